This design comes from an exercise in tuning for small area on the open sky130 flow, not from production work.
Where RTL was checked, it was by simulation tests only, not by an equivalence proof against the original.
Order is by start time. A run may have started before the one above it ended, and the first run may already hold edits.
Some runs may be left out. An edit can pass the tests and still lose a function that they never use.
Function not checked in runs 3 to 6, 9 to 12, 14 and 15: the RTL went through the layout flow alone.
Power is estimated from default activity; no workload was simulated.

`config.mk`:
```
export PLATFORM = sky130hd
export DESIGN_NAME = fpga_top
export DESIGN_NICKNAME = fpga_top
export VERILOG_FILES = /design/flow/design.v
export SDC_FILE = /design/flow/constraint.sdc
export NUM_CORES = 4
export LEC_CHECK = 0
export CAP_MARGIN = 20
export CORE_MARGIN = 2
export CORE_UTILIZATION = 40
export SLEW_MARGIN = 20
```
`design.v`:
```
`timescale 1ns/1ps
module edge_det #( 
    parameter   FF_NUM = 2 
) ( 
    input clk,
    input rst_n,
    input din,
    output din_pos_edge,
    output din_neg_edge
    ); 
generate
if (FF_NUM == 1) begin
    reg               din_ff;
    always@(posedge clk or negedge rst_n) begin
        if(~rst_n) 
            din_ff <= 1'b1;
        else 
            din_ff <= din  ;
    end
    assign  din_pos_edge = din & ~din_ff; 
    reg  [FF_NUM-1:0] din_fall_ff;
    always@(posedge clk or negedge rst_n) begin
        if(~rst_n) 
            din_fall_ff <= 1'b0;
        else 
            din_fall_ff <= din  ;
    end
    assign  din_neg_edge = ~din & din_fall_ff; 
end
else begin
    reg  [FF_NUM-1:0] din_ff;
    always@(posedge clk or negedge rst_n) begin
        if(~rst_n) 
            din_ff <= {FF_NUM{1'b1}};
        else 
            din_ff <= { din_ff[FF_NUM-2:0],din } ;
    end
    assign  din_pos_edge = din_ff[FF_NUM-2] & ~din_ff[FF_NUM-1]; 
    reg  [FF_NUM-1:0] din_fall_ff;
    always@(posedge clk or negedge rst_n) begin
        if(~rst_n) 
            din_fall_ff <= {FF_NUM{1'b0}};
        else 
            din_fall_ff <= { din_fall_ff[FF_NUM-2:0],din } ;
    end
    assign  din_neg_edge = ~din_fall_ff[FF_NUM-2] & din_fall_ff[FF_NUM-1]; 
end
endgenerate 
endmodule 
module uart_tx 
#(
    parameter  CLK        =   26'd50000000    ,     
    parameter  BAUD        =   17'd115200            
)
(
    input   wire            clk         ,
    input   wire            rstn        ,   
    input   wire    [7 : 0] data_in     ,    
    input   wire            flag_in     ,    
    output  wire            tx_done     ,    
    output  reg             UART_tx          
);
    localparam Baud_Clk     =   CLK/BAUD       ;     
    reg             tx_en       ;    
    reg             flag_bit    ;    
    reg [8 : 0]     cnt_baud    ;    
    reg [3 : 0]     cnt_bit     ;    
    always @(posedge clk or negedge rstn) begin
        if(!rstn) begin
            tx_en <= 1'b0;
        end
        else if(cnt_bit == 4'd9 && flag_bit == 1'b1) begin
            tx_en <= 1'b0;
        end
        else if(flag_in == 1'b1) begin
            tx_en <= 1'b1;
        end
    end
    always @(posedge clk or negedge rstn) begin
        if(!rstn) begin
            cnt_baud <= 9'd0;
        end
        else if(cnt_baud == Baud_Clk - 1'b1 || tx_en == 1'b0) begin
            cnt_baud <= 9'd0;
        end
        else begin
            cnt_baud <= cnt_baud + 9'd1;
        end
    end
    always @(posedge clk or negedge rstn) begin
        if(!rstn) begin
            flag_bit <= 1'b0;
        end
        else if(cnt_baud == 9'd1) begin
            flag_bit <= 1'b1;
        end
        else begin
            flag_bit <= 1'b0;
        end
    end
    always @(posedge clk or negedge rstn) begin
        if(!rstn) begin
            cnt_bit <= 4'd0;
        end
        else if(cnt_bit == 4'd9 && flag_bit == 1'b1) begin
            cnt_bit <= 4'd0;
        end
        else if(flag_bit == 1'b1 && tx_en == 1'b1) begin
            cnt_bit <= cnt_bit + 4'd1;
        end
        else begin
            cnt_bit <= cnt_bit;
        end
    end
    always @(posedge clk or negedge rstn) begin
        if(!rstn) begin
            UART_tx <= 1'd1;
        end
        else if(flag_bit == 1'b1) begin
            case (cnt_bit)
                0:       UART_tx <= 1'd0        ;
                1:       UART_tx <= data_in[0]  ;
                2:       UART_tx <= data_in[1]  ;
                3:       UART_tx <= data_in[2]  ;
                4:       UART_tx <= data_in[3]  ;
                5:       UART_tx <= data_in[4]  ;
                6:       UART_tx <= data_in[5]  ;
                7:       UART_tx <= data_in[6]  ;
                8:       UART_tx <= data_in[7]  ;
                9:       UART_tx <= 1'd1        ;
                default: UART_tx <= 1'd1        ;
            endcase
        end
    end
edge_det #(.FF_NUM (2) ) U_TX_DONE (.clk (clk) , .rst_n (rstn),  .din (tx_en),  .din_pos_edge ( ) ,  .din_neg_edge( tx_done ) ); 
endmodule  
module tx8 #(
    parameter  CLKFREQ     =   26'd50000000 ,     
    parameter  BAUD        =   17'd115200   ,      
    parameter  INIT_PAHSE  =   8'd50
) (
    input   clk, rst_n,
    input      [7 : 0] d0,    
    input      [7 : 0] d1,    
    input      [7 : 0] d2,    
    input      [7 : 0] d3,    
    input      [7 : 0] d4,    
    input      [7 : 0] d5,    
    input      [7 : 0] d6,    
    input      [7 : 0] d7,    
    output     UART_tx
);
reg [7:0] tx_data;
wire tx_done ;
reg [2:0]  cnt_byte_index;
reg   pi_flag;
reg  [26:0]  cnt_wait ;
wire [25:0]  clk_freq = CLKFREQ;
always @(posedge clk or negedge rst_n) 
    if(!rst_n) 
        cnt_wait <= CLKFREQ;
    else if(cnt_wait == CLKFREQ + clk_freq[25:8] * INIT_PAHSE )
        cnt_wait <= clk_freq[25:8] * INIT_PAHSE; 
    else 
        cnt_wait <= cnt_wait + 1; 
reg tx_en;
always @(posedge clk or negedge rst_n) begin
    if(!rst_n) 
        tx_en  <= 1'b0; 
    else if(cnt_wait == CLKFREQ + clk_freq[25:8] * INIT_PAHSE )
        tx_en  <= 1'b1; 
    else if(tx_done && cnt_byte_index == 3'h7) 
        tx_en  <= 1'b0; 
    else;
end
localparam Baud_Clk     =   CLKFREQ/BAUD       ;     
reg [3:0]  cnt_flag;
reg [8:0]  cnt_baud;
always @(posedge clk or negedge rst_n) begin
    if(!rst_n) begin
        cnt_baud <= 9'd0;
    end
    else begin
        cnt_baud <= cnt_baud + 9'd1;
    end
end
wire baud_en = cnt_baud == 9'h00f;
always @(posedge clk or negedge rst_n) begin
    if(!rst_n) begin
        cnt_flag <= 4'd0;
    end
    else if(baud_en == 1'b1)
        cnt_flag <= cnt_flag + 4'd1;
end
always @(posedge clk or negedge rst_n) begin
    if(!rst_n) begin
        pi_flag  <= 1'b0;
    end
    else if(cnt_flag == 4'h1 && baud_en)
        pi_flag  <= 1'b1;
    else 
        pi_flag  <= 1'b0;
end
always @(posedge clk or negedge rst_n) 
    if(!rst_n) 
        cnt_byte_index <= 3'h0;
    else if (tx_done) 
            cnt_byte_index <= cnt_byte_index + 1;
    else if( tx_en == 1'b0) 
        cnt_byte_index <= 3'h0;
always@(*)
    case(cnt_byte_index)
    3'h0: tx_data = d0;
    3'h1: tx_data = d1;
    3'h2: tx_data = d2;
    3'h3: tx_data = d3;
    3'h4: tx_data = d4;
    3'h5: tx_data = d5;
    3'h6: tx_data = d6;
    3'h7: tx_data = d7;
    endcase;
uart_tx
#(
    .BAUD(BAUD     ) ,
    .CLK (CLKFREQ  )
)uart_tx_inst
(
    .clk     (clk  ),
    .rstn    (rst_n),
    .data_in     (tx_data ),
    .tx_done     (tx_done ),
    .flag_in     (pi_flag & tx_en  ),
    .UART_tx    (UART_tx)
);
endmodule
module fpga_top (
output tx_R19,
output tx_T11,
output tx_T10,
output tx_T12,
output tx_U12,
output tx_U13,
output tx_V13,
output tx_V12,
output tx_W13,
output tx_T14,
output tx_T15,
output tx_P14,
output tx_R14,
output tx_Y16,
output tx_Y17,
output tx_W14,
output tx_Y14,
output tx_T16,
output tx_U17,
output tx_V15,
output tx_W15,
output tx_U14,
output tx_U15,
output tx_U18,
output tx_U19,
output tx_P19,
output tx_N20,
output tx_P20,
output tx_T20,
output tx_U20,
output tx_V20,
output tx_W20,
output tx_Y18,
output tx_Y19,
output tx_V16,
output tx_W16,
output tx_R16,
output tx_R17,
output tx_T17,
output tx_R18,
output tx_V17,
output tx_V18,
output tx_W18,
output tx_W19,
output tx_N17,
output tx_P18,
output tx_P15,
output tx_P16,
output tx_T19,
output tx_G14,
output tx_C20,
output tx_B20,
output tx_B19,
output tx_A20,
output tx_E17,
output tx_D18,
output tx_D19,
output tx_D20,
output tx_E18,
output tx_E19,
output tx_F16,
output tx_F17,
output tx_M19,
output tx_M20,
output tx_M17,
output tx_M18,
output tx_L19,
output tx_L20,
output tx_K19,
output tx_J19,
output tx_L16,
output tx_L17,
output tx_K17,
output tx_K18,
output tx_H16,
output tx_H17,
output tx_J18,
output tx_H18,
output tx_F19,
output tx_F20,
output tx_G17,
output tx_G18,
output tx_J20,
output tx_H20,
output tx_G19,
output tx_G20,
output tx_H15,
output tx_G15,
output tx_K14,
output tx_J14,
output tx_N15,
output tx_N16,
output tx_L14,
output tx_L15,
output tx_M14,
output tx_M15,
output tx_K16,
output tx_J16,
output tx_J15,
input clk,
input rst_n );
tx8 #(.BAUD('d230 ), .INIT_PAHSE (8'd1), .CLKFREQ ('d100_000 )) U_R19(
    .clk     (clk), .rst_n   (rst_n),
    .d0(8'd82), 
    .d1(8'd49), 
    .d2(8'd57), 
    .d3(8'd32), 
    .d4(8'd32), 
    .d5(8'd32), 
    .d6(8'd32), 
    .d7(8'd32), 
    .UART_tx (tx_R19));
tx8 #(.BAUD('d230 ), .INIT_PAHSE (8'd2), .CLKFREQ ('d100_000 )) U_T11(
    .clk     (clk), .rst_n   (rst_n),
    .d0(8'd84), 
    .d1(8'd49), 
    .d2(8'd49), 
    .d3(8'd32), 
    .d4(8'd32), 
    .d5(8'd32), 
    .d6(8'd32), 
    .d7(8'd32), 
    .UART_tx (tx_T11));
tx8 #(.BAUD('d230 ), .INIT_PAHSE (8'd3), .CLKFREQ ('d100_000 )) U_T10(
    .clk     (clk), .rst_n   (rst_n),
    .d0(8'd84), 
    .d1(8'd49), 
    .d2(8'd48), 
    .d3(8'd32), 
    .d4(8'd32), 
    .d5(8'd32), 
    .d6(8'd32), 
    .d7(8'd32), 
    .UART_tx (tx_T10));
tx8 #(.BAUD('d230 ), .INIT_PAHSE (8'd4), .CLKFREQ ('d100_000 )) U_T12(
    .clk     (clk), .rst_n   (rst_n),
    .d0(8'd84), 
    .d1(8'd49), 
    .d2(8'd50), 
    .d3(8'd32), 
    .d4(8'd32), 
    .d5(8'd32), 
    .d6(8'd32), 
    .d7(8'd32), 
    .UART_tx (tx_T12));
tx8 #(.BAUD('d230 ), .INIT_PAHSE (8'd5), .CLKFREQ ('d100_000 )) U_U12(
    .clk     (clk), .rst_n   (rst_n),
    .d0(8'd85), 
    .d1(8'd49), 
    .d2(8'd50), 
    .d3(8'd32), 
    .d4(8'd32), 
    .d5(8'd32), 
    .d6(8'd32), 
    .d7(8'd32), 
    .UART_tx (tx_U12));
tx8 #(.BAUD('d230 ), .INIT_PAHSE (8'd6), .CLKFREQ ('d100_000 )) U_U13(
    .clk     (clk), .rst_n   (rst_n),
    .d0(8'd85), 
    .d1(8'd49), 
    .d2(8'd51), 
    .d3(8'd32), 
    .d4(8'd32), 
    .d5(8'd32), 
    .d6(8'd32), 
    .d7(8'd32), 
    .UART_tx (tx_U13));
tx8 #(.BAUD('d230 ), .INIT_PAHSE (8'd7), .CLKFREQ ('d100_000 )) U_V13(
    .clk     (clk), .rst_n   (rst_n),
    .d0(8'd86), 
    .d1(8'd49), 
    .d2(8'd51), 
    .d3(8'd32), 
    .d4(8'd32), 
    .d5(8'd32), 
    .d6(8'd32), 
    .d7(8'd32), 
    .UART_tx (tx_V13));
tx8 #(.BAUD('d230 ), .INIT_PAHSE (8'd8), .CLKFREQ ('d100_000 )) U_V12(
    .clk     (clk), .rst_n   (rst_n),
    .d0(8'd86), 
    .d1(8'd49), 
    .d2(8'd50), 
    .d3(8'd32), 
    .d4(8'd32), 
    .d5(8'd32), 
    .d6(8'd32), 
    .d7(8'd32), 
    .UART_tx (tx_V12));
tx8 #(.BAUD('d230 ), .INIT_PAHSE (8'd9), .CLKFREQ ('d100_000 )) U_W13(
    .clk     (clk), .rst_n   (rst_n),
    .d0(8'd87), 
    .d1(8'd49), 
    .d2(8'd51), 
    .d3(8'd32), 
    .d4(8'd32), 
    .d5(8'd32), 
    .d6(8'd32), 
    .d7(8'd32), 
    .UART_tx (tx_W13));
tx8 #(.BAUD('d230 ), .INIT_PAHSE (8'd10), .CLKFREQ ('d100_000 )) U_T14(
    .clk     (clk), .rst_n   (rst_n),
    .d0(8'd84), 
    .d1(8'd49), 
    .d2(8'd52), 
    .d3(8'd32), 
    .d4(8'd32), 
    .d5(8'd32), 
    .d6(8'd32), 
    .d7(8'd32), 
    .UART_tx (tx_T14));
tx8 #(.BAUD('d230 ), .INIT_PAHSE (8'd11), .CLKFREQ ('d100_000 )) U_T15(
    .clk     (clk), .rst_n   (rst_n),
    .d0(8'd84), 
    .d1(8'd49), 
    .d2(8'd53), 
    .d3(8'd32), 
    .d4(8'd32), 
    .d5(8'd32), 
    .d6(8'd32), 
    .d7(8'd32), 
    .UART_tx (tx_T15));
tx8 #(.BAUD('d230 ), .INIT_PAHSE (8'd12), .CLKFREQ ('d100_000 )) U_P14(
    .clk     (clk), .rst_n   (rst_n),
    .d0(8'd80), 
    .d1(8'd49), 
    .d2(8'd52), 
    .d3(8'd32), 
    .d4(8'd32), 
    .d5(8'd32), 
    .d6(8'd32), 
    .d7(8'd32), 
    .UART_tx (tx_P14));
tx8 #(.BAUD('d230 ), .INIT_PAHSE (8'd13), .CLKFREQ ('d100_000 )) U_R14(
    .clk     (clk), .rst_n   (rst_n),
    .d0(8'd82), 
    .d1(8'd49), 
    .d2(8'd52), 
    .d3(8'd32), 
    .d4(8'd32), 
    .d5(8'd32), 
    .d6(8'd32), 
    .d7(8'd32), 
    .UART_tx (tx_R14));
tx8 #(.BAUD('d230 ), .INIT_PAHSE (8'd14), .CLKFREQ ('d100_000 )) U_Y16(
    .clk     (clk), .rst_n   (rst_n),
    .d0(8'd89), 
    .d1(8'd49), 
    .d2(8'd54), 
    .d3(8'd32), 
    .d4(8'd32), 
    .d5(8'd32), 
    .d6(8'd32), 
    .d7(8'd32), 
    .UART_tx (tx_Y16));
tx8 #(.BAUD('d230 ), .INIT_PAHSE (8'd15), .CLKFREQ ('d100_000 )) U_Y17(
    .clk     (clk), .rst_n   (rst_n),
    .d0(8'd89), 
    .d1(8'd49), 
    .d2(8'd55), 
    .d3(8'd32), 
    .d4(8'd32), 
    .d5(8'd32), 
    .d6(8'd32), 
    .d7(8'd32), 
    .UART_tx (tx_Y17));
tx8 #(.BAUD('d230 ), .INIT_PAHSE (8'd16), .CLKFREQ ('d100_000 )) U_W14(
    .clk     (clk), .rst_n   (rst_n),
    .d0(8'd87), 
    .d1(8'd49), 
    .d2(8'd52), 
    .d3(8'd32), 
    .d4(8'd32), 
    .d5(8'd32), 
    .d6(8'd32), 
    .d7(8'd32), 
    .UART_tx (tx_W14));
tx8 #(.BAUD('d230 ), .INIT_PAHSE (8'd17), .CLKFREQ ('d100_000 )) U_Y14(
    .clk     (clk), .rst_n   (rst_n),
    .d0(8'd89), 
    .d1(8'd49), 
    .d2(8'd52), 
    .d3(8'd32), 
    .d4(8'd32), 
    .d5(8'd32), 
    .d6(8'd32), 
    .d7(8'd32), 
    .UART_tx (tx_Y14));
tx8 #(.BAUD('d230 ), .INIT_PAHSE (8'd18), .CLKFREQ ('d100_000 )) U_T16(
    .clk     (clk), .rst_n   (rst_n),
    .d0(8'd84), 
    .d1(8'd49), 
    .d2(8'd54), 
    .d3(8'd32), 
    .d4(8'd32), 
    .d5(8'd32), 
    .d6(8'd32), 
    .d7(8'd32), 
    .UART_tx (tx_T16));
tx8 #(.BAUD('d230 ), .INIT_PAHSE (8'd19), .CLKFREQ ('d100_000 )) U_U17(
    .clk     (clk), .rst_n   (rst_n),
    .d0(8'd85), 
    .d1(8'd49), 
    .d2(8'd55), 
    .d3(8'd32), 
    .d4(8'd32), 
    .d5(8'd32), 
    .d6(8'd32), 
    .d7(8'd32), 
    .UART_tx (tx_U17));
tx8 #(.BAUD('d230 ), .INIT_PAHSE (8'd20), .CLKFREQ ('d100_000 )) U_V15(
    .clk     (clk), .rst_n   (rst_n),
    .d0(8'd86), 
    .d1(8'd49), 
    .d2(8'd53), 
    .d3(8'd32), 
    .d4(8'd32), 
    .d5(8'd32), 
    .d6(8'd32), 
    .d7(8'd32), 
    .UART_tx (tx_V15));
tx8 #(.BAUD('d230 ), .INIT_PAHSE (8'd21), .CLKFREQ ('d100_000 )) U_W15(
    .clk     (clk), .rst_n   (rst_n),
    .d0(8'd87), 
    .d1(8'd49), 
    .d2(8'd53), 
    .d3(8'd32), 
    .d4(8'd32), 
    .d5(8'd32), 
    .d6(8'd32), 
    .d7(8'd32), 
    .UART_tx (tx_W15));
tx8 #(.BAUD('d230 ), .INIT_PAHSE (8'd22), .CLKFREQ ('d100_000 )) U_U14(
    .clk     (clk), .rst_n   (rst_n),
    .d0(8'd85), 
    .d1(8'd49), 
    .d2(8'd52), 
    .d3(8'd32), 
    .d4(8'd32), 
    .d5(8'd32), 
    .d6(8'd32), 
    .d7(8'd32), 
    .UART_tx (tx_U14));
tx8 #(.BAUD('d230 ), .INIT_PAHSE (8'd23), .CLKFREQ ('d100_000 )) U_U15(
    .clk     (clk), .rst_n   (rst_n),
    .d0(8'd85), 
    .d1(8'd49), 
    .d2(8'd53), 
    .d3(8'd32), 
    .d4(8'd32), 
    .d5(8'd32), 
    .d6(8'd32), 
    .d7(8'd32), 
    .UART_tx (tx_U15));
tx8 #(.BAUD('d230 ), .INIT_PAHSE (8'd24), .CLKFREQ ('d100_000 )) U_U18(
    .clk     (clk), .rst_n   (rst_n),
    .d0(8'd85), 
    .d1(8'd49), 
    .d2(8'd56), 
    .d3(8'd32), 
    .d4(8'd32), 
    .d5(8'd32), 
    .d6(8'd32), 
    .d7(8'd32), 
    .UART_tx (tx_U18));
tx8 #(.BAUD('d230 ), .INIT_PAHSE (8'd25), .CLKFREQ ('d100_000 )) U_U19(
    .clk     (clk), .rst_n   (rst_n),
    .d0(8'd85), 
    .d1(8'd49), 
    .d2(8'd57), 
    .d3(8'd32), 
    .d4(8'd32), 
    .d5(8'd32), 
    .d6(8'd32), 
    .d7(8'd32), 
    .UART_tx (tx_U19));
tx8 #(.BAUD('d230 ), .INIT_PAHSE (8'd26), .CLKFREQ ('d100_000 )) U_P19(
    .clk     (clk), .rst_n   (rst_n),
    .d0(8'd80), 
    .d1(8'd49), 
    .d2(8'd57), 
    .d3(8'd32), 
    .d4(8'd32), 
    .d5(8'd32), 
    .d6(8'd32), 
    .d7(8'd32), 
    .UART_tx (tx_P19));
tx8 #(.BAUD('d230 ), .INIT_PAHSE (8'd27), .CLKFREQ ('d100_000 )) U_N20(
    .clk     (clk), .rst_n   (rst_n),
    .d0(8'd78), 
    .d1(8'd50), 
    .d2(8'd48), 
    .d3(8'd32), 
    .d4(8'd32), 
    .d5(8'd32), 
    .d6(8'd32), 
    .d7(8'd32), 
    .UART_tx (tx_N20));
tx8 #(.BAUD('d230 ), .INIT_PAHSE (8'd28), .CLKFREQ ('d100_000 )) U_P20(
    .clk     (clk), .rst_n   (rst_n),
    .d0(8'd80), 
    .d1(8'd50), 
    .d2(8'd48), 
    .d3(8'd32), 
    .d4(8'd32), 
    .d5(8'd32), 
    .d6(8'd32), 
    .d7(8'd32), 
    .UART_tx (tx_P20));
tx8 #(.BAUD('d230 ), .INIT_PAHSE (8'd29), .CLKFREQ ('d100_000 )) U_T20(
    .clk     (clk), .rst_n   (rst_n),
    .d0(8'd84), 
    .d1(8'd50), 
    .d2(8'd48), 
    .d3(8'd32), 
    .d4(8'd32), 
    .d5(8'd32), 
    .d6(8'd32), 
    .d7(8'd32), 
    .UART_tx (tx_T20));
tx8 #(.BAUD('d230 ), .INIT_PAHSE (8'd30), .CLKFREQ ('d100_000 )) U_U20(
    .clk     (clk), .rst_n   (rst_n),
    .d0(8'd85), 
    .d1(8'd50), 
    .d2(8'd48), 
    .d3(8'd32), 
    .d4(8'd32), 
    .d5(8'd32), 
    .d6(8'd32), 
    .d7(8'd32), 
    .UART_tx (tx_U20));
tx8 #(.BAUD('d230 ), .INIT_PAHSE (8'd31), .CLKFREQ ('d100_000 )) U_V20(
    .clk     (clk), .rst_n   (rst_n),
    .d0(8'd86), 
    .d1(8'd50), 
    .d2(8'd48), 
    .d3(8'd32), 
    .d4(8'd32), 
    .d5(8'd32), 
    .d6(8'd32), 
    .d7(8'd32), 
    .UART_tx (tx_V20));
tx8 #(.BAUD('d230 ), .INIT_PAHSE (8'd32), .CLKFREQ ('d100_000 )) U_W20(
    .clk     (clk), .rst_n   (rst_n),
    .d0(8'd87), 
    .d1(8'd50), 
    .d2(8'd48), 
    .d3(8'd32), 
    .d4(8'd32), 
    .d5(8'd32), 
    .d6(8'd32), 
    .d7(8'd32), 
    .UART_tx (tx_W20));
tx8 #(.BAUD('d230 ), .INIT_PAHSE (8'd33), .CLKFREQ ('d100_000 )) U_Y18(
    .clk     (clk), .rst_n   (rst_n),
    .d0(8'd89), 
    .d1(8'd49), 
    .d2(8'd56), 
    .d3(8'd32), 
    .d4(8'd32), 
    .d5(8'd32), 
    .d6(8'd32), 
    .d7(8'd32), 
    .UART_tx (tx_Y18));
tx8 #(.BAUD('d230 ), .INIT_PAHSE (8'd34), .CLKFREQ ('d100_000 )) U_Y19(
    .clk     (clk), .rst_n   (rst_n),
    .d0(8'd89), 
    .d1(8'd49), 
    .d2(8'd57), 
    .d3(8'd32), 
    .d4(8'd32), 
    .d5(8'd32), 
    .d6(8'd32), 
    .d7(8'd32), 
    .UART_tx (tx_Y19));
tx8 #(.BAUD('d230 ), .INIT_PAHSE (8'd35), .CLKFREQ ('d100_000 )) U_V16(
    .clk     (clk), .rst_n   (rst_n),
    .d0(8'd86), 
    .d1(8'd49), 
    .d2(8'd54), 
    .d3(8'd32), 
    .d4(8'd32), 
    .d5(8'd32), 
    .d6(8'd32), 
    .d7(8'd32), 
    .UART_tx (tx_V16));
tx8 #(.BAUD('d230 ), .INIT_PAHSE (8'd36), .CLKFREQ ('d100_000 )) U_W16(
    .clk     (clk), .rst_n   (rst_n),
    .d0(8'd87), 
    .d1(8'd49), 
    .d2(8'd54), 
    .d3(8'd32), 
    .d4(8'd32), 
    .d5(8'd32), 
    .d6(8'd32), 
    .d7(8'd32), 
    .UART_tx (tx_W16));
tx8 #(.BAUD('d230 ), .INIT_PAHSE (8'd37), .CLKFREQ ('d100_000 )) U_R16(
    .clk     (clk), .rst_n   (rst_n),
    .d0(8'd82), 
    .d1(8'd49), 
    .d2(8'd54), 
    .d3(8'd32), 
    .d4(8'd32), 
    .d5(8'd32), 
    .d6(8'd32), 
    .d7(8'd32), 
    .UART_tx (tx_R16));
tx8 #(.BAUD('d230 ), .INIT_PAHSE (8'd38), .CLKFREQ ('d100_000 )) U_R17(
    .clk     (clk), .rst_n   (rst_n),
    .d0(8'd82), 
    .d1(8'd49), 
    .d2(8'd55), 
    .d3(8'd32), 
    .d4(8'd32), 
    .d5(8'd32), 
    .d6(8'd32), 
    .d7(8'd32), 
    .UART_tx (tx_R17));
tx8 #(.BAUD('d230 ), .INIT_PAHSE (8'd39), .CLKFREQ ('d100_000 )) U_T17(
    .clk     (clk), .rst_n   (rst_n),
    .d0(8'd84), 
    .d1(8'd49), 
    .d2(8'd55), 
    .d3(8'd32), 
    .d4(8'd32), 
    .d5(8'd32), 
    .d6(8'd32), 
    .d7(8'd32), 
    .UART_tx (tx_T17));
tx8 #(.BAUD('d230 ), .INIT_PAHSE (8'd40), .CLKFREQ ('d100_000 )) U_R18(
    .clk     (clk), .rst_n   (rst_n),
    .d0(8'd82), 
    .d1(8'd49), 
    .d2(8'd56), 
    .d3(8'd32), 
    .d4(8'd32), 
    .d5(8'd32), 
    .d6(8'd32), 
    .d7(8'd32), 
    .UART_tx (tx_R18));
tx8 #(.BAUD('d230 ), .INIT_PAHSE (8'd41), .CLKFREQ ('d100_000 )) U_V17(
    .clk     (clk), .rst_n   (rst_n),
    .d0(8'd86), 
    .d1(8'd49), 
    .d2(8'd55), 
    .d3(8'd32), 
    .d4(8'd32), 
    .d5(8'd32), 
    .d6(8'd32), 
    .d7(8'd32), 
    .UART_tx (tx_V17));
tx8 #(.BAUD('d230 ), .INIT_PAHSE (8'd42), .CLKFREQ ('d100_000 )) U_V18(
    .clk     (clk), .rst_n   (rst_n),
    .d0(8'd86), 
    .d1(8'd49), 
    .d2(8'd56), 
    .d3(8'd32), 
    .d4(8'd32), 
    .d5(8'd32), 
    .d6(8'd32), 
    .d7(8'd32), 
    .UART_tx (tx_V18));
tx8 #(.BAUD('d230 ), .INIT_PAHSE (8'd43), .CLKFREQ ('d100_000 )) U_W18(
    .clk     (clk), .rst_n   (rst_n),
    .d0(8'd87), 
    .d1(8'd49), 
    .d2(8'd56), 
    .d3(8'd32), 
    .d4(8'd32), 
    .d5(8'd32), 
    .d6(8'd32), 
    .d7(8'd32), 
    .UART_tx (tx_W18));
tx8 #(.BAUD('d230 ), .INIT_PAHSE (8'd44), .CLKFREQ ('d100_000 )) U_W19(
    .clk     (clk), .rst_n   (rst_n),
    .d0(8'd87), 
    .d1(8'd49), 
    .d2(8'd57), 
    .d3(8'd32), 
    .d4(8'd32), 
    .d5(8'd32), 
    .d6(8'd32), 
    .d7(8'd32), 
    .UART_tx (tx_W19));
tx8 #(.BAUD('d230 ), .INIT_PAHSE (8'd45), .CLKFREQ ('d100_000 )) U_N17(
    .clk     (clk), .rst_n   (rst_n),
    .d0(8'd78), 
    .d1(8'd49), 
    .d2(8'd55), 
    .d3(8'd32), 
    .d4(8'd32), 
    .d5(8'd32), 
    .d6(8'd32), 
    .d7(8'd32), 
    .UART_tx (tx_N17));
tx8 #(.BAUD('d230 ), .INIT_PAHSE (8'd46), .CLKFREQ ('d100_000 )) U_P18(
    .clk     (clk), .rst_n   (rst_n),
    .d0(8'd80), 
    .d1(8'd49), 
    .d2(8'd56), 
    .d3(8'd32), 
    .d4(8'd32), 
    .d5(8'd32), 
    .d6(8'd32), 
    .d7(8'd32), 
    .UART_tx (tx_P18));
tx8 #(.BAUD('d230 ), .INIT_PAHSE (8'd47), .CLKFREQ ('d100_000 )) U_P15(
    .clk     (clk), .rst_n   (rst_n),
    .d0(8'd80), 
    .d1(8'd49), 
    .d2(8'd53), 
    .d3(8'd32), 
    .d4(8'd32), 
    .d5(8'd32), 
    .d6(8'd32), 
    .d7(8'd32), 
    .UART_tx (tx_P15));
tx8 #(.BAUD('d230 ), .INIT_PAHSE (8'd48), .CLKFREQ ('d100_000 )) U_P16(
    .clk     (clk), .rst_n   (rst_n),
    .d0(8'd80), 
    .d1(8'd49), 
    .d2(8'd54), 
    .d3(8'd32), 
    .d4(8'd32), 
    .d5(8'd32), 
    .d6(8'd32), 
    .d7(8'd32), 
    .UART_tx (tx_P16));
tx8 #(.BAUD('d230 ), .INIT_PAHSE (8'd49), .CLKFREQ ('d100_000 )) U_T19(
    .clk     (clk), .rst_n   (rst_n),
    .d0(8'd84), 
    .d1(8'd49), 
    .d2(8'd57), 
    .d3(8'd32), 
    .d4(8'd32), 
    .d5(8'd32), 
    .d6(8'd32), 
    .d7(8'd32), 
    .UART_tx (tx_T19));
tx8 #(.BAUD('d230 ), .INIT_PAHSE (8'd50), .CLKFREQ ('d100_000 )) U_G14(
    .clk     (clk), .rst_n   (rst_n),
    .d0(8'd71), 
    .d1(8'd49), 
    .d2(8'd52), 
    .d3(8'd32), 
    .d4(8'd32), 
    .d5(8'd32), 
    .d6(8'd32), 
    .d7(8'd32), 
    .UART_tx (tx_G14));
tx8 #(.BAUD('d230 ), .INIT_PAHSE (8'd51), .CLKFREQ ('d100_000 )) U_C20(
    .clk     (clk), .rst_n   (rst_n),
    .d0(8'd67), 
    .d1(8'd50), 
    .d2(8'd48), 
    .d3(8'd32), 
    .d4(8'd32), 
    .d5(8'd32), 
    .d6(8'd32), 
    .d7(8'd32), 
    .UART_tx (tx_C20));
tx8 #(.BAUD('d230 ), .INIT_PAHSE (8'd52), .CLKFREQ ('d100_000 )) U_B20(
    .clk     (clk), .rst_n   (rst_n),
    .d0(8'd66), 
    .d1(8'd50), 
    .d2(8'd48), 
    .d3(8'd32), 
    .d4(8'd32), 
    .d5(8'd32), 
    .d6(8'd32), 
    .d7(8'd32), 
    .UART_tx (tx_B20));
tx8 #(.BAUD('d230 ), .INIT_PAHSE (8'd53), .CLKFREQ ('d100_000 )) U_B19(
    .clk     (clk), .rst_n   (rst_n),
    .d0(8'd66), 
    .d1(8'd49), 
    .d2(8'd57), 
    .d3(8'd32), 
    .d4(8'd32), 
    .d5(8'd32), 
    .d6(8'd32), 
    .d7(8'd32), 
    .UART_tx (tx_B19));
tx8 #(.BAUD('d230 ), .INIT_PAHSE (8'd54), .CLKFREQ ('d100_000 )) U_A20(
    .clk     (clk), .rst_n   (rst_n),
    .d0(8'd65), 
    .d1(8'd50), 
    .d2(8'd48), 
    .d3(8'd32), 
    .d4(8'd32), 
    .d5(8'd32), 
    .d6(8'd32), 
    .d7(8'd32), 
    .UART_tx (tx_A20));
tx8 #(.BAUD('d230 ), .INIT_PAHSE (8'd55), .CLKFREQ ('d100_000 )) U_E17(
    .clk     (clk), .rst_n   (rst_n),
    .d0(8'd69), 
    .d1(8'd49), 
    .d2(8'd55), 
    .d3(8'd32), 
    .d4(8'd32), 
    .d5(8'd32), 
    .d6(8'd32), 
    .d7(8'd32), 
    .UART_tx (tx_E17));
tx8 #(.BAUD('d230 ), .INIT_PAHSE (8'd56), .CLKFREQ ('d100_000 )) U_D18(
    .clk     (clk), .rst_n   (rst_n),
    .d0(8'd68), 
    .d1(8'd49), 
    .d2(8'd56), 
    .d3(8'd32), 
    .d4(8'd32), 
    .d5(8'd32), 
    .d6(8'd32), 
    .d7(8'd32), 
    .UART_tx (tx_D18));
tx8 #(.BAUD('d230 ), .INIT_PAHSE (8'd57), .CLKFREQ ('d100_000 )) U_D19(
    .clk     (clk), .rst_n   (rst_n),
    .d0(8'd68), 
    .d1(8'd49), 
    .d2(8'd57), 
    .d3(8'd32), 
    .d4(8'd32), 
    .d5(8'd32), 
    .d6(8'd32), 
    .d7(8'd32), 
    .UART_tx (tx_D19));
tx8 #(.BAUD('d230 ), .INIT_PAHSE (8'd58), .CLKFREQ ('d100_000 )) U_D20(
    .clk     (clk), .rst_n   (rst_n),
    .d0(8'd68), 
    .d1(8'd50), 
    .d2(8'd48), 
    .d3(8'd32), 
    .d4(8'd32), 
    .d5(8'd32), 
    .d6(8'd32), 
    .d7(8'd32), 
    .UART_tx (tx_D20));
tx8 #(.BAUD('d230 ), .INIT_PAHSE (8'd59), .CLKFREQ ('d100_000 )) U_E18(
    .clk     (clk), .rst_n   (rst_n),
    .d0(8'd69), 
    .d1(8'd49), 
    .d2(8'd56), 
    .d3(8'd32), 
    .d4(8'd32), 
    .d5(8'd32), 
    .d6(8'd32), 
    .d7(8'd32), 
    .UART_tx (tx_E18));
tx8 #(.BAUD('d230 ), .INIT_PAHSE (8'd60), .CLKFREQ ('d100_000 )) U_E19(
    .clk     (clk), .rst_n   (rst_n),
    .d0(8'd69), 
    .d1(8'd49), 
    .d2(8'd57), 
    .d3(8'd32), 
    .d4(8'd32), 
    .d5(8'd32), 
    .d6(8'd32), 
    .d7(8'd32), 
    .UART_tx (tx_E19));
tx8 #(.BAUD('d230 ), .INIT_PAHSE (8'd61), .CLKFREQ ('d100_000 )) U_F16(
    .clk     (clk), .rst_n   (rst_n),
    .d0(8'd70), 
    .d1(8'd49), 
    .d2(8'd54), 
    .d3(8'd32), 
    .d4(8'd32), 
    .d5(8'd32), 
    .d6(8'd32), 
    .d7(8'd32), 
    .UART_tx (tx_F16));
tx8 #(.BAUD('d230 ), .INIT_PAHSE (8'd62), .CLKFREQ ('d100_000 )) U_F17(
    .clk     (clk), .rst_n   (rst_n),
    .d0(8'd70), 
    .d1(8'd49), 
    .d2(8'd55), 
    .d3(8'd32), 
    .d4(8'd32), 
    .d5(8'd32), 
    .d6(8'd32), 
    .d7(8'd32), 
    .UART_tx (tx_F17));
tx8 #(.BAUD('d230 ), .INIT_PAHSE (8'd63), .CLKFREQ ('d100_000 )) U_M19(
    .clk     (clk), .rst_n   (rst_n),
    .d0(8'd77), 
    .d1(8'd49), 
    .d2(8'd57), 
    .d3(8'd32), 
    .d4(8'd32), 
    .d5(8'd32), 
    .d6(8'd32), 
    .d7(8'd32), 
    .UART_tx (tx_M19));
tx8 #(.BAUD('d230 ), .INIT_PAHSE (8'd64), .CLKFREQ ('d100_000 )) U_M20(
    .clk     (clk), .rst_n   (rst_n),
    .d0(8'd77), 
    .d1(8'd50), 
    .d2(8'd48), 
    .d3(8'd32), 
    .d4(8'd32), 
    .d5(8'd32), 
    .d6(8'd32), 
    .d7(8'd32), 
    .UART_tx (tx_M20));
tx8 #(.BAUD('d230 ), .INIT_PAHSE (8'd65), .CLKFREQ ('d100_000 )) U_M17(
    .clk     (clk), .rst_n   (rst_n),
    .d0(8'd77), 
    .d1(8'd49), 
    .d2(8'd55), 
    .d3(8'd32), 
    .d4(8'd32), 
    .d5(8'd32), 
    .d6(8'd32), 
    .d7(8'd32), 
    .UART_tx (tx_M17));
tx8 #(.BAUD('d230 ), .INIT_PAHSE (8'd66), .CLKFREQ ('d100_000 )) U_M18(
    .clk     (clk), .rst_n   (rst_n),
    .d0(8'd77), 
    .d1(8'd49), 
    .d2(8'd56), 
    .d3(8'd32), 
    .d4(8'd32), 
    .d5(8'd32), 
    .d6(8'd32), 
    .d7(8'd32), 
    .UART_tx (tx_M18));
tx8 #(.BAUD('d230 ), .INIT_PAHSE (8'd67), .CLKFREQ ('d100_000 )) U_L19(
    .clk     (clk), .rst_n   (rst_n),
    .d0(8'd76), 
    .d1(8'd49), 
    .d2(8'd57), 
    .d3(8'd32), 
    .d4(8'd32), 
    .d5(8'd32), 
    .d6(8'd32), 
    .d7(8'd32), 
    .UART_tx (tx_L19));
tx8 #(.BAUD('d230 ), .INIT_PAHSE (8'd68), .CLKFREQ ('d100_000 )) U_L20(
    .clk     (clk), .rst_n   (rst_n),
    .d0(8'd76), 
    .d1(8'd50), 
    .d2(8'd48), 
    .d3(8'd32), 
    .d4(8'd32), 
    .d5(8'd32), 
    .d6(8'd32), 
    .d7(8'd32), 
    .UART_tx (tx_L20));
tx8 #(.BAUD('d230 ), .INIT_PAHSE (8'd69), .CLKFREQ ('d100_000 )) U_K19(
    .clk     (clk), .rst_n   (rst_n),
    .d0(8'd75), 
    .d1(8'd49), 
    .d2(8'd57), 
    .d3(8'd32), 
    .d4(8'd32), 
    .d5(8'd32), 
    .d6(8'd32), 
    .d7(8'd32), 
    .UART_tx (tx_K19));
tx8 #(.BAUD('d230 ), .INIT_PAHSE (8'd70), .CLKFREQ ('d100_000 )) U_J19(
    .clk     (clk), .rst_n   (rst_n),
    .d0(8'd74), 
    .d1(8'd49), 
    .d2(8'd57), 
    .d3(8'd32), 
    .d4(8'd32), 
    .d5(8'd32), 
    .d6(8'd32), 
    .d7(8'd32), 
    .UART_tx (tx_J19));
tx8 #(.BAUD('d230 ), .INIT_PAHSE (8'd71), .CLKFREQ ('d100_000 )) U_L16(
    .clk     (clk), .rst_n   (rst_n),
    .d0(8'd76), 
    .d1(8'd49), 
    .d2(8'd54), 
    .d3(8'd32), 
    .d4(8'd32), 
    .d5(8'd32), 
    .d6(8'd32), 
    .d7(8'd32), 
    .UART_tx (tx_L16));
tx8 #(.BAUD('d230 ), .INIT_PAHSE (8'd72), .CLKFREQ ('d100_000 )) U_L17(
    .clk     (clk), .rst_n   (rst_n),
    .d0(8'd76), 
    .d1(8'd49), 
    .d2(8'd55), 
    .d3(8'd32), 
    .d4(8'd32), 
    .d5(8'd32), 
    .d6(8'd32), 
    .d7(8'd32), 
    .UART_tx (tx_L17));
tx8 #(.BAUD('d230 ), .INIT_PAHSE (8'd73), .CLKFREQ ('d100_000 )) U_K17(
    .clk     (clk), .rst_n   (rst_n),
    .d0(8'd75), 
    .d1(8'd49), 
    .d2(8'd55), 
    .d3(8'd32), 
    .d4(8'd32), 
    .d5(8'd32), 
    .d6(8'd32), 
    .d7(8'd32), 
    .UART_tx (tx_K17));
tx8 #(.BAUD('d230 ), .INIT_PAHSE (8'd74), .CLKFREQ ('d100_000 )) U_K18(
    .clk     (clk), .rst_n   (rst_n),
    .d0(8'd75), 
    .d1(8'd49), 
    .d2(8'd56), 
    .d3(8'd32), 
    .d4(8'd32), 
    .d5(8'd32), 
    .d6(8'd32), 
    .d7(8'd32), 
    .UART_tx (tx_K18));
tx8 #(.BAUD('d230 ), .INIT_PAHSE (8'd75), .CLKFREQ ('d100_000 )) U_H16(
    .clk     (clk), .rst_n   (rst_n),
    .d0(8'd72), 
    .d1(8'd49), 
    .d2(8'd54), 
    .d3(8'd32), 
    .d4(8'd32), 
    .d5(8'd32), 
    .d6(8'd32), 
    .d7(8'd32), 
    .UART_tx (tx_H16));
tx8 #(.BAUD('d230 ), .INIT_PAHSE (8'd76), .CLKFREQ ('d100_000 )) U_H17(
    .clk     (clk), .rst_n   (rst_n),
    .d0(8'd72), 
    .d1(8'd49), 
    .d2(8'd55), 
    .d3(8'd32), 
    .d4(8'd32), 
    .d5(8'd32), 
    .d6(8'd32), 
    .d7(8'd32), 
    .UART_tx (tx_H17));
tx8 #(.BAUD('d230 ), .INIT_PAHSE (8'd77), .CLKFREQ ('d100_000 )) U_J18(
    .clk     (clk), .rst_n   (rst_n),
    .d0(8'd74), 
    .d1(8'd49), 
    .d2(8'd56), 
    .d3(8'd32), 
    .d4(8'd32), 
    .d5(8'd32), 
    .d6(8'd32), 
    .d7(8'd32), 
    .UART_tx (tx_J18));
tx8 #(.BAUD('d230 ), .INIT_PAHSE (8'd78), .CLKFREQ ('d100_000 )) U_H18(
    .clk     (clk), .rst_n   (rst_n),
    .d0(8'd72), 
    .d1(8'd49), 
    .d2(8'd56), 
    .d3(8'd32), 
    .d4(8'd32), 
    .d5(8'd32), 
    .d6(8'd32), 
    .d7(8'd32), 
    .UART_tx (tx_H18));
tx8 #(.BAUD('d230 ), .INIT_PAHSE (8'd79), .CLKFREQ ('d100_000 )) U_F19(
    .clk     (clk), .rst_n   (rst_n),
    .d0(8'd70), 
    .d1(8'd49), 
    .d2(8'd57), 
    .d3(8'd32), 
    .d4(8'd32), 
    .d5(8'd32), 
    .d6(8'd32), 
    .d7(8'd32), 
    .UART_tx (tx_F19));
tx8 #(.BAUD('d230 ), .INIT_PAHSE (8'd80), .CLKFREQ ('d100_000 )) U_F20(
    .clk     (clk), .rst_n   (rst_n),
    .d0(8'd70), 
    .d1(8'd50), 
    .d2(8'd48), 
    .d3(8'd32), 
    .d4(8'd32), 
    .d5(8'd32), 
    .d6(8'd32), 
    .d7(8'd32), 
    .UART_tx (tx_F20));
tx8 #(.BAUD('d230 ), .INIT_PAHSE (8'd81), .CLKFREQ ('d100_000 )) U_G17(
    .clk     (clk), .rst_n   (rst_n),
    .d0(8'd71), 
    .d1(8'd49), 
    .d2(8'd55), 
    .d3(8'd32), 
    .d4(8'd32), 
    .d5(8'd32), 
    .d6(8'd32), 
    .d7(8'd32), 
    .UART_tx (tx_G17));
tx8 #(.BAUD('d230 ), .INIT_PAHSE (8'd82), .CLKFREQ ('d100_000 )) U_G18(
    .clk     (clk), .rst_n   (rst_n),
    .d0(8'd71), 
    .d1(8'd49), 
    .d2(8'd56), 
    .d3(8'd32), 
    .d4(8'd32), 
    .d5(8'd32), 
    .d6(8'd32), 
    .d7(8'd32), 
    .UART_tx (tx_G18));
tx8 #(.BAUD('d230 ), .INIT_PAHSE (8'd83), .CLKFREQ ('d100_000 )) U_J20(
    .clk     (clk), .rst_n   (rst_n),
    .d0(8'd74), 
    .d1(8'd50), 
    .d2(8'd48), 
    .d3(8'd32), 
    .d4(8'd32), 
    .d5(8'd32), 
    .d6(8'd32), 
    .d7(8'd32), 
    .UART_tx (tx_J20));
tx8 #(.BAUD('d230 ), .INIT_PAHSE (8'd84), .CLKFREQ ('d100_000 )) U_H20(
    .clk     (clk), .rst_n   (rst_n),
    .d0(8'd72), 
    .d1(8'd50), 
    .d2(8'd48), 
    .d3(8'd32), 
    .d4(8'd32), 
    .d5(8'd32), 
    .d6(8'd32), 
    .d7(8'd32), 
    .UART_tx (tx_H20));
tx8 #(.BAUD('d230 ), .INIT_PAHSE (8'd85), .CLKFREQ ('d100_000 )) U_G19(
    .clk     (clk), .rst_n   (rst_n),
    .d0(8'd71), 
    .d1(8'd49), 
    .d2(8'd57), 
    .d3(8'd32), 
    .d4(8'd32), 
    .d5(8'd32), 
    .d6(8'd32), 
    .d7(8'd32), 
    .UART_tx (tx_G19));
tx8 #(.BAUD('d230 ), .INIT_PAHSE (8'd86), .CLKFREQ ('d100_000 )) U_G20(
    .clk     (clk), .rst_n   (rst_n),
    .d0(8'd71), 
    .d1(8'd50), 
    .d2(8'd48), 
    .d3(8'd32), 
    .d4(8'd32), 
    .d5(8'd32), 
    .d6(8'd32), 
    .d7(8'd32), 
    .UART_tx (tx_G20));
tx8 #(.BAUD('d230 ), .INIT_PAHSE (8'd87), .CLKFREQ ('d100_000 )) U_H15(
    .clk     (clk), .rst_n   (rst_n),
    .d0(8'd72), 
    .d1(8'd49), 
    .d2(8'd53), 
    .d3(8'd32), 
    .d4(8'd32), 
    .d5(8'd32), 
    .d6(8'd32), 
    .d7(8'd32), 
    .UART_tx (tx_H15));
tx8 #(.BAUD('d230 ), .INIT_PAHSE (8'd88), .CLKFREQ ('d100_000 )) U_G15(
    .clk     (clk), .rst_n   (rst_n),
    .d0(8'd71), 
    .d1(8'd49), 
    .d2(8'd53), 
    .d3(8'd32), 
    .d4(8'd32), 
    .d5(8'd32), 
    .d6(8'd32), 
    .d7(8'd32), 
    .UART_tx (tx_G15));
tx8 #(.BAUD('d230 ), .INIT_PAHSE (8'd89), .CLKFREQ ('d100_000 )) U_K14(
    .clk     (clk), .rst_n   (rst_n),
    .d0(8'd75), 
    .d1(8'd49), 
    .d2(8'd52), 
    .d3(8'd32), 
    .d4(8'd32), 
    .d5(8'd32), 
    .d6(8'd32), 
    .d7(8'd32), 
    .UART_tx (tx_K14));
tx8 #(.BAUD('d230 ), .INIT_PAHSE (8'd90), .CLKFREQ ('d100_000 )) U_J14(
    .clk     (clk), .rst_n   (rst_n),
    .d0(8'd74), 
    .d1(8'd49), 
    .d2(8'd52), 
    .d3(8'd32), 
    .d4(8'd32), 
    .d5(8'd32), 
    .d6(8'd32), 
    .d7(8'd32), 
    .UART_tx (tx_J14));
tx8 #(.BAUD('d230 ), .INIT_PAHSE (8'd91), .CLKFREQ ('d100_000 )) U_N15(
    .clk     (clk), .rst_n   (rst_n),
    .d0(8'd78), 
    .d1(8'd49), 
    .d2(8'd53), 
    .d3(8'd32), 
    .d4(8'd32), 
    .d5(8'd32), 
    .d6(8'd32), 
    .d7(8'd32), 
    .UART_tx (tx_N15));
tx8 #(.BAUD('d230 ), .INIT_PAHSE (8'd92), .CLKFREQ ('d100_000 )) U_N16(
    .clk     (clk), .rst_n   (rst_n),
    .d0(8'd78), 
    .d1(8'd49), 
    .d2(8'd54), 
    .d3(8'd32), 
    .d4(8'd32), 
    .d5(8'd32), 
    .d6(8'd32), 
    .d7(8'd32), 
    .UART_tx (tx_N16));
tx8 #(.BAUD('d230 ), .INIT_PAHSE (8'd93), .CLKFREQ ('d100_000 )) U_L14(
    .clk     (clk), .rst_n   (rst_n),
    .d0(8'd76), 
    .d1(8'd49), 
    .d2(8'd52), 
    .d3(8'd32), 
    .d4(8'd32), 
    .d5(8'd32), 
    .d6(8'd32), 
    .d7(8'd32), 
    .UART_tx (tx_L14));
tx8 #(.BAUD('d230 ), .INIT_PAHSE (8'd94), .CLKFREQ ('d100_000 )) U_L15(
    .clk     (clk), .rst_n   (rst_n),
    .d0(8'd76), 
    .d1(8'd49), 
    .d2(8'd53), 
    .d3(8'd32), 
    .d4(8'd32), 
    .d5(8'd32), 
    .d6(8'd32), 
    .d7(8'd32), 
    .UART_tx (tx_L15));
tx8 #(.BAUD('d230 ), .INIT_PAHSE (8'd95), .CLKFREQ ('d100_000 )) U_M14(
    .clk     (clk), .rst_n   (rst_n),
    .d0(8'd77), 
    .d1(8'd49), 
    .d2(8'd52), 
    .d3(8'd32), 
    .d4(8'd32), 
    .d5(8'd32), 
    .d6(8'd32), 
    .d7(8'd32), 
    .UART_tx (tx_M14));
tx8 #(.BAUD('d230 ), .INIT_PAHSE (8'd96), .CLKFREQ ('d100_000 )) U_M15(
    .clk     (clk), .rst_n   (rst_n),
    .d0(8'd77), 
    .d1(8'd49), 
    .d2(8'd53), 
    .d3(8'd32), 
    .d4(8'd32), 
    .d5(8'd32), 
    .d6(8'd32), 
    .d7(8'd32), 
    .UART_tx (tx_M15));
tx8 #(.BAUD('d230 ), .INIT_PAHSE (8'd97), .CLKFREQ ('d100_000 )) U_K16(
    .clk     (clk), .rst_n   (rst_n),
    .d0(8'd75), 
    .d1(8'd49), 
    .d2(8'd54), 
    .d3(8'd32), 
    .d4(8'd32), 
    .d5(8'd32), 
    .d6(8'd32), 
    .d7(8'd32), 
    .UART_tx (tx_K16));
tx8 #(.BAUD('d230 ), .INIT_PAHSE (8'd98), .CLKFREQ ('d100_000 )) U_J16(
    .clk     (clk), .rst_n   (rst_n),
    .d0(8'd74), 
    .d1(8'd49), 
    .d2(8'd54), 
    .d3(8'd32), 
    .d4(8'd32), 
    .d5(8'd32), 
    .d6(8'd32), 
    .d7(8'd32), 
    .UART_tx (tx_J16));
tx8 #(.BAUD('d230 ), .INIT_PAHSE (8'd99), .CLKFREQ ('d100_000 )) U_J15(
    .clk     (clk), .rst_n   (rst_n),
    .d0(8'd74), 
    .d1(8'd49), 
    .d2(8'd53), 
    .d3(8'd32), 
    .d4(8'd32), 
    .d5(8'd32), 
    .d6(8'd32), 
    .d7(8'd32), 
    .UART_tx (tx_J15));
endmodule
```
`constraint.sdc`:
```
create_clock -name core_clock -period 6.0 [get_ports {clk}]
set_input_delay 1.2000 -clock core_clock [delete_from_list [all_inputs] [get_ports {clk}]]
set_output_delay 1.2000 -clock core_clock [all_outputs]
set_load 0.01 [all_outputs]
```
`run.sh`:
```
#!/bin/bash
# synth_recipe.tcl (not shown) runs the flow's synth.tcl, then flattens the netlist and writes it again
# the make line also repeats each setting of config.mk as NAME=value (left out here)
make -C /OpenROAD-flow-scripts/flow DESIGN_CONFIG=/design/flow/config.mk WORK_HOME=/design/flow/orfs CLKGATE_MAP_FILE= SYNTH_SCRIPT=/design/flow/synth_recipe.tcl finish
```
==> out/summary.txt, run 1 <==
outcome -> no timing/DRC/antenna violations
ys async rst share -> 100.0%
Post-Syn Nets -> 29320
num ports -> 101
routed len/inst -> 13.08 um
DR vias -> 193300
Detailed Route WL -> 508400 um
Post-Synth Simple-Gate Area -> 21.00%
CP required -> 4.80 ns
worst-path cell chain -> clkdlybuf4s50_1
Post-layout nets -> 30030
number of synthesized flops with an enable pin -> 0
WP buf/inv -> 1
gr usage total -> 13.61%
most frequent cells after synthesis -> 5544 x dfrtp_1, 3153 x nor2_1, 2508 x nand2_1, 2395 x xnor2_1, 2160 x nand3_1
Levels on crit path -> 1
violation count after the first detailed-route iteration -> 10190
setup tns final -> 0 ns
Slew headroom -> 23.56%
r2r endpoint -> U_T20.cnt_wait[26]
Unique masters post-synth -> 93
CTS Buffer Depth -> 4
predominant post-synthesis flop cell -> dfrtp_1
starting density of the core -> 40.16%
TritonCTS clock tree -> yes
r2r setup slk -> 3.50 ns
post-CTS setup buffers -> 0
largest family of logic cells by synthesized area -> simple AND/OR/NAND/NOR gates
Remaining Overflow, GRT -> 0
Synth Warn # -> 101
H-tree Lvls -> 6
drt drc -> 0
Synth Area in XOR/XNOR -> 12.32%
antenna violations before repair -> 2
first-pass GRT wire length -> 910100 um
largest net degree at the start of global routing -> 162
crit path DAT -> 2.26 ns
CTS clk-pin slew, worst paths -> 0.06 ns
# setup viols final -> 0
port bufs -> 100
complex-gate fraction of the synthesized area -> 3.788%
Hold WS -> 0.1732 ns
DIE WIDTH -> 860.8 um
vias in the first global route -> 195000
post-synthesis mux area share -> 0.9962%
synthesized area -> 293600 um2
Setup crit start kind -> flop
Detail Placement HPWL -> 334900 um
dominant cells by area after synthesis -> dfrtp_1 47%, xnor2_1 7.1%, ha_1 6.6%
post-synthesis sequential element count -> 6237
Cells after Synth -> 27760
Setup Crit Path Kind -> flop to primary output
share of the synthesized area in the top cell type -> 47.25%
DP Worst Slack -> 2.907 ns
CTS root buf -> clkbuf_16
cell family with most CP delay -> buffers and inverters
adder-cell share of the synthesized area -> 6.647%
fmax -> 288.8 MHz
Hold Path Class -> input port to asynchronous set/reset pin
layout cell share with drive strength beyond 1 -> 7.836%
RSZ-0062 raised after global routing -> no
Leak Pwr -> 148.8 nW
Worst IR Drop VDD -> 0.3356 mV
Layout area overhead -> 13.07%
pwr dens -> 261.9 nW/um2
Max stage delay on crit path -> 0.64 ns
period utilization -> 57.71%
Via density -> 4.974
Clock Latency Late Sink -> 1.10 ns
Final GP Congestion -> 0.7805
Final Util -> 45.41%
Hold Fails Final Rpt -> 0
CTS buffer count -> 683
syn avg cell area -> 10.58 um2
TritonCTS Sinks -> 6237
R2R Path Start -> U_T20.cnt_wait[0]
Die H -> 860.8 um
Slew Limit Fails -> 0
Max Cap Violations -> 0
most numerous cell in the Yosys netlist -> dfrtp_1
crit path max fanout -> 2
slowest CP cell -> clkdlybuf4s50_1
actual transition at the worst max-transition pin -> 1.131 ns
final worst slack -> 2.537 ns
hold_buf cts -> 0
Worst Reg-to-Reg Cells -> 8
sequential-to-total area share from yosys stat -> 53.45%
DR pass1 iterations -> 6
Die ar. -> 741000 um2
post_cts resized -> 0
Yosys top cell by area -> dfrtp_1
Worst setup EP type -> primary output
antenna-violating nets left -> 0
min Tclk post-route -> 3.463 ns
core area -> 731100 um2
skew final -> 0.04640 ns
row cnt -> 314
==> worst max path at each step <==
stage	endpoint	slack (ns)	from
final	tx_T19	2.54	U_T19.uart_tx_inst.UART_tx
after global routing	tx_T19	2.40	U_T19.uart_tx_inst.UART_tx
after CTS	tx_N16	2.35	U_N16.uart_tx_inst.UART_tx
after detailed placement	U_G14.uart_tx_inst.cnt_baud[0]	2.91	rst_n
after global placement	U_G14.uart_tx_inst.cnt_baud[0]	2.94	rst_n
after floorplan	U_P15.cnt_wait[23]	3.89	U_P15.cnt_wait[0]
==> per-layer routing <==
layer  GRT usage (%)  share of wire (%)  up-vias
met5               0                  0        -
met4           3.238                2.2        0
met3           1.821                2.8      790
li1                -                  -    96710
met2           22.65                 46     1557
met1           18.93                 49    94260
==> per-stage QoR <==
step | power (mW) | cell area [um2] | instances
after floorplan | 42.85 | 293600 | 27760
after global routing | 90.49 | 332000 | 38870
after CTS | 88.66 | 332000 | 38870
after detailed placement | 43.82 | 307900 | 37580
after global placement | 43.80 | 307900 | 37580
final | 86.95 | 332000 | 38870
==> where the power goes <==
part	internal [mW]	switching (mW)
logic	0.0887	0.801
registers	42.1	0
clock network	26.2	17.8
==> logic make-up (layout without fill, tap and decap cells) <==
family                   Yosys count  count (layout)
XOR/XNOR                        4131            4131
buffers and inverters           1411            2726
multiplexers                     282             282
adder cells (fa/ha/maj)         1560            1560
AO/OA/AOI/OAI                   1875            1875
AND/OR/NAND/NOR                12260           12260
flip-flops                      6237            6237
other                              0               1
==> cells in the final DEF, fill, tap and decap left out, types with 102 or more instances in the layout <==
cell	n
dfrtp_1	5544
nand4_1	756
and4_1	215
clkbuf_16	686
nor2b_1	193
clkbuf_8	157
nand3_1	2160
clkinv_2	136
nand2_1	2508
buf_4	102
mux2i_1	200
or3_1	153
ha_1	1560
dfstp_2	693
or4_1	285
nor4_1	462
nor4b_1	215
clkbuf_1	155
nor2_1	3153
and2_1	150
a21oi_1	526
nand2b_1	173
xor2_1	1736
inv_1	1192
o21ai_0	671
and3_1	858
xnor2_1	2395
nor3_1	554
==> layout make-up <==
class,count,area (um2)
clock inverters,289,4161
flip-flops and latches,6237,156900
multi-input cells,20110,131600
inverters,1192,4474
fillers,67460,399100
clock buffers,998,19910
repair buffers,247,2685
well taps,9796,12260
diodes,1,2.502
==> run 2, diff against run 1 <==
==> design.v (replaced) <==
module fpga_top (
output tx_R19,
output tx_T11,
output tx_T10,
output tx_T12,
output tx_U12,
output tx_U13,
output tx_V13,
output tx_V12,
output tx_W13,
output tx_T14,
output tx_T15,
output tx_P14,
output tx_R14,
output tx_Y16,
output tx_Y17,
output tx_W14,
output tx_Y14,
output tx_T16,
output tx_U17,
output tx_V15,
output tx_W15,
output tx_U14,
output tx_U15,
output tx_U18,
output tx_U19,
output tx_P19,
output tx_N20,
output tx_P20,
output tx_T20,
output tx_U20,
output tx_V20,
output tx_W20,
output tx_Y18,
output tx_Y19,
output tx_V16,
output tx_W16,
output tx_R16,
output tx_R17,
output tx_T17,
output tx_R18,
output tx_V17,
output tx_V18,
output tx_W18,
output tx_W19,
output tx_N17,
output tx_P18,
output tx_P15,
output tx_P16,
output tx_T19,
output tx_G14,
output tx_C20,
output tx_B20,
output tx_B19,
output tx_A20,
output tx_E17,
output tx_D18,
output tx_D19,
output tx_D20,
output tx_E18,
output tx_E19,
output tx_F16,
output tx_F17,
output tx_M19,
output tx_M20,
output tx_M17,
output tx_M18,
output tx_L19,
output tx_L20,
output tx_K19,
output tx_J19,
output tx_L16,
output tx_L17,
output tx_K17,
output tx_K18,
output tx_H16,
output tx_H17,
output tx_J18,
output tx_H18,
output tx_F19,
output tx_F20,
output tx_G17,
output tx_G18,
output tx_J20,
output tx_H20,
output tx_G19,
output tx_G20,
output tx_H15,
output tx_G15,
output tx_K14,
output tx_J14,
output tx_N15,
output tx_N16,
output tx_L14,
output tx_L15,
output tx_M14,
output tx_M15,
output tx_K16,
output tx_J16,
output tx_J15,
input clk,
input rst_n );
reg  [8:0] w;               
reg  [4:0] j;               
reg  signed [17:0] e;       
reg        first;           
reg  [99:1] sh;             
reg  [99:1] q;              
wire tick = (w == 9'd0);
wire sweep = (w != 9'd0) && (w <= 9'd99);
wire adv = tick && (j == 5'd9);
wire signed [17:0] e_rest = e - 18'sd38610;
wire signed [17:0] e_adv  = e_rest + 18'sd8192;
wire wrap = e_adv >= 18'sd61391;
always @(posedge clk or negedge rst_n)
  if (!rst_n) begin
    w <= 9'd151; j <= 5'd18; e <= -18'sd38083; first <= 1'b1;
  end else begin
    if (tick) begin
      w <= (j == 5'd18) ? 9'd379 : 9'd433;
      j <= (j == 5'd18) ? 5'd0 : j + 5'd1;
    end else
      w <= w - 9'd1;
    if (sweep) e <= e + 18'sd390;
    else if (adv) e <= wrap ? e_adv - 18'sd100001 : e_adv;
    else if (tick) e <= e_rest;
    if (adv && wrap) first <= 1'b0;
  end
reg [4:0] let_r; reg d1_r; reg [3:0] d2_r;
always @(*) begin
  case (w[6:0])
    7'd1: begin let_r = 5'd18; d1_r = 1'b0; d2_r = 4'd9; end
    7'd2: begin let_r = 5'd20; d1_r = 1'b0; d2_r = 4'd1; end
    7'd3: begin let_r = 5'd20; d1_r = 1'b0; d2_r = 4'd0; end
    7'd4: begin let_r = 5'd20; d1_r = 1'b0; d2_r = 4'd2; end
    7'd5: begin let_r = 5'd21; d1_r = 1'b0; d2_r = 4'd2; end
    7'd6: begin let_r = 5'd21; d1_r = 1'b0; d2_r = 4'd3; end
    7'd7: begin let_r = 5'd22; d1_r = 1'b0; d2_r = 4'd3; end
    7'd8: begin let_r = 5'd22; d1_r = 1'b0; d2_r = 4'd2; end
    7'd9: begin let_r = 5'd23; d1_r = 1'b0; d2_r = 4'd3; end
    7'd10: begin let_r = 5'd20; d1_r = 1'b0; d2_r = 4'd4; end
    7'd11: begin let_r = 5'd20; d1_r = 1'b0; d2_r = 4'd5; end
    7'd12: begin let_r = 5'd16; d1_r = 1'b0; d2_r = 4'd4; end
    7'd13: begin let_r = 5'd18; d1_r = 1'b0; d2_r = 4'd4; end
    7'd14: begin let_r = 5'd25; d1_r = 1'b0; d2_r = 4'd6; end
    7'd15: begin let_r = 5'd25; d1_r = 1'b0; d2_r = 4'd7; end
    7'd16: begin let_r = 5'd23; d1_r = 1'b0; d2_r = 4'd4; end
    7'd17: begin let_r = 5'd25; d1_r = 1'b0; d2_r = 4'd4; end
    7'd18: begin let_r = 5'd20; d1_r = 1'b0; d2_r = 4'd6; end
    7'd19: begin let_r = 5'd21; d1_r = 1'b0; d2_r = 4'd7; end
    7'd20: begin let_r = 5'd22; d1_r = 1'b0; d2_r = 4'd5; end
    7'd21: begin let_r = 5'd23; d1_r = 1'b0; d2_r = 4'd5; end
    7'd22: begin let_r = 5'd21; d1_r = 1'b0; d2_r = 4'd4; end
    7'd23: begin let_r = 5'd21; d1_r = 1'b0; d2_r = 4'd5; end
    7'd24: begin let_r = 5'd21; d1_r = 1'b0; d2_r = 4'd8; end
    7'd25: begin let_r = 5'd21; d1_r = 1'b0; d2_r = 4'd9; end
    7'd26: begin let_r = 5'd16; d1_r = 1'b0; d2_r = 4'd9; end
    7'd27: begin let_r = 5'd14; d1_r = 1'b1; d2_r = 4'd0; end
    7'd28: begin let_r = 5'd16; d1_r = 1'b1; d2_r = 4'd0; end
    7'd29: begin let_r = 5'd20; d1_r = 1'b1; d2_r = 4'd0; end
    7'd30: begin let_r = 5'd21; d1_r = 1'b1; d2_r = 4'd0; end
    7'd31: begin let_r = 5'd22; d1_r = 1'b1; d2_r = 4'd0; end
    7'd32: begin let_r = 5'd23; d1_r = 1'b1; d2_r = 4'd0; end
    7'd33: begin let_r = 5'd25; d1_r = 1'b0; d2_r = 4'd8; end
    7'd34: begin let_r = 5'd25; d1_r = 1'b0; d2_r = 4'd9; end
    7'd35: begin let_r = 5'd22; d1_r = 1'b0; d2_r = 4'd6; end
    7'd36: begin let_r = 5'd23; d1_r = 1'b0; d2_r = 4'd6; end
    7'd37: begin let_r = 5'd18; d1_r = 1'b0; d2_r = 4'd6; end
    7'd38: begin let_r = 5'd18; d1_r = 1'b0; d2_r = 4'd7; end
    7'd39: begin let_r = 5'd20; d1_r = 1'b0; d2_r = 4'd7; end
    7'd40: begin let_r = 5'd18; d1_r = 1'b0; d2_r = 4'd8; end
    7'd41: begin let_r = 5'd22; d1_r = 1'b0; d2_r = 4'd7; end
    7'd42: begin let_r = 5'd22; d1_r = 1'b0; d2_r = 4'd8; end
    7'd43: begin let_r = 5'd23; d1_r = 1'b0; d2_r = 4'd8; end
    7'd44: begin let_r = 5'd23; d1_r = 1'b0; d2_r = 4'd9; end
    7'd45: begin let_r = 5'd14; d1_r = 1'b0; d2_r = 4'd7; end
    7'd46: begin let_r = 5'd16; d1_r = 1'b0; d2_r = 4'd8; end
    7'd47: begin let_r = 5'd16; d1_r = 1'b0; d2_r = 4'd5; end
    7'd48: begin let_r = 5'd16; d1_r = 1'b0; d2_r = 4'd6; end
    7'd49: begin let_r = 5'd20; d1_r = 1'b0; d2_r = 4'd9; end
    7'd50: begin let_r = 5'd7; d1_r = 1'b0; d2_r = 4'd4; end
    7'd51: begin let_r = 5'd3; d1_r = 1'b1; d2_r = 4'd0; end
    7'd52: begin let_r = 5'd2; d1_r = 1'b1; d2_r = 4'd0; end
    7'd53: begin let_r = 5'd2; d1_r = 1'b0; d2_r = 4'd9; end
    7'd54: begin let_r = 5'd1; d1_r = 1'b1; d2_r = 4'd0; end
    7'd55: begin let_r = 5'd5; d1_r = 1'b0; d2_r = 4'd7; end
    7'd56: begin let_r = 5'd4; d1_r = 1'b0; d2_r = 4'd8; end
    7'd57: begin let_r = 5'd4; d1_r = 1'b0; d2_r = 4'd9; end
    7'd58: begin let_r = 5'd4; d1_r = 1'b1; d2_r = 4'd0; end
    7'd59: begin let_r = 5'd5; d1_r = 1'b0; d2_r = 4'd8; end
    7'd60: begin let_r = 5'd5; d1_r = 1'b0; d2_r = 4'd9; end
    7'd61: begin let_r = 5'd6; d1_r = 1'b0; d2_r = 4'd6; end
    7'd62: begin let_r = 5'd6; d1_r = 1'b0; d2_r = 4'd7; end
    7'd63: begin let_r = 5'd13; d1_r = 1'b0; d2_r = 4'd9; end
    7'd64: begin let_r = 5'd13; d1_r = 1'b1; d2_r = 4'd0; end
    7'd65: begin let_r = 5'd13; d1_r = 1'b0; d2_r = 4'd7; end
    7'd66: begin let_r = 5'd13; d1_r = 1'b0; d2_r = 4'd8; end
    7'd67: begin let_r = 5'd12; d1_r = 1'b0; d2_r = 4'd9; end
    7'd68: begin let_r = 5'd12; d1_r = 1'b1; d2_r = 4'd0; end
    7'd69: begin let_r = 5'd11; d1_r = 1'b0; d2_r = 4'd9; end
    7'd70: begin let_r = 5'd10; d1_r = 1'b0; d2_r = 4'd9; end
    7'd71: begin let_r = 5'd12; d1_r = 1'b0; d2_r = 4'd6; end
    7'd72: begin let_r = 5'd12; d1_r = 1'b0; d2_r = 4'd7; end
    7'd73: begin let_r = 5'd11; d1_r = 1'b0; d2_r = 4'd7; end
    7'd74: begin let_r = 5'd11; d1_r = 1'b0; d2_r = 4'd8; end
    7'd75: begin let_r = 5'd8; d1_r = 1'b0; d2_r = 4'd6; end
    7'd76: begin let_r = 5'd8; d1_r = 1'b0; d2_r = 4'd7; end
    7'd77: begin let_r = 5'd10; d1_r = 1'b0; d2_r = 4'd8; end
    7'd78: begin let_r = 5'd8; d1_r = 1'b0; d2_r = 4'd8; end
    7'd79: begin let_r = 5'd6; d1_r = 1'b0; d2_r = 4'd9; end
    7'd80: begin let_r = 5'd6; d1_r = 1'b1; d2_r = 4'd0; end
    7'd81: begin let_r = 5'd7; d1_r = 1'b0; d2_r = 4'd7; end
    7'd82: begin let_r = 5'd7; d1_r = 1'b0; d2_r = 4'd8; end
    7'd83: begin let_r = 5'd10; d1_r = 1'b1; d2_r = 4'd0; end
    7'd84: begin let_r = 5'd8; d1_r = 1'b1; d2_r = 4'd0; end
    7'd85: begin let_r = 5'd7; d1_r = 1'b0; d2_r = 4'd9; end
    7'd86: begin let_r = 5'd7; d1_r = 1'b1; d2_r = 4'd0; end
    7'd87: begin let_r = 5'd8; d1_r = 1'b0; d2_r = 4'd5; end
    7'd88: begin let_r = 5'd7; d1_r = 1'b0; d2_r = 4'd5; end
    7'd89: begin let_r = 5'd11; d1_r = 1'b0; d2_r = 4'd4; end
    7'd90: begin let_r = 5'd10; d1_r = 1'b0; d2_r = 4'd4; end
    7'd91: begin let_r = 5'd14; d1_r = 1'b0; d2_r = 4'd5; end
    7'd92: begin let_r = 5'd14; d1_r = 1'b0; d2_r = 4'd6; end
    7'd93: begin let_r = 5'd12; d1_r = 1'b0; d2_r = 4'd4; end
    7'd94: begin let_r = 5'd12; d1_r = 1'b0; d2_r = 4'd5; end
    7'd95: begin let_r = 5'd13; d1_r = 1'b0; d2_r = 4'd4; end
    7'd96: begin let_r = 5'd13; d1_r = 1'b0; d2_r = 4'd5; end
    7'd97: begin let_r = 5'd11; d1_r = 1'b0; d2_r = 4'd6; end
    7'd98: begin let_r = 5'd10; d1_r = 1'b0; d2_r = 4'd6; end
    7'd99: begin let_r = 5'd10; d1_r = 1'b0; d2_r = 4'd5; end
    default: begin let_r = 5'bx; d1_r = 1'bx; d2_r = 4'bx; end
  endcase
end
wire lt64k = ~e[17] & ~e[16];
wire wrapact = ~first & e[17] & (e < -18'sd34465);
wire act = lt64k | wrapact;
wire [2:0] b = e[15:13];
reg [7:0] ch;
always @(*) begin
  if (wrapact || b >= 3'd3) ch = 8'h20;
  else if (b == 3'd0) ch = {3'b010, let_r};
  else if (b == 3'd1) ch = {6'b001100, d1_r, ~d1_r};
  else ch = {4'b0011, d2_r};
end
reg feed;
always @(*) begin
  if (!act) feed = 1'b1;
  else if (j == 5'd0) feed = 1'b0;
  else if (j <= 5'd8) feed = ch[j[2:0]-3'd1];
  else feed = 1'b1;
end
always @(posedge clk) sh <= {sh[98:1], feed};
always @(posedge clk or negedge rst_n)
  if (!rst_n) q <= {99{1'b1}};
  else if (tick) q <= sh;
assign tx_R19 = q[1];
assign tx_T11 = q[2];
assign tx_T10 = q[3];
assign tx_T12 = q[4];
assign tx_U12 = q[5];
assign tx_U13 = q[6];
assign tx_V13 = q[7];
assign tx_V12 = q[8];
assign tx_W13 = q[9];
assign tx_T14 = q[10];
assign tx_T15 = q[11];
assign tx_P14 = q[12];
assign tx_R14 = q[13];
assign tx_Y16 = q[14];
assign tx_Y17 = q[15];
assign tx_W14 = q[16];
assign tx_Y14 = q[17];
assign tx_T16 = q[18];
assign tx_U17 = q[19];
assign tx_V15 = q[20];
assign tx_W15 = q[21];
assign tx_U14 = q[22];
assign tx_U15 = q[23];
assign tx_U18 = q[24];
assign tx_U19 = q[25];
assign tx_P19 = q[26];
assign tx_N20 = q[27];
assign tx_P20 = q[28];
assign tx_T20 = q[29];
assign tx_U20 = q[30];
assign tx_V20 = q[31];
assign tx_W20 = q[32];
assign tx_Y18 = q[33];
assign tx_Y19 = q[34];
assign tx_V16 = q[35];
assign tx_W16 = q[36];
assign tx_R16 = q[37];
assign tx_R17 = q[38];
assign tx_T17 = q[39];
assign tx_R18 = q[40];
assign tx_V17 = q[41];
assign tx_V18 = q[42];
assign tx_W18 = q[43];
assign tx_W19 = q[44];
assign tx_N17 = q[45];
assign tx_P18 = q[46];
assign tx_P15 = q[47];
assign tx_P16 = q[48];
assign tx_T19 = q[49];
assign tx_G14 = q[50];
assign tx_C20 = q[51];
assign tx_B20 = q[52];
assign tx_B19 = q[53];
assign tx_A20 = q[54];
assign tx_E17 = q[55];
assign tx_D18 = q[56];
assign tx_D19 = q[57];
assign tx_D20 = q[58];
assign tx_E18 = q[59];
assign tx_E19 = q[60];
assign tx_F16 = q[61];
assign tx_F17 = q[62];
assign tx_M19 = q[63];
assign tx_M20 = q[64];
assign tx_M17 = q[65];
assign tx_M18 = q[66];
assign tx_L19 = q[67];
assign tx_L20 = q[68];
assign tx_K19 = q[69];
assign tx_J19 = q[70];
assign tx_L16 = q[71];
assign tx_L17 = q[72];
assign tx_K17 = q[73];
assign tx_K18 = q[74];
assign tx_H16 = q[75];
assign tx_H17 = q[76];
assign tx_J18 = q[77];
assign tx_H18 = q[78];
assign tx_F19 = q[79];
assign tx_F20 = q[80];
assign tx_G17 = q[81];
assign tx_G18 = q[82];
assign tx_J20 = q[83];
assign tx_H20 = q[84];
assign tx_G19 = q[85];
assign tx_G20 = q[86];
assign tx_H15 = q[87];
assign tx_G15 = q[88];
assign tx_K14 = q[89];
assign tx_J14 = q[90];
assign tx_N15 = q[91];
assign tx_N16 = q[92];
assign tx_L14 = q[93];
assign tx_L15 = q[94];
assign tx_M14 = q[95];
assign tx_M15 = q[96];
assign tx_K16 = q[97];
assign tx_J16 = q[98];
assign tx_J15 = q[99];
endmodule
==> run 2 against run 1 <==
Synthesized cell count fell by 96%. Largest cell class unchanged. Flip-flop and latch count fell by 6006. Critical path type is now flop to flop. Highest routed layer unchanged. Utilization rose by 2.8 points. Final cell count fell by 96%. Routed wire length fell by 95%. Clock skew fell by 0.036 ns.
==> out/summary.txt, run 2 <==
TritonCTS clock tree -> yes
Clock Latency Late Sink -> 0.51 ns
Die ar. -> 27440 um2
routed len/inst -> 16.56 um
actual transition at the worst max-transition pin -> 1.060 ns
antenna-violating nets left -> 0
TritonCTS Sinks -> 231
ys async rst share -> 57.14%
Layout area overhead -> 19.20%
core area -> 25840 um2
hold depth -> 0
outcome -> no timing/DRC/antenna violations
antenna violations before repair -> 0
Post-Syn Nets -> 1186
post_cts resized -> 0
Detailed Route WL -> 25960 um
DR vias -> 8377
cell seen most often among critical-path stages -> buf_4
HP Start -> sh[7]
Sequential Area -> 5434 um2
layout cell share with drive strength beyond 1 -> 16.30%
Max stage delay on crit path -> 0.76 ns
Die H -> 165.7 um
Cells after Synth -> 1162
Remaining Overflow, GRT -> 0
crit path DAT -> 4.33 ns
Max Cap Violations -> 0
CP required -> 6.42 ns
post-CTS setup buffers -> 0
Hold Fails Final Rpt -> 0
dominant cells by area after synthesis -> dfstp_2 30%, dfxtp_1 19%, nand2_1 13%
CTS buffer count -> 24
Hold Path Class -> flop to flop
first-pass GRT wire length -> 43640 um
met3 Use GR -> 5.639%
Final GP Congestion -> 0.8913
Via density -> 5.342
gr usage total -> 18.79%
violation count after the first detailed-route iteration -> 832
fillers -> 2450
CTS root buf -> clkbuf_16
commonest non-fill, non-tap cells in the layout -> 375 x nand2_1, 119 x dfstp_2, 99 x clkdlybuf4s50_1, 99 x dfxtp_1, 59 x o21ai_0
share of the synthesized area in the top cell type -> 29.91%
r2r endpoint -> j[4]
met2 usage -> 28.79%
predominant post-synthesis flop cell -> dfstp_2
most common cell after layout, fill and taps aside -> nand2_1
DIE WIDTH -> 165.7 um
met1 GRT Util -> 26.19%
fmax -> 255.5 MHz
# setup viols final -> 0
DR pass1 iterations -> 5
largest net degree at the start of global routing -> 90
number of synthesized flops with an enable pin -> 0
Multi-input gate area -> 4604 um2
Unique masters post-synth -> 88
Yosys top cell by area -> dfstp_2
Antenna Cells -> 0
H-tree Lvls -> 1
Slew Limit Fails -> 0
Largest regs -> q (99), sh (99), e (18)
row cnt -> 59
Post-layout nets -> 1239
crit path max fanout -> 86
slowest CP cell -> buf_4
worst-path cell chain -> buf_4 -> nor2_1 -> nand4_1 -> nor3_2 -> buf_4 -> buf_4 -> and3_1 -> nor2_1 -> a311oi_1
Synth Warn # -> 1
RSZ-0062 raised after global routing -> no
Worst Hold End -> sh[8]
hold_buf cts -> 0
starting density of the core -> 40.46%
R2R Path Start -> w[3]
setup tns final -> 0 ns
most frequent cells after synthesis -> 375 x nand2_1, 119 x dfstp_2, 99 x dfxtp_1, 59 x clkbuf_1, 59 x o21ai_0
layer with the highest usage -> met2
CTS Buffer Depth -> 3
sequential-to-total area share from yosys stat -> 51.98%
period utilization -> 65.24%
Slew headroom -> 29.31%
Setup crit start kind -> flop
synthesized area -> 10450 um2
Worst setup EP type -> flop
syn avg cell area -> 8.996 um2
vias in the first global route -> 8266
most numerous cell in the Yosys netlist -> nand2_1
drt drc -> 0
Detail Placement HPWL -> 16620 um
CTS clk-pin slew, worst paths -> 0.06 ns
Setup Crit Path Kind -> flop to flop
num ports -> 101
port bufs -> 100
min Tclk post-route -> 3.914 ns
r2r setup slk -> 2.09 ns
skew final -> 0.009910 ns
post-synthesis sequential element count -> 231
Worst Reg-to-Reg Cells -> 9
## run 2: layout make-up
type,instances,share of cell area [%]
inverter,25,0.7531
timing repair buffer,107,8.465
tap,335,3.364
multi-input combinational,826,36.95
clock buffer,33,5.824
sequential,231,43.61
clock inverter,11,1.034
## run 2: logic make-up (layout without fill, tap and decap cells)
group	Yosys count	in the layout	synth area share, %
xor+xnor	28	28	2.418
flops	231	231	51.98
mux	13	13	1.628
fa+ha+maj	22	22	2.633
simple gates	534	534	21.98
buf+inv	105	176	4.117
compound gates	229	229	15.25
## run 2: per-stage QoR
| step | hold WS [ns] | utilization (%) | cell area [um2] | std cells | setup WS, ns |
|---|---|---|---|---|---|
| floorplan | 0.3306 | - | 10450 | 1162 | 2.758 |
| global placement | 0.3321 | 44.92 | 11610 | 1524 | 2.162 |
| detailed placement | 0.3353 | 44.92 | 11610 | 1524 | 2.105 |
| CTS | 0.3499 | 48.23 | 12460 | 1568 | 2.100 |
| global route | 0.3558 | 48.23 | 12460 | 1568 | 1.709 |
| finish | 0.3468 | 48.23 | 12460 | 1568 | 2.086 |
## run 2: worst max-delay path: cells and delay by family (launching register included)
kind,cells,cell delay (ns)
flip-flops,1,0.36
AND/OR/NAND/NOR,5,1.80
AO/OA/AOI/OAI,1,0.23
buffers and inverters,3,1.38
## run 2: worst max path at each step
stage               cells past startpoint  slack (ns)  from   end
CTS                                     9        2.10  w[3]  j[4]
global placement                        9        2.16  w[3]  j[4]
floorplan                              12        2.76  e[2]  e[3]
detailed placement                      9        2.11  w[3]  j[4]
global route                            9        1.71  w[3]  j[4]
finish                                  9        2.09  w[3]  j[4]
## run 2: routing by layer
layer | share of wire, % | up-vias
li1 | - | 4075
met1 | 46 | 3999
met2 | 44 | 263
met3 | 8.6 | 40
met4 | 1.9 | 0
met5 | 0 | -
Power of run 2 is not shown: the default activity estimate is doubtful for this run.
==> run 3, diff against run 2 <==
--- a/design.v
+++ b/design.v
@@ -105,15 +105,21 @@
 reg  signed [17:0] e;       
 reg        first;           
-reg  [99:1] sh;             
-reg  [99:1] q;              
+reg        en;              
+reg  [99:1] sh;
+reg  [99:1] p;
 wire tick = (w == 9'd0);
-wire sweep = (w != 9'd0) && (w <= 9'd99);
-wire adv = tick && (j == 5'd9);
-wire signed [17:0] e_rest = e - 18'sd38610;
-wire signed [17:0] e_adv  = e_rest + 18'sd8192;
-wire wrap = e_adv >= 18'sd61391;
+wire sweep = ~w[8] & ~w[7] & (w[6:0] != 7'd0) & (w[6:0] <= 7'd99);
+wire adv = tick & (j == 5'd9);
+wire wrap = e >= 18'sd91809;
+reg signed [17:0] op;
+always @(*) begin
+  if (sweep) op = 18'sd390;
+  else if (adv) op = wrap ? (18'sd8192 - 18'sd38610 - 18'sd100001) : (18'sd8192 - 18'sd38610);
+  else if (tick) op = -18'sd38610;
+  else op = 18'sd0;
+end
 always @(posedge clk or negedge rst_n)
   if (!rst_n) begin
-    w <= 9'd151; j <= 5'd18; e <= -18'sd38083; first <= 1'b1;
+    w <= 9'd151; j <= 5'd18; e <= -18'sd38083; first <= 1'b1; en <= 1'b0;
   end else begin
     if (tick) begin
@@ -122,8 +128,7 @@
     end else
       w <= w - 9'd1;
-    if (sweep) e <= e + 18'sd390;
-    else if (adv) e <= wrap ? e_adv - 18'sd100001 : e_adv;
-    else if (tick) e <= e_rest;
+    e <= e + op;
     if (adv && wrap) first <= 1'b0;
+    if (tick) en <= 1'b1;
   end
 reg [4:0] let_r; reg d1_r; reg [3:0] d2_r;
@@ -250,106 +255,108 @@
   else feed = 1'b1;
 end
-always @(posedge clk) sh <= {sh[98:1], feed};
+always @(posedge clk) sh <= {sh[98:1], ~feed};
+reg ld, hold;
 always @(posedge clk or negedge rst_n)
-  if (!rst_n) q <= {99{1'b1}};
-  else if (tick) q <= sh;
-assign tx_R19 = q[1];
-assign tx_T11 = q[2];
-assign tx_T10 = q[3];
-assign tx_T12 = q[4];
-assign tx_U12 = q[5];
-assign tx_U13 = q[6];
-assign tx_V13 = q[7];
-assign tx_V12 = q[8];
-assign tx_W13 = q[9];
-assign tx_T14 = q[10];
-assign tx_T15 = q[11];
-assign tx_P14 = q[12];
-assign tx_R14 = q[13];
-assign tx_Y16 = q[14];
-assign tx_Y17 = q[15];
-assign tx_W14 = q[16];
-assign tx_Y14 = q[17];
-assign tx_T16 = q[18];
-assign tx_U17 = q[19];
-assign tx_V15 = q[20];
-assign tx_W15 = q[21];
-assign tx_U14 = q[22];
-assign tx_U15 = q[23];
-assign tx_U18 = q[24];
-assign tx_U19 = q[25];
-assign tx_P19 = q[26];
-assign tx_N20 = q[27];
-assign tx_P20 = q[28];
-assign tx_T20 = q[29];
-assign tx_U20 = q[30];
-assign tx_V20 = q[31];
-assign tx_W20 = q[32];
-assign tx_Y18 = q[33];
-assign tx_Y19 = q[34];
-assign tx_V16 = q[35];
-assign tx_W16 = q[36];
-assign tx_R16 = q[37];
-assign tx_R17 = q[38];
-assign tx_T17 = q[39];
-assign tx_R18 = q[40];
-assign tx_V17 = q[41];
-assign tx_V18 = q[42];
-assign tx_W18 = q[43];
-assign tx_W19 = q[44];
-assign tx_N17 = q[45];
-assign tx_P18 = q[46];
-assign tx_P15 = q[47];
-assign tx_P16 = q[48];
-assign tx_T19 = q[49];
-assign tx_G14 = q[50];
-assign tx_C20 = q[51];
-assign tx_B20 = q[52];
-assign tx_B19 = q[53];
-assign tx_A20 = q[54];
-assign tx_E17 = q[55];
-assign tx_D18 = q[56];
-assign tx_D19 = q[57];
-assign tx_D20 = q[58];
-assign tx_E18 = q[59];
-assign tx_E19 = q[60];
-assign tx_F16 = q[61];
-assign tx_F17 = q[62];
-assign tx_M19 = q[63];
-assign tx_M20 = q[64];
-assign tx_M17 = q[65];
-assign tx_M18 = q[66];
-assign tx_L19 = q[67];
-assign tx_L20 = q[68];
-assign tx_K19 = q[69];
-assign tx_J19 = q[70];
-assign tx_L16 = q[71];
-assign tx_L17 = q[72];
-assign tx_K17 = q[73];
-assign tx_K18 = q[74];
-assign tx_H16 = q[75];
-assign tx_H17 = q[76];
-assign tx_J18 = q[77];
-assign tx_H18 = q[78];
-assign tx_F19 = q[79];
-assign tx_F20 = q[80];
-assign tx_G17 = q[81];
-assign tx_G18 = q[82];
-assign tx_J20 = q[83];
-assign tx_H20 = q[84];
-assign tx_G19 = q[85];
-assign tx_G20 = q[86];
-assign tx_H15 = q[87];
-assign tx_G15 = q[88];
-assign tx_K14 = q[89];
-assign tx_J14 = q[90];
-assign tx_N15 = q[91];
-assign tx_N16 = q[92];
-assign tx_L14 = q[93];
-assign tx_L15 = q[94];
-assign tx_M14 = q[95];
-assign tx_M15 = q[96];
-assign tx_K16 = q[97];
-assign tx_J16 = q[98];
-assign tx_J15 = q[99];
+  if (!rst_n) begin ld <= 1'b0; hold <= 1'b1; end
+  else begin ld <= (w == 9'd1); hold <= (w != 9'd1); end
+always @(posedge clk) p <= (sh & {99{ld}}) | (p & {99{hold}});
+assign tx_R19 = ~(p[1] & en);
+assign tx_T11 = ~(p[2] & en);
+assign tx_T10 = ~(p[3] & en);
+assign tx_T12 = ~(p[4] & en);
+assign tx_U12 = ~(p[5] & en);
+assign tx_U13 = ~(p[6] & en);
+assign tx_V13 = ~(p[7] & en);
+assign tx_V12 = ~(p[8] & en);
+assign tx_W13 = ~(p[9] & en);
+assign tx_T14 = ~(p[10] & en);
+assign tx_T15 = ~(p[11] & en);
+assign tx_P14 = ~(p[12] & en);
+assign tx_R14 = ~(p[13] & en);
+assign tx_Y16 = ~(p[14] & en);
+assign tx_Y17 = ~(p[15] & en);
+assign tx_W14 = ~(p[16] & en);
+assign tx_Y14 = ~(p[17] & en);
+assign tx_T16 = ~(p[18] & en);
+assign tx_U17 = ~(p[19] & en);
+assign tx_V15 = ~(p[20] & en);
+assign tx_W15 = ~(p[21] & en);
+assign tx_U14 = ~(p[22] & en);
+assign tx_U15 = ~(p[23] & en);
+assign tx_U18 = ~(p[24] & en);
+assign tx_U19 = ~(p[25] & en);
+assign tx_P19 = ~(p[26] & en);
+assign tx_N20 = ~(p[27] & en);
+assign tx_P20 = ~(p[28] & en);
+assign tx_T20 = ~(p[29] & en);
+assign tx_U20 = ~(p[30] & en);
+assign tx_V20 = ~(p[31] & en);
+assign tx_W20 = ~(p[32] & en);
+assign tx_Y18 = ~(p[33] & en);
+assign tx_Y19 = ~(p[34] & en);
+assign tx_V16 = ~(p[35] & en);
+assign tx_W16 = ~(p[36] & en);
+assign tx_R16 = ~(p[37] & en);
+assign tx_R17 = ~(p[38] & en);
+assign tx_T17 = ~(p[39] & en);
+assign tx_R18 = ~(p[40] & en);
+assign tx_V17 = ~(p[41] & en);
+assign tx_V18 = ~(p[42] & en);
+assign tx_W18 = ~(p[43] & en);
+assign tx_W19 = ~(p[44] & en);
+assign tx_N17 = ~(p[45] & en);
+assign tx_P18 = ~(p[46] & en);
+assign tx_P15 = ~(p[47] & en);
+assign tx_P16 = ~(p[48] & en);
+assign tx_T19 = ~(p[49] & en);
+assign tx_G14 = ~(p[50] & en);
+assign tx_C20 = ~(p[51] & en);
+assign tx_B20 = ~(p[52] & en);
+assign tx_B19 = ~(p[53] & en);
+assign tx_A20 = ~(p[54] & en);
+assign tx_E17 = ~(p[55] & en);
+assign tx_D18 = ~(p[56] & en);
+assign tx_D19 = ~(p[57] & en);
+assign tx_D20 = ~(p[58] & en);
+assign tx_E18 = ~(p[59] & en);
+assign tx_E19 = ~(p[60] & en);
+assign tx_F16 = ~(p[61] & en);
+assign tx_F17 = ~(p[62] & en);
+assign tx_M19 = ~(p[63] & en);
+assign tx_M20 = ~(p[64] & en);
+assign tx_M17 = ~(p[65] & en);
+assign tx_M18 = ~(p[66] & en);
+assign tx_L19 = ~(p[67] & en);
+assign tx_L20 = ~(p[68] & en);
+assign tx_K19 = ~(p[69] & en);
+assign tx_J19 = ~(p[70] & en);
+assign tx_L16 = ~(p[71] & en);
+assign tx_L17 = ~(p[72] & en);
+assign tx_K17 = ~(p[73] & en);
+assign tx_K18 = ~(p[74] & en);
+assign tx_H16 = ~(p[75] & en);
+assign tx_H17 = ~(p[76] & en);
+assign tx_J18 = ~(p[77] & en);
+assign tx_H18 = ~(p[78] & en);
+assign tx_F19 = ~(p[79] & en);
+assign tx_F20 = ~(p[80] & en);
+assign tx_G17 = ~(p[81] & en);
+assign tx_G18 = ~(p[82] & en);
+assign tx_J20 = ~(p[83] & en);
+assign tx_H20 = ~(p[84] & en);
+assign tx_G19 = ~(p[85] & en);
+assign tx_G20 = ~(p[86] & en);
+assign tx_H15 = ~(p[87] & en);
+assign tx_G15 = ~(p[88] & en);
+assign tx_K14 = ~(p[89] & en);
+assign tx_J14 = ~(p[90] & en);
+assign tx_N15 = ~(p[91] & en);
+assign tx_N16 = ~(p[92] & en);
+assign tx_L14 = ~(p[93] & en);
+assign tx_L15 = ~(p[94] & en);
+assign tx_M14 = ~(p[95] & en);
+assign tx_M15 = ~(p[96] & en);
+assign tx_K16 = ~(p[97] & en);
+assign tx_J16 = ~(p[98] & en);
+assign tx_J15 = ~(p[99] & en);
 endmodule
--- a/config.mk
+++ b/config.mk
@@ -6,4 +6,5 @@
 export NUM_CORES = 4
 export LEC_CHECK = 0
+export ABC_AREA = 1
 export CAP_MARGIN = 20
 export CORE_MARGIN = 2
==> run 3 against run 2 <==
Still clean on timing, DRC and antenna. Critical path depth up 11. Sequential share of layout area increased by 0.57 points. Register-to-register slack worse by 0.27 ns. Clock-buffer cell count increased by 2. First-iteration DRC count down 24%. Flip-flop and latch count is 3 higher. Routed wire length is 12% lower. Maximum frequency decreased by 6.5%. Global-route usage about the same. Hold slack better by 0.0038 ns. Critical endpoint is now e[14].
==> out/summary.txt, run 3 <==
crit path max fanout -> 13
Die H -> 154.8 um
vias in the first global route -> 6721
TritonCTS clock tree -> yes
post_cts resized -> 0
share of the synthesized area in the top cell type -> 43.58%
commonest non-fill, non-tap cells in the layout -> 298 x nand2_1, 198 x dfxtp_1, 100 x clkdlybuf4s50_1
Post-Place Cell Area -> 10240 um2
routed wl met3 -> 1261 um
number of synthesized flops with an enable pin -> 0
worst-path cell chain -> inv_1 -> ha_1 -> nand2_1 -> nor2_1 -> inv_1 -> nor2_4 -> inv_2 -> nor2_2 -> inv_1 -> nor2_2 -> ha_1 -> fa_1 -> nand3_1 -> nand3_1 -> a21oi_1 -> o21bai_1 -> a21boi_1 -> o21ai_0 -> a31oi_1 -> xnor2_1
hold_buf cts -> 0
Levels on crit path -> 20
slowest CP cell -> dfstp_2
Die ar. -> 23960 um2
min Tclk post-route -> 4.186 ns
Unique masters post-synth -> 40
gr usage total -> 18.83%
Hold Fails Final Rpt -> 0
skew final -> 0.008299 ns
Setup crit start kind -> flop
actual transition at the worst max-transition pin -> 1.080 ns
routed len/inst -> 16.27 um
outcome -> no timing/DRC/antenna violations
first-pass GRT wire length -> 36710 um
dominant cells by area after synthesis -> dfxtp_1 44%, nand2_1 12%, a22o_1 9.5%
starting density of the core -> 40.42%
most numerous cell in the Yosys netlist -> nand2_1
row cnt -> 55
Max stage delay on crit path -> 0.43 ns
H-tree Lvls -> 1
most common cell after layout, fill and taps aside -> nand2_1
violation count after the first detailed-route iteration -> 634
HP Start -> sh[7]
Detail Placement HPWL -> 15240 um
RSZ-0062 raised after global routing -> no
Remaining Overflow, GRT -> 0
Slew headroom -> 27.99%
Slew Limit Fails -> 0
r2r setup slk -> 1.81 ns
crit path capture -> e[14]
DR pass1 iterations -> 7
Via density -> 5.131
CTS root buf -> clkbuf_16
antenna-violating nets left -> 0
Worst Reg-to-Reg Cells -> 20
Clock Latency Late Sink -> 0.50 ns
highest routed layer -> met4
Max Cap Violations -> 0
setup tns final -> 0 ns
Largest regs -> p (99), sh (99), e (18)
Worst Setup SP -> w[1]
CTS clk-pin slew, worst paths -> 0.07 ns
num ports -> 101
drt drc -> 0
fmax -> 238.9 MHz
met2 wire len -> 9497 um
Worst setup EP type -> flop
DR vias -> 7199
post-synthesis sequential element count -> 234
cell seen most often among critical-path stages -> inv_1
r2r endpoint -> e[14]
synthesized area -> 9096 um2
largest net degree at the start of global routing -> 101
CP required -> 6.43 ns
crit path DAT -> 4.61 ns
most frequent cells after synthesis -> 298 x nand2_1, 198 x dfxtp_1, 99 x a22o_1, 60 x nand3_1, 53 x nor2_1
Post-layout nets -> 1131
layout cell share with drive strength beyond 1 -> 8.318%
Layout area overhead -> 21.98%
core area -> 22500 um2
CTS buffer count -> 24
WP buf/inv -> 4
Post-Syn Nets -> 1053
Hold Path Class -> flop to flop
Synth Warn # -> 1
port bufs -> 100
CTS Buffer Depth -> 3
Detailed Route WL -> 22830 um
TritonCTS Sinks -> 234
Antenna Cells -> 0
post-route cell area -> 11100 um2
ys async rst share -> 15.38%
Setup Crit Path Kind -> flop to flop
period utilization -> 69.77%
sequential-to-total area share from yosys stat -> 53.77%
antenna violations before repair -> 0
Cells after Synth -> 1022
cell family with most CP delay -> simple AND/OR/NAND/NOR gates
R2R Path Start -> w[1]
predominant post-synthesis flop cell -> dfxtp_1
# setup viols final -> 0
DIE WIDTH -> 154.8 um
Yosys top cell by area -> dfxtp_1
M1 WL -> 11680 um
syn avg cell area -> 8.900 um2
Final GP Congestion -> 0.9389
post-CTS setup buffers -> 0
## run 3: changes by cell type in the layout (fill, tap and decap cells not counted), sizes merged, moves of 9 or more
cell    before  now
a211oi      16    0
a22o         0   99
dfstp      119   21
dfxtp       99  198
inv         28   65
nand2      376  298
nand3       14   60
nor2        47   65
nor2b        9    0
nor3        30    5
o21ai       65   30
xnor2       21    4
xor2         7   16
## run 3: worst min path at each step
stage | to | slack (ns) | cells after the start
floorplan | sh[10] | 0.33 | 0
global placement | sh[96] | 0.34 | 0
detailed placement | sh[42] | 0.34 | 0
CTS | sh[8] | 0.35 | 0
global route | sh[54] | 0.35 | 0
finish | sh[8] | 0.35 | 0
## run 3: final cells by class
class,instances,area [um2]
Fill cell,2115,11410
Sequential cell,234,4902
Multi-Input combinational cell,675,3735
Timing Repair Buffer,103,1044
Clock buffer,35,744.5
Tap cell,285,356.6
Inverter,62,232.7
Clock inverter,9,81.33
## run 3: cell families after synthesis
kind of cell / share of synthesized area (%)
AOI/OAI and AO/OA: 14.39
xor gates and xnor gates: 2.008
adders and majority gates: 4.072
buffers and inverters: 5.172
DFF: 53.77
and+or+nand+nor: 20.59
## run 3: per-layer routing
metal,global-route usage (%),up-vias
met3,3.250,26
li1,-,3583
met1,29.06,3370
met5,0,-
met4,4.982,0
met2,27.00,220
## run 3: through the flow
stage | setup slack (ns) | cells | util, % | hold slack, ns
floorplan | 2.577 | 1022 | - | 0.3319
global placement | 2.064 | 1358 | 45.52 | 0.3369
detailed placement | 1.841 | 1358 | 45.52 | 0.3375
CTS | 1.809 | 1402 | 49.19 | 0.3458
global route | 1.344 | 1403 | 49.31 | 0.3530
finish | 1.814 | 1403 | 49.31 | 0.3507
Power of run 3 is not shown: the default activity estimate is doubtful for this run.
==> run 4, diff against run 3 <==
==> flow/run.sh (new file) <==
#!/bin/bash
# Standard ORFS layout with smaller port buffers and a clock tree of small
# buffers without dummy loads. All tool output goes to flow.log (and ORFS's
# own per-step logs under orfs/logs).
set -o pipefail
bash standard.sh \
  ABC_AREA=1 \
  BUFFER_PORTS_ARGS="-buffer_cell sky130_fd_sc_hd__buf_1" \
  CTS_ARGS="-sink_clustering_enable -repair_clock_nets -dont_use_dummy_load -buf_list {sky130_fd_sc_hd__clkbuf_2 sky130_fd_sc_hd__clkbuf_4 sky130_fd_sc_hd__clkbuf_8}" \
  finish > flow.log 2>&1
==> standard.sh (new file) <==
#!/bin/bash
# synth_recipe.tcl (not shown) runs the flow's synth.tcl, then flattens the netlist and writes it again
# the make line also repeats each setting of config.mk as NAME=value (left out here)
make -C /OpenROAD-flow-scripts/flow DESIGN_CONFIG=/design/flow/config.mk WORK_HOME=/design/flow/orfs CLKGATE_MAP_FILE= SYNTH_SCRIPT=/design/flow/synth_recipe.tcl "${@:-finish}"
--- a/config.mk
+++ b/config.mk
@@ -6,5 +6,4 @@
 export NUM_CORES = 4
 export LEC_CHECK = 0
-export ABC_AREA = 1
 export CAP_MARGIN = 20
 export CORE_MARGIN = 2
removed: run.sh
==> run 4 against run 3 <==
Utilization down 4.1 points. Setup slack gained 0.031 ns. Routed wire length fell by 1.1%. Die area did not move. Hold slack got worse by 0.043 ns. Final cell count decreased by 0.43%. Register-to-register slack better by 0.03 ns. Final area shrank 8.4%.
==> out/summary.txt, run 4 <==
dominant cells by area after synthesis -> dfxtp_1 44%, nand2_1 12%, a22o_1 9.5%
TritonCTS Sinks -> 234
most numerous cell in the Yosys netlist -> nand2_1
share of the synthesized area in the top cell type -> 43.58%
gr usage total -> 18.81%
Slew headroom -> 32.14%
Slew Limit Fails -> 0
vias in the first global route -> 6838
synthesized area -> 9096 um2
DR pass1 iterations -> 5
Via density -> 5.168
ys async rst share -> 15.38%
Die ar. -> 23960 um2
met2 usage -> 28.00%
hold_buf cts -> 0
RSZ-0062 raised after global routing -> no
syn avg cell area -> 8.900 um2
outcome -> no timing/DRC/antenna violations
Post-Syn Nets -> 1053
Layout area overhead -> 11.79%
largest net degree at the start of global routing -> 101
Post-layout nets -> 1145
sequential-to-total area share from yosys stat -> 53.77%
Hold WS -> 0.3080 ns
DIE WIDTH -> 154.8 um
fin cells -> 1397
Hold Path Class -> flop to flop
most common cell after layout, fill and taps aside -> nand2_1
post-synthesis sequential element count -> 234
violation count after the first detailed-route iteration -> 602
Placed Instances -> 1358
drt drc -> 0
Hold Fails Final Rpt -> 0
skew final -> 0.04692 ns
post_cts resized -> 0
Detail Placement HPWL -> 15100 um
num ports -> 101
row cnt -> 55
Unique masters post-synth -> 40
Cells after Synth -> 1022
# setup viols final -> 0
r2r endpoint -> e[14]
Synth Warn # -> 1
predominant post-synthesis flop cell -> dfxtp_1
actual transition at the worst max-transition pin -> 1.018 ns
Clock Latency Late Sink -> 0.52 ns
Worst Hold End -> sh[84]
antenna-violating nets left -> 0
post-CTS setup buffers -> 0
Setup Crit Path Kind -> flop to flop
HP Start -> sh[83]
met1 GRT Util -> 27.43%
Antenna Cells -> 0
DR vias -> 7219
layer with the highest usage -> met2
Detailed Route WL -> 22580 um
port bufs -> 100
Worst Reg-to-Reg Cells -> 20
commonest non-fill, non-tap cells in the layout -> 298 x nand2_1, 198 x dfxtp_1, 99 x a22o_1, 99 x buf_1, 60 x nand3_1
final worst slack -> 1.845 ns
fmax -> 240.7 MHz
Die H -> 154.8 um
crit path max fanout -> 13
Setup crit start kind -> flop
CTS buffer count -> 38
antenna violations before repair -> 0
first-pass GRT wire length -> 36570 um
hold depth -> 0
min Tclk post-route -> 4.155 ns
setup tns final -> 0 ns
layout cell share with drive strength beyond 1 -> 8.183%
Remaining Overflow, GRT -> 0
TritonCTS clock tree -> yes
Worst setup EP type -> flop
CTS clk-pin slew, worst paths -> 0.06 ns
routed len/inst -> 16.16 um
Yosys top cell by area -> dfxtp_1
R2R Path Start -> w[1]
Largest regs -> p (99), sh (99), e (18)
number of synthesized flops with an enable pin -> 0
period utilization -> 69.25%
fillers -> 2191
Final GP Congestion -> 0.9886
CP required -> 6.42 ns
DP Worst Slack -> 1.939 ns
met3 Use GR -> 3.923%
r2r setup slk -> 1.85 ns
CTS Buffer Depth -> 3
starting density of the core -> 40.42%
most frequent cells after synthesis -> 298 x nand2_1, 198 x dfxtp_1, 99 x a22o_1, 60 x nand3_1, 53 x nor2_1
crit path DAT -> 4.57 ns
Max Cap Violations -> 0
core area -> 22500 um2
CTS root buf -> clkbuf_8
H-tree Lvls -> 2
run 4: area by class of cell:
class | count | area (um2) | area share, %
sequential | 234 | 4902 | 48.21
inverter | 62 | 232.7 | 2.289
clock buffer | 38 | 523.0 | 5.143
multi-input combinational | 675 | 3735 | 36.73
timing repair buffer | 103 | 419.2 | 4.122
tap | 285 | 356.6 | 3.507
run 4: worst max-delay path, stage by stage (launching register included):
cell      delay [ns]
dfstp_2         0.42
inv_1           0.23
ha_1            0.34
nand2_1         0.17
nor2_1          0.13
inv_1           0.09
nor2_4          0.31
inv_2           0.20
nor2_2          0.11
inv_1           0.06
nor2_2          0.20
ha_1            0.26
fa_1            0.23
nand3_1         0.08
nand3_1         0.11
a21oi_1         0.11
o21bai_1        0.29
a21boi_1        0.14
o21ai_0         0.29
a31oi_1         0.15
xnor2_1         0.15
run 4: how the worst max path moves through the flow:
stage          cells past startpoint     to  from  slack (ns)
4_1_cts                           20  e[14]  w[1]        1.90
3_3_place_gp                      20  e[14]  w[1]        2.09
6_report                          20  e[14]  w[1]        1.85
2_1_floorplan                     21  e[14]  w[0]        2.58
3_5_place_dp                      20  e[14]  w[1]        1.94
5_1_grt                           20  e[14]  w[1]        1.52
run 4: cells by family (layout without fill, tap and decap cells):
family                     Yosys count  count (layout)  synth area share [%]
and+or+nand+nor                    447             447                 20.59
adders and majority gates           29              29                 4.072
buffers and inverters              113             203                 5.172
xor gates and xnor gates            20              20                 2.008
AOI/OAI and AO/OA                  179             179                 14.39
DFF                                234             234                 53.77
run 4: per-layer routing:
metal	up-vias	wire (um)
met1	3378	11310
met4	0	404
met2	215	9607
met5	-	0
met3	42	1258
li1	3584	-
run 4: metrics by stage:
| step | cell area (um2) | utilization, % |
|---|---|---|
| after global routing | 10170 | 45.19 |
| after detailed placement | 9618 | 42.74 |
| after floorplan | 9096 | - |
| final | 10170 | 45.19 |
| after global placement | 9618 | 42.74 |
| after CTS | 10140 | 45.07 |
Power of run 4 is not shown: the default activity estimate is doubtful for this run.
==> run 5, diff against run 4 <==
==> design.v (replaced) <==
module beacon_chars(k, j, e, first, nfeed);
  input [6:0] k;
  wire [6:0] k;
  input [4:0] j;
  wire [4:0] j;
  input [17:0] e;
  wire [17:0] e;
  input first;
  wire first;
  output nfeed;
  wire nfeed;
  wire _000_;
  wire _001_;
  wire _002_;
  wire _003_;
  wire _004_;
  wire _005_;
  wire _006_;
  wire _007_;
  wire _008_;
  wire _009_;
  wire _010_;
  wire _011_;
  wire _012_;
  wire _013_;
  wire _014_;
  wire _015_;
  wire _016_;
  wire _017_;
  wire _018_;
  wire _019_;
  wire _020_;
  wire _021_;
  wire _022_;
  wire _023_;
  wire _024_;
  wire _025_;
  wire _026_;
  wire _027_;
  wire _028_;
  wire _029_;
  wire _030_;
  wire _031_;
  wire _032_;
  wire _033_;
  wire _034_;
  wire _035_;
  wire _036_;
  wire _037_;
  wire _038_;
  wire _039_;
  wire _040_;
  wire _041_;
  wire _042_;
  wire _043_;
  wire _044_;
  wire _045_;
  wire _046_;
  wire _047_;
  wire _048_;
  wire _049_;
  wire _050_;
  wire _051_;
  wire _052_;
  wire _053_;
  wire _054_;
  wire _055_;
  wire _056_;
  wire _057_;
  wire _058_;
  wire _059_;
  wire _060_;
  wire _061_;
  wire _062_;
  wire _063_;
  wire _064_;
  wire _065_;
  wire _066_;
  wire _067_;
  wire _068_;
  wire _069_;
  wire _070_;
  wire _071_;
  wire _072_;
  wire _073_;
  wire _074_;
  wire _075_;
  wire _076_;
  wire _077_;
  wire _078_;
  wire _079_;
  wire _080_;
  wire _081_;
  wire _082_;
  wire _083_;
  wire _084_;
  wire _085_;
  wire _086_;
  wire _087_;
  wire _088_;
  wire _089_;
  wire _090_;
  wire _091_;
  wire _092_;
  wire _093_;
  wire _094_;
  wire _095_;
  wire _096_;
  wire _097_;
  wire _098_;
  wire _099_;
  wire _100_;
  wire _101_;
  wire _102_;
  wire _103_;
  wire _104_;
  wire _105_;
  wire _106_;
  wire _107_;
  wire _108_;
  wire _109_;
  wire _110_;
  wire _111_;
  wire _112_;
  wire _113_;
  wire _114_;
  wire _115_;
  wire _116_;
  wire _117_;
  wire _118_;
  wire _119_;
  wire _120_;
  wire _121_;
  wire _122_;
  wire _123_;
  wire _124_;
  wire _125_;
  wire _126_;
  wire _127_;
  wire _128_;
  wire _129_;
  wire _130_;
  wire _131_;
  wire _132_;
  wire _133_;
  wire _134_;
  wire _135_;
  wire _136_;
  wire _137_;
  wire _138_;
  wire _139_;
  wire _140_;
  wire _141_;
  wire _142_;
  wire _143_;
  wire _144_;
  wire _145_;
  wire _146_;
  wire _147_;
  wire _148_;
  wire _149_;
  wire _150_;
  wire _151_;
  wire _152_;
  wire _153_;
  wire _154_;
  wire _155_;
  wire _156_;
  wire _157_;
  wire _158_;
  wire _159_;
  wire _160_;
  wire _161_;
  wire _162_;
  wire _163_;
  wire _164_;
  wire _165_;
  wire _166_;
  wire _167_;
  wire _168_;
  wire _169_;
  wire _170_;
  wire _171_;
  wire _172_;
  wire _173_;
  wire _174_;
  wire _175_;
  wire _176_;
  wire _177_;
  wire _178_;
  wire _179_;
  wire _180_;
  wire _181_;
  wire _182_;
  wire _183_;
  wire _184_;
  wire _185_;
  wire _186_;
  wire _187_;
  wire _188_;
  wire _189_;
  wire _190_;
  wire _191_;
  wire _192_;
  wire _193_;
  wire _194_;
  wire _195_;
  wire _196_;
  wire _197_;
  wire _198_;
  wire _199_;
  wire _200_;
  wire _201_;
  wire _202_;
  wire _203_;
  wire _204_;
  wire _205_;
  wire _206_;
  wire _207_;
  wire _208_;
  wire _209_;
  wire _210_;
  wire _211_;
  wire _212_;
  wire _213_;
  wire _214_;
  wire _215_;
  wire _216_;
  wire _217_;
  wire _218_;
  wire _219_;
  wire _220_;
  wire _221_;
  wire _222_;
  wire _223_;
  wire _224_;
  wire _225_;
  wire _226_;
  wire _227_;
  wire _228_;
  wire _229_;
  wire _230_;
  wire _231_;
  wire _232_;
  wire _233_;
  wire _234_;
  wire _235_;
  wire _236_;
  wire _237_;
  wire _238_;
  wire _239_;
  wire _240_;
  wire _241_;
  wire _242_;
  wire _243_;
  wire _244_;
  wire _245_;
  wire _246_;
  wire _247_;
  wire _248_;
  wire _249_;
  wire _250_;
  wire _251_;
  wire _252_;
  wire _253_;
  wire _254_;
  wire _255_;
  wire _256_;
  wire _257_;
  wire _258_;
  wire _259_;
  wire _260_;
  wire _261_;
  wire _262_;
  wire _263_;
  wire _264_;
  wire _265_;
  wire _266_;
  wire _267_;
  wire _268_;
  wire _269_;
  wire _270_;
  wire _271_;
  wire _272_;
  wire _273_;
  wire _274_;
  wire _275_;
  wire _276_;
  wire _277_;
  wire _278_;
  wire _279_;
  wire _280_;
  wire _281_;
  wire _282_;
  wire _283_;
  wire _284_;
  wire _285_;
  wire _286_;
  wire _287_;
  wire _288_;
  wire _289_;
  wire _290_;
  wire _291_;
  wire _292_;
  wire _293_;
  wire _294_;
  wire _295_;
  wire _296_;
  wire _297_;
  wire _298_;
  wire _299_;
  wire _300_;
  wire _301_;
  wire _302_;
  wire _303_;
  wire _304_;
  wire _305_;
  wire _306_;
  wire _307_;
  wire _308_;
  wire _309_;
  wire _310_;
  wire _311_;
  wire _312_;
  wire _313_;
  wire _314_;
  assign _230_ = 4'h2 >> { k[0], k[1] };
  assign _241_ = 4'h8 >> { _230_, k[3] };
  assign _250_ = 4'h2 >> { k[2], k[4] };
  assign _251_ = 4'h8 >> { _250_, _241_ };
  assign _252_ = 4'h8 >> { k[0], k[1] };
  assign _253_ = 4'h4 >> { _252_, k[3] };
  assign _254_ = 4'h1 >> { k[2], k[4] };
  assign _255_ = 4'h2 >> { _254_, _253_ };
  assign _256_ = 4'h1 >> { _255_, _251_ };
  assign _257_ = 4'h2 >> { k[3], k[4] };
  assign _258_ = 4'h8 >> { _257_, k[2] };
  assign _259_ = 4'h2 >> { _258_, _256_ };
  assign _260_ = 4'h4 >> { _252_, k[2] };
  assign _261_ = 4'h2 >> { _260_, k[0] };
  assign _262_ = 4'h2 >> { _261_, k[5] };
  assign _263_ = 4'h4 >> { _262_, _259_ };
  assign _264_ = 4'h1 >> { k[0], k[1] };
  assign _265_ = 4'h1 >> { k[3], k[4] };
  assign _266_ = 4'h4 >> { _265_, k[2] };
  assign _267_ = 4'h8 >> { _266_, _264_ };
  assign _268_ = 4'h8 >> { _267_, k[5] };
  assign _269_ = 4'h2 >> { k[5], k[0] };
  assign _270_ = 4'h8 >> { k[3], k[4] };
  assign _271_ = 4'h8 >> { _270_, k[1] };
  assign _272_ = 4'h8 >> { _271_, _269_ };
  assign _273_ = 4'h8 >> { _270_, k[2] };
  assign _274_ = 4'h4 >> { _273_, k[5] };
  assign _275_ = 4'h1 >> { _274_, _272_ };
  assign _276_ = 4'h4 >> { _275_, _268_ };
  assign _277_ = 4'h4 >> { _276_, _263_ };
  assign _278_ = 4'h1 >> { _277_, k[6] };
  assign _279_ = 4'h1 >> { k[5], k[3] };
  assign _280_ = 4'h8 >> { k[2], k[4] };
  assign _281_ = 4'h4 >> { _280_, k[0] };
  assign _282_ = 4'h8 >> { _260_, k[4] };
  assign _283_ = 4'h1 >> { _282_, _264_ };
  assign _284_ = 4'h4 >> { _283_, _281_ };
  assign _285_ = 4'h2 >> { _284_, k[6] };
  assign _286_ = 4'h8 >> { _285_, _279_ };
  assign _287_ = 4'h2 >> { _286_, e[13] };
  assign _288_ = 4'h4 >> { _287_, _278_ };
  assign _289_ = 4'h2 >> { k[5], k[6] };
  assign _290_ = 4'h8 >> { _266_, k[6] };
  assign _291_ = 4'h1 >> { _290_, _289_ };
  assign _292_ = 4'h8 >> { k[0], k[3] };
  assign _293_ = 4'h8 >> { _292_, k[2] };
  assign _294_ = 4'h1 >> { _293_, _241_ };
  assign _295_ = 4'h4 >> { _294_, _291_ };
  assign _296_ = 4'h4 >> { _292_, k[1] };
  assign _297_ = 4'h1 >> { _296_, _253_ };
  assign _298_ = 4'h1 >> { _297_, _250_ };
  assign _299_ = 4'h8 >> { _280_, _241_ };
  assign _300_ = 4'h1 >> { _299_, _298_ };
  assign _301_ = 4'h4 >> { k[2], k[4] };
  assign _302_ = 4'h4 >> { _250_, k[0] };
  assign _303_ = 4'h1 >> { _302_, _301_ };
  assign _304_ = 4'h2 >> { k[0], k[3] };
  assign _305_ = 4'h1 >> { _304_, _303_ };
  assign _306_ = 4'h2 >> { _305_, _300_ };
  assign _307_ = 4'h4 >> { _266_, _264_ };
  assign _308_ = 4'h1 >> { _307_, _293_ };
  assign _309_ = 4'h2 >> { _308_, k[5] };
  assign _310_ = 4'h8 >> { _309_, _306_ };
  assign _311_ = 4'h1 >> { _310_, k[3] };
  assign _312_ = 4'h1 >> { _311_, _250_ };
  assign _313_ = 4'h4 >> { k[0], k[1] };
  assign _314_ = 4'h4 >> { _313_, k[3] };
  assign _000_ = 4'h4 >> { _314_, k[2] };
  assign _001_ = 4'h8 >> { _301_, k[1] };
  assign _002_ = 4'h8 >> { _001_, k[0] };
  assign _003_ = 4'h1 >> { _002_, _000_ };
  assign _004_ = 4'h4 >> { _003_, _312_ };
  assign _005_ = 4'h2 >> { _004_, _295_ };
  assign _006_ = 4'h4 >> { _302_, k[1] };
  assign _007_ = 4'h8 >> { _006_, k[5] };
  assign _008_ = 4'h1 >> { _007_, _301_ };
  assign _009_ = 4'h1 >> { _008_, k[3] };
  assign _010_ = 4'h8 >> { _300_, k[5] };
  assign _011_ = 4'h2 >> { k[2], k[3] };
  assign _012_ = 4'h1 >> { _011_, _257_ };
  assign _013_ = 4'h1 >> { _012_, k[1] };
  assign _014_ = 4'h4 >> { _013_, _250_ };
  assign _015_ = 4'h8 >> { _014_, k[3] };
  assign _016_ = 4'h4 >> { k[2], k[3] };
  assign _017_ = 4'h1 >> { _016_, _011_ };
  assign _018_ = 4'h8 >> { _017_, k[1] };
  assign _019_ = 4'h8 >> { _018_, _250_ };
  assign _020_ = 4'h1 >> { _001_, k[5] };
  assign _021_ = 4'h4 >> { _020_, _019_ };
  assign _022_ = 4'h4 >> { _021_, _015_ };
  assign _023_ = 4'h1 >> { _022_, _010_ };
  assign _024_ = 4'h1 >> { _023_, _009_ };
  assign _025_ = 4'h1 >> { _024_, k[6] };
  assign _026_ = 4'h1 >> { _025_, e[13] };
  assign _027_ = 4'h4 >> { _026_, _005_ };
  assign _028_ = 4'h1 >> { _027_, _288_ };
  assign _029_ = 4'h2 >> { _028_, j[0] };
  assign _030_ = 4'h8 >> { _265_, _230_ };
  assign _031_ = 4'h8 >> { _292_, _254_ };
  assign _032_ = 4'h1 >> { _031_, k[6] };
  assign _033_ = 4'h4 >> { _032_, _030_ };
  assign _034_ = 4'h8 >> { _033_, _256_ };
  assign _035_ = 4'h2 >> { _280_, k[3] };
  assign _036_ = 4'h4 >> { _035_, _283_ };
  assign _037_ = 4'h2 >> { _314_, k[6] };
  assign _038_ = 4'h4 >> { _037_, _299_ };
  assign _039_ = 4'h4 >> { _038_, _036_ };
  assign _040_ = 4'h1 >> { _039_, _034_ };
  assign _041_ = 4'h4 >> { _258_, _230_ };
  assign _042_ = 4'h4 >> { _041_, _285_ };
  assign _043_ = 4'h1 >> { _264_, _252_ };
  assign _044_ = 4'h4 >> { _043_, _017_ };
  assign _045_ = 4'h8 >> { _270_, _264_ };
  assign _046_ = 4'h8 >> { _301_, _292_ };
  assign _047_ = 4'h1 >> { _046_, _250_ };
  assign _048_ = 4'h4 >> { _047_, _045_ };
  assign _049_ = 4'h4 >> { _048_, _044_ };
  assign _050_ = 4'h2 >> { _049_, _001_ };
  assign _051_ = 4'h4 >> { _011_, k[6] };
  assign _052_ = 4'h1 >> { _051_, _254_ };
  assign _053_ = 4'h2 >> { _052_, _313_ };
  assign _054_ = 4'h1 >> { _053_, _050_ };
  assign _055_ = 4'h4 >> { _054_, _042_ };
  assign _056_ = 4'h4 >> { _055_, _040_ };
  assign _057_ = 4'h1 >> { _056_, k[5] };
  assign _058_ = 4'h2 >> { _273_, k[0] };
  assign _059_ = 4'h4 >> { _012_, _313_ };
  assign _060_ = 4'h1 >> { _059_, _058_ };
  assign _061_ = 4'h1 >> { k[1], k[3] };
  assign _062_ = 4'h1 >> { _061_, _241_ };
  assign _063_ = 4'h1 >> { _062_, k[4] };
  assign _064_ = 4'h4 >> { k[5], k[6] };
  assign _065_ = 4'h4 >> { _064_, _260_ };
  assign _066_ = 4'h4 >> { _065_, _063_ };
  assign _067_ = 4'h4 >> { _066_, _060_ };
  assign _068_ = 4'h4 >> { _264_, k[5] };
  assign _069_ = 4'h1 >> { _068_, _043_ };
  assign _070_ = 4'h8 >> { _069_, _290_ };
  assign _071_ = 4'h1 >> { _070_, j[0] };
  assign _072_ = 4'h4 >> { _071_, _067_ };
  assign _073_ = 4'h4 >> { _072_, _288_ };
  assign _074_ = 4'h4 >> { _073_, _057_ };
  assign _075_ = 4'h1 >> { _074_, _029_ };
  assign _076_ = 4'h1 >> { _075_, j[2] };
  assign _077_ = 4'h1 >> { _076_, j[1] };
  assign _078_ = 4'h1 >> { _270_, _265_ };
  assign _079_ = 4'h1 >> { k[0], k[4] };
  assign _080_ = 4'h1 >> { _079_, _078_ };
  assign _081_ = 4'h1 >> { _080_, k[5] };
  assign _082_ = 4'h1 >> { _081_, k[6] };
  assign _083_ = 4'h8 >> { _082_, _306_ };
  assign _084_ = 4'h8 >> { _083_, _277_ };
  assign _085_ = 4'h8 >> { _289_, k[4] };
  assign _086_ = 4'h1 >> { _085_, _295_ };
  assign _087_ = 4'h2 >> { _044_, _261_ };
  assign _088_ = 4'h2 >> { _087_, _279_ };
  assign _089_ = 4'h1 >> { _088_, _086_ };
  assign _090_ = 4'h4 >> { _289_, _286_ };
  assign _091_ = 4'h4 >> { _090_, _089_ };
  assign _092_ = 4'h1 >> { _091_, _084_ };
  assign _093_ = 4'h2 >> { _092_, j[0] };
  assign _094_ = 4'h4 >> { _064_, _306_ };
  assign _095_ = 4'h1 >> { k[5], k[6] };
  assign _096_ = 4'h8 >> { _095_, _078_ };
  assign _097_ = 4'h4 >> { _096_, _015_ };
  assign _098_ = 4'h1 >> { _097_, _089_ };
  assign _099_ = 4'h4 >> { _098_, _094_ };
  assign _100_ = 4'h1 >> { _099_, j[0] };
  assign _101_ = 4'h1 >> { _100_, _093_ };
  assign _102_ = 4'h2 >> j[2:1];
  assign _103_ = 4'h4 >> { _102_, _101_ };
  assign _104_ = 4'h2 >> { _103_, e[14] };
  assign _105_ = 4'h1 >> { _104_, e[13] };
  assign _106_ = 4'h1 >> { _105_, _077_ };
  assign _107_ = 4'h1 >> { e[15], e[17] };
  assign _108_ = 4'h8 >> { e[13], e[14] };
  assign _109_ = 4'h2 >> { _108_, _107_ };
  assign _110_ = 4'h8 >> { j[2], j[0] };
  assign _111_ = 4'h4 >> { _110_, j[1] };
  assign _112_ = 4'h1 >> { _111_, _109_ };
  assign _113_ = 4'h8 >> { _301_, k[3] };
  assign _114_ = 4'h8 >> { _113_, _023_ };
  assign _115_ = 4'h8 >> { _269_, _250_ };
  assign _116_ = 4'h8 >> { _115_, _297_ };
  assign _117_ = 4'h1 >> { _116_, _310_ };
  assign _118_ = 4'h4 >> { _117_, _114_ };
  assign _119_ = 4'h1 >> { _118_, k[6] };
  assign _120_ = 4'h8 >> { _043_, _257_ };
  assign _121_ = 4'h8 >> { _001_, _292_ };
  assign _122_ = 4'h1 >> { _121_, _006_ };
  assign _123_ = 4'h4 >> { _122_, _120_ };
  assign _124_ = 4'h4 >> { _123_, _291_ };
  assign _125_ = 4'h2 >> { _124_, j[1] };
  assign _126_ = 4'h4 >> { _125_, _119_ };
  assign _127_ = 4'h1 >> { _019_, _299_ };
  assign _128_ = 4'h2 >> { _127_, k[5] };
  assign _129_ = 4'h8 >> { _068_, _257_ };
  assign _130_ = 4'h1 >> { _016_, k[5] };
  assign _131_ = 4'h4 >> { _313_, k[4] };
  assign _132_ = 4'h8 >> { _131_, _130_ };
  assign _133_ = 4'h1 >> { _132_, _129_ };
  assign _134_ = 4'h4 >> { _133_, _014_ };
  assign _135_ = 4'h8 >> { k[5], k[2] };
  assign _136_ = 4'h4 >> { _252_, k[4] };
  assign _137_ = 4'h4 >> { _136_, _135_ };
  assign _138_ = 4'h4 >> { _137_, _130_ };
  assign _139_ = 4'h8 >> { _135_, _313_ };
  assign _140_ = 4'h1 >> { _139_, k[6] };
  assign _141_ = 4'h4 >> { _140_, _272_ };
  assign _142_ = 4'h8 >> { _079_, k[5] };
  assign _143_ = 4'h4 >> { _142_, _018_ };
  assign _144_ = 4'h2 >> { _143_, _141_ };
  assign _145_ = 4'h4 >> { _144_, _138_ };
  assign _146_ = 4'h8 >> { _145_, _134_ };
  assign _147_ = 4'h4 >> { _146_, _128_ };
  assign _148_ = 4'h1 >> { _049_, k[5] };
  assign _149_ = 4'h8 >> { _307_, k[5] };
  assign _150_ = 4'h2 >> { _149_, k[6] };
  assign _151_ = 4'h4 >> { _150_, _148_ };
  assign _152_ = 4'h1 >> { _151_, _147_ };
  assign _153_ = 4'h1 >> { _152_, j[1] };
  assign _154_ = 4'h2 >> { _153_, j[0] };
  assign _155_ = 4'h4 >> { _154_, _126_ };
  assign _156_ = 4'h4 >> { _012_, k[1] };
  assign _157_ = 4'h8 >> { _156_, _306_ };
  assign _158_ = 4'h2 >> { _113_, _095_ };
  assign _159_ = 4'h4 >> { _158_, _251_ };
  assign _160_ = 4'h4 >> { _159_, _000_ };
  assign _161_ = 4'h4 >> { _160_, _157_ };
  assign _162_ = 4'h1 >> { _264_, k[2] };
  assign _163_ = 4'h4 >> { _162_, _265_ };
  assign _164_ = 4'h4 >> { _163_, _253_ };
  assign _165_ = 4'h4 >> { _156_, _314_ };
  assign _166_ = 4'h1 >> { _270_, _253_ };
  assign _167_ = 4'h1 >> { _166_, _163_ };
  assign _168_ = 4'h1 >> { _167_, _165_ };
  assign _169_ = 4'h4 >> { _168_, _164_ };
  assign _170_ = 4'h2 >> { _169_, _064_ };
  assign _171_ = 4'h1 >> { _113_, _257_ };
  assign _172_ = 4'h4 >> { _171_, _044_ };
  assign _173_ = 4'h2 >> { _172_, _123_ };
  assign _174_ = 4'h2 >> { _031_, _289_ };
  assign _175_ = 4'h4 >> { _174_, _173_ };
  assign _176_ = 4'h2 >> { _268_, j[1] };
  assign _177_ = 4'h4 >> { _176_, _175_ };
  assign _178_ = 4'h4 >> { _177_, _170_ };
  assign _179_ = 4'h4 >> { _178_, _161_ };
  assign _180_ = 4'h1 >> { _254_, k[0] };
  assign _181_ = 4'h4 >> { _180_, _257_ };
  assign _182_ = 4'h2 >> { _058_, _289_ };
  assign _183_ = 4'h4 >> { _182_, _181_ };
  assign _184_ = 4'h2 >> { _017_, k[0] };
  assign _185_ = 4'h1 >> { _184_, _250_ };
  assign _186_ = 4'h1 >> { _185_, k[5] };
  assign _187_ = 4'h4 >> { _186_, _183_ };
  assign _188_ = 4'h1 >> { _187_, _290_ };
  assign _189_ = 4'h1 >> { _188_, k[1] };
  assign _190_ = 4'h2 >> { _013_, k[5] };
  assign _191_ = 4'h2 >> { _254_, k[1] };
  assign _192_ = 4'h4 >> { _191_, _302_ };
  assign _193_ = 4'h1 >> { _192_, _190_ };
  assign _194_ = 4'h4 >> { _253_, k[4] };
  assign _195_ = 4'h1 >> { _001_, _241_ };
  assign _196_ = 4'h2 >> { _195_, k[5] };
  assign _197_ = 4'h1 >> { _196_, _194_ };
  assign _198_ = 4'h8 >> { _197_, _141_ };
  assign _199_ = 4'h4 >> { _198_, _193_ };
  assign _200_ = 4'h8 >> { _183_, k[1] };
  assign _201_ = 4'h1 >> { _200_, j[1] };
  assign _202_ = 4'h4 >> { _201_, _199_ };
  assign _203_ = 4'h4 >> { _202_, _189_ };
  assign _204_ = 4'h1 >> { _203_, j[0] };
  assign _205_ = 4'h4 >> { _204_, _179_ };
  assign _206_ = 4'h1 >> { _205_, j[2] };
  assign _207_ = 4'h4 >> { _206_, _155_ };
  assign _208_ = 4'h4 >> { _095_, _267_ };
  assign _209_ = 4'h1 >> { _296_, k[4] };
  assign _210_ = 4'h2 >> { _209_, k[2] };
  assign _211_ = 4'h4 >> { _064_, _270_ };
  assign _212_ = 4'h4 >> { _211_, _019_ };
  assign _213_ = 4'h4 >> { _212_, _210_ };
  assign _214_ = 4'h1 >> { _213_, _208_ };
  assign _215_ = 4'h8 >> { _282_, k[3] };
  assign _216_ = 4'h1 >> { _215_, _214_ };
  assign _217_ = 4'h1 >> { _216_, j[1] };
  assign _218_ = 4'h1 >> { _217_, j[0] };
  assign _219_ = 4'h8 >> { _107_, j[2] };
  assign _220_ = 4'h4 >> { _219_, _218_ };
  assign _221_ = 4'h1 >> { _220_, _207_ };
  assign _222_ = 4'h1 >> { e[13], e[14] };
  assign _223_ = 4'h4 >> { _222_, _221_ };
  assign _224_ = 4'h1 >> { _223_, _112_ };
  assign _225_ = 4'h4 >> { _224_, _106_ };
  assign _226_ = 4'h8 >> { e[2], e[4] };
  assign _227_ = 4'h8 >> { e[0], e[3] };
  assign _228_ = 4'h8 >> { _227_, e[1] };
  assign _229_ = 4'h8 >> { _228_, _226_ };
  assign _231_ = 4'h1 >> { _229_, e[5] };
  assign _232_ = 4'h2 >> { _231_, e[6] };
  assign _233_ = 4'h1 >> { _232_, e[7] };
  assign _234_ = 4'h2 >> { _233_, e[8] };
  assign _235_ = 4'h1 >> e[10:9];
  assign _236_ = 4'h4 >> { _235_, _234_ };
  assign _237_ = 4'h8 >> e[12:11];
  assign _238_ = 4'h8 >> { _237_, _108_ };
  assign _239_ = 4'h4 >> { _238_, _236_ };
  assign _240_ = 4'h2 >> { e[15], e[17] };
  assign _242_ = 4'h4 >> { _240_, _239_ };
  assign _243_ = 4'h2 >> { _242_, e[16] };
  assign _244_ = 4'h8 >> { _110_, j[1] };
  assign _245_ = 4'h1 >> { _244_, j[3] };
  assign _246_ = 4'h8 >> { first, e[17] };
  assign _247_ = 4'h1 >> { _246_, j[4] };
  assign _248_ = 4'h4 >> { _247_, _245_ };
  assign _249_ = 4'h4 >> { _248_, _243_ };
  assign nfeed = 4'h4 >> { _249_, _225_ };
endmodule
module beacon_engine (
    input  clk,
    input  rst_n,
    output nfeed,      
    output reg ld,     
    output reg hold,   
    output reg en      
);
reg  [8:0] w;               
reg  [4:0] j;               
reg  [17:0] e;              
reg        first;           
wire tick = (w == 9'd0);
wire sweep = ~w[8] & ~w[7] & (w[6:0] != 7'd0) & (w[6:0] <= 7'd99);
wire adv = tick & (j == 5'd16);
wire wrap = ~e[17] & (e[16:0] >= 17'd91809);
reg  [17:0] op;
always @(*) begin
  if (sweep) op = 18'd390;
  else if (adv) op = wrap ? 18'h2_028D : 18'h3_892E;
  else if (tick) op = 18'h3_692E;
  else op = 18'd0;
end
wire [18:0] c;
wire [17:0] e_n;
assign c[0] = 1'b0;
genvar i;
generate for (i = 0; i < 18; i = i + 1) begin : g_add
  assign e_n[i] = e[i] ^ op[i] ^ c[i];
  assign c[i+1] = (e[i] & op[i]) | (c[i] & (e[i] ^ op[i]));
end endgenerate
always @(posedge clk or negedge rst_n)
  if (!rst_n) begin
    w <= 9'd151; j <= 5'd25; e <= 18'h3_6B3D; first <= 1'b1; en <= 1'b0;
    ld <= 1'b0; hold <= 1'b1;
  end else begin
    if (tick) begin
      w <= (j == 5'd25) ? 9'd379 : 9'd433;
      j <= (j == 5'd25) ? 5'd7 : j + 5'd1;
    end else
      w <= w - 9'd1;
    e <= e_n;
    if (adv && wrap) first <= 1'b0;
    if (tick) en <= 1'b1;
    ld <= (w == 9'd1);
    hold <= (w != 9'd1);
  end
beacon_chars u_chars (.k(w[6:0]), .j(j), .e(e), .first(first), .nfeed(nfeed));
endmodule
module fpga_top (
output tx_R19,
output tx_T11,
output tx_T10,
output tx_T12,
output tx_U12,
output tx_U13,
output tx_V13,
output tx_V12,
output tx_W13,
output tx_T14,
output tx_T15,
output tx_P14,
output tx_R14,
output tx_Y16,
output tx_Y17,
output tx_W14,
output tx_Y14,
output tx_T16,
output tx_U17,
output tx_V15,
output tx_W15,
output tx_U14,
output tx_U15,
output tx_U18,
output tx_U19,
output tx_P19,
output tx_N20,
output tx_P20,
output tx_T20,
output tx_U20,
output tx_V20,
output tx_W20,
output tx_Y18,
output tx_Y19,
output tx_V16,
output tx_W16,
output tx_R16,
output tx_R17,
output tx_T17,
output tx_R18,
output tx_V17,
output tx_V18,
output tx_W18,
output tx_W19,
output tx_N17,
output tx_P18,
output tx_P15,
output tx_P16,
output tx_T19,
output tx_G14,
output tx_C20,
output tx_B20,
output tx_B19,
output tx_A20,
output tx_E17,
output tx_D18,
output tx_D19,
output tx_D20,
output tx_E18,
output tx_E19,
output tx_F16,
output tx_F17,
output tx_M19,
output tx_M20,
output tx_M17,
output tx_M18,
output tx_L19,
output tx_L20,
output tx_K19,
output tx_J19,
output tx_L16,
output tx_L17,
output tx_K17,
output tx_K18,
output tx_H16,
output tx_H17,
output tx_J18,
output tx_H18,
output tx_F19,
output tx_F20,
output tx_G17,
output tx_G18,
output tx_J20,
output tx_H20,
output tx_G19,
output tx_G20,
output tx_H15,
output tx_G15,
output tx_K14,
output tx_J14,
output tx_N15,
output tx_N16,
output tx_L14,
output tx_L15,
output tx_M14,
output tx_M15,
output tx_K16,
output tx_J16,
output tx_J15,
input clk,
input rst_n );
wire nfeed, ld, hold, en;
beacon_engine u_eng (.clk(clk), .rst_n(rst_n), .nfeed(nfeed), .ld(ld), .hold(hold), .en(en));
reg [99:1] sh;
reg [99:1] p;
always @(posedge clk) sh <= {sh[98:1], nfeed};
always @(posedge clk) p <= (sh & {99{ld}}) | (p & {99{hold}});
assign tx_R19 = ~(p[1] & en);
assign tx_T11 = ~(p[2] & en);
assign tx_T10 = ~(p[3] & en);
assign tx_T12 = ~(p[4] & en);
assign tx_U12 = ~(p[5] & en);
assign tx_U13 = ~(p[6] & en);
assign tx_V13 = ~(p[7] & en);
assign tx_V12 = ~(p[8] & en);
assign tx_W13 = ~(p[9] & en);
assign tx_T14 = ~(p[10] & en);
assign tx_T15 = ~(p[11] & en);
assign tx_P14 = ~(p[12] & en);
assign tx_R14 = ~(p[13] & en);
assign tx_Y16 = ~(p[14] & en);
assign tx_Y17 = ~(p[15] & en);
assign tx_W14 = ~(p[16] & en);
assign tx_Y14 = ~(p[17] & en);
assign tx_T16 = ~(p[18] & en);
assign tx_U17 = ~(p[19] & en);
assign tx_V15 = ~(p[20] & en);
assign tx_W15 = ~(p[21] & en);
assign tx_U14 = ~(p[22] & en);
assign tx_U15 = ~(p[23] & en);
assign tx_U18 = ~(p[24] & en);
assign tx_U19 = ~(p[25] & en);
assign tx_P19 = ~(p[26] & en);
assign tx_N20 = ~(p[27] & en);
assign tx_P20 = ~(p[28] & en);
assign tx_T20 = ~(p[29] & en);
assign tx_U20 = ~(p[30] & en);
assign tx_V20 = ~(p[31] & en);
assign tx_W20 = ~(p[32] & en);
assign tx_Y18 = ~(p[33] & en);
assign tx_Y19 = ~(p[34] & en);
assign tx_V16 = ~(p[35] & en);
assign tx_W16 = ~(p[36] & en);
assign tx_R16 = ~(p[37] & en);
assign tx_R17 = ~(p[38] & en);
assign tx_T17 = ~(p[39] & en);
assign tx_R18 = ~(p[40] & en);
assign tx_V17 = ~(p[41] & en);
assign tx_V18 = ~(p[42] & en);
assign tx_W18 = ~(p[43] & en);
assign tx_W19 = ~(p[44] & en);
assign tx_N17 = ~(p[45] & en);
assign tx_P18 = ~(p[46] & en);
assign tx_P15 = ~(p[47] & en);
assign tx_P16 = ~(p[48] & en);
assign tx_T19 = ~(p[49] & en);
assign tx_G14 = ~(p[50] & en);
assign tx_C20 = ~(p[51] & en);
assign tx_B20 = ~(p[52] & en);
assign tx_B19 = ~(p[53] & en);
assign tx_A20 = ~(p[54] & en);
assign tx_E17 = ~(p[55] & en);
assign tx_D18 = ~(p[56] & en);
assign tx_D19 = ~(p[57] & en);
assign tx_D20 = ~(p[58] & en);
assign tx_E18 = ~(p[59] & en);
assign tx_E19 = ~(p[60] & en);
assign tx_F16 = ~(p[61] & en);
assign tx_F17 = ~(p[62] & en);
assign tx_M19 = ~(p[63] & en);
assign tx_M20 = ~(p[64] & en);
assign tx_M17 = ~(p[65] & en);
assign tx_M18 = ~(p[66] & en);
assign tx_L19 = ~(p[67] & en);
assign tx_L20 = ~(p[68] & en);
assign tx_K19 = ~(p[69] & en);
assign tx_J19 = ~(p[70] & en);
assign tx_L16 = ~(p[71] & en);
assign tx_L17 = ~(p[72] & en);
assign tx_K17 = ~(p[73] & en);
assign tx_K18 = ~(p[74] & en);
assign tx_H16 = ~(p[75] & en);
assign tx_H17 = ~(p[76] & en);
assign tx_J18 = ~(p[77] & en);
assign tx_H18 = ~(p[78] & en);
assign tx_F19 = ~(p[79] & en);
assign tx_F20 = ~(p[80] & en);
assign tx_G17 = ~(p[81] & en);
assign tx_G18 = ~(p[82] & en);
assign tx_J20 = ~(p[83] & en);
assign tx_H20 = ~(p[84] & en);
assign tx_G19 = ~(p[85] & en);
assign tx_G20 = ~(p[86] & en);
assign tx_H15 = ~(p[87] & en);
assign tx_G15 = ~(p[88] & en);
assign tx_K14 = ~(p[89] & en);
assign tx_J14 = ~(p[90] & en);
assign tx_N15 = ~(p[91] & en);
assign tx_N16 = ~(p[92] & en);
assign tx_L14 = ~(p[93] & en);
assign tx_L15 = ~(p[94] & en);
assign tx_M14 = ~(p[95] & en);
assign tx_M15 = ~(p[96] & en);
assign tx_K16 = ~(p[97] & en);
assign tx_J16 = ~(p[98] & en);
assign tx_J15 = ~(p[99] & en);
endmodule
==> flow/run.sh (replaced) <==
#!/bin/bash
# Standard ORFS layout with small port buffers and a small clock tree.
set -o pipefail
bash standard.sh \
  ABC_AREA=1 \
  BUFFER_PORTS_ARGS="-buffer_cell sky130_fd_sc_hd__buf_1" \
  CTS_ARGS="-sink_clustering_enable -repair_clock_nets -dont_use_dummy_load -sink_clustering_size 16 -sink_clustering_max_diameter 60 -buf_list {sky130_fd_sc_hd__clkbuf_8}" \
  finish > flow.log 2>&1
==> run 5 against run 4 <==
Non-clock buffer count grew 42. Clock-buffer cell count shrank 18. Routed wire length shrank 10%. Now fails the layout checks on setup timing. Final area shrank 3.8%. Maximum frequency shrank 33%. Critical endpoint is now u_eng.e[17].
==> out/summary.txt, run 5 <==
outcome -> complete, but fails checks
SO Viols -> setup timing
Slew headroom -> 30.13%
RSZ-0062 raised after global routing -> yes
fillers -> 2088
CTS clk-pin slew, worst paths -> 0.09 ns
hold_buf cts -> 0
Layout area overhead -> 15.94%
Post-Synth Simple-Gate Area -> 17.09%
crit path DAT -> 6.61 ns
complex-gate fraction of the synthesized area -> 13.74%
Via density -> 5.000
Yosys top cell by area -> dfxtp_1
most frequent cells after synthesis -> 233 x nand2_1, 198 x dfxtp_1, 99 x a22o_1, 60 x inv_1, 53 x nand3_1
Setup Crit Path Kind -> flop to flop
port bufs -> 100
Remaining Overflow, GRT -> 0
post-synthesis sequential element count -> 234
vias in the first global route -> 6138
post-synthesis mux area share -> 0%
Hold Fails Final Rpt -> 0
CP required -> 6.44 ns
antenna-violating nets left -> 0
final worst slack -> -0.1728 ns
cell seen most often among critical-path stages -> fa_2
Synth Area in XOR/XNOR -> 0.4151%
CTS root buf -> clkbuf_8
CTS buffer count -> 20
Final GP Congestion -> 0.9764
Synth Warn # -> 2
share of the synthesized area in the top cell type -> 46.97%
Hold WS -> 0.3112 ns
H-tree Lvls -> 1
number of synthesized flops with an enable pin -> 0
adder-cell share of the synthesized area -> 5.663%
antenna violations before repair -> 0
commonest non-fill, non-tap cells in the layout -> 231 x nand2_1, 198 x dfxtp_1, 99 x a22o_1, 99 x buf_1, 53 x nand3_1
row cnt -> 53
violation count after the first detailed-route iteration -> 335
DIE WIDTH -> 149.3 um
Hold Path Class -> flop to flop
most common cell after layout, fill and taps aside -> nand2_1
actual transition at the worst max-transition pin -> 1.048 ns
slowest CP cell -> dfrtp_1
Detail Placement HPWL -> 13490 um
Worst setup EP type -> flop
Detailed Route WL -> 20300 um
synthesized area -> 8439 um2
layout cell share with drive strength beyond 1 -> 13.89%
syn avg cell area -> 9.601 um2
first-pass GRT wire length -> 32610 um
fmax -> 162.0 MHz
Die H -> 149.3 um
min Tclk post-route -> 6.173 ns
sequential-to-total area share from yosys stat -> 57.97%
most numerous cell in the Yosys netlist -> nand2_1
largest net degree at the start of global routing -> 101
drt drc -> 0
Slew Limit Fails -> 0
DR pass1 iterations -> 4
fin cells -> 1276
Post-Syn Nets -> 912
Antenna Cells -> 0
Max Cap Violations -> 0
predominant post-synthesis flop cell -> dfxtp_1
Largest regs -> p (99), sh (99), u_eng.e (18)
skew final -> 0.06777 ns
dominant cells by area after synthesis -> dfxtp_1 47%, nand2_1 10%, a22o_1 10%
Setup crit start kind -> flop
hold depth -> 0
# setup viols final -> 1
Cells after Synth -> 879
Die ar. -> 22280 um2
largest family of logic cells by synthesized area -> simple AND/OR/NAND/NOR gates
Max stage delay on crit path -> 0.40 ns
num ports -> 101
Post-layout nets -> 1036
CTS Buffer Depth -> 3
Clock Latency Late Sink -> 0.54 ns
crit path max fanout -> 3
gr usage total -> 18.19%
ys async rst share -> 15.38%
Placed Instances -> 1248
DR vias -> 6380
routed len/inst -> 15.91 um
Worst Reg-to-Reg Cells -> 35
TritonCTS clock tree -> yes
core area -> 20890 um2
TritonCTS Sinks -> 234
Unique masters post-synth -> 37
period utilization -> 102.9%
starting density of the core -> 40.40%
-- run 5: final cells by class --
class / instances / area (um2) / area share, %
sequential: 234 / 4903 / 50.12
multi-input combinational: 534 / 3269 / 33.41
clock buffer: 20 / 275.3 / 2.813
timing repair buffer: 145 / 726.9 / 7.430
tap: 275 / 344.1 / 3.517
inverter: 68 / 265.3 / 2.711
-- run 5: critical path, delay by kind of cell (launching register included) --
kind	cells	cell delay, ns
buffers and inverters	8	0.43
DFF	1	0.40
and+or+nand+nor	8	0.71
xor gates and xnor gates	2	0.36
adders and majority gates	17	4.18
-- run 5: per-stage QoR --
| step | TNS [ns] | instance area [um2] | util [%] | worst slack (ns) |
|---|---|---|---|---|
| after floorplan | -0.5358 | 8598 | - | -0.3522 |
| after global placement | -0.08530 | 9413 | 45.06 | -0.08530 |
| after detailed placement | -0.3259 | 9413 | 45.06 | -0.2570 |
| after CTS | -0.2258 | 9713 | 46.50 | -0.2068 |
| after global routing | -0.7459 | 9784 | 46.84 | -0.4929 |
| final | -0.1728 | 9784 | 46.84 | -0.1728 |
-- run 5: logic make-up (layout without fill, tap and decap cells) --
| group | count (synthesis) | after routing |
|---|---|---|
| AO/OA/AOI/OAI | 151 | 151 |
| buffers and inverters | 111 | 233 |
| adder cells (fa/ha/maj) | 31 | 31 |
| AND/OR/NAND/NOR | 348 | 348 |
| flip-flops | 234 | 234 |
| XOR/XNOR | 4 | 4 |
-- run 5: metal layers --
metal | routed length [um] | vias to the layer above | GRT usage [%]
met1 | 9809 | 3022 | 26.87
met5 | 0 | - | 0
li1 | - | 3151 | -
met4 | 515 | 0 | 5.667
met3 | 1180 | 43 | 2.844
met2 | 8796 | 164 | 27.33
-- run 5: final timing paths --
path                            slack, ns  startpoint           to
min in group asynchronous            0.79       rst_n  u_eng.e[10]
worst min register to register       0.31       sh[3]        sh[4]
worst max-delay path                -0.17  u_eng.w[3]  u_eng.e[17]
worst min-delay path                 0.31       sh[3]        sh[4]
max in group asynchronous            4.56       rst_n     u_eng.ld
worst max register to register      -0.17  u_eng.w[3]  u_eng.e[17]
-- run 5: timing repair --
item / 4_1_cts / 5_1_grt
setup endpoints to repair: 2 / 3
pin swaps: 2 / 0
gates resized for setup: 2 / 6
buffers inserted: 3 / 4
Power of run 5 is not shown: the default activity estimate is doubtful for this run.
==> run 6, diff against run 5 <==
==> flow/run.sh (replaced) <==
#!/bin/bash
# Standard ORFS layout with small port buffers and a small clock tree.
set -o pipefail
bash standard.sh \
  ABC_AREA=1 \
  BUFFER_PORTS_ARGS="-buffer_cell sky130_fd_sc_hd__buf_1" \
  CTS_ARGS="-sink_clustering_enable -repair_clock_nets -dont_use_dummy_load -sink_clustering_size 10 -sink_clustering_max_diameter 40 -buf_list {sky130_fd_sc_hd__clkbuf_4}" \
  finish > flow.log 2>&1
==> run 6 against run 5 <==
Still fails the layout checks on setup timing. Final area shrank 0.49%. Final cell count up 0.86%. Flip-flop and latch count did not move. Highest routed layer unchanged. Critical path depth did not move. Non-clock buffer count shrank 1. Global-route usage rose by 0.085 points. Clock skew is 0.035 ns higher. Maximum frequency grew 0.57%. Area after synthesis unchanged. Sequential share of layout area rose by 0.24 points.
==> out/summary.txt, run 6 <==
RSZ-0062 raised after global routing -> yes
post-synthesis sequential element count -> 234
Synth Area in XOR/XNOR -> 0.4151%
CP required -> 6.54 ns
crit path DAT -> 6.68 ns
met2 usage -> 27.51%
Clock Latency Late Sink -> 0.70 ns
fillers -> 2100
Worst setup EP type -> flop
cell seen most often among critical-path stages -> fa_2
Yosys top cell by area -> dfxtp_1
layout cell share with drive strength beyond 1 -> 14.74%
port bufs -> 100
Max Cap Violations -> 0
Unique masters post-synth -> 37
Die H -> 149.3 um
CTS clk-pin slew, worst paths -> 0.09 ns
Detail Placement HPWL -> 13490 um
crit path max fanout -> 3
TritonCTS Sinks -> 234
largest family of logic cells by synthesized area -> simple AND/OR/NAND/NOR gates
Worst Setup SP -> u_eng.w[3]
DR vias -> 6441
antenna violations before repair -> 1
largest net degree at the start of global routing -> 101
HP Start -> sh[4]
row cnt -> 53
first-pass GRT wire length -> 32780 um
most frequent cells after synthesis -> 233 x nand2_1, 198 x dfxtp_1, 99 x a22o_1, 60 x inv_1, 53 x nand3_1
most common cell after layout, fill and taps aside -> nand2_1
DR pass1 iterations -> 4
final worst slack -> -0.1379 ns
Synth Warn # -> 2
met3 Use GR -> 3.425%
Post-Place Cell Area -> 9413 um2
Max stage delay on crit path -> 0.40 ns
outcome -> complete, but fails checks
Slew Limit Fails -> 0
min Tclk post-route -> 6.138 ns
dominant cells by area after synthesis -> dfxtp_1 47%, nand2_1 10%, a22o_1 10%
synthesized area -> 8439 um2
met1 GRT Util -> 26.54%
predominant post-synthesis flop cell -> dfxtp_1
drt drc -> 0
post-synthesis mux area share -> 0%
Post-Syn Nets -> 912
starting density of the core -> 40.40%
Post-layout nets -> 1046
DIE WIDTH -> 149.3 um
TritonCTS clock tree -> yes
most numerous cell in the Yosys netlist -> nand2_1
Final GP Congestion -> 0.9764
# setup viols final -> 1
fmax -> 162.9 MHz
Hold Path Class -> flop to flop
Post-Synth Simple-Gate Area -> 17.09%
gr usage total -> 18.28%
Slew headroom -> 31.28%
hold_buf cts -> 0
num ports -> 101
post-route cell area -> 9737 um2
vias in the first global route -> 6229
antenna-violating nets left -> 0
syn avg cell area -> 9.601 um2
period utilization -> 102.3%
Layout area overhead -> 15.37%
Remaining Overflow, GRT -> 0
Die ar. -> 22280 um2
violation count after the first detailed-route iteration -> 397
routed len/inst -> 15.88 um
H-tree Lvls -> 1
skew final -> 0.1029 ns
Detailed Route WL -> 20440 um
share of the synthesized area in the top cell type -> 46.97%
Via density -> 5.005
layer with the highest usage -> met2
complex-gate fraction of the synthesized area -> 13.74%
SO Viols -> setup timing
Setup crit start kind -> flop
slowest CP cell -> dfrtp_1
core area -> 20890 um2
Largest regs -> p (99), sh (99), u_eng.e (18)
Setup Crit Path Kind -> flop to flop
actual transition at the worst max-transition pin -> 1.031 ns
Cells after Synth -> 879
sequential-to-total area share from yosys stat -> 57.97%
R2R Path Start -> u_eng.w[3]
Hold Fails Final Rpt -> 0
commonest non-fill, non-tap cells in the layout -> 231 x nand2_1, 198 x dfxtp_1, 99 x a22o_1, 99 x buf_1, 53 x nand3_1
ys async rst share -> 15.38%
adder-cell share of the synthesized area -> 5.663%
CTS root buf -> clkbuf_4
CTS buffer count -> 31
number of synthesized flops with an enable pin -> 0
CTS Buffer Depth -> 3
[run 6: path summary, 6_finish.rpt]
| check | end | slack [ns] | cells past startpoint |
|---|---|---|---|
| worst max-delay path | u_eng.e[17] | -0.14 | 35 |
| worst min-delay path | sh[5] | 0.24 | 0 |
| worst max register to register | u_eng.e[17] | -0.14 | 35 |
| worst min register to register | sh[5] | 0.24 | 0 |
| max in group asynchronous | u_eng.ld | 4.67 | 1 |
| min in group asynchronous | u_eng.e[1] | 0.68 | 1 |
[run 6: critical path: cells and delay by family (launching register included)]
kind	cells	cell delay [ns]
and+or+nand+nor	8	0.70
buffers and inverters	8	0.43
adders and majority gates	17	4.18
DFF	1	0.40
xor gates and xnor gates	2	0.36
[run 6: stage by stage]
stage               util, %  TNS (ns)  setup WS [ns]  cells  hold slack, ns
global route          46.61   -0.6214        -0.4308   1287          0.2837
finish                46.61   -0.1379        -0.1379   1287          0.2408
global placement      45.06  -0.08530       -0.08530   1248          0.3331
floorplan                 -   -0.5358        -0.3522    879          0.3319
CTS                   46.22   -0.1808        -0.1808   1280          0.2859
detailed placement    45.06   -0.3259        -0.2570   1248          0.3377
[run 6: logic make-up (layout without fill, tap and decap cells)]
kind of cell,count (synthesis),after routing
buffers and inverters,111,243
XOR/XNOR,4,4
flip-flops,234,234
other,0,1
AO/OA/AOI/OAI,151,151
AND/OR/NAND/NOR,348,348
adder cells (fa/ha/maj),31,31
[run 6: per-layer routing]
metal | routed length, um | vias up
li1 | - | 3184
met1 | 9739 | 3043
met2 | 8939 | 171
met3 | 1162 | 43
met4 | 595 | 0
met5 | 0 | -
[run 6: what timing repair did]
item / 4_1_cts / 5_1_grt
buffers inserted: 1 / 5
resized for setup: 2 / 6
pin swaps: 3 / 0
setup endpoints to repair: 2 / 3
[run 6: layout make-up]
class	count	area [um2]	share of cell area (%)
sequential	234	4903	50.36
multi-input combinational	534	3269	33.58
timing repair buffer	144	719.4	7.389
tap	275	344.1	3.534
inverter	68	265.3	2.724
clock buffer	31	232.7	2.390
antenna	1	2.502	0.02570
Power of run 6 is not shown: the default activity estimate is doubtful for this run.
==> run 7, diff against run 6 <==
--- a/design.v
+++ b/design.v
@@ -652,40 +652,53 @@
 reg  [8:0] w;               
 reg  [4:0] j;               
-reg  [17:0] e;              
+reg  [12:0] lo;
+reg  [4:0] hi;
+reg        cy;
 reg        first;           
-wire tick = (w == 9'd0);
-wire sweep = ~w[8] & ~w[7] & (w[6:0] != 7'd0) & (w[6:0] <= 7'd99);
-wire adv = tick & (j == 5'd16);
-wire wrap = ~e[17] & (e[16:0] >= 17'd91809);
+reg        sw;              
+reg        tk;              
+reg        adv;             
+reg        wrap;            
+wire [4:0] ht = hi + {4'd0, cy};
+wire [17:0] e = {ht, lo};
 reg  [17:0] op;
 always @(*) begin
-  if (sweep) op = 18'd390;
+  if (sw) op = 18'd390;
   else if (adv) op = wrap ? 18'h2_028D : 18'h3_892E;
-  else if (tick) op = 18'h3_692E;
+  else if (tk) op = 18'h3_692E;
   else op = 18'd0;
 end
-wire [18:0] c;
-wire [17:0] e_n;
+wire [13:0] c;
+wire [12:0] lo_n;
 assign c[0] = 1'b0;
 genvar i;
-generate for (i = 0; i < 18; i = i + 1) begin : g_add
-  assign e_n[i] = e[i] ^ op[i] ^ c[i];
-  assign c[i+1] = (e[i] & op[i]) | (c[i] & (e[i] ^ op[i]));
+generate for (i = 0; i < 13; i = i + 1) begin : g_add
+  assign lo_n[i] = lo[i] ^ op[i] ^ c[i];
+  assign c[i+1] = (lo[i] & op[i]) | (c[i] & (lo[i] ^ op[i]));
 end endgenerate
+wire last = (w == 9'd1);
 always @(posedge clk or negedge rst_n)
   if (!rst_n) begin
-    w <= 9'd151; j <= 5'd25; e <= 18'h3_6B3D; first <= 1'b1; en <= 1'b0;
+    w <= 9'd151; j <= 5'd25; lo <= 13'h0B3D; hi <= 5'h1B; cy <= 1'b0;
+    first <= 1'b1; en <= 1'b0; sw <= 1'b0; tk <= 1'b0; adv <= 1'b0; wrap <= 1'b0;
     ld <= 1'b0; hold <= 1'b1;
   end else begin
-    if (tick) begin
+    if (tk) begin
       w <= (j == 5'd25) ? 9'd379 : 9'd433;
       j <= (j == 5'd25) ? 5'd7 : j + 5'd1;
     end else
       w <= w - 9'd1;
-    e <= e_n;
+    lo <= lo_n;
+    hi <= hi + op[17:13] + {4'd0, cy};
+    cy <= c[13];
+    if (w == 9'd100) sw <= 1'b1;
+    else if (last) sw <= 1'b0;
+    tk <= last;
+    adv <= last & (j == 5'd16);
+    wrap <= ~e[17] & (e[16:0] >= 17'd91419);
     if (adv && wrap) first <= 1'b0;
-    if (tick) en <= 1'b1;
-    ld <= (w == 9'd1);
-    hold <= (w != 9'd1);
+    if (tk) en <= 1'b1;
+    ld <= last;
+    hold <= ~last;
   end
 beacon_chars u_chars (.k(w[6:0]), .j(j), .e(e), .first(first), .nfeed(nfeed));
--- a/flow/run.sh
+++ b/flow/run.sh
@@ -3,5 +3,5 @@
 set -o pipefail
 bash standard.sh \
-  ABC_AREA=1 \
+  ABC_AREA=1 RECOVER_POWER=100 \
   BUFFER_PORTS_ARGS="-buffer_cell sky130_fd_sc_hd__buf_1" \
   CTS_ARGS="-sink_clustering_enable -repair_clock_nets -dont_use_dummy_load -sink_clustering_size 10 -sink_clustering_max_diameter 40 -buf_list {sky130_fd_sc_hd__clkbuf_4}" \
==> run 7 against run 6 <==
Fails layout checks on capacitance limit, slew limit. Maximum frequency rose by 19%. Non-clock buffer count fell by 43. Sequential share of layout area rose by 2.6 points. Routed wire length fell by 6.0%. Utilization fell by 2.2 points. Critical path depth fell by 13. Setup slack improved by 0.98 ns. Hold slack improved by 0.098 ns. Register-to-register slack improved by 0.98 ns. Clock skew fell by 0.047 ns. Area after synthesis rose by 3.2%. Highest routed layer unchanged.
==> out/summary.txt, run 7 <==
R2R Path Start -> u_eng.ld
antenna violations before repair -> 0
most frequent cells after synthesis -> 203 x nand2_1, 198 x dfxtp_1, 99 x a22o_1, 60 x inv_1, 49 x nor2_1
worst-path cell chain -> nor2_1 -> inv_1 -> nor2_1 -> nor2_1 -> fa_1 -> inv_1 -> fa_1 -> fa_1 -> inv_1 -> ha_1 -> inv_1 -> fa_1 -> inv_1 -> ha_1 -> inv_1 -> fa_1 -> inv_1 -> fa_1 -> fa_1 -> ha_1 -> fa_1 -> ha_1
Detail Placement HPWL -> 12540 um
CP required -> 6.50 ns
DP Worst Slack -> 1.028 ns
Antenna Cells -> 0
sequential-to-total area share from yosys stat -> 57.34%
crit path DAT -> 5.65 ns
vias in the first global route -> 6083
Slew Limit Fails -> 323
Die ar. -> 22960 um2
Layout area overhead -> 8.321%
DIE WIDTH -> 151.5 um
period utilization -> 85.97%
syn avg cell area -> 9.804 um2
number of synthesized flops with an enable pin -> 0
most numerous cell in the Yosys netlist -> nand2_1
Largest regs -> p (99), sh (99), u_eng.lo (13)
row cnt -> 53
post_cts resized -> 0
Cells after Synth -> 888
Clock Latency Late Sink -> 0.62 ns
Final GP Congestion -> 0.9331
Placed Instances -> 1220
CTS root buf -> clkbuf_4
antenna-violating nets left -> 0
largest net degree at the start of global routing -> 101
Hold WS -> 0.3391 ns
routed len/inst -> 15.39 um
CTS Buffer Depth -> 3
CTS buffer count -> 28
Hold Path Class -> flop to flop
most common cell after layout, fill and taps aside -> nand2_1
setup tns final -> 0 ns
drt drc -> 0
Detailed Route WL -> 19210 um
commonest non-fill, non-tap cells in the layout -> 203 x nand2_1, 198 x dfxtp_1, 99 x a22o_1, 99 x buf_1, 60 x inv_1
Slew headroom -> -142.0%
min Tclk post-route -> 5.158 ns
port bufs -> 100
Via density -> 5.113
Max Cap Violations -> 4
layout cell share with drive strength beyond 1 -> 7.811%
first-pass GRT wire length -> 30940 um
dominant cells by area after synthesis -> dfxtp_1 46%, a22o_1 10%, nand2_1 8.8%
Multi-input gate area -> 3227 um2
Unique masters post-synth -> 46
slowest CP cell -> dfrtp_1
gr usage total -> 16.60%
Hold Fails Final Rpt -> 0
cell family with most CP delay -> adder cells
share of the synthesized area in the top cell type -> 45.53%
Post-layout nets -> 1011
cell seen most often among critical-path stages -> fa_1
Worst setup EP type -> flop
crit path max fanout -> 33
Sequential Area -> 4992 um2
# setup viols final -> 0
Setup Crit Path Kind -> flop to flop
ys async rst share -> 16.81%
fmax -> 193.9 MHz
fillers -> 2068
Worst Setup SP -> u_eng.ld
core area -> 21220 um2
post-synthesis sequential element count -> 238
Die H -> 151.5 um
H-tree Lvls -> 1
skew final -> 0.05600 ns
HP Start -> sh[77]
starting density of the core -> 41.03%
Synth Warn # -> 2
Remaining Overflow, GRT -> 0
SO Viols -> capacitance limit, slew limit
Max stage delay on crit path -> 0.80 ns
TritonCTS clock tree -> yes
DR vias -> 6381
Post-Syn Nets -> 924
predominant post-synthesis flop cell -> dfxtp_1
WP buf/inv -> 7
outcome -> complete, but fails checks
fin cells -> 1248
synthesized area -> 8706 um2
final worst slack -> 0.8420 ns
Setup crit start kind -> flop
actual transition at the worst max-transition pin -> 3.631 ns
Yosys top cell by area -> dfxtp_1
DR pass1 iterations -> 6
post-CTS setup buffers -> 0
hold_buf cts -> 0
num ports -> 101
TritonCTS Sinks -> 238
violation count after the first detailed-route iteration -> 419
CTS clk-pin slew, worst paths -> 0.10 ns
RSZ-0062 raised after global routing -> no
## run 7: per-layer routing
metal / wire length [um] / vias up / global-route usage, %
met5: 0 / - / 0
met4: 348 / 0 / 4.028
met3: 1175 / 35 / 2.784
met2: 8101 / 216 / 24.32
met1: 9582 / 2992 / 25.46
li1: - / 3138 / -
## run 7: layout make-up
| cell class | instances | area share [%] |
|---|---|---|
| tap | 275 | 3.649 |
| sequential | 238 | 52.94 |
| timing repair buffer | 101 | 4.020 |
| multi-input combinational | 534 | 34.22 |
| inverter | 72 | 2.945 |
| clock buffer | 28 | 2.229 |
## run 7: logic make-up (layout without fill, tap and decap cells)
family / after synthesis / in the layout / share of synthesized area (%)
xor gates and xnor gates: 7 / 7 / 0.7042
DFF: 238 / 238 / 57.34
AOI/OAI and AO/OA: 165 / 165 / 14.65
buffers and inverters: 116 / 201 / 5.548
and+or+nand+nor: 328 / 328 / 16.01
adders and majority gates: 34 / 34 / 5.749
## run 7: worst register-to-register path, cell delays in order, from the launching register on
cell,delay (ns)
dfrtp_1,0.80
nor2_1,0.24
inv_1,0.09
nor2_1,0.20
nor2_1,0.14
fa_1,0.44
inv_1,0.09
fa_1,0.20
fa_1,0.17
inv_1,0.04
ha_1,0.18
inv_1,0.08
fa_1,0.17
inv_1,0.04
ha_1,0.18
inv_1,0.07
fa_1,0.16
inv_1,0.05
fa_1,0.41
fa_1,0.40
ha_1,0.22
fa_1,0.40
ha_1,0.30
## run 7: stage by stage
stage / instance area, um2 / utilization (%)
after floorplan: 8706 / -
after global placement: 9240 / 43.54
after detailed placement: 9240 / 43.54
after CTS: 9450 / 44.53
after global routing: 9430 / 44.44
final: 9430 / 44.44
## run 7: final timing paths
kind / endpoint / slack, ns / depth (start not counted)
max in group asynchronous: u_eng.w[6] / 3.57 / 1
max reg2reg: u_eng.lo[12] / 0.84 / 22
max: u_eng.lo[12] / 0.84 / 22
min in group asynchronous: u_eng.w[5] / 1.21 / 1
min reg2reg: sh[78] / 0.34 / 0
min: sh[78] / 0.34 / 0
Power of run 7 is not shown: the default activity estimate is doubtful for this run.
==> run 8, diff against run 7 <==
--- a/flow/run.sh
+++ b/flow/run.sh
@@ -3,5 +3,5 @@
 set -o pipefail
 bash standard.sh \
-  ABC_AREA=1 RECOVER_POWER=100 \
+  ABC_AREA=1 \
   BUFFER_PORTS_ARGS="-buffer_cell sky130_fd_sc_hd__buf_1" \
   CTS_ARGS="-sink_clustering_enable -repair_clock_nets -dont_use_dummy_load -sink_clustering_size 10 -sink_clustering_max_diameter 40 -buf_list {sky130_fd_sc_hd__clkbuf_4}" \
==> run 8 against run 7 <==
The run now finishes clean. Maximum frequency rose by 5.2%. Global-route usage did not move. Synthesized cell count did not move. Routed wire length fell by 0.10%. Setup slack improved by 0.26 ns. Critical path depth did not move.
==> out/summary.txt, run 8 <==
Hold Fails Final Rpt -> 0
commonest non-fill, non-tap cells in the layout -> 203 x nand2_1, 198 x dfxtp_1, 99 x a22o_1, 99 x buf_1, 60 x inv_1
TritonCTS clock tree -> yes
Clock Latency Late Sink -> 0.62 ns
Die ar. -> 22960 um2
Post-Synth Simple-Gate Area -> 16.01%
setup tns final -> 0 ns
num ports -> 101
Via density -> 5.131
outcome -> no timing/DRC/antenna violations
Antenna Cells -> 0
port bufs -> 100
min Tclk post-route -> 4.902 ns
syn avg cell area -> 9.804 um2
layout cell share with drive strength beyond 1 -> 8.736%
Yosys top cell by area -> dfxtp_1
Sequential Area -> 5004 um2
Final GP Congestion -> 0.9331
Cells after Synth -> 888
crit path capture -> u_eng.lo[12]
crit path max fanout -> 33
Max Cap Violations -> 0
Hold Path Class -> flop to flop
RSZ-0062 raised after global routing -> no
post-synthesis mux area share -> 0%
most frequent cells after synthesis -> 203 x nand2_1, 198 x dfxtp_1, 99 x a22o_1, 60 x inv_1, 49 x nor2_1
Setup Crit Path Kind -> flop to flop
post_cts resized -> 0
period utilization -> 81.70%
Post-layout nets -> 1011
CTS Buffer Depth -> 3
gr usage total -> 16.60%
TritonCTS Sinks -> 238
ys async rst share -> 16.81%
Post-Syn Nets -> 924
complex-gate fraction of the synthesized area -> 14.65%
WP buf/inv -> 7
Worst Setup SP -> u_eng.ld
Multi-input gate area -> 3231 um2
antenna-violating nets left -> 0
sequential-to-total area share from yosys stat -> 57.34%
number of synthesized flops with an enable pin -> 0
CTS root buf -> clkbuf_4
skew final -> 0.05373 ns
synthesized area -> 8706 um2
# setup viols final -> 0
hold_buf cts -> 0
Largest regs -> p (99), sh (99), u_eng.lo (13)
post-CTS setup buffers -> 0
DIE WIDTH -> 151.5 um
share of the synthesized area in the top cell type -> 45.53%
starting density of the core -> 41.03%
CTS buffer count -> 28
dominant cells by area after synthesis -> dfxtp_1 46%, a22o_1 10%, nand2_1 8.8%
worst-path cell chain -> nor2_1 -> inv_1 -> nor2_1 -> nor2_1 -> fa_1 -> inv_1 -> fa_1 -> fa_1 -> inv_1 -> ha_1 -> inv_1 -> fa_1 -> inv_1 -> ha_1 -> inv_1 -> fa_1 -> inv_1 -> fa_1 -> fa_1 -> ha_1 -> fa_1 -> ha_1
Die H -> 151.5 um
fillers -> 2062
DR vias -> 6404
DR pass1 iterations -> 5
adder-cell share of the synthesized area -> 5.749%
largest net degree at the start of global routing -> 101
Setup crit start kind -> flop
H-tree Lvls -> 1
HP Start -> sh[77]
Remaining Overflow, GRT -> 0
r2r endpoint -> u_eng.lo[12]
most numerous cell in the Yosys netlist -> nand2_1
most common cell after layout, fill and taps aside -> nand2_1
cell family with most CP delay -> adder cells
cell seen most often among critical-path stages -> fa_1
routed len/inst -> 15.37 um
slowest CP cell -> dfrtp_4
Unique masters post-synth -> 46
Final Util -> 44.53%
Slew headroom -> 31.77%
CTS clk-pin slew, worst paths -> 0.10 ns
Worst Reg-to-Reg Cells -> 22
Detailed Route WL -> 19190 um
violation count after the first detailed-route iteration -> 452
vias in the first global route -> 6083
core area -> 21220 um2
Levels on crit path -> 22
fmax -> 204.0 MHz
CP required -> 6.50 ns
drt drc -> 0
post-synthesis sequential element count -> 238
R2R Path Start -> u_eng.ld
Layout area overhead -> 8.551%
Worst setup EP type -> flop
antenna violations before repair -> 0
Synth Warn # -> 2
Max stage delay on crit path -> 0.64 ns
r2r setup slk -> 1.10 ns
actual transition at the worst max-transition pin -> 1.023 ns
largest family of logic cells by synthesized area -> simple AND/OR/NAND/NOR gates
first-pass GRT wire length -> 30940 um
row cnt -> 53
Detail Placement HPWL -> 12540 um
Synth Area in XOR/XNOR -> 0.7042%
Slew Limit Fails -> 0
predominant post-synthesis flop cell -> dfxtp_1
crit path DAT -> 5.40 ns
run 8: cell counts after synthesis:
No cell type changed its count.
run 8: per-stage QoR:
step                      worst slack (ns)  area, um2  hold WS [ns]  instances
after floorplan                      1.625       8706        0.3319        888
after global placement               1.140       9240        0.3349       1220
after detailed placement             1.028       9240        0.3375       1220
after CTS                            1.015       9450        0.3414       1248
after global routing                0.7984       9450        0.3451       1248
final                                1.098       9450        0.3391       1248
run 8: cells by family after synthesis:
family | after synthesis
buf+inv | 116
fa+ha+maj | 34
xor+xnor | 7
compound gates | 165
simple gates | 328
flops | 238
run 8: area by class of cell:
type,instances,share of cell area [%]
inverters,72,2.939
multi-input cells,534,34.19
repair buffers,101,4.065
well taps,275,3.641
flip-flops and latches,238,52.95
clock buffers,28,2.224
run 8: worst min path at each step:
| stage | end | slack [ns] | cells past startpoint |
|---|---|---|---|
| floorplan | sh[10] | 0.33 | 0 |
| global placement | sh[31] | 0.33 | 0 |
| detailed placement | sh[7] | 0.34 | 0 |
| CTS | sh[78] | 0.34 | 0 |
| global route | sh[78] | 0.35 | 0 |
| finish | sh[78] | 0.34 | 0 |
run 8: metal layers:
metal	routed length (um)	GRT usage, %
met5	0	0
met2	8060	24.32
met3	1218	2.784
met1	9501	25.46
met4	407	4.028
Power of run 8 is not shown: the default activity estimate is doubtful for this run.
==> run 9, diff against run 8 <==
==> design.v (replaced) <==
module beacon_chars(k, j, e, first, nfeed);
  input [6:0] k;
  wire [6:0] k;
  input [4:0] j;
  wire [4:0] j;
  input [17:0] e;
  wire [17:0] e;
  input first;
  wire first;
  output nfeed;
  wire nfeed;
  wire _000_;
  wire _001_;
  wire _002_;
  wire _003_;
  wire _004_;
  wire _005_;
  wire _006_;
  wire _007_;
  wire _008_;
  wire _009_;
  wire _010_;
  wire _011_;
  wire _012_;
  wire _013_;
  wire _014_;
  wire _015_;
  wire _016_;
  wire _017_;
  wire _018_;
  wire _019_;
  wire _020_;
  wire _021_;
  wire _022_;
  wire _023_;
  wire _024_;
  wire _025_;
  wire _026_;
  wire _027_;
  wire _028_;
  wire _029_;
  wire _030_;
  wire _031_;
  wire _032_;
  wire _033_;
  wire _034_;
  wire _035_;
  wire _036_;
  wire _037_;
  wire _038_;
  wire _039_;
  wire _040_;
  wire _041_;
  wire _042_;
  wire _043_;
  wire _044_;
  wire _045_;
  wire _046_;
  wire _047_;
  wire _048_;
  wire _049_;
  wire _050_;
  wire _051_;
  wire _052_;
  wire _053_;
  wire _054_;
  wire _055_;
  wire _056_;
  wire _057_;
  wire _058_;
  wire _059_;
  wire _060_;
  wire _061_;
  wire _062_;
  wire _063_;
  wire _064_;
  wire _065_;
  wire _066_;
  wire _067_;
  wire _068_;
  wire _069_;
  wire _070_;
  wire _071_;
  wire _072_;
  wire _073_;
  wire _074_;
  wire _075_;
  wire _076_;
  wire _077_;
  wire _078_;
  wire _079_;
  wire _080_;
  wire _081_;
  wire _082_;
  wire _083_;
  wire _084_;
  wire _085_;
  wire _086_;
  wire _087_;
  wire _088_;
  wire _089_;
  wire _090_;
  wire _091_;
  wire _092_;
  wire _093_;
  wire _094_;
  wire _095_;
  wire _096_;
  wire _097_;
  wire _098_;
  wire _099_;
  wire _100_;
  wire _101_;
  wire _102_;
  wire _103_;
  wire _104_;
  wire _105_;
  wire _106_;
  wire _107_;
  wire _108_;
  wire _109_;
  wire _110_;
  wire _111_;
  wire _112_;
  wire _113_;
  wire _114_;
  wire _115_;
  wire _116_;
  wire _117_;
  wire _118_;
  wire _119_;
  wire _120_;
  wire _121_;
  wire _122_;
  wire _123_;
  wire _124_;
  wire _125_;
  wire _126_;
  wire _127_;
  wire _128_;
  wire _129_;
  wire _130_;
  wire _131_;
  wire _132_;
  wire _133_;
  wire _134_;
  wire _135_;
  wire _136_;
  wire _137_;
  wire _138_;
  wire _139_;
  wire _140_;
  wire _141_;
  wire _142_;
  wire _143_;
  wire _144_;
  wire _145_;
  wire _146_;
  wire _147_;
  wire _148_;
  wire _149_;
  wire _150_;
  wire _151_;
  wire _152_;
  wire _153_;
  wire _154_;
  wire _155_;
  wire _156_;
  wire _157_;
  wire _158_;
  wire _159_;
  wire _160_;
  wire _161_;
  wire _162_;
  wire _163_;
  wire _164_;
  wire _165_;
  wire _166_;
  wire _167_;
  wire _168_;
  wire _169_;
  wire _170_;
  wire _171_;
  wire _172_;
  wire _173_;
  wire _174_;
  wire _175_;
  wire _176_;
  wire _177_;
  wire _178_;
  wire _179_;
  wire _180_;
  wire _181_;
  wire _182_;
  wire _183_;
  wire _184_;
  wire _185_;
  wire _186_;
  wire _187_;
  wire _188_;
  wire _189_;
  wire _190_;
  wire _191_;
  wire _192_;
  wire _193_;
  wire _194_;
  wire _195_;
  wire _196_;
  wire _197_;
  wire _198_;
  wire _199_;
  wire _200_;
  wire _201_;
  wire _202_;
  wire _203_;
  wire _204_;
  wire _205_;
  wire _206_;
  wire _207_;
  wire _208_;
  wire _209_;
  wire _210_;
  wire _211_;
  wire _212_;
  wire _213_;
  wire _214_;
  wire _215_;
  wire _216_;
  wire _217_;
  wire _218_;
  wire _219_;
  wire _220_;
  wire _221_;
  wire _222_;
  wire _223_;
  wire _224_;
  wire _225_;
  wire _226_;
  wire _227_;
  wire _228_;
  wire _229_;
  wire _230_;
  wire _231_;
  wire _232_;
  wire _233_;
  wire _234_;
  wire _235_;
  wire _236_;
  wire _237_;
  wire _238_;
  wire _239_;
  wire _240_;
  wire _241_;
  wire _242_;
  wire _243_;
  wire _244_;
  wire _245_;
  wire _246_;
  wire _247_;
  wire _248_;
  wire _249_;
  wire _250_;
  wire _251_;
  wire _252_;
  wire _253_;
  wire _254_;
  wire _255_;
  wire _256_;
  wire _257_;
  wire _258_;
  wire _259_;
  wire _260_;
  wire _261_;
  wire _262_;
  wire _263_;
  wire _264_;
  wire _265_;
  wire _266_;
  wire _267_;
  wire _268_;
  wire _269_;
  wire _270_;
  wire _271_;
  wire _272_;
  wire _273_;
  wire _274_;
  wire _275_;
  wire _276_;
  wire _277_;
  wire _278_;
  wire _279_;
  wire _280_;
  wire _281_;
  wire _282_;
  wire _283_;
  wire _284_;
  wire _285_;
  wire _286_;
  wire _287_;
  wire _288_;
  wire _289_;
  wire _290_;
  wire _291_;
  wire _292_;
  wire _293_;
  wire _294_;
  wire _295_;
  wire _296_;
  wire _297_;
  wire _298_;
  wire _299_;
  wire _300_;
  wire _301_;
  wire _302_;
  wire _303_;
  wire _304_;
  wire _305_;
  assign _230_ = 4'h8 >> e[14:13];
  assign _240_ = 4'h1 >> { _230_, e[15] };
  assign _241_ = 4'h1 >> { k[0], k[1] };
  assign _242_ = 4'h8 >> { k[0], k[1] };
  assign _243_ = 4'h1 >> { _242_, _241_ };
  assign _244_ = 4'h4 >> { _243_, k[2] };
  assign _245_ = 4'h8 >> { _244_, k[3] };
  assign _246_ = 4'h2 >> { _245_, k[4] };
  assign _247_ = 4'h1 >> k[2:1];
  assign _248_ = 4'h8 >> { k[2], k[0] };
  assign _249_ = 4'h8 >> { _248_, k[1] };
  assign _250_ = 4'h1 >> { _249_, _247_ };
  assign _251_ = 4'h2 >> { _250_, k[3] };
  assign _252_ = 4'h1 >> { _242_, k[2] };
  assign _253_ = 4'h2 >> { _243_, k[3] };
  assign _254_ = 4'h4 >> { _253_, _252_ };
  assign _255_ = 4'h1 >> { _254_, _251_ };
  assign _256_ = 4'h8 >> { _255_, _246_ };
  assign _257_ = 4'h8 >> k[2:1];
  assign _258_ = 4'h1 >> { _257_, _247_ };
  assign _259_ = 4'h1 >> { _258_, k[3] };
  assign _260_ = 4'h2 >> { _259_, _256_ };
  assign _261_ = 4'h8 >> { _257_, k[3] };
  assign _262_ = 4'h1 >> { _261_, k[4] };
  assign _263_ = 4'h1 >> { _244_, k[3] };
  assign _264_ = 4'h4 >> { _263_, _249_ };
  assign _265_ = 4'h1 >> { _264_, k[3] };
  assign _266_ = 4'h2 >> { _265_, _262_ };
  assign _267_ = 4'h1 >> { _266_, _260_ };
  assign _268_ = 4'h2 >> { _267_, k[5] };
  assign _269_ = 4'h2 >> { k[2], k[0] };
  assign _270_ = 4'h4 >> { _269_, k[1] };
  assign _271_ = 4'h4 >> { k[1], k[3] };
  assign _272_ = 4'h1 >> { _271_, _270_ };
  assign _273_ = 4'h8 >> { _272_, k[4] };
  assign _274_ = 4'h2 >> { _269_, k[3] };
  assign _275_ = 4'h4 >> { _274_, _249_ };
  assign _276_ = 4'h2 >> { _275_, _273_ };
  assign _277_ = 4'h1 >> { _249_, k[3] };
  assign _278_ = 4'h4 >> { _277_, _270_ };
  assign _279_ = 4'h8 >> { _258_, k[3] };
  assign _280_ = 4'h2 >> { _279_, _262_ };
  assign _281_ = 4'h4 >> { k[0], k[1] };
  assign _282_ = 4'h2 >> { _281_, k[3] };
  assign _283_ = 4'h1 >> { _282_, k[4] };
  assign _284_ = 4'h1 >> { _283_, _280_ };
  assign _285_ = 4'h1 >> { _284_, _278_ };
  assign _286_ = 4'h1 >> { _285_, _276_ };
  assign _287_ = 4'h1 >> { _286_, k[5] };
  assign _288_ = 4'h1 >> { _287_, k[6] };
  assign _289_ = 4'h4 >> { _288_, _268_ };
  assign _290_ = 4'h1 >> e[14:13];
  assign _291_ = 4'h4 >> { _290_, e[15] };
  assign _292_ = 4'h1 >> { k[3], k[4] };
  assign _293_ = 4'h4 >> { _292_, k[2] };
  assign _294_ = 4'h8 >> { _293_, k[5] };
  assign _295_ = 4'h2 >> { _294_, k[6] };
  assign _296_ = 4'h8 >> { _293_, _241_ };
  assign _297_ = 4'h2 >> { _296_, k[5] };
  assign _298_ = 4'h2 >> { _297_, k[6] };
  assign _299_ = 4'h1 >> { _298_, _295_ };
  assign _300_ = 4'h4 >> { _243_, k[3] };
  assign _301_ = 4'h1 >> { _300_, k[4] };
  assign _302_ = 4'h1 >> { _301_, _293_ };
  assign _303_ = 4'h1 >> { _302_, _245_ };
  assign _304_ = 4'h1 >> { _281_, _248_ };
  assign _305_ = 4'h2 >> { _304_, k[3] };
  assign _000_ = 4'h2 >> { _305_, _303_ };
  assign _001_ = 4'h2 >> { _300_, k[4] };
  assign _002_ = 4'h8 >> { k[3], k[4] };
  assign _003_ = 4'h4 >> { _258_, k[0] };
  assign _004_ = 4'h8 >> { _003_, _002_ };
  assign _005_ = 4'h2 >> { _004_, k[2] };
  assign _006_ = 4'h8 >> { _005_, _001_ };
  assign _007_ = 4'h1 >> { _006_, k[5] };
  assign _008_ = 4'h4 >> { _007_, _000_ };
  assign _009_ = 4'h1 >> { _008_, _299_ };
  assign _010_ = 4'h2 >> { _009_, _291_ };
  assign _011_ = 4'h4 >> { _010_, _289_ };
  assign _012_ = 4'h1 >> { k[2], k[0] };
  assign _013_ = 4'h2 >> { _012_, _277_ };
  assign _014_ = 4'h2 >> { _013_, _256_ };
  assign _015_ = 4'h1 >> { _252_, k[3] };
  assign _016_ = 4'h1 >> { _015_, _305_ };
  assign _017_ = 4'h1 >> { _016_, k[4] };
  assign _018_ = 4'h1 >> { _017_, _014_ };
  assign _019_ = 4'h2 >> { _018_, k[5] };
  assign _020_ = 4'h2 >> { _001_, _284_ };
  assign _021_ = 4'h2 >> { _020_, _019_ };
  assign _022_ = 4'h2 >> k[2:1];
  assign _023_ = 4'h2 >> { _022_, k[4] };
  assign _024_ = 4'h1 >> { _293_, k[5] };
  assign _025_ = 4'h4 >> { _024_, _023_ };
  assign _026_ = 4'h4 >> { _025_, _279_ };
  assign _027_ = 4'h1 >> { _026_, k[6] };
  assign _028_ = 4'h4 >> { _027_, _021_ };
  assign _029_ = 4'h8 >> { k[2], k[3] };
  assign _030_ = 4'h4 >> { _247_, k[3] };
  assign _031_ = 4'h2 >> { _030_, k[4] };
  assign _032_ = 4'h1 >> { _031_, _276_ };
  assign _033_ = 4'h1 >> { _032_, _029_ };
  assign _034_ = 4'h1 >> { _278_, k[5] };
  assign _035_ = 4'h4 >> { _274_, _241_ };
  assign _036_ = 4'h2 >> { _035_, _034_ };
  assign _037_ = 4'h4 >> { _036_, _033_ };
  assign _038_ = 4'h8 >> { _294_, _243_ };
  assign _039_ = 4'h2 >> { _038_, k[6] };
  assign _040_ = 4'h4 >> { _039_, _037_ };
  assign _041_ = 4'h1 >> { _040_, _028_ };
  assign _042_ = 4'h2 >> { _041_, e[14] };
  assign _043_ = 4'h4 >> { _281_, k[3] };
  assign _044_ = 4'h2 >> { _043_, k[4] };
  assign _045_ = 4'h8 >> { _044_, _255_ };
  assign _046_ = 4'h4 >> { _045_, _014_ };
  assign _047_ = 4'h2 >> { _046_, _297_ };
  assign _048_ = 4'h1 >> { _043_, k[4] };
  assign _049_ = 4'h4 >> { _252_, k[5] };
  assign _050_ = 4'h4 >> { _049_, _048_ };
  assign _051_ = 4'h4 >> { _050_, _256_ };
  assign _052_ = 4'h1 >> { _051_, k[6] };
  assign _053_ = 4'h1 >> { _002_, k[5] };
  assign _054_ = 4'h2 >> { _053_, _052_ };
  assign _055_ = 4'h4 >> { _054_, _047_ };
  assign _056_ = 4'h4 >> { _035_, k[4] };
  assign _057_ = 4'h2 >> { _056_, _034_ };
  assign _058_ = 4'h2 >> { _057_, _295_ };
  assign _059_ = 4'h2 >> { _248_, k[4] };
  assign _060_ = 4'h4 >> { _059_, _252_ };
  assign _061_ = 4'h1 >> { _060_, _241_ };
  assign _062_ = 4'h1 >> { _061_, k[5] };
  assign _063_ = 4'h8 >> { _062_, _058_ };
  assign _064_ = 4'h1 >> { _063_, e[14] };
  assign _065_ = 4'h4 >> { _064_, _055_ };
  assign _066_ = 4'h1 >> { _065_, _291_ };
  assign _067_ = 4'h4 >> { _066_, _042_ };
  assign _068_ = 4'h1 >> { _067_, _011_ };
  assign _069_ = 4'h2 >> { _068_, j[0] };
  assign _070_ = 4'h1 >> { _258_, _242_ };
  assign _071_ = 4'h2 >> { _070_, _263_ };
  assign _072_ = 4'h2 >> { _071_, _246_ };
  assign _073_ = 4'h4 >> { _272_, _242_ };
  assign _074_ = 4'h8 >> { _271_, _269_ };
  assign _075_ = 4'h1 >> { _074_, _073_ };
  assign _076_ = 4'h1 >> { _075_, k[4] };
  assign _077_ = 4'h1 >> { _076_, k[5] };
  assign _078_ = 4'h4 >> { _077_, _072_ };
  assign _079_ = 4'h2 >> { _012_, k[3] };
  assign _080_ = 4'h8 >> { _304_, k[3] };
  assign _081_ = 4'h4 >> { _080_, _003_ };
  assign _082_ = 4'h2 >> { _081_, _079_ };
  assign _083_ = 4'h4 >> { _082_, _248_ };
  assign _084_ = 4'h4 >> { k[0], k[3] };
  assign _085_ = 4'h2 >> { _084_, k[4] };
  assign _086_ = 4'h1 >> { _085_, _060_ };
  assign _087_ = 4'h1 >> { _086_, _261_ };
  assign _088_ = 4'h4 >> { _087_, _083_ };
  assign _089_ = 4'h4 >> { _271_, _269_ };
  assign _090_ = 4'h1 >> { _089_, k[4] };
  assign _091_ = 4'h4 >> { _090_, _082_ };
  assign _092_ = 4'h2 >> { _091_, k[5] };
  assign _093_ = 4'h4 >> { _092_, _088_ };
  assign _094_ = 4'h1 >> { _093_, _078_ };
  assign _095_ = 4'h1 >> { _094_, k[6] };
  assign _096_ = 4'h4 >> { _294_, _243_ };
  assign _097_ = 4'h8 >> { _241_, k[3] };
  assign _098_ = 4'h4 >> { _084_, k[2] };
  assign _099_ = 4'h1 >> { _098_, _097_ };
  assign _100_ = 4'h4 >> { _099_, _251_ };
  assign _101_ = 4'h4 >> { _100_, _302_ };
  assign _102_ = 4'h1 >> { _086_, _081_ };
  assign _103_ = 4'h1 >> { _102_, k[5] };
  assign _104_ = 4'h4 >> { _103_, _101_ };
  assign _105_ = 4'h1 >> { _104_, _096_ };
  assign _106_ = 4'h2 >> { _105_, k[6] };
  assign _107_ = 4'h1 >> { _106_, _095_ };
  assign _108_ = 4'h8 >> { _107_, _066_ };
  assign _109_ = 4'h4 >> { _274_, _258_ };
  assign _110_ = 4'h1 >> { _074_, _248_ };
  assign _111_ = 4'h4 >> { _110_, _109_ };
  assign _112_ = 4'h8 >> { _111_, _000_ };
  assign _113_ = 4'h1 >> { _271_, _254_ };
  assign _114_ = 4'h2 >> { _113_, k[4] };
  assign _115_ = 4'h2 >> { _114_, k[5] };
  assign _116_ = 4'h4 >> { _115_, _112_ };
  assign _117_ = 4'h4 >> { _085_, _070_ };
  assign _118_ = 4'h4 >> { _079_, _258_ };
  assign _119_ = 4'h1 >> { _118_, _302_ };
  assign _120_ = 4'h1 >> { _119_, _117_ };
  assign _121_ = 4'h1 >> { _120_, k[5] };
  assign _122_ = 4'h1 >> { _121_, k[6] };
  assign _123_ = 4'h4 >> { _122_, _116_ };
  assign _124_ = 4'h4 >> { _294_, k[1] };
  assign _125_ = 4'h4 >> { _001_, _251_ };
  assign _126_ = 4'h2 >> { _097_, _252_ };
  assign _127_ = 4'h2 >> { _126_, _048_ };
  assign _128_ = 4'h1 >> { _127_, k[5] };
  assign _129_ = 4'h4 >> { _128_, _125_ };
  assign _130_ = 4'h1 >> { _129_, _124_ };
  assign _131_ = 4'h2 >> { _130_, k[6] };
  assign _132_ = 4'h2 >> { _131_, _291_ };
  assign _133_ = 4'h4 >> { _132_, _123_ };
  assign _134_ = 4'h1 >> { _133_, j[0] };
  assign _135_ = 4'h4 >> { _134_, _108_ };
  assign _136_ = 4'h1 >> { _135_, _069_ };
  assign _137_ = 4'h1 >> { _136_, j[1] };
  assign _138_ = 4'h1 >> { _030_, _029_ };
  assign _139_ = 4'h2 >> { _138_, _032_ };
  assign _140_ = 4'h1 >> { _139_, _004_ };
  assign _141_ = 4'h1 >> { _140_, k[5] };
  assign _142_ = 4'h2 >> { _264_, k[4] };
  assign _143_ = 4'h2 >> { _109_, _301_ };
  assign _144_ = 4'h2 >> { _143_, k[5] };
  assign _145_ = 4'h4 >> { _144_, _142_ };
  assign _146_ = 4'h1 >> { _145_, k[6] };
  assign _147_ = 4'h4 >> { _146_, _141_ };
  assign _148_ = 4'h8 >> { _250_, k[3] };
  assign _149_ = 4'h2 >> { _148_, _303_ };
  assign _150_ = 4'h8 >> { _273_, k[0] };
  assign _151_ = 4'h1 >> { _150_, _072_ };
  assign _152_ = 4'h4 >> { _151_, _149_ };
  assign _153_ = 4'h2 >> { _152_, _298_ };
  assign _154_ = 4'h1 >> { _153_, _147_ };
  assign _155_ = 4'h2 >> { _154_, _291_ };
  assign _156_ = 4'h4 >> { _053_, _280_ };
  assign _157_ = 4'h1 >> { _156_, k[6] };
  assign _158_ = 4'h4 >> { _157_, _019_ };
  assign _159_ = 4'h2 >> { _291_, e[14] };
  assign _160_ = 4'h4 >> { _159_, _058_ };
  assign _161_ = 4'h4 >> { _160_, _158_ };
  assign _162_ = 4'h1 >> { _161_, j[0] };
  assign _163_ = 4'h4 >> { _162_, _155_ };
  assign _164_ = 4'h8 >> { _117_, _269_ };
  assign _165_ = 4'h1 >> { _164_, k[5] };
  assign _166_ = 4'h4 >> { _032_, _262_ };
  assign _167_ = 4'h2 >> { _166_, _165_ };
  assign _168_ = 4'h2 >> { _118_, _283_ };
  assign _169_ = 4'h4 >> { _168_, _263_ };
  assign _170_ = 4'h8 >> { _002_, _249_ };
  assign _171_ = 4'h2 >> { _170_, k[5] };
  assign _172_ = 4'h4 >> { _171_, _169_ };
  assign _173_ = 4'h1 >> { _172_, _167_ };
  assign _174_ = 4'h1 >> { _173_, k[6] };
  assign _175_ = 4'h4 >> { _247_, k[0] };
  assign _176_ = 4'h2 >> { _175_, _001_ };
  assign _177_ = 4'h1 >> { _176_, _262_ };
  assign _178_ = 4'h4 >> { _177_, _091_ };
  assign _179_ = 4'h1 >> { _178_, k[5] };
  assign _180_ = 4'h2 >> { _179_, _295_ };
  assign _181_ = 4'h2 >> { _180_, _291_ };
  assign _182_ = 4'h4 >> { _181_, _174_ };
  assign _183_ = 4'h2 >> { _017_, _297_ };
  assign _184_ = 4'h4 >> { _183_, _045_ };
  assign _185_ = 4'h2 >> { _184_, _052_ };
  assign _186_ = 4'h4 >> { _061_, k[5] };
  assign _187_ = 4'h4 >> { _186_, _057_ };
  assign _188_ = 4'h2 >> { _187_, k[6] };
  assign _189_ = 4'h2 >> { _188_, e[14] };
  assign _190_ = 4'h4 >> { _189_, _185_ };
  assign _191_ = 4'h2 >> { _190_, j[0] };
  assign _192_ = 4'h4 >> { _191_, _182_ };
  assign _193_ = 4'h2 >> { _192_, j[1] };
  assign _194_ = 4'h4 >> { _193_, _163_ };
  assign _195_ = 4'h1 >> { _194_, _137_ };
  assign _196_ = 4'h2 >> { _195_, _240_ };
  assign _197_ = 4'h1 >> { _196_, j[2] };
  assign _198_ = 4'h1 >> { _240_, j[0] };
  assign _199_ = 4'h1 >> { _198_, _291_ };
  assign _200_ = 4'h4 >> { _165_, _296_ };
  assign _201_ = 4'h8 >> { _029_, _281_ };
  assign _202_ = 4'h2 >> { _201_, k[5] };
  assign _203_ = 4'h4 >> { _202_, _031_ };
  assign _204_ = 4'h1 >> { _203_, _200_ };
  assign _205_ = 4'h1 >> { k[6], j[0] };
  assign _206_ = 4'h8 >> { _205_, _240_ };
  assign _207_ = 4'h4 >> { _206_, _204_ };
  assign _208_ = 4'h1 >> { _207_, _199_ };
  assign _209_ = 4'h1 >> { _208_, j[1] };
  assign _210_ = 4'h4 >> j[1:0];
  assign _211_ = 4'h8 >> { _210_, _291_ };
  assign _212_ = 4'h2 >> { _211_, j[2] };
  assign _213_ = 4'h4 >> { _212_, _209_ };
  assign _214_ = 4'h1 >> { _213_, _197_ };
  assign _215_ = 4'h8 >> { e[2], e[4] };
  assign _216_ = 4'h8 >> { e[0], e[3] };
  assign _217_ = 4'h8 >> { _216_, e[1] };
  assign _218_ = 4'h8 >> { _217_, _215_ };
  assign _219_ = 4'h1 >> { _218_, e[5] };
  assign _220_ = 4'h2 >> { _219_, e[6] };
  assign _221_ = 4'h1 >> { _220_, e[7] };
  assign _222_ = 4'h2 >> { _221_, e[8] };
  assign _223_ = 4'h1 >> e[10:9];
  assign _224_ = 4'h4 >> { _223_, _222_ };
  assign _225_ = 4'h8 >> { e[11], e[12] };
  assign _226_ = 4'h4 >> { _225_, _224_ };
  assign _227_ = 4'h2 >> { e[15], e[17] };
  assign _228_ = 4'h4 >> { _227_, first };
  assign _229_ = 4'h8 >> { _228_, _230_ };
  assign _231_ = 4'h4 >> { _229_, _226_ };
  assign _232_ = 4'h2 >> { _231_, e[16] };
  assign _233_ = 4'h8 >> j[1:0];
  assign _234_ = 4'h8 >> { _233_, j[2] };
  assign _235_ = 4'h1 >> { _234_, j[3] };
  assign _236_ = 4'h2 >> { e[16], e[17] };
  assign _237_ = 4'h1 >> { _236_, j[4] };
  assign _238_ = 4'h4 >> { _237_, _235_ };
  assign _239_ = 4'h4 >> { _238_, _232_ };
  assign nfeed = 4'h4 >> { _239_, _214_ };
endmodule
module beacon_engine (
    input  clk,
    input  rst_n,
    output nfeed,      
    output reg ld,     
    output reg hold,   
    output reg en      
);
reg  [8:0] w;               
reg  [4:0] j;               
reg  [12:0] lo;
reg  [4:0] hi;
reg        cy;
reg        first;           
reg        wrap;            
wire tk = ld;               
wire sw = ~w[8] & ~w[7] & (w[6:0] != 7'd0) & (w[6:0] <= 7'd99);    
wire adv = tk & (j == 5'd16);    
wire [4:0] ht = hi + {4'd0, cy};
wire [17:0] e = {ht, lo};
reg  [17:0] op;
always @(*) begin
  if (sw) op = 18'd390;
  else if (adv) op = wrap ? 18'h2_028D : 18'h3_892E;
  else if (tk) op = 18'h3_692E;
  else op = 18'd0;
end
wire [13:0] c;
wire [12:0] lo_n;
assign c[0] = 1'b0;
genvar i;
generate for (i = 0; i < 13; i = i + 1) begin : g_add
  assign lo_n[i] = lo[i] ^ op[i] ^ c[i];
  assign c[i+1] = (lo[i] & op[i]) | (c[i] & (lo[i] ^ op[i]));
end endgenerate
wire last = (w == 9'd1);
always @(posedge clk or negedge rst_n)
  if (!rst_n) begin
    w <= 9'd151; j <= 5'd25; lo <= 13'h0B3D; hi <= 5'h1B; cy <= 1'b0;
    first <= 1'b1; en <= 1'b0; wrap <= 1'b0;
    ld <= 1'b0; hold <= 1'b1;
  end else begin
    if (tk) begin
      w <= (j == 5'd25) ? 9'd379 : 9'd433;
      j <= (j == 5'd25) ? 5'd7 : j + 5'd1;
    end else
      w <= w - 9'd1;
    lo <= lo_n;
    hi <= hi + op[17:13] + {4'd0, cy};
    cy <= c[13];
    wrap <= ~ht[4] & ((ht[3] & ht[2]) | ((ht[3:0] == 4'd11) & (lo >= 13'h51B)));
    if (adv && wrap) first <= 1'b0;
    if (tk) en <= 1'b1;
    ld <= last;
    hold <= ~last;
  end
beacon_chars u_chars (.k(w[6:0]), .j(j), .e(e), .first(first), .nfeed(nfeed));
endmodule
module fpga_top (
output tx_R19,
output tx_T11,
output tx_T10,
output tx_T12,
output tx_U12,
output tx_U13,
output tx_V13,
output tx_V12,
output tx_W13,
output tx_T14,
output tx_T15,
output tx_P14,
output tx_R14,
output tx_Y16,
output tx_Y17,
output tx_W14,
output tx_Y14,
output tx_T16,
output tx_U17,
output tx_V15,
output tx_W15,
output tx_U14,
output tx_U15,
output tx_U18,
output tx_U19,
output tx_P19,
output tx_N20,
output tx_P20,
output tx_T20,
output tx_U20,
output tx_V20,
output tx_W20,
output tx_Y18,
output tx_Y19,
output tx_V16,
output tx_W16,
output tx_R16,
output tx_R17,
output tx_T17,
output tx_R18,
output tx_V17,
output tx_V18,
output tx_W18,
output tx_W19,
output tx_N17,
output tx_P18,
output tx_P15,
output tx_P16,
output tx_T19,
output tx_G14,
output tx_C20,
output tx_B20,
output tx_B19,
output tx_A20,
output tx_E17,
output tx_D18,
output tx_D19,
output tx_D20,
output tx_E18,
output tx_E19,
output tx_F16,
output tx_F17,
output tx_M19,
output tx_M20,
output tx_M17,
output tx_M18,
output tx_L19,
output tx_L20,
output tx_K19,
output tx_J19,
output tx_L16,
output tx_L17,
output tx_K17,
output tx_K18,
output tx_H16,
output tx_H17,
output tx_J18,
output tx_H18,
output tx_F19,
output tx_F20,
output tx_G17,
output tx_G18,
output tx_J20,
output tx_H20,
output tx_G19,
output tx_G20,
output tx_H15,
output tx_G15,
output tx_K14,
output tx_J14,
output tx_N15,
output tx_N16,
output tx_L14,
output tx_L15,
output tx_M14,
output tx_M15,
output tx_K16,
output tx_J16,
output tx_J15,
input clk,
input rst_n );
wire nfeed, ld, hold, en;
beacon_engine u_eng (.clk(clk), .rst_n(rst_n), .nfeed(nfeed), .ld(ld), .hold(hold), .en(en));
reg [99:1] sh;
reg [99:1] p;
always @(posedge clk) sh <= {sh[98:1], nfeed};
always @(posedge clk) p <= (sh & {99{ld}}) | (p & {99{hold}});
assign tx_R19 = ~(p[1] & en);
assign tx_T11 = ~(p[2] & en);
assign tx_T10 = ~(p[3] & en);
assign tx_T12 = ~(p[4] & en);
assign tx_U12 = ~(p[5] & en);
assign tx_U13 = ~(p[6] & en);
assign tx_V13 = ~(p[7] & en);
assign tx_V12 = ~(p[8] & en);
assign tx_W13 = ~(p[9] & en);
assign tx_T14 = ~(p[10] & en);
assign tx_T15 = ~(p[11] & en);
assign tx_P14 = ~(p[12] & en);
assign tx_R14 = ~(p[13] & en);
assign tx_Y16 = ~(p[14] & en);
assign tx_Y17 = ~(p[15] & en);
assign tx_W14 = ~(p[16] & en);
assign tx_Y14 = ~(p[17] & en);
assign tx_T16 = ~(p[18] & en);
assign tx_U17 = ~(p[19] & en);
assign tx_V15 = ~(p[20] & en);
assign tx_W15 = ~(p[21] & en);
assign tx_U14 = ~(p[22] & en);
assign tx_U15 = ~(p[23] & en);
assign tx_U18 = ~(p[24] & en);
assign tx_U19 = ~(p[25] & en);
assign tx_P19 = ~(p[26] & en);
assign tx_N20 = ~(p[27] & en);
assign tx_P20 = ~(p[28] & en);
assign tx_T20 = ~(p[29] & en);
assign tx_U20 = ~(p[30] & en);
assign tx_V20 = ~(p[31] & en);
assign tx_W20 = ~(p[32] & en);
assign tx_Y18 = ~(p[33] & en);
assign tx_Y19 = ~(p[34] & en);
assign tx_V16 = ~(p[35] & en);
assign tx_W16 = ~(p[36] & en);
assign tx_R16 = ~(p[37] & en);
assign tx_R17 = ~(p[38] & en);
assign tx_T17 = ~(p[39] & en);
assign tx_R18 = ~(p[40] & en);
assign tx_V17 = ~(p[41] & en);
assign tx_V18 = ~(p[42] & en);
assign tx_W18 = ~(p[43] & en);
assign tx_W19 = ~(p[44] & en);
assign tx_N17 = ~(p[45] & en);
assign tx_P18 = ~(p[46] & en);
assign tx_P15 = ~(p[47] & en);
assign tx_P16 = ~(p[48] & en);
assign tx_T19 = ~(p[49] & en);
assign tx_G14 = ~(p[50] & en);
assign tx_C20 = ~(p[51] & en);
assign tx_B20 = ~(p[52] & en);
assign tx_B19 = ~(p[53] & en);
assign tx_A20 = ~(p[54] & en);
assign tx_E17 = ~(p[55] & en);
assign tx_D18 = ~(p[56] & en);
assign tx_D19 = ~(p[57] & en);
assign tx_D20 = ~(p[58] & en);
assign tx_E18 = ~(p[59] & en);
assign tx_E19 = ~(p[60] & en);
assign tx_F16 = ~(p[61] & en);
assign tx_F17 = ~(p[62] & en);
assign tx_M19 = ~(p[63] & en);
assign tx_M20 = ~(p[64] & en);
assign tx_M17 = ~(p[65] & en);
assign tx_M18 = ~(p[66] & en);
assign tx_L19 = ~(p[67] & en);
assign tx_L20 = ~(p[68] & en);
assign tx_K19 = ~(p[69] & en);
assign tx_J19 = ~(p[70] & en);
assign tx_L16 = ~(p[71] & en);
assign tx_L17 = ~(p[72] & en);
assign tx_K17 = ~(p[73] & en);
assign tx_K18 = ~(p[74] & en);
assign tx_H16 = ~(p[75] & en);
assign tx_H17 = ~(p[76] & en);
assign tx_J18 = ~(p[77] & en);
assign tx_H18 = ~(p[78] & en);
assign tx_F19 = ~(p[79] & en);
assign tx_F20 = ~(p[80] & en);
assign tx_G17 = ~(p[81] & en);
assign tx_G18 = ~(p[82] & en);
assign tx_J20 = ~(p[83] & en);
assign tx_H20 = ~(p[84] & en);
assign tx_G19 = ~(p[85] & en);
assign tx_G20 = ~(p[86] & en);
assign tx_H15 = ~(p[87] & en);
assign tx_G15 = ~(p[88] & en);
assign tx_K14 = ~(p[89] & en);
assign tx_J14 = ~(p[90] & en);
assign tx_N15 = ~(p[91] & en);
assign tx_N16 = ~(p[92] & en);
assign tx_L14 = ~(p[93] & en);
assign tx_L15 = ~(p[94] & en);
assign tx_M14 = ~(p[95] & en);
assign tx_M15 = ~(p[96] & en);
assign tx_K16 = ~(p[97] & en);
assign tx_J16 = ~(p[98] & en);
assign tx_J15 = ~(p[99] & en);
endmodule
==> run 9 against run 8 <==
Critical path type unchanged. Flip-flop and latch count down 2. Highest routed layer unchanged. Utilization up 0.24 points. Sequential share of layout area down 0.48 points. Clock skew up 0.027 ns.
==> out/summary.txt, run 9 <==
outcome -> no timing/DRC/antenna violations
row cnt -> 53
Layout area overhead -> 9.252%
Max Cap Violations -> 0
RSZ-0062 raised after global routing -> no
most common cell after layout, fill and taps aside -> nand2_1
Hold Path Class -> flop to flop
largest net degree at the start of global routing -> 101
CTS clk-pin slew, worst paths -> 0.10 ns
port bufs -> 100
DR vias -> 6335
Antenna Cells -> 0
hold_buf cts -> 0
min Tclk post-route -> 5.605 ns
fillers -> 2083
most numerous cell in the Yosys netlist -> nand2_1
Setup crit start kind -> flop
CP required -> 6.48 ns
gr usage total -> 16.45%
Unique masters post-synth -> 43
post-CTS setup buffers -> 0
synthesized area -> 8642 um2
dominant cells by area after synthesis -> dfxtp_1 46%, a22o_1 10%, nand2_1 8.8%
vias in the first global route -> 6098
TritonCTS Sinks -> 236
Slew headroom -> 32.08%
Detail Placement HPWL -> 12510 um
crit path DAT -> 6.08 ns
Yosys top cell by area -> dfxtp_1
CTS Buffer Depth -> 3
starting density of the core -> 40.98%
actual transition at the worst max-transition pin -> 1.019 ns
Final GP Congestion -> 0.9665
DR pass1 iterations -> 5
Clock Latency Late Sink -> 0.65 ns
crit path max fanout -> 12
number of synthesized flops with an enable pin -> 0
routed len/inst -> 15.21 um
Cells after Synth -> 885
DIE WIDTH -> 151.0 um
commonest non-fill, non-tap cells in the layout -> 203 x nand2_1, 198 x dfxtp_1, 99 x a22o_1, 99 x buf_1, 61 x inv_1
CTS buffer count -> 30
ys async rst share -> 16.10%
Die ar. -> 22800 um2
syn avg cell area -> 9.765 um2
Slew Limit Fails -> 0
Setup Crit Path Kind -> flop to flop
core area -> 21090 um2
share of the synthesized area in the top cell type -> 45.87%
drt drc -> 0
Remaining Overflow, GRT -> 0
Synth Warn # -> 2
first-pass GRT wire length -> 30470 um
violation count after the first detailed-route iteration -> 361
Largest regs -> p (99), sh (99), u_eng.lo (13)
num ports -> 101
Worst setup EP type -> flop
fmax -> 178.4 MHz
post-synthesis sequential element count -> 236
most frequent cells after synthesis -> 203 x nand2_1, 198 x dfxtp_1, 99 x a22o_1, 62 x inv_1, 41 x nand3_1
Hold Fails Final Rpt -> 0
antenna-violating nets left -> 0
antenna violations before repair -> 0
sequential-to-total area share from yosys stat -> 57.19%
# setup viols final -> 0
Detailed Route WL -> 19010 um
skew final -> 0.08106 ns
Post-Syn Nets -> 919
period utilization -> 93.41%
Post-layout nets -> 1011
predominant post-synthesis flop cell -> dfxtp_1
Die H -> 151.0 um
TritonCTS clock tree -> yes
CTS root buf -> clkbuf_4
setup tns final -> 0 ns
Via density -> 5.068
H-tree Lvls -> 1
layout cell share with drive strength beyond 1 -> 9.333%
## run 9: cell types whose count changed after synthesis, moves of 3 or more
| cell | delta |
|---|---|
| a21oi_1 | +16 |
| nor2_1 | -14 |
| o21ai_0 | +8 |
| nand2_2 | -6 |
| inv_2 | +4 |
| buf_2 | -3 |
| clkbuf_1 | +3 |
| clkinv_1 | -3 |
| inv_4 | -3 |
| nand3_2 | +3 |
| xnor2_1 | +3 |
## run 9: critical path: stages, from the launching register on
cell and delay, ns:
dfstp_2 0.69, inv_4 0.09, ha_2 0.23, nand3_4 0.12, nor2_1 0.06, nor2_1 0.08
o21ai_0 0.11, inv_2 0.15, a21oi_1 0.12, fa_1 0.47, fa_1 0.42, fa_1 0.40
inv_1 0.07, ha_1 0.13, inv_1 0.05, fa_1 0.38, inv_1 0.07, ha_1 0.14
inv_1 0.05, fa_1 0.40, fa_1 0.40, inv_1 0.08, fa_1 0.18, ha_1 0.19
fa_1 0.19, ha_1 0.22
## run 9: kinds of logic after synthesis
logic type      count (synthesis)  share of synthesized area, %
compound gates                182                         15.36
xor+xnor                       10                         1.014
fa+ha+maj                      32                         5.502
buf+inv                       119                         5.863
flops                         236                         57.19
simple gates                  306                         15.07
## run 9: final cells by class
| class | instances | area [um2] | area share (%) |
|---|---|---|---|
| clock buffer | 30 | 225.2 | 2.385 |
| timing repair buffer | 106 | 434.2 | 4.598 |
| tap | 275 | 344.1 | 3.644 |
| multi-input combinational | 530 | 3203 | 33.93 |
| sequential | 236 | 4954 | 52.46 |
| inverter | 73 | 281.5 | 2.982 |
## run 9: what timing repair did
| action | CTS | global route |
|---|---|---|
| setup endpoints to repair | 0 | 3 |
| resized for setup | 0 | 5 |
| hold endpoints to repair | 0 | 0 |
## run 9: layer usage
metal / track usage, % / vias up / part of all wire (%)
li1: - / 3156 / -
met3: 3.223 / 37 / 5.2
met1: 23.95 / 2959 / 50
met5: 0 / - / 0
met4: 4.533 / 0 / 2.2
met2: 24.93 / 183 / 43
## run 9: worst paths after layout
kind                                 start      endpoint  slack, ns  cells past startpoint
worst min register to register      sh[10]        sh[11]       0.30                      0
min in group asynchronous            rst_n      u_eng.cy       0.67                      1
worst min-delay path                sh[10]        sh[11]       0.30                      0
worst max-delay path            u_eng.w[0]  u_eng.lo[12]       0.40                     25
worst max register to register  u_eng.w[0]  u_eng.lo[12]       0.40                     25
max in group asynchronous            rst_n      u_eng.ld       4.64                      1
## run 9: through the flow
stage | util (%) | instance area (um2) | hold WS (ns) | worst slack, ns | cells
3_5_place_dp | 43.65 | 9204 | 0.3368 | 0.2267 | 1220
6_report | 44.77 | 9442 | 0.2975 | 0.3952 | 1250
4_1_cts | 44.71 | 9429 | 0.3104 | 0.1999 | 1250
3_3_place_gp | 43.55 | 9184 | 0.3362 | 0.3667 | 1219
2_1_floorplan | - | 8642 | 0.3319 | 0.6083 | 885
5_1_grt | 44.77 | 9442 | 0.3037 | 0.009789 | 1250
Power of run 9 is not shown: the default activity estimate is doubtful for this run.
==> run 10, diff against run 9 <==
==> design.v (replaced) <==
module beacon_chars(k, j, e, first, nfeed);
  input [6:0] k;
  wire [6:0] k;
  input [4:0] j;
  wire [4:0] j;
  input [17:0] e;
  wire [17:0] e;
  input first;
  wire first;
  output nfeed;
  wire nfeed;
  wire _000_;
  wire _001_;
  wire _002_;
  wire _003_;
  wire _004_;
  wire _005_;
  wire _006_;
  wire _007_;
  wire _008_;
  wire _009_;
  wire _010_;
  wire _011_;
  wire _012_;
  wire _013_;
  wire _014_;
  wire _015_;
  wire _016_;
  wire _017_;
  wire _018_;
  wire _019_;
  wire _020_;
  wire _021_;
  wire _022_;
  wire _023_;
  wire _024_;
  wire _025_;
  wire _026_;
  wire _027_;
  wire _028_;
  wire _029_;
  wire _030_;
  wire _031_;
  wire _032_;
  wire _033_;
  wire _034_;
  wire _035_;
  wire _036_;
  wire _037_;
  wire _038_;
  wire _039_;
  wire _040_;
  wire _041_;
  wire _042_;
  wire _043_;
  wire _044_;
  wire _045_;
  wire _046_;
  wire _047_;
  wire _048_;
  wire _049_;
  wire _050_;
  wire _051_;
  wire _052_;
  wire _053_;
  wire _054_;
  wire _055_;
  wire _056_;
  wire _057_;
  wire _058_;
  wire _059_;
  wire _060_;
  wire _061_;
  wire _062_;
  wire _063_;
  wire _064_;
  wire _065_;
  wire _066_;
  wire _067_;
  wire _068_;
  wire _069_;
  wire _070_;
  wire _071_;
  wire _072_;
  wire _073_;
  wire _074_;
  wire _075_;
  wire _076_;
  wire _077_;
  wire _078_;
  wire _079_;
  wire _080_;
  wire _081_;
  wire _082_;
  wire _083_;
  wire _084_;
  wire _085_;
  wire _086_;
  wire _087_;
  wire _088_;
  wire _089_;
  wire _090_;
  wire _091_;
  wire _092_;
  wire _093_;
  wire _094_;
  wire _095_;
  wire _096_;
  wire _097_;
  wire _098_;
  wire _099_;
  wire _100_;
  wire _101_;
  wire _102_;
  wire _103_;
  wire _104_;
  wire _105_;
  wire _106_;
  wire _107_;
  wire _108_;
  wire _109_;
  wire _110_;
  wire _111_;
  wire _112_;
  wire _113_;
  wire _114_;
  wire _115_;
  wire _116_;
  wire _117_;
  wire _118_;
  wire _119_;
  wire _120_;
  wire _121_;
  wire _122_;
  wire _123_;
  wire _124_;
  wire _125_;
  wire _126_;
  wire _127_;
  wire _128_;
  wire _129_;
  wire _130_;
  wire _131_;
  wire _132_;
  wire _133_;
  wire _134_;
  wire _135_;
  wire _136_;
  wire _137_;
  wire _138_;
  wire _139_;
  wire _140_;
  wire _141_;
  wire _142_;
  wire _143_;
  wire _144_;
  wire _145_;
  wire _146_;
  wire _147_;
  wire _148_;
  wire _149_;
  wire _150_;
  wire _151_;
  wire _152_;
  wire _153_;
  wire _154_;
  wire _155_;
  wire _156_;
  wire _157_;
  wire _158_;
  wire _159_;
  wire _160_;
  wire _161_;
  wire _162_;
  wire _163_;
  wire _164_;
  wire _165_;
  wire _166_;
  wire _167_;
  wire _168_;
  wire _169_;
  wire _170_;
  wire _171_;
  wire _172_;
  wire _173_;
  wire _174_;
  wire _175_;
  wire _176_;
  wire _177_;
  wire _178_;
  wire _179_;
  wire _180_;
  wire _181_;
  wire _182_;
  wire _183_;
  wire _184_;
  wire _185_;
  wire _186_;
  wire _187_;
  wire _188_;
  wire _189_;
  wire _190_;
  wire _191_;
  wire _192_;
  wire _193_;
  wire _194_;
  wire _195_;
  wire _196_;
  wire _197_;
  wire _198_;
  wire _199_;
  wire _200_;
  wire _201_;
  wire _202_;
  wire _203_;
  wire _204_;
  wire _205_;
  wire _206_;
  wire _207_;
  wire _208_;
  wire _209_;
  wire _210_;
  wire _211_;
  wire _212_;
  wire _213_;
  wire _214_;
  wire _215_;
  wire _216_;
  wire _217_;
  wire _218_;
  wire _219_;
  wire _220_;
  wire _221_;
  wire _222_;
  wire _223_;
  wire _224_;
  wire _225_;
  wire _226_;
  wire _227_;
  wire _228_;
  wire _229_;
  wire _230_;
  wire _231_;
  wire _232_;
  wire _233_;
  wire _234_;
  wire _235_;
  wire _236_;
  wire _237_;
  wire _238_;
  wire _239_;
  wire _240_;
  wire _241_;
  wire _242_;
  wire _243_;
  wire _244_;
  wire _245_;
  wire _246_;
  wire _247_;
  wire _248_;
  wire _249_;
  wire _250_;
  wire _251_;
  wire _252_;
  wire _253_;
  wire _254_;
  wire _255_;
  wire _256_;
  wire _257_;
  wire _258_;
  wire _259_;
  wire _260_;
  wire _261_;
  wire _262_;
  wire _263_;
  wire _264_;
  wire _265_;
  wire _266_;
  wire _267_;
  wire _268_;
  wire _269_;
  wire _270_;
  wire _271_;
  wire _272_;
  wire _273_;
  wire _274_;
  wire _275_;
  wire _276_;
  wire _277_;
  wire _278_;
  wire _279_;
  wire _280_;
  wire _281_;
  wire _282_;
  wire _283_;
  wire _284_;
  wire _285_;
  wire _286_;
  wire _287_;
  wire _288_;
  wire _289_;
  wire _290_;
  wire _291_;
  assign _225_ = 4'h1 >> { k[3], k[4] };
  assign _226_ = 4'h4 >> { _225_, k[2] };
  assign _227_ = 4'h8 >> { k[5], k[6] };
  assign _228_ = 4'h4 >> { _227_, _226_ };
  assign _229_ = 4'h4 >> { k[2], k[4] };
  assign _230_ = 4'h2 >> { k[5], k[1] };
  assign _231_ = 4'h2 >> { _230_, k[3] };
  assign _232_ = 4'h2 >> { _231_, _229_ };
  assign _233_ = 4'h8 >> { k[5], k[2] };
  assign _234_ = 4'h4 >> { k[5], k[2] };
  assign _235_ = 4'h4 >> { _234_, k[4] };
  assign _236_ = 4'h1 >> { _235_, _233_ };
  assign _237_ = 4'h8 >> { k[0], k[1] };
  assign _238_ = 4'h4 >> { _237_, k[3] };
  assign _239_ = 4'h8 >> { k[3], k[4] };
  assign _240_ = 4'h1 >> { _239_, _225_ };
  assign _241_ = 4'h4 >> { _240_, k[0] };
  assign _242_ = 4'h1 >> { k[0], k[1] };
  assign _243_ = 4'h1 >> { _242_, _237_ };
  assign _244_ = 4'h4 >> { _243_, _241_ };
  assign _245_ = 4'h8 >> { _244_, k[3] };
  assign _246_ = 4'h1 >> { _245_, _238_ };
  assign _247_ = 4'h1 >> { _246_, _236_ };
  assign _248_ = 4'h1 >> { _247_, _232_ };
  assign _249_ = 4'h2 >> { k[3], k[4] };
  assign _250_ = 4'h4 >> { _249_, k[2] };
  assign _251_ = 4'h1 >> k[2:1];
  assign _252_ = 4'h4 >> { _251_, k[5] };
  assign _253_ = 4'h8 >> { _252_, k[3] };
  assign _254_ = 4'h1 >> { _253_, k[6] };
  assign _255_ = 4'h8 >> { k[2], k[3] };
  assign _256_ = 4'h2 >> { _255_, k[4] };
  assign _257_ = 4'h1 >> { _256_, _254_ };
  assign _258_ = 4'h1 >> { _257_, _250_ };
  assign _259_ = 4'h8 >> k[5:4];
  assign _260_ = 4'h4 >> { _259_, _242_ };
  assign _261_ = 4'h1 >> { _260_, _258_ };
  assign _262_ = 4'h2 >> { _261_, _248_ };
  assign _263_ = 4'h8 >> k[2:1];
  assign _264_ = 4'h1 >> { _263_, _251_ };
  assign _265_ = 4'h2 >> { _255_, k[0] };
  assign _266_ = 4'h4 >> { _265_, _264_ };
  assign _267_ = 4'h2 >> { k[0], k[1] };
  assign _268_ = 4'h4 >> { _267_, k[5] };
  assign _269_ = 4'h1 >> { _267_, k[3] };
  assign _270_ = 4'h8 >> { k[2], k[0] };
  assign _271_ = 4'h1 >> { _270_, _269_ };
  assign _272_ = 4'h4 >> { _271_, _268_ };
  assign _273_ = 4'h1 >> { _272_, _266_ };
  assign _274_ = 4'h2 >> { _273_, k[6] };
  assign _275_ = 4'h8 >> { _252_, _249_ };
  assign _276_ = 4'h1 >> { _275_, k[6] };
  assign _277_ = 4'h1 >> { _276_, _274_ };
  assign _278_ = 4'h1 >> { _277_, _262_ };
  assign _279_ = 4'h8 >> { e[14], j[0] };
  assign _280_ = 4'h8 >> { _279_, _278_ };
  assign _281_ = 4'h4 >> { k[0], k[1] };
  assign _282_ = 4'h1 >> { _259_, _240_ };
  assign _283_ = 4'h8 >> { _282_, k[4] };
  assign _284_ = 4'h1 >> { _283_, _255_ };
  assign _285_ = 4'h1 >> { _284_, _281_ };
  assign _286_ = 4'h2 >> { _285_, _231_ };
  assign _287_ = 4'h2 >> { _243_, k[5] };
  assign _288_ = 4'h4 >> { _287_, _270_ };
  assign _289_ = 4'h4 >> { _266_, k[5] };
  assign _290_ = 4'h1 >> { _289_, _288_ };
  assign _291_ = 4'h4 >> { _290_, _286_ };
  assign _000_ = 4'h1 >> { _291_, k[4] };
  assign _001_ = 4'h8 >> { _283_, _237_ };
  assign _002_ = 4'h4 >> { _251_, k[3] };
  assign _003_ = 4'h2 >> { _002_, _259_ };
  assign _004_ = 4'h8 >> { _003_, _250_ };
  assign _005_ = 4'h1 >> { _004_, _001_ };
  assign _006_ = 4'h8 >> { _244_, _233_ };
  assign _007_ = 4'h4 >> { _249_, k[1] };
  assign _008_ = 4'h2 >> { k[2], k[0] };
  assign _009_ = 4'h1 >> { _008_, _234_ };
  assign _010_ = 4'h8 >> { _009_, _007_ };
  assign _011_ = 4'h1 >> { _010_, k[6] };
  assign _012_ = 4'h4 >> { _011_, _006_ };
  assign _013_ = 4'h8 >> { _012_, _005_ };
  assign _014_ = 4'h4 >> { _013_, _000_ };
  assign _015_ = 4'h1 >> e[14:13];
  assign _016_ = 4'h8 >> { _267_, k[2] };
  assign _017_ = 4'h8 >> { _008_, k[1] };
  assign _018_ = 4'h4 >> { _017_, k[4] };
  assign _019_ = 4'h1 >> { _018_, _016_ };
  assign _020_ = 4'h2 >> { _019_, k[3] };
  assign _021_ = 4'h1 >> { _242_, _239_ };
  assign _022_ = 4'h2 >> { _270_, k[4] };
  assign _023_ = 4'h1 >> { _022_, _021_ };
  assign _024_ = 4'h4 >> { _226_, k[5] };
  assign _025_ = 4'h4 >> { k[2], k[3] };
  assign _026_ = 4'h4 >> { _025_, _243_ };
  assign _027_ = 4'h1 >> { _026_, _024_ };
  assign _028_ = 4'h4 >> { _027_, _023_ };
  assign _029_ = 4'h4 >> { _028_, _020_ };
  assign _030_ = 4'h2 >> { _029_, k[6] };
  assign _031_ = 4'h2 >> { _030_, _015_ };
  assign _032_ = 4'h4 >> { _031_, _014_ };
  assign _033_ = 4'h1 >> { _032_, _280_ };
  assign _034_ = 4'h1 >> { _033_, _228_ };
  assign _035_ = 4'h2 >> { _249_, _243_ };
  assign _036_ = 4'h1 >> { _251_, _229_ };
  assign _037_ = 4'h4 >> { _036_, _243_ };
  assign _038_ = 4'h1 >> { _037_, _035_ };
  assign _039_ = 4'h8 >> { _038_, _285_ };
  assign _040_ = 4'h2 >> { _240_, k[0] };
  assign _041_ = 4'h1 >> { _249_, k[1] };
  assign _042_ = 4'h1 >> { _041_, _241_ };
  assign _043_ = 4'h4 >> { _042_, _040_ };
  assign _044_ = 4'h8 >> { _043_, k[2] };
  assign _045_ = 4'h8 >> { _284_, _281_ };
  assign _046_ = 4'h1 >> { _045_, _044_ };
  assign _047_ = 4'h4 >> { _046_, _039_ };
  assign _048_ = 4'h1 >> { _047_, k[5] };
  assign _049_ = 4'h8 >> { _017_, _282_ };
  assign _050_ = 4'h4 >> { k[5], k[1] };
  assign _051_ = 4'h8 >> { _050_, _226_ };
  assign _052_ = 4'h1 >> { _051_, _253_ };
  assign _053_ = 4'h1 >> { _052_, k[0] };
  assign _054_ = 4'h1 >> { _053_, _049_ };
  assign _055_ = 4'h4 >> { _054_, _048_ };
  assign _056_ = 4'h2 >> { _055_, k[6] };
  assign _057_ = 4'h4 >> { _267_, k[2] };
  assign _058_ = 4'h1 >> { _057_, _241_ };
  assign _059_ = 4'h2 >> { _058_, _259_ };
  assign _060_ = 4'h8 >> { _050_, _225_ };
  assign _061_ = 4'h1 >> { _237_, k[5] };
  assign _062_ = 4'h8 >> { _061_, _255_ };
  assign _063_ = 4'h1 >> { _062_, _060_ };
  assign _064_ = 4'h4 >> { _063_, _059_ };
  assign _065_ = 4'h8 >> { _064_, _005_ };
  assign _066_ = 4'h4 >> { _065_, k[6] };
  assign _067_ = 4'h4 >> k[2:1];
  assign _068_ = 4'h1 >> { _067_, k[0] };
  assign _069_ = 4'h4 >> { _068_, _043_ };
  assign _070_ = 4'h1 >> { _022_, _240_ };
  assign _071_ = 4'h1 >> { _070_, _234_ };
  assign _072_ = 4'h1 >> { k[2], k[0] };
  assign _073_ = 4'h2 >> { _072_, _264_ };
  assign _074_ = 4'h4 >> { _073_, _071_ };
  assign _075_ = 4'h1 >> { _074_, _275_ };
  assign _076_ = 4'h4 >> { _075_, _069_ };
  assign _077_ = 4'h8 >> { _076_, _066_ };
  assign _078_ = 4'h2 >> { _077_, e[14] };
  assign _079_ = 4'h4 >> { _078_, _056_ };
  assign _080_ = 4'h1 >> { _079_, j[0] };
  assign _081_ = 4'h1 >> { _080_, _034_ };
  assign _082_ = 4'h8 >> { _025_, _281_ };
  assign _083_ = 4'h4 >> { _250_, k[0] };
  assign _084_ = 4'h8 >> { _229_, k[0] };
  assign _085_ = 4'h1 >> { _239_, k[5] };
  assign _086_ = 4'h1 >> { _085_, k[6] };
  assign _087_ = 4'h4 >> { _086_, _084_ };
  assign _088_ = 4'h4 >> { _087_, _083_ };
  assign _089_ = 4'h8 >> { _088_, _248_ };
  assign _090_ = 4'h4 >> { _254_, _225_ };
  assign _091_ = 4'h2 >> { _090_, _085_ };
  assign _092_ = 4'h4 >> { _091_, _274_ };
  assign _093_ = 4'h1 >> { _092_, _089_ };
  assign _094_ = 4'h4 >> { _267_, _229_ };
  assign _095_ = 4'h4 >> { _094_, _093_ };
  assign _096_ = 4'h8 >> { _001_, k[2] };
  assign _097_ = 4'h4 >> { _251_, _241_ };
  assign _098_ = 4'h2 >> { _097_, k[6] };
  assign _099_ = 4'h4 >> { _098_, _096_ };
  assign _100_ = 4'h4 >> { _099_, _095_ };
  assign _101_ = 4'h8 >> { _266_, k[3] };
  assign _102_ = 4'h1 >> { k[5], k[6] };
  assign _103_ = 4'h1 >> { k[1], k[4] };
  assign _104_ = 4'h8 >> { k[1], k[4] };
  assign _105_ = 4'h1 >> { _104_, _103_ };
  assign _106_ = 4'h4 >> { _105_, _264_ };
  assign _107_ = 4'h2 >> { _106_, _102_ };
  assign _108_ = 4'h1 >> { _016_, _238_ };
  assign _109_ = 4'h8 >> { _108_, _107_ };
  assign _110_ = 4'h4 >> { _109_, _101_ };
  assign _111_ = 4'h1 >> { _110_, _100_ };
  assign _112_ = 4'h1 >> { _111_, _082_ };
  assign _113_ = 4'h8 >> { _237_, _225_ };
  assign _114_ = 4'h8 >> { _267_, k[3] };
  assign _115_ = 4'h1 >> { _281_, _251_ };
  assign _116_ = 4'h4 >> { _115_, _007_ };
  assign _117_ = 4'h4 >> { _116_, _114_ };
  assign _118_ = 4'h4 >> { _117_, _106_ };
  assign _119_ = 4'h2 >> { _118_, k[5] };
  assign _120_ = 4'h1 >> { _119_, _113_ };
  assign _121_ = 4'h4 >> { _120_, _112_ };
  assign _122_ = 4'h4 >> { _015_, j[0] };
  assign _123_ = 4'h4 >> { _122_, _051_ };
  assign _124_ = 4'h4 >> { _123_, _121_ };
  assign _125_ = 4'h2 >> { _072_, _022_ };
  assign _126_ = 4'h2 >> { _125_, _021_ };
  assign _127_ = 4'h1 >> { _126_, _066_ };
  assign _128_ = 4'h8 >> { _127_, e[13] };
  assign _129_ = 4'h4 >> { _128_, _093_ };
  assign _130_ = 4'h1 >> { _129_, _124_ };
  assign _131_ = 4'h2 >> { _130_, _081_ };
  assign _132_ = 4'h4 >> { _130_, _081_ };
  assign _133_ = 4'h1 >> { _132_, j[1] };
  assign _134_ = 4'h4 >> { _133_, _131_ };
  assign _135_ = 4'h4 >> { _038_, _030_ };
  assign _136_ = 4'h8 >> { _049_, k[4] };
  assign _137_ = 4'h8 >> { _233_, k[3] };
  assign _138_ = 4'h4 >> { _137_, _105_ };
  assign _139_ = 4'h8 >> { _138_, k[0] };
  assign _140_ = 4'h1 >> { _139_, k[6] };
  assign _141_ = 4'h4 >> { _140_, _136_ };
  assign _142_ = 4'h1 >> { _141_, _135_ };
  assign _143_ = 4'h8 >> { _232_, k[3] };
  assign _144_ = 4'h1 >> { _275_, _235_ };
  assign _145_ = 4'h4 >> { _144_, _143_ };
  assign _146_ = 4'h2 >> { _145_, _014_ };
  assign _147_ = 4'h1 >> { _146_, _142_ };
  assign _148_ = 4'h8 >> { _015_, j[0] };
  assign _149_ = 4'h4 >> { _148_, _147_ };
  assign _150_ = 4'h1 >> { _126_, _225_ };
  assign _151_ = 4'h8 >> { _150_, _288_ };
  assign _152_ = 4'h1 >> { _097_, k[5] };
  assign _153_ = 4'h4 >> { _234_, _225_ };
  assign _154_ = 4'h1 >> { _153_, _287_ };
  assign _155_ = 4'h4 >> { _154_, _152_ };
  assign _156_ = 4'h2 >> { _155_, _284_ };
  assign _157_ = 4'h4 >> { _156_, _151_ };
  assign _158_ = 4'h8 >> { _065_, k[6] };
  assign _159_ = 4'h1 >> { _138_, _239_ };
  assign _160_ = 4'h8 >> { _102_, _242_ };
  assign _161_ = 4'h1 >> { _160_, _057_ };
  assign _162_ = 4'h4 >> { _161_, _159_ };
  assign _163_ = 4'h1 >> { _162_, _253_ };
  assign _164_ = 4'h4 >> { _163_, _158_ };
  assign _165_ = 4'h4 >> { _164_, _157_ };
  assign _166_ = 4'h1 >> { _038_, _024_ };
  assign _167_ = 4'h8 >> { _166_, _158_ };
  assign _168_ = 4'h2 >> { _167_, _122_ };
  assign _169_ = 4'h4 >> { _168_, _165_ };
  assign _170_ = 4'h4 >> { e[14], j[0] };
  assign _171_ = 4'h8 >> { _170_, _093_ };
  assign _172_ = 4'h1 >> { _171_, _169_ };
  assign _173_ = 4'h4 >> { _172_, _149_ };
  assign _174_ = 4'h1 >> { _173_, _228_ };
  assign _175_ = 4'h1 >> { _281_, k[3] };
  assign _176_ = 4'h8 >> { _175_, _107_ };
  assign _177_ = 4'h2 >> { _176_, _279_ };
  assign _178_ = 4'h4 >> { _177_, _127_ };
  assign _179_ = 4'h4 >> { _178_, _278_ };
  assign _180_ = 4'h4 >> { _179_, _093_ };
  assign _181_ = 4'h2 >> { _180_, j[1] };
  assign _182_ = 4'h4 >> { _181_, _174_ };
  assign _183_ = 4'h8 >> e[14:13];
  assign _184_ = 4'h1 >> { _183_, e[15] };
  assign _185_ = 4'h4 >> { _184_, j[2] };
  assign _186_ = 4'h4 >> { _185_, _182_ };
  assign _187_ = 4'h4 >> { _186_, _134_ };
  assign _188_ = 4'h8 >> { e[2], e[4] };
  assign _189_ = 4'h8 >> { e[0], e[3] };
  assign _190_ = 4'h8 >> { _189_, e[1] };
  assign _191_ = 4'h8 >> { _190_, _188_ };
  assign _192_ = 4'h1 >> { _191_, e[5] };
  assign _193_ = 4'h2 >> { _192_, e[6] };
  assign _194_ = 4'h1 >> { _193_, e[7] };
  assign _195_ = 4'h2 >> { _194_, e[8] };
  assign _196_ = 4'h1 >> e[10:9];
  assign _197_ = 4'h4 >> { _196_, _195_ };
  assign _198_ = 4'h8 >> { e[11], e[12] };
  assign _199_ = 4'h4 >> { _198_, _197_ };
  assign _200_ = 4'h2 >> { e[15], e[16] };
  assign _201_ = 4'h4 >> { _200_, first };
  assign _202_ = 4'h8 >> { _201_, _183_ };
  assign _203_ = 4'h4 >> { _202_, _199_ };
  assign _204_ = 4'h2 >> { _203_, e[17] };
  assign _205_ = 4'h8 >> { _024_, _242_ };
  assign _206_ = 4'h1 >> { _003_, j[0] };
  assign _207_ = 4'h4 >> { _206_, _205_ };
  assign _208_ = 4'h8 >> { _207_, _141_ };
  assign _209_ = 4'h1 >> { j[1], e[15] };
  assign _210_ = 4'h8 >> { _209_, _015_ };
  assign _211_ = 4'h4 >> { _210_, _208_ };
  assign _212_ = 4'h1 >> { _184_, j[0] };
  assign _213_ = 4'h2 >> { _122_, j[1] };
  assign _214_ = 4'h2 >> { _213_, j[2] };
  assign _215_ = 4'h4 >> { _214_, _212_ };
  assign _216_ = 4'h4 >> { _215_, _211_ };
  assign _217_ = 4'h8 >> j[1:0];
  assign _218_ = 4'h8 >> { _217_, j[2] };
  assign _219_ = 4'h1 >> { _218_, j[3] };
  assign _220_ = 4'h4 >> { e[16], e[17] };
  assign _221_ = 4'h1 >> { _220_, j[4] };
  assign _222_ = 4'h4 >> { _221_, _219_ };
  assign _223_ = 4'h4 >> { _222_, _216_ };
  assign _224_ = 4'h4 >> { _223_, _204_ };
  assign nfeed = 4'h4 >> { _224_, _187_ };
endmodule
module beacon_engine (
    input  clk,
    input  rst_n,
    output nfeed,      
    output reg ld,     
    output reg hold,   
    output reg en      
);
reg  [8:0] w;               
reg  [4:0] j;               
reg  [12:0] lo;
reg  [4:0] hi;
reg        cy;
reg        first;           
reg        wrap;            
wire tk = ld;               
wire sw = ~w[8] & ~w[7] & (w[6:0] != 7'd0) & (w[6:0] <= 7'd99);    
wire adv = tk & (j == 5'd16);    
wire [4:0] ht = hi + {4'd0, cy};
wire [17:0] e = {ht, lo};
reg  [17:0] op;
always @(*) begin
  if (sw) op = 18'd390;
  else if (adv) op = wrap ? 18'h2_028D : 18'h3_892E;
  else if (tk) op = 18'h3_692E;
  else op = 18'd0;
end
wire [13:0] c;
wire [12:0] lo_n;
assign c[0] = 1'b0;
genvar i;
generate for (i = 0; i < 13; i = i + 1) begin : g_add
  assign lo_n[i] = lo[i] ^ op[i] ^ c[i];
  assign c[i+1] = (lo[i] & op[i]) | (c[i] & (lo[i] ^ op[i]));
end endgenerate
wire last = (w == 9'd1);
always @(posedge clk or negedge rst_n)
  if (!rst_n) begin
    w <= 9'd151; j <= 5'd25; lo <= 13'h0B3D; hi <= 5'h1B; cy <= 1'b0;
    first <= 1'b1; en <= 1'b0; wrap <= 1'b0;
    ld <= 1'b0; hold <= 1'b1;
  end else begin
    if (tk) begin
      w <= (j == 5'd25) ? 9'd379 : 9'd433;
      j <= (j == 5'd25) ? 5'd7 : j + 5'd1;
    end else
      w <= w - 9'd1;
    lo <= lo_n;
    hi <= hi + op[17:13] + {4'd0, cy};
    cy <= c[13];
    wrap <= ~ht[4] & ((ht[3] & ht[2]) | ((ht[3:0] == 4'd11) & (lo >= 13'h51B)));
    if (adv && wrap) first <= 1'b0;
    if (tk) en <= 1'b1;
    ld <= last;
    hold <= ~last;
  end
beacon_chars u_chars (.k(w[6:0]), .j(j), .e(e), .first(first), .nfeed(nfeed));
endmodule
module fpga_top (
output tx_R19,
output tx_T11,
output tx_T10,
output tx_T12,
output tx_U12,
output tx_U13,
output tx_V13,
output tx_V12,
output tx_W13,
output tx_T14,
output tx_T15,
output tx_P14,
output tx_R14,
output tx_Y16,
output tx_Y17,
output tx_W14,
output tx_Y14,
output tx_T16,
output tx_U17,
output tx_V15,
output tx_W15,
output tx_U14,
output tx_U15,
output tx_U18,
output tx_U19,
output tx_P19,
output tx_N20,
output tx_P20,
output tx_T20,
output tx_U20,
output tx_V20,
output tx_W20,
output tx_Y18,
output tx_Y19,
output tx_V16,
output tx_W16,
output tx_R16,
output tx_R17,
output tx_T17,
output tx_R18,
output tx_V17,
output tx_V18,
output tx_W18,
output tx_W19,
output tx_N17,
output tx_P18,
output tx_P15,
output tx_P16,
output tx_T19,
output tx_G14,
output tx_C20,
output tx_B20,
output tx_B19,
output tx_A20,
output tx_E17,
output tx_D18,
output tx_D19,
output tx_D20,
output tx_E18,
output tx_E19,
output tx_F16,
output tx_F17,
output tx_M19,
output tx_M20,
output tx_M17,
output tx_M18,
output tx_L19,
output tx_L20,
output tx_K19,
output tx_J19,
output tx_L16,
output tx_L17,
output tx_K17,
output tx_K18,
output tx_H16,
output tx_H17,
output tx_J18,
output tx_H18,
output tx_F19,
output tx_F20,
output tx_G17,
output tx_G18,
output tx_J20,
output tx_H20,
output tx_G19,
output tx_G20,
output tx_H15,
output tx_G15,
output tx_K14,
output tx_J14,
output tx_N15,
output tx_N16,
output tx_L14,
output tx_L15,
output tx_M14,
output tx_M15,
output tx_K16,
output tx_J16,
output tx_J15,
input clk,
input rst_n );
wire nfeed, ld, hold, en;
beacon_engine u_eng (.clk(clk), .rst_n(rst_n), .nfeed(nfeed), .ld(ld), .hold(hold), .en(en));
reg [99:1] sh;
reg [99:1] p;
always @(posedge clk) sh <= {sh[98:1], nfeed};
always @(posedge clk) p <= (sh & {99{ld}}) | (p & {99{hold}});
assign tx_R19 = ~(p[1] & en);
assign tx_T11 = ~(p[2] & en);
assign tx_T10 = ~(p[3] & en);
assign tx_T12 = ~(p[4] & en);
assign tx_U12 = ~(p[5] & en);
assign tx_U13 = ~(p[6] & en);
assign tx_V13 = ~(p[7] & en);
assign tx_V12 = ~(p[8] & en);
assign tx_W13 = ~(p[9] & en);
assign tx_T14 = ~(p[10] & en);
assign tx_T15 = ~(p[11] & en);
assign tx_P14 = ~(p[12] & en);
assign tx_R14 = ~(p[13] & en);
assign tx_Y16 = ~(p[14] & en);
assign tx_Y17 = ~(p[15] & en);
assign tx_W14 = ~(p[16] & en);
assign tx_Y14 = ~(p[17] & en);
assign tx_T16 = ~(p[18] & en);
assign tx_U17 = ~(p[19] & en);
assign tx_V15 = ~(p[20] & en);
assign tx_W15 = ~(p[21] & en);
assign tx_U14 = ~(p[22] & en);
assign tx_U15 = ~(p[23] & en);
assign tx_U18 = ~(p[24] & en);
assign tx_U19 = ~(p[25] & en);
assign tx_P19 = ~(p[26] & en);
assign tx_N20 = ~(p[27] & en);
assign tx_P20 = ~(p[28] & en);
assign tx_T20 = ~(p[29] & en);
assign tx_U20 = ~(p[30] & en);
assign tx_V20 = ~(p[31] & en);
assign tx_W20 = ~(p[32] & en);
assign tx_Y18 = ~(p[33] & en);
assign tx_Y19 = ~(p[34] & en);
assign tx_V16 = ~(p[35] & en);
assign tx_W16 = ~(p[36] & en);
assign tx_R16 = ~(p[37] & en);
assign tx_R17 = ~(p[38] & en);
assign tx_T17 = ~(p[39] & en);
assign tx_R18 = ~(p[40] & en);
assign tx_V17 = ~(p[41] & en);
assign tx_V18 = ~(p[42] & en);
assign tx_W18 = ~(p[43] & en);
assign tx_W19 = ~(p[44] & en);
assign tx_N17 = ~(p[45] & en);
assign tx_P18 = ~(p[46] & en);
assign tx_P15 = ~(p[47] & en);
assign tx_P16 = ~(p[48] & en);
assign tx_T19 = ~(p[49] & en);
assign tx_G14 = ~(p[50] & en);
assign tx_C20 = ~(p[51] & en);
assign tx_B20 = ~(p[52] & en);
assign tx_B19 = ~(p[53] & en);
assign tx_A20 = ~(p[54] & en);
assign tx_E17 = ~(p[55] & en);
assign tx_D18 = ~(p[56] & en);
assign tx_D19 = ~(p[57] & en);
assign tx_D20 = ~(p[58] & en);
assign tx_E18 = ~(p[59] & en);
assign tx_E19 = ~(p[60] & en);
assign tx_F16 = ~(p[61] & en);
assign tx_F17 = ~(p[62] & en);
assign tx_M19 = ~(p[63] & en);
assign tx_M20 = ~(p[64] & en);
assign tx_M17 = ~(p[65] & en);
assign tx_M18 = ~(p[66] & en);
assign tx_L19 = ~(p[67] & en);
assign tx_L20 = ~(p[68] & en);
assign tx_K19 = ~(p[69] & en);
assign tx_J19 = ~(p[70] & en);
assign tx_L16 = ~(p[71] & en);
assign tx_L17 = ~(p[72] & en);
assign tx_K17 = ~(p[73] & en);
assign tx_K18 = ~(p[74] & en);
assign tx_H16 = ~(p[75] & en);
assign tx_H17 = ~(p[76] & en);
assign tx_J18 = ~(p[77] & en);
assign tx_H18 = ~(p[78] & en);
assign tx_F19 = ~(p[79] & en);
assign tx_F20 = ~(p[80] & en);
assign tx_G17 = ~(p[81] & en);
assign tx_G18 = ~(p[82] & en);
assign tx_J20 = ~(p[83] & en);
assign tx_H20 = ~(p[84] & en);
assign tx_G19 = ~(p[85] & en);
assign tx_G20 = ~(p[86] & en);
assign tx_H15 = ~(p[87] & en);
assign tx_G15 = ~(p[88] & en);
assign tx_K14 = ~(p[89] & en);
assign tx_J14 = ~(p[90] & en);
assign tx_N15 = ~(p[91] & en);
assign tx_N16 = ~(p[92] & en);
assign tx_L14 = ~(p[93] & en);
assign tx_L15 = ~(p[94] & en);
assign tx_M14 = ~(p[95] & en);
assign tx_M15 = ~(p[96] & en);
assign tx_K16 = ~(p[97] & en);
assign tx_J16 = ~(p[98] & en);
assign tx_J15 = ~(p[99] & en);
endmodule
==> flow/run.sh (replaced) <==
#!/bin/bash
# Standard ORFS layout with small port buffers and a small clock tree.
set -o pipefail
bash standard.sh \
  ABC_AREA=1 \
  BUFFER_PORTS_ARGS="-buffer_cell sky130_fd_sc_hd__buf_1" \
  CTS_ARGS="-sink_clustering_enable -repair_clock_nets -dont_use_dummy_load -sink_clustering_size 12 -sink_clustering_max_diameter 40 -buf_list {sky130_fd_sc_hd__clkbuf_4}" \
  finish > flow.log 2>&1
==> run 10 against run 9 <==
Highest routed layer unchanged. Largest cell class unchanged. First-iteration DRC count grew 22%. Utilization grew 0.28 points. Final area up 0.64%. Critical path type unchanged. Setup slack gained 0.032 ns. Final cell count increased by 1.4%.
==> out/summary.txt, run 10 <==
Slew Limit Fails -> 0
most numerous cell in the Yosys netlist -> nand2_1
Synth Area in XOR/XNOR -> 0.8141%
skew final -> 0.1337 ns
routed len/inst -> 15.70 um
setup tns final -> 0 ns
TritonCTS clock tree -> yes
Die H -> 150.7 um
antenna-violating nets left -> 0
CTS root buf -> clkbuf_4
Post-Place Cell Area -> 9266 um2
DR pass1 iterations -> 5
share of the synthesized area in the top cell type -> 46.05%
Synth Warn # -> 2
crit path max fanout -> 9
DR vias -> 6368
post-synthesis mux area share -> 0%
CTS clk-pin slew, worst paths -> 0.12 ns
cell seen most often among critical-path stages -> fa_1
ys async rst share -> 16.10%
largest net degree at the start of global routing -> 101
num ports -> 101
core area -> 21090 um2
Setup Crit Path Kind -> flop to flop
Hold Fails Final Rpt -> 0
commonest non-fill, non-tap cells in the layout -> 201 x nand2_1, 198 x dfxtp_1, 99 x a22o_1, 99 x buf_1, 70 x inv_1
predominant post-synthesis flop cell -> dfxtp_1
drt drc -> 0
Detailed Route WL -> 19890 um
layout cell share with drive strength beyond 1 -> 8.880%
synthesized area -> 8607 um2
complex-gate fraction of the synthesized area -> 15.26%
Detail Placement HPWL -> 13390 um
post-CTS setup buffers -> 0
Post-Syn Nets -> 923
fmax -> 179.4 MHz
Post-Synth Simple-Gate Area -> 14.86%
period utilization -> 92.88%
Largest regs -> p (99), sh (99), u_eng.lo (13)
vias in the first global route -> 6032
Unique masters post-synth -> 38
most common cell after layout, fill and taps aside -> nand2_1
hold_buf cts -> 0
largest family of logic cells by synthesized area -> compound AO/OA/AOI/OAI gates
first-pass GRT wire length -> 31490 um
dominant cells by area after synthesis -> dfxtp_1 46%, a22o_1 10%, nand2_1 8.8%
post-synthesis sequential element count -> 236
Post-layout nets -> 1030
Cells after Synth -> 886
CTS Buffer Depth -> 3
min Tclk post-route -> 5.573 ns
slowest CP cell -> fa_1
starting density of the core -> 40.82%
Max stage delay on crit path -> 0.43 ns
number of synthesized flops with an enable pin -> 0
Final GP Congestion -> 0.9677
Die ar. -> 22710 um2
H-tree Lvls -> 1
Layout area overhead -> 10.39%
violation count after the first detailed-route iteration -> 441
Max Cap Violations -> 0
Worst setup EP type -> flop
RSZ-0062 raised after global routing -> no
adder-cell share of the synthesized area -> 5.960%
sequential-to-total area share from yosys stat -> 57.42%
syn avg cell area -> 9.714 um2
Final Util -> 45.06%
most frequent cells after synthesis -> 201 x nand2_1, 198 x dfxtp_1, 99 x a22o_1, 71 x inv_1, 46 x nor2_1
Hold Path Class -> flop to flop
Setup crit start kind -> flop
row cnt -> 53
Remaining Overflow, GRT -> 0
outcome -> no timing/DRC/antenna violations
Clock Latency Late Sink -> 0.69 ns
antenna violations before repair -> 1
actual transition at the worst max-transition pin -> 1.026 ns
# setup viols final -> 0
CP required -> 6.53 ns
DIE WIDTH -> 150.7 um
Via density -> 5.026
Yosys top cell by area -> dfxtp_1
gr usage total -> 17.23%
port bufs -> 100
post-route cell area -> 9502 um2
CTS buffer count -> 31
Slew headroom -> 31.59%
crit path DAT -> 6.10 ns
TritonCTS Sinks -> 236
[run 10: logic make-up (layout without fill, tap and decap cells)]
| kind of cell | after synthesis | after routing |
|---|---|---|
| compound gates | 178 | 178 |
| buf+inv | 118 | 223 |
| other cells | 0 | 1 |
| simple gates | 311 | 311 |
| xor+xnor | 8 | 8 |
| fa+ha+maj | 35 | 35 |
| flops | 236 | 236 |
[run 10: path summary, 6_finish.rpt]
check | from | end | slack [ns] | cells after the start
hold / removal | sh[3] | sh[4] | 0.28 | 0
max in group asynchronous | rst_n | u_eng.w[4] | 4.98 | 2
setup reg to reg | u_eng.w[0] | u_eng.lo[12] | 0.43 | 28
setup / recovery | u_eng.w[0] | u_eng.lo[12] | 0.43 | 28
min in group asynchronous | rst_n | u_eng.en | 0.55 | 2
hold reg to reg | sh[3] | sh[4] | 0.28 | 0
[run 10: area by class of cell]
class / count / area [um2]
fillers: 2115 / 11590
flip-flops and latches: 236 / 4954
multi-input cells: 532 / 3176
repair buffers: 119 / 519.2
well taps: 275 / 344.1
inverters: 73 / 274.0
clock buffers: 31 / 232.7
diodes: 1 / 2.502
[run 10: per-layer routing]
metal | wire length [um] | GRT usage (%) | part of all wire, %
met1 | 9964 | 25.58 | 50
met2 | 8395 | 25.02 | 42
met3 | 1111 | 3.455 | 5.6
met4 | 416 | 5.607 | 2.1
met5 | 0 | 0 | 0
[run 10: timing repair]
item | 4_1_cts | 5_1_grt
hold endpoints to repair | 0 | 0
endpoints found under the setup margin | 0 | 2
gates resized for setup | 0 | 2
[run 10: through the flow]
| step | hold WS (ns) | cells | setup slack (ns) |
|---|---|---|---|
| finish | 0.2797 | 1267 | 0.4274 |
| global route | 0.2766 | 1267 | 0.03269 |
| CTS | 0.2742 | 1266 | 0.3460 |
| detailed placement | 0.3368 | 1235 | 0.3152 |
| global placement | 0.3341 | 1235 | 0.3763 |
| floorplan | 0.3319 | 886 | 0.4291 |
[run 10: critical path, delay by kind of cell (launching register included)]
kind          cells  cell delay [ns]
buf+inv           9             0.64
simple gates      5             0.70
flops             1             0.42
fa+ha+maj        14             3.79
Power of run 10 is not shown: the default activity estimate is doubtful for this run.
==> run 11, diff against run 10 <==
==> flow/run.sh (replaced) <==
#!/bin/bash
# Standard ORFS layout with small port buffers and a small clock tree.
set -o pipefail
bash standard.sh \
  ABC_AREA=1 \
  BUFFER_PORTS_ARGS="-buffer_cell sky130_fd_sc_hd__buf_1" \
  CTS_ARGS="-sink_clustering_enable -repair_clock_nets -dont_use_dummy_load -sink_clustering_size 10 -sink_clustering_max_diameter 40 -buf_list {sky130_fd_sc_hd__clkbuf_4}" \
  finish > flow.log 2>&1
==> run 11 against run 10 <==
Still clean on timing, DRC and antenna. Final cell count is 0.32% higher. Hold slack better by 0.032 ns. Die area stayed put. Clock-buffer cell count is 4 higher. Critical path type unchanged. Critical endpoint unchanged. Largest cell class unchanged.
==> out/summary.txt, run 11 <==
commonest non-fill, non-tap cells in the layout -> 201 x nand2_1, 198 x dfxtp_1, 99 x a22o_1, 99 x buf_1, 70 x inv_1
core area -> 21090 um2
WP buf/inv -> 9
cell family with most CP delay -> adder cells
Clock Latency Late Sink -> 0.61 ns
most common cell after layout, fill and taps aside -> nand2_1
slowest CP cell -> fa_1
outcome -> no timing/DRC/antenna violations
Detail Placement HPWL -> 13390 um
TritonCTS Sinks -> 236
fmax -> 178.8 MHz
Die ar. -> 22710 um2
predominant post-synthesis flop cell -> dfxtp_1
Synth Warn # -> 2
min Tclk post-route -> 5.592 ns
syn avg cell area -> 9.714 um2
routed len/inst -> 15.79 um
port bufs -> 100
Post-layout nets -> 1034
Unique masters post-synth -> 38
crit path max fanout -> 9
cell seen most often among critical-path stages -> fa_1
dominant cells by area after synthesis -> dfxtp_1 46%, a22o_1 10%, nand2_1 8.8%
CP required -> 6.46 ns
gr usage total -> 17.56%
routed wl met3 -> 1125 um
Remaining Overflow, GRT -> 0
CTS buffer count -> 35
Yosys top cell by area -> dfxtp_1
largest net degree at the start of global routing -> 101
num ports -> 101
post-synthesis sequential element count -> 236
vias in the first global route -> 6060
Cells after Synth -> 886
Die H -> 150.7 um
sequential-to-total area share from yosys stat -> 57.42%
# setup viols final -> 0
DR vias -> 6368
actual transition at the worst max-transition pin -> 1.029 ns
row cnt -> 53
Setup crit start kind -> flop
drt drc -> 0
post-CTS setup buffers -> 0
Largest regs -> p (99), sh (99), u_eng.lo (13)
antenna violations before repair -> 1
highest routed layer -> met4
met2 wire len -> 8483 um
hold depth -> 0
DR pass1 iterations -> 5
RSZ-0062 raised after global routing -> no
ys async rst share -> 16.10%
Final GP Congestion -> 0.9677
synthesized area -> 8607 um2
Setup Crit Path Kind -> flop to flop
Max Cap Violations -> 0
crit path DAT -> 6.05 ns
skew final -> 0.1004 ns
Hold Fails Final Rpt -> 0
Levels on crit path -> 28
most frequent cells after synthesis -> 201 x nand2_1, 198 x dfxtp_1, 99 x a22o_1, 71 x inv_1, 46 x nor2_1
hold_buf cts -> 0
DIE WIDTH -> 150.7 um
Hold Path Class -> flop to flop
period utilization -> 93.20%
share of the synthesized area in the top cell type -> 46.05%
CTS clk-pin slew, worst paths -> 0.09 ns
antenna-violating nets left -> 0
Detailed Route WL -> 20070 um
Worst setup EP type -> flop
number of synthesized flops with an enable pin -> 0
layout cell share with drive strength beyond 1 -> 9.246%
Max stage delay on crit path -> 0.44 ns
CTS Buffer Depth -> 3
Worst Reg-to-Reg Cells -> 28
first-pass GRT wire length -> 31770 um
Slew headroom -> 31.41%
TritonCTS clock tree -> yes
post_cts resized -> 0
Via density -> 5.010
violation count after the first detailed-route iteration -> 467
setup tns final -> 0 ns
Slew Limit Fails -> 0
starting density of the core -> 40.82%
CTS root buf -> clkbuf_4
Layout area overhead -> 10.74%
H-tree Lvls -> 2
M1 WL -> 10070 um
Post-Syn Nets -> 923
most numerous cell in the Yosys netlist -> nand2_1
run 11: kinds of logic (layout without fill, tap and decap cells):
group	count (synthesis)	in the layout	synth area share (%)
other	0	1	0
buffers and inverters	118	227	5.684
DFF	236	236	57.42
adders and majority gates	35	35	5.960
and+or+nand+nor	311	311	14.86
AOI/OAI and AO/OA	178	178	15.26
xor gates and xnor gates	8	8	0.8141
run 11: worst paths after layout:
kind,start,endpoint,slack (ns)
hold / removal,sh[32],sh[33],0.31
max in group asynchronous,rst_n,u_eng.ld,4.92
setup reg to reg,u_eng.w[0],u_eng.lo[12],0.41
hold reg to reg,sh[32],sh[33],0.31
min in group asynchronous,rst_n,u_eng.en,0.63
setup / recovery,u_eng.w[0],u_eng.lo[12],0.41
run 11: layout make-up:
class | count | area (um2)
Timing Repair Buffer | 119 | 519.2
Fill cell | 2109 | 11560
Tap cell | 275 | 344.1
Multi-Input combinational cell | 532 | 3176
Inverter | 73 | 274.0
Clock buffer | 35 | 262.8
Antenna cell | 1 | 2.502
Sequential cell | 236 | 4954
run 11: worst reg2reg max path: cells and delay by family (launching register included):
kind | cells | cell delay, ns
fa+ha+maj | 14 | 3.80
simple gates | 5 | 0.70
buf+inv | 9 | 0.64
flops | 1 | 0.42
run 11: metrics by stage:
| step | setup slack [ns] | area, um2 | util, % | hold slack, ns | std cells |
|---|---|---|---|---|---|
| floorplan | 0.4291 | 8607 | - | 0.3319 | 886 |
| finish | 0.4078 | 9532 | 45.20 | 0.3120 | 1271 |
| CTS | 0.3175 | 9529 | 45.19 | 0.3045 | 1270 |
| global placement | 0.3763 | 9266 | 43.94 | 0.3341 | 1235 |
| detailed placement | 0.3152 | 9266 | 43.94 | 0.3368 | 1235 |
| global route | 0.01099 | 9532 | 45.20 | 0.3036 | 1271 |
run 11: metal layers:
layer  vias to the layer above  global-route usage (%)
met5                         -                       0
met4                         0                   6.308
met3                        35                   4.121
met2                       167                   25.09
met1                      2993                   25.80
li1                       3173                       -
Power of run 11 is not shown: the default activity estimate is doubtful for this run.
==> run 12, diff against run 11 <==
--- a/flow/run.sh
+++ b/flow/run.sh
@@ -3,5 +3,5 @@
 set -o pipefail
 bash standard.sh \
-  ABC_AREA=1 \
+  ABC_AREA=1 CORE_UTILIZATION=65 PLACE_DENSITY=0.75 \
   BUFFER_PORTS_ARGS="-buffer_cell sky130_fd_sc_hd__buf_1" \
   CTS_ARGS="-sink_clustering_enable -repair_clock_nets -dont_use_dummy_load -sink_clustering_size 10 -sink_clustering_max_diameter 40 -buf_list {sky130_fd_sc_hd__clkbuf_4}" \
==> run 12 against run 11 <==
Register-to-register slack got worse by 0.11 ns. First-iteration DRC count rose by 35%. Final cell count fell by 8.4%. Clock skew fell by 0.051 ns. Global-route usage rose by 11 points. Setup slack got worse by 0.11 ns. Area after synthesis did not move. Routed wire length rose by 1.7%. Die area fell by 38%. Utilization rose by 26 points. Critical endpoint unchanged.
==> out/summary.txt, run 12 <==
fmax -> 175.5 MHz
number of synthesized flops with an enable pin -> 0
routed len/inst -> 17.54 um
crit path DAT -> 6.22 ns
Largest regs -> p (99), sh (99), u_eng.lo (13)
RSZ-0062 raised after global routing -> no
worst-path cell chain -> buf_4 -> ha_2 -> nand2_1 -> o2111ai_1 -> nand3b_1 -> inv_2 -> a21oi_1 -> fa_1 -> fa_1 -> fa_1 -> inv_1 -> ha_1 -> inv_1 -> fa_1 -> inv_1 -> ha_1 -> inv_1 -> fa_1 -> fa_1 -> inv_1 -> fa_1 -> ha_1 -> fa_1 -> ha_1
complex-gate fraction of the synthesized area -> 15.26%
syn avg cell area -> 9.714 um2
r2r setup slk -> 0.30 ns
TritonCTS clock tree -> yes
Layout area overhead -> 8.853%
largest net degree at the start of global routing -> 112
core area -> 13090 um2
synthesized area -> 8607 um2
most common cell after layout, fill and taps aside -> nand2_1
post-synthesis mux area share -> 0%
CTS root buf -> clkbuf_4
Setup crit start kind -> flop
CTS buffer count -> 29
actual transition at the worst max-transition pin -> 1.028 ns
Max Cap Violations -> 0
Hold Fails Final Rpt -> 0
crit path max fanout -> 8
dominant cells by area after synthesis -> dfxtp_1 46%, a22o_1 10%, nand2_1 8.8%
outcome -> no timing/DRC/antenna violations
sequential-to-total area share from yosys stat -> 57.42%
row cnt -> 42
antenna violations before repair -> 1
Die H -> 119.1 um
first-pass GRT wire length -> 32710 um
Die ar. -> 14180 um2
cell family with most CP delay -> adder cells
layout cell share with drive strength beyond 1 -> 9.017%
Hold Path Class -> flop to flop
ys async rst share -> 16.10%
Clock Latency Late Sink -> 0.66 ns
CP required -> 6.52 ns
Synth Area in XOR/XNOR -> 0.8141%
H-tree Lvls -> 1
starting density of the core -> 65.78%
largest family of logic cells by synthesized area -> compound AO/OA/AOI/OAI gates
TritonCTS Sinks -> 236
cell seen most often among critical-path stages -> fa_1
Via density -> 5.735
CTS Buffer Depth -> 3
Setup Crit Path Kind -> flop to flop
vias in the first global route -> 6587
DR vias -> 6675
DIE WIDTH -> 119.1 um
Unique masters post-synth -> 38
Detail Placement HPWL -> 14170 um
most frequent cells after synthesis -> 201 x nand2_1, 198 x dfxtp_1, 99 x a22o_1, 71 x inv_1, 46 x nor2_1
adder-cell share of the synthesized area -> 5.960%
Cells after Synth -> 886
port bufs -> 100
DR pass1 iterations -> 5
share of the synthesized area in the top cell type -> 46.05%
Final GP Congestion -> 0.9664
skew final -> 0.04911 ns
Synth Warn # -> 2
Yosys top cell by area -> dfxtp_1
antenna-violating nets left -> 0
Remaining Overflow, GRT -> 0
most numerous cell in the Yosys netlist -> nand2_1
gr usage total -> 28.48%
Worst setup EP type -> flop
CTS clk-pin slew, worst paths -> 0.10 ns
predominant post-synthesis flop cell -> dfxtp_1
min Tclk post-route -> 5.699 ns
num ports -> 101
setup tns final -> 0 ns
WP buf/inv -> 7
Post-Syn Nets -> 923
Detailed Route WL -> 20420 um
post-synthesis sequential element count -> 236
period utilization -> 94.98%
Post-Synth Simple-Gate Area -> 14.86%
Max stage delay on crit path -> 0.56 ns
Slew Limit Fails -> 0
drt drc -> 0
violation count after the first detailed-route iteration -> 629
commonest non-fill, non-tap cells in the layout -> 201 x nand2_1, 198 x dfxtp_1, 99 x a22o_1, 99 x buf_1, 69 x inv_1
Post-layout nets -> 1026
Slew headroom -> 31.45%
slowest CP cell -> dfstp_2
# setup viols final -> 0
-- run 12: cell types whose count changed in the layout (fill, tap and decap cells not counted), moves of 2 or more --
cell and delta:
nor2_1 -2, buf_4 -3, clkbuf_4 -6, nor2_2 +2, ha_1 -2
-- run 12: cells by family after synthesis --
family,after synthesis
DFF,236
adders and majority gates,35
buffers and inverters,118
xor gates and xnor gates,8
AOI/OAI and AO/OA,178
and+or+nand+nor,311
-- run 12: through the flow --
stage               worst slack [ns]  std cells  instance area (um2)  hold WS [ns]  util, %
CTS                          0.07564       1158                 9301        0.2947    71.08
global placement              0.3045       1129                 9084        0.3334    69.42
global route                0.007460       1164                 9369        0.3061    71.60
detailed placement           0.09645       1129                 9084        0.3375    69.42
floorplan                     0.4291        886                 8607        0.3319        -
finish                        0.3014       1164                 9369        0.3042    71.60
-- run 12: area by class of cell --
| type | count | area [um2] |
|---|---|---|
| inverter | 73 | 277.8 |
| fill | 966 | 3716 |
| antenna | 1 | 2.502 |
| timing repair buffer | 117 | 508.0 |
| sequential | 236 | 4947 |
| multi-input combinational | 532 | 3196 |
| clock buffer | 29 | 217.7 |
| tap | 176 | 220.2 |
-- run 12: final timing paths --
| kind | cells past startpoint | start | endpoint |
|---|---|---|---|
| worst max-delay path | 24 | u_eng.w[0] | u_eng.lo[12] |
| worst min-delay path | 0 | sh[9] | sh[10] |
| worst max register to register | 24 | u_eng.w[0] | u_eng.lo[12] |
| worst min register to register | 0 | sh[9] | sh[10] |
| max in group asynchronous | 1 | rst_n | u_eng.ld |
| min in group asynchronous | 1 | rst_n | u_eng.cy |
-- run 12: what timing repair did --
action / CTS / global route
hold endpoints to repair: 0 / 0
buffers inserted: 0 / 5
hold buffers: 0 / 0
endpoints found under the setup margin: 0 / 3
resized for setup: 0 / 8
-- run 12: metal layers --
layer / GRT usage [%] / routed length (um)
met1: 39.14 / 8960
met5: 0 / 0
met2: 46.88 / 9792
met4: 8.333 / 579
met3: 4.550 / 1086
Power of run 12 is not shown: the default activity estimate is doubtful for this run.
==> run 13, diff against run 12 <==
--- a/design.v
+++ b/design.v
@@ -610,8 +610,7 @@
 reg        cy;
 reg        first;           
+reg        sw;              
+reg        adv;             
 reg        wrap;            
-wire tk = ld;               
-wire sw = ~w[8] & ~w[7] & (w[6:0] != 7'd0) & (w[6:0] <= 7'd99);    
-wire adv = tk & (j == 5'd16);    
 wire [4:0] ht = hi + {4'd0, cy};
 wire [17:0] e = {ht, lo};
@@ -632,8 +631,9 @@
 end endgenerate
 wire last = (w == 9'd1);
+wire tk = ld;               
 always @(posedge clk or negedge rst_n)
   if (!rst_n) begin
     w <= 9'd151; j <= 5'd25; lo <= 13'h0B3D; hi <= 5'h1B; cy <= 1'b0;
-    first <= 1'b1; en <= 1'b0; wrap <= 1'b0;
+    first <= 1'b1; en <= 1'b0; sw <= 1'b0; adv <= 1'b0; wrap <= 1'b0;
     ld <= 1'b0; hold <= 1'b1;
   end else begin
@@ -646,4 +646,7 @@
     hi <= hi + op[17:13] + {4'd0, cy};
     cy <= c[13];
+    if (w == 9'd100) sw <= 1'b1;
+    else if (last) sw <= 1'b0;
+    adv <= last & (j == 5'd16);
     wrap <= ~ht[4] & ((ht[3] & ht[2]) | ((ht[3:0] == 4'd11) & (lo >= 13'h51B)));
     if (adv && wrap) first <= 1'b0;
==> flow/run.sh (replaced) <==
#!/bin/bash
# Standard ORFS layout with small port buffers and a small clock tree.
set -o pipefail
bash standard.sh \
  ABC_AREA=1 \
  BUFFER_PORTS_ARGS="-buffer_cell sky130_fd_sc_hd__buf_1" \
  CTS_ARGS="-sink_clustering_enable -repair_clock_nets -dont_use_dummy_load -sink_clustering_size 10 -sink_clustering_max_diameter 40 -buf_list {sky130_fd_sc_hd__clkbuf_4}" \
  finish > flow.log 2>&1
==> run 13 against run 12 <==
Still clean. Sequential share of layout area up 0.43 points. Clock skew up 0.010 ns. Non-clock buffer count down 15. Routed wire length down 9.3%. Area after synthesis unchanged. Setup slack better by 1.0 ns. Hold slack better by 0.016 ns. Final area up 0.32%. Utilization down 27 points. Critical endpoint unchanged. Largest cell class unchanged.
==> out/summary.txt, run 13 <==
ys async rst share -> 16.81%
most numerous cell in the Yosys netlist -> nand2_1
WP buf/inv -> 6
setup tns final -> 0 ns
largest net degree at the start of global routing -> 101
CTS root buf -> clkbuf_4
CP required -> 6.51 ns
number of synthesized flops with an enable pin -> 0
RSZ-0062 raised after global routing -> no
Setup Crit Path Kind -> flop to flop
sequential-to-total area share from yosys stat -> 58.00%
antenna violations before repair -> 1
Die H -> 150.7 um
num ports -> 101
worst-path cell chain -> nor3_1 -> nor2_1 -> fa_1 -> inv_1 -> fa_1 -> fa_1 -> inv_1 -> ha_1 -> inv_1 -> fa_1 -> inv_1 -> ha_1 -> inv_1 -> fa_1 -> inv_1 -> fa_1 -> fa_1 -> ha_1 -> fa_1 -> ha_1
Multi-input gate area -> 3149 um2
Hold Path Class -> flop to flop
outcome -> no timing/DRC/antenna violations
TritonCTS Sinks -> 238
most common cell after layout, fill and taps aside -> nand2_1
CTS Buffer Depth -> 3
synthesized area -> 8607 um2
crit path DAT -> 5.20 ns
Hold Fails Final Rpt -> 0
core area -> 21090 um2
H-tree Lvls -> 1
Detail Placement HPWL -> 12050 um
Worst setup EP type -> flop
post_cts resized -> 0
vias in the first global route -> 5694
actual transition at the worst max-transition pin -> 1.021 ns
syn avg cell area -> 9.770 um2
HP Start -> sh[21]
Final GP Congestion -> 0.9581
Largest regs -> p (99), sh (99), u_eng.lo (13)
slowest CP cell -> dfrtp_4
TritonCTS clock tree -> yes
predominant post-synthesis flop cell -> dfxtp_1
skew final -> 0.05936 ns
cell family with most CP delay -> adder cells
starting density of the core -> 40.82%
gr usage total -> 15.97%
row cnt -> 53
routed len/inst -> 14.88 um
post-synthesis sequential element count -> 238
Max Cap Violations -> 0
Synth Warn # -> 2
Remaining Overflow, GRT -> 0
Detailed Route WL -> 18530 um
fmax -> 213.2 MHz
first-pass GRT wire length -> 29530 um
Worst Setup SP -> u_eng.ld
Yosys top cell by area -> dfxtp_1
cell seen most often among critical-path stages -> fa_1
DIE WIDTH -> 150.7 um
layout cell share with drive strength beyond 1 -> 7.327%
Max stage delay on crit path -> 0.49 ns
R2R Path Start -> u_eng.ld
drt drc -> 0
CTS buffer count -> 30
Layout area overhead -> 9.202%
Unique masters post-synth -> 45
Clock Latency Late Sink -> 0.61 ns
Sequential Area -> 5004 um2
Slew Limit Fails -> 0
min Tclk post-route -> 4.691 ns
Setup crit start kind -> flop
Post-Syn Nets -> 916
Cells after Synth -> 881
most frequent cells after synthesis -> 209 x nand2_1, 198 x dfxtp_1, 99 x a22o_1, 67 x inv_1, 51 x nor2_1
Die ar. -> 22710 um2
# setup viols final -> 0
hold_buf cts -> 0
CTS clk-pin slew, worst paths -> 0.10 ns
violation count after the first detailed-route iteration -> 464
antenna-violating nets left -> 0
share of the synthesized area in the top cell type -> 46.05%
fillers -> 2102
crit path max fanout -> 4
period utilization -> 78.18%
DR pass1 iterations -> 5
dominant cells by area after synthesis -> dfxtp_1 46%, a22o_1 10%, nand2_1 9.1%
DR vias -> 6221
Slew headroom -> 31.90%
Via density -> 4.997
commonest non-fill, non-tap cells in the layout -> 209 x nand2_1, 198 x dfxtp_1, 99 x a22o_1, 99 x buf_1, 67 x inv_1
Post-layout nets -> 1006
port bufs -> 100
post-CTS setup buffers -> 0
## run 13: final cells by class
class / instances / share of cell area, %
well taps: 275 / 3.661
repair buffers: 102 / 4.380
clock buffers: 30 / 2.396
multi-input cells: 529 / 33.51
diodes: 1 / 0.02662
flip-flops and latches: 238 / 53.23
inverters: 70 / 2.796
## run 13: through the flow
stage / cell area, um2 / setup WS (ns) / hold WS (ns) / cells / util [%]
final: 9399 / 1.309 / 0.3201 / 1245 / 44.57
after global routing: 9399 / 0.9580 / 0.3119 / 1245 / 44.57
after CTS: 9397 / 1.234 / 0.3248 / 1244 / 44.56
after detailed placement: 9171 / 1.196 / 0.3382 / 1214 / 43.49
after global placement: 9144 / 1.287 / 0.3343 / 1213 / 43.36
after floorplan: 8607 / 1.400 / 0.3319 / 881 / -
## run 13: final timing paths
check                               endpoint  slack (ns)  depth (start not counted)
worst max-delay path            u_eng.lo[12]        1.31                         20
worst min-delay path                  sh[22]        0.32                          0
min in group asynchronous        u_eng.lo[7]        0.70                          1
worst max register to register  u_eng.lo[12]        1.31                         20
max in group asynchronous           u_eng.ld        4.62                          1
worst min register to register        sh[22]        0.32                          0
## run 13: cell families (layout without fill, tap and decap cells)
kind of cell / count (synthesis) / in the layout / synth area share (%)
simple gates: 332 / 332 / 16.08
buf+inv: 114 / 202 / 5.408
fa+ha+maj: 33 / 33 / 5.669
other cells: 0 / 1 / 0
flops: 238 / 238 / 58.00
compound gates: 156 / 156 / 14.03
xor+xnor: 8 / 8 / 0.8141
## run 13: layer usage
layer | wire length, um | vias up | share of wire, % | global-route usage, %
met5 | 0 | - | 0 | 0
met4 | 289 | 0 | 1.6 | 4.065
met3 | 1101 | 26 | 5.9 | 3.000
met2 | 7808 | 200 | 42 | 23.11
met1 | 9330 | 2882 | 50 | 24.37
li1 | - | 3113 | - | -
## run 13: worst reg2reg max path: stages, from the launching register on
cell and delay [ns]:
dfrtp_4 0.49, nor3_1 0.38, nor2_1 0.17, fa_1 0.44
inv_1 0.08, fa_1 0.19, fa_1 0.17, inv_1 0.04
ha_1 0.18, inv_1 0.07, fa_1 0.16, inv_1 0.04
ha_1 0.18, inv_1 0.07, fa_1 0.16, inv_1 0.05
fa_1 0.41, fa_1 0.41, ha_1 0.22, fa_1 0.39
ha_1 0.29
Power of run 13 is not shown: the default activity estimate is doubtful for this run.
==> run 14, diff against run 13 <==
==> design.v (replaced) <==
module beacon_chars(k, j, e, first, nfeed);
  input [6:0] k;
  wire [6:0] k;
  input [4:0] j;
  wire [4:0] j;
  input [17:0] e;
  wire [17:0] e;
  input first;
  wire first;
  output nfeed;
  wire nfeed;
  wire _000_;
  wire _001_;
  wire _002_;
  wire _003_;
  wire _004_;
  wire _005_;
  wire _006_;
  wire _007_;
  wire _008_;
  wire _009_;
  wire _010_;
  wire _011_;
  wire _012_;
  wire _013_;
  wire _014_;
  wire _015_;
  wire _016_;
  wire _017_;
  wire _018_;
  wire _019_;
  wire _020_;
  wire _021_;
  wire _022_;
  wire _023_;
  wire _024_;
  wire _025_;
  wire _026_;
  wire _027_;
  wire _028_;
  wire _029_;
  wire _030_;
  wire _031_;
  wire _032_;
  wire _033_;
  wire _034_;
  wire _035_;
  wire _036_;
  wire _037_;
  wire _038_;
  wire _039_;
  wire _040_;
  wire _041_;
  wire _042_;
  wire _043_;
  wire _044_;
  wire _045_;
  wire _046_;
  wire _047_;
  wire _048_;
  wire _049_;
  wire _050_;
  wire _051_;
  wire _052_;
  wire _053_;
  wire _054_;
  wire _055_;
  wire _056_;
  wire _057_;
  wire _058_;
  wire _059_;
  wire _060_;
  wire _061_;
  wire _062_;
  wire _063_;
  wire _064_;
  wire _065_;
  wire _066_;
  wire _067_;
  wire _068_;
  wire _069_;
  wire _070_;
  wire _071_;
  wire _072_;
  wire _073_;
  wire _074_;
  wire _075_;
  wire _076_;
  wire _077_;
  wire _078_;
  wire _079_;
  wire _080_;
  wire _081_;
  wire _082_;
  wire _083_;
  wire _084_;
  wire _085_;
  wire _086_;
  wire _087_;
  wire _088_;
  wire _089_;
  wire _090_;
  wire _091_;
  wire _092_;
  wire _093_;
  wire _094_;
  wire _095_;
  wire _096_;
  wire _097_;
  wire _098_;
  wire _099_;
  wire _100_;
  wire _101_;
  wire _102_;
  wire _103_;
  wire _104_;
  wire _105_;
  wire _106_;
  wire _107_;
  wire _108_;
  wire _109_;
  wire _110_;
  wire _111_;
  wire _112_;
  wire _113_;
  wire _114_;
  wire _115_;
  wire _116_;
  wire _117_;
  wire _118_;
  wire _119_;
  wire _120_;
  wire _121_;
  wire _122_;
  wire _123_;
  wire _124_;
  wire _125_;
  wire _126_;
  wire _127_;
  wire _128_;
  wire _129_;
  wire _130_;
  wire _131_;
  wire _132_;
  wire _133_;
  wire _134_;
  wire _135_;
  wire _136_;
  wire _137_;
  wire _138_;
  wire _139_;
  wire _140_;
  wire _141_;
  wire _142_;
  wire _143_;
  wire _144_;
  wire _145_;
  wire _146_;
  wire _147_;
  wire _148_;
  wire _149_;
  wire _150_;
  wire _151_;
  wire _152_;
  wire _153_;
  wire _154_;
  wire _155_;
  wire _156_;
  wire _157_;
  wire _158_;
  wire _159_;
  wire _160_;
  wire _161_;
  wire _162_;
  wire _163_;
  wire _164_;
  wire _165_;
  wire _166_;
  wire _167_;
  wire _168_;
  wire _169_;
  wire _170_;
  wire _171_;
  wire _172_;
  wire _173_;
  wire _174_;
  wire _175_;
  wire _176_;
  wire _177_;
  wire _178_;
  wire _179_;
  wire _180_;
  wire _181_;
  wire _182_;
  wire _183_;
  wire _184_;
  wire _185_;
  wire _186_;
  wire _187_;
  wire _188_;
  wire _189_;
  wire _190_;
  wire _191_;
  wire _192_;
  wire _193_;
  wire _194_;
  wire _195_;
  wire _196_;
  wire _197_;
  wire _198_;
  wire _199_;
  wire _200_;
  wire _201_;
  wire _202_;
  wire _203_;
  wire _204_;
  wire _205_;
  wire _206_;
  wire _207_;
  wire _208_;
  wire _209_;
  wire _210_;
  wire _211_;
  wire _212_;
  wire _213_;
  wire _214_;
  wire _215_;
  wire _216_;
  wire _217_;
  wire _218_;
  wire _219_;
  wire _220_;
  wire _221_;
  wire _222_;
  wire _223_;
  wire _224_;
  wire _225_;
  wire _226_;
  wire _227_;
  wire _228_;
  wire _229_;
  wire _230_;
  wire _231_;
  wire _232_;
  wire _233_;
  wire _234_;
  wire _235_;
  wire _236_;
  wire _237_;
  wire _238_;
  wire _239_;
  wire _240_;
  wire _241_;
  wire _242_;
  wire _243_;
  wire _244_;
  wire _245_;
  wire _246_;
  wire _247_;
  wire _248_;
  wire _249_;
  wire _250_;
  wire _251_;
  wire _252_;
  wire _253_;
  wire _254_;
  wire _255_;
  wire _256_;
  wire _257_;
  wire _258_;
  wire _259_;
  wire _260_;
  wire _261_;
  wire _262_;
  wire _263_;
  wire _264_;
  wire _265_;
  wire _266_;
  wire _267_;
  wire _268_;
  wire _269_;
  wire _270_;
  wire _271_;
  wire _272_;
  wire _273_;
  wire _274_;
  wire _275_;
  wire _276_;
  wire _277_;
  wire _278_;
  wire _279_;
  wire _280_;
  assign _214_ = 4'h1 >> { e[15], e[13] };
  assign _215_ = 4'h4 >> { _214_, e[14] };
  assign _216_ = 4'h1 >> { k[5], k[6] };
  assign _217_ = 4'h1 >> { k[0], k[1] };
  assign _218_ = 4'h8 >> { k[2], k[4] };
  assign _219_ = 4'h1 >> { _218_, _217_ };
  assign _220_ = 4'h2 >> { k[0], k[4] };
  assign _221_ = 4'h1 >> { _220_, _219_ };
  assign _222_ = 4'h1 >> k[2:1];
  assign _223_ = 4'h8 >> k[2:1];
  assign _224_ = 4'h1 >> { _223_, _222_ };
  assign _225_ = 4'h1 >> { _224_, _221_ };
  assign _226_ = 4'h1 >> { _225_, k[0] };
  assign _227_ = 4'h1 >> { k[3], k[4] };
  assign _228_ = 4'h4 >> { _227_, k[2] };
  assign _229_ = 4'h1 >> { _228_, _226_ };
  assign _230_ = 4'h2 >> { _229_, _216_ };
  assign _231_ = 4'h4 >> { k[2], k[4] };
  assign _232_ = 4'h8 >> { _220_, k[3] };
  assign _233_ = 4'h1 >> { _232_, _231_ };
  assign _234_ = 4'h2 >> { _216_, k[1] };
  assign _235_ = 4'h4 >> { _234_, _233_ };
  assign _236_ = 4'h1 >> { _235_, _230_ };
  assign _237_ = 4'h8 >> { k[0], k[1] };
  assign _238_ = 4'h8 >> { _237_, k[4] };
  assign _239_ = 4'h1 >> { _238_, _218_ };
  assign _240_ = 4'h1 >> { _239_, _221_ };
  assign _241_ = 4'h4 >> { k[5], k[3] };
  assign _242_ = 4'h8 >> { _241_, _240_ };
  assign _243_ = 4'h8 >> { k[3], k[4] };
  assign _244_ = 4'h4 >> { _243_, k[5] };
  assign _245_ = 4'h4 >> { k[1], k[3] };
  assign _246_ = 4'h1 >> { _243_, _227_ };
  assign _247_ = 4'h1 >> { _246_, _245_ };
  assign _248_ = 4'h1 >> { k[2], k[0] };
  assign _249_ = 4'h2 >> { k[1], k[4] };
  assign _250_ = 4'h2 >> { _249_, _248_ };
  assign _251_ = 4'h8 >> { _250_, _247_ };
  assign _252_ = 4'h1 >> { _251_, _244_ };
  assign _253_ = 4'h4 >> { _252_, _242_ };
  assign _254_ = 4'h1 >> { k[5], k[2] };
  assign _255_ = 4'h4 >> { _254_, _237_ };
  assign _256_ = 4'h1 >> { _255_, _253_ };
  assign _257_ = 4'h8 >> { _256_, _236_ };
  assign _258_ = 4'h4 >> { k[5], k[0] };
  assign _259_ = 4'h1 >> { _258_, _251_ };
  assign _260_ = 4'h2 >> { _259_, _222_ };
  assign _261_ = 4'h1 >> { _260_, k[6] };
  assign _262_ = 4'h8 >> { k[2], k[3] };
  assign _263_ = 4'h1 >> { _262_, _243_ };
  assign _264_ = 4'h2 >> { _263_, k[1] };
  assign _265_ = 4'h4 >> { _222_, k[3] };
  assign _266_ = 4'h8 >> { _265_, k[0] };
  assign _267_ = 4'h1 >> { _266_, _262_ };
  assign _268_ = 4'h1 >> { _267_, k[5] };
  assign _269_ = 4'h1 >> { _268_, _264_ };
  assign _270_ = 4'h8 >> { _269_, _261_ };
  assign _271_ = 4'h1 >> { _270_, _257_ };
  assign _272_ = 4'h2 >> { _217_, k[5] };
  assign _273_ = 4'h4 >> { _272_, _237_ };
  assign _274_ = 4'h8 >> { _273_, _227_ };
  assign _275_ = 4'h1 >> { _274_, _271_ };
  assign _276_ = 4'h1 >> { _248_, _227_ };
  assign _277_ = 4'h8 >> { _276_, _226_ };
  assign _278_ = 4'h8 >> { _237_, k[2] };
  assign _279_ = 4'h2 >> { k[2], k[3] };
  assign _280_ = 4'h1 >> { _279_, _231_ };
  assign _000_ = 4'h1 >> { _280_, _217_ };
  assign _001_ = 4'h4 >> { _000_, _278_ };
  assign _002_ = 4'h2 >> { k[5], k[6] };
  assign _003_ = 4'h4 >> { _002_, _238_ };
  assign _004_ = 4'h4 >> { _003_, _001_ };
  assign _005_ = 4'h4 >> { _004_, _277_ };
  assign _006_ = 4'h4 >> { k[5], k[6] };
  assign _007_ = 4'h8 >> { _006_, k[4] };
  assign _008_ = 4'h4 >> { _007_, _265_ };
  assign _009_ = 4'h1 >> { _008_, _005_ };
  assign _010_ = 4'h4 >> { _009_, _275_ };
  assign _011_ = 4'h8 >> { _010_, _215_ };
  assign _012_ = 4'h4 >> { _241_, _222_ };
  assign _013_ = 4'h2 >> { _012_, _215_ };
  assign _014_ = 4'h2 >> { _246_, k[2] };
  assign _015_ = 4'h8 >> { k[5], k[6] };
  assign _016_ = 4'h4 >> { _015_, _228_ };
  assign _017_ = 4'h2 >> { _016_, k[6] };
  assign _018_ = 4'h8 >> { _249_, k[0] };
  assign _019_ = 4'h1 >> { _018_, k[1] };
  assign _020_ = 4'h2 >> { _019_, k[5] };
  assign _021_ = 4'h2 >> { _020_, _276_ };
  assign _022_ = 4'h4 >> { _021_, _010_ };
  assign _023_ = 4'h2 >> { k[2], k[0] };
  assign _024_ = 4'h4 >> { k[1], k[6] };
  assign _025_ = 4'h4 >> { _024_, _023_ };
  assign _026_ = 4'h2 >> { _024_, k[0] };
  assign _027_ = 4'h8 >> { _026_, _228_ };
  assign _028_ = 4'h1 >> { _027_, _025_ };
  assign _029_ = 4'h4 >> { _028_, _022_ };
  assign _030_ = 4'h1 >> { _029_, _256_ };
  assign _031_ = 4'h8 >> { _030_, _254_ };
  assign _032_ = 4'h1 >> { _030_, _254_ };
  assign _033_ = 4'h2 >> { _032_, _236_ };
  assign _034_ = 4'h4 >> { _033_, _031_ };
  assign _035_ = 4'h1 >> { _034_, _017_ };
  assign _036_ = 4'h8 >> { _035_, _014_ };
  assign _037_ = 4'h2 >> { _224_, k[0] };
  assign _038_ = 4'h1 >> { _037_, k[3] };
  assign _039_ = 4'h2 >> { k[0], k[1] };
  assign _040_ = 4'h8 >> { _039_, _246_ };
  assign _041_ = 4'h4 >> { k[0], k[4] };
  assign _042_ = 4'h8 >> { _041_, _262_ };
  assign _043_ = 4'h1 >> { _042_, _040_ };
  assign _044_ = 4'h4 >> { _043_, _038_ };
  assign _045_ = 4'h2 >> { _044_, _002_ };
  assign _046_ = 4'h4 >> { _247_, k[6] };
  assign _047_ = 4'h4 >> { _237_, _227_ };
  assign _048_ = 4'h2 >> { _047_, _041_ };
  assign _049_ = 4'h2 >> { k[2], k[4] };
  assign _050_ = 4'h4 >> { _049_, k[0] };
  assign _051_ = 4'h4 >> { _006_, _278_ };
  assign _052_ = 4'h4 >> { _051_, _050_ };
  assign _053_ = 4'h4 >> { _052_, _048_ };
  assign _054_ = 4'h1 >> { _053_, _046_ };
  assign _055_ = 4'h4 >> { _054_, _045_ };
  assign _056_ = 4'h1 >> { _055_, _036_ };
  assign _057_ = 4'h4 >> { _249_, k[3] };
  assign _058_ = 4'h2 >> { _057_, _216_ };
  assign _059_ = 4'h4 >> { _246_, _222_ };
  assign _060_ = 4'h2 >> { _059_, _058_ };
  assign _061_ = 4'h1 >> { _060_, _016_ };
  assign _062_ = 4'h4 >> { _061_, _056_ };
  assign _063_ = 4'h1 >> { _062_, _013_ };
  assign _064_ = 4'h1 >> { _063_, _011_ };
  assign _065_ = 4'h2 >> { _064_, j[1] };
  assign _066_ = 4'h8 >> { _056_, _018_ };
  assign _067_ = 4'h1 >> { _240_, _217_ };
  assign _068_ = 4'h1 >> { _067_, k[3] };
  assign _069_ = 4'h8 >> { _068_, _002_ };
  assign _070_ = 4'h1 >> { _041_, _248_ };
  assign _071_ = 4'h2 >> { _070_, k[1] };
  assign _072_ = 4'h4 >> { _249_, _248_ };
  assign _073_ = 4'h8 >> { _262_, k[0] };
  assign _074_ = 4'h1 >> { _073_, _072_ };
  assign _075_ = 4'h4 >> { _074_, _071_ };
  assign _076_ = 4'h8 >> { _075_, _017_ };
  assign _077_ = 4'h4 >> { _076_, _069_ };
  assign _078_ = 4'h1 >> { _077_, _030_ };
  assign _079_ = 4'h8 >> { _274_, k[0] };
  assign _080_ = 4'h1 >> { _079_, _040_ };
  assign _081_ = 4'h4 >> { _080_, _078_ };
  assign _082_ = 4'h1 >> { _081_, _215_ };
  assign _083_ = 4'h4 >> { _082_, _066_ };
  assign _084_ = 4'h1 >> { _279_, _245_ };
  assign _085_ = 4'h4 >> { _084_, _035_ };
  assign _086_ = 4'h1 >> { k[3], k[6] };
  assign _087_ = 4'h4 >> { _086_, _249_ };
  assign _088_ = 4'h4 >> { _087_, _041_ };
  assign _089_ = 4'h1 >> { _237_, k[5] };
  assign _090_ = 4'h8 >> { _047_, _006_ };
  assign _091_ = 4'h1 >> { _090_, _089_ };
  assign _092_ = 4'h4 >> { _091_, _088_ };
  assign _093_ = 4'h4 >> { _092_, _085_ };
  assign _094_ = 4'h1 >> { _246_, k[2] };
  assign _095_ = 4'h2 >> { k[0], k[6] };
  assign _096_ = 4'h4 >> { _095_, _094_ };
  assign _097_ = 4'h1 >> { _096_, _073_ };
  assign _098_ = 4'h1 >> { _097_, k[1] };
  assign _099_ = 4'h2 >> { _098_, _236_ };
  assign _100_ = 4'h4 >> { _099_, _093_ };
  assign _101_ = 4'h2 >> { _100_, _215_ };
  assign _102_ = 4'h1 >> { _101_, _083_ };
  assign _103_ = 4'h4 >> { _256_, k[6] };
  assign _104_ = 4'h2 >> { _069_, e[13] };
  assign _105_ = 4'h4 >> { _104_, _103_ };
  assign _106_ = 4'h1 >> { _105_, j[1] };
  assign _107_ = 4'h4 >> { _106_, _102_ };
  assign _108_ = 4'h1 >> { _107_, _065_ };
  assign _109_ = 4'h1 >> { _108_, j[0] };
  assign _110_ = 4'h4 >> { _214_, j[2] };
  assign _111_ = 4'h1 >> { _006_, _261_ };
  assign _112_ = 4'h1 >> { _008_, j[0] };
  assign _113_ = 4'h4 >> { _112_, _111_ };
  assign _114_ = 4'h2 >> { _113_, _215_ };
  assign _115_ = 4'h8 >> e[14:13];
  assign _116_ = 4'h1 >> { _115_, e[15] };
  assign _117_ = 4'h8 >> { j[2], j[0] };
  assign _118_ = 4'h1 >> { _117_, _116_ };
  assign _119_ = 4'h1 >> { _118_, j[1] };
  assign _120_ = 4'h4 >> { _119_, _114_ };
  assign _121_ = 4'h1 >> { _120_, _110_ };
  assign _122_ = 4'h2 >> { _243_, k[6] };
  assign _123_ = 4'h2 >> { _263_, k[0] };
  assign _124_ = 4'h4 >> { _123_, _122_ };
  assign _125_ = 4'h2 >> { _262_, k[4] };
  assign _126_ = 4'h2 >> { _073_, k[6] };
  assign _127_ = 4'h4 >> { _126_, _125_ };
  assign _128_ = 4'h1 >> { _127_, _124_ };
  assign _129_ = 4'h4 >> { _128_, _010_ };
  assign _130_ = 4'h2 >> { _129_, _215_ };
  assign _131_ = 4'h4 >> { _130_, _035_ };
  assign _132_ = 4'h2 >> { _068_, e[14] };
  assign _133_ = 4'h4 >> { _132_, _256_ };
  assign _134_ = 4'h8 >> { _133_, _056_ };
  assign _135_ = 4'h1 >> { _134_, _131_ };
  assign _136_ = 4'h2 >> { _038_, _223_ };
  assign _137_ = 4'h4 >> { _228_, k[5] };
  assign _138_ = 4'h4 >> { k[3], k[4] };
  assign _139_ = 4'h8 >> { _138_, _237_ };
  assign _140_ = 4'h1 >> { _139_, _057_ };
  assign _141_ = 4'h4 >> { _140_, _221_ };
  assign _142_ = 4'h4 >> { _141_, _137_ };
  assign _143_ = 4'h4 >> { _142_, _136_ };
  assign _144_ = 4'h1 >> { _143_, _135_ };
  assign _145_ = 4'h4 >> { _106_, _016_ };
  assign _146_ = 4'h1 >> { _274_, _243_ };
  assign _147_ = 4'h1 >> { _049_, k[3] };
  assign _148_ = 4'h1 >> { _227_, k[1] };
  assign _149_ = 4'h2 >> { _148_, e[14] };
  assign _150_ = 4'h4 >> { _149_, _147_ };
  assign _151_ = 4'h1 >> { _224_, e[14] };
  assign _152_ = 4'h4 >> { _151_, _228_ };
  assign _153_ = 4'h1 >> { _152_, _150_ };
  assign _154_ = 4'h8 >> { _153_, _146_ };
  assign _155_ = 4'h2 >> { _154_, _006_ };
  assign _156_ = 4'h1 >> { _049_, _231_ };
  assign _157_ = 4'h2 >> { _156_, _149_ };
  assign _158_ = 4'h2 >> { _157_, _216_ };
  assign _159_ = 4'h2 >> { _258_, k[6] };
  assign _160_ = 4'h2 >> { _159_, _253_ };
  assign _161_ = 4'h1 >> { _265_, _217_ };
  assign _162_ = 4'h1 >> { _161_, _267_ };
  assign _163_ = 4'h1 >> { _162_, _139_ };
  assign _164_ = 4'h4 >> { _163_, _160_ };
  assign _165_ = 4'h1 >> { _164_, _158_ };
  assign _166_ = 4'h4 >> { _037_, k[4] };
  assign _167_ = 4'h4 >> { _124_, _249_ };
  assign _168_ = 4'h2 >> { _167_, _058_ };
  assign _169_ = 4'h1 >> { _168_, e[14] };
  assign _170_ = 4'h1 >> { _169_, _166_ };
  assign _171_ = 4'h4 >> { _170_, _165_ };
  assign _172_ = 4'h1 >> { _171_, _155_ };
  assign _173_ = 4'h8 >> { _014_, _273_ };
  assign _174_ = 4'h8 >> { _138_, _222_ };
  assign _175_ = 4'h1 >> { _174_, e[13] };
  assign _176_ = 4'h4 >> { _175_, _173_ };
  assign _177_ = 4'h4 >> { _176_, _172_ };
  assign _178_ = 4'h2 >> { _177_, _145_ };
  assign _179_ = 4'h4 >> { _178_, _144_ };
  assign _180_ = 4'h1 >> { _145_, _135_ };
  assign _181_ = 4'h2 >> { _180_, j[0] };
  assign _182_ = 4'h4 >> { _181_, _179_ };
  assign _183_ = 4'h1 >> { _182_, _121_ };
  assign _184_ = 4'h4 >> { _183_, _109_ };
  assign _185_ = 4'h8 >> { _120_, j[2] };
  assign _186_ = 4'h4 >> { _185_, _131_ };
  assign _187_ = 4'h8 >> { e[2], e[4] };
  assign _188_ = 4'h8 >> { e[0], e[3] };
  assign _189_ = 4'h8 >> { _188_, e[1] };
  assign _190_ = 4'h8 >> { _189_, _187_ };
  assign _191_ = 4'h1 >> { _190_, e[5] };
  assign _192_ = 4'h2 >> { _191_, e[6] };
  assign _193_ = 4'h1 >> { _192_, e[7] };
  assign _194_ = 4'h2 >> { _193_, e[8] };
  assign _195_ = 4'h1 >> e[10:9];
  assign _196_ = 4'h4 >> { _195_, _194_ };
  assign _197_ = 4'h8 >> { e[11], e[12] };
  assign _198_ = 4'h4 >> { _197_, _196_ };
  assign _199_ = 4'h2 >> { e[15], e[17] };
  assign _200_ = 4'h4 >> { _199_, first };
  assign _201_ = 4'h8 >> { _200_, _115_ };
  assign _202_ = 4'h4 >> { _201_, _198_ };
  assign _203_ = 4'h2 >> { _202_, e[16] };
  assign _204_ = 4'h8 >> { _117_, j[1] };
  assign _205_ = 4'h8 >> j[2:1];
  assign _206_ = 4'h8 >> { _205_, _215_ };
  assign _207_ = 4'h2 >> { _206_, j[3] };
  assign _208_ = 4'h1 >> { _207_, _204_ };
  assign _209_ = 4'h2 >> { e[16], e[17] };
  assign _210_ = 4'h1 >> { _209_, j[4] };
  assign _211_ = 4'h4 >> { _210_, _208_ };
  assign _212_ = 4'h4 >> { _211_, _203_ };
  assign _213_ = 4'h4 >> { _212_, _186_ };
  assign nfeed = 4'h4 >> { _213_, _184_ };
endmodule
module beacon_engine (
    input  clk,
    input  rst_n,
    output nfeed,      
    output reg ld,     
    output reg hold,   
    output reg en      
);
reg  [8:0] w;               
reg  [4:0] j;               
reg  [12:0] lo;
reg  [4:0] hi;
reg        cy;
reg        first;           
reg        sw;              
reg        adv;             
reg        wrap;            
wire [4:0] ht = hi + {4'd0, cy};
wire [17:0] e = {ht, lo};
reg  [17:0] op;
always @(*) begin
  if (sw) op = 18'd390;
  else if (adv) op = wrap ? 18'h2_028D : 18'h3_892E;
  else if (tk) op = 18'h3_692E;
  else op = 18'd0;
end
wire [13:0] c;
wire [12:0] lo_n;
assign c[0] = 1'b0;
genvar i;
generate for (i = 0; i < 13; i = i + 1) begin : g_add
  assign lo_n[i] = lo[i] ^ op[i] ^ c[i];
  assign c[i+1] = (lo[i] & op[i]) | (c[i] & (lo[i] ^ op[i]));
end endgenerate
wire last = (w == 9'd1);
wire tk = ld;               
always @(posedge clk or negedge rst_n)
  if (!rst_n) begin
    w <= 9'd151; j <= 5'd25; lo <= 13'h0B3D; hi <= 5'h1B; cy <= 1'b0;
    first <= 1'b1; en <= 1'b0; sw <= 1'b0; adv <= 1'b0; wrap <= 1'b0;
    ld <= 1'b0; hold <= 1'b1;
  end else begin
    if (tk) begin
      w <= (j == 5'd25) ? 9'd379 : 9'd433;
      j <= (j == 5'd25) ? 5'd7 : j + 5'd1;
    end else
      w <= w - 9'd1;
    lo <= lo_n;
    hi <= hi + op[17:13] + {4'd0, cy};
    cy <= c[13];
    if (w == 9'd100) sw <= 1'b1;
    else if (last) sw <= 1'b0;
    adv <= last & (j == 5'd16);
    wrap <= ~ht[4] & ((ht[3] & ht[2]) | ((ht[3:0] == 4'd11) & (lo >= 13'h51B)));
    if (adv && wrap) first <= 1'b0;
    if (tk) en <= 1'b1;
    ld <= last;
    hold <= ~last;
  end
beacon_chars u_chars (.k(w[6:0]), .j(j), .e(e), .first(first), .nfeed(nfeed));
endmodule
module fpga_top (
output tx_R19,
output tx_T11,
output tx_T10,
output tx_T12,
output tx_U12,
output tx_U13,
output tx_V13,
output tx_V12,
output tx_W13,
output tx_T14,
output tx_T15,
output tx_P14,
output tx_R14,
output tx_Y16,
output tx_Y17,
output tx_W14,
output tx_Y14,
output tx_T16,
output tx_U17,
output tx_V15,
output tx_W15,
output tx_U14,
output tx_U15,
output tx_U18,
output tx_U19,
output tx_P19,
output tx_N20,
output tx_P20,
output tx_T20,
output tx_U20,
output tx_V20,
output tx_W20,
output tx_Y18,
output tx_Y19,
output tx_V16,
output tx_W16,
output tx_R16,
output tx_R17,
output tx_T17,
output tx_R18,
output tx_V17,
output tx_V18,
output tx_W18,
output tx_W19,
output tx_N17,
output tx_P18,
output tx_P15,
output tx_P16,
output tx_T19,
output tx_G14,
output tx_C20,
output tx_B20,
output tx_B19,
output tx_A20,
output tx_E17,
output tx_D18,
output tx_D19,
output tx_D20,
output tx_E18,
output tx_E19,
output tx_F16,
output tx_F17,
output tx_M19,
output tx_M20,
output tx_M17,
output tx_M18,
output tx_L19,
output tx_L20,
output tx_K19,
output tx_J19,
output tx_L16,
output tx_L17,
output tx_K17,
output tx_K18,
output tx_H16,
output tx_H17,
output tx_J18,
output tx_H18,
output tx_F19,
output tx_F20,
output tx_G17,
output tx_G18,
output tx_J20,
output tx_H20,
output tx_G19,
output tx_G20,
output tx_H15,
output tx_G15,
output tx_K14,
output tx_J14,
output tx_N15,
output tx_N16,
output tx_L14,
output tx_L15,
output tx_M14,
output tx_M15,
output tx_K16,
output tx_J16,
output tx_J15,
input clk,
input rst_n );
wire nfeed, ld, hold, en;
beacon_engine u_eng (.clk(clk), .rst_n(rst_n), .nfeed(nfeed), .ld(ld), .hold(hold), .en(en));
reg [99:1] sh;
reg [99:1] p;
always @(posedge clk) sh <= {sh[98:1], nfeed};
always @(posedge clk) p <= (sh & {99{ld}}) | (p & {99{hold}});
assign tx_R19 = ~(p[1] & en);
assign tx_T11 = ~(p[2] & en);
assign tx_T10 = ~(p[3] & en);
assign tx_T12 = ~(p[4] & en);
assign tx_U12 = ~(p[5] & en);
assign tx_U13 = ~(p[6] & en);
assign tx_V13 = ~(p[7] & en);
assign tx_V12 = ~(p[8] & en);
assign tx_W13 = ~(p[9] & en);
assign tx_T14 = ~(p[10] & en);
assign tx_T15 = ~(p[11] & en);
assign tx_P14 = ~(p[12] & en);
assign tx_R14 = ~(p[13] & en);
assign tx_Y16 = ~(p[14] & en);
assign tx_Y17 = ~(p[15] & en);
assign tx_W14 = ~(p[16] & en);
assign tx_Y14 = ~(p[17] & en);
assign tx_T16 = ~(p[18] & en);
assign tx_U17 = ~(p[19] & en);
assign tx_V15 = ~(p[20] & en);
assign tx_W15 = ~(p[21] & en);
assign tx_U14 = ~(p[22] & en);
assign tx_U15 = ~(p[23] & en);
assign tx_U18 = ~(p[24] & en);
assign tx_U19 = ~(p[25] & en);
assign tx_P19 = ~(p[26] & en);
assign tx_N20 = ~(p[27] & en);
assign tx_P20 = ~(p[28] & en);
assign tx_T20 = ~(p[29] & en);
assign tx_U20 = ~(p[30] & en);
assign tx_V20 = ~(p[31] & en);
assign tx_W20 = ~(p[32] & en);
assign tx_Y18 = ~(p[33] & en);
assign tx_Y19 = ~(p[34] & en);
assign tx_V16 = ~(p[35] & en);
assign tx_W16 = ~(p[36] & en);
assign tx_R16 = ~(p[37] & en);
assign tx_R17 = ~(p[38] & en);
assign tx_T17 = ~(p[39] & en);
assign tx_R18 = ~(p[40] & en);
assign tx_V17 = ~(p[41] & en);
assign tx_V18 = ~(p[42] & en);
assign tx_W18 = ~(p[43] & en);
assign tx_W19 = ~(p[44] & en);
assign tx_N17 = ~(p[45] & en);
assign tx_P18 = ~(p[46] & en);
assign tx_P15 = ~(p[47] & en);
assign tx_P16 = ~(p[48] & en);
assign tx_T19 = ~(p[49] & en);
assign tx_G14 = ~(p[50] & en);
assign tx_C20 = ~(p[51] & en);
assign tx_B20 = ~(p[52] & en);
assign tx_B19 = ~(p[53] & en);
assign tx_A20 = ~(p[54] & en);
assign tx_E17 = ~(p[55] & en);
assign tx_D18 = ~(p[56] & en);
assign tx_D19 = ~(p[57] & en);
assign tx_D20 = ~(p[58] & en);
assign tx_E18 = ~(p[59] & en);
assign tx_E19 = ~(p[60] & en);
assign tx_F16 = ~(p[61] & en);
assign tx_F17 = ~(p[62] & en);
assign tx_M19 = ~(p[63] & en);
assign tx_M20 = ~(p[64] & en);
assign tx_M17 = ~(p[65] & en);
assign tx_M18 = ~(p[66] & en);
assign tx_L19 = ~(p[67] & en);
assign tx_L20 = ~(p[68] & en);
assign tx_K19 = ~(p[69] & en);
assign tx_J19 = ~(p[70] & en);
assign tx_L16 = ~(p[71] & en);
assign tx_L17 = ~(p[72] & en);
assign tx_K17 = ~(p[73] & en);
assign tx_K18 = ~(p[74] & en);
assign tx_H16 = ~(p[75] & en);
assign tx_H17 = ~(p[76] & en);
assign tx_J18 = ~(p[77] & en);
assign tx_H18 = ~(p[78] & en);
assign tx_F19 = ~(p[79] & en);
assign tx_F20 = ~(p[80] & en);
assign tx_G17 = ~(p[81] & en);
assign tx_G18 = ~(p[82] & en);
assign tx_J20 = ~(p[83] & en);
assign tx_H20 = ~(p[84] & en);
assign tx_G19 = ~(p[85] & en);
assign tx_G20 = ~(p[86] & en);
assign tx_H15 = ~(p[87] & en);
assign tx_G15 = ~(p[88] & en);
assign tx_K14 = ~(p[89] & en);
assign tx_J14 = ~(p[90] & en);
assign tx_N15 = ~(p[91] & en);
assign tx_N16 = ~(p[92] & en);
assign tx_L14 = ~(p[93] & en);
assign tx_L15 = ~(p[94] & en);
assign tx_M14 = ~(p[95] & en);
assign tx_M15 = ~(p[96] & en);
assign tx_K16 = ~(p[97] & en);
assign tx_J16 = ~(p[98] & en);
assign tx_J15 = ~(p[99] & en);
endmodule
==> run 14 against run 13 <==
Maximum frequency decreased by 11%. Critical path type unchanged. Die area is essentially flat. Final area grew 0.49%. Still clean. First-iteration DRC count fell by 0.86%. Clock skew grew 0.024 ns. Register-to-register slack got worse by 0.58 ns.
==> out/summary.txt, run 14 <==
H-tree Lvls -> 2
largest net degree at the start of global routing -> 101
ys async rst share -> 16.81%
port bufs -> 100
period utilization -> 87.89%
DR vias -> 6261
post-CTS setup buffers -> 0
CTS Buffer Depth -> 3
routed wl met3 -> 1108 um
worst-path cell chain -> nand2_1 -> nor2_1 -> ha_1 -> inv_1 -> fa_1 -> fa_1 -> fa_1 -> inv_1 -> ha_1 -> inv_1 -> fa_1 -> inv_1 -> ha_1 -> inv_1 -> fa_1 -> fa_1 -> fa_1 -> inv_1 -> ha_1 -> inv_1 -> fa_1 -> inv_1 -> ha_1
Unique masters post-synth -> 40
first-pass GRT wire length -> 30170 um
Post-Syn Nets -> 911
post_cts resized -> 0
Hold Path Class -> flop to flop
min Tclk post-route -> 5.273 ns
Layout area overhead -> 9.756%
DR pass1 iterations -> 5
syn avg cell area -> 9.880 um2
number of synthesized flops with an enable pin -> 0
antenna-violating nets left -> 0
most numerous cell in the Yosys netlist -> dfxtp_1
Worst setup EP type -> flop
hold_buf cts -> 0
CTS clk-pin slew, worst paths -> 0.10 ns
Slew headroom -> 30.45%
crit path DAT -> 5.71 ns
share of the synthesized area in the top cell type -> 46.06%
actual transition at the worst max-transition pin -> 1.043 ns
# setup viols final -> 0
Synth Warn # -> 2
highest routed layer -> met4
Yosys top cell by area -> dfxtp_1
vias in the first global route -> 5943
M1 WL -> 9099 um
most common cell after layout, fill and taps aside -> dfxtp_1
dominant cells by area after synthesis -> dfxtp_1 46%, a22o_1 10%, nand2_1 8.5%
CP required -> 6.44 ns
drt drc -> 0
r2r setup slk -> 0.73 ns
TritonCTS Sinks -> 238
Remaining Overflow, GRT -> 0
gr usage total -> 16.49%
Max Cap Violations -> 0
layout cell share with drive strength beyond 1 -> 8.583%
sequential-to-total area share from yosys stat -> 58.01%
Clock Latency Late Sink -> 0.63 ns
Final GP Congestion -> 0.9459
num ports -> 101
Hold Fails Final Rpt -> 0
synthesized area -> 8606 um2
Max stage delay on crit path -> 0.43 ns
starting density of the core -> 40.81%
Die H -> 150.7 um
crit path max fanout -> 4
DIE WIDTH -> 150.7 um
fmax -> 189.6 MHz
met2 wire len -> 8127 um
CTS buffer count -> 35
antenna violations before repair -> 1
Hold WS -> 0.2970 ns
Via density -> 5.037
skew final -> 0.08296 ns
fillers -> 2063
setup tns final -> 0 ns
outcome -> no timing/DRC/antenna violations
Slew Limit Fails -> 0
post-synthesis sequential element count -> 238
row cnt -> 53
Cells after Synth -> 871
most frequent cells after synthesis -> 198 x dfxtp_1, 196 x nand2_1, 99 x a22o_1, 78 x inv_1
commonest non-fill, non-tap cells in the layout -> 198 x dfxtp_1, 196 x nand2_1, 99 x a22o_1, 99 x buf_1, 78 x inv_1
Largest regs -> p (99), sh (99), u_eng.lo (13)
slowest CP cell -> fa_1
Die ar. -> 22700 um2
Setup crit start kind -> flop
Detailed Route WL -> 18790 um
Detail Placement HPWL -> 12140 um
Post-layout nets -> 1009
Setup Crit Path Kind -> flop to flop
TritonCTS clock tree -> yes
CTS root buf -> clkbuf_4
routed len/inst -> 15.12 um
violation count after the first detailed-route iteration -> 460
core area -> 21090 um2
predominant post-synthesis flop cell -> dfxtp_1
RSZ-0062 raised after global routing -> no
[run 14: cell count changes in the layout (fill, tap and decap cells not counted), moves of 3 or more]
cell / change
nor2_1: -17
a21oi_1: +13
nand2_1: -13
inv_1: +11
nand3_1: -11
clkbuf_4: +5
ha_1: +5
nor3_1: +4
nand2_2: +3
xnor2_1: -3
[run 14: final timing paths]
check	start	end	depth (start not counted)
worst max-delay path	u_eng.adv	u_eng.lo[12]	23
worst min-delay path	sh[1]	sh[2]	0
worst max register to register	u_eng.adv	u_eng.lo[12]	23
worst min register to register	sh[1]	sh[2]	0
max in group asynchronous	rst_n	u_eng.ld	1
min in group asynchronous	rst_n	u_eng.lo[6]	1
[run 14: cell type report]
class	count	area [um2]	area share [%]
Antenna cell	1	2.502	0.02649
Clock buffer	35	262.8	2.782
Inverter	83	312.8	3.312
Multi-Input combinational cell	509	3128	33.12
Sequential cell	238	5004	52.97
Tap cell	275	344.1	3.643
Timing Repair Buffer	102	391.6	4.146
[run 14: per-layer routing]
| metal | GRT usage, % | up-vias |
|---|---|---|
| met2 | 24.86 | 194 |
| met4 | 5.561 | 0 |
| met1 | 23.44 | 2921 |
| met5 | 0 | - |
| li1 | - | 3103 |
| met3 | 3.636 | 43 |
[run 14: logic make-up after synthesis]
| family | after synthesis | synth area share, % |
|---|---|---|
| AOI/OAI and AO/OA | 171 | 15.03 |
| xor gates and xnor gates | 7 | 0.7124 |
| adders and majority gates | 38 | 6.397 |
| buffers and inverters | 124 | 5.641 |
| DFF | 238 | 58.01 |
| and+or+nand+nor | 293 | 14.20 |
[run 14: critical path: cells and delay by family (launching register included)]
kind	cells	cell delay, ns
fa+ha+maj	13	4.05
buf+inv	8	0.48
flops	1	0.38
simple gates	2	0.24
[run 14: metrics by stage]
stage	instances	util, %	worst slack, ns	area, um2
after floorplan	871	-	0.9381	8606
after global placement	1207	43.53	0.7480	9180
after detailed placement	1207	43.53	0.6936	9180
after CTS	1242	44.78	0.6714	9443
after global routing	1243	44.79	0.3286	9445
final	1243	44.79	0.7268	9445
Power of run 14 is not shown: the default activity estimate is doubtful for this run.
==> run 15, diff against run 14 <==
--- a/flow/run.sh
+++ b/flow/run.sh
@@ -3,5 +3,5 @@
 set -o pipefail
 bash standard.sh \
-  ABC_AREA=1 \
+  ABC_AREA=1 CORE_UTILIZATION=65 PLACE_DENSITY=0.75 \
   BUFFER_PORTS_ARGS="-buffer_cell sky130_fd_sc_hd__buf_1" \
   CTS_ARGS="-sink_clustering_enable -repair_clock_nets -dont_use_dummy_load -sink_clustering_size 10 -sink_clustering_max_diameter 40 -buf_list {sky130_fd_sc_hd__clkbuf_4}" \
==> run 15 against run 14 <==
Sequential share of layout area up 0.83 points. Global-route usage up 9.8 points. Utilization up 26 points. Register-to-register slack worse by 0.15 ns. Setup slack worse by 0.15 ns. Clock skew down 0.018 ns. Maximum frequency down 2.8%. Clock-buffer cell count down 4. Critical endpoint unchanged.
==> out/summary.txt, run 15 <==
row cnt -> 42
fmax -> 184.3 MHz
Post-Syn Nets -> 911
Synth Warn # -> 2
Slew headroom -> 34.95%
ys async rst share -> 16.81%
post-synthesis sequential element count -> 238
Detail Placement HPWL -> 12600 um
largest net degree at the start of global routing -> 111
drt drc -> 0
port bufs -> 100
min Tclk post-route -> 5.425 ns
CTS Buffer Depth -> 3
actual transition at the worst max-transition pin -> 0.9757 ns
Worst setup EP type -> flop
sequential-to-total area share from yosys stat -> 58.01%
CP required -> 6.52 ns
Layout area overhead -> 8.011%
skew final -> 0.06473 ns
core area -> 13090 um2
fillers -> 995
number of synthesized flops with an enable pin -> 0
TritonCTS clock tree -> yes
DR pass1 iterations -> 5
Unique masters post-synth -> 40
first-pass GRT wire length -> 30620 um
setup tns final -> 0 ns
hold_buf cts -> 0
r2r setup slk -> 0.57 ns
CTS root buf -> clkbuf_4
Hold Path Class -> flop to flop
DP Worst Slack -> 0.6212 ns
most common cell after layout, fill and taps aside -> dfxtp_1
Worst Hold End -> sh[97]
most frequent cells after synthesis -> 198 x dfxtp_1, 196 x nand2_1, 99 x a22o_1, 78 x inv_1
routed len/inst -> 16.36 um
most numerous cell in the Yosys netlist -> dfxtp_1
starting density of the core -> 65.77%
Setup Crit Path Kind -> flop to flop
Final GP Congestion -> 0.9735
Hold Fails Final Rpt -> 0
Post-layout nets -> 1005
r2r endpoint -> u_eng.lo[12]
Slew Limit Fails -> 0
predominant post-synthesis flop cell -> dfxtp_1
syn avg cell area -> 9.880 um2
Max Cap Violations -> 0
R2R Path Start -> u_eng.adv
Detailed Route WL -> 18670 um
vias in the first global route -> 6340
hold depth -> 0
Remaining Overflow, GRT -> 0
gr usage total -> 26.32%
synthesized area -> 8606 um2
Via density -> 5.608
crit path DAT -> 5.94 ns
crit path max fanout -> 4
period utilization -> 90.42%
num ports -> 101
antenna violations before repair -> 2
Die ar. -> 14180 um2
RSZ-0062 raised after global routing -> no
Yosys top cell by area -> dfxtp_1
violation count after the first detailed-route iteration -> 439
post_cts resized -> 0
# setup viols final -> 0
final worst slack -> 0.5747 ns
Largest regs -> p (99), sh (99), u_eng.lo (13)
CTS clk-pin slew, worst paths -> 0.10 ns
DIE WIDTH -> 119.1 um
H-tree Lvls -> 1
Clock Latency Late Sink -> 0.66 ns
share of the synthesized area in the top cell type -> 46.06%
TritonCTS Sinks -> 238
post-CTS setup buffers -> 0
CTS buffer count -> 31
Worst Reg-to-Reg Cells -> 23
layout cell share with drive strength beyond 1 -> 8.204%
outcome -> no timing/DRC/antenna violations
Cells after Synth -> 871
dominant cells by area after synthesis -> dfxtp_1 46%, a22o_1 10%, nand2_1 8.5%
Setup crit start kind -> flop
commonest non-fill, non-tap cells in the layout -> 198 x dfxtp_1, 196 x nand2_1, 99 x a22o_1, 99 x buf_1, 78 x inv_1
antenna-violating nets left -> 0
HP Start -> sh[96]
Die H -> 119.1 um
DR vias -> 6399
run 15: cell counts after synthesis:
No cell type changed its count.
run 15: final cells by class:
class | count | area (um2) | share of cell area [%]
sequential | 238 | 5001 | 53.80
multi-input combinational | 509 | 3128 | 33.65
clock buffer | 31 | 232.7 | 2.504
inverter | 83 | 312.8 | 3.365
timing repair buffer | 102 | 395.4 | 4.254
tap | 176 | 220.2 | 2.369
antenna | 2 | 5.005 | 0.05384
run 15: kinds of logic (layout without fill, tap and decap cells):
| logic type | after synthesis | after routing | synth area share, % |
|---|---|---|---|
| buffers and inverters | 124 | 216 | 5.641 |
| and+or+nand+nor | 293 | 293 | 14.20 |
| AOI/OAI and AO/OA | 171 | 171 | 15.03 |
| adders and majority gates | 38 | 38 | 6.397 |
| DFF | 238 | 238 | 58.01 |
| xor gates and xnor gates | 7 | 7 | 0.7124 |
| other | 0 | 2 | 0 |
run 15: how the worst max path moves through the flow:
stage	startpoint	end	slack, ns	depth (start not counted)
final	u_eng.adv	u_eng.lo[12]	0.57	23
after CTS	u_eng.adv	u_eng.lo[12]	0.55	23
after floorplan	u_eng.adv	u_eng.lo[12]	0.94	23
after detailed placement	u_eng.adv	u_eng.lo[12]	0.62	23
after global routing	u_eng.adv	u_eng.lo[12]	0.32	23
after global placement	u_eng.adv	u_eng.lo[12]	0.81	23
run 15: critical path: stages, from the launching register on:
cell and delay (ns):
dfrtp_1 0.40, nand2_1 0.11, nor2_1 0.19, ha_1 0.18, inv_1 0.05, fa_1 0.41, fa_1 0.42, fa_1 0.40
inv_1 0.07, ha_1 0.14, inv_1 0.05, fa_1 0.41, inv_1 0.08, ha_1 0.15, inv_1 0.05, fa_1 0.42
fa_1 0.42, fa_1 0.39, inv_1 0.06, ha_1 0.13, inv_1 0.05, fa_1 0.41, inv_1 0.06, ha_1 0.23
run 15: layer usage:
| metal | vias up | part of all wire, % | track usage (%) |
|---|---|---|---|
| li1 | 3075 | - | - |
| met4 | 0 | 1.5 | 7.068 |
| met2 | 194 | 47 | 42.64 |
| met3 | 27 | 6.3 | 5.603 |
| met5 | - | 0 | 0 |
| met1 | 3103 | 45 | 36.12 |
run 15: stage by stage:
stage | util [%] | hold slack, ns | cells | cell area (um2)
floorplan | - | 0.3319 | 871 | 8606
global placement | 69.19 | 0.3337 | 1108 | 9054
detailed placement | 69.19 | 0.3379 | 1108 | 9054
finish | 71.04 | 0.3132 | 1141 | 9295
CTS | 70.97 | 0.2873 | 1139 | 9286
global route | 71.02 | 0.2757 | 1140 | 9293
Power of run 15 is not shown: the default activity estimate is doubtful for this run.
==> run 16, diff against run 15 <==
==> design.v (replaced) <==
module beacon_chars(k, j, e, first, nfeed);
  input [6:0] k;
  wire [6:0] k;
  input [4:0] j;
  wire [4:0] j;
  input [17:0] e;
  wire [17:0] e;
  input first;
  wire first;
  output nfeed;
  wire nfeed;
  wire _000_;
  wire _001_;
  wire _002_;
  wire _003_;
  wire _004_;
  wire _005_;
  wire _006_;
  wire _007_;
  wire _008_;
  wire _009_;
  wire _010_;
  wire _011_;
  wire _012_;
  wire _013_;
  wire _014_;
  wire _015_;
  wire _016_;
  wire _017_;
  wire _018_;
  wire _019_;
  wire _020_;
  wire _021_;
  wire _022_;
  wire _023_;
  wire _024_;
  wire _025_;
  wire _026_;
  wire _027_;
  wire _028_;
  wire _029_;
  wire _030_;
  wire _031_;
  wire _032_;
  wire _033_;
  wire _034_;
  wire _035_;
  wire _036_;
  wire _037_;
  wire _038_;
  wire _039_;
  wire _040_;
  wire _041_;
  wire _042_;
  wire _043_;
  wire _044_;
  wire _045_;
  wire _046_;
  wire _047_;
  wire _048_;
  wire _049_;
  wire _050_;
  wire _051_;
  wire _052_;
  wire _053_;
  wire _054_;
  wire _055_;
  wire _056_;
  wire _057_;
  wire _058_;
  wire _059_;
  wire _060_;
  wire _061_;
  wire _062_;
  wire _063_;
  wire _064_;
  wire _065_;
  wire _066_;
  wire _067_;
  wire _068_;
  wire _069_;
  wire _070_;
  wire _071_;
  wire _072_;
  wire _073_;
  wire _074_;
  wire _075_;
  wire _076_;
  wire _077_;
  wire _078_;
  wire _079_;
  wire _080_;
  wire _081_;
  wire _082_;
  wire _083_;
  wire _084_;
  wire _085_;
  wire _086_;
  wire _087_;
  wire _088_;
  wire _089_;
  wire _090_;
  wire _091_;
  wire _092_;
  wire _093_;
  wire _094_;
  wire _095_;
  wire _096_;
  wire _097_;
  wire _098_;
  wire _099_;
  wire _100_;
  wire _101_;
  wire _102_;
  wire _103_;
  wire _104_;
  wire _105_;
  wire _106_;
  wire _107_;
  wire _108_;
  wire _109_;
  wire _110_;
  wire _111_;
  wire _112_;
  wire _113_;
  wire _114_;
  wire _115_;
  wire _116_;
  wire _117_;
  wire _118_;
  wire _119_;
  wire _120_;
  wire _121_;
  wire _122_;
  wire _123_;
  wire _124_;
  wire _125_;
  wire _126_;
  wire _127_;
  wire _128_;
  wire _129_;
  wire _130_;
  wire _131_;
  wire _132_;
  wire _133_;
  wire _134_;
  wire _135_;
  wire _136_;
  wire _137_;
  wire _138_;
  wire _139_;
  wire _140_;
  wire _141_;
  wire _142_;
  wire _143_;
  wire _144_;
  wire _145_;
  wire _146_;
  wire _147_;
  wire _148_;
  wire _149_;
  wire _150_;
  wire _151_;
  wire _152_;
  wire _153_;
  wire _154_;
  wire _155_;
  wire _156_;
  wire _157_;
  wire _158_;
  wire _159_;
  wire _160_;
  wire _161_;
  wire _162_;
  wire _163_;
  wire _164_;
  wire _165_;
  wire _166_;
  wire _167_;
  wire _168_;
  wire _169_;
  wire _170_;
  wire _171_;
  wire _172_;
  wire _173_;
  wire _174_;
  wire _175_;
  wire _176_;
  wire _177_;
  wire _178_;
  wire _179_;
  wire _180_;
  wire _181_;
  wire _182_;
  wire _183_;
  wire _184_;
  wire _185_;
  wire _186_;
  wire _187_;
  wire _188_;
  wire _189_;
  wire _190_;
  wire _191_;
  wire _192_;
  wire _193_;
  wire _194_;
  wire _195_;
  wire _196_;
  wire _197_;
  wire _198_;
  wire _199_;
  wire _200_;
  wire _201_;
  wire _202_;
  wire _203_;
  wire _204_;
  wire _205_;
  wire _206_;
  wire _207_;
  wire _208_;
  wire _209_;
  wire _210_;
  wire _211_;
  wire _212_;
  wire _213_;
  wire _214_;
  wire _215_;
  wire _216_;
  wire _217_;
  wire _218_;
  wire _219_;
  wire _220_;
  wire _221_;
  wire _222_;
  wire _223_;
  wire _224_;
  wire _225_;
  wire _226_;
  wire _227_;
  wire _228_;
  wire _229_;
  wire _230_;
  wire _231_;
  wire _232_;
  wire _233_;
  wire _234_;
  wire _235_;
  wire _236_;
  wire _237_;
  wire _238_;
  wire _239_;
  wire _240_;
  wire _241_;
  wire _242_;
  wire _243_;
  wire _244_;
  wire _245_;
  wire _246_;
  wire _247_;
  wire _248_;
  wire _249_;
  wire _250_;
  wire _251_;
  wire _252_;
  wire _253_;
  wire _254_;
  wire _255_;
  wire _256_;
  wire _257_;
  wire _258_;
  wire _259_;
  wire _260_;
  wire _261_;
  wire _262_;
  wire _263_;
  wire _264_;
  wire _265_;
  wire _266_;
  wire _267_;
  wire _268_;
  wire _269_;
  wire _270_;
  wire _271_;
  wire _272_;
  wire _273_;
  wire _274_;
  wire _275_;
  wire _276_;
  wire _277_;
  wire _278_;
  wire _279_;
  wire _280_;
  wire _281_;
  wire _282_;
  wire _283_;
  wire _284_;
  wire _285_;
  wire _286_;
  wire _287_;
  wire _288_;
  wire _289_;
  wire _290_;
  wire _291_;
  assign _225_ = 4'h1 >> { k[3], k[4] };
  assign _226_ = 4'h4 >> { _225_, k[2] };
  assign _227_ = 4'h8 >> { k[5], k[6] };
  assign _228_ = 4'h4 >> { _227_, _226_ };
  assign _229_ = 4'h4 >> { k[2], k[4] };
  assign _230_ = 4'h2 >> { k[5], k[1] };
  assign _231_ = 4'h2 >> { _230_, k[3] };
  assign _232_ = 4'h2 >> { _231_, _229_ };
  assign _233_ = 4'h8 >> { k[5], k[2] };
  assign _234_ = 4'h4 >> { k[5], k[2] };
  assign _235_ = 4'h4 >> { _234_, k[4] };
  assign _236_ = 4'h1 >> { _235_, _233_ };
  assign _237_ = 4'h8 >> { k[0], k[1] };
  assign _238_ = 4'h4 >> { _237_, k[3] };
  assign _239_ = 4'h8 >> { k[3], k[4] };
  assign _240_ = 4'h1 >> { _239_, _225_ };
  assign _241_ = 4'h4 >> { _240_, k[0] };
  assign _242_ = 4'h1 >> { k[0], k[1] };
  assign _243_ = 4'h1 >> { _242_, _237_ };
  assign _244_ = 4'h4 >> { _243_, _241_ };
  assign _245_ = 4'h8 >> { _244_, k[3] };
  assign _246_ = 4'h1 >> { _245_, _238_ };
  assign _247_ = 4'h1 >> { _246_, _236_ };
  assign _248_ = 4'h1 >> { _247_, _232_ };
  assign _249_ = 4'h2 >> { k[3], k[4] };
  assign _250_ = 4'h4 >> { _249_, k[2] };
  assign _251_ = 4'h1 >> k[2:1];
  assign _252_ = 4'h4 >> { _251_, k[5] };
  assign _253_ = 4'h8 >> { _252_, k[3] };
  assign _254_ = 4'h1 >> { _253_, k[6] };
  assign _255_ = 4'h8 >> { k[2], k[3] };
  assign _256_ = 4'h2 >> { _255_, k[4] };
  assign _257_ = 4'h1 >> { _256_, _254_ };
  assign _258_ = 4'h1 >> { _257_, _250_ };
  assign _259_ = 4'h8 >> k[5:4];
  assign _260_ = 4'h4 >> { _259_, _242_ };
  assign _261_ = 4'h1 >> { _260_, _258_ };
  assign _262_ = 4'h2 >> { _261_, _248_ };
  assign _263_ = 4'h8 >> k[2:1];
  assign _264_ = 4'h1 >> { _263_, _251_ };
  assign _265_ = 4'h2 >> { _255_, k[0] };
  assign _266_ = 4'h4 >> { _265_, _264_ };
  assign _267_ = 4'h2 >> { k[0], k[1] };
  assign _268_ = 4'h4 >> { _267_, k[5] };
  assign _269_ = 4'h1 >> { _267_, k[3] };
  assign _270_ = 4'h8 >> { k[2], k[0] };
  assign _271_ = 4'h1 >> { _270_, _269_ };
  assign _272_ = 4'h4 >> { _271_, _268_ };
  assign _273_ = 4'h1 >> { _272_, _266_ };
  assign _274_ = 4'h2 >> { _273_, k[6] };
  assign _275_ = 4'h8 >> { _252_, _249_ };
  assign _276_ = 4'h1 >> { _275_, k[6] };
  assign _277_ = 4'h1 >> { _276_, _274_ };
  assign _278_ = 4'h1 >> { _277_, _262_ };
  assign _279_ = 4'h8 >> { e[14], j[0] };
  assign _280_ = 4'h8 >> { _279_, _278_ };
  assign _281_ = 4'h4 >> { k[0], k[1] };
  assign _282_ = 4'h1 >> { _259_, _240_ };
  assign _283_ = 4'h8 >> { _282_, k[4] };
  assign _284_ = 4'h1 >> { _283_, _255_ };
  assign _285_ = 4'h1 >> { _284_, _281_ };
  assign _286_ = 4'h2 >> { _285_, _231_ };
  assign _287_ = 4'h2 >> { _243_, k[5] };
  assign _288_ = 4'h4 >> { _287_, _270_ };
  assign _289_ = 4'h4 >> { _266_, k[5] };
  assign _290_ = 4'h1 >> { _289_, _288_ };
  assign _291_ = 4'h4 >> { _290_, _286_ };
  assign _000_ = 4'h1 >> { _291_, k[4] };
  assign _001_ = 4'h8 >> { _283_, _237_ };
  assign _002_ = 4'h4 >> { _251_, k[3] };
  assign _003_ = 4'h2 >> { _002_, _259_ };
  assign _004_ = 4'h8 >> { _003_, _250_ };
  assign _005_ = 4'h1 >> { _004_, _001_ };
  assign _006_ = 4'h8 >> { _244_, _233_ };
  assign _007_ = 4'h4 >> { _249_, k[1] };
  assign _008_ = 4'h2 >> { k[2], k[0] };
  assign _009_ = 4'h1 >> { _008_, _234_ };
  assign _010_ = 4'h8 >> { _009_, _007_ };
  assign _011_ = 4'h1 >> { _010_, k[6] };
  assign _012_ = 4'h4 >> { _011_, _006_ };
  assign _013_ = 4'h8 >> { _012_, _005_ };
  assign _014_ = 4'h4 >> { _013_, _000_ };
  assign _015_ = 4'h1 >> e[14:13];
  assign _016_ = 4'h8 >> { _267_, k[2] };
  assign _017_ = 4'h8 >> { _008_, k[1] };
  assign _018_ = 4'h4 >> { _017_, k[4] };
  assign _019_ = 4'h1 >> { _018_, _016_ };
  assign _020_ = 4'h2 >> { _019_, k[3] };
  assign _021_ = 4'h1 >> { _242_, _239_ };
  assign _022_ = 4'h2 >> { _270_, k[4] };
  assign _023_ = 4'h1 >> { _022_, _021_ };
  assign _024_ = 4'h4 >> { _226_, k[5] };
  assign _025_ = 4'h4 >> { k[2], k[3] };
  assign _026_ = 4'h4 >> { _025_, _243_ };
  assign _027_ = 4'h1 >> { _026_, _024_ };
  assign _028_ = 4'h4 >> { _027_, _023_ };
  assign _029_ = 4'h4 >> { _028_, _020_ };
  assign _030_ = 4'h2 >> { _029_, k[6] };
  assign _031_ = 4'h2 >> { _030_, _015_ };
  assign _032_ = 4'h4 >> { _031_, _014_ };
  assign _033_ = 4'h1 >> { _032_, _280_ };
  assign _034_ = 4'h1 >> { _033_, _228_ };
  assign _035_ = 4'h2 >> { _249_, _243_ };
  assign _036_ = 4'h1 >> { _251_, _229_ };
  assign _037_ = 4'h4 >> { _036_, _243_ };
  assign _038_ = 4'h1 >> { _037_, _035_ };
  assign _039_ = 4'h8 >> { _038_, _285_ };
  assign _040_ = 4'h2 >> { _240_, k[0] };
  assign _041_ = 4'h1 >> { _249_, k[1] };
  assign _042_ = 4'h1 >> { _041_, _241_ };
  assign _043_ = 4'h4 >> { _042_, _040_ };
  assign _044_ = 4'h8 >> { _043_, k[2] };
  assign _045_ = 4'h8 >> { _284_, _281_ };
  assign _046_ = 4'h1 >> { _045_, _044_ };
  assign _047_ = 4'h4 >> { _046_, _039_ };
  assign _048_ = 4'h1 >> { _047_, k[5] };
  assign _049_ = 4'h8 >> { _017_, _282_ };
  assign _050_ = 4'h4 >> { k[5], k[1] };
  assign _051_ = 4'h8 >> { _050_, _226_ };
  assign _052_ = 4'h1 >> { _051_, _253_ };
  assign _053_ = 4'h1 >> { _052_, k[0] };
  assign _054_ = 4'h1 >> { _053_, _049_ };
  assign _055_ = 4'h4 >> { _054_, _048_ };
  assign _056_ = 4'h2 >> { _055_, k[6] };
  assign _057_ = 4'h4 >> { _267_, k[2] };
  assign _058_ = 4'h1 >> { _057_, _241_ };
  assign _059_ = 4'h2 >> { _058_, _259_ };
  assign _060_ = 4'h8 >> { _050_, _225_ };
  assign _061_ = 4'h1 >> { _237_, k[5] };
  assign _062_ = 4'h8 >> { _061_, _255_ };
  assign _063_ = 4'h1 >> { _062_, _060_ };
  assign _064_ = 4'h4 >> { _063_, _059_ };
  assign _065_ = 4'h8 >> { _064_, _005_ };
  assign _066_ = 4'h4 >> { _065_, k[6] };
  assign _067_ = 4'h4 >> k[2:1];
  assign _068_ = 4'h1 >> { _067_, k[0] };
  assign _069_ = 4'h4 >> { _068_, _043_ };
  assign _070_ = 4'h1 >> { _022_, _240_ };
  assign _071_ = 4'h1 >> { _070_, _234_ };
  assign _072_ = 4'h1 >> { k[2], k[0] };
  assign _073_ = 4'h2 >> { _072_, _264_ };
  assign _074_ = 4'h4 >> { _073_, _071_ };
  assign _075_ = 4'h1 >> { _074_, _275_ };
  assign _076_ = 4'h4 >> { _075_, _069_ };
  assign _077_ = 4'h8 >> { _076_, _066_ };
  assign _078_ = 4'h2 >> { _077_, e[14] };
  assign _079_ = 4'h4 >> { _078_, _056_ };
  assign _080_ = 4'h1 >> { _079_, j[0] };
  assign _081_ = 4'h1 >> { _080_, _034_ };
  assign _082_ = 4'h8 >> { _025_, _281_ };
  assign _083_ = 4'h4 >> { _250_, k[0] };
  assign _084_ = 4'h8 >> { _229_, k[0] };
  assign _085_ = 4'h1 >> { _239_, k[5] };
  assign _086_ = 4'h1 >> { _085_, k[6] };
  assign _087_ = 4'h4 >> { _086_, _084_ };
  assign _088_ = 4'h4 >> { _087_, _083_ };
  assign _089_ = 4'h8 >> { _088_, _248_ };
  assign _090_ = 4'h4 >> { _254_, _225_ };
  assign _091_ = 4'h2 >> { _090_, _085_ };
  assign _092_ = 4'h4 >> { _091_, _274_ };
  assign _093_ = 4'h1 >> { _092_, _089_ };
  assign _094_ = 4'h4 >> { _267_, _229_ };
  assign _095_ = 4'h4 >> { _094_, _093_ };
  assign _096_ = 4'h8 >> { _001_, k[2] };
  assign _097_ = 4'h4 >> { _251_, _241_ };
  assign _098_ = 4'h2 >> { _097_, k[6] };
  assign _099_ = 4'h4 >> { _098_, _096_ };
  assign _100_ = 4'h4 >> { _099_, _095_ };
  assign _101_ = 4'h8 >> { _266_, k[3] };
  assign _102_ = 4'h1 >> { k[5], k[6] };
  assign _103_ = 4'h1 >> { k[1], k[4] };
  assign _104_ = 4'h8 >> { k[1], k[4] };
  assign _105_ = 4'h1 >> { _104_, _103_ };
  assign _106_ = 4'h4 >> { _105_, _264_ };
  assign _107_ = 4'h2 >> { _106_, _102_ };
  assign _108_ = 4'h1 >> { _016_, _238_ };
  assign _109_ = 4'h8 >> { _108_, _107_ };
  assign _110_ = 4'h4 >> { _109_, _101_ };
  assign _111_ = 4'h1 >> { _110_, _100_ };
  assign _112_ = 4'h1 >> { _111_, _082_ };
  assign _113_ = 4'h8 >> { _237_, _225_ };
  assign _114_ = 4'h8 >> { _267_, k[3] };
  assign _115_ = 4'h1 >> { _281_, _251_ };
  assign _116_ = 4'h4 >> { _115_, _007_ };
  assign _117_ = 4'h4 >> { _116_, _114_ };
  assign _118_ = 4'h4 >> { _117_, _106_ };
  assign _119_ = 4'h2 >> { _118_, k[5] };
  assign _120_ = 4'h1 >> { _119_, _113_ };
  assign _121_ = 4'h4 >> { _120_, _112_ };
  assign _122_ = 4'h4 >> { _015_, j[0] };
  assign _123_ = 4'h4 >> { _122_, _051_ };
  assign _124_ = 4'h4 >> { _123_, _121_ };
  assign _125_ = 4'h2 >> { _072_, _022_ };
  assign _126_ = 4'h2 >> { _125_, _021_ };
  assign _127_ = 4'h1 >> { _126_, _066_ };
  assign _128_ = 4'h8 >> { _127_, e[13] };
  assign _129_ = 4'h4 >> { _128_, _093_ };
  assign _130_ = 4'h1 >> { _129_, _124_ };
  assign _131_ = 4'h2 >> { _130_, _081_ };
  assign _132_ = 4'h4 >> { _130_, _081_ };
  assign _133_ = 4'h1 >> { _132_, j[1] };
  assign _134_ = 4'h4 >> { _133_, _131_ };
  assign _135_ = 4'h4 >> { _038_, _030_ };
  assign _136_ = 4'h8 >> { _049_, k[4] };
  assign _137_ = 4'h8 >> { _233_, k[3] };
  assign _138_ = 4'h4 >> { _137_, _105_ };
  assign _139_ = 4'h8 >> { _138_, k[0] };
  assign _140_ = 4'h1 >> { _139_, k[6] };
  assign _141_ = 4'h4 >> { _140_, _136_ };
  assign _142_ = 4'h1 >> { _141_, _135_ };
  assign _143_ = 4'h8 >> { _232_, k[3] };
  assign _144_ = 4'h1 >> { _275_, _235_ };
  assign _145_ = 4'h4 >> { _144_, _143_ };
  assign _146_ = 4'h2 >> { _145_, _014_ };
  assign _147_ = 4'h1 >> { _146_, _142_ };
  assign _148_ = 4'h8 >> { _015_, j[0] };
  assign _149_ = 4'h4 >> { _148_, _147_ };
  assign _150_ = 4'h1 >> { _126_, _225_ };
  assign _151_ = 4'h8 >> { _150_, _288_ };
  assign _152_ = 4'h1 >> { _097_, k[5] };
  assign _153_ = 4'h4 >> { _234_, _225_ };
  assign _154_ = 4'h1 >> { _153_, _287_ };
  assign _155_ = 4'h4 >> { _154_, _152_ };
  assign _156_ = 4'h2 >> { _155_, _284_ };
  assign _157_ = 4'h4 >> { _156_, _151_ };
  assign _158_ = 4'h8 >> { _065_, k[6] };
  assign _159_ = 4'h1 >> { _138_, _239_ };
  assign _160_ = 4'h8 >> { _102_, _242_ };
  assign _161_ = 4'h1 >> { _160_, _057_ };
  assign _162_ = 4'h4 >> { _161_, _159_ };
  assign _163_ = 4'h1 >> { _162_, _253_ };
  assign _164_ = 4'h4 >> { _163_, _158_ };
  assign _165_ = 4'h4 >> { _164_, _157_ };
  assign _166_ = 4'h1 >> { _038_, _024_ };
  assign _167_ = 4'h8 >> { _166_, _158_ };
  assign _168_ = 4'h2 >> { _167_, _122_ };
  assign _169_ = 4'h4 >> { _168_, _165_ };
  assign _170_ = 4'h4 >> { e[14], j[0] };
  assign _171_ = 4'h8 >> { _170_, _093_ };
  assign _172_ = 4'h1 >> { _171_, _169_ };
  assign _173_ = 4'h4 >> { _172_, _149_ };
  assign _174_ = 4'h1 >> { _173_, _228_ };
  assign _175_ = 4'h1 >> { _281_, k[3] };
  assign _176_ = 4'h8 >> { _175_, _107_ };
  assign _177_ = 4'h2 >> { _176_, _279_ };
  assign _178_ = 4'h4 >> { _177_, _127_ };
  assign _179_ = 4'h4 >> { _178_, _278_ };
  assign _180_ = 4'h4 >> { _179_, _093_ };
  assign _181_ = 4'h2 >> { _180_, j[1] };
  assign _182_ = 4'h4 >> { _181_, _174_ };
  assign _183_ = 4'h8 >> e[14:13];
  assign _184_ = 4'h1 >> { _183_, e[15] };
  assign _185_ = 4'h4 >> { _184_, j[2] };
  assign _186_ = 4'h4 >> { _185_, _182_ };
  assign _187_ = 4'h4 >> { _186_, _134_ };
  assign _188_ = 4'h8 >> { e[2], e[4] };
  assign _189_ = 4'h8 >> { e[0], e[3] };
  assign _190_ = 4'h8 >> { _189_, e[1] };
  assign _191_ = 4'h8 >> { _190_, _188_ };
  assign _192_ = 4'h1 >> { _191_, e[5] };
  assign _193_ = 4'h2 >> { _192_, e[6] };
  assign _194_ = 4'h1 >> { _193_, e[7] };
  assign _195_ = 4'h2 >> { _194_, e[8] };
  assign _196_ = 4'h1 >> e[10:9];
  assign _197_ = 4'h4 >> { _196_, _195_ };
  assign _198_ = 4'h8 >> { e[11], e[12] };
  assign _199_ = 4'h4 >> { _198_, _197_ };
  assign _200_ = 4'h2 >> { e[15], e[16] };
  assign _201_ = 4'h4 >> { _200_, first };
  assign _202_ = 4'h8 >> { _201_, _183_ };
  assign _203_ = 4'h4 >> { _202_, _199_ };
  assign _204_ = 4'h2 >> { _203_, e[17] };
  assign _205_ = 4'h8 >> { _024_, _242_ };
  assign _206_ = 4'h1 >> { _003_, j[0] };
  assign _207_ = 4'h4 >> { _206_, _205_ };
  assign _208_ = 4'h8 >> { _207_, _141_ };
  assign _209_ = 4'h1 >> { j[1], e[15] };
  assign _210_ = 4'h8 >> { _209_, _015_ };
  assign _211_ = 4'h4 >> { _210_, _208_ };
  assign _212_ = 4'h1 >> { _184_, j[0] };
  assign _213_ = 4'h2 >> { _122_, j[1] };
  assign _214_ = 4'h2 >> { _213_, j[2] };
  assign _215_ = 4'h4 >> { _214_, _212_ };
  assign _216_ = 4'h4 >> { _215_, _211_ };
  assign _217_ = 4'h8 >> j[1:0];
  assign _218_ = 4'h8 >> { _217_, j[2] };
  assign _219_ = 4'h1 >> { _218_, j[3] };
  assign _220_ = 4'h4 >> { e[16], e[17] };
  assign _221_ = 4'h1 >> { _220_, j[4] };
  assign _222_ = 4'h4 >> { _221_, _219_ };
  assign _223_ = 4'h4 >> { _222_, _216_ };
  assign _224_ = 4'h4 >> { _223_, _204_ };
  assign nfeed = 4'h4 >> { _224_, _187_ };
endmodule
module beacon_engine (
    input  clk,
    input  rst_n,
    output nfeed,      
    output reg ld,     
    output reg hold,   
    output reg en      
);
reg  [8:0] w;               
reg  [4:0] j;               
reg  [12:0] lo;
reg  [4:0] hi;
reg        cy;
reg        first;           
reg        sw;              
reg        adv;             
reg        wrap;            
wire last = (w == 9'd1);
wire tk = ld;               
wire [4:0] ht = hi + {4'd0, cy};
wire [17:0] e = {ht, lo};
reg  [17:0] op;
always @(*) begin
  if (sw) op = 18'd390;
  else if (adv) op = wrap ? 18'h2_028D : 18'h3_892E;
  else if (tk) op = 18'h3_692E;
  else op = 18'd0;
end
wire [13:0] c;
wire [12:0] lo_n;
assign c[0] = 1'b0;
genvar i;
generate for (i = 0; i < 13; i = i + 1) begin : g_add
  assign lo_n[i] = lo[i] ^ op[i] ^ c[i];
  assign c[i+1] = (lo[i] & op[i]) | (c[i] & (lo[i] ^ op[i]));
end endgenerate
always @(posedge clk or negedge rst_n)
  if (!rst_n) begin
    w <= 9'd151; j <= 5'd25; lo <= 13'h0B3D; hi <= 5'h1B; cy <= 1'b0;
    first <= 1'b1; en <= 1'b0; sw <= 1'b0; adv <= 1'b0; wrap <= 1'b0;
    ld <= 1'b0; hold <= 1'b1;
  end else begin
    if (tk) begin
      w <= (j == 5'd25) ? 9'd379 : 9'd433;
      j <= (j == 5'd25) ? 5'd7 : j + 5'd1;
    end else
      w <= w - 9'd1;
    lo <= lo_n;
    hi <= hi + op[17:13] + {4'd0, cy};
    cy <= c[13];
    if (w == 9'd100) sw <= 1'b1;
    else if (last) sw <= 1'b0;
    adv <= last & (j == 5'd16);
    wrap <= ~ht[4] & ((ht[3] & ht[2]) | ((ht[3:0] == 4'd11) & (lo >= 13'h51B)));
    if (adv && wrap) first <= 1'b0;
    if (tk) en <= 1'b1;
    ld <= last;
    hold <= ~last;
  end
beacon_chars u_chars (.k(w[6:0]), .j(j), .e(e), .first(first), .nfeed(nfeed));
endmodule
module fpga_top (
output tx_R19,
output tx_T11,
output tx_T10,
output tx_T12,
output tx_U12,
output tx_U13,
output tx_V13,
output tx_V12,
output tx_W13,
output tx_T14,
output tx_T15,
output tx_P14,
output tx_R14,
output tx_Y16,
output tx_Y17,
output tx_W14,
output tx_Y14,
output tx_T16,
output tx_U17,
output tx_V15,
output tx_W15,
output tx_U14,
output tx_U15,
output tx_U18,
output tx_U19,
output tx_P19,
output tx_N20,
output tx_P20,
output tx_T20,
output tx_U20,
output tx_V20,
output tx_W20,
output tx_Y18,
output tx_Y19,
output tx_V16,
output tx_W16,
output tx_R16,
output tx_R17,
output tx_T17,
output tx_R18,
output tx_V17,
output tx_V18,
output tx_W18,
output tx_W19,
output tx_N17,
output tx_P18,
output tx_P15,
output tx_P16,
output tx_T19,
output tx_G14,
output tx_C20,
output tx_B20,
output tx_B19,
output tx_A20,
output tx_E17,
output tx_D18,
output tx_D19,
output tx_D20,
output tx_E18,
output tx_E19,
output tx_F16,
output tx_F17,
output tx_M19,
output tx_M20,
output tx_M17,
output tx_M18,
output tx_L19,
output tx_L20,
output tx_K19,
output tx_J19,
output tx_L16,
output tx_L17,
output tx_K17,
output tx_K18,
output tx_H16,
output tx_H17,
output tx_J18,
output tx_H18,
output tx_F19,
output tx_F20,
output tx_G17,
output tx_G18,
output tx_J20,
output tx_H20,
output tx_G19,
output tx_G20,
output tx_H15,
output tx_G15,
output tx_K14,
output tx_J14,
output tx_N15,
output tx_N16,
output tx_L14,
output tx_L15,
output tx_M14,
output tx_M15,
output tx_K16,
output tx_J16,
output tx_J15,
input clk,
input rst_n );
wire nfeed, ld, hold, en;
beacon_engine u_eng (.clk(clk), .rst_n(rst_n), .nfeed(nfeed), .ld(ld), .hold(hold), .en(en));
reg [99:1] sh;
reg [99:1] p;
always @(posedge clk) sh <= {sh[98:1], nfeed};
always @(posedge clk) p <= (sh & {99{ld}}) | (p & {99{hold}});
assign tx_R19 = ~(p[1] & en);
assign tx_T11 = ~(p[2] & en);
assign tx_T10 = ~(p[3] & en);
assign tx_T12 = ~(p[4] & en);
assign tx_U12 = ~(p[5] & en);
assign tx_U13 = ~(p[6] & en);
assign tx_V13 = ~(p[7] & en);
assign tx_V12 = ~(p[8] & en);
assign tx_W13 = ~(p[9] & en);
assign tx_T14 = ~(p[10] & en);
assign tx_T15 = ~(p[11] & en);
assign tx_P14 = ~(p[12] & en);
assign tx_R14 = ~(p[13] & en);
assign tx_Y16 = ~(p[14] & en);
assign tx_Y17 = ~(p[15] & en);
assign tx_W14 = ~(p[16] & en);
assign tx_Y14 = ~(p[17] & en);
assign tx_T16 = ~(p[18] & en);
assign tx_U17 = ~(p[19] & en);
assign tx_V15 = ~(p[20] & en);
assign tx_W15 = ~(p[21] & en);
assign tx_U14 = ~(p[22] & en);
assign tx_U15 = ~(p[23] & en);
assign tx_U18 = ~(p[24] & en);
assign tx_U19 = ~(p[25] & en);
assign tx_P19 = ~(p[26] & en);
assign tx_N20 = ~(p[27] & en);
assign tx_P20 = ~(p[28] & en);
assign tx_T20 = ~(p[29] & en);
assign tx_U20 = ~(p[30] & en);
assign tx_V20 = ~(p[31] & en);
assign tx_W20 = ~(p[32] & en);
assign tx_Y18 = ~(p[33] & en);
assign tx_Y19 = ~(p[34] & en);
assign tx_V16 = ~(p[35] & en);
assign tx_W16 = ~(p[36] & en);
assign tx_R16 = ~(p[37] & en);
assign tx_R17 = ~(p[38] & en);
assign tx_T17 = ~(p[39] & en);
assign tx_R18 = ~(p[40] & en);
assign tx_V17 = ~(p[41] & en);
assign tx_V18 = ~(p[42] & en);
assign tx_W18 = ~(p[43] & en);
assign tx_W19 = ~(p[44] & en);
assign tx_N17 = ~(p[45] & en);
assign tx_P18 = ~(p[46] & en);
assign tx_P15 = ~(p[47] & en);
assign tx_P16 = ~(p[48] & en);
assign tx_T19 = ~(p[49] & en);
assign tx_G14 = ~(p[50] & en);
assign tx_C20 = ~(p[51] & en);
assign tx_B20 = ~(p[52] & en);
assign tx_B19 = ~(p[53] & en);
assign tx_A20 = ~(p[54] & en);
assign tx_E17 = ~(p[55] & en);
assign tx_D18 = ~(p[56] & en);
assign tx_D19 = ~(p[57] & en);
assign tx_D20 = ~(p[58] & en);
assign tx_E18 = ~(p[59] & en);
assign tx_E19 = ~(p[60] & en);
assign tx_F16 = ~(p[61] & en);
assign tx_F17 = ~(p[62] & en);
assign tx_M19 = ~(p[63] & en);
assign tx_M20 = ~(p[64] & en);
assign tx_M17 = ~(p[65] & en);
assign tx_M18 = ~(p[66] & en);
assign tx_L19 = ~(p[67] & en);
assign tx_L20 = ~(p[68] & en);
assign tx_K19 = ~(p[69] & en);
assign tx_J19 = ~(p[70] & en);
assign tx_L16 = ~(p[71] & en);
assign tx_L17 = ~(p[72] & en);
assign tx_K17 = ~(p[73] & en);
assign tx_K18 = ~(p[74] & en);
assign tx_H16 = ~(p[75] & en);
assign tx_H17 = ~(p[76] & en);
assign tx_J18 = ~(p[77] & en);
assign tx_H18 = ~(p[78] & en);
assign tx_F19 = ~(p[79] & en);
assign tx_F20 = ~(p[80] & en);
assign tx_G17 = ~(p[81] & en);
assign tx_G18 = ~(p[82] & en);
assign tx_J20 = ~(p[83] & en);
assign tx_H20 = ~(p[84] & en);
assign tx_G19 = ~(p[85] & en);
assign tx_G20 = ~(p[86] & en);
assign tx_H15 = ~(p[87] & en);
assign tx_G15 = ~(p[88] & en);
assign tx_K14 = ~(p[89] & en);
assign tx_J14 = ~(p[90] & en);
assign tx_N15 = ~(p[91] & en);
assign tx_N16 = ~(p[92] & en);
assign tx_L14 = ~(p[93] & en);
assign tx_L15 = ~(p[94] & en);
assign tx_M14 = ~(p[95] & en);
assign tx_M15 = ~(p[96] & en);
assign tx_K16 = ~(p[97] & en);
assign tx_J16 = ~(p[98] & en);
assign tx_J15 = ~(p[99] & en);
endmodule
==> flow/run.sh (replaced) <==
#!/bin/bash
# Standard ORFS layout with small port buffers and a small clock tree.
set -o pipefail
bash standard.sh \
  ABC_AREA=1 GPL_TIMING_DRIVEN=0 \
  BUFFER_PORTS_ARGS="-buffer_cell sky130_fd_sc_hd__buf_1" \
  CTS_ARGS="-sink_clustering_enable -repair_clock_nets -dont_use_dummy_load -sink_clustering_size 10 -sink_clustering_max_diameter 40 -buf_list {sky130_fd_sc_hd__clkbuf_4}" \
  finish > flow.log 2>&1
==> run 16 against run 15 <==
Via count down 1.5%. Non-clock buffer count increased by 43. Hold slack better by 0.027 ns. Setup slack improved by 0.42 ns. Area after synthesis barely moved. Die area is 60% higher. First-iteration DRC count decreased by 8.2%. Largest cell class unchanged.
==> out/summary.txt, run 16 <==
outcome -> no timing/DRC/antenna violations
Hold WS -> 0.3403 ns
Detail Placement HPWL -> 13500 um
Via density -> 4.899
Clock Latency Late Sink -> 0.63 ns
Detailed Route WL -> 19040 um
Slew Limit Fails -> 0
predominant post-synthesis flop cell -> dfxtp_1
drt drc -> 0
RSZ-0062 raised after global routing -> no
commonest non-fill, non-tap cells in the layout -> 209 x nand2_1, 198 x dfxtp_1, 101 x buf_1
DIE WIDTH -> 150.7 um
antenna violations before repair -> 1
Largest regs -> p (99), sh (99), u_eng.lo (13)
Die ar. -> 22710 um2
Max Cap Violations -> 0
dominant cells by area after synthesis -> dfxtp_1 46%, a22o_1 10%, nand2_1 9.1%
Final Util -> 45.34%
core area -> 21090 um2
TritonCTS clock tree -> yes
sequential-to-total area share from yosys stat -> 58.00%
Final GP Congestion -> 0.9511
Post-layout nets -> 1047
Slew headroom -> 53.75%
largest net degree at the start of global routing -> 32
worst-path cell chain -> clkbuf_1 -> nor3_1 -> nor2_1 -> fa_1 -> inv_1 -> fa_1 -> fa_1 -> inv_1 -> ha_1 -> inv_1 -> fa_1 -> inv_1 -> ha_1 -> inv_1 -> fa_1 -> inv_1 -> fa_1 -> fa_1 -> ha_1 -> fa_1 -> ha_1
Max stage delay on crit path -> 0.44 ns
Layout area overhead -> 11.08%
syn avg cell area -> 9.770 um2
post-route cell area -> 9560 um2
post_cts resized -> 0
antenna-violating nets left -> 0
fmax -> 199.8 MHz
Synth Warn # -> 2
hold depth -> 0
r2r endpoint -> u_eng.lo[12]
port bufs -> 100
CTS clk-pin slew, worst paths -> 0.11 ns
met2 wire len -> 8022 um
Die H -> 150.7 um
DR vias -> 6300
CTS buffer count -> 28
CTS root buf -> clkbuf_4
number of synthesized flops with an enable pin -> 0
Hold Fails Final Rpt -> 0
CP required -> 6.49 ns
most common cell after layout, fill and taps aside -> nand2_1
num ports -> 101
Worst Hold End -> sh[15]
actual transition at the worst max-transition pin -> 0.6938 ns
most frequent cells after synthesis -> 209 x nand2_1, 198 x dfxtp_1, 99 x a22o_1, 67 x inv_1, 51 x nor2_1
layout cell share with drive strength beyond 1 -> 7.426%
period utilization -> 83.40%
highest routed layer -> met4
crit path DAT -> 5.49 ns
Yosys top cell by area -> dfxtp_1
Remaining Overflow, GRT -> 0
routed len/inst -> 14.80 um
routed wl met3 -> 976 um
# setup viols final -> 0
Unique masters post-synth -> 45
starting density of the core -> 40.82%
slowest CP cell -> fa_1
vias in the first global route -> 6086
Post-Syn Nets -> 916
Cells after Synth -> 881
setup tns final -> 0 ns
H-tree Lvls -> 1
Post-Place Cell Area -> 9348 um2
first-pass GRT wire length -> 30940 um
cell seen most often among critical-path stages -> fa_1
violation count after the first detailed-route iteration -> 403
share of the synthesized area in the top cell type -> 46.05%
post-CTS setup buffers -> 0
CTS Buffer Depth -> 3
Hold Path Class -> flop to flop
hold_buf cts -> 0
most numerous cell in the Yosys netlist -> nand2_1
synthesized area -> 8607 um2
gr usage total -> 16.79%
Worst Reg-to-Reg Cells -> 21
M1 WL -> 9634 um
R2R Path Start -> u_eng.ld
row cnt -> 53
min Tclk post-route -> 5.004 ns
skew final -> 0.04123 ns
r2r setup slk -> 1.0 ns
ys async rst share -> 16.81%
DR pass1 iterations -> 6
Setup Crit Path Kind -> flop to flop
Setup crit start kind -> flop
post-synthesis sequential element count -> 238
HP Start -> sh[14]
fillers -> 2078
TritonCTS Sinks -> 238
Worst setup EP type -> flop
crit path max fanout -> 10
-- run 16: changes by cell type after synthesis, moves of 4 or more --
cell	change
nor2_1	+17
inv_1	-11
nand2_1	+13
a21oi_1	-13
ha_1	-5
nor3_1	-4
nand3_1	+11
-- run 16: kinds of logic (layout without fill, tap and decap cells) --
family	count (synthesis)	count (layout)	synth area share, %
compound gates	156	156	14.03
xor+xnor	8	8	0.8141
simple gates	332	332	16.08
fa+ha+maj	33	33	5.669
other cells	0	1	0
buf+inv	114	243	5.408
flops	238	238	58.00
-- run 16: final cells by class --
type	instances	area [um2]	share of cell area, %
antenna	1	2.502	0.02617
buffer	44	202.7	2.120
multi-input combinational	529	3149	32.94
inverter	70	262.8	2.748
timing repair buffer	101	396.6	4.149
clock buffer	28	210.2	2.199
sequential	238	4992	52.22
tap	275	344.1	3.599
-- run 16: how the worst max path moves through the flow --
stage	start	to	slack, ns	cells past startpoint
floorplan	u_eng.ld	u_eng.lo[12]	1.40	21
global placement	u_eng.ld	u_eng.lo[12]	1.02	21
detailed placement	u_eng.ld	u_eng.lo[12]	0.96	21
CTS	u_eng.ld	u_eng.lo[12]	0.92	21
global route	u_eng.ld	u_eng.lo[12]	0.59	21
finish	u_eng.ld	u_eng.lo[12]	1.0	21
-- run 16: critical path, delay by kind of cell, from the launching register on --
family	cells	cell delay, ns
buffers and inverters	7	0.62
DFF	1	0.42
and+or+nand+nor	2	0.59
adders and majority gates	12	3.24
-- run 16: routing by layer --
layer	GRT usage (%)	vias up
met3	3.121	35
met2	24.84	164
met1	24.88	2904
met5	0	-
met4	5.047	0
li1	-	3197
-- run 16: through the flow --
| step | instances | worst slack (ns) |
|---|---|---|
| 6_report | 1286 | 0.9960 |
| 5_1_grt | 1286 | 0.5854 |
| 4_1_cts | 1285 | 0.9178 |
| 3_5_place_dp | 1257 | 0.9617 |
| 3_3_place_gp | 1256 | 1.015 |
| 2_1_floorplan | 881 | 1.400 |
Power of run 16 is not shown: the default activity estimate is doubtful for this run.
==> run 17, diff against run 16 <==
--- a/flow/run.sh
+++ b/flow/run.sh
@@ -3,5 +3,5 @@
 set -o pipefail
 bash standard.sh \
-  ABC_AREA=1 GPL_TIMING_DRIVEN=0 \
+  ABC_AREA=1 CORE_UTILIZATION=72 PLACE_DENSITY=0.82 \
   BUFFER_PORTS_ARGS="-buffer_cell sky130_fd_sc_hd__buf_1" \
   CTS_ARGS="-sink_clustering_enable -repair_clock_nets -dont_use_dummy_load -sink_clustering_size 10 -sink_clustering_max_diameter 40 -buf_list {sky130_fd_sc_hd__clkbuf_4}" \
==> run 17 against run 16 <==
Clock skew grew 0.051 ns. Final area shrank 3.6%. Synthesized cell count stayed put. Register-to-register slack better by 0.04 ns. Maximum frequency rose by 0.74%. Critical path type unchanged. Critical endpoint unchanged.
==> out/summary.txt, run 17 <==
# setup viols final -> 0
largest net degree at the start of global routing -> 112
Remaining Overflow, GRT -> 0
crit path DAT -> 5.49 ns
Post-layout nets -> 1006
Die ar. -> 12840 um2
TritonCTS clock tree -> yes
H-tree Lvls -> 1
routed len/inst -> 19.65 um
Unique masters post-synth -> 45
commonest non-fill, non-tap cells in the layout -> 209 x nand2_1, 198 x dfxtp_1, 99 x a22o_1, 99 x buf_1, 67 x inv_1
sequential-to-total area share from yosys stat -> 58.00%
post_cts resized -> 0
crit path max fanout -> 7
Setup Crit Path Kind -> flop to flop
Slew Limit Fails -> 0
Detailed Route WL -> 21890 um
vias in the first global route -> 6761
Post-Syn Nets -> 916
setup tns final -> 0 ns
most frequent cells after synthesis -> 209 x nand2_1, 198 x dfxtp_1, 99 x a22o_1, 67 x inv_1, 51 x nor2_1
period utilization -> 82.79%
antenna-violating nets left -> 0
actual transition at the worst max-transition pin -> 1.070 ns
Die H -> 113.3 um
antenna violations before repair -> 1
Largest regs -> p (99), sh (99), u_eng.lo (13)
Hold Path Class -> flop to flop
first-pass GRT wire length -> 35220 um
hold depth -> 0
num ports -> 101
post-synthesis sequential element count -> 238
M1 WL -> 8907 um
outcome -> no timing/DRC/antenna violations
predominant post-synthesis flop cell -> dfxtp_1
CTS buffer count -> 29
Yosys top cell by area -> dfxtp_1
dominant cells by area after synthesis -> dfxtp_1 46%, a22o_1 10%, nand2_1 9.1%
row cnt -> 39
synthesized area -> 8607 um2
Cells after Synth -> 881
starting density of the core -> 74.42%
Synth Warn # -> 2
Layout area overhead -> 7.050%
min Tclk post-route -> 4.967 ns
Slew headroom -> 28.67%
number of synthesized flops with an enable pin -> 0
Via density -> 6.039
CTS clk-pin slew, worst paths -> 0.11 ns
layout cell share with drive strength beyond 1 -> 7.327%
most numerous cell in the Yosys netlist -> nand2_1
DR pass1 iterations -> 5
Worst setup EP type -> flop
Clock Latency Late Sink -> 0.64 ns
DR vias -> 6728
CTS Buffer Depth -> 3
core area -> 11560 um2
TritonCTS Sinks -> 238
hold_buf cts -> 0
fmax -> 201.3 MHz
CTS root buf -> clkbuf_4
gr usage total -> 34.37%
RSZ-0062 raised after global routing -> no
highest routed layer -> met4
met2 wire len -> 10750 um
skew final -> 0.09230 ns
post-CTS setup buffers -> 0
Final GP Congestion -> 1.013
Max Cap Violations -> 0
syn avg cell area -> 9.770 um2
DIE WIDTH -> 113.3 um
CP required -> 6.52 ns
drt drc -> 0
share of the synthesized area in the top cell type -> 46.05%
Hold Fails Final Rpt -> 0
violation count after the first detailed-route iteration -> 887
routed wl met3 -> 1738 um
ys async rst share -> 16.81%
port bufs -> 100
Setup crit start kind -> flop
most common cell after layout, fill and taps aside -> nand2_1
Worst Reg-to-Reg Cells -> 20
Detail Placement HPWL -> 14130 um
run 17: cell count changes in the layout (fill, tap and decap cells not counted):
cell	change
clkbuf_1	-33
buf_2	-4
buf_1	-2
buf_6	-2
dfrtp_1	-2
buf_12	-1
buf_4	-1
clkbuf_2	+1
clkbuf_4	+1
dfrtp_2	+1
dfrtp_4	+1
diode_2	+1
run 17: kinds of logic (layout without fill, tap and decap cells):
logic type / Yosys count / in the layout / share of synthesized area (%)
DFF: 238 / 238 / 58.00
other: 0 / 2 / 0
AOI/OAI and AO/OA: 156 / 156 / 14.03
and+or+nand+nor: 332 / 332 / 16.08
adders and majority gates: 33 / 33 / 5.669
buffers and inverters: 114 / 202 / 5.408
xor gates and xnor gates: 8 / 8 / 0.8141
run 17: metal layers:
metal	vias to the layer above	track usage, %
met5	-	0
met4	0	9.919
met3	51	6.481
met2	359	59.12
met1	3209	44.72
li1	3109	-
run 17: worst paths after layout:
path	from	end	slack, ns
setup reg to reg	u_eng.sw	u_eng.lo[12]	1.03
max in group asynchronous	rst_n	u_eng.en	4.62
min in group asynchronous	rst_n	u_eng.hi[2]	0.69
setup / recovery	u_eng.sw	u_eng.lo[12]	1.03
hold / removal	sh[5]	sh[6]	0.33
hold reg to reg	sh[5]	sh[6]	0.33
run 17: final cells by class:
| class | instances | area [um2] |
|---|---|---|
| Tap cell | 143 | 178.9 |
| Fill cell | 662 | 2351 |
| Sequential cell | 238 | 4997 |
| Inverter | 70 | 262.8 |
| Antenna cell | 2 | 5.005 |
| Timing Repair Buffer | 103 | 402.9 |
| Clock buffer | 29 | 217.7 |
| Multi-Input combinational cell | 529 | 3149 |
run 17: metrics by stage:
stage               hold WS (ns)  cells  utilization, %  cell area, um2  worst slack (ns)
finish                    0.3296   1114           79.67            9214             1.033
global route              0.3472   1114           79.67            9214            0.7747
CTS                       0.3457   1112           79.60            9205             1.028
detailed placement        0.3393   1083           77.71            8987             1.093
global placement          0.3330   1083           77.71            8987             1.376
floorplan                 0.3319    881               -            8607             1.400
run 17: critical path, cell delays in order (launching register included):
cell and delay [ns]:
dfrtp_1 0.47, nor3_1 0.37, nor2_1 0.17, fa_1 0.45
inv_1 0.09, fa_1 0.20, fa_1 0.19, inv_1 0.07
ha_1 0.21, inv_1 0.10, fa_1 0.20, inv_1 0.05
ha_1 0.18, inv_1 0.08, fa_1 0.18, inv_1 0.05
fa_1 0.41, fa_1 0.40, ha_1 0.24, fa_1 0.44
ha_1 0.31
Power of run 17 is not shown: the default activity estimate is doubtful for this run.
==> run 18, diff against run 17 <==
==> flow/run.sh (replaced) <==
#!/bin/bash
# Standard ORFS layout with small port buffers and a small clock tree.
set -o pipefail
bash standard.sh \
  ABC_AREA=1 CORE_UTILIZATION=80 PLACE_DENSITY=0.88 \
  BUFFER_PORTS_ARGS="-buffer_cell sky130_fd_sc_hd__buf_1" \
  CTS_ARGS="-sink_clustering_enable -repair_clock_nets -dont_use_dummy_load -sink_clustering_size 10 -sink_clustering_max_diameter 40 -buf_list {sky130_fd_sc_hd__clkbuf_4}" \
  finish > flow.log 2>&1
==> run 18 against run 17 <==
Hold slack got worse by 0.0062 ns. Still clean. Final area decreased by 0.15%. Largest cell class unchanged. Flip-flop and latch count is the same.
==> out/summary.txt, run 18 <==
fillers -> 480
H-tree Lvls -> 1
DIE WIDTH -> 107.7 um
violation count after the first detailed-route iteration -> 737
r2r endpoint -> u_eng.lo[12]
Detailed Route WL -> 21510 um
Unique masters post-synth -> 45
routed len/inst -> 19.47 um
Clock Latency Late Sink -> 0.64 ns
setup tns final -> 0 ns
Via density -> 6.220
period utilization -> 82.76%
hold_buf cts -> 0
vias in the first global route -> 6789
Setup crit start kind -> flop
Post-layout nets -> 1006
dominant cells by area after synthesis -> dfxtp_1 46%, a22o_1 10%, nand2_1 9.1%
Layout area overhead -> 6.890%
Sequential Area -> 4997 um2
R2R Path Start -> u_eng.ld
Multi-input gate area -> 3149 um2
DR pass1 iterations -> 6
actual transition at the worst max-transition pin -> 1.075 ns
skew final -> 0.07408 ns
Worst setup EP type -> flop
Die H -> 107.7 um
Post-Syn Nets -> 916
Detail Placement HPWL -> 13880 um
Cells after Synth -> 881
CTS root buf -> clkbuf_4
share of the synthesized area in the top cell type -> 46.05%
row cnt -> 37
post_cts resized -> 0
antenna-violating nets left -> 0
antenna violations before repair -> 0
most numerous cell in the Yosys netlist -> nand2_1
predominant post-synthesis flop cell -> dfxtp_1
Max Cap Violations -> 0
Placed Instances -> 1076
crit path capture -> u_eng.lo[12]
Slew Limit Fails -> 0
most frequent cells after synthesis -> 209 x nand2_1, 198 x dfxtp_1, 99 x a22o_1, 67 x inv_1, 51 x nor2_1
sequential-to-total area share from yosys stat -> 58.00%
outcome -> no timing/DRC/antenna violations
CP required -> 6.53 ns
CTS buffer count -> 29
layout cell share with drive strength beyond 1 -> 7.327%
most common cell after layout, fill and taps aside -> nand2_1
r2r setup slk -> 1.03 ns
largest net degree at the start of global routing -> 112
crit path DAT -> 5.50 ns
synthesized area -> 8607 um2
TritonCTS Sinks -> 238
fin cells -> 1105
Synth Warn # -> 2
# setup viols final -> 0
post-CTS setup buffers -> 0
starting density of the core -> 83.00%
commonest non-fill, non-tap cells in the layout -> 209 x nand2_1, 198 x dfxtp_1, 99 x a22o_1, 99 x buf_1, 67 x inv_1
core area -> 10370 um2
Worst Reg-to-Reg Cells -> 20
Remaining Overflow, GRT -> 0
CTS clk-pin slew, worst paths -> 0.11 ns
RSZ-0062 raised after global routing -> no
drt drc -> 0
crit path max fanout -> 2
post-synthesis sequential element count -> 238
TritonCTS clock tree -> yes
Hold Fails Final Rpt -> 0
DR vias -> 6873
Die ar. -> 11600 um2
Hold Path Class -> flop to flop
fmax -> 201.4 MHz
syn avg cell area -> 9.770 um2
Slew headroom -> 28.33%
first-pass GRT wire length -> 33890 um
number of synthesized flops with an enable pin -> 0
ys async rst share -> 16.81%
Worst Setup SP -> u_eng.ld
Largest regs -> p (99), sh (99), u_eng.lo (13)
min Tclk post-route -> 4.965 ns
CTS Buffer Depth -> 3
Yosys top cell by area -> dfxtp_1
Setup Crit Path Kind -> flop to flop
Final GP Congestion -> 1.087
num ports -> 101
gr usage total -> 37.28%
Antenna Cells -> 0
port bufs -> 100
-- run 18: cell types whose count changed in the layout (fill, tap and decap cells not counted) --
cell and delta:
diode_2 -2, buf_2 +1, clkbuf_2 -1
-- run 18: logic make-up (layout without fill, tap and decap cells) --
kind of cell             Yosys count  in the layout  synth area share [%]
AND/OR/NAND/NOR                  332            332                 16.08
flip-flops                       238            238                 58.00
AO/OA/AOI/OAI                    156            156                 14.03
buffers and inverters            114            202                 5.408
adder cells (fa/ha/maj)           33             33                 5.669
XOR/XNOR                           8              8                0.8141
-- run 18: metrics by stage --
stage / area [um2] / setup slack, ns / utilization (%) / hold slack [ns]
after floorplan: 8607 / 1.400 / - / 0.3319
after global placement: 8979 / 1.367 / 86.58 / 0.3360
after detailed placement: 8979 / 1.066 / 86.58 / 0.3377
after CTS: 9196 / 1.011 / 88.68 / 0.3119
after global routing: 9200 / 0.7930 / 88.72 / 0.3177
final: 9200 / 1.035 / 88.72 / 0.3234
-- run 18: layout make-up --
class                      instances  share of cell area (%)
multi-input combinational        529                   34.23
timing repair buffer             103                   4.379
sequential                       238                   54.32
inverter                          70                   2.856
tap                              136                   1.850
clock buffer                      29                   2.366
-- run 18: worst min path at each step --
stage	start	to	slack, ns	depth (start not counted)
2_1_floorplan	sh[9]	sh[10]	0.33	0
3_3_place_gp	sh[8]	sh[9]	0.34	0
3_5_place_dp	sh[70]	sh[71]	0.34	0
4_1_cts	sh[5]	sh[6]	0.31	0
5_1_grt	sh[24]	sh[25]	0.32	0
6_report	sh[24]	sh[25]	0.32	0
-- run 18: layer usage --
layer / global-route usage, % / routed length (um) / part of all wire, %
met3: 5.932 / 1523 / 7.1
met2: 63.43 / 10650 / 50
met4: 16.39 / 914 / 4.2
met5: 0 / 0 / 0
met1: 47.16 / 8423 / 39
-- run 18: worst max-delay path: stages, from the launching register on --
cell	delay (ns)
dfrtp_4	0.50
nor3_1	0.40
nor2_1	0.19
fa_1	0.44
inv_1	0.08
fa_1	0.19
fa_1	0.17
inv_1	0.04
ha_1	0.20
inv_1	0.12
fa_1	0.22
inv_1	0.05
ha_1	0.18
inv_1	0.07
fa_1	0.17
inv_1	0.05
fa_1	0.42
fa_1	0.42
ha_1	0.25
fa_1	0.40
ha_1	0.30
Power of run 18 is not shown: the default activity estimate is doubtful for this run.
==> run 19, diff against run 18 <==
==> flow/run.sh (replaced) <==
#!/bin/bash
# Standard ORFS layout with small port buffers and a small clock tree.
set -o pipefail
bash standard.sh \
  ABC_AREA=1 CORE_UTILIZATION=65 PLACE_DENSITY=0.75 \
  BUFFER_PORTS_ARGS="-buffer_cell sky130_fd_sc_hd__buf_1" \
  CTS_ARGS="-sink_clustering_enable -repair_clock_nets -dont_use_dummy_load -sink_clustering_size 10 -sink_clustering_max_diameter 40 -buf_list {sky130_fd_sc_hd__clkbuf_4}" \
  finish > flow.log 2>&1
==> run 19 against run 18 <==
Synthesized cell count did not move. Non-clock buffer count fell by 1. Die area rose by 22%. Via count fell by 7.0%. Largest cell class unchanged. Highest routed layer unchanged.
==> out/summary.txt, run 19 <==
outcome -> no timing/DRC/antenna violations
antenna violations before repair -> 1
# setup viols final -> 0
synthesized area -> 8607 um2
Worst Hold End -> sh[98]
dominant cells by area after synthesis -> dfxtp_1 46%, a22o_1 10%, nand2_1 9.1%
actual transition at the worst max-transition pin -> 1.042 ns
CTS Buffer Depth -> 3
Placed Instances -> 1115
row cnt -> 42
Yosys top cell by area -> dfxtp_1
slowest CP cell -> dfrtp_4
R2R Path Start -> u_eng.ld
Hold Path Class -> flop to flop
TritonCTS Sinks -> 238
Clock Latency Late Sink -> 0.63 ns
r2r setup slk -> 1.17 ns
share of the synthesized area in the top cell type -> 46.05%
Slew headroom -> 30.57%
Largest regs -> p (99), sh (99), u_eng.lo (13)
Die H -> 119.1 um
Via density -> 5.587
num ports -> 101
min Tclk post-route -> 4.826 ns
DIE WIDTH -> 119.1 um
fillers -> 1017
fmax -> 207.2 MHz
Slew Limit Fails -> 0
Final GP Congestion -> 0.9031
antenna-violating nets left -> 0
first-pass GRT wire length -> 30620 um
Setup crit start kind -> flop
Die ar. -> 14180 um2
worst-path cell chain -> nor3_1 -> nor2_1 -> fa_1 -> inv_1 -> fa_1 -> fa_1 -> inv_1 -> ha_1 -> inv_1 -> fa_1 -> inv_1 -> ha_1 -> inv_1 -> fa_1 -> inv_1 -> fa_1 -> fa_1 -> ha_1 -> fa_1 -> ha_1
r2r endpoint -> u_eng.lo[12]
number of synthesized flops with an enable pin -> 0
DR pass1 iterations -> 5
Layout area overhead -> 7.327%
DR vias -> 6392
CTS root buf -> clkbuf_4
Max stage delay on crit path -> 0.55 ns
Post-Syn Nets -> 916
Synth Warn # -> 2
Worst Reg-to-Reg Cells -> 20
RSZ-0062 raised after global routing -> no
most numerous cell in the Yosys netlist -> nand2_1
violation count after the first detailed-route iteration -> 494
syn avg cell area -> 9.770 um2
crit path DAT -> 5.34 ns
Unique masters post-synth -> 45
period utilization -> 80.43%
H-tree Lvls -> 1
CP required -> 6.52 ns
ys async rst share -> 16.81%
Setup Crit Path Kind -> flop to flop
Detailed Route WL -> 18610 um
sequential-to-total area share from yosys stat -> 58.00%
routed len/inst -> 16.27 um
Detail Placement HPWL -> 12610 um
post-CTS setup buffers -> 0
Hold Fails Final Rpt -> 0
CTS clk-pin slew, worst paths -> 0.10 ns
hold depth -> 0
Max Cap Violations -> 0
Hold WS -> 0.3375 ns
gr usage total -> 26.38%
core area -> 13090 um2
Cells after Synth -> 881
most common cell after layout, fill and taps aside -> nand2_1
predominant post-synthesis flop cell -> dfxtp_1
TritonCTS clock tree -> yes
crit path max fanout -> 12
cell seen most often among critical-path stages -> fa_1
hold_buf cts -> 0
Post-layout nets -> 1004
vias in the first global route -> 6159
starting density of the core -> 65.78%
largest net degree at the start of global routing -> 102
port bufs -> 100
setup tns final -> 0 ns
most frequent cells after synthesis -> 209 x nand2_1, 198 x dfxtp_1, 99 x a22o_1, 67 x inv_1, 51 x nor2_1
CTS buffer count -> 28
post_cts resized -> 0
Remaining Overflow, GRT -> 0
commonest non-fill, non-tap cells in the layout -> 209 x nand2_1, 198 x dfxtp_1, 99 x a22o_1, 99 x buf_1, 67 x inv_1
Worst setup EP type -> flop
post-synthesis sequential element count -> 238
skew final -> 0.03825 ns
fin cells -> 1144
layout cell share with drive strength beyond 1 -> 7.135%
HP Start -> sh[97]
drt drc -> 0
-- run 19: cell counts after synthesis --
Identical to the previous run, type by type.
-- run 19: logic make-up (layout without fill, tap and decap cells) --
kind of cell	count (synthesis)	after routing	share of synthesized area, %
simple gates	332	332	16.08
xor+xnor	8	8	0.8141
flops	238	238	58.00
fa+ha+maj	33	33	5.669
buf+inv	114	200	5.408
compound gates	156	156	14.03
other cells	0	1	0
-- run 19: final cells by class --
type | instances | area (um2) | area share, %
Sequential cell | 238 | 5001 | 54.14
Inverter | 70 | 262.8 | 2.844
Antenna cell | 1 | 2.502 | 0.02709
Multi-Input combinational cell | 529 | 3149 | 34.09
Timing Repair Buffer | 102 | 391.6 | 4.239
Clock buffer | 28 | 210.2 | 2.276
Tap cell | 176 | 220.2 | 2.384
-- run 19: worst max-delay path by stage --
stage / startpoint / endpoint / slack, ns / cells after the start
final: u_eng.ld / u_eng.lo[12] / 1.17 / 20
after CTS: u_eng.ld / u_eng.lo[12] / 1.08 / 20
after global routing: u_eng.ld / u_eng.lo[12] / 0.82 / 20
after detailed placement: u_eng.ld / u_eng.lo[12] / 1.07 / 20
after floorplan: u_eng.ld / u_eng.lo[12] / 1.40 / 21
after global placement: u_eng.ld / u_eng.lo[12] / 1.23 / 20
-- run 19: layer usage --
| layer | track usage (%) | wire length, um |
|---|---|---|
| met1 | 38.34 | 8418 |
| met4 | 6.027 | 265 |
| met2 | 40.73 | 8462 |
| met5 | 0 | 0 |
| met3 | 5.843 | 1467 |
-- run 19: worst max-delay path, delay by kind of cell, from the launching register on --
kind / cells / cell delay [ns]
adder cells (fa/ha/maj): 12 / 3.24
buffers and inverters: 6 / 0.36
flip-flops: 1 / 0.55
AND/OR/NAND/NOR: 2 / 0.54
-- run 19: through the flow --
| stage | cell area (um2) | utilization (%) | setup WS [ns] |
|---|---|---|---|
| floorplan | 8607 | - | 1.400 |
| global placement | 9025 | 68.97 | 1.233 |
| detailed placement | 9025 | 68.97 | 1.066 |
| CTS | 9235 | 70.58 | 1.076 |
| global route | 9238 | 70.60 | 0.8184 |
| finish | 9238 | 70.60 | 1.174 |
Power of run 19 is not shown: the default activity estimate is doubtful for this run.
==> run 20, diff against run 19 <==
==> design.v (replaced) <==
module beacon_chars(k, j, hi, cy, lo, first, nfeed, wrap_n);
  input [6:0] k;
  wire [6:0] k;
  input [4:0] j;
  wire [4:0] j;
  input [4:0] hi;
  wire [4:0] hi;
  input cy;
  wire cy;
  input [12:0] lo;
  wire [12:0] lo;
  input first;
  wire first;
  output nfeed;
  wire nfeed;
  output wrap_n;
  wire wrap_n;
  wire _000_;
  wire _001_;
  wire _002_;
  wire _003_;
  wire _004_;
  wire _005_;
  wire _006_;
  wire _007_;
  wire _008_;
  wire _009_;
  wire _010_;
  wire _011_;
  wire _012_;
  wire _013_;
  wire _014_;
  wire _015_;
  wire _016_;
  wire _017_;
  wire _018_;
  wire _019_;
  wire _020_;
  wire _021_;
  wire _022_;
  wire _023_;
  wire _024_;
  wire _025_;
  wire _026_;
  wire _027_;
  wire _028_;
  wire _029_;
  wire _030_;
  wire _031_;
  wire _032_;
  wire _033_;
  wire _034_;
  wire _035_;
  wire _036_;
  wire _037_;
  wire _038_;
  wire _039_;
  wire _040_;
  wire _041_;
  wire _042_;
  wire _043_;
  wire _044_;
  wire _045_;
  wire _046_;
  wire _047_;
  wire _048_;
  wire _049_;
  wire _050_;
  wire _051_;
  wire _052_;
  wire _053_;
  wire _054_;
  wire _055_;
  wire _056_;
  wire _057_;
  wire _058_;
  wire _059_;
  wire _060_;
  wire _061_;
  wire _062_;
  wire _063_;
  wire _064_;
  wire _065_;
  wire _066_;
  wire _067_;
  wire _068_;
  wire _069_;
  wire _070_;
  wire _071_;
  wire _072_;
  wire _073_;
  wire _074_;
  wire _075_;
  wire _076_;
  wire _077_;
  wire _078_;
  wire _079_;
  wire _080_;
  wire _081_;
  wire _082_;
  wire _083_;
  wire _084_;
  wire _085_;
  wire _086_;
  wire _087_;
  wire _088_;
  wire _089_;
  wire _090_;
  wire _091_;
  wire _092_;
  wire _093_;
  wire _094_;
  wire _095_;
  wire _096_;
  wire _097_;
  wire _098_;
  wire _099_;
  wire _100_;
  wire _101_;
  wire _102_;
  wire _103_;
  wire _104_;
  wire _105_;
  wire _106_;
  wire _107_;
  wire _108_;
  wire _109_;
  wire _110_;
  wire _111_;
  wire _112_;
  wire _113_;
  wire _114_;
  wire _115_;
  wire _116_;
  wire _117_;
  wire _118_;
  wire _119_;
  wire _120_;
  wire _121_;
  wire _122_;
  wire _123_;
  wire _124_;
  wire _125_;
  wire _126_;
  wire _127_;
  wire _128_;
  wire _129_;
  wire _130_;
  wire _131_;
  wire _132_;
  wire _133_;
  wire _134_;
  wire _135_;
  wire _136_;
  wire _137_;
  wire _138_;
  wire _139_;
  wire _140_;
  wire _141_;
  wire _142_;
  wire _143_;
  wire _144_;
  wire _145_;
  wire _146_;
  wire _147_;
  wire _148_;
  wire _149_;
  wire _150_;
  wire _151_;
  wire _152_;
  wire _153_;
  wire _154_;
  wire _155_;
  wire _156_;
  wire _157_;
  wire _158_;
  wire _159_;
  wire _160_;
  wire _161_;
  wire _162_;
  wire _163_;
  wire _164_;
  wire _165_;
  wire _166_;
  wire _167_;
  wire _168_;
  wire _169_;
  wire _170_;
  wire _171_;
  wire _172_;
  wire _173_;
  wire _174_;
  wire _175_;
  wire _176_;
  wire _177_;
  wire _178_;
  wire _179_;
  wire _180_;
  wire _181_;
  wire _182_;
  wire _183_;
  wire _184_;
  wire _185_;
  wire _186_;
  wire _187_;
  wire _188_;
  wire _189_;
  wire _190_;
  wire _191_;
  wire _192_;
  wire _193_;
  wire _194_;
  wire _195_;
  wire _196_;
  wire _197_;
  wire _198_;
  wire _199_;
  wire _200_;
  wire _201_;
  wire _202_;
  wire _203_;
  wire _204_;
  wire _205_;
  wire _206_;
  wire _207_;
  wire _208_;
  wire _209_;
  wire _210_;
  wire _211_;
  wire _212_;
  wire _213_;
  wire _214_;
  wire _215_;
  wire _216_;
  wire _217_;
  wire _218_;
  wire _219_;
  wire _220_;
  wire _221_;
  wire _222_;
  wire _223_;
  wire _224_;
  wire _225_;
  wire _226_;
  wire _227_;
  wire _228_;
  wire _229_;
  wire _230_;
  wire _231_;
  wire _232_;
  wire _233_;
  wire _234_;
  wire _235_;
  wire _236_;
  wire _237_;
  wire _238_;
  wire _239_;
  wire _240_;
  wire _241_;
  wire _242_;
  wire _243_;
  wire _244_;
  wire _245_;
  wire _246_;
  wire _247_;
  wire _248_;
  wire _249_;
  wire _250_;
  wire _251_;
  wire _252_;
  wire _253_;
  wire _254_;
  wire _255_;
  wire _256_;
  wire _257_;
  wire _258_;
  wire _259_;
  wire _260_;
  wire _261_;
  wire _262_;
  wire _263_;
  wire _264_;
  wire _265_;
  wire _266_;
  wire _267_;
  wire _268_;
  wire _269_;
  wire _270_;
  wire _271_;
  wire _272_;
  wire _273_;
  wire _274_;
  wire _275_;
  wire _276_;
  wire _277_;
  wire _278_;
  wire _279_;
  wire _280_;
  wire _281_;
  wire _282_;
  wire _283_;
  wire _284_;
  wire _285_;
  wire _286_;
  wire _287_;
  wire _288_;
  wire _289_;
  wire _290_;
  wire _291_;
  wire _292_;
  wire _293_;
  wire _294_;
  wire _295_;
  wire _296_;
  wire _297_;
  wire _298_;
  wire _299_;
  wire _300_;
  wire _301_;
  wire _302_;
  wire _303_;
  wire _304_;
  wire _305_;
  wire _306_;
  wire _307_;
  wire _308_;
  wire _309_;
  wire _310_;
  wire _311_;
  wire _312_;
  wire _313_;
  assign _249_ = 4'h2 >> { k[0], k[1] };
  assign _250_ = 4'h4 >> { k[0], k[1] };
  assign _251_ = 4'h1 >> { _250_, _249_ };
  assign _252_ = 4'h4 >> { _251_, k[3] };
  assign _253_ = 4'h2 >> { k[5], k[2] };
  assign _254_ = 4'h8 >> k[5:4];
  assign _255_ = 4'h8 >> { _254_, _249_ };
  assign _256_ = 4'h1 >> { _255_, _253_ };
  assign _257_ = 4'h2 >> { k[5], k[1] };
  assign _258_ = 4'h8 >> { _257_, k[0] };
  assign _259_ = 4'h4 >> { k[0], k[3] };
  assign _260_ = 4'h1 >> k[5:4];
  assign _261_ = 4'h4 >> { _260_, _259_ };
  assign _262_ = 4'h1 >> { _261_, _258_ };
  assign _263_ = 4'h8 >> { _262_, _256_ };
  assign _264_ = 4'h4 >> { _263_, _252_ };
  assign _265_ = 4'h2 >> { k[3], k[4] };
  assign _266_ = 4'h8 >> { k[5], k[2] };
  assign _267_ = 4'h4 >> { _266_, _265_ };
  assign _268_ = 4'h8 >> { k[2], k[3] };
  assign _269_ = 4'h4 >> { k[0], k[4] };
  assign _270_ = 4'h2 >> { _269_, _268_ };
  assign _271_ = 4'h1 >> { k[3], k[4] };
  assign _272_ = 4'h4 >> { _271_, k[2] };
  assign _273_ = 4'h4 >> { _272_, k[5] };
  assign _274_ = 4'h1 >> { _273_, _270_ };
  assign _275_ = 4'h1 >> { _274_, _255_ };
  assign _276_ = 4'h2 >> { _275_, _267_ };
  assign _277_ = 4'h2 >> { k[2], k[4] };
  assign _278_ = 4'h8 >> { k[5], k[3] };
  assign _279_ = 4'h8 >> { _278_, _250_ };
  assign _280_ = 4'h8 >> { k[5], k[1] };
  assign _281_ = 4'h8 >> { _280_, _259_ };
  assign _282_ = 4'h1 >> { _281_, _279_ };
  assign _283_ = 4'h1 >> { _282_, _277_ };
  assign _284_ = 4'h4 >> { _265_, k[5] };
  assign _285_ = 4'h1 >> { k[0], k[3] };
  assign _286_ = 4'h8 >> { _285_, _277_ };
  assign _287_ = 4'h1 >> { _286_, k[6] };
  assign _288_ = 4'h4 >> { _287_, _284_ };
  assign _289_ = 4'h4 >> { _288_, _283_ };
  assign _290_ = 4'h4 >> { _289_, _276_ };
  assign _291_ = 4'h1 >> { k[1], k[2] };
  assign _292_ = 4'h2 >> { _291_, k[3] };
  assign _293_ = 4'h8 >> { _292_, _260_ };
  assign _294_ = 4'h2 >> { _293_, _290_ };
  assign _295_ = 4'h2 >> { k[5], k[6] };
  assign _296_ = 4'h4 >> { _295_, k[3] };
  assign _297_ = 4'h4 >> { k[1], k[2] };
  assign _298_ = 4'h4 >> { _297_, k[0] };
  assign _299_ = 4'h2 >> { _297_, k[0] };
  assign _300_ = 4'h1 >> { _299_, _298_ };
  assign _301_ = 4'h4 >> { k[1], k[4] };
  assign _302_ = 4'h2 >> { _301_, _300_ };
  assign _303_ = 4'h8 >> { _302_, _296_ };
  assign _304_ = 4'h1 >> { _303_, _294_ };
  assign _305_ = 4'h2 >> { _304_, _264_ };
  assign _306_ = 4'h8 >> { k[5], k[6] };
  assign _307_ = 4'h4 >> { _306_, _272_ };
  assign _308_ = 4'h8 >> { k[1], k[2] };
  assign _309_ = 4'h1 >> { _308_, _291_ };
  assign _310_ = 4'h4 >> { _309_, k[3] };
  assign _311_ = 4'h8 >> { k[0], k[3] };
  assign _312_ = 4'h8 >> { _311_, k[2] };
  assign _313_ = 4'h1 >> { _312_, _249_ };
  assign _000_ = 4'h1 >> { _313_, k[4] };
  assign _001_ = 4'h1 >> { _000_, _310_ };
  assign _002_ = 4'h2 >> { _001_, _295_ };
  assign _003_ = 4'h1 >> { _002_, j[0] };
  assign _004_ = 4'h8 >> { _002_, j[0] };
  assign _005_ = 4'h1 >> { _004_, _003_ };
  assign _006_ = 4'h1 >> { _005_, _307_ };
  assign _007_ = 4'h1 >> { _006_, _305_ };
  assign _008_ = 4'h8 >> { cy, hi[0] };
  assign _009_ = 4'h8 >> { _008_, hi[1] };
  assign _010_ = 4'h1 >> { cy, hi[0] };
  assign _011_ = 4'h4 >> { _010_, hi[1] };
  assign _012_ = 4'h1 >> { _011_, _009_ };
  assign _013_ = 4'h1 >> { _012_, _307_ };
  assign _014_ = 4'h4 >> { _290_, _260_ };
  assign _015_ = 4'h4 >> { _014_, _264_ };
  assign _016_ = 4'h1 >> { _010_, _008_ };
  assign _017_ = 4'h4 >> { _016_, _303_ };
  assign _018_ = 4'h4 >> { _017_, _015_ };
  assign _019_ = 4'h1 >> { _018_, _013_ };
  assign _020_ = 4'h4 >> { _006_, _304_ };
  assign _021_ = 4'h2 >> { _020_, _019_ };
  assign _022_ = 4'h4 >> { _021_, _007_ };
  assign _023_ = 4'h4 >> { k[2], k[4] };
  assign _024_ = 4'h1 >> { _023_, _277_ };
  assign _025_ = 4'h2 >> { _024_, _257_ };
  assign _026_ = 4'h2 >> { _023_, k[5] };
  assign _027_ = 4'h1 >> { _026_, _025_ };
  assign _028_ = 4'h4 >> { _291_, k[3] };
  assign _029_ = 4'h4 >> { _028_, _286_ };
  assign _030_ = 4'h8 >> { _029_, _027_ };
  assign _031_ = 4'h8 >> { _254_, _252_ };
  assign _032_ = 4'h8 >> { _031_, _300_ };
  assign _033_ = 4'h2 >> { _251_, k[5] };
  assign _034_ = 4'h1 >> { _277_, k[3] };
  assign _035_ = 4'h8 >> { _034_, _033_ };
  assign _036_ = 4'h1 >> { _035_, _032_ };
  assign _037_ = 4'h4 >> { _036_, _030_ };
  assign _038_ = 4'h8 >> { k[3], k[4] };
  assign _039_ = 4'h1 >> { _038_, _271_ };
  assign _040_ = 4'h1 >> { _277_, k[1] };
  assign _041_ = 4'h8 >> { _040_, _039_ };
  assign _042_ = 4'h1 >> { _041_, k[1] };
  assign _043_ = 4'h4 >> { _042_, _294_ };
  assign _044_ = 4'h1 >> { k[0], k[1] };
  assign _045_ = 4'h1 >> { _044_, _271_ };
  assign _046_ = 4'h4 >> { k[2], k[6] };
  assign _047_ = 4'h2 >> { _046_, _251_ };
  assign _048_ = 4'h4 >> { _047_, _045_ };
  assign _049_ = 4'h8 >> { _039_, _249_ };
  assign _050_ = 4'h2 >> { k[1], k[4] };
  assign _051_ = 4'h1 >> { _050_, _301_ };
  assign _052_ = 4'h2 >> { _265_, _253_ };
  assign _053_ = 4'h8 >> { _052_, _051_ };
  assign _054_ = 4'h1 >> { _053_, _049_ };
  assign _055_ = 4'h4 >> { _054_, _048_ };
  assign _056_ = 4'h4 >> { _055_, _043_ };
  assign _057_ = 4'h1 >> { _056_, _023_ };
  assign _058_ = 4'h2 >> { k[5], k[3] };
  assign _059_ = 4'h4 >> { _058_, _057_ };
  assign _060_ = 4'h4 >> { _278_, k[4] };
  assign _061_ = 4'h4 >> { _060_, _309_ };
  assign _062_ = 4'h4 >> { _044_, k[5] };
  assign _063_ = 4'h8 >> { _062_, _268_ };
  assign _064_ = 4'h2 >> { _063_, k[6] };
  assign _065_ = 4'h1 >> { _064_, _061_ };
  assign _066_ = 4'h4 >> { _065_, _059_ };
  assign _067_ = 4'h8 >> { _302_, _257_ };
  assign _068_ = 4'h2 >> { _291_, k[4] };
  assign _069_ = 4'h2 >> { _068_, _062_ };
  assign _070_ = 4'h8 >> { _291_, _260_ };
  assign _071_ = 4'h8 >> { _272_, _251_ };
  assign _072_ = 4'h1 >> { _071_, _070_ };
  assign _073_ = 4'h4 >> { _072_, _069_ };
  assign _074_ = 4'h4 >> { _073_, _067_ };
  assign _075_ = 4'h2 >> { _303_, k[6] };
  assign _076_ = 4'h4 >> { _075_, _074_ };
  assign _077_ = 4'h1 >> { k[5], k[6] };
  assign _078_ = 4'h1 >> { _077_, k[4] };
  assign _079_ = 4'h8 >> { _078_, _028_ };
  assign _080_ = 4'h1 >> { _278_, k[6] };
  assign _081_ = 4'h2 >> { _080_, _297_ };
  assign _082_ = 4'h1 >> { _081_, _307_ };
  assign _083_ = 4'h4 >> { _082_, _079_ };
  assign _084_ = 4'h8 >> { _083_, _056_ };
  assign _085_ = 4'h1 >> { _084_, _076_ };
  assign _086_ = 4'h2 >> { k[0], k[6] };
  assign _087_ = 4'h4 >> { k[0], k[6] };
  assign _088_ = 4'h1 >> { _087_, _086_ };
  assign _089_ = 4'h1 >> { _088_, _023_ };
  assign _090_ = 4'h4 >> { _089_, _085_ };
  assign _091_ = 4'h1 >> { _090_, _066_ };
  assign _092_ = 4'h2 >> { _091_, _037_ };
  assign _093_ = 4'h8 >> { _268_, k[1] };
  assign _094_ = 4'h2 >> { _277_, _251_ };
  assign _095_ = 4'h4 >> { _094_, _093_ };
  assign _096_ = 4'h2 >> { _095_, _274_ };
  assign _097_ = 4'h1 >> { _096_, _066_ };
  assign _098_ = 4'h1 >> { _062_, _033_ };
  assign _099_ = 4'h1 >> { _098_, _294_ };
  assign _100_ = 4'h4 >> { _269_, k[5] };
  assign _101_ = 4'h8 >> { _100_, _001_ };
  assign _102_ = 4'h1 >> { _041_, k[6] };
  assign _103_ = 4'h8 >> { _038_, _258_ };
  assign _104_ = 4'h8 >> { _078_, _044_ };
  assign _105_ = 4'h1 >> { _104_, _103_ };
  assign _106_ = 4'h8 >> { _105_, _102_ };
  assign _107_ = 4'h4 >> { _106_, _101_ };
  assign _108_ = 4'h4 >> { _107_, _099_ };
  assign _109_ = 4'h1 >> { _108_, _097_ };
  assign _110_ = 4'h8 >> { k[0], k[1] };
  assign _111_ = 4'h1 >> { _110_, _265_ };
  assign _112_ = 4'h8 >> { _110_, _265_ };
  assign _113_ = 4'h1 >> { _112_, _111_ };
  assign _114_ = 4'h2 >> { _113_, _109_ };
  assign _115_ = 4'h2 >> { _109_, _039_ };
  assign _116_ = 4'h2 >> { _115_, _295_ };
  assign _117_ = 4'h4 >> { _116_, _114_ };
  assign _118_ = 4'h1 >> { _117_, _092_ };
  assign _119_ = 4'h4 >> { _033_, k[2] };
  assign _120_ = 4'h8 >> { _058_, _301_ };
  assign _121_ = 4'h1 >> { _120_, _284_ };
  assign _122_ = 4'h4 >> { _121_, _119_ };
  assign _123_ = 4'h4 >> { _291_, k[5] };
  assign _124_ = 4'h1 >> { _038_, _311_ };
  assign _125_ = 4'h2 >> { _124_, _123_ };
  assign _126_ = 4'h1 >> { _125_, _012_ };
  assign _127_ = 4'h8 >> { _126_, _122_ };
  assign _128_ = 4'h1 >> { _127_, _118_ };
  assign _129_ = 4'h1 >> { _025_, _266_ };
  assign _130_ = 4'h8 >> { _051_, _311_ };
  assign _131_ = 4'h4 >> { _130_, _129_ };
  assign _132_ = 4'h1 >> { _131_, k[6] };
  assign _133_ = 4'h8 >> { _132_, _122_ };
  assign _134_ = 4'h8 >> { _013_, j[0] };
  assign _135_ = 4'h4 >> { _134_, _133_ };
  assign _136_ = 4'h4 >> { _135_, _128_ };
  assign _137_ = 4'h1 >> { _136_, _022_ };
  assign _138_ = 4'h1 >> { _137_, j[2] };
  assign _139_ = 4'h4 >> { _118_, j[2] };
  assign _140_ = 4'h1 >> { _012_, j[0] };
  assign _141_ = 4'h4 >> { _140_, _139_ };
  assign _142_ = 4'h2 >> { _141_, j[1] };
  assign _143_ = 4'h4 >> { _142_, _138_ };
  assign _144_ = 4'h8 >> { _109_, _049_ };
  assign _145_ = 4'h1 >> { _122_, _037_ };
  assign _146_ = 4'h2 >> { _145_, _064_ };
  assign _147_ = 4'h1 >> { _146_, _014_ };
  assign _148_ = 4'h1 >> { _147_, _101_ };
  assign _149_ = 4'h1 >> { _148_, _144_ };
  assign _150_ = 4'h1 >> { _149_, _016_ };
  assign _151_ = 4'h8 >> { _132_, _027_ };
  assign _152_ = 4'h4 >> { _151_, _148_ };
  assign _153_ = 4'h1 >> { _152_, _150_ };
  assign _154_ = 4'h8 >> { _046_, _271_ };
  assign _155_ = 4'h8 >> { _070_, k[3] };
  assign _156_ = 4'h1 >> { _155_, _154_ };
  assign _157_ = 4'h4 >> { _156_, _153_ };
  assign _158_ = 4'h8 >> { _019_, j[0] };
  assign _159_ = 4'h4 >> { _158_, _157_ };
  assign _160_ = 4'h1 >> { _311_, _285_ };
  assign _161_ = 4'h2 >> { _160_, k[1] };
  assign _162_ = 4'h8 >> { _161_, _148_ };
  assign _163_ = 4'h4 >> { _162_, _109_ };
  assign _164_ = 4'h1 >> { _123_, _110_ };
  assign _165_ = 4'h2 >> { _164_, _265_ };
  assign _166_ = 4'h2 >> { _311_, _253_ };
  assign _167_ = 4'h4 >> { _166_, _251_ };
  assign _168_ = 4'h8 >> { _044_, _267_ };
  assign _169_ = 4'h8 >> { _093_, _260_ };
  assign _170_ = 4'h1 >> { _169_, _168_ };
  assign _171_ = 4'h4 >> { _170_, _167_ };
  assign _172_ = 4'h4 >> { _171_, _165_ };
  assign _173_ = 4'h1 >> { _172_, k[6] };
  assign _174_ = 4'h4 >> { _126_, _079_ };
  assign _175_ = 4'h4 >> { _174_, _173_ };
  assign _176_ = 4'h4 >> { _175_, _144_ };
  assign _177_ = 4'h4 >> { _176_, _163_ };
  assign _178_ = 4'h1 >> { _085_, _015_ };
  assign _179_ = 4'h2 >> { _178_, _019_ };
  assign _180_ = 4'h1 >> { _179_, j[0] };
  assign _181_ = 4'h4 >> { _180_, _177_ };
  assign _182_ = 4'h1 >> { _060_, _281_ };
  assign _183_ = 4'h1 >> { _182_, k[2] };
  assign _184_ = 4'h1 >> { _183_, _109_ };
  assign _185_ = 4'h2 >> { _184_, _134_ };
  assign _186_ = 4'h4 >> { _250_, j[0] };
  assign _187_ = 4'h8 >> { _186_, _296_ };
  assign _188_ = 4'h1 >> j[2:1];
  assign _189_ = 4'h4 >> { _188_, _187_ };
  assign _190_ = 4'h4 >> { _189_, _185_ };
  assign _191_ = 4'h4 >> { _190_, _181_ };
  assign _192_ = 4'h4 >> { _191_, _159_ };
  assign _193_ = 4'h8 >> { j[2], j[0] };
  assign _194_ = 4'h8 >> { _009_, hi[2] };
  assign _195_ = 4'h2 >> { _010_, hi[1] };
  assign _196_ = 4'h1 >> { _195_, hi[2] };
  assign _197_ = 4'h1 >> { _196_, _194_ };
  assign _198_ = 4'h4 >> { _197_, _193_ };
  assign _199_ = 4'h4 >> { _030_, k[0] };
  assign _200_ = 4'h2 >> { _028_, _254_ };
  assign _201_ = 4'h2 >> { _200_, _132_ };
  assign _202_ = 4'h4 >> { _201_, _199_ };
  assign _203_ = 4'h1 >> { _202_, j[1] };
  assign _204_ = 4'h1 >> { _203_, j[0] };
  assign _205_ = 4'h2 >> { _012_, j[2] };
  assign _206_ = 4'h4 >> { _205_, _197_ };
  assign _207_ = 4'h4 >> { _206_, _204_ };
  assign _208_ = 4'h1 >> { _207_, _198_ };
  assign _209_ = 4'h4 >> { _208_, _192_ };
  assign _210_ = 4'h4 >> { _209_, _143_ };
  assign _211_ = 4'h1 >> { _194_, hi[4] };
  assign _212_ = 4'h8 >> { lo[3], lo[4] };
  assign _213_ = 4'h8 >> lo[1:0];
  assign _214_ = 4'h8 >> { _213_, lo[2] };
  assign _215_ = 4'h8 >> { _214_, _212_ };
  assign _216_ = 4'h1 >> { _215_, lo[5] };
  assign _217_ = 4'h2 >> { _216_, lo[6] };
  assign _218_ = 4'h1 >> { _217_, lo[7] };
  assign _219_ = 4'h2 >> { _218_, lo[8] };
  assign _220_ = 4'h1 >> { lo[9], lo[10] };
  assign _221_ = 4'h4 >> { _220_, _219_ };
  assign _222_ = 4'h8 >> lo[12:11];
  assign _223_ = 4'h4 >> { _222_, _221_ };
  assign _224_ = 4'h4 >> { _016_, hi[2] };
  assign _225_ = 4'h4 >> { hi[1], first };
  assign _226_ = 4'h8 >> { _225_, _224_ };
  assign _227_ = 4'h4 >> { _226_, _223_ };
  assign _228_ = 4'h1 >> { _227_, _194_ };
  assign _229_ = 4'h2 >> { _228_, hi[3] };
  assign _230_ = 4'h1 >> { _229_, _211_ };
  assign _231_ = 4'h8 >> { _193_, j[1] };
  assign _232_ = 4'h1 >> { _231_, j[3] };
  assign _233_ = 4'h2 >> hi[4:3];
  assign _234_ = 4'h1 >> { _233_, j[4] };
  assign _235_ = 4'h4 >> { _234_, _232_ };
  assign _236_ = 4'h4 >> { _235_, _230_ };
  assign nfeed = 4'h4 >> { _236_, _210_ };
  assign _237_ = 4'h1 >> { _213_, lo[2] };
  assign _238_ = 4'h2 >> { _237_, _212_ };
  assign _239_ = 4'h1 >> lo[7:6];
  assign _240_ = 4'h4 >> { _239_, lo[5] };
  assign _241_ = 4'h4 >> { _240_, _238_ };
  assign _242_ = 4'h2 >> { _241_, lo[8] };
  assign _243_ = 4'h1 >> { _242_, lo[9] };
  assign _244_ = 4'h2 >> { _243_, lo[10] };
  assign _245_ = 4'h1 >> lo[12:11];
  assign _246_ = 4'h8 >> { _245_, _224_ };
  assign _247_ = 4'h4 >> { _246_, _244_ };
  assign _248_ = 4'h8 >> { _233_, _197_ };
  assign wrap_n = 4'h4 >> { _248_, _247_ };
endmodule
module beacon_engine (
    input  clk,
    input  rst_n,
    output nfeed,      
    output reg ld,     
    output reg hold,   
    output reg en      
);
reg  [8:0] w;               
reg  [4:0] j;               
reg  [12:0] lo;
reg  [4:0] hi;
reg        cy;
reg        first;           
reg        sw;              
reg        adv;             
reg        wrap;            
wire last = (w == 9'd1);
wire tk = ld;               
wire wrap_n;
reg  [17:0] op;
always @(*) begin
  if (sw) op = 18'd390;
  else if (adv) op = wrap ? 18'h2_028D : 18'h3_892E;
  else if (tk) op = 18'h3_692E;
  else op = 18'd0;
end
wire [13:0] c;
wire [12:0] lo_n;
assign c[0] = 1'b0;
genvar i;
generate for (i = 0; i < 13; i = i + 1) begin : g_add
  assign lo_n[i] = lo[i] ^ op[i] ^ c[i];
  assign c[i+1] = (lo[i] & op[i]) | (c[i] & (lo[i] ^ op[i]));
end endgenerate
wire [5:0] ch_;
wire [4:0] hi_n;
assign ch_[0] = cy;
generate for (i = 0; i < 5; i = i + 1) begin : g_add_hi
  assign hi_n[i] = hi[i] ^ op[13+i] ^ ch_[i];
  assign ch_[i+1] = (hi[i] & op[13+i]) | (ch_[i] & (hi[i] ^ op[13+i]));
end endgenerate
always @(posedge clk or negedge rst_n)
  if (!rst_n) begin
    w <= 9'd151; j <= 5'd25; lo <= 13'h0B3D; hi <= 5'h1B; cy <= 1'b0;
    first <= 1'b1; en <= 1'b0; sw <= 1'b0; adv <= 1'b0; wrap <= 1'b0;
    ld <= 1'b0; hold <= 1'b1;
  end else begin
    if (tk) begin
      w <= (j == 5'd25) ? 9'd379 : 9'd433;
      j <= (j == 5'd25) ? 5'd7 : j + 5'd1;
    end else
      w <= w - 9'd1;
    lo <= lo_n;
    hi <= hi_n;
    cy <= c[13];
    if (w == 9'd100) sw <= 1'b1;
    else if (last) sw <= 1'b0;
    adv <= last & (j == 5'd16);
    wrap <= wrap_n;
    if (adv && wrap) first <= 1'b0;
    if (tk) en <= 1'b1;
    ld <= last;
    hold <= ~last;
  end
beacon_chars u_chars (.k(w[6:0]), .j(j), .hi(hi), .cy(cy), .lo(lo), .first(first),
    .nfeed(nfeed), .wrap_n(wrap_n));
endmodule
module fpga_top (
output tx_R19,
output tx_T11,
output tx_T10,
output tx_T12,
output tx_U12,
output tx_U13,
output tx_V13,
output tx_V12,
output tx_W13,
output tx_T14,
output tx_T15,
output tx_P14,
output tx_R14,
output tx_Y16,
output tx_Y17,
output tx_W14,
output tx_Y14,
output tx_T16,
output tx_U17,
output tx_V15,
output tx_W15,
output tx_U14,
output tx_U15,
output tx_U18,
output tx_U19,
output tx_P19,
output tx_N20,
output tx_P20,
output tx_T20,
output tx_U20,
output tx_V20,
output tx_W20,
output tx_Y18,
output tx_Y19,
output tx_V16,
output tx_W16,
output tx_R16,
output tx_R17,
output tx_T17,
output tx_R18,
output tx_V17,
output tx_V18,
output tx_W18,
output tx_W19,
output tx_N17,
output tx_P18,
output tx_P15,
output tx_P16,
output tx_T19,
output tx_G14,
output tx_C20,
output tx_B20,
output tx_B19,
output tx_A20,
output tx_E17,
output tx_D18,
output tx_D19,
output tx_D20,
output tx_E18,
output tx_E19,
output tx_F16,
output tx_F17,
output tx_M19,
output tx_M20,
output tx_M17,
output tx_M18,
output tx_L19,
output tx_L20,
output tx_K19,
output tx_J19,
output tx_L16,
output tx_L17,
output tx_K17,
output tx_K18,
output tx_H16,
output tx_H17,
output tx_J18,
output tx_H18,
output tx_F19,
output tx_F20,
output tx_G17,
output tx_G18,
output tx_J20,
output tx_H20,
output tx_G19,
output tx_G20,
output tx_H15,
output tx_G15,
output tx_K14,
output tx_J14,
output tx_N15,
output tx_N16,
output tx_L14,
output tx_L15,
output tx_M14,
output tx_M15,
output tx_K16,
output tx_J16,
output tx_J15,
input clk,
input rst_n );
wire nfeed, ld, hold, en;
beacon_engine u_eng (.clk(clk), .rst_n(rst_n), .nfeed(nfeed), .ld(ld), .hold(hold), .en(en));
reg [99:1] sh;
reg [99:1] p;
always @(posedge clk) sh <= {sh[98:1], nfeed};
always @(posedge clk) p <= (sh & {99{ld}}) | (p & {99{hold}});
assign tx_R19 = ~(p[1] & en);
assign tx_T11 = ~(p[2] & en);
assign tx_T10 = ~(p[3] & en);
assign tx_T12 = ~(p[4] & en);
assign tx_U12 = ~(p[5] & en);
assign tx_U13 = ~(p[6] & en);
assign tx_V13 = ~(p[7] & en);
assign tx_V12 = ~(p[8] & en);
assign tx_W13 = ~(p[9] & en);
assign tx_T14 = ~(p[10] & en);
assign tx_T15 = ~(p[11] & en);
assign tx_P14 = ~(p[12] & en);
assign tx_R14 = ~(p[13] & en);
assign tx_Y16 = ~(p[14] & en);
assign tx_Y17 = ~(p[15] & en);
assign tx_W14 = ~(p[16] & en);
assign tx_Y14 = ~(p[17] & en);
assign tx_T16 = ~(p[18] & en);
assign tx_U17 = ~(p[19] & en);
assign tx_V15 = ~(p[20] & en);
assign tx_W15 = ~(p[21] & en);
assign tx_U14 = ~(p[22] & en);
assign tx_U15 = ~(p[23] & en);
assign tx_U18 = ~(p[24] & en);
assign tx_U19 = ~(p[25] & en);
assign tx_P19 = ~(p[26] & en);
assign tx_N20 = ~(p[27] & en);
assign tx_P20 = ~(p[28] & en);
assign tx_T20 = ~(p[29] & en);
assign tx_U20 = ~(p[30] & en);
assign tx_V20 = ~(p[31] & en);
assign tx_W20 = ~(p[32] & en);
assign tx_Y18 = ~(p[33] & en);
assign tx_Y19 = ~(p[34] & en);
assign tx_V16 = ~(p[35] & en);
assign tx_W16 = ~(p[36] & en);
assign tx_R16 = ~(p[37] & en);
assign tx_R17 = ~(p[38] & en);
assign tx_T17 = ~(p[39] & en);
assign tx_R18 = ~(p[40] & en);
assign tx_V17 = ~(p[41] & en);
assign tx_V18 = ~(p[42] & en);
assign tx_W18 = ~(p[43] & en);
assign tx_W19 = ~(p[44] & en);
assign tx_N17 = ~(p[45] & en);
assign tx_P18 = ~(p[46] & en);
assign tx_P15 = ~(p[47] & en);
assign tx_P16 = ~(p[48] & en);
assign tx_T19 = ~(p[49] & en);
assign tx_G14 = ~(p[50] & en);
assign tx_C20 = ~(p[51] & en);
assign tx_B20 = ~(p[52] & en);
assign tx_B19 = ~(p[53] & en);
assign tx_A20 = ~(p[54] & en);
assign tx_E17 = ~(p[55] & en);
assign tx_D18 = ~(p[56] & en);
assign tx_D19 = ~(p[57] & en);
assign tx_D20 = ~(p[58] & en);
assign tx_E18 = ~(p[59] & en);
assign tx_E19 = ~(p[60] & en);
assign tx_F16 = ~(p[61] & en);
assign tx_F17 = ~(p[62] & en);
assign tx_M19 = ~(p[63] & en);
assign tx_M20 = ~(p[64] & en);
assign tx_M17 = ~(p[65] & en);
assign tx_M18 = ~(p[66] & en);
assign tx_L19 = ~(p[67] & en);
assign tx_L20 = ~(p[68] & en);
assign tx_K19 = ~(p[69] & en);
assign tx_J19 = ~(p[70] & en);
assign tx_L16 = ~(p[71] & en);
assign tx_L17 = ~(p[72] & en);
assign tx_K17 = ~(p[73] & en);
assign tx_K18 = ~(p[74] & en);
assign tx_H16 = ~(p[75] & en);
assign tx_H17 = ~(p[76] & en);
assign tx_J18 = ~(p[77] & en);
assign tx_H18 = ~(p[78] & en);
assign tx_F19 = ~(p[79] & en);
assign tx_F20 = ~(p[80] & en);
assign tx_G17 = ~(p[81] & en);
assign tx_G18 = ~(p[82] & en);
assign tx_J20 = ~(p[83] & en);
assign tx_H20 = ~(p[84] & en);
assign tx_G19 = ~(p[85] & en);
assign tx_G20 = ~(p[86] & en);
assign tx_H15 = ~(p[87] & en);
assign tx_G15 = ~(p[88] & en);
assign tx_K14 = ~(p[89] & en);
assign tx_J14 = ~(p[90] & en);
assign tx_N15 = ~(p[91] & en);
assign tx_N16 = ~(p[92] & en);
assign tx_L14 = ~(p[93] & en);
assign tx_L15 = ~(p[94] & en);
assign tx_M14 = ~(p[95] & en);
assign tx_M15 = ~(p[96] & en);
assign tx_K16 = ~(p[97] & en);
assign tx_J16 = ~(p[98] & en);
assign tx_J15 = ~(p[99] & en);
endmodule
==> run 20 against run 19 <==
Still clean on timing, DRC and antenna. Register-to-register slack got worse by 0.39 ns. Setup slack got worse by 0.39 ns. Utilization increased by 1.8 points. Die area decreased by 0.65%. First-iteration DRC count decreased by 12%. Routed wire length decreased by 0.65%. Hold slack got worse by 0.080 ns. Global-route usage increased by 0.059 points. Clock-buffer cell count increased by 2. Maximum frequency decreased by 7.5%. Final area decreased by 0.28%. Flip-flop and latch count unchanged. Highest routed layer unchanged.
==> out/summary.txt, run 20 <==
Synth Warn # -> 2
Max stage delay on crit path -> 0.59 ns
ys async rst share -> 16.81%
Detail Placement HPWL -> 12610 um
fmax -> 191.7 MHz
Largest regs -> p (99), sh (99), u_eng.lo (13)
crit path max fanout -> 22
Sequential Area -> 4997 um2
most frequent cells after synthesis -> 198 x dfxtp_1, 190 x nand2_1, 99 x a22o_1, 67 x inv_1, 44 x nor2_1
Die H -> 118.7 um
Setup crit start kind -> flop
routed len/inst -> 16.53 um
Worst setup EP type -> flop
Multi-input gate area -> 3090 um2
Via density -> 5.702
# setup viols final -> 0
period utilization -> 86.96%
Final GP Congestion -> 0.9495
CTS Buffer Depth -> 3
R2R Path Start -> u_eng.ld
skew final -> 0.1395 ns
share of the synthesized area in the top cell type -> 46.37%
sequential-to-total area share from yosys stat -> 58.40%
Cells after Synth -> 854
post-synthesis sequential element count -> 238
CTS clk-pin slew, worst paths -> 0.11 ns
DR pass1 iterations -> 5
min Tclk post-route -> 5.218 ns
syn avg cell area -> 10.01 um2
vias in the first global route -> 6301
HP Start -> sh[48]
Post-Syn Nets -> 894
hold_buf cts -> 0
crit path DAT -> 5.76 ns
number of synthesized flops with an enable pin -> 0
Max Cap Violations -> 0
Yosys top cell by area -> dfxtp_1
outcome -> no timing/DRC/antenna violations
Worst Setup SP -> u_eng.ld
violation count after the first detailed-route iteration -> 437
Slew Limit Fails -> 0
antenna violations before repair -> 0
setup tns final -> 0 ns
Post-layout nets -> 988
WP buf/inv -> 6
Layout area overhead -> 7.758%
drt drc -> 0
CP required -> 6.55 ns
core area -> 12720 um2
Unique masters post-synth -> 41
cell seen most often among critical-path stages -> fa_1
actual transition at the worst max-transition pin -> 1.056 ns
r2r setup slk -> 0.78 ns
antenna-violating nets left -> 0
starting density of the core -> 67.19%
RSZ-0062 raised after global routing -> no
Hold Fails Final Rpt -> 0
Remaining Overflow, GRT -> 0
TritonCTS clock tree -> yes
DR vias -> 6380
TritonCTS Sinks -> 238
fillers -> 952
worst-path cell chain -> clkinv_1 -> nand2_1 -> a21oi_1 -> fa_1 -> fa_1 -> fa_1 -> inv_1 -> ha_1 -> inv_1 -> fa_1 -> inv_1 -> ha_1 -> inv_1 -> fa_1 -> fa_1 -> inv_1 -> fa_1 -> ha_1 -> fa_1 -> ha_1
predominant post-synthesis flop cell -> dfxtp_1
CTS root buf -> clkbuf_4
DIE WIDTH -> 118.7 um
Detailed Route WL -> 18490 um
post-CTS setup buffers -> 0
dominant cells by area after synthesis -> dfxtp_1 46%, a22o_1 10%, nand2_1 8.3%
gr usage total -> 26.44%
port bufs -> 100
most numerous cell in the Yosys netlist -> dfxtp_1
most common cell after layout, fill and taps aside -> dfxtp_1
cell family with most CP delay -> adder cells
Hold Path Class -> flop to flop
commonest non-fill, non-tap cells in the layout -> 198 x dfxtp_1, 190 x nand2_1, 99 x a22o_1, 99 x buf_1, 67 x inv_1
Clock Latency Late Sink -> 0.66 ns
H-tree Lvls -> 1
Setup Crit Path Kind -> flop to flop
synthesized area -> 8548 um2
first-pass GRT wire length -> 30780 um
row cnt -> 41
slowest CP cell -> dfrtp_4
num ports -> 101
largest net degree at the start of global routing -> 100
CTS buffer count -> 30
layout cell share with drive strength beyond 1 -> 8.245%
Slew headroom -> 29.61%
Die ar. -> 14080 um2
post_cts resized -> 0
==> run 20: worst paths after layout <==
check                                     to  cells past startpoint
min in group asynchronous        u_eng.lo[6]                      1
max in group asynchronous           u_eng.ld                      1
worst max-delay path            u_eng.lo[12]                     20
worst min-delay path                  sh[49]                      0
worst min register to register        sh[49]                      0
worst max register to register  u_eng.lo[12]                     20
==> run 20: kinds of logic (layout without fill, tap and decap cells) <==
logic type,count (synthesis),after routing,share of synthesized area (%)
AOI/OAI and AO/OA,167,167,14.71
xor gates and xnor gates,4,4,0.4099
adders and majority gates,38,38,6.616
buffers and inverters,114,206,5.445
DFF,238,238,58.40
other,0,1,0
and+or+nand+nor,293,293,14.42
==> run 20: final cells by class <==
cell class	instances	area share, %
Sequential cell	238	54.25
Clock buffer	30	2.445
Multi-Input combinational cell	502	33.55
Tap cell	172	2.336
Timing Repair Buffer	103	4.333
Inverter	73	3.056
Antenna cell	1	0.02717
==> run 20: per-stage QoR <==
step / std cells / cell area (um2) / hold slack (ns) / worst slack [ns] / utilization, %
final: 1119 / 9211 / 0.2575 / 0.7824 / 72.40
after global routing: 1118 / 9209 / 0.2496 / 0.4392 / 72.38
after CTS: 1118 / 9209 / 0.2546 / 0.7804 / 72.38
after detailed placement: 1088 / 8984 / 0.3375 / 0.7740 / 70.61
after global placement: 1088 / 8984 / 0.3328 / 0.9207 / 70.61
after floorplan: 854 / 8548 / 0.3319 / 1.435 / -
==> run 20: per-layer routing <==
layer	GRT usage, %	routed length (um)	part of all wire, %	vias up
li1	-	-	-	3037
met1	36.10	8313	45	3116
met2	42.92	8803	48	188
met3	4.295	935	5.1	39
met4	9.226	440	2.4	0
met5	0	0	0	-
==> run 20: worst reg2reg max path, stage by stage, from the launching register on <==
cell,delay (ns)
dfrtp_4,0.59
clkinv_1,0.33
nand2_1,0.21
a21oi_1,0.16
fa_1,0.48
fa_1,0.43
fa_1,0.39
inv_1,0.06
ha_1,0.14
inv_1,0.05
fa_1,0.37
inv_1,0.07
ha_1,0.14
inv_1,0.05
fa_1,0.41
fa_1,0.39
inv_1,0.08
fa_1,0.18
ha_1,0.17
fa_1,0.18
ha_1,0.23
Power of run 20 is not shown: the default activity estimate is doubtful for this run.
==> run 21, diff against run 20 <==
==> design.v (replaced) <==
module beacon_chars(k, j, hi, cy, lo, first, nfeed, wrap_n);
  input [6:0] k;
  wire [6:0] k;
  input [4:0] j;
  wire [4:0] j;
  input [4:0] hi;
  wire [4:0] hi;
  input cy;
  wire cy;
  input [12:0] lo;
  wire [12:0] lo;
  input first;
  wire first;
  output nfeed;
  wire nfeed;
  output wrap_n;
  wire wrap_n;
  wire _000_;
  wire _001_;
  wire _002_;
  wire _003_;
  wire _004_;
  wire _005_;
  wire _006_;
  wire _007_;
  wire _008_;
  wire _009_;
  wire _010_;
  wire _011_;
  wire _012_;
  wire _013_;
  wire _014_;
  wire _015_;
  wire _016_;
  wire _017_;
  wire _018_;
  wire _019_;
  wire _020_;
  wire _021_;
  wire _022_;
  wire _023_;
  wire _024_;
  wire _025_;
  wire _026_;
  wire _027_;
  wire _028_;
  wire _029_;
  wire _030_;
  wire _031_;
  wire _032_;
  wire _033_;
  wire _034_;
  wire _035_;
  wire _036_;
  wire _037_;
  wire _038_;
  wire _039_;
  wire _040_;
  wire _041_;
  wire _042_;
  wire _043_;
  wire _044_;
  wire _045_;
  wire _046_;
  wire _047_;
  wire _048_;
  wire _049_;
  wire _050_;
  wire _051_;
  wire _052_;
  wire _053_;
  wire _054_;
  wire _055_;
  wire _056_;
  wire _057_;
  wire _058_;
  wire _059_;
  wire _060_;
  wire _061_;
  wire _062_;
  wire _063_;
  wire _064_;
  wire _065_;
  wire _066_;
  wire _067_;
  wire _068_;
  wire _069_;
  wire _070_;
  wire _071_;
  wire _072_;
  wire _073_;
  wire _074_;
  wire _075_;
  wire _076_;
  wire _077_;
  wire _078_;
  wire _079_;
  wire _080_;
  wire _081_;
  wire _082_;
  wire _083_;
  wire _084_;
  wire _085_;
  wire _086_;
  wire _087_;
  wire _088_;
  wire _089_;
  wire _090_;
  wire _091_;
  wire _092_;
  wire _093_;
  wire _094_;
  wire _095_;
  wire _096_;
  wire _097_;
  wire _098_;
  wire _099_;
  wire _100_;
  wire _101_;
  wire _102_;
  wire _103_;
  wire _104_;
  wire _105_;
  wire _106_;
  wire _107_;
  wire _108_;
  wire _109_;
  wire _110_;
  wire _111_;
  wire _112_;
  wire _113_;
  wire _114_;
  wire _115_;
  wire _116_;
  wire _117_;
  wire _118_;
  wire _119_;
  wire _120_;
  wire _121_;
  wire _122_;
  wire _123_;
  wire _124_;
  wire _125_;
  wire _126_;
  wire _127_;
  wire _128_;
  wire _129_;
  wire _130_;
  wire _131_;
  wire _132_;
  wire _133_;
  wire _134_;
  wire _135_;
  wire _136_;
  wire _137_;
  wire _138_;
  wire _139_;
  wire _140_;
  wire _141_;
  wire _142_;
  wire _143_;
  wire _144_;
  wire _145_;
  wire _146_;
  wire _147_;
  wire _148_;
  wire _149_;
  wire _150_;
  wire _151_;
  wire _152_;
  wire _153_;
  wire _154_;
  wire _155_;
  wire _156_;
  wire _157_;
  wire _158_;
  wire _159_;
  wire _160_;
  wire _161_;
  wire _162_;
  wire _163_;
  wire _164_;
  wire _165_;
  wire _166_;
  wire _167_;
  wire _168_;
  wire _169_;
  wire _170_;
  wire _171_;
  wire _172_;
  wire _173_;
  wire _174_;
  wire _175_;
  wire _176_;
  wire _177_;
  wire _178_;
  wire _179_;
  wire _180_;
  wire _181_;
  wire _182_;
  wire _183_;
  wire _184_;
  wire _185_;
  wire _186_;
  wire _187_;
  wire _188_;
  wire _189_;
  wire _190_;
  wire _191_;
  wire _192_;
  wire _193_;
  wire _194_;
  wire _195_;
  wire _196_;
  wire _197_;
  wire _198_;
  wire _199_;
  wire _200_;
  wire _201_;
  wire _202_;
  wire _203_;
  wire _204_;
  wire _205_;
  wire _206_;
  wire _207_;
  wire _208_;
  wire _209_;
  wire _210_;
  wire _211_;
  wire _212_;
  wire _213_;
  wire _214_;
  wire _215_;
  wire _216_;
  wire _217_;
  wire _218_;
  wire _219_;
  wire _220_;
  wire _221_;
  wire _222_;
  wire _223_;
  wire _224_;
  wire _225_;
  wire _226_;
  wire _227_;
  wire _228_;
  wire _229_;
  wire _230_;
  wire _231_;
  wire _232_;
  wire _233_;
  wire _234_;
  wire _235_;
  wire _236_;
  wire _237_;
  wire _238_;
  wire _239_;
  wire _240_;
  wire _241_;
  wire _242_;
  wire _243_;
  wire _244_;
  wire _245_;
  wire _246_;
  wire _247_;
  wire _248_;
  wire _249_;
  wire _250_;
  wire _251_;
  wire _252_;
  wire _253_;
  wire _254_;
  wire _255_;
  wire _256_;
  wire _257_;
  wire _258_;
  wire _259_;
  wire _260_;
  wire _261_;
  wire _262_;
  wire _263_;
  wire _264_;
  wire _265_;
  wire _266_;
  wire _267_;
  wire _268_;
  wire _269_;
  wire _270_;
  wire _271_;
  wire _272_;
  wire _273_;
  wire _274_;
  wire _275_;
  wire _276_;
  wire _277_;
  wire _278_;
  wire _279_;
  wire _280_;
  wire _281_;
  wire _282_;
  wire _283_;
  wire _284_;
  wire _285_;
  wire _286_;
  wire _287_;
  wire _288_;
  wire _289_;
  wire _290_;
  wire _291_;
  wire _292_;
  wire _293_;
  wire _294_;
  wire _295_;
  wire _296_;
  wire _297_;
  wire _298_;
  wire _299_;
  wire _300_;
  wire _301_;
  wire _302_;
  wire _303_;
  wire _304_;
  wire _305_;
  wire _306_;
  wire _307_;
  wire _308_;
  wire _309_;
  assign _245_ = 4'h8 >> { cy, hi[0] };
  assign _246_ = 4'h1 >> { cy, hi[0] };
  assign _247_ = 4'h1 >> { _246_, _245_ };
  assign _248_ = 4'h1 >> { k[3], k[4] };
  assign _249_ = 4'h4 >> { k[5], k[1] };
  assign _250_ = 4'h1 >> { k[0], k[2] };
  assign _251_ = 4'h8 >> { _250_, _249_ };
  assign _252_ = 4'h8 >> { _251_, _248_ };
  assign _253_ = 4'h4 >> { k[5], k[0] };
  assign _254_ = 4'h2 >> { k[5], k[1] };
  assign _255_ = 4'h1 >> { _254_, k[2] };
  assign _256_ = 4'h1 >> { _255_, _253_ };
  assign _257_ = 4'h2 >> { k[3], k[4] };
  assign _258_ = 4'h8 >> { _257_, k[2] };
  assign _259_ = 4'h2 >> { k[5], k[2] };
  assign _260_ = 4'h4 >> { _259_, k[0] };
  assign _261_ = 4'h1 >> { k[0], k[1] };
  assign _262_ = 4'h8 >> { k[0], k[1] };
  assign _263_ = 4'h1 >> { _262_, _261_ };
  assign _264_ = 4'h1 >> { k[1], k[2] };
  assign _265_ = 4'h2 >> { _264_, _257_ };
  assign _266_ = 4'h4 >> { _265_, _263_ };
  assign _267_ = 4'h1 >> { _266_, _260_ };
  assign _268_ = 4'h2 >> { _267_, k[1] };
  assign _269_ = 4'h1 >> { _268_, _258_ };
  assign _270_ = 4'h1 >> { _269_, _256_ };
  assign _271_ = 4'h1 >> { _270_, k[6] };
  assign _272_ = 4'h2 >> { _250_, k[5] };
  assign _273_ = 4'h2 >> { _272_, k[4] };
  assign _274_ = 4'h1 >> { k[5], k[2] };
  assign _275_ = 4'h4 >> { _274_, k[0] };
  assign _276_ = 4'h2 >> { _264_, k[3] };
  assign _277_ = 4'h4 >> { _276_, _275_ };
  assign _278_ = 4'h8 >> { _277_, _273_ };
  assign _279_ = 4'h2 >> { _278_, _271_ };
  assign _280_ = 4'h4 >> { _279_, _252_ };
  assign _281_ = 4'h1 >> { k[5], k[3] };
  assign _282_ = 4'h8 >> { k[1], k[2] };
  assign _283_ = 4'h1 >> { _282_, _264_ };
  assign _284_ = 4'h2 >> { _283_, k[0] };
  assign _285_ = 4'h2 >> { _284_, _281_ };
  assign _286_ = 4'h1 >> { k[5], k[1] };
  assign _287_ = 4'h4 >> { _248_, k[2] };
  assign _288_ = 4'h4 >> { _287_, _286_ };
  assign _289_ = 4'h1 >> { _288_, _263_ };
  assign _290_ = 4'h8 >> { _289_, _285_ };
  assign _291_ = 4'h1 >> { k[5], k[0] };
  assign _292_ = 4'h8 >> { _291_, _258_ };
  assign _293_ = 4'h2 >> { _292_, k[6] };
  assign _294_ = 4'h4 >> { _293_, _290_ };
  assign _295_ = 4'h1 >> { _294_, _280_ };
  assign _296_ = 4'h8 >> { _295_, _247_ };
  assign _297_ = 4'h1 >> { _296_, j[1] };
  assign _298_ = 4'h2 >> { k[0], k[1] };
  assign _299_ = 4'h8 >> { k[0], k[3] };
  assign _300_ = 4'h8 >> { _299_, k[2] };
  assign _301_ = 4'h1 >> { _300_, _298_ };
  assign _302_ = 4'h1 >> k[5:4];
  assign _303_ = 4'h4 >> { _302_, _301_ };
  assign _304_ = 4'h1 >> { _303_, _285_ };
  assign _305_ = 4'h2 >> { _304_, k[6] };
  assign _306_ = 4'h2 >> { k[2], k[4] };
  assign _307_ = 4'h2 >> { _306_, k[5] };
  assign _308_ = 4'h8 >> { _307_, _263_ };
  assign _309_ = 4'h4 >> { k[2], k[4] };
  assign _000_ = 4'h4 >> { _309_, k[3] };
  assign _001_ = 4'h8 >> { k[3], k[4] };
  assign _002_ = 4'h1 >> { _001_, _000_ };
  assign _003_ = 4'h2 >> { _002_, _308_ };
  assign _004_ = 4'h1 >> { _003_, k[6] };
  assign _005_ = 4'h2 >> { k[1], k[3] };
  assign _006_ = 4'h4 >> { k[1], k[3] };
  assign _007_ = 4'h1 >> { _006_, _005_ };
  assign _008_ = 4'h2 >> { _007_, k[0] };
  assign _009_ = 4'h8 >> { _008_, _307_ };
  assign _010_ = 4'h2 >> { _009_, _004_ };
  assign _011_ = 4'h4 >> { k[3], k[4] };
  assign _012_ = 4'h8 >> { _011_, _256_ };
  assign _013_ = 4'h8 >> { _309_, k[5] };
  assign _014_ = 4'h1 >> { _013_, _273_ };
  assign _015_ = 4'h1 >> { _014_, k[3] };
  assign _016_ = 4'h1 >> { _015_, _012_ };
  assign _017_ = 4'h8 >> { _016_, _010_ };
  assign _018_ = 4'h8 >> { _011_, _283_ };
  assign _019_ = 4'h1 >> { _018_, k[5] };
  assign _020_ = 4'h8 >> { _019_, _011_ };
  assign _021_ = 4'h2 >> { _262_, k[3] };
  assign _022_ = 4'h2 >> { _021_, _274_ };
  assign _023_ = 4'h1 >> { _022_, _261_ };
  assign _024_ = 4'h4 >> { _257_, k[2] };
  assign _025_ = 4'h4 >> { _024_, _286_ };
  assign _026_ = 4'h4 >> { _025_, _023_ };
  assign _027_ = 4'h1 >> { _026_, _000_ };
  assign _028_ = 4'h4 >> { _027_, _020_ };
  assign _029_ = 4'h8 >> { _028_, _304_ };
  assign _030_ = 4'h8 >> { _029_, _017_ };
  assign _031_ = 4'h1 >> { _030_, _305_ };
  assign _032_ = 4'h8 >> { _031_, k[4] };
  assign _033_ = 4'h1 >> { _032_, _281_ };
  assign _034_ = 4'h2 >> { _033_, _264_ };
  assign _035_ = 4'h4 >> { _308_, k[3] };
  assign _036_ = 4'h2 >> { _249_, k[2] };
  assign _037_ = 4'h1 >> { _036_, _251_ };
  assign _038_ = 4'h2 >> { _037_, _011_ };
  assign _039_ = 4'h1 >> { _038_, _035_ };
  assign _040_ = 4'h4 >> { _039_, _034_ };
  assign _041_ = 4'h2 >> { _287_, k[5] };
  assign _042_ = 4'h4 >> { _286_, k[4] };
  assign _043_ = 4'h1 >> { _042_, _041_ };
  assign _044_ = 4'h4 >> { _043_, _040_ };
  assign _045_ = 4'h1 >> { _044_, _268_ };
  assign _046_ = 4'h8 >> { _259_, k[6] };
  assign _047_ = 4'h4 >> { _046_, _045_ };
  assign _048_ = 4'h1 >> { _047_, _279_ };
  assign _049_ = 4'h4 >> { _263_, k[3] };
  assign _050_ = 4'h8 >> { k[0], k[4] };
  assign _051_ = 4'h2 >> { _298_, k[3] };
  assign _052_ = 4'h4 >> { _051_, _050_ };
  assign _053_ = 4'h1 >> { _052_, _049_ };
  assign _054_ = 4'h1 >> { k[0], k[4] };
  assign _055_ = 4'h2 >> { _011_, k[1] };
  assign _056_ = 4'h4 >> { _055_, _054_ };
  assign _057_ = 4'h1 >> { _056_, _301_ };
  assign _058_ = 4'h8 >> { _057_, _053_ };
  assign _059_ = 4'h2 >> { k[1], k[2] };
  assign _060_ = 4'h2 >> { _059_, k[4] };
  assign _061_ = 4'h4 >> { _060_, _249_ };
  assign _062_ = 4'h8 >> { _061_, _049_ };
  assign _063_ = 4'h1 >> { _287_, _255_ };
  assign _064_ = 4'h1 >> { _063_, _263_ };
  assign _065_ = 4'h2 >> { _248_, k[5] };
  assign _066_ = 4'h1 >> { _309_, k[5] };
  assign _067_ = 4'h1 >> { _066_, k[1] };
  assign _068_ = 4'h4 >> { _067_, _065_ };
  assign _069_ = 4'h1 >> { _068_, _064_ };
  assign _070_ = 4'h4 >> { _069_, _062_ };
  assign _071_ = 4'h4 >> { _070_, _058_ };
  assign _072_ = 4'h4 >> { _071_, _048_ };
  assign _073_ = 4'h2 >> { _246_, hi[1] };
  assign _074_ = 4'h1 >> { _245_, hi[1] };
  assign _075_ = 4'h1 >> { _074_, _073_ };
  assign _076_ = 4'h8 >> { _001_, _274_ };
  assign _077_ = 4'h1 >> { _076_, _288_ };
  assign _078_ = 4'h1 >> { _077_, _263_ };
  assign _079_ = 4'h1 >> { k[0], k[3] };
  assign _080_ = 4'h1 >> { _079_, _300_ };
  assign _081_ = 4'h2 >> { _001_, _286_ };
  assign _082_ = 4'h8 >> { _081_, _080_ };
  assign _083_ = 4'h1 >> { _082_, _078_ };
  assign _084_ = 4'h2 >> { _083_, k[6] };
  assign _085_ = 4'h2 >> { _084_, _075_ };
  assign _086_ = 4'h4 >> { _085_, _072_ };
  assign _087_ = 4'h1 >> { _079_, _299_ };
  assign _088_ = 4'h2 >> { _309_, k[1] };
  assign _089_ = 4'h4 >> { _088_, _087_ };
  assign _090_ = 4'h8 >> { _261_, k[2] };
  assign _091_ = 4'h4 >> { _090_, _257_ };
  assign _092_ = 4'h1 >> { _091_, _089_ };
  assign _093_ = 4'h2 >> { _092_, k[5] };
  assign _094_ = 4'h2 >> { _093_, _045_ };
  assign _095_ = 4'h1 >> { _094_, k[6] };
  assign _096_ = 4'h8 >> { _054_, _274_ };
  assign _097_ = 4'h4 >> { _096_, _031_ };
  assign _098_ = 4'h1 >> { _299_, _250_ };
  assign _099_ = 4'h1 >> { _098_, k[1] };
  assign _100_ = 4'h1 >> { _099_, _056_ };
  assign _101_ = 4'h2 >> { _100_, k[6] };
  assign _102_ = 4'h2 >> { _080_, _254_ };
  assign _103_ = 4'h8 >> { _102_, _101_ };
  assign _104_ = 4'h2 >> { k[3], k[6] };
  assign _105_ = 4'h1 >> { _104_, _023_ };
  assign _106_ = 4'h2 >> { _105_, _082_ };
  assign _107_ = 4'h1 >> { _075_, _247_ };
  assign _108_ = 4'h2 >> { _077_, _264_ };
  assign _109_ = 4'h2 >> { _108_, _107_ };
  assign _110_ = 4'h4 >> { _109_, _106_ };
  assign _111_ = 4'h4 >> { _110_, _103_ };
  assign _112_ = 4'h4 >> { _111_, _097_ };
  assign _113_ = 4'h4 >> { _112_, _095_ };
  assign _114_ = 4'h1 >> { _113_, _086_ };
  assign _115_ = 4'h2 >> { _114_, _297_ };
  assign _116_ = 4'h1 >> { _104_, k[2] };
  assign _117_ = 4'h1 >> { _116_, _309_ };
  assign _118_ = 4'h2 >> { _117_, _263_ };
  assign _119_ = 4'h1 >> { _060_, k[6] };
  assign _120_ = 4'h1 >> { _119_, _266_ };
  assign _121_ = 4'h8 >> { _120_, _019_ };
  assign _122_ = 4'h4 >> { _121_, _118_ };
  assign _123_ = 4'h4 >> { _264_, k[3] };
  assign _124_ = 4'h1 >> { _123_, _271_ };
  assign _125_ = 4'h2 >> { _031_, _291_ };
  assign _126_ = 4'h1 >> { _125_, _124_ };
  assign _127_ = 4'h8 >> { _126_, _040_ };
  assign _128_ = 4'h1 >> { _127_, _122_ };
  assign _129_ = 4'h2 >> { _128_, _107_ };
  assign _130_ = 4'h8 >> { _041_, k[6] };
  assign _131_ = 4'h2 >> { _130_, _075_ };
  assign _132_ = 4'h4 >> { _131_, _305_ };
  assign _133_ = 4'h4 >> { _132_, _017_ };
  assign _134_ = 4'h1 >> { _133_, _297_ };
  assign _135_ = 4'h4 >> { _134_, _129_ };
  assign _136_ = 4'h1 >> { _135_, j[0] };
  assign _137_ = 4'h4 >> { _136_, _115_ };
  assign _138_ = 4'h2 >> { _044_, _016_ };
  assign _139_ = 4'h2 >> { _138_, _122_ };
  assign _140_ = 4'h2 >> { _130_, _107_ };
  assign _141_ = 4'h8 >> { _012_, _249_ };
  assign _142_ = 4'h2 >> { _263_, k[4] };
  assign _143_ = 4'h8 >> { _142_, _007_ };
  assign _144_ = 4'h2 >> { _259_, _256_ };
  assign _145_ = 4'h8 >> { _144_, _143_ };
  assign _146_ = 4'h1 >> { _145_, k[6] };
  assign _147_ = 4'h4 >> { _146_, _141_ };
  assign _148_ = 4'h4 >> { _147_, _044_ };
  assign _149_ = 4'h2 >> { _148_, _140_ };
  assign _150_ = 4'h4 >> { _149_, _139_ };
  assign _151_ = 4'h4 >> { _075_, _031_ };
  assign _152_ = 4'h4 >> { _151_, _295_ };
  assign _153_ = 4'h2 >> { _152_, j[1] };
  assign _154_ = 4'h4 >> { _153_, _150_ };
  assign _155_ = 4'h1 >> { _101_, _010_ };
  assign _156_ = 4'h2 >> { _155_, _028_ };
  assign _157_ = 4'h2 >> { _156_, _132_ };
  assign _158_ = 4'h8 >> { _008_, _309_ };
  assign _159_ = 4'h1 >> { _158_, _143_ };
  assign _160_ = 4'h1 >> { _159_, k[5] };
  assign _161_ = 4'h8 >> { _054_, k[5] };
  assign _162_ = 4'h1 >> { _013_, _258_ };
  assign _163_ = 4'h4 >> { _162_, _161_ };
  assign _164_ = 4'h1 >> { _163_, k[1] };
  assign _165_ = 4'h1 >> { _054_, _249_ };
  assign _166_ = 4'h1 >> { _165_, k[3] };
  assign _167_ = 4'h2 >> { _006_, k[4] };
  assign _168_ = 4'h2 >> { _167_, _255_ };
  assign _169_ = 4'h4 >> { _168_, _166_ };
  assign _170_ = 4'h2 >> { _169_, _004_ };
  assign _171_ = 4'h4 >> { _170_, _164_ };
  assign _172_ = 4'h4 >> { _171_, _160_ };
  assign _173_ = 4'h8 >> { _053_, k[2] };
  assign _174_ = 4'h1 >> { _023_, k[4] };
  assign _175_ = 4'h1 >> { _174_, _173_ };
  assign _176_ = 4'h1 >> { _175_, _147_ };
  assign _177_ = 4'h2 >> { _176_, _140_ };
  assign _178_ = 4'h4 >> { _177_, _172_ };
  assign _179_ = 4'h1 >> { _178_, _157_ };
  assign _180_ = 4'h8 >> { _179_, _297_ };
  assign _181_ = 4'h2 >> { _180_, j[0] };
  assign _182_ = 4'h4 >> { _181_, _154_ };
  assign _183_ = 4'h1 >> { _182_, j[2] };
  assign _184_ = 4'h4 >> { _183_, _137_ };
  assign _185_ = 4'h8 >> { hi[1], hi[2] };
  assign _186_ = 4'h8 >> { _185_, _245_ };
  assign _187_ = 4'h1 >> { _073_, hi[2] };
  assign _188_ = 4'h1 >> { _187_, _186_ };
  assign _189_ = 4'h8 >> { _123_, _096_ };
  assign _190_ = 4'h8 >> k[5:4];
  assign _191_ = 4'h4 >> { _190_, _123_ };
  assign _192_ = 4'h1 >> { _191_, _189_ };
  assign _193_ = 4'h8 >> { _192_, _147_ };
  assign _194_ = 4'h1 >> { _193_, j[1] };
  assign _195_ = 4'h4 >> { _107_, j[0] };
  assign _196_ = 4'h4 >> { _195_, _194_ };
  assign _197_ = 4'h1 >> { _107_, j[1] };
  assign _198_ = 4'h2 >> { _197_, j[2] };
  assign _199_ = 4'h4 >> { _198_, _196_ };
  assign _200_ = 4'h1 >> { _199_, _188_ };
  assign _201_ = 4'h4 >> { _200_, _184_ };
  assign _202_ = 4'h8 >> lo[1:0];
  assign _203_ = 4'h8 >> { lo[3], lo[4] };
  assign _204_ = 4'h8 >> { _203_, lo[2] };
  assign _205_ = 4'h8 >> { _204_, _202_ };
  assign _206_ = 4'h1 >> { lo[5], lo[7] };
  assign _207_ = 4'h4 >> { _206_, _205_ };
  assign _208_ = 4'h1 >> lo[7:6];
  assign _209_ = 4'h2 >> { _208_, lo[8] };
  assign _210_ = 4'h4 >> { _209_, _207_ };
  assign _211_ = 4'h1 >> { lo[9], lo[10] };
  assign _212_ = 4'h4 >> { _211_, _210_ };
  assign _213_ = 4'h8 >> lo[12:11];
  assign _214_ = 4'h4 >> { _213_, _212_ };
  assign _215_ = 4'h1 >> { first, hi[2] };
  assign _216_ = 4'h8 >> { _215_, hi[1] };
  assign _217_ = 4'h8 >> { _216_, _247_ };
  assign _218_ = 4'h4 >> { _217_, _214_ };
  assign _219_ = 4'h2 >> { _186_, hi[3] };
  assign _220_ = 4'h4 >> { _219_, _218_ };
  assign _221_ = 4'h8 >> { j[2], j[0] };
  assign _222_ = 4'h8 >> { _221_, j[1] };
  assign _223_ = 4'h8 >> { _221_, _188_ };
  assign _224_ = 4'h2 >> { _223_, j[3] };
  assign _225_ = 4'h1 >> { _224_, _222_ };
  assign _226_ = 4'h1 >> { _186_, hi[4] };
  assign _227_ = 4'h1 >> { _226_, hi[3] };
  assign _228_ = 4'h2 >> hi[4:3];
  assign _229_ = 4'h1 >> { _228_, j[4] };
  assign _230_ = 4'h4 >> { _229_, _227_ };
  assign _231_ = 4'h4 >> { _230_, _225_ };
  assign _232_ = 4'h4 >> { _231_, _220_ };
  assign nfeed = 4'h4 >> { _232_, _201_ };
  assign _233_ = 4'h1 >> { _202_, lo[2] };
  assign _234_ = 4'h2 >> { _233_, _203_ };
  assign _235_ = 4'h4 >> { _208_, lo[5] };
  assign _236_ = 4'h4 >> { _235_, _234_ };
  assign _237_ = 4'h2 >> { _236_, lo[8] };
  assign _238_ = 4'h1 >> { _237_, lo[9] };
  assign _239_ = 4'h2 >> { _238_, lo[10] };
  assign _240_ = 4'h1 >> { lo[11], hi[2] };
  assign _241_ = 4'h4 >> { _240_, lo[12] };
  assign _242_ = 4'h4 >> { _241_, _245_ };
  assign _243_ = 4'h4 >> { _242_, _239_ };
  assign _244_ = 4'h8 >> { _228_, _188_ };
  assign wrap_n = 4'h4 >> { _244_, _243_ };
endmodule
module beacon_engine (
    input  clk,
    input  rst_n,
    output nfeed,      
    output reg ld,     
    output reg hold,   
    output reg en      
);
reg  [8:0] w;               
reg  [4:0] j;               
reg  [12:0] lo;
reg  [4:0] hi;
reg        cy;
reg        first;           
reg        sw;              
reg        adv;             
reg        wrap;            
wire last = (w == 9'd1);
wire tk = ld;               
wire wrap_n;
reg  [17:0] op;
always @(*) begin
  if (sw) op = 18'd390;
  else if (adv) op = wrap ? 18'h2_028D : 18'h3_892E;
  else if (tk) op = 18'h3_692E;
  else op = 18'd0;
end
wire [13:0] c;
wire [12:0] lo_n;
assign c[0] = 1'b0;
genvar i;
generate for (i = 0; i < 13; i = i + 1) begin : g_add
  assign lo_n[i] = lo[i] ^ op[i] ^ c[i];
  assign c[i+1] = (lo[i] & op[i]) | (c[i] & (lo[i] ^ op[i]));
end endgenerate
wire [5:0] ch_;
wire [4:0] hi_n;
assign ch_[0] = cy;
generate for (i = 0; i < 5; i = i + 1) begin : g_add_hi
  assign hi_n[i] = hi[i] ^ op[13+i] ^ ch_[i];
  assign ch_[i+1] = (hi[i] & op[13+i]) | (ch_[i] & (hi[i] ^ op[13+i]));
end endgenerate
always @(posedge clk or negedge rst_n)
  if (!rst_n) begin
    w <= 9'd151; j <= 5'd25; lo <= 13'h0B3D; hi <= 5'h1B; cy <= 1'b0;
    first <= 1'b1; en <= 1'b0; sw <= 1'b0; adv <= 1'b0; wrap <= 1'b0;
    ld <= 1'b0; hold <= 1'b1;
  end else begin
    if (tk) begin
      w <= (j == 5'd25) ? 9'd379 : 9'd433;
      j <= (j == 5'd25) ? 5'd7 : j + 5'd1;
    end else
      w <= w - 9'd1;
    lo <= lo_n;
    hi <= hi_n;
    cy <= c[13];
    if (w == 9'd100) sw <= 1'b1;
    else if (last) sw <= 1'b0;
    adv <= last & (j == 5'd16);
    wrap <= wrap_n;
    if (adv && wrap) first <= 1'b0;
    if (tk) en <= 1'b1;
    ld <= last;
    hold <= ~last;
  end
beacon_chars u_chars (.k(w[6:0]), .j(j), .hi(hi), .cy(cy), .lo(lo), .first(first),
    .nfeed(nfeed), .wrap_n(wrap_n));
endmodule
module fpga_top (
output tx_R19,
output tx_T11,
output tx_T10,
output tx_T12,
output tx_U12,
output tx_U13,
output tx_V13,
output tx_V12,
output tx_W13,
output tx_T14,
output tx_T15,
output tx_P14,
output tx_R14,
output tx_Y16,
output tx_Y17,
output tx_W14,
output tx_Y14,
output tx_T16,
output tx_U17,
output tx_V15,
output tx_W15,
output tx_U14,
output tx_U15,
output tx_U18,
output tx_U19,
output tx_P19,
output tx_N20,
output tx_P20,
output tx_T20,
output tx_U20,
output tx_V20,
output tx_W20,
output tx_Y18,
output tx_Y19,
output tx_V16,
output tx_W16,
output tx_R16,
output tx_R17,
output tx_T17,
output tx_R18,
output tx_V17,
output tx_V18,
output tx_W18,
output tx_W19,
output tx_N17,
output tx_P18,
output tx_P15,
output tx_P16,
output tx_T19,
output tx_G14,
output tx_C20,
output tx_B20,
output tx_B19,
output tx_A20,
output tx_E17,
output tx_D18,
output tx_D19,
output tx_D20,
output tx_E18,
output tx_E19,
output tx_F16,
output tx_F17,
output tx_M19,
output tx_M20,
output tx_M17,
output tx_M18,
output tx_L19,
output tx_L20,
output tx_K19,
output tx_J19,
output tx_L16,
output tx_L17,
output tx_K17,
output tx_K18,
output tx_H16,
output tx_H17,
output tx_J18,
output tx_H18,
output tx_F19,
output tx_F20,
output tx_G17,
output tx_G18,
output tx_J20,
output tx_H20,
output tx_G19,
output tx_G20,
output tx_H15,
output tx_G15,
output tx_K14,
output tx_J14,
output tx_N15,
output tx_N16,
output tx_L14,
output tx_L15,
output tx_M14,
output tx_M15,
output tx_K16,
output tx_J16,
output tx_J15,
input clk,
input rst_n );
wire nfeed, ld, hold, en;
beacon_engine u_eng (.clk(clk), .rst_n(rst_n), .nfeed(nfeed), .ld(ld), .hold(hold), .en(en));
reg [99:1] sh;
reg [99:1] p;
always @(posedge clk) sh <= {sh[98:1], nfeed};
always @(posedge clk) p <= (sh & {99{ld}}) | (p & {99{hold}});
assign tx_R19 = ~(p[1] & en);
assign tx_T11 = ~(p[2] & en);
assign tx_T10 = ~(p[3] & en);
assign tx_T12 = ~(p[4] & en);
assign tx_U12 = ~(p[5] & en);
assign tx_U13 = ~(p[6] & en);
assign tx_V13 = ~(p[7] & en);
assign tx_V12 = ~(p[8] & en);
assign tx_W13 = ~(p[9] & en);
assign tx_T14 = ~(p[10] & en);
assign tx_T15 = ~(p[11] & en);
assign tx_P14 = ~(p[12] & en);
assign tx_R14 = ~(p[13] & en);
assign tx_Y16 = ~(p[14] & en);
assign tx_Y17 = ~(p[15] & en);
assign tx_W14 = ~(p[16] & en);
assign tx_Y14 = ~(p[17] & en);
assign tx_T16 = ~(p[18] & en);
assign tx_U17 = ~(p[19] & en);
assign tx_V15 = ~(p[20] & en);
assign tx_W15 = ~(p[21] & en);
assign tx_U14 = ~(p[22] & en);
assign tx_U15 = ~(p[23] & en);
assign tx_U18 = ~(p[24] & en);
assign tx_U19 = ~(p[25] & en);
assign tx_P19 = ~(p[26] & en);
assign tx_N20 = ~(p[27] & en);
assign tx_P20 = ~(p[28] & en);
assign tx_T20 = ~(p[29] & en);
assign tx_U20 = ~(p[30] & en);
assign tx_V20 = ~(p[31] & en);
assign tx_W20 = ~(p[32] & en);
assign tx_Y18 = ~(p[33] & en);
assign tx_Y19 = ~(p[34] & en);
assign tx_V16 = ~(p[35] & en);
assign tx_W16 = ~(p[36] & en);
assign tx_R16 = ~(p[37] & en);
assign tx_R17 = ~(p[38] & en);
assign tx_T17 = ~(p[39] & en);
assign tx_R18 = ~(p[40] & en);
assign tx_V17 = ~(p[41] & en);
assign tx_V18 = ~(p[42] & en);
assign tx_W18 = ~(p[43] & en);
assign tx_W19 = ~(p[44] & en);
assign tx_N17 = ~(p[45] & en);
assign tx_P18 = ~(p[46] & en);
assign tx_P15 = ~(p[47] & en);
assign tx_P16 = ~(p[48] & en);
assign tx_T19 = ~(p[49] & en);
assign tx_G14 = ~(p[50] & en);
assign tx_C20 = ~(p[51] & en);
assign tx_B20 = ~(p[52] & en);
assign tx_B19 = ~(p[53] & en);
assign tx_A20 = ~(p[54] & en);
assign tx_E17 = ~(p[55] & en);
assign tx_D18 = ~(p[56] & en);
assign tx_D19 = ~(p[57] & en);
assign tx_D20 = ~(p[58] & en);
assign tx_E18 = ~(p[59] & en);
assign tx_E19 = ~(p[60] & en);
assign tx_F16 = ~(p[61] & en);
assign tx_F17 = ~(p[62] & en);
assign tx_M19 = ~(p[63] & en);
assign tx_M20 = ~(p[64] & en);
assign tx_M17 = ~(p[65] & en);
assign tx_M18 = ~(p[66] & en);
assign tx_L19 = ~(p[67] & en);
assign tx_L20 = ~(p[68] & en);
assign tx_K19 = ~(p[69] & en);
assign tx_J19 = ~(p[70] & en);
assign tx_L16 = ~(p[71] & en);
assign tx_L17 = ~(p[72] & en);
assign tx_K17 = ~(p[73] & en);
assign tx_K18 = ~(p[74] & en);
assign tx_H16 = ~(p[75] & en);
assign tx_H17 = ~(p[76] & en);
assign tx_J18 = ~(p[77] & en);
assign tx_H18 = ~(p[78] & en);
assign tx_F19 = ~(p[79] & en);
assign tx_F20 = ~(p[80] & en);
assign tx_G17 = ~(p[81] & en);
assign tx_G18 = ~(p[82] & en);
assign tx_J20 = ~(p[83] & en);
assign tx_H20 = ~(p[84] & en);
assign tx_G19 = ~(p[85] & en);
assign tx_G20 = ~(p[86] & en);
assign tx_H15 = ~(p[87] & en);
assign tx_G15 = ~(p[88] & en);
assign tx_K14 = ~(p[89] & en);
assign tx_J14 = ~(p[90] & en);
assign tx_N15 = ~(p[91] & en);
assign tx_N16 = ~(p[92] & en);
assign tx_L14 = ~(p[93] & en);
assign tx_L15 = ~(p[94] & en);
assign tx_M14 = ~(p[95] & en);
assign tx_M15 = ~(p[96] & en);
assign tx_K16 = ~(p[97] & en);
assign tx_J16 = ~(p[98] & en);
assign tx_J15 = ~(p[99] & en);
endmodule
==> run 21 against run 20 <==
Still clean on timing, DRC and antenna. Synthesized cell count down 0.47%. Setup slack improved by 0.16 ns. Register-to-register slack gained 0.16 ns. Non-clock buffer count unchanged. Global-route usage down 0.49 points. Final cell count shrank 0.63%. Clock-buffer cell count shrank 1. Critical path depth unchanged. Hold slack gained 0.069 ns. Clock skew decreased by 0.086 ns. Critical path type unchanged. Highest routed layer unchanged.
==> out/summary.txt, run 21 <==
outcome -> no timing/DRC/antenna violations
vias in the first global route -> 6020
slowest CP cell -> fa_1
Yosys top cell by area -> dfxtp_1
Cells after Synth -> 850
port bufs -> 100
routed len/inst -> 16.26 um
number of synthesized flops with an enable pin -> 0
crit path DAT -> 5.55 ns
core area -> 12670 um2
Setup crit start kind -> flop
drt drc -> 0
Multi-input gate area -> 3007 um2
CP required -> 6.49 ns
predominant post-synthesis flop cell -> dfxtp_1
Detailed Route WL -> 18080 um
Antenna Cells -> 0
row cnt -> 41
Hold Path Class -> flop to flop
WP buf/inv -> 6
DR pass1 iterations -> 5
violation count after the first detailed-route iteration -> 473
Clock Latency Late Sink -> 0.61 ns
cell family with most CP delay -> adder cells
CTS root buf -> clkbuf_4
DR vias -> 6260
Post-layout nets -> 976
Worst setup EP type -> flop
antenna violations before repair -> 0
num ports -> 101
Post-Syn Nets -> 884
Layout area overhead -> 7.968%
Detail Placement HPWL -> 12180 um
period utilization -> 84.35%
first-pass GRT wire length -> 29960 um
Final GP Congestion -> 0.9464
gr usage total -> 25.95%
most common cell after layout, fill and taps aside -> dfxtp_1
CTS clk-pin slew, worst paths -> 0.10 ns
most frequent cells after synthesis -> 198 x dfxtp_1, 178 x nand2_1, 100 x a22o_1, 71 x inv_1, 50 x nor2_1
cell seen most often among critical-path stages -> fa_1
syn avg cell area -> 9.976 um2
RSZ-0062 raised after global routing -> no
skew final -> 0.05351 ns
Sequential Area -> 5001 um2
DIE WIDTH -> 118.2 um
Die H -> 118.2 um
Largest regs -> p (99), sh (99), u_eng.lo (13)
Max stage delay on crit path -> 0.49 ns
TritonCTS Sinks -> 238
Slew headroom -> 26.02%
Synth Warn # -> 2
setup tns final -> 0 ns
Setup Crit Path Kind -> flop to flop
largest net degree at the start of global routing -> 111
hold_buf cts -> 0
Remaining Overflow, GRT -> 0
worst-path cell chain -> clkinv_1 -> nand2_1 -> a21oi_1 -> fa_1 -> fa_1 -> fa_1 -> inv_1 -> ha_1 -> inv_1 -> fa_1 -> inv_1 -> ha_1 -> inv_1 -> fa_1 -> fa_1 -> inv_1 -> fa_1 -> ha_1 -> fa_1 -> ha_1
post-CTS setup buffers -> 0
Slew Limit Fails -> 0
fillers -> 914
commonest non-fill, non-tap cells in the layout -> 198 x dfxtp_1, 178 x nand2_1, 100 x a22o_1
crit path max fanout -> 10
share of the synthesized area in the top cell type -> 46.75%
Hold Fails Final Rpt -> 0
CTS buffer count -> 29
layout cell share with drive strength beyond 1 -> 8.404%
sequential-to-total area share from yosys stat -> 58.88%
min Tclk post-route -> 5.061 ns
most numerous cell in the Yosys netlist -> dfxtp_1
actual transition at the worst max-transition pin -> 1.110 ns
ys async rst share -> 16.81%
antenna-violating nets left -> 0
Max Cap Violations -> 0
TritonCTS clock tree -> yes
Unique masters post-synth -> 46
post-synthesis sequential element count -> 238
H-tree Lvls -> 1
r2r setup slk -> 0.94 ns
starting density of the core -> 66.92%
Die ar. -> 13970 um2
synthesized area -> 8479 um2
# setup viols final -> 0
Via density -> 5.629
post_cts resized -> 0
dominant cells by area after synthesis -> dfxtp_1 47%, a22o_1 10%, nand2_1 7.9%
CTS Buffer Depth -> 3
fmax -> 197.6 MHz
run 21: area by class of cell:
class / instances / share of cell area [%]
sequential: 238 / 54.63
multi-input combinational: 492 / 32.84
clock buffer: 29 / 2.378
timing repair buffer: 103 / 4.578
tap: 172 / 2.351
inverter: 78 / 3.225
run 21: per-layer routing:
layer | routed length, um | global-route usage (%)
met5 | 0 | 0
met4 | 469 | 8.283
met3 | 1048 | 4.054
met2 | 8585 | 41.62
met1 | 7972 | 36.39
run 21: per-stage QoR:
step                      cell area [um2]  setup WS (ns)  util (%)  std cells  hold slack [ns]
after floorplan                      8479          1.435         -        850           0.3319
after global placement               8910          1.191     70.32       1082           0.3339
after detailed placement             8910         0.9311     70.32       1082           0.3368
after CTS                            9128         0.9288     72.04       1111           0.3114
after global routing                 9155         0.6744     72.25       1112           0.2972
final                                9155         0.9391     72.25       1112           0.3269
run 21: cell families (layout without fill, tap and decap cells):
group / after synthesis / after routing / share of synthesized area, %
buffers and inverters: 120 / 210 / 5.666
AND/OR/NAND/NOR: 280 / 280 / 13.72
adder cells (fa/ha/maj): 32 / 32 / 5.784
AO/OA/AOI/OAI: 177 / 177 / 15.64
flip-flops: 238 / 238 / 58.88
XOR/XNOR: 3 / 3 / 0.3099
run 21: final timing paths:
check	start	endpoint	cells past startpoint
worst max-delay path	u_eng.ld	u_eng.lo[12]	20
worst min-delay path	sh[10]	sh[11]	0
worst max register to register	u_eng.ld	u_eng.lo[12]	20
worst min register to register	sh[10]	sh[11]	0
max in group asynchronous	rst_n	u_eng.w[2]	2
min in group asynchronous	rst_n	u_eng.lo[7]	1
run 21: worst register-to-register path, cell delays in order (launching register included):
cell and delay (ns):
dfrtp_4 0.42, clkinv_1 0.24, nand2_1 0.21, a21oi_1 0.16
fa_1 0.49, fa_1 0.44, fa_1 0.39, inv_1 0.07
ha_1 0.14, inv_1 0.05, fa_1 0.39, inv_1 0.07
ha_1 0.13, inv_1 0.05, fa_1 0.42, fa_1 0.40
inv_1 0.09, fa_1 0.19, ha_1 0.18, fa_1 0.17
ha_1 0.23
Power of run 21 is not shown: the default activity estimate is doubtful for this run.
==> run 22, diff against run 21 <==
==> flow/run.sh (replaced) <==
#!/bin/bash
# Standard ORFS layout with small port buffers and a small clock tree.
set -o pipefail
bash standard.sh \
  ABC_AREA=1 CORE_UTILIZATION=65 PLACE_DENSITY=0.75 \
  BUFFER_PORTS_ARGS="-buffer_cell sky130_fd_sc_hd__buf_1" \
  CTS_ARGS="-sink_clustering_enable -repair_clock_nets -dont_use_dummy_load -sink_clustering_size 12 -sink_clustering_max_diameter 35 -buf_list {sky130_fd_sc_hd__clkbuf_4}" \
  finish > flow.log 2>&1
==> run 22 against run 21 <==
Still clean. Register-to-register slack improved by 0.05 ns. Clock skew increased by 0.027 ns. Non-clock buffer count decreased by 1. Sequential share of layout area increased by 0.16 points. Via count increased by 0.11%. Final area decreased by 0.30%. Final cell count about the same. Critical path depth unchanged. Global-route usage about the same. Area after synthesis unchanged. Flip-flop and latch count unchanged. Largest cell class unchanged.
==> out/summary.txt, run 22 <==
Hold WS -> 0.2887 ns
post_cts resized -> 0
r2r endpoint -> u_eng.lo[12]
dominant cells by area after synthesis -> dfxtp_1 47%, a22o_1 10%, nand2_1 7.9%
layout cell share with drive strength beyond 1 -> 8.307%
share of the synthesized area in the top cell type -> 46.75%
Max Cap Violations -> 0
Post-layout nets -> 975
post-synthesis sequential element count -> 238
final worst slack -> 0.9880 ns
post-route cell area -> 9128 um2
violation count after the first detailed-route iteration -> 539
Slew Limit Fails -> 0
Setup crit start kind -> flop
core area -> 12670 um2
CTS root buf -> clkbuf_4
Layout area overhead -> 7.643%
actual transition at the worst max-transition pin -> 1.128 ns
TritonCTS Sinks -> 238
crit path max fanout -> 10
Final GP Congestion -> 0.9464
CP required -> 6.47 ns
H-tree Lvls -> 1
CTS Buffer Depth -> 3
TritonCTS clock tree -> yes
Post-Syn Nets -> 884
setup tns final -> 0 ns
skew final -> 0.08097 ns
Worst Setup SP -> u_eng.ld
Synth Warn # -> 2
port bufs -> 100
Remaining Overflow, GRT -> 0
Detail Placement HPWL -> 12180 um
largest net degree at the start of global routing -> 111
period utilization -> 83.53%
commonest non-fill, non-tap cells in the layout -> 198 x dfxtp_1, 178 x nand2_1, 100 x a22o_1
vias in the first global route -> 6064
antenna-violating nets left -> 0
most common cell after layout, fill and taps aside -> dfxtp_1
num ports -> 101
antenna violations before repair -> 0
predominant post-synthesis flop cell -> dfxtp_1
sequential-to-total area share from yosys stat -> 58.88%
outcome -> no timing/DRC/antenna violations
syn avg cell area -> 9.976 um2
crit path DAT -> 5.48 ns
routed len/inst -> 16.11 um
first-pass GRT wire length -> 29990 um
DR vias -> 6267
row cnt -> 41
fmax -> 199.5 MHz
DIE WIDTH -> 118.2 um
Hold Path Class -> flop to flop
Post-Place Cell Area -> 8910 um2
crit path capture -> u_eng.lo[12]
ys async rst share -> 16.81%
Setup Crit Path Kind -> flop to flop
min Tclk post-route -> 5.012 ns
most numerous cell in the Yosys netlist -> dfxtp_1
starting density of the core -> 66.92%
number of synthesized flops with an enable pin -> 0
drt drc -> 0
gr usage total -> 25.97%
Antenna Cells -> 0
Die ar. -> 13970 um2
R2R Path Start -> u_eng.ld
DP Worst Slack -> 0.9311 ns
RSZ-0062 raised after global routing -> no
# setup viols final -> 0
Slew headroom -> 24.78%
Cells after Synth -> 850
CTS buffer count -> 29
CTS clk-pin slew, worst paths -> 0.11 ns
Hold Fails Final Rpt -> 0
Die H -> 118.2 um
hold_buf cts -> 0
Yosys top cell by area -> dfxtp_1
most frequent cells after synthesis -> 198 x dfxtp_1, 178 x nand2_1, 100 x a22o_1, 71 x inv_1, 50 x nor2_1
Largest regs -> p (99), sh (99), u_eng.lo (13)
r2r setup slk -> 0.99 ns
Worst Reg-to-Reg Cells -> 20
Unique masters post-synth -> 46
Via density -> 5.641
DR pass1 iterations -> 5
Worst setup EP type -> flop
Clock Latency Late Sink -> 0.64 ns
post-CTS setup buffers -> 0
synthesized area -> 8479 um2
Detailed Route WL -> 17900 um
[run 22: cell counts after synthesis]
No cell type changed its count.
[run 22: layout make-up]
type | instances | area, um2
Fill cell | 932 | 3543
Sequential cell | 238 | 5001
Inverter | 78 | 295.3
Multi-Input combinational cell | 492 | 3007
Clock buffer | 29 | 217.7
Timing Repair Buffer | 102 | 391.6
Tap cell | 172 | 215.2
[run 22: worst min-delay path by stage]
stage,start,to,cells after the start
after floorplan,sh[9],sh[10],0
after global placement,sh[16],sh[17],0
after detailed placement,sh[62],sh[63],0
after CTS,sh[1],sh[2],0
after global routing,sh[1],sh[2],0
final,sh[1],sh[2],0
[run 22: stage by stage]
stage	utilization (%)	instances
2_1_floorplan	-	850
5_1_grt	72.04	1111
6_report	72.04	1111
3_3_place_gp	70.32	1082
3_5_place_dp	70.32	1082
4_1_cts	72.04	1111
[run 22: cells by family (layout without fill, tap and decap cells)]
group,Yosys count,in the layout,share of synthesized area (%)
AOI/OAI and AO/OA,177,177,15.64
xor gates and xnor gates,3,3,0.3099
adders and majority gates,32,32,5.784
buffers and inverters,120,209,5.666
DFF,238,238,58.88
and+or+nand+nor,280,280,13.72
[run 22: metal layers]
layer	global-route usage, %	vias up	part of all wire, %
li1	-	3022	-
met1	36.35	2965	43
met2	42.09	245	48
met3	3.813	35	6.6
met4	7.907	0	2.3
met5	0	-	0
[run 22: critical path, cell delays in order (launching register included)]
cell and delay (ns):
dfrtp_4 0.41, clkinv_1 0.25, nand2_1 0.20, a21oi_1 0.15
fa_1 0.49, fa_1 0.44, fa_1 0.39, inv_1 0.08
ha_1 0.16, inv_1 0.06, fa_1 0.39, inv_1 0.07
ha_1 0.13, inv_1 0.05, fa_1 0.42, fa_1 0.40
inv_1 0.09, fa_1 0.18, ha_1 0.17, fa_1 0.17
ha_1 0.23
Power of run 22 is not shown: the default activity estimate is doubtful for this run.

-- re-timing with driven ports --
In the flow no input, the clock included, has a driving cell. The finished layouts below were timed again as built, in two steps.
Step 1, drivers: a clkbuf_16 drives clk and a buf_2 each remaining input, both assumed.
Step 2 moves the port delays by t, midway between the first and last clock arrival at a register: inputs arrive t later, outputs are due t later. That takes back most of the time a late clock gives input paths.
Slacks: ideal / step 1 / step 2; pairs: ideal / step 1.
run	t (ns)	slack for setup (ns)	worst setup path at the end	worst register clock-pin slew, ns
run 1	1.204	2.537 / 2.413 / 2.837	input, reset recovery	0.07 / 0.07
run 2	0.549	2.086 / 2.086 / 2.086	register to register	0.07 / 0.07
run 3	0.540	1.814 / 1.814 / 1.814	register to register	0.07 / 0.07
run 4	0.532	1.845 / 1.845 / 1.845	register to register	0.06 / 0.06
run 5	0.551	-0.173 / -0.173 / -0.173	register to register	0.09 / 0.09
run 6	0.680	-0.138 / -0.138 / -0.138	register to register	0.11 / 0.11
run 7	0.625	0.842 / 0.842 / 0.842	register to register	0.11 / 0.11
run 8	0.627	1.098 / 1.098 / 1.098	register to register	0.11 / 0.11
run 9	0.646	0.395 / 0.395 / 0.395	register to register	0.11 / 0.11
run 10	0.656	0.427 / 0.427 / 0.427	register to register	0.12 / 0.12
run 11	0.599	0.408 / 0.408 / 0.408	register to register	0.11 / 0.11
run 12	0.673	0.301 / 0.301 / 0.301	register to register	0.11 / 0.11
run 13	0.627	1.309 / 1.309 / 1.309	register to register	0.11 / 0.11
run 14	0.625	0.727 / 0.727 / 0.727	register to register	0.10 / 0.10
run 15	0.660	0.575 / 0.575 / 0.575	register to register	0.10 / 0.10
run 16	0.649	0.996 / 0.996 / 0.996	register to register	0.11 / 0.11
run 17	0.634	1.033 / 1.033 / 1.033	register to register	0.11 / 0.11
run 18	0.640	1.035 / 1.035 / 1.035	register to register	0.11 / 0.11
run 19	0.647	1.174 / 1.174 / 1.174	register to register	0.11 / 0.11
run 20	0.625	0.782 / 0.782 / 0.782	register to register	0.11 / 0.11
run 21	0.629	0.939 / 0.939 / 0.939	register to register	0.11 / 0.11
run 22	0.627	0.988 / 0.988 / 0.988	register to register	0.12 / 0.12
Setup slack includes reset recovery checks.
